This design comes from an exercise in tuning for small area and a short achievable clock period on the open sky130 flow, not from production work.
At most, simulation tests tie the RTL to the original design; equivalence was not proved.
Order is by start time. A run may have started before the one above it ended, and the first run may already hold edits.
Some runs may be left out. An edit can pass the tests and still lose a function that they never use.
Function not checked in runs 2 to 5, 12, 14 and 15: the RTL went through the layout flow alone.

### run.sh
#!/bin/bash
# synth_recipe.tcl (not shown) runs the flow's synth.tcl, then flattens the netlist and writes it again
# the make line also repeats each setting of config.mk as NAME=value (left out here)
make -C /OpenROAD-flow-scripts/flow DESIGN_CONFIG=/design/flow/config.mk WORK_HOME=/design/flow/orfs CLKGATE_MAP_FILE= SYNTH_SCRIPT=/design/flow/synth_recipe.tcl finish
### config.mk
export PLATFORM = sky130hd
export DESIGN_NAME = Subtractor
export DESIGN_NICKNAME = Subtractor
export VERILOG_FILES = /design/flow/design.v
export SDC_FILE = /design/flow/constraint.sdc
export NUM_CORES = 4
export LEC_CHECK = 0
export CAP_MARGIN = 20
export CORE_MARGIN = 2
export CORE_UTILIZATION = 40
export SLEW_MARGIN = 20
### constraint.sdc
create_clock -name core_clock -period 33.0 [get_ports {clk}]
set_input_delay 6.6000 -clock core_clock [delete_from_list [all_inputs] [get_ports {clk}]]
set_output_delay 6.6000 -clock core_clock [all_outputs]
set_load 0.01 [all_outputs]
### design.v
`timescale 1ns / 1ps
module Subtractor(
    input clk,
    input rst,               
    input in_valid,
    input [1:0] sel,         
    input [15:0] a,
    input [15:0] b,
    output out_valid,
    output [3:0] LED,
    output [26:0] binary_out,
    output [55:0] seg
);
reg [26:0] binary;
wire [3:0] ones, tens, hundreds, thousand1, thousand10, thousand100, million, million10;
wire [6:0] _ones, _tens, _hundreds, _thousand1, _thousand10, _thousand100, _million, _million10;
wire [55:0] disarray;
reg [15:0] A,B;
reg [3:0] led;
reg [1:0] Sel;
reg v1;
reg [55:0] seg_r;
reg [3:0] led_r;
reg [26:0] binary_r;
reg v2;
wire [15:0] addition_sum;
wire [15:0] subtraction_sum;
wire [26:0] addition_total;
wire [26:0] subtraction_total;
wire [15:0] shift_total;
assign addition_total = {11'd0, addition_sum};
assign subtraction_total = {11'd0, subtraction_sum};
always @ (posedge clk) begin
if (rst) v1 <= 1'b0;
else v1 <= in_valid;
if (in_valid) begin Sel <= sel; A <= a; B <= b; end
end
always @ (*) begin
case (Sel)
2'b00: begin
binary = addition_total;
led [3:0] = 4'b0001;
end
2'b01: begin
binary = subtraction_total;
led [3:0] = 4'b0010;
end
2'b10: begin
binary = A*B;
led [3:0] = 4'b0100;
end
2'b11: begin
binary = shift_total;
led [3:0] = 4'b1000;
end
default: begin binary = A+B; led [3:0] = 4'b0001; end
endcase
end
Adder_16 add1(.a(A),.b(B),.cin(1'b0),.sum(addition_sum),.cout());
Adder_16 sub1(.a(A),.b(~B+1),.cin(1'b0),.sum(subtraction_sum),.cout());
Right_Shift RS1(A,shift_total);
BCD x1(binary, ones, tens, hundreds, thousand1, thousand10, thousand100, million, million10);
conversion c1(ones, _ones); conversion c6(tens, _tens); conversion c2(hundreds, _hundreds); conversion c3(thousand1, _thousand1); conversion c4(thousand10, _thousand10); conversion c5(thousand100, _thousand100);
conversion c7(million, _million); conversion c8(million10, _million10);
assign disarray = {_million10,_million,_thousand100,_thousand10,_thousand1,_hundreds,_tens,_ones};
always @ (posedge clk) begin
if (rst) v2 <= 1'b0;
else v2 <= v1;
seg_r <= disarray;
led_r <= led;
binary_r <= binary;
end
assign out_valid = v2;
assign LED = led_r;
assign binary_out = binary_r;
assign seg = seg_r;
endmodule
module BCD(
input [26:0] binary,
output reg [3:0] ones,
output reg [3:0] tens,
output reg [3:0] hundreds,
output reg [3:0] thousand1,
output reg [3:0] thousand10,
output reg [3:0] thousand100,
output reg [3:0] million,
output reg [3:0] million10
);
integer i;
always @ (binary) begin
ones = 4'b0000; tens = 4'b0000; hundreds = 4'b0000; thousand1 = 4'b0000; thousand10 = 4'b0000; thousand100 = 4'b0000; million = 4'b0000; million10 = 4'b0000;
for (i=26;i>=0;i=i-1) begin
if (million10 >= 4'b0101)
    million10 = million10 + 3;
if (million >= 4'b0101)
        million = million + 3;
if (thousand100 >= 4'b0101)
        thousand100 = thousand100 + 3;
if (thousand10 >= 4'b0101)
        thousand10 = thousand10 + 3;
if (thousand1 >= 4'b0101)
        thousand1 = thousand1 + 3;
if (hundreds >= 4'b0101)
        hundreds = hundreds + 3;
if (tens >= 4'b0101)
        tens = tens + 3;
if (ones >= 4'b0101)
        ones = ones + 3;
million10 = million10 << 1;
million10[0] = million[3];
million = million << 1;
million[0] = thousand100[3];
thousand100 = thousand100 << 1;
thousand100[0] = thousand10[3];
thousand10 = thousand10 << 1;
thousand10[0] = thousand1[3];
thousand1 = thousand1 << 1;
thousand1[0] = hundreds[3];
hundreds = hundreds << 1;
hundreds[0] = tens[3];
tens = tens << 1;
tens[0] = ones[3];
ones = ones << 1;
ones[0] = binary[i];
end
if (million10 == 4'b0000) begin million10 = 4'b1111;
    if (million == 4'b0000) begin million = 4'b1111;
        if (thousand100 == 4'b0000) begin thousand100 = 4'b1111;
            if (thousand10 == 4'b0000) begin thousand10 = 4'b1111;
                if (thousand1 == 4'b0000) begin thousand1 = 4'b1111;
                    if (hundreds == 4'b0000) begin hundreds = 4'b1111;
                        if (tens == 4'b0000) begin tens = 4'b1111;
                            if (ones == 4'b0000) begin ones = 4'b1111;
end
    end
        end
            end
                end
                    end
                        end
                            end
end
endmodule
module conversion(
    input [3:0]number,
    output reg [6:0]led
    );   
    always @(number[3:0]) begin
        case (number[3:0])
            4'b0000: led = ~(7'b0111111);
            4'b0001: led = ~(7'b0000110);
            4'b0010: led = ~(7'b1011011);
            4'b0011: led = ~(7'b1001111);
            4'b0100: led = ~(7'b1100110);
            4'b0101: led = ~(7'b1101101);
            4'b0110: led = ~(7'b1111101);
            4'b0111: led = ~(7'b0000111);
            4'b1000: led = ~(7'b1111111);
            4'b1001: led = ~(7'b1101111);
            4'b1111: led = ~(7'b0000000);
            default: led = ~(7'b0000000);
        endcase
    end   
endmodule
module Adder_16 (input  [15:0] a, b, input cin,
                 output [15:0] sum, output cout);
  wire [16:0] c;	     
  assign c[0] = cin;	 
  assign cout = c[16];	 
  Full_Adder adder [15:0] (a[15:0], b[15:0], c[15:0], c[16:1], sum[15:0]);
endmodule
module Full_Adder(input a, b, c, output cout, sum);
  wire w1, w2, w3;
  and (w1, a, b);
  xor (w2, a, b);
  and (w3, w2, c);
  xor (sum, w2, c);
  or  (cout, w1, w3);
endmodule
module Right_Shift(input [15:0] a, output [15:0] c);
reg [15:0] c_1;
always @ (a) begin
c_1 <= a;
c_1 [0] <= a [1];
c_1 [1] <= a [2];
c_1 [2] <= a [3];
c_1 [3] <= a [4];
c_1 [4] <= a [5];
c_1 [5] <= a [6];
c_1 [6] <= a [7];
c_1 [7] <= a [8];
c_1 [8] <= a [9];
c_1 [9] <= a [10];
c_1 [10] <= a [11];
c_1 [11] <= a [12];
c_1 [12] <= a [13];
c_1 [13] <= a [14];
c_1 [14] <= a [15];
c_1 [15] <= 1'b0; 
end
assign c = c_1;
endmodule
==> impl_metrics.prom, run 1 <==
# TYPE chip_impl_metric gauge
chip_impl_metric{name="slowest_delay",unit="ns"} 0.54
chip_impl_metric{name="total_count_of_max_transition_violations_in_the_final_report",unit=""} 0
chip_impl_metric{name="gpl.final_weighted_congestion",unit=""} 0.943
chip_impl_metric{name="worst_pin_slew",unit="ns"} 0.952
chip_impl_metric{name="diodes",unit=""} 0
chip_impl_metric{name="synth-warning-count",unit=""} 5
chip_impl_metric{name="grt_pass1_wl",unit="mm"} 129
chip_impl_metric{name="worst_ep_arrival_time",unit="ns"} 31.71
chip_impl_metric{name="synth.distinct_cells",unit=""} 146
chip_impl_metric{name="clock_insertion_delay_worst_skew",unit="ns"} 0.48
chip_impl_info{name="worstSetupPathType",value="register to register"} 1
chip_impl_metric{name="finalSetupTns",unit="ns"} 0
chip_impl_metric{name="final_nets",unit=""} 4661
chip_impl_metric{name="port-buffer-count",unit=""} 124
chip_impl_metric{name="routed_wire_length_per_instance",unit="um"} 15.5
chip_impl_metric{name="antenna_found_initial",unit=""} 0
chip_impl_info{name="postSynth.topFlopCell",value="sky130_fd_sc_hd__dfxtp_1"} 1
chip_impl_metric{name="clock_skew",unit="ns"} 0.0175
chip_impl_metric{name="r2r_slack",unit="ns"} 1.69
chip_impl_metric{name="sinks_on_the_clock_net",unit=""} 123
chip_impl_info{name="setup.worst_path.end_class",value="register"} 1
chip_impl_metric{name="antenna_violating_nets_post_route",unit=""} 0
chip_impl_info{name="critPathSlowestCell",value="sky130_fd_sc_hd__fa_1"} 1
chip_impl_metric{name="synth-edff-count",unit=""} 34
chip_impl_info{name="cts_tree",value="done"} 1
chip_impl_metric{name="post_synth_instance_area",unit="mm2"} 0.0302
chip_impl_metric{name="clockBufferDepth",unit=""} 2
chip_impl_metric{name="timing.max_slew.rel_slack",unit="%"} 36.5
chip_impl_metric{name="max-cap-violations",unit=""} 0
chip_impl_metric{name="first_iter_violations",unit=""} 1703
chip_impl_metric{name="grt.overflow.total",unit=""} 0
chip_impl_info{name="run_status",value="timing/DRC/antenna clean"} 1
chip_impl_metric{name="floorplan.initialDensity",unit="%"} 40.5
chip_impl_metric{name="flow.area_growth_from_synthesis",unit="%"} 17.2
chip_impl_metric{name="clock_tree.htree_level_count",unit=""} 4
chip_impl_metric{name="finalHoldViolCount",unit=""} 0
chip_impl_metric{name="cts-buffers-inserted",unit=""} 17
chip_impl_metric{name="setup_viol",unit=""} 0
chip_impl_metric{name="core-area",unit="mm2"} 0.0746
chip_impl_metric{name="dr_total_vias",unit=""} 27785
chip_impl_metric{name="fp-row-count",unit=""} 100
chip_impl_metric{name="syn-num-nets",unit=""} 4412
chip_impl_metric{name="die_w",unit="um"} 279
chip_impl_metric{name="pre_cts_slack",unit="ns"} -0.661
chip_impl_info{name="path_delay_family",value="simple AND/OR/NAND/NOR gates"} 1
chip_impl_metric{name="design.portCount",unit=""} 125
chip_impl_metric{name="floorplan_die_height",unit="um"} 279
chip_impl_metric{name="timing.final.crit_share",unit="%"} 94.9
chip_impl_metric{name="timing.final.ws_setup",unit="ns"} 1.69
chip_impl_metric{name="worstPathRequired",unit="ns"} 33.40
chip_impl_metric{name="dieArea",unit="mm2"} 0.0778
chip_impl_metric{name="place.detailed.hpwl",unit="mm"} 61.8
chip_impl_metric{name="async_s_r_ff_share_synth",unit="%"} 0
chip_impl_metric{name="nFillCells",unit=""} 7385
chip_impl_metric{name="post_cts_hold_buffer_count",unit=""} 0
chip_impl_metric{name="totalWireLength",unit="mm"} 78.8
chip_impl_metric{name="share_of_final_layout_standard_cells_stronger_than_drive_strength_1",unit="%"} 15.9
chip_impl_metric{name="post_synthesis_cell_count",unit=""} 3856
chip_impl_metric{name="max_freq",unit="GHz"} 0.0319
chip_impl_metric{name="fin_crit",unit="ns"} 31.31
chip_impl_metric{name="ys_seq_elements",unit=""} 123
chip_impl_metric{name="post-route-drc-count",unit=""} 0
chip_impl_metric{name="path_max_fanout",unit=""} 9
chip_impl_metric{name="post_dp_cell_area",unit="mm2"} 0.0331
chip_impl_metric{name="synth_area_per_cell",unit="um2"} 7.84
chip_impl_info{name="worstSetupStartpointType",value="register"} 1
chip_impl_metric{name="first_pass_detailed_route_iteration_total",unit=""} 5
chip_impl_metric{name="first_global_vias",unit=""} 26288
chip_impl_metric{name="critical_path_buf_inv_count",unit=""} 25
chip_impl_metric{name="design_area",unit="mm2"} 0.0354
chip_impl_info{name="ctsRootBufferMaster",value="sky130_fd_sc_hd__clkbuf_16"} 1
chip_impl_metric{name="yosysSeqAreaShare",unit="%"} 9.27
chip_impl_metric{name="grt_max_degree",unit=""} 35
chip_impl_info{name="hold_path_class",value="register to register"} 1
chip_impl_metric{name="worst_setup_hold_path_clk_slew",unit="ns"} 0.07
chip_impl_metric{name="grt.total_usage",unit="%"} 19.8
chip_impl_metric{name="via_per_inst",unit=""} 5.46
state kept, by name (all words and copies together), names as in the netlist:
register  flops
B            16
Sel           2
v2            1
A            16
led_r         4
binary_r     27
v1            1
seg_r        56
what timing repair did:
action	4_1_cts	5_1_grt
pin swaps	7	70
endpoints found under the hold margin	0	0
buffers inserted	15	80
gates resized for setup	20	201
cloned	0	1
endpoints found under the setup margin	37	56
worst reg2reg max path, delay by kind of cell, from the launching register on:
| kind | cells | cell delay, ns |
|---|---|---|
| simple gates | 65 | 11.30 |
| fa+ha+maj | 35 | 8.77 |
| flops | 1 | 0.44 |
| compound gates | 38 | 6.64 |
| buf+inv | 25 | 2.04 |
| xor+xnor | 8 | 1.63 |
| mux | 2 | 0.35 |
cell type report:
class                      instances  area (um2)  share of cell area [%]
timing repair buffer             331        2860                    8.09
tap                              969        1210                    3.42
inverter                         530        2020                    5.69
clock buffer                      20         478                    1.35
clock inverter                    12         161                   0.456
multi-input combinational       3102       25900                    73.1
sequential                       123        2800                    7.91
placed cells by master, fill, tap and decap left out, drive strengths merged, types with 49 or more instances in the layout:
cell type	netlist	routed
nand2	358	358
a21o	71	71
xnor2	98	98
fa	214	214
dfxtp	89	89
mux2i	101	101
ha	305	305
nor2	338	338
nor3	74	74
and2	86	86
or2	49	49
a21oi	207	207
nand3	81	81
buf	34	207
inv	518	515
clkdlybuf4s50	0	124
mux2	58	58
o21ai	190	190
nand2b	86	86
nor2b	55	55
cell families after synthesis:
family / count (synthesis) / share of synthesized area, %
compound gates: 984 / 23.7
fa+ha+maj: 519 / 26.8
flops: 123 / 9.27
simple gates: 1306 / 21.6
mux: 166 / 6.30
buf+inv: 631 / 8.07
xor+xnor: 127 / 4.24
routing by layer:
metal | share of wire (%) | vias to the layer above | GRT usage, % | routed length, um
li1 | - | 13965 | - | -
met1 | 47 | 13059 | 26.6 | 36700
met2 | 46 | 639 | 32.8 | 36200
met3 | 5.1 | 122 | 3.15 | 4010
met4 | 2.4 | 0 | 5.47 | 1870
met5 | 0 | - | 0 | 0
stage by stage:
stage | std cells | util [%] | hold WS, ns
after floorplan | 3856 | - | 0.414
after global placement | 4959 | 44.3 | 0.419
after detailed placement | 4959 | 44.3 | 0.430
after CTS | 5006 | 45.5 | 0.444
after global routing | 5087 | 47.5 | 0.468
final | 5087 | 47.5 | 0.439
worst paths after layout:
check / end / startpoint / cells past startpoint
max: seg_r[3] / B[6] / 173
min: v2 / v1 / 1
max reg2reg: seg_r[3] / B[6] / 173
min reg2reg: v2 / v1 / 1
synthesized netlist by cell type, types with 15 or more instances:
library cell	count	area share, %
sky130_fd_sc_hd__ha_1	305	13
sky130_fd_sc_hd__nor2b_1	55	1.1
sky130_fd_sc_hd__nor3b_1	16	0.40
sky130_fd_sc_hd__nand2b_1	85	1.8
sky130_fd_sc_hd__o21ai_0	137	2.3
sky130_fd_sc_hd__fa_1	214	14
sky130_fd_sc_hd__o21bai_1	20	0.50
sky130_fd_sc_hd__o21ai_1	44	0.73
sky130_fd_sc_hd__o31ai_1	20	0.50
sky130_fd_sc_hd__o22ai_1	33	0.68
sky130_fd_sc_hd__and3_1	41	0.85
sky130_fd_sc_hd__a21o_1	71	1.8
sky130_fd_sc_hd__a21oi_1	195	3.2
sky130_fd_sc_hd__dfxtp_1	89	5.9
sky130_fd_sc_hd__xor2_1	21	0.61
sky130_fd_sc_hd__or2_2	19	0.39
sky130_fd_sc_hd__inv_1	494	6.1
sky130_fd_sc_hd__o211ai_1	42	1.0
sky130_fd_sc_hd__or2_1	29	0.60
sky130_fd_sc_hd__mux2_2	48	1.8
sky130_fd_sc_hd__inv_2	24	0.30
sky130_fd_sc_hd__a31oi_1	39	0.81
sky130_fd_sc_hd__nor3_1	67	1.1
sky130_fd_sc_hd__nor2_1	333	4.1
sky130_fd_sc_hd__nand2_1	357	4.4
sky130_fd_sc_hd__o21a_1	38	0.94
sky130_fd_sc_hd__a21boi_1	15	0.37
sky130_fd_sc_hd__nor4_1	15	0.31
sky130_fd_sc_hd__mux2i_1	89	2.9
sky130_fd_sc_hd__and2_1	85	1.8
sky130_fd_sc_hd__buf_2	15	0.25
sky130_fd_sc_hd__nand4_1	16	0.33
sky130_fd_sc_hd__edfxtp_1	34	3.4
sky130_fd_sc_hd__a211oi_1	39	0.97
sky130_fd_sc_hd__nand3_1	79	1.3
sky130_fd_sc_hd__clkbuf_1	67	0.83
sky130_fd_sc_hd__or3_1	36	0.75
sky130_fd_sc_hd__xnor2_1	91	2.6
Power of run 1 is left out: the tool's default activity adds up to more than one toggle a clock period on the data nets, which glitch-free logic cannot reach.
==> inputs of run 2 (changes only) <==
==> design.v (replaced) <==
`timescale 1ns / 1ps
module Subtractor(
    input clk,
    input rst,               
    input in_valid,
    input [1:0] sel,         
    input [15:0] a,
    input [15:0] b,
    output out_valid,
    output [3:0] LED,
    output [26:0] binary_out,
    output [55:0] seg
);
function [3:0] add3(input [3:0] d);
    add3 = (d >= 4'd5) ? d + 4'd3 : d;
endfunction
function [6:0] seg7(input [3:0] d);
    case (d)
        4'd0: seg7 = ~7'b0111111;
        4'd1: seg7 = ~7'b0000110;
        4'd2: seg7 = ~7'b1011011;
        4'd3: seg7 = ~7'b1001111;
        4'd4: seg7 = ~7'b1100110;
        4'd5: seg7 = ~7'b1101101;
        4'd6: seg7 = ~7'b1111101;
        4'd7: seg7 = ~7'b0000111;
        4'd8: seg7 = ~7'b1111111;
        4'd9: seg7 = ~7'b1101111;
        default: seg7 = ~7'b0000000;
    endcase
endfunction
reg [15:0] A, B;
reg [1:0] S0;
reg v0;
always @(posedge clk) begin
    v0 <= in_valid & ~rst;
    A <= a; B <= b; S0 <= sel;
end
wire [15:0] addsub = A + (B ^ {16{S0[0]}}) + {15'd0, S0[0]};
wire [26:0] prod = A * B;
reg [26:0] res;
always @(*) begin
    case (S0)
        2'd2: res = prod;
        2'd3: res = {12'd0, A[15:1]};
        default: res = {11'd0, addsub};
    endcase
end
reg [26:0] R1;
reg [1:0] S1;
reg v1;
always @(posedge clk) begin
    v1 <= v0 & ~rst;
    R1 <= res; S1 <= S0;
end
localparam K = 13;                
reg [31:0] dd;
integer i, k;
always @(*) begin
    dd = 32'd0;
    for (i = 26; i >= K; i = i - 1) begin
        for (k = 0; k < 8; k = k + 1) dd[4*k +: 4] = add3(dd[4*k +: 4]);
        dd = {dd[30:0], R1[i]};
    end
end
reg [26:0] R2;
reg [19:0] D2;                    
reg [1:0] S2;
reg v2;
always @(posedge clk) begin
    v2 <= v1 & ~rst;
    R2 <= R1; S2 <= S1; D2 <= dd[19:0];
end
reg [31:0] de;
reg [3:0] dg;
reg blank;
reg [55:0] sg;
always @(*) begin
    de = {12'd0, D2};
    for (i = K - 1; i >= 0; i = i - 1) begin
        for (k = 0; k < 8; k = k + 1) de[4*k +: 4] = add3(de[4*k +: 4]);
        de = {de[30:0], R2[i]};
    end
    blank = 1'b1;
    for (k = 7; k >= 0; k = k - 1) begin
        dg = de[4*k +: 4];
        if (blank && dg == 4'd0) dg = 4'hF;
        else blank = 1'b0;
        sg[7*k +: 7] = seg7(dg);
    end
end
reg [55:0] seg_r;
reg [3:0] led_r;
reg [26:0] bin_r;
reg v3;
always @(posedge clk) begin
    v3 <= v2 & ~rst;
    seg_r <= sg;
    bin_r <= R2;
    led_r <= 4'b0001 << S2;
end
assign out_valid = v3;
assign LED = led_r;
assign binary_out = bin_r;
assign seg = seg_r;
endmodule
==> run 2 against run 1 <==
Clock skew grew 0.015 ns; wire length shrank 18%; sequential share of layout area grew 4.8 points; flip-flop and latch count grew 77; critical path depth shrank 105; global-route usage shrank 2.5 points; hold slack lost 0.11 ns; maximum frequency grew 100%; design area shrank 11%; via count shrank 10%; non-clock buffer count shrank 196; critical path type unchanged; critical endpoint unchanged; largest cell class unchanged.
==> impl_metrics.prom, run 2 <==
# TYPE chip_impl_metric gauge
chip_impl_metric{name="total_count_of_max_transition_violations_in_the_final_report",unit=""} 0
chip_impl_info{name="hold_path_class",value="register to register"} 1
chip_impl_metric{name="max-cap-violations",unit=""} 0
chip_impl_metric{name="first_pass_detailed_route_iteration_total",unit=""} 5
chip_impl_metric{name="synth_area_per_cell",unit="um2"} 7.92
chip_impl_metric{name="antenna_found_initial",unit=""} 1
chip_impl_metric{name="synth-warning-count",unit=""} 1
chip_impl_metric{name="post_synthesis_cell_count",unit=""} 3649
chip_impl_metric{name="cts.repair.resized",unit=""} 0
chip_impl_info{name="yosys-top-cells-count",value="426 x sky130_fd_sc_hd__inv_1, 378 x sky130_fd_sc_hd__nand2_1, 273 x sky130_fd_sc_hd__ha_1, 228 x sky130_fd_sc_hd__nor2_1, 210 x sky130_fd_sc_hd__a21oi_1"} 1
chip_impl_metric{name="synth-edff-count",unit=""} 0
chip_impl_metric{name="largest_register_ffs",unit=""} 56
chip_impl_metric{name="grt_max_degree",unit=""} 44
chip_impl_info{name="main_combinational_cell_family_by_area_after_synthesis",value="adder cells"} 1
chip_impl_metric{name="grt_pass1_wl",unit="mm"} 110
chip_impl_info{name="grt_setup_unrepaired",value="false"} 1
chip_impl_metric{name="port-buffer-count",unit=""} 124
chip_impl_info{name="synth_most_common_cell",value="sky130_fd_sc_hd__inv_1"} 1
chip_impl_metric{name="core-area",unit="mm2"} 0.0715
chip_impl_metric{name="grt.total_usage",unit="%"} 17.3
chip_impl_metric{name="timing.max_slew.rel_slack",unit="%"} 34.4
chip_impl_metric{name="dieArea",unit="mm2"} 0.0744
chip_impl_metric{name="final_nets",unit=""} 4187
chip_impl_metric{name="via_per_inst",unit=""} 5.35
chip_impl_metric{name="antenna_violating_nets_post_route",unit=""} 0
chip_impl_metric{name="yosysSeqAreaShare",unit="%"} 13.9
chip_impl_metric{name="setup_viol",unit=""} 0
chip_impl_metric{name="worstPathRequired",unit="ns"} 33.39
chip_impl_metric{name="timing.final.crit_share",unit="%"} 46.8
chip_impl_metric{name="finalHoldViolCount",unit=""} 0
chip_impl_metric{name="fp-row-count",unit=""} 98
chip_impl_metric{name="fraction_of_the_mapped_netlist_area_in_compound_gates",unit="%"} 23.7
chip_impl_metric{name="yosys.area.top_type_share",unit="%"} 13.9
chip_impl_metric{name="synthMuxAreaShare",unit="%"} 6.13
chip_impl_metric{name="routed_wire_length_per_instance",unit="um"} 13.8
chip_impl_metric{name="worst_ep_arrival_time",unit="ns"} 15.85
chip_impl_metric{name="fin_crit",unit="ns"} 15.46
chip_impl_info{name="rr_endpoint",value="seg_r[3]"} 1
chip_impl_info{name="leading_cell_type_in_the_layout_fill_and_taps_excluded",value="sky130_fd_sc_hd__inv_1"} 1
chip_impl_metric{name="place.detailed.hpwl",unit="mm"} 49.1
chip_impl_info{name="synth_top_area_cells",value="sky130_fd_sc_hd__dfxtp_1 14%, sky130_fd_sc_hd__fa_1 13%, sky130_fd_sc_hd__ha_1 12%"} 1
chip_impl_metric{name="clockBufferDepth",unit=""} 2
chip_impl_metric{name="clock_skew",unit="ns"} 0.0329
chip_impl_metric{name="floorplan_die_height",unit="um"} 273
chip_impl_metric{name="sinks_on_the_clock_net",unit=""} 200
chip_impl_metric{name="synth.distinct_cells",unit=""} 132
chip_impl_metric{name="post-route-drc-count",unit=""} 0
chip_impl_metric{name="max_freq",unit="GHz"} 0.0647
chip_impl_metric{name="post_synth_instance_area",unit="mm2"} 0.0289
chip_impl_metric{name="dr_total_vias",unit=""} 24908
chip_impl_info{name="critPathSlowestCell",value="sky130_fd_sc_hd__nor4_1"} 1
chip_impl_info{name="regMostFlops",value="seg_r"} 1
chip_impl_info{name="worstSetupPathType",value="register to register"} 1
chip_impl_metric{name="r2r.worst_path.cells",unit=""} 68
chip_impl_info{name="postSynth.topFlopCell",value="sky130_fd_sc_hd__dfxtp_1"} 1
chip_impl_metric{name="fraction_of_the_mapped_netlist_area_in_adder_cells",unit="%"} 24.8
chip_impl_metric{name="synth_simple_gate_area_share",unit="%"} 19.8
chip_impl_metric{name="post_dp_cell_area",unit="mm2"} 0.0309
chip_impl_metric{name="clock_insertion_delay_worst_skew",unit="ns"} 0.50
chip_impl_info{name="path_common_cell",value="sky130_fd_sc_hd__ha_1"} 1
chip_impl_info{name="hold_end",value="R2[7]"} 1
chip_impl_info{name="ctsRootBufferMaster",value="sky130_fd_sc_hd__clkbuf_16"} 1
chip_impl_metric{name="die_w",unit="um"} 273
chip_impl_metric{name="path_max_fanout",unit=""} 15
chip_impl_metric{name="flow.area_growth_from_synthesis",unit="%"} 9.26
chip_impl_info{name="netlist.top_cell.by_area",value="sky130_fd_sc_hd__dfxtp_1"} 1
chip_impl_metric{name="slowest_delay",unit="ns"} 0.61
chip_impl_metric{name="gpl.final_weighted_congestion",unit=""} 0.840
chip_impl_metric{name="yosys.area_share.xor_xnor",unit="%"} 4.27
chip_impl_info{name="run_status",value="timing/DRC/antenna clean"} 1
chip_impl_metric{name="clock_tree.htree_level_count",unit=""} 4
chip_impl_metric{name="first_global_vias",unit=""} 23583
chip_impl_metric{name="first_iter_violations",unit=""} 1416
chip_impl_info{name="setup.worst_path.end_class",value="register"} 1
chip_impl_metric{name="min_path_cells",unit=""} 0
chip_impl_info{name="timing.hold.worst.start",value="R1[7]"} 1
chip_impl_metric{name="design.portCount",unit=""} 125
chip_impl_metric{name="worst_setup_hold_path_clk_slew",unit="ns"} 0.09
chip_impl_info{name="worstSetupStartpointType",value="register"} 1
chip_impl_metric{name="cts-buffers-inserted",unit=""} 17
chip_impl_metric{name="finalSetupTns",unit="ns"} 0
chip_impl_metric{name="async_s_r_ff_share_synth",unit="%"} 0
chip_impl_metric{name="share_of_final_layout_standard_cells_stronger_than_drive_strength_1",unit="%"} 6.59
chip_impl_metric{name="nFillCells",unit=""} 7111
chip_impl_info{name="top_regs",value="seg_r (56), R1 (27), bin_r (27)"} 1
chip_impl_metric{name="ys_seq_elements",unit=""} 200
chip_impl_metric{name="grt.overflow.total",unit=""} 0
chip_impl_metric{name="post_cts_hold_buffer_count",unit=""} 0
chip_impl_metric{name="design_area",unit="mm2"} 0.0316
chip_impl_info{name="cts_tree",value="done"} 1
chip_impl_metric{name="cts_setup_buffers",unit=""} 0
chip_impl_metric{name="floorplan.initialDensity",unit="%"} 40.4
chip_impl_metric{name="totalWireLength",unit="mm"} 64.2
chip_impl_info{name="rr_startpoint",value="D2[12]"} 1
chip_impl_info{name="most_used_cells_in_the_layout_excluding_fill_and_tap_cells",value="426 x sky130_fd_sc_hd__inv_1, 378 x sky130_fd_sc_hd__nand2_1, 273 x sky130_fd_sc_hd__ha_1"} 1
chip_impl_metric{name="r2r_slack",unit="ns"} 17.54
chip_impl_metric{name="worst_pin_slew",unit="ns"} 0.983
chip_impl_metric{name="syn-num-nets",unit=""} 4146
==> run 2: metal layers <==
layer  vias up  wire, um  global-route usage (%)
met5         -         0                       0
met4         0       625                    3.79
met3        39      2250                    2.47
met2       406     29700                    29.2
met1     11598     31600                    23.5
li1      12865         -                       -
==> run 2: worst max path at each step <==
stage | startpoint | to | slack (ns) | cells after the start
global placement | D2[12] | seg_r[3] | 18.08 | 66
CTS | D2[12] | seg_r[3] | 17.58 | 66
finish | D2[12] | seg_r[3] | 17.54 | 68
global route | D2[12] | seg_r[3] | 15.91 | 69
detailed placement | D2[12] | seg_r[3] | 17.66 | 66
floorplan | D2[4] | seg_r[3] | 19.58 | 70
==> run 2: critical path, delay by kind of cell, from the launching register on <==
kind,cells,cell delay (ns)
flops,1,0.44
mux,2,0.40
xor+xnor,5,1.41
fa+ha+maj,13,3.04
simple gates,17,3.33
buf+inv,9,0.80
compound gates,22,5.88
==> run 2: area by class of cell <==
type	count	area [um2]	share of cell area, %
multi-input combinational	2889	22700	72.0
sequential	200	4010	12.7
inverter	447	1680	5.33
timing repair buffer	135	1320	4.19
tap	950	1190	3.77
clock buffer	17	425	1.35
clock inverter	15	206	0.654
antenna	1	2.50	0.00793
==> run 2: logic make-up (layout without fill, tap and decap cells) <==
group	after synthesis	after routing
and+or+nand+nor	1162	1162
AOI/OAI and AO/OA	973	973
buffers and inverters	560	614
adders and majority gates	460	460
DFF	200	200
muxes	164	164
xor gates and xnor gates	130	130
other	0	1
==> run 2: through the flow <==
stage | utilization, % | instances | worst slack, ns | hold WS, ns
2_1_floorplan | - | 3649 | 19.58 | 0.310
3_3_place_gp | 43.3 | 4620 | 18.08 | 0.310
3_5_place_dp | 43.3 | 4620 | 17.66 | 0.312
4_1_cts | 44.1 | 4652 | 17.58 | 0.330
5_1_grt | 44.2 | 4654 | 15.91 | 0.337
6_report | 44.2 | 4654 | 17.54 | 0.329
Power of run 2 is left out for the same reason.
==> inputs of run 3 (changes only) <==
==> design.v (replaced) <==
`timescale 1ns / 1ps
module Subtractor(
    input clk,
    input rst,               
    input in_valid,
    input [1:0] sel,         
    input [15:0] a,
    input [15:0] b,
    output out_valid,
    output [3:0] LED,
    output [26:0] binary_out,
    output [55:0] seg
);
function [3:0] add3(input [3:0] x);
    reg ge5;
    begin
        ge5 = x[3] | (x[2] & (x[1] | x[0]));
        add3[3] = ge5;
        add3[2] = (x[3] & x[0]) | (x[2] & ~x[1] & ~x[0]);
        add3[1] = (x[3] & ~x[0]) | (x[1] & (~x[2] | x[0]));
        add3[0] = x[0] ^ ge5;
    end
endfunction
function [6:0] seg7(input [3:0] d, input blank);
    reg [6:0] s;
    begin
        case (d)
            4'd0: s = ~7'b0111111;
            4'd1: s = ~7'b0000110;
            4'd2: s = ~7'b1011011;
            4'd3: s = ~7'b1001111;
            4'd4: s = ~7'b1100110;
            4'd5: s = ~7'b1101101;
            4'd6: s = ~7'b1111101;
            4'd7: s = ~7'b0000111;
            4'd8: s = ~7'b1111111;
            default: s = ~7'b1101111;
        endcase
        seg7 = blank ? 7'b1111111 : s;
    end
endfunction
reg [15:0] A, B;
reg [1:0] S0;
reg v0;
always @(posedge clk) begin
    v0 <= in_valid & ~rst;
    A <= a; B <= b; S0 <= sel;
end
wire mul = (S0 == 2'd2);
wire shr = (S0 == 2'd3);
wire sub = (S0 == 2'd1);
wire as  = ~S0[1];                   
wire [15:0] X = shr ? {1'b0, A[15:1]} : A;
wire [15:0] Y = (B ^ {16{sub}}) & {16{as}};
wire cin = sub;
wire y0 = Y[0];
wire pp0_0 = mul ? (A[0] & B[0]) : X[0];
wire pp0_1 = mul ? (A[1] & B[0]) : X[1];
wire pp0_2 = mul ? (A[2] & B[0]) : X[2];
wire pp0_3 = mul ? (A[3] & B[0]) : X[3];
wire pp0_4 = mul ? (A[4] & B[0]) : X[4];
wire pp0_5 = mul ? (A[5] & B[0]) : X[5];
wire pp0_6 = mul ? (A[6] & B[0]) : X[6];
wire pp0_7 = mul ? (A[7] & B[0]) : X[7];
wire pp0_8 = mul ? (A[8] & B[0]) : X[8];
wire pp0_9 = mul ? (A[9] & B[0]) : X[9];
wire pp0_10 = mul ? (A[10] & B[0]) : X[10];
wire pp0_11 = mul ? (A[11] & B[0]) : X[11];
wire pp0_12 = mul ? (A[12] & B[0]) : X[12];
wire pp0_13 = mul ? (A[13] & B[0]) : X[13];
wire pp0_14 = mul ? (A[14] & B[0]) : X[14];
wire pp0_15 = mul ? (A[15] & B[0]) : X[15];
wire pp1_0 = mul ? (A[0] & B[1]) : Y[1];
wire pp1_1 = mul ? (A[1] & B[1]) : Y[2];
wire pp1_2 = mul ? (A[2] & B[1]) : Y[3];
wire pp1_3 = mul ? (A[3] & B[1]) : Y[4];
wire pp1_4 = mul ? (A[4] & B[1]) : Y[5];
wire pp1_5 = mul ? (A[5] & B[1]) : Y[6];
wire pp1_6 = mul ? (A[6] & B[1]) : Y[7];
wire pp1_7 = mul ? (A[7] & B[1]) : Y[8];
wire pp1_8 = mul ? (A[8] & B[1]) : Y[9];
wire pp1_9 = mul ? (A[9] & B[1]) : Y[10];
wire pp1_10 = mul ? (A[10] & B[1]) : Y[11];
wire pp1_11 = mul ? (A[11] & B[1]) : Y[12];
wire pp1_12 = mul ? (A[12] & B[1]) : Y[13];
wire pp1_13 = mul ? (A[13] & B[1]) : Y[14];
wire pp1_14 = mul ? (A[14] & B[1]) : Y[15];
wire pp1_15 = mul ? (A[15] & B[1]) : 1'b0;
wire pp2_0 = A[0] & B[2] & mul;
wire pp2_1 = A[1] & B[2] & mul;
wire pp2_2 = A[2] & B[2] & mul;
wire pp2_3 = A[3] & B[2] & mul;
wire pp2_4 = A[4] & B[2] & mul;
wire pp2_5 = A[5] & B[2] & mul;
wire pp2_6 = A[6] & B[2] & mul;
wire pp2_7 = A[7] & B[2] & mul;
wire pp2_8 = A[8] & B[2] & mul;
wire pp2_9 = A[9] & B[2] & mul;
wire pp2_10 = A[10] & B[2] & mul;
wire pp2_11 = A[11] & B[2] & mul;
wire pp2_12 = A[12] & B[2] & mul;
wire pp2_13 = A[13] & B[2] & mul;
wire pp2_14 = A[14] & B[2] & mul;
wire pp2_15 = A[15] & B[2] & mul;
wire pp3_0 = A[0] & B[3] & mul;
wire pp3_1 = A[1] & B[3] & mul;
wire pp3_2 = A[2] & B[3] & mul;
wire pp3_3 = A[3] & B[3] & mul;
wire pp3_4 = A[4] & B[3] & mul;
wire pp3_5 = A[5] & B[3] & mul;
wire pp3_6 = A[6] & B[3] & mul;
wire pp3_7 = A[7] & B[3] & mul;
wire pp3_8 = A[8] & B[3] & mul;
wire pp3_9 = A[9] & B[3] & mul;
wire pp3_10 = A[10] & B[3] & mul;
wire pp3_11 = A[11] & B[3] & mul;
wire pp3_12 = A[12] & B[3] & mul;
wire pp3_13 = A[13] & B[3] & mul;
wire pp3_14 = A[14] & B[3] & mul;
wire pp3_15 = A[15] & B[3] & mul;
wire pp4_0 = A[0] & B[4] & mul;
wire pp4_1 = A[1] & B[4] & mul;
wire pp4_2 = A[2] & B[4] & mul;
wire pp4_3 = A[3] & B[4] & mul;
wire pp4_4 = A[4] & B[4] & mul;
wire pp4_5 = A[5] & B[4] & mul;
wire pp4_6 = A[6] & B[4] & mul;
wire pp4_7 = A[7] & B[4] & mul;
wire pp4_8 = A[8] & B[4] & mul;
wire pp4_9 = A[9] & B[4] & mul;
wire pp4_10 = A[10] & B[4] & mul;
wire pp4_11 = A[11] & B[4] & mul;
wire pp4_12 = A[12] & B[4] & mul;
wire pp4_13 = A[13] & B[4] & mul;
wire pp4_14 = A[14] & B[4] & mul;
wire pp4_15 = A[15] & B[4] & mul;
wire pp5_0 = A[0] & B[5] & mul;
wire pp5_1 = A[1] & B[5] & mul;
wire pp5_2 = A[2] & B[5] & mul;
wire pp5_3 = A[3] & B[5] & mul;
wire pp5_4 = A[4] & B[5] & mul;
wire pp5_5 = A[5] & B[5] & mul;
wire pp5_6 = A[6] & B[5] & mul;
wire pp5_7 = A[7] & B[5] & mul;
wire pp5_8 = A[8] & B[5] & mul;
wire pp5_9 = A[9] & B[5] & mul;
wire pp5_10 = A[10] & B[5] & mul;
wire pp5_11 = A[11] & B[5] & mul;
wire pp5_12 = A[12] & B[5] & mul;
wire pp5_13 = A[13] & B[5] & mul;
wire pp5_14 = A[14] & B[5] & mul;
wire pp5_15 = A[15] & B[5] & mul;
wire pp6_0 = A[0] & B[6] & mul;
wire pp6_1 = A[1] & B[6] & mul;
wire pp6_2 = A[2] & B[6] & mul;
wire pp6_3 = A[3] & B[6] & mul;
wire pp6_4 = A[4] & B[6] & mul;
wire pp6_5 = A[5] & B[6] & mul;
wire pp6_6 = A[6] & B[6] & mul;
wire pp6_7 = A[7] & B[6] & mul;
wire pp6_8 = A[8] & B[6] & mul;
wire pp6_9 = A[9] & B[6] & mul;
wire pp6_10 = A[10] & B[6] & mul;
wire pp6_11 = A[11] & B[6] & mul;
wire pp6_12 = A[12] & B[6] & mul;
wire pp6_13 = A[13] & B[6] & mul;
wire pp6_14 = A[14] & B[6] & mul;
wire pp6_15 = A[15] & B[6] & mul;
wire pp7_0 = A[0] & B[7] & mul;
wire pp7_1 = A[1] & B[7] & mul;
wire pp7_2 = A[2] & B[7] & mul;
wire pp7_3 = A[3] & B[7] & mul;
wire pp7_4 = A[4] & B[7] & mul;
wire pp7_5 = A[5] & B[7] & mul;
wire pp7_6 = A[6] & B[7] & mul;
wire pp7_7 = A[7] & B[7] & mul;
wire pp7_8 = A[8] & B[7] & mul;
wire pp7_9 = A[9] & B[7] & mul;
wire pp7_10 = A[10] & B[7] & mul;
wire pp7_11 = A[11] & B[7] & mul;
wire pp7_12 = A[12] & B[7] & mul;
wire pp7_13 = A[13] & B[7] & mul;
wire pp7_14 = A[14] & B[7] & mul;
wire pp7_15 = A[15] & B[7] & mul;
wire pp8_0 = A[0] & B[8] & mul;
wire pp8_1 = A[1] & B[8] & mul;
wire pp8_2 = A[2] & B[8] & mul;
wire pp8_3 = A[3] & B[8] & mul;
wire pp8_4 = A[4] & B[8] & mul;
wire pp8_5 = A[5] & B[8] & mul;
wire pp8_6 = A[6] & B[8] & mul;
wire pp8_7 = A[7] & B[8] & mul;
wire pp8_8 = A[8] & B[8] & mul;
wire pp8_9 = A[9] & B[8] & mul;
wire pp8_10 = A[10] & B[8] & mul;
wire pp8_11 = A[11] & B[8] & mul;
wire pp8_12 = A[12] & B[8] & mul;
wire pp8_13 = A[13] & B[8] & mul;
wire pp8_14 = A[14] & B[8] & mul;
wire pp8_15 = A[15] & B[8] & mul;
wire pp9_0 = A[0] & B[9] & mul;
wire pp9_1 = A[1] & B[9] & mul;
wire pp9_2 = A[2] & B[9] & mul;
wire pp9_3 = A[3] & B[9] & mul;
wire pp9_4 = A[4] & B[9] & mul;
wire pp9_5 = A[5] & B[9] & mul;
wire pp9_6 = A[6] & B[9] & mul;
wire pp9_7 = A[7] & B[9] & mul;
wire pp9_8 = A[8] & B[9] & mul;
wire pp9_9 = A[9] & B[9] & mul;
wire pp9_10 = A[10] & B[9] & mul;
wire pp9_11 = A[11] & B[9] & mul;
wire pp9_12 = A[12] & B[9] & mul;
wire pp9_13 = A[13] & B[9] & mul;
wire pp9_14 = A[14] & B[9] & mul;
wire pp9_15 = A[15] & B[9] & mul;
wire pp10_0 = A[0] & B[10] & mul;
wire pp10_1 = A[1] & B[10] & mul;
wire pp10_2 = A[2] & B[10] & mul;
wire pp10_3 = A[3] & B[10] & mul;
wire pp10_4 = A[4] & B[10] & mul;
wire pp10_5 = A[5] & B[10] & mul;
wire pp10_6 = A[6] & B[10] & mul;
wire pp10_7 = A[7] & B[10] & mul;
wire pp10_8 = A[8] & B[10] & mul;
wire pp10_9 = A[9] & B[10] & mul;
wire pp10_10 = A[10] & B[10] & mul;
wire pp10_11 = A[11] & B[10] & mul;
wire pp10_12 = A[12] & B[10] & mul;
wire pp10_13 = A[13] & B[10] & mul;
wire pp10_14 = A[14] & B[10] & mul;
wire pp10_15 = A[15] & B[10] & mul;
wire pp11_0 = A[0] & B[11] & mul;
wire pp11_1 = A[1] & B[11] & mul;
wire pp11_2 = A[2] & B[11] & mul;
wire pp11_3 = A[3] & B[11] & mul;
wire pp11_4 = A[4] & B[11] & mul;
wire pp11_5 = A[5] & B[11] & mul;
wire pp11_6 = A[6] & B[11] & mul;
wire pp11_7 = A[7] & B[11] & mul;
wire pp11_8 = A[8] & B[11] & mul;
wire pp11_9 = A[9] & B[11] & mul;
wire pp11_10 = A[10] & B[11] & mul;
wire pp11_11 = A[11] & B[11] & mul;
wire pp11_12 = A[12] & B[11] & mul;
wire pp11_13 = A[13] & B[11] & mul;
wire pp11_14 = A[14] & B[11] & mul;
wire pp11_15 = A[15] & B[11] & mul;
wire pp12_0 = A[0] & B[12] & mul;
wire pp12_1 = A[1] & B[12] & mul;
wire pp12_2 = A[2] & B[12] & mul;
wire pp12_3 = A[3] & B[12] & mul;
wire pp12_4 = A[4] & B[12] & mul;
wire pp12_5 = A[5] & B[12] & mul;
wire pp12_6 = A[6] & B[12] & mul;
wire pp12_7 = A[7] & B[12] & mul;
wire pp12_8 = A[8] & B[12] & mul;
wire pp12_9 = A[9] & B[12] & mul;
wire pp12_10 = A[10] & B[12] & mul;
wire pp12_11 = A[11] & B[12] & mul;
wire pp12_12 = A[12] & B[12] & mul;
wire pp12_13 = A[13] & B[12] & mul;
wire pp12_14 = A[14] & B[12] & mul;
wire pp13_0 = A[0] & B[13] & mul;
wire pp13_1 = A[1] & B[13] & mul;
wire pp13_2 = A[2] & B[13] & mul;
wire pp13_3 = A[3] & B[13] & mul;
wire pp13_4 = A[4] & B[13] & mul;
wire pp13_5 = A[5] & B[13] & mul;
wire pp13_6 = A[6] & B[13] & mul;
wire pp13_7 = A[7] & B[13] & mul;
wire pp13_8 = A[8] & B[13] & mul;
wire pp13_9 = A[9] & B[13] & mul;
wire pp13_10 = A[10] & B[13] & mul;
wire pp13_11 = A[11] & B[13] & mul;
wire pp13_12 = A[12] & B[13] & mul;
wire pp13_13 = A[13] & B[13] & mul;
wire pp14_0 = A[0] & B[14] & mul;
wire pp14_1 = A[1] & B[14] & mul;
wire pp14_2 = A[2] & B[14] & mul;
wire pp14_3 = A[3] & B[14] & mul;
wire pp14_4 = A[4] & B[14] & mul;
wire pp14_5 = A[5] & B[14] & mul;
wire pp14_6 = A[6] & B[14] & mul;
wire pp14_7 = A[7] & B[14] & mul;
wire pp14_8 = A[8] & B[14] & mul;
wire pp14_9 = A[9] & B[14] & mul;
wire pp14_10 = A[10] & B[14] & mul;
wire pp14_11 = A[11] & B[14] & mul;
wire pp14_12 = A[12] & B[14] & mul;
wire pp15_0 = A[0] & B[15] & mul;
wire pp15_1 = A[1] & B[15] & mul;
wire pp15_2 = A[2] & B[15] & mul;
wire pp15_3 = A[3] & B[15] & mul;
wire pp15_4 = A[4] & B[15] & mul;
wire pp15_5 = A[5] & B[15] & mul;
wire pp15_6 = A[6] & B[15] & mul;
wire pp15_7 = A[7] & B[15] & mul;
wire pp15_8 = A[8] & B[15] & mul;
wire pp15_9 = A[9] & B[15] & mul;
wire pp15_10 = A[10] & B[15] & mul;
wire pp15_11 = A[11] & B[15] & mul;
wire hs13_0;
wire hc13_0;
wire s14_0;
wire c14_0;
wire hs14_1;
wire hc14_1;
wire s15_1;
wire c15_1;
wire s15_2;
wire c15_2;
wire hs15_2;
wire hc15_2;
wire s16_3;
wire c16_3;
wire s16_4;
wire c16_4;
wire hs16_3;
wire hc16_3;
wire s17_5;
wire c17_5;
wire s17_6;
wire c17_6;
wire s18_7;
wire c18_7;
wire hs9_4;
wire hc9_4;
wire s10_8;
wire c10_8;
wire hs10_5;
wire hc10_5;
wire s11_9;
wire c11_9;
wire s11_10;
wire c11_10;
wire hs11_6;
wire hc11_6;
wire s12_11;
wire c12_11;
wire s12_12;
wire c12_12;
wire s12_13;
wire c12_13;
wire hs12_7;
wire hc12_7;
wire s13_14;
wire c13_14;
wire s13_15;
wire c13_15;
wire s13_16;
wire c13_16;
wire s13_17;
wire c13_17;
wire s14_18;
wire c14_18;
wire s14_19;
wire c14_19;
wire s14_20;
wire c14_20;
wire s14_21;
wire c14_21;
wire s15_22;
wire c15_22;
wire s15_23;
wire c15_23;
wire s15_24;
wire c15_24;
wire s15_25;
wire c15_25;
wire s16_26;
wire c16_26;
wire s16_27;
wire c16_27;
wire s16_28;
wire c16_28;
wire s16_29;
wire c16_29;
wire s17_30;
wire c17_30;
wire s17_31;
wire c17_31;
wire s17_32;
wire c17_32;
wire s17_33;
wire c17_33;
wire s18_34;
wire c18_34;
wire s18_35;
wire c18_35;
wire s18_36;
wire c18_36;
wire s18_37;
wire c18_37;
wire s19_38;
wire c19_38;
wire s19_39;
wire c19_39;
wire s19_40;
wire c19_40;
wire s19_41;
wire c19_41;
wire s20_42;
wire c20_42;
wire s20_43;
wire c20_43;
wire s20_44;
wire c20_44;
wire s21_45;
wire c21_45;
wire s21_46;
wire c21_46;
wire s22_47;
wire c22_47;
wire hs6_8;
wire hc6_8;
wire s7_48;
wire c7_48;
wire hs7_9;
wire hc7_9;
wire s8_49;
wire c8_49;
wire s8_50;
wire c8_50;
wire hs8_10;
wire hc8_10;
wire s9_51;
wire c9_51;
wire s9_52;
wire c9_52;
wire s9_53;
wire c9_53;
wire s10_54;
wire c10_54;
wire s10_55;
wire c10_55;
wire s10_56;
wire c10_56;
wire s11_57;
wire c11_57;
wire s11_58;
wire c11_58;
wire s11_59;
wire c11_59;
wire s12_60;
wire c12_60;
wire s12_61;
wire c12_61;
wire s12_62;
wire c12_62;
wire s13_63;
wire c13_63;
wire s13_64;
wire c13_64;
wire s13_65;
wire c13_65;
wire s14_66;
wire c14_66;
wire s14_67;
wire c14_67;
wire s14_68;
wire c14_68;
wire s15_69;
wire c15_69;
wire s15_70;
wire c15_70;
wire s15_71;
wire c15_71;
wire s16_72;
wire c16_72;
wire s16_73;
wire c16_73;
wire s16_74;
wire c16_74;
wire s17_75;
wire c17_75;
wire s17_76;
wire c17_76;
wire s17_77;
wire c17_77;
wire s18_78;
wire c18_78;
wire s18_79;
wire c18_79;
wire s18_80;
wire c18_80;
wire s19_81;
wire c19_81;
wire s19_82;
wire c19_82;
wire s19_83;
wire c19_83;
wire s20_84;
wire c20_84;
wire s20_85;
wire c20_85;
wire s20_86;
wire c20_86;
wire s21_87;
wire c21_87;
wire s21_88;
wire c21_88;
wire s21_89;
wire c21_89;
wire s22_90;
wire c22_90;
wire s22_91;
wire c22_91;
wire s22_92;
wire c22_92;
wire s23_93;
wire c23_93;
wire s23_94;
wire c23_94;
wire s23_95;
wire c23_95;
wire s24_96;
wire c24_96;
wire s24_97;
wire c24_97;
wire s25_98;
wire c25_98;
wire hs4_11;
wire hc4_11;
wire s5_99;
wire c5_99;
wire hs5_12;
wire hc5_12;
wire s6_100;
wire c6_100;
wire s6_101;
wire c6_101;
wire s7_102;
wire c7_102;
wire s7_103;
wire c7_103;
wire s8_104;
wire c8_104;
wire s8_105;
wire c8_105;
wire s9_106;
wire c9_106;
wire s9_107;
wire c9_107;
wire s10_108;
wire c10_108;
wire s10_109;
wire c10_109;
wire s11_110;
wire c11_110;
wire s11_111;
wire c11_111;
wire s12_112;
wire c12_112;
wire s12_113;
wire c12_113;
wire s13_114;
wire c13_114;
wire s13_115;
wire c13_115;
wire s14_116;
wire c14_116;
wire s14_117;
wire c14_117;
wire s15_118;
wire c15_118;
wire s15_119;
wire c15_119;
wire s16_120;
wire c16_120;
wire s16_121;
wire c16_121;
wire s17_122;
wire c17_122;
wire s17_123;
wire c17_123;
wire s18_124;
wire c18_124;
wire s18_125;
wire c18_125;
wire s19_126;
wire c19_126;
wire s19_127;
wire c19_127;
wire s20_128;
wire c20_128;
wire s20_129;
wire c20_129;
wire s21_130;
wire c21_130;
wire s21_131;
wire c21_131;
wire s22_132;
wire c22_132;
wire s22_133;
wire c22_133;
wire s23_134;
wire c23_134;
wire s23_135;
wire c23_135;
wire s24_136;
wire c24_136;
wire s24_137;
wire c24_137;
wire s25_138;
wire c25_138;
wire s25_139;
wire c25_139;
wire x26_306;
wire x26_307;
wire hs3_13;
wire hc3_13;
wire s4_140;
wire c4_140;
wire s5_141;
wire c5_141;
wire s6_142;
wire c6_142;
wire s7_143;
wire c7_143;
wire s8_144;
wire c8_144;
wire s9_145;
wire c9_145;
wire s10_146;
wire c10_146;
wire s11_147;
wire c11_147;
wire s12_148;
wire c12_148;
wire s13_149;
wire c13_149;
wire s14_150;
wire c14_150;
wire s15_151;
wire c15_151;
wire s16_152;
wire c16_152;
wire s17_153;
wire c17_153;
wire s18_154;
wire c18_154;
wire s19_155;
wire c19_155;
wire s20_156;
wire c20_156;
wire s21_157;
wire c21_157;
wire s22_158;
wire c22_158;
wire s23_159;
wire c23_159;
wire s24_160;
wire c24_160;
wire s25_161;
wire c25_161;
wire x26_354;
wire hs0_14;
wire hc0_14;
wire hs1_15;
wire hc1_15;
wire s2_162;
wire c2_162;
wire s3_163;
wire c3_163;
wire s4_164;
wire c4_164;
wire s5_165;
wire c5_165;
wire s6_166;
wire c6_166;
wire s7_167;
wire c7_167;
wire s8_168;
wire c8_168;
wire s9_169;
wire c9_169;
wire s10_170;
wire c10_170;
wire s11_171;
wire c11_171;
wire s12_172;
wire c12_172;
wire s13_173;
wire c13_173;
wire s14_174;
wire c14_174;
wire s15_175;
wire c15_175;
wire s16_176;
wire c16_176;
wire s17_177;
wire c17_177;
wire s18_178;
wire c18_178;
wire s19_179;
wire c19_179;
wire s20_180;
wire c20_180;
wire s21_181;
wire c21_181;
wire s22_182;
wire c22_182;
wire s23_183;
wire c23_183;
wire s24_184;
wire c24_184;
wire s25_185;
wire c25_185;
wire x26_407;
assign hs13_0 = pp10_3 ^ pp11_2;
assign hc13_0 = pp10_3 & pp11_2;
assign s14_0 = pp10_4 ^ pp11_3 ^ pp12_2;
assign c14_0 = (pp10_4 & pp11_3) | (pp10_4 & pp12_2) | (pp11_3 & pp12_2);
assign hs14_1 = pp13_1 ^ pp14_0;
assign hc14_1 = pp13_1 & pp14_0;
assign s15_1 = pp10_5 ^ pp11_4 ^ pp12_3;
assign c15_1 = (pp10_5 & pp11_4) | (pp10_5 & pp12_3) | (pp11_4 & pp12_3);
assign s15_2 = pp13_2 ^ pp14_1 ^ pp15_0;
assign c15_2 = (pp13_2 & pp14_1) | (pp13_2 & pp15_0) | (pp14_1 & pp15_0);
assign hs15_2 = pp2_13 ^ pp3_12;
assign hc15_2 = pp2_13 & pp3_12;
assign s16_3 = pp10_6 ^ pp11_5 ^ pp12_4;
assign c16_3 = (pp10_6 & pp11_5) | (pp10_6 & pp12_4) | (pp11_5 & pp12_4);
assign s16_4 = pp13_3 ^ pp14_2 ^ pp15_1;
assign c16_4 = (pp13_3 & pp14_2) | (pp13_3 & pp15_1) | (pp14_2 & pp15_1);
assign hs16_3 = pp2_14 ^ pp3_13;
assign hc16_3 = pp2_14 & pp3_13;
assign s17_5 = pp10_7 ^ pp11_6 ^ pp12_5;
assign c17_5 = (pp10_7 & pp11_6) | (pp10_7 & pp12_5) | (pp11_6 & pp12_5);
assign s17_6 = pp13_4 ^ pp14_3 ^ pp15_2;
assign c17_6 = (pp13_4 & pp14_3) | (pp13_4 & pp15_2) | (pp14_3 & pp15_2);
assign s18_7 = pp10_8 ^ pp11_7 ^ pp12_6;
assign c18_7 = (pp10_8 & pp11_7) | (pp10_8 & pp12_6) | (pp11_7 & pp12_6);
assign hs9_4 = pp2_7 ^ pp3_6;
assign hc9_4 = pp2_7 & pp3_6;
assign s10_8 = pp10_0 ^ pp2_8 ^ pp3_7;
assign c10_8 = (pp10_0 & pp2_8) | (pp10_0 & pp3_7) | (pp2_8 & pp3_7);
assign hs10_5 = pp4_6 ^ pp5_5;
assign hc10_5 = pp4_6 & pp5_5;
assign s11_9 = pp10_1 ^ pp11_0 ^ pp2_9;
assign c11_9 = (pp10_1 & pp11_0) | (pp10_1 & pp2_9) | (pp11_0 & pp2_9);
assign s11_10 = pp3_8 ^ pp4_7 ^ pp5_6;
assign c11_10 = (pp3_8 & pp4_7) | (pp3_8 & pp5_6) | (pp4_7 & pp5_6);
assign hs11_6 = pp6_5 ^ pp7_4;
assign hc11_6 = pp6_5 & pp7_4;
assign s12_11 = pp10_2 ^ pp11_1 ^ pp12_0;
assign c12_11 = (pp10_2 & pp11_1) | (pp10_2 & pp12_0) | (pp11_1 & pp12_0);
assign s12_12 = pp2_10 ^ pp3_9 ^ pp4_8;
assign c12_12 = (pp2_10 & pp3_9) | (pp2_10 & pp4_8) | (pp3_9 & pp4_8);
assign s12_13 = pp5_7 ^ pp6_6 ^ pp7_5;
assign c12_13 = (pp5_7 & pp6_6) | (pp5_7 & pp7_5) | (pp6_6 & pp7_5);
assign hs12_7 = pp8_4 ^ pp9_3;
assign hc12_7 = pp8_4 & pp9_3;
assign s13_14 = pp12_1 ^ pp13_0 ^ pp2_11;
assign c13_14 = (pp12_1 & pp13_0) | (pp12_1 & pp2_11) | (pp13_0 & pp2_11);
assign s13_15 = pp3_10 ^ pp4_9 ^ pp5_8;
assign c13_15 = (pp3_10 & pp4_9) | (pp3_10 & pp5_8) | (pp4_9 & pp5_8);
assign s13_16 = pp6_7 ^ pp7_6 ^ pp8_5;
assign c13_16 = (pp6_7 & pp7_6) | (pp6_7 & pp8_5) | (pp7_6 & pp8_5);
assign s13_17 = pp9_4 ^ pp0_13 ^ pp1_12;
assign c13_17 = (pp9_4 & pp0_13) | (pp9_4 & pp1_12) | (pp0_13 & pp1_12);
assign s14_18 = pp2_12 ^ pp3_11 ^ pp4_10;
assign c14_18 = (pp2_12 & pp3_11) | (pp2_12 & pp4_10) | (pp3_11 & pp4_10);
assign s14_19 = pp5_9 ^ pp6_8 ^ pp7_7;
assign c14_19 = (pp5_9 & pp6_8) | (pp5_9 & pp7_7) | (pp6_8 & pp7_7);
assign s14_20 = pp8_6 ^ pp9_5 ^ hc13_0;
assign c14_20 = (pp8_6 & pp9_5) | (pp8_6 & hc13_0) | (pp9_5 & hc13_0);
assign s14_21 = pp0_14 ^ pp1_13 ^ hs14_1;
assign c14_21 = (pp0_14 & pp1_13) | (pp0_14 & hs14_1) | (pp1_13 & hs14_1);
assign s15_22 = pp4_11 ^ pp5_10 ^ pp6_9;
assign c15_22 = (pp4_11 & pp5_10) | (pp4_11 & pp6_9) | (pp5_10 & pp6_9);
assign s15_23 = pp7_8 ^ pp8_7 ^ pp9_6;
assign c15_23 = (pp7_8 & pp8_7) | (pp7_8 & pp9_6) | (pp8_7 & pp9_6);
assign s15_24 = hc14_1 ^ pp0_15 ^ pp1_14;
assign c15_24 = (hc14_1 & pp0_15) | (hc14_1 & pp1_14) | (pp0_15 & pp1_14);
assign s15_25 = hs15_2 ^ c14_0 ^ s15_1;
assign c15_25 = (hs15_2 & c14_0) | (hs15_2 & s15_1) | (c14_0 & s15_1);
assign s16_26 = pp4_12 ^ pp5_11 ^ pp6_10;
assign c16_26 = (pp4_12 & pp5_11) | (pp4_12 & pp6_10) | (pp5_11 & pp6_10);
assign s16_27 = pp7_9 ^ pp8_8 ^ pp9_7;
assign c16_27 = (pp7_9 & pp8_8) | (pp7_9 & pp9_7) | (pp8_8 & pp9_7);
assign s16_28 = hc15_2 ^ pp1_15 ^ hs16_3;
assign c16_28 = (hc15_2 & pp1_15) | (hc15_2 & hs16_3) | (pp1_15 & hs16_3);
assign s16_29 = c15_1 ^ c15_2 ^ s16_3;
assign c16_29 = (c15_1 & c15_2) | (c15_1 & s16_3) | (c15_2 & s16_3);
assign s17_30 = pp2_15 ^ pp3_14 ^ pp4_13;
assign c17_30 = (pp2_15 & pp3_14) | (pp2_15 & pp4_13) | (pp3_14 & pp4_13);
assign s17_31 = pp5_12 ^ pp6_11 ^ pp7_10;
assign c17_31 = (pp5_12 & pp6_11) | (pp5_12 & pp7_10) | (pp6_11 & pp7_10);
assign s17_32 = pp8_9 ^ pp9_8 ^ hc16_3;
assign c17_32 = (pp8_9 & pp9_8) | (pp8_9 & hc16_3) | (pp9_8 & hc16_3);
assign s17_33 = c16_3 ^ c16_4 ^ s17_5;
assign c17_33 = (c16_3 & c16_4) | (c16_3 & s17_5) | (c16_4 & s17_5);
assign s18_34 = pp13_5 ^ pp14_4 ^ pp15_3;
assign c18_34 = (pp13_5 & pp14_4) | (pp13_5 & pp15_3) | (pp14_4 & pp15_3);
assign s18_35 = pp3_15 ^ pp4_14 ^ pp5_13;
assign c18_35 = (pp3_15 & pp4_14) | (pp3_15 & pp5_13) | (pp4_14 & pp5_13);
assign s18_36 = pp6_12 ^ pp7_11 ^ pp8_10;
assign c18_36 = (pp6_12 & pp7_11) | (pp6_12 & pp8_10) | (pp7_11 & pp8_10);
assign s18_37 = pp9_9 ^ c17_5 ^ c17_6;
assign c18_37 = (pp9_9 & c17_5) | (pp9_9 & c17_6) | (c17_5 & c17_6);
assign s19_38 = pp10_9 ^ pp11_8 ^ pp12_7;
assign c19_38 = (pp10_9 & pp11_8) | (pp10_9 & pp12_7) | (pp11_8 & pp12_7);
assign s19_39 = pp13_6 ^ pp14_5 ^ pp15_4;
assign c19_39 = (pp13_6 & pp14_5) | (pp13_6 & pp15_4) | (pp14_5 & pp15_4);
assign s19_40 = pp4_15 ^ pp5_14 ^ pp6_13;
assign c19_40 = (pp4_15 & pp5_14) | (pp4_15 & pp6_13) | (pp5_14 & pp6_13);
assign s19_41 = pp7_12 ^ pp8_11 ^ pp9_10;
assign c19_41 = (pp7_12 & pp8_11) | (pp7_12 & pp9_10) | (pp8_11 & pp9_10);
assign s20_42 = pp10_10 ^ pp11_9 ^ pp12_8;
assign c20_42 = (pp10_10 & pp11_9) | (pp10_10 & pp12_8) | (pp11_9 & pp12_8);
assign s20_43 = pp13_7 ^ pp14_6 ^ pp15_5;
assign c20_43 = (pp13_7 & pp14_6) | (pp13_7 & pp15_5) | (pp14_6 & pp15_5);
assign s20_44 = pp5_15 ^ pp6_14 ^ pp7_13;
assign c20_44 = (pp5_15 & pp6_14) | (pp5_15 & pp7_13) | (pp6_14 & pp7_13);
assign s21_45 = pp10_11 ^ pp11_10 ^ pp12_9;
assign c21_45 = (pp10_11 & pp11_10) | (pp10_11 & pp12_9) | (pp11_10 & pp12_9);
assign s21_46 = pp13_8 ^ pp14_7 ^ pp15_6;
assign c21_46 = (pp13_8 & pp14_7) | (pp13_8 & pp15_6) | (pp14_7 & pp15_6);
assign s22_47 = pp10_12 ^ pp11_11 ^ pp12_10;
assign c22_47 = (pp10_12 & pp11_11) | (pp10_12 & pp12_10) | (pp11_11 & pp12_10);
assign hs6_8 = pp2_4 ^ pp3_3;
assign hc6_8 = pp2_4 & pp3_3;
assign s7_48 = pp2_5 ^ pp3_4 ^ pp4_3;
assign c7_48 = (pp2_5 & pp3_4) | (pp2_5 & pp4_3) | (pp3_4 & pp4_3);
assign hs7_9 = pp5_2 ^ pp6_1;
assign hc7_9 = pp5_2 & pp6_1;
assign s8_49 = pp2_6 ^ pp3_5 ^ pp4_4;
assign c8_49 = (pp2_6 & pp3_5) | (pp2_6 & pp4_4) | (pp3_5 & pp4_4);
assign s8_50 = pp5_3 ^ pp6_2 ^ pp7_1;
assign c8_50 = (pp5_3 & pp6_2) | (pp5_3 & pp7_1) | (pp6_2 & pp7_1);
assign hs8_10 = pp8_0 ^ pp0_8;
assign hc8_10 = pp8_0 & pp0_8;
assign s9_51 = pp4_5 ^ pp5_4 ^ pp6_3;
assign c9_51 = (pp4_5 & pp5_4) | (pp4_5 & pp6_3) | (pp5_4 & pp6_3);
assign s9_52 = pp7_2 ^ pp8_1 ^ pp9_0;
assign c9_52 = (pp7_2 & pp8_1) | (pp7_2 & pp9_0) | (pp8_1 & pp9_0);
assign s9_53 = pp0_9 ^ pp1_8 ^ hs9_4;
assign c9_53 = (pp0_9 & pp1_8) | (pp0_9 & hs9_4) | (pp1_8 & hs9_4);
assign s10_54 = pp6_4 ^ pp7_3 ^ pp8_2;
assign c10_54 = (pp6_4 & pp7_3) | (pp6_4 & pp8_2) | (pp7_3 & pp8_2);
assign s10_55 = pp9_1 ^ hc9_4 ^ pp0_10;
assign c10_55 = (pp9_1 & hc9_4) | (pp9_1 & pp0_10) | (hc9_4 & pp0_10);
assign s10_56 = pp1_9 ^ hs10_5 ^ s10_8;
assign c10_56 = (pp1_9 & hs10_5) | (pp1_9 & s10_8) | (hs10_5 & s10_8);
assign s11_57 = pp8_3 ^ pp9_2 ^ hc10_5;
assign c11_57 = (pp8_3 & pp9_2) | (pp8_3 & hc10_5) | (pp9_2 & hc10_5);
assign s11_58 = pp0_11 ^ pp1_10 ^ hs11_6;
assign c11_58 = (pp0_11 & pp1_10) | (pp0_11 & hs11_6) | (pp1_10 & hs11_6);
assign s11_59 = c10_8 ^ s11_10 ^ s11_9;
assign c11_59 = (c10_8 & s11_10) | (c10_8 & s11_9) | (s11_10 & s11_9);
assign s12_60 = hc11_6 ^ pp0_12 ^ pp1_11;
assign c12_60 = (hc11_6 & pp0_12) | (hc11_6 & pp1_11) | (pp0_12 & pp1_11);
assign s12_61 = hs12_7 ^ c11_10 ^ c11_9;
assign c12_61 = (hs12_7 & c11_10) | (hs12_7 & c11_9) | (c11_10 & c11_9);
assign s12_62 = s12_11 ^ s12_12 ^ s12_13;
assign c12_62 = (s12_11 & s12_12) | (s12_11 & s12_13) | (s12_12 & s12_13);
assign s13_63 = hc12_7 ^ hs13_0 ^ c12_11;
assign c13_63 = (hc12_7 & hs13_0) | (hc12_7 & c12_11) | (hs13_0 & c12_11);
assign s13_64 = c12_12 ^ c12_13 ^ s13_14;
assign c13_64 = (c12_12 & c12_13) | (c12_12 & s13_14) | (c12_13 & s13_14);
assign s13_65 = s13_15 ^ s13_16 ^ s13_17;
assign c13_65 = (s13_15 & s13_16) | (s13_15 & s13_17) | (s13_16 & s13_17);
assign s14_66 = c13_14 ^ c13_15 ^ c13_16;
assign c14_66 = (c13_14 & c13_15) | (c13_14 & c13_16) | (c13_15 & c13_16);
assign s14_67 = s14_0 ^ s14_18 ^ s14_19;
assign c14_67 = (s14_0 & s14_18) | (s14_0 & s14_19) | (s14_18 & s14_19);
assign s14_68 = c13_17 ^ s14_20 ^ s14_21;
assign c14_68 = (c13_17 & s14_20) | (c13_17 & s14_21) | (s14_20 & s14_21);
assign s15_69 = c14_18 ^ c14_19 ^ s15_2;
assign c15_69 = (c14_18 & c14_19) | (c14_18 & s15_2) | (c14_19 & s15_2);
assign s15_70 = s15_22 ^ s15_23 ^ c14_20;
assign c15_70 = (s15_22 & s15_23) | (s15_22 & c14_20) | (s15_23 & c14_20);
assign s15_71 = s15_24 ^ c14_21 ^ s15_25;
assign c15_71 = (s15_24 & c14_21) | (s15_24 & s15_25) | (c14_21 & s15_25);
assign s16_72 = c15_22 ^ c15_23 ^ s16_26;
assign c16_72 = (c15_22 & c15_23) | (c15_22 & s16_26) | (c15_23 & s16_26);
assign s16_73 = s16_27 ^ s16_4 ^ c15_24;
assign c16_73 = (s16_27 & s16_4) | (s16_27 & c15_24) | (s16_4 & c15_24);
assign s16_74 = s16_28 ^ c15_25 ^ s16_29;
assign c16_74 = (s16_28 & c15_25) | (s16_28 & s16_29) | (c15_25 & s16_29);
assign s17_75 = c16_26 ^ c16_27 ^ s17_30;
assign c17_75 = (c16_26 & c16_27) | (c16_26 & s17_30) | (c16_27 & s17_30);
assign s17_76 = s17_31 ^ s17_6 ^ s17_32;
assign c17_76 = (s17_31 & s17_6) | (s17_31 & s17_32) | (s17_6 & s17_32);
assign s17_77 = c16_28 ^ c16_29 ^ s17_33;
assign c17_77 = (c16_28 & c16_29) | (c16_28 & s17_33) | (c16_29 & s17_33);
assign s18_78 = c17_30 ^ c17_31 ^ s18_34;
assign c18_78 = (c17_30 & c17_31) | (c17_30 & s18_34) | (c17_31 & s18_34);
assign s18_79 = s18_35 ^ s18_36 ^ s18_7;
assign c18_79 = (s18_35 & s18_36) | (s18_35 & s18_7) | (s18_36 & s18_7);
assign s18_80 = c17_32 ^ c17_33 ^ s18_37;
assign c18_80 = (c17_32 & c17_33) | (c17_32 & s18_37) | (c17_33 & s18_37);
assign s19_81 = c18_34 ^ c18_35 ^ c18_36;
assign c19_81 = (c18_34 & c18_35) | (c18_34 & c18_36) | (c18_35 & c18_36);
assign s19_82 = c18_7 ^ s19_38 ^ s19_39;
assign c19_82 = (c18_7 & s19_38) | (c18_7 & s19_39) | (s19_38 & s19_39);
assign s19_83 = s19_40 ^ s19_41 ^ c18_37;
assign c19_83 = (s19_40 & s19_41) | (s19_40 & c18_37) | (s19_41 & c18_37);
assign s20_84 = pp8_12 ^ pp9_11 ^ c19_38;
assign c20_84 = (pp8_12 & pp9_11) | (pp8_12 & c19_38) | (pp9_11 & c19_38);
assign s20_85 = c19_39 ^ c19_40 ^ c19_41;
assign c20_85 = (c19_39 & c19_40) | (c19_39 & c19_41) | (c19_40 & c19_41);
assign s20_86 = s20_42 ^ s20_43 ^ s20_44;
assign c20_86 = (s20_42 & s20_43) | (s20_42 & s20_44) | (s20_43 & s20_44);
assign s21_87 = pp6_15 ^ pp7_14 ^ pp8_13;
assign c21_87 = (pp6_15 & pp7_14) | (pp6_15 & pp8_13) | (pp7_14 & pp8_13);
assign s21_88 = pp9_12 ^ c20_42 ^ c20_43;
assign c21_88 = (pp9_12 & c20_42) | (pp9_12 & c20_43) | (c20_42 & c20_43);
assign s21_89 = c20_44 ^ s21_45 ^ s21_46;
assign c21_89 = (c20_44 & s21_45) | (c20_44 & s21_46) | (s21_45 & s21_46);
assign s22_90 = pp13_9 ^ pp14_8 ^ pp15_7;
assign c22_90 = (pp13_9 & pp14_8) | (pp13_9 & pp15_7) | (pp14_8 & pp15_7);
assign s22_91 = pp7_15 ^ pp8_14 ^ pp9_13;
assign c22_91 = (pp7_15 & pp8_14) | (pp7_15 & pp9_13) | (pp8_14 & pp9_13);
assign s22_92 = c21_45 ^ c21_46 ^ s22_47;
assign c22_92 = (c21_45 & c21_46) | (c21_45 & s22_47) | (c21_46 & s22_47);
assign s23_93 = pp10_13 ^ pp11_12 ^ pp12_11;
assign c23_93 = (pp10_13 & pp11_12) | (pp10_13 & pp12_11) | (pp11_12 & pp12_11);
assign s23_94 = pp13_10 ^ pp14_9 ^ pp15_8;
assign c23_94 = (pp13_10 & pp14_9) | (pp13_10 & pp15_8) | (pp14_9 & pp15_8);
assign s23_95 = pp8_15 ^ pp9_14 ^ c22_47;
assign c23_95 = (pp8_15 & pp9_14) | (pp8_15 & c22_47) | (pp9_14 & c22_47);
assign s24_96 = pp10_14 ^ pp11_13 ^ pp12_12;
assign c24_96 = (pp10_14 & pp11_13) | (pp10_14 & pp12_12) | (pp11_13 & pp12_12);
assign s24_97 = pp13_11 ^ pp14_10 ^ pp15_9;
assign c24_97 = (pp13_11 & pp14_10) | (pp13_11 & pp15_9) | (pp14_10 & pp15_9);
assign s25_98 = pp10_15 ^ pp11_14 ^ pp12_13;
assign c25_98 = (pp10_15 & pp11_14) | (pp10_15 & pp12_13) | (pp11_14 & pp12_13);
assign hs4_11 = pp2_2 ^ pp3_1;
assign hc4_11 = pp2_2 & pp3_1;
assign s5_99 = pp2_3 ^ pp3_2 ^ pp4_1;
assign c5_99 = (pp2_3 & pp3_2) | (pp2_3 & pp4_1) | (pp3_2 & pp4_1);
assign hs5_12 = pp5_0 ^ pp0_5;
assign hc5_12 = pp5_0 & pp0_5;
assign s6_100 = pp4_2 ^ pp5_1 ^ pp6_0;
assign c6_100 = (pp4_2 & pp5_1) | (pp4_2 & pp6_0) | (pp5_1 & pp6_0);
assign s6_101 = pp0_6 ^ pp1_5 ^ hs6_8;
assign c6_101 = (pp0_6 & pp1_5) | (pp0_6 & hs6_8) | (pp1_5 & hs6_8);
assign s7_102 = pp7_0 ^ hc6_8 ^ pp0_7;
assign c7_102 = (pp7_0 & hc6_8) | (pp7_0 & pp0_7) | (hc6_8 & pp0_7);
assign s7_103 = pp1_6 ^ hs7_9 ^ s7_48;
assign c7_103 = (pp1_6 & hs7_9) | (pp1_6 & s7_48) | (hs7_9 & s7_48);
assign s8_104 = hc7_9 ^ pp1_7 ^ c7_48;
assign c8_104 = (hc7_9 & pp1_7) | (hc7_9 & c7_48) | (pp1_7 & c7_48);
assign s8_105 = s8_49 ^ s8_50 ^ hs8_10;
assign c8_105 = (s8_49 & s8_50) | (s8_49 & hs8_10) | (s8_50 & hs8_10);
assign s9_106 = c8_49 ^ c8_50 ^ hc8_10;
assign c9_106 = (c8_49 & c8_50) | (c8_49 & hc8_10) | (c8_50 & hc8_10);
assign s9_107 = s9_51 ^ s9_52 ^ s9_53;
assign c9_107 = (s9_51 & s9_52) | (s9_51 & s9_53) | (s9_52 & s9_53);
assign s10_108 = c9_51 ^ c9_52 ^ s10_54;
assign c10_108 = (c9_51 & c9_52) | (c9_51 & s10_54) | (c9_52 & s10_54);
assign s10_109 = s10_55 ^ c9_53 ^ s10_56;
assign c10_109 = (s10_55 & c9_53) | (s10_55 & s10_56) | (c9_53 & s10_56);
assign s11_110 = c10_54 ^ c10_55 ^ s11_57;
assign c11_110 = (c10_54 & c10_55) | (c10_54 & s11_57) | (c10_55 & s11_57);
assign s11_111 = s11_58 ^ c10_56 ^ s11_59;
assign c11_111 = (s11_58 & c10_56) | (s11_58 & s11_59) | (c10_56 & s11_59);
assign s12_112 = c11_57 ^ s12_60 ^ c11_58;
assign c12_112 = (c11_57 & s12_60) | (c11_57 & c11_58) | (s12_60 & c11_58);
assign s12_113 = c11_59 ^ s12_61 ^ s12_62;
assign c12_113 = (c11_59 & s12_61) | (c11_59 & s12_62) | (s12_61 & s12_62);
assign s13_114 = c12_60 ^ c12_61 ^ c12_62;
assign c13_114 = (c12_60 & c12_61) | (c12_60 & c12_62) | (c12_61 & c12_62);
assign s13_115 = s13_63 ^ s13_64 ^ s13_65;
assign c13_115 = (s13_63 & s13_64) | (s13_63 & s13_65) | (s13_64 & s13_65);
assign s14_116 = c13_63 ^ c13_64 ^ s14_66;
assign c14_116 = (c13_63 & c13_64) | (c13_63 & s14_66) | (c13_64 & s14_66);
assign s14_117 = s14_67 ^ c13_65 ^ s14_68;
assign c14_117 = (s14_67 & c13_65) | (s14_67 & s14_68) | (c13_65 & s14_68);
assign s15_118 = c14_66 ^ c14_67 ^ s15_69;
assign c15_118 = (c14_66 & c14_67) | (c14_66 & s15_69) | (c14_67 & s15_69);
assign s15_119 = s15_70 ^ c14_68 ^ s15_71;
assign c15_119 = (s15_70 & c14_68) | (s15_70 & s15_71) | (c14_68 & s15_71);
assign s16_120 = c15_69 ^ s16_72 ^ c15_70;
assign c16_120 = (c15_69 & s16_72) | (c15_69 & c15_70) | (s16_72 & c15_70);
assign s16_121 = s16_73 ^ c15_71 ^ s16_74;
assign c16_121 = (s16_73 & c15_71) | (s16_73 & s16_74) | (c15_71 & s16_74);
assign s17_122 = c16_72 ^ s17_75 ^ c16_73;
assign c17_122 = (c16_72 & s17_75) | (c16_72 & c16_73) | (s17_75 & c16_73);
assign s17_123 = s17_76 ^ c16_74 ^ s17_77;
assign c17_123 = (s17_76 & c16_74) | (s17_76 & s17_77) | (c16_74 & s17_77);
assign s18_124 = c17_75 ^ s18_78 ^ s18_79;
assign c18_124 = (c17_75 & s18_78) | (c17_75 & s18_79) | (s18_78 & s18_79);
assign s18_125 = c17_76 ^ s18_80 ^ c17_77;
assign c18_125 = (c17_76 & s18_80) | (c17_76 & c17_77) | (s18_80 & c17_77);
assign s19_126 = c18_78 ^ c18_79 ^ s19_81;
assign c19_126 = (c18_78 & c18_79) | (c18_78 & s19_81) | (c18_79 & s19_81);
assign s19_127 = s19_82 ^ c18_80 ^ s19_83;
assign c19_127 = (s19_82 & c18_80) | (s19_82 & s19_83) | (c18_80 & s19_83);
assign s20_128 = c19_81 ^ c19_82 ^ s20_84;
assign c20_128 = (c19_81 & c19_82) | (c19_81 & s20_84) | (c19_82 & s20_84);
assign s20_129 = s20_85 ^ s20_86 ^ c19_83;
assign c20_129 = (s20_85 & s20_86) | (s20_85 & c19_83) | (s20_86 & c19_83);
assign s21_130 = s21_87 ^ c20_84 ^ c20_85;
assign c21_130 = (s21_87 & c20_84) | (s21_87 & c20_85) | (c20_84 & c20_85);
assign s21_131 = c20_86 ^ s21_88 ^ s21_89;
assign c21_131 = (c20_86 & s21_88) | (c20_86 & s21_89) | (s21_88 & s21_89);
assign s22_132 = c21_87 ^ s22_90 ^ s22_91;
assign c22_132 = (c21_87 & s22_90) | (c21_87 & s22_91) | (s22_90 & s22_91);
assign s22_133 = c21_88 ^ c21_89 ^ s22_92;
assign c22_133 = (c21_88 & c21_89) | (c21_88 & s22_92) | (c21_89 & s22_92);
assign s23_134 = c22_90 ^ c22_91 ^ s23_93;
assign c23_134 = (c22_90 & c22_91) | (c22_90 & s23_93) | (c22_91 & s23_93);
assign s23_135 = s23_94 ^ c22_92 ^ s23_95;
assign c23_135 = (s23_94 & c22_92) | (s23_94 & s23_95) | (c22_92 & s23_95);
assign s24_136 = pp9_15 ^ c23_93 ^ c23_94;
assign c24_136 = (pp9_15 & c23_93) | (pp9_15 & c23_94) | (c23_93 & c23_94);
assign s24_137 = s24_96 ^ s24_97 ^ c23_95;
assign c24_137 = (s24_96 & s24_97) | (s24_96 & c23_95) | (s24_97 & c23_95);
assign s25_138 = pp13_12 ^ pp14_11 ^ pp15_10;
assign c25_138 = (pp13_12 & pp14_11) | (pp13_12 & pp15_10) | (pp14_11 & pp15_10);
assign s25_139 = c24_96 ^ c24_97 ^ s25_98;
assign c25_139 = (c24_96 & c24_97) | (c24_96 & s25_98) | (c24_97 & s25_98);
assign x26_306 = pp11_15 ^ pp12_14 ^ pp13_13;
assign x26_307 = pp14_12 ^ pp15_11 ^ c25_98;
assign hs3_13 = pp2_1 ^ pp3_0;
assign hc3_13 = pp2_1 & pp3_0;
assign s4_140 = pp4_0 ^ pp0_4 ^ pp1_3;
assign c4_140 = (pp4_0 & pp0_4) | (pp4_0 & pp1_3) | (pp0_4 & pp1_3);
assign s5_141 = hc4_11 ^ pp1_4 ^ s5_99;
assign c5_141 = (hc4_11 & pp1_4) | (hc4_11 & s5_99) | (pp1_4 & s5_99);
assign s6_142 = c5_99 ^ hc5_12 ^ s6_100;
assign c6_142 = (c5_99 & hc5_12) | (c5_99 & s6_100) | (hc5_12 & s6_100);
assign s7_143 = c6_100 ^ s7_102 ^ c6_101;
assign c7_143 = (c6_100 & s7_102) | (c6_100 & c6_101) | (s7_102 & c6_101);
assign s8_144 = c7_102 ^ c7_103 ^ s8_104;
assign c8_144 = (c7_102 & c7_103) | (c7_102 & s8_104) | (c7_103 & s8_104);
assign s9_145 = c8_104 ^ s9_106 ^ c8_105;
assign c9_145 = (c8_104 & s9_106) | (c8_104 & c8_105) | (s9_106 & c8_105);
assign s10_146 = c9_106 ^ s10_108 ^ c9_107;
assign c10_146 = (c9_106 & s10_108) | (c9_106 & c9_107) | (s10_108 & c9_107);
assign s11_147 = c10_108 ^ s11_110 ^ c10_109;
assign c11_147 = (c10_108 & s11_110) | (c10_108 & c10_109) | (s11_110 & c10_109);
assign s12_148 = c11_110 ^ s12_112 ^ c11_111;
assign c12_148 = (c11_110 & s12_112) | (c11_110 & c11_111) | (s12_112 & c11_111);
assign s13_149 = c12_112 ^ s13_114 ^ c12_113;
assign c13_149 = (c12_112 & s13_114) | (c12_112 & c12_113) | (s13_114 & c12_113);
assign s14_150 = c13_114 ^ s14_116 ^ c13_115;
assign c14_150 = (c13_114 & s14_116) | (c13_114 & c13_115) | (s14_116 & c13_115);
assign s15_151 = c14_116 ^ s15_118 ^ c14_117;
assign c15_151 = (c14_116 & s15_118) | (c14_116 & c14_117) | (s15_118 & c14_117);
assign s16_152 = c15_118 ^ s16_120 ^ c15_119;
assign c16_152 = (c15_118 & s16_120) | (c15_118 & c15_119) | (s16_120 & c15_119);
assign s17_153 = c16_120 ^ s17_122 ^ c16_121;
assign c17_153 = (c16_120 & s17_122) | (c16_120 & c16_121) | (s17_122 & c16_121);
assign s18_154 = s18_124 ^ c17_122 ^ c17_123;
assign c18_154 = (s18_124 & c17_122) | (s18_124 & c17_123) | (c17_122 & c17_123);
assign s19_155 = s19_126 ^ c18_124 ^ c18_125;
assign c19_155 = (s19_126 & c18_124) | (s19_126 & c18_125) | (c18_124 & c18_125);
assign s20_156 = c19_126 ^ s20_128 ^ s20_129;
assign c20_156 = (c19_126 & s20_128) | (c19_126 & s20_129) | (s20_128 & s20_129);
assign s21_157 = c20_128 ^ s21_130 ^ s21_131;
assign c21_157 = (c20_128 & s21_130) | (c20_128 & s21_131) | (s21_130 & s21_131);
assign s22_158 = s22_132 ^ c21_130 ^ c21_131;
assign c22_158 = (s22_132 & c21_130) | (s22_132 & c21_131) | (c21_130 & c21_131);
assign s23_159 = c22_132 ^ s23_134 ^ s23_135;
assign c23_159 = (c22_132 & s23_134) | (c22_132 & s23_135) | (s23_134 & s23_135);
assign s24_160 = c23_134 ^ s24_136 ^ c23_135;
assign c24_160 = (c23_134 & s24_136) | (c23_134 & c23_135) | (s24_136 & c23_135);
assign s25_161 = s25_138 ^ c24_136 ^ s25_139;
assign c25_161 = (s25_138 & c24_136) | (s25_138 & s25_139) | (c24_136 & s25_139);
assign x26_354 = c25_138 ^ x26_306 ^ c25_139;
assign hs0_14 = cin ^ y0;
assign hc0_14 = cin & y0;
assign hs1_15 = pp0_1 ^ pp1_0;
assign hc1_15 = pp0_1 & pp1_0;
assign s2_162 = pp2_0 ^ pp0_2 ^ pp1_1;
assign c2_162 = (pp2_0 & pp0_2) | (pp2_0 & pp1_1) | (pp0_2 & pp1_1);
assign s3_163 = pp0_3 ^ pp1_2 ^ hs3_13;
assign c3_163 = (pp0_3 & pp1_2) | (pp0_3 & hs3_13) | (pp1_2 & hs3_13);
assign s4_164 = hc3_13 ^ hs4_11 ^ s4_140;
assign c4_164 = (hc3_13 & hs4_11) | (hc3_13 & s4_140) | (hs4_11 & s4_140);
assign s5_165 = hs5_12 ^ c4_140 ^ s5_141;
assign c5_165 = (hs5_12 & c4_140) | (hs5_12 & s5_141) | (c4_140 & s5_141);
assign s6_166 = s6_101 ^ c5_141 ^ s6_142;
assign c6_166 = (s6_101 & c5_141) | (s6_101 & s6_142) | (c5_141 & s6_142);
assign s7_167 = c6_142 ^ s7_103 ^ s7_143;
assign c7_167 = (c6_142 & s7_103) | (c6_142 & s7_143) | (s7_103 & s7_143);
assign s8_168 = s8_105 ^ c7_143 ^ s8_144;
assign c8_168 = (s8_105 & c7_143) | (s8_105 & s8_144) | (c7_143 & s8_144);
assign s9_169 = s9_107 ^ c8_144 ^ s9_145;
assign c9_169 = (s9_107 & c8_144) | (s9_107 & s9_145) | (c8_144 & s9_145);
assign s10_170 = c9_145 ^ s10_109 ^ s10_146;
assign c10_170 = (c9_145 & s10_109) | (c9_145 & s10_146) | (s10_109 & s10_146);
assign s11_171 = s11_111 ^ c10_146 ^ s11_147;
assign c11_171 = (s11_111 & c10_146) | (s11_111 & s11_147) | (c10_146 & s11_147);
assign s12_172 = s12_113 ^ c11_147 ^ s12_148;
assign c12_172 = (s12_113 & c11_147) | (s12_113 & s12_148) | (c11_147 & s12_148);
assign s13_173 = s13_115 ^ c12_148 ^ s13_149;
assign c13_173 = (s13_115 & c12_148) | (s13_115 & s13_149) | (c12_148 & s13_149);
assign s14_174 = s14_117 ^ c13_149 ^ s14_150;
assign c14_174 = (s14_117 & c13_149) | (s14_117 & s14_150) | (c13_149 & s14_150);
assign s15_175 = s15_119 ^ c14_150 ^ s15_151;
assign c15_175 = (s15_119 & c14_150) | (s15_119 & s15_151) | (c14_150 & s15_151);
assign s16_176 = s16_121 ^ c15_151 ^ s16_152;
assign c16_176 = (s16_121 & c15_151) | (s16_121 & s16_152) | (c15_151 & s16_152);
assign s17_177 = s17_123 ^ c16_152 ^ s17_153;
assign c17_177 = (s17_123 & c16_152) | (s17_123 & s17_153) | (c16_152 & s17_153);
assign s18_178 = s18_125 ^ c17_153 ^ s18_154;
assign c18_178 = (s18_125 & c17_153) | (s18_125 & s18_154) | (c17_153 & s18_154);
assign s19_179 = s19_127 ^ c18_154 ^ s19_155;
assign c19_179 = (s19_127 & c18_154) | (s19_127 & s19_155) | (c18_154 & s19_155);
assign s20_180 = c19_127 ^ c19_155 ^ s20_156;
assign c20_180 = (c19_127 & c19_155) | (c19_127 & s20_156) | (c19_155 & s20_156);
assign s21_181 = c20_129 ^ s21_157 ^ c20_156;
assign c21_181 = (c20_129 & s21_157) | (c20_129 & c20_156) | (s21_157 & c20_156);
assign s22_182 = s22_133 ^ c21_157 ^ s22_158;
assign c22_182 = (s22_133 & c21_157) | (s22_133 & s22_158) | (c21_157 & s22_158);
assign s23_183 = c22_133 ^ c22_158 ^ s23_159;
assign c23_183 = (c22_133 & c22_158) | (c22_133 & s23_159) | (c22_158 & s23_159);
assign s24_184 = s24_137 ^ s24_160 ^ c23_159;
assign c24_184 = (s24_137 & s24_160) | (s24_137 & c23_159) | (s24_160 & c23_159);
assign s25_185 = c24_137 ^ s25_161 ^ c24_160;
assign c25_185 = (c24_137 & s25_161) | (c24_137 & c24_160) | (s25_161 & c24_160);
assign x26_407 = x26_307 ^ x26_354 ^ c25_161;
wire [26:0] ta = {x26_407, s25_185, s24_184, s23_183, s22_182, s21_181, s20_180, s19_179, s18_178, s17_177, s16_176, s15_175, s14_174, s13_173, s12_172, s11_171, s10_170, s9_169, s8_168, s7_167, s6_166, s5_165, s4_164, s3_163, s2_162, hs1_15, pp0_0};
wire [26:0] tb = {c25_185, c24_184, c23_183, c22_182, c21_181, c20_180, c19_179, c18_178, c17_177, c16_176, c15_175, c14_174, c13_173, c12_172, c11_171, c10_170, c9_169, c8_168, c7_167, c6_166, c5_165, c4_164, c3_163, c2_162, hc1_15, hc0_14, hs0_14};
wire [26:0] tsum = ta + tb;
wire [26:0] res = {tsum[26:16] & {11{mul}}, tsum[15:0]};
reg [26:0] R1;
reg [1:0] S1;
reg v1;
always @(posedge clk) begin
    v1 <= v0 & ~rst;
    R1 <= res; S1 <= S0;
end
reg [31:0] dd;
integer i, k;
always @(*) begin
    dd = 32'd0;
    for (i = 26; i >= 13; i = i - 1) begin
        for (k = 0; k < 8; k = k + 1) dd[4*k +: 4] = add3(dd[4*k +: 4]);
        dd = {dd[30:0], R1[i]};
    end
end
reg [26:0] R2;
reg [16:0] D2;                    
reg [1:0] S2;
reg v2;
always @(posedge clk) begin
    v2 <= v1 & ~rst;
    R2 <= R1; S2 <= S1; D2 <= dd[16:0];
end
reg [31:0] de;
reg blank;
reg [55:0] sg;
always @(*) begin
    de = {15'd0, D2};
    for (i = 12; i >= 0; i = i - 1) begin
        for (k = 0; k < 8; k = k + 1) de[4*k +: 4] = add3(de[4*k +: 4]);
        de = {de[30:0], R2[i]};
    end
    blank = 1'b1;
    for (k = 7; k >= 0; k = k - 1) begin
        blank = blank & (de[4*k +: 4] == 4'd0);
        sg[7*k +: 7] = seg7(de[4*k +: 4], blank);
    end
end
reg [55:0] seg_r;
reg [3:0] led_r;
reg [26:0] bin_r;
reg v3;
always @(posedge clk) begin
    v3 <= v2 & ~rst;
    seg_r <= sg;
    bin_r <= R2;
    led_r <= {S2 == 2'd3, S2 == 2'd2, S2 == 2'd1, S2 == 2'd0};
end
assign out_valid = v3;
assign LED = led_r;
assign binary_out = bin_r;
assign seg = seg_r;
endmodule
--- a/config.mk
+++ b/config.mk
@@ -5,7 +5,8 @@
 export SDC_FILE = /design/flow/constraint.sdc
 export NUM_CORES = 4
 export LEC_CHECK = 0
+export ABC_AREA = 1
 export CAP_MARGIN = 20
 export CORE_MARGIN = 2
-export CORE_UTILIZATION = 40
+export CORE_UTILIZATION = 60
 export SLEW_MARGIN = 20
==> run 3 against run 2 <==
Design area down 33%; still clean; synthesized area is 35% lower; register-to-register slack better by 7.4 ns; sequential share of layout area up 6.3 points; highest routed layer is now met5; hold slack worse by 0.0012 ns; non-clock buffer count fell by 8; first-iteration DRC count shrank 28%; largest cell class unchanged.
==> impl_metrics.prom, run 3 <==
# TYPE chip_impl_metric gauge
chip_impl_metric{name="worstPathRequired",unit="ns"} 33.37
chip_impl_metric{name="synth_area_per_cell",unit="um2"} 7.10
chip_impl_metric{name="first_pass_detailed_route_iteration_total",unit=""} 7
chip_impl_metric{name="dieArea",unit="mm2"} 0.0326
chip_impl_info{name="synth_top_area_cells",value="sky130_fd_sc_hd__dfxtp_1 21%, sky130_fd_sc_hd__fa_1 20%, sky130_fd_sc_hd__nand2_1 13%"} 1
chip_impl_metric{name="nFillCells",unit=""} 2564
chip_impl_info{name="regMostFlops",value="seg_r"} 1
chip_impl_metric{name="grt_max_degree",unit=""} 28
chip_impl_metric{name="timing.final.ws_setup",unit="ns"} 24.94
chip_impl_metric{name="total_count_of_max_transition_violations_in_the_final_report",unit=""} 0
chip_impl_metric{name="port-buffer-count",unit=""} 124
chip_impl_info{name="most_used_cells_in_the_layout_excluding_fill_and_tap_cells",value="647 x sky130_fd_sc_hd__nand2_1, 484 x sky130_fd_sc_hd__inv_1, 219 x sky130_fd_sc_hd__nor2_1"} 1
chip_impl_metric{name="max_freq",unit="GHz"} 0.124
chip_impl_info{name="hold_path_class",value="register to register"} 1
chip_impl_metric{name="antenna_found_initial",unit=""} 1
chip_impl_info{name="ctsRootBufferMaster",value="sky130_fd_sc_hd__clkbuf_16"} 1
chip_impl_metric{name="critical_path_buf_inv_count",unit=""} 12
chip_impl_info{name="timing.hold.worst.start",value="R1[1]"} 1
chip_impl_metric{name="antenna_violating_nets_post_route",unit=""} 0
chip_impl_metric{name="path_max_fanout",unit=""} 27
chip_impl_info{name="path_delay_family",value="adder cells"} 1
chip_impl_metric{name="clock_insertion_delay_worst_skew",unit="ns"} 0.48
chip_impl_metric{name="diodes",unit=""} 0
chip_impl_info{name="top_regs",value="seg_r (56), R1 (27), bin_r (27)"} 1
chip_impl_metric{name="fin_crit",unit="ns"} 8.06
chip_impl_info{name="run_status",value="timing/DRC/antenna clean"} 1
chip_impl_info{name="grt_setup_unrepaired",value="false"} 1
chip_impl_metric{name="utilization",unit="%"} 68.5
chip_impl_info{name="worstSetupPathType",value="register to register"} 1
chip_impl_metric{name="cts-buffers-inserted",unit=""} 17
chip_impl_metric{name="worst_ep_arrival_time",unit="ns"} 8.42
chip_impl_metric{name="post_cts_hold_buffer_count",unit=""} 0
chip_impl_metric{name="max-cap-violations",unit=""} 0
chip_impl_metric{name="r2r.worst_path.cells",unit=""} 43
chip_impl_info{name="rr_endpoint",value="R1[25]"} 1
chip_impl_metric{name="sinks_on_the_clock_net",unit=""} 199
chip_impl_metric{name="placed_cells",unit=""} 3135
chip_impl_metric{name="die_w",unit="um"} 180
chip_impl_metric{name="gpl.final_weighted_congestion",unit=""} 1.08
chip_impl_metric{name="yosysSeqAreaShare",unit="%"} 21.3
chip_impl_metric{name="post_synthesis_cell_count",unit=""} 2632
chip_impl_metric{name="core-area",unit="mm2"} 0.0307
chip_impl_info{name="netlist.top_cell.by_area",value="sky130_fd_sc_hd__dfxtp_1"} 1
chip_impl_metric{name="syn-num-nets",unit=""} 2929
chip_impl_metric{name="via_per_inst",unit=""} 5.41
chip_impl_info{name="synth_most_common_cell",value="sky130_fd_sc_hd__nand2_1"} 1
chip_impl_metric{name="first_global_vias",unit=""} 16855
chip_impl_metric{name="instances_no_fill",unit=""} 3167
chip_impl_metric{name="ys_seq_elements",unit=""} 199
chip_impl_metric{name="dr_total_vias",unit=""} 17146
chip_impl_metric{name="synth-edff-count",unit=""} 0
chip_impl_metric{name="worst_pin_slew",unit="ns"} 0.783
chip_impl_metric{name="finalSetupTns",unit="ns"} 0
chip_impl_info{name="setup.worst_path.end_class",value="register"} 1
chip_impl_info{name="worstSetupStartpointType",value="register"} 1
chip_impl_metric{name="design.portCount",unit=""} 125
chip_impl_metric{name="final_nets",unit=""} 3055
chip_impl_info{name="rr_startpoint",value="S0[1]"} 1
chip_impl_metric{name="routed_wire_length_per_instance",unit="um"} 15.0
chip_impl_metric{name="flow.area_growth_from_synthesis",unit="%"} 12.4
chip_impl_metric{name="finalHoldViolCount",unit=""} 0
chip_impl_metric{name="floorplan_die_height",unit="um"} 180
chip_impl_metric{name="first_iter_violations",unit=""} 1016
chip_impl_info{name="path_common_cell",value="sky130_fd_sc_hd__inv_1"} 1
chip_impl_metric{name="grt_pass1_wl",unit="mm"} 77.5
chip_impl_metric{name="post-route-drc-count",unit=""} 0
chip_impl_metric{name="fp-row-count",unit=""} 64
chip_impl_metric{name="cts.repair.resized",unit=""} 0
chip_impl_info{name="yosys-top-cells-count",value="647 x sky130_fd_sc_hd__nand2_1, 484 x sky130_fd_sc_hd__inv_1, 219 x sky130_fd_sc_hd__nor2_1, 199 x sky130_fd_sc_hd__dfxtp_1, 187 x sky130_fd_sc_hd__fa_1"} 1
chip_impl_metric{name="largest_register_ffs",unit=""} 56
chip_impl_metric{name="clock_tree.htree_level_count",unit=""} 4
chip_impl_metric{name="place.detailed.hpwl",unit="mm"} 38.6
chip_impl_info{name="hold_end",value="R2[1]"} 1
chip_impl_metric{name="slowest_delay",unit="ns"} 0.64
chip_impl_metric{name="totalWireLength",unit="mm"} 47.4
chip_impl_metric{name="timing.final.crit_share",unit="%"} 24.4
chip_impl_metric{name="grt.total_usage",unit="%"} 29.4
chip_impl_metric{name="async_s_r_ff_share_synth",unit="%"} 0
chip_impl_metric{name="synth.distinct_cells",unit=""} 54
chip_impl_metric{name="yosys.area.top_type_share",unit="%"} 21.3
chip_impl_metric{name="clock_skew",unit="ns"} 0.0127
chip_impl_metric{name="setup_viol",unit=""} 0
chip_impl_info{name="postSynth.topFlopCell",value="sky130_fd_sc_hd__dfxtp_1"} 1
chip_impl_metric{name="floorplan.initialDensity",unit="%"} 60.9
chip_impl_metric{name="grt.overflow.total",unit=""} 0
chip_impl_metric{name="timing.max_slew.rel_slack",unit="%"} 47.8
chip_impl_metric{name="clockBufferDepth",unit=""} 2
chip_impl_metric{name="share_of_final_layout_standard_cells_stronger_than_drive_strength_1",unit="%"} 8.88
chip_impl_info{name="leading_cell_type_in_the_layout_fill_and_taps_excluded",value="sky130_fd_sc_hd__nand2_1"} 1
chip_impl_metric{name="cts_setup_buffers",unit=""} 0
chip_impl_metric{name="synth-warning-count",unit=""} 1
chip_impl_metric{name="post_synth_instance_area",unit="mm2"} 0.0187
chip_impl_metric{name="r2r_slack",unit="ns"} 24.94
chip_impl_info{name="critPathSlowestCell",value="sky130_fd_sc_hd__dfxtp_1"} 1
chip_impl_metric{name="min_path_cells",unit=""} 0
chip_impl_info{name="cts_tree",value="done"} 1
chip_impl_metric{name="worst_setup_hold_path_clk_slew",unit="ns"} 0.09
chip_impl_metric{name="pre_cts_slack",unit="ns"} 25.02
[run 3: changes by cell type in the layout (fill, tap and decap cells not counted), sizes merged, moves of 83 or more]
cell | before | now
ha | 273 | 73
and2 | 129 | 15
mux2i | 112 | 0
inv | 453 | 547
nor3 | 93 | 10
a21oi | 214 | 57
nand2 | 382 | 747
[run 3: worst max path at each step]
stage | from | end | slack, ns | cells past startpoint
after floorplan | led_r[0] | LED[0] | 26.07 | 0
after CTS | S0[1] | R1[25] | 24.96 | 43
after global placement | S0[1] | R1[25] | 25.23 | 43
after global routing | S0[1] | R1[25] | 24.26 | 43
after detailed placement | S0[1] | R1[25] | 25.02 | 43
final | S0[1] | R1[25] | 24.94 | 43
[run 3: worst reg2reg max path: cells and delay by family (launching register included)]
kind | cells | cell delay [ns]
AND/OR/NAND/NOR | 14 | 1.71
flip-flops | 1 | 0.64
AO/OA/AOI/OAI | 10 | 1.63
buffers and inverters | 12 | 1.39
adder cells (fa/ha/maj) | 6 | 2.40
XOR/XNOR | 1 | 0.18
[run 3: routing by layer]
layer | track usage, % | part of all wire [%]
met1 | 33.3 | 40
met2 | 55.2 | 52
met3 | 4.10 | 4.8
met4 | 12.3 | 3.7
met5 | 0 | 0.023
[run 3: area by class of cell]
class	count	area [um2]	area share (%)
multi-input cells	1868	12600	59.8
flip-flops and latches	199	3980	19.0
inverters	545	2050	9.76
repair buffers	127	1260	6.01
well taps	396	495	2.36
clock buffers	17	425	2.02
clock inverters	15	223	1.06
[run 3: kinds of logic after synthesis]
logic type	synth area share (%)
AND/OR/NAND/NOR	28.4
buffers and inverters	11.4
AO/OA/AOI/OAI	11.3
adder cells (fa/ha/maj)	24.9
flip-flops	21.3
XOR/XNOR	2.62
[run 3: metrics by stage]
step           instance area [um2]  hold slack [ns]
2_1_floorplan                18700            0.310
4_1_cts                      21000            0.332
3_5_place_dp                 20400            0.312
6_report                     21000            0.328
5_1_grt                      21000            0.334
3_3_place_gp                 20400            0.311
Power of run 3 is left out for the same reason.
==> inputs of run 4 (changes only) <==
--- a/design.v
+++ b/design.v
@@ -39,267 +39,265 @@
         seg7 = blank ? 7'b1111111 : s;
     end
 endfunction
-reg [15:0] A, B;
+reg [15:0] Ap, Bm, Yp;
+reg cin;
 reg [1:0] S0;
 reg v0;
 always @(posedge clk) begin
     v0 <= in_valid & ~rst;
-    A <= a; B <= b; S0 <= sel;
+    S0 <= sel;
+    Ap <= (sel == 2'd3) ? {1'b0, a[15:1]} : a;
+    Bm <= (sel == 2'd2) ? b : 16'd1;
+    Yp <= (b ^ {16{sel[0]}}) & {16{~sel[1]}};
+    cin <= (sel == 2'd1);
 end
-wire mul = (S0 == 2'd2);
-wire shr = (S0 == 2'd3);
-wire sub = (S0 == 2'd1);
-wire as  = ~S0[1];                   
-wire [15:0] X = shr ? {1'b0, A[15:1]} : A;
-wire [15:0] Y = (B ^ {16{sub}}) & {16{as}};
-wire cin = sub;
-wire y0 = Y[0];
-wire pp0_0 = mul ? (A[0] & B[0]) : X[0];
-wire pp0_1 = mul ? (A[1] & B[0]) : X[1];
-wire pp0_2 = mul ? (A[2] & B[0]) : X[2];
-wire pp0_3 = mul ? (A[3] & B[0]) : X[3];
-wire pp0_4 = mul ? (A[4] & B[0]) : X[4];
-wire pp0_5 = mul ? (A[5] & B[0]) : X[5];
-wire pp0_6 = mul ? (A[6] & B[0]) : X[6];
-wire pp0_7 = mul ? (A[7] & B[0]) : X[7];
-wire pp0_8 = mul ? (A[8] & B[0]) : X[8];
-wire pp0_9 = mul ? (A[9] & B[0]) : X[9];
-wire pp0_10 = mul ? (A[10] & B[0]) : X[10];
-wire pp0_11 = mul ? (A[11] & B[0]) : X[11];
-wire pp0_12 = mul ? (A[12] & B[0]) : X[12];
-wire pp0_13 = mul ? (A[13] & B[0]) : X[13];
-wire pp0_14 = mul ? (A[14] & B[0]) : X[14];
-wire pp0_15 = mul ? (A[15] & B[0]) : X[15];
-wire pp1_0 = mul ? (A[0] & B[1]) : Y[1];
-wire pp1_1 = mul ? (A[1] & B[1]) : Y[2];
-wire pp1_2 = mul ? (A[2] & B[1]) : Y[3];
-wire pp1_3 = mul ? (A[3] & B[1]) : Y[4];
-wire pp1_4 = mul ? (A[4] & B[1]) : Y[5];
-wire pp1_5 = mul ? (A[5] & B[1]) : Y[6];
-wire pp1_6 = mul ? (A[6] & B[1]) : Y[7];
-wire pp1_7 = mul ? (A[7] & B[1]) : Y[8];
-wire pp1_8 = mul ? (A[8] & B[1]) : Y[9];
-wire pp1_9 = mul ? (A[9] & B[1]) : Y[10];
-wire pp1_10 = mul ? (A[10] & B[1]) : Y[11];
-wire pp1_11 = mul ? (A[11] & B[1]) : Y[12];
-wire pp1_12 = mul ? (A[12] & B[1]) : Y[13];
-wire pp1_13 = mul ? (A[13] & B[1]) : Y[14];
-wire pp1_14 = mul ? (A[14] & B[1]) : Y[15];
-wire pp1_15 = mul ? (A[15] & B[1]) : 1'b0;
-wire pp2_0 = A[0] & B[2] & mul;
-wire pp2_1 = A[1] & B[2] & mul;
-wire pp2_2 = A[2] & B[2] & mul;
-wire pp2_3 = A[3] & B[2] & mul;
-wire pp2_4 = A[4] & B[2] & mul;
-wire pp2_5 = A[5] & B[2] & mul;
-wire pp2_6 = A[6] & B[2] & mul;
-wire pp2_7 = A[7] & B[2] & mul;
-wire pp2_8 = A[8] & B[2] & mul;
-wire pp2_9 = A[9] & B[2] & mul;
-wire pp2_10 = A[10] & B[2] & mul;
-wire pp2_11 = A[11] & B[2] & mul;
-wire pp2_12 = A[12] & B[2] & mul;
-wire pp2_13 = A[13] & B[2] & mul;
-wire pp2_14 = A[14] & B[2] & mul;
-wire pp2_15 = A[15] & B[2] & mul;
-wire pp3_0 = A[0] & B[3] & mul;
-wire pp3_1 = A[1] & B[3] & mul;
-wire pp3_2 = A[2] & B[3] & mul;
-wire pp3_3 = A[3] & B[3] & mul;
-wire pp3_4 = A[4] & B[3] & mul;
-wire pp3_5 = A[5] & B[3] & mul;
-wire pp3_6 = A[6] & B[3] & mul;
-wire pp3_7 = A[7] & B[3] & mul;
-wire pp3_8 = A[8] & B[3] & mul;
-wire pp3_9 = A[9] & B[3] & mul;
-wire pp3_10 = A[10] & B[3] & mul;
-wire pp3_11 = A[11] & B[3] & mul;
-wire pp3_12 = A[12] & B[3] & mul;
-wire pp3_13 = A[13] & B[3] & mul;
-wire pp3_14 = A[14] & B[3] & mul;
-wire pp3_15 = A[15] & B[3] & mul;
-wire pp4_0 = A[0] & B[4] & mul;
-wire pp4_1 = A[1] & B[4] & mul;
-wire pp4_2 = A[2] & B[4] & mul;
-wire pp4_3 = A[3] & B[4] & mul;
-wire pp4_4 = A[4] & B[4] & mul;
-wire pp4_5 = A[5] & B[4] & mul;
-wire pp4_6 = A[6] & B[4] & mul;
-wire pp4_7 = A[7] & B[4] & mul;
-wire pp4_8 = A[8] & B[4] & mul;
-wire pp4_9 = A[9] & B[4] & mul;
-wire pp4_10 = A[10] & B[4] & mul;
-wire pp4_11 = A[11] & B[4] & mul;
-wire pp4_12 = A[12] & B[4] & mul;
-wire pp4_13 = A[13] & B[4] & mul;
-wire pp4_14 = A[14] & B[4] & mul;
-wire pp4_15 = A[15] & B[4] & mul;
-wire pp5_0 = A[0] & B[5] & mul;
-wire pp5_1 = A[1] & B[5] & mul;
-wire pp5_2 = A[2] & B[5] & mul;
-wire pp5_3 = A[3] & B[5] & mul;
-wire pp5_4 = A[4] & B[5] & mul;
-wire pp5_5 = A[5] & B[5] & mul;
-wire pp5_6 = A[6] & B[5] & mul;
-wire pp5_7 = A[7] & B[5] & mul;
-wire pp5_8 = A[8] & B[5] & mul;
-wire pp5_9 = A[9] & B[5] & mul;
-wire pp5_10 = A[10] & B[5] & mul;
-wire pp5_11 = A[11] & B[5] & mul;
-wire pp5_12 = A[12] & B[5] & mul;
-wire pp5_13 = A[13] & B[5] & mul;
-wire pp5_14 = A[14] & B[5] & mul;
-wire pp5_15 = A[15] & B[5] & mul;
-wire pp6_0 = A[0] & B[6] & mul;
-wire pp6_1 = A[1] & B[6] & mul;
-wire pp6_2 = A[2] & B[6] & mul;
-wire pp6_3 = A[3] & B[6] & mul;
-wire pp6_4 = A[4] & B[6] & mul;
-wire pp6_5 = A[5] & B[6] & mul;
-wire pp6_6 = A[6] & B[6] & mul;
-wire pp6_7 = A[7] & B[6] & mul;
-wire pp6_8 = A[8] & B[6] & mul;
-wire pp6_9 = A[9] & B[6] & mul;
-wire pp6_10 = A[10] & B[6] & mul;
-wire pp6_11 = A[11] & B[6] & mul;
-wire pp6_12 = A[12] & B[6] & mul;
-wire pp6_13 = A[13] & B[6] & mul;
-wire pp6_14 = A[14] & B[6] & mul;
-wire pp6_15 = A[15] & B[6] & mul;
-wire pp7_0 = A[0] & B[7] & mul;
-wire pp7_1 = A[1] & B[7] & mul;
-wire pp7_2 = A[2] & B[7] & mul;
-wire pp7_3 = A[3] & B[7] & mul;
-wire pp7_4 = A[4] & B[7] & mul;
-wire pp7_5 = A[5] & B[7] & mul;
-wire pp7_6 = A[6] & B[7] & mul;
-wire pp7_7 = A[7] & B[7] & mul;
-wire pp7_8 = A[8] & B[7] & mul;
-wire pp7_9 = A[9] & B[7] & mul;
-wire pp7_10 = A[10] & B[7] & mul;
-wire pp7_11 = A[11] & B[7] & mul;
-wire pp7_12 = A[12] & B[7] & mul;
-wire pp7_13 = A[13] & B[7] & mul;
-wire pp7_14 = A[14] & B[7] & mul;
-wire pp7_15 = A[15] & B[7] & mul;
-wire pp8_0 = A[0] & B[8] & mul;
-wire pp8_1 = A[1] & B[8] & mul;
-wire pp8_2 = A[2] & B[8] & mul;
-wire pp8_3 = A[3] & B[8] & mul;
-wire pp8_4 = A[4] & B[8] & mul;
-wire pp8_5 = A[5] & B[8] & mul;
-wire pp8_6 = A[6] & B[8] & mul;
-wire pp8_7 = A[7] & B[8] & mul;
-wire pp8_8 = A[8] & B[8] & mul;
-wire pp8_9 = A[9] & B[8] & mul;
-wire pp8_10 = A[10] & B[8] & mul;
-wire pp8_11 = A[11] & B[8] & mul;
-wire pp8_12 = A[12] & B[8] & mul;
-wire pp8_13 = A[13] & B[8] & mul;
-wire pp8_14 = A[14] & B[8] & mul;
-wire pp8_15 = A[15] & B[8] & mul;
-wire pp9_0 = A[0] & B[9] & mul;
-wire pp9_1 = A[1] & B[9] & mul;
-wire pp9_2 = A[2] & B[9] & mul;
-wire pp9_3 = A[3] & B[9] & mul;
-wire pp9_4 = A[4] & B[9] & mul;
-wire pp9_5 = A[5] & B[9] & mul;
-wire pp9_6 = A[6] & B[9] & mul;
-wire pp9_7 = A[7] & B[9] & mul;
-wire pp9_8 = A[8] & B[9] & mul;
-wire pp9_9 = A[9] & B[9] & mul;
-wire pp9_10 = A[10] & B[9] & mul;
-wire pp9_11 = A[11] & B[9] & mul;
-wire pp9_12 = A[12] & B[9] & mul;
-wire pp9_13 = A[13] & B[9] & mul;
-wire pp9_14 = A[14] & B[9] & mul;
-wire pp9_15 = A[15] & B[9] & mul;
-wire pp10_0 = A[0] & B[10] & mul;
-wire pp10_1 = A[1] & B[10] & mul;
-wire pp10_2 = A[2] & B[10] & mul;
-wire pp10_3 = A[3] & B[10] & mul;
-wire pp10_4 = A[4] & B[10] & mul;
-wire pp10_5 = A[5] & B[10] & mul;
-wire pp10_6 = A[6] & B[10] & mul;
-wire pp10_7 = A[7] & B[10] & mul;
-wire pp10_8 = A[8] & B[10] & mul;
-wire pp10_9 = A[9] & B[10] & mul;
-wire pp10_10 = A[10] & B[10] & mul;
-wire pp10_11 = A[11] & B[10] & mul;
-wire pp10_12 = A[12] & B[10] & mul;
-wire pp10_13 = A[13] & B[10] & mul;
-wire pp10_14 = A[14] & B[10] & mul;
-wire pp10_15 = A[15] & B[10] & mul;
-wire pp11_0 = A[0] & B[11] & mul;
-wire pp11_1 = A[1] & B[11] & mul;
-wire pp11_2 = A[2] & B[11] & mul;
-wire pp11_3 = A[3] & B[11] & mul;
-wire pp11_4 = A[4] & B[11] & mul;
-wire pp11_5 = A[5] & B[11] & mul;
-wire pp11_6 = A[6] & B[11] & mul;
-wire pp11_7 = A[7] & B[11] & mul;
-wire pp11_8 = A[8] & B[11] & mul;
-wire pp11_9 = A[9] & B[11] & mul;
-wire pp11_10 = A[10] & B[11] & mul;
-wire pp11_11 = A[11] & B[11] & mul;
-wire pp11_12 = A[12] & B[11] & mul;
-wire pp11_13 = A[13] & B[11] & mul;
-wire pp11_14 = A[14] & B[11] & mul;
-wire pp11_15 = A[15] & B[11] & mul;
-wire pp12_0 = A[0] & B[12] & mul;
-wire pp12_1 = A[1] & B[12] & mul;
-wire pp12_2 = A[2] & B[12] & mul;
-wire pp12_3 = A[3] & B[12] & mul;
-wire pp12_4 = A[4] & B[12] & mul;
-wire pp12_5 = A[5] & B[12] & mul;
-wire pp12_6 = A[6] & B[12] & mul;
-wire pp12_7 = A[7] & B[12] & mul;
-wire pp12_8 = A[8] & B[12] & mul;
-wire pp12_9 = A[9] & B[12] & mul;
-wire pp12_10 = A[10] & B[12] & mul;
-wire pp12_11 = A[11] & B[12] & mul;
-wire pp12_12 = A[12] & B[12] & mul;
-wire pp12_13 = A[13] & B[12] & mul;
-wire pp12_14 = A[14] & B[12] & mul;
-wire pp13_0 = A[0] & B[13] & mul;
-wire pp13_1 = A[1] & B[13] & mul;
-wire pp13_2 = A[2] & B[13] & mul;
-wire pp13_3 = A[3] & B[13] & mul;
-wire pp13_4 = A[4] & B[13] & mul;
-wire pp13_5 = A[5] & B[13] & mul;
-wire pp13_6 = A[6] & B[13] & mul;
-wire pp13_7 = A[7] & B[13] & mul;
-wire pp13_8 = A[8] & B[13] & mul;
-wire pp13_9 = A[9] & B[13] & mul;
-wire pp13_10 = A[10] & B[13] & mul;
-wire pp13_11 = A[11] & B[13] & mul;
-wire pp13_12 = A[12] & B[13] & mul;
-wire pp13_13 = A[13] & B[13] & mul;
-wire pp14_0 = A[0] & B[14] & mul;
-wire pp14_1 = A[1] & B[14] & mul;
-wire pp14_2 = A[2] & B[14] & mul;
-wire pp14_3 = A[3] & B[14] & mul;
-wire pp14_4 = A[4] & B[14] & mul;
-wire pp14_5 = A[5] & B[14] & mul;
-wire pp14_6 = A[6] & B[14] & mul;
-wire pp14_7 = A[7] & B[14] & mul;
-wire pp14_8 = A[8] & B[14] & mul;
-wire pp14_9 = A[9] & B[14] & mul;
-wire pp14_10 = A[10] & B[14] & mul;
-wire pp14_11 = A[11] & B[14] & mul;
-wire pp14_12 = A[12] & B[14] & mul;
-wire pp15_0 = A[0] & B[15] & mul;
-wire pp15_1 = A[1] & B[15] & mul;
-wire pp15_2 = A[2] & B[15] & mul;
-wire pp15_3 = A[3] & B[15] & mul;
-wire pp15_4 = A[4] & B[15] & mul;
-wire pp15_5 = A[5] & B[15] & mul;
-wire pp15_6 = A[6] & B[15] & mul;
-wire pp15_7 = A[7] & B[15] & mul;
-wire pp15_8 = A[8] & B[15] & mul;
-wire pp15_9 = A[9] & B[15] & mul;
-wire pp15_10 = A[10] & B[15] & mul;
-wire pp15_11 = A[11] & B[15] & mul;
+wire y0 = Yp[0];
+wire pp0_0 = Ap[0] & Bm[0];
+wire pp0_1 = Ap[1] & Bm[0];
+wire pp0_2 = Ap[2] & Bm[0];
+wire pp0_3 = Ap[3] & Bm[0];
+wire pp0_4 = Ap[4] & Bm[0];
+wire pp0_5 = Ap[5] & Bm[0];
+wire pp0_6 = Ap[6] & Bm[0];
+wire pp0_7 = Ap[7] & Bm[0];
+wire pp0_8 = Ap[8] & Bm[0];
+wire pp0_9 = Ap[9] & Bm[0];
+wire pp0_10 = Ap[10] & Bm[0];
+wire pp0_11 = Ap[11] & Bm[0];
+wire pp0_12 = Ap[12] & Bm[0];
+wire pp0_13 = Ap[13] & Bm[0];
+wire pp0_14 = Ap[14] & Bm[0];
+wire pp0_15 = Ap[15] & Bm[0];
+wire pp1_0 = (Ap[0] & Bm[1]) | Yp[1];
+wire pp1_1 = (Ap[1] & Bm[1]) | Yp[2];
+wire pp1_2 = (Ap[2] & Bm[1]) | Yp[3];
+wire pp1_3 = (Ap[3] & Bm[1]) | Yp[4];
+wire pp1_4 = (Ap[4] & Bm[1]) | Yp[5];
+wire pp1_5 = (Ap[5] & Bm[1]) | Yp[6];
+wire pp1_6 = (Ap[6] & Bm[1]) | Yp[7];
+wire pp1_7 = (Ap[7] & Bm[1]) | Yp[8];
+wire pp1_8 = (Ap[8] & Bm[1]) | Yp[9];
+wire pp1_9 = (Ap[9] & Bm[1]) | Yp[10];
+wire pp1_10 = (Ap[10] & Bm[1]) | Yp[11];
+wire pp1_11 = (Ap[11] & Bm[1]) | Yp[12];
+wire pp1_12 = (Ap[12] & Bm[1]) | Yp[13];
+wire pp1_13 = (Ap[13] & Bm[1]) | Yp[14];
+wire pp1_14 = (Ap[14] & Bm[1]) | Yp[15];
+wire pp1_15 = Ap[15] & Bm[1];
+wire pp2_0 = Ap[0] & Bm[2];
+wire pp2_1 = Ap[1] & Bm[2];
+wire pp2_2 = Ap[2] & Bm[2];
+wire pp2_3 = Ap[3] & Bm[2];
+wire pp2_4 = Ap[4] & Bm[2];
+wire pp2_5 = Ap[5] & Bm[2];
+wire pp2_6 = Ap[6] & Bm[2];
+wire pp2_7 = Ap[7] & Bm[2];
+wire pp2_8 = Ap[8] & Bm[2];
+wire pp2_9 = Ap[9] & Bm[2];
+wire pp2_10 = Ap[10] & Bm[2];
+wire pp2_11 = Ap[11] & Bm[2];
+wire pp2_12 = Ap[12] & Bm[2];
+wire pp2_13 = Ap[13] & Bm[2];
+wire pp2_14 = Ap[14] & Bm[2];
+wire pp2_15 = Ap[15] & Bm[2];
+wire pp3_0 = Ap[0] & Bm[3];
+wire pp3_1 = Ap[1] & Bm[3];
+wire pp3_2 = Ap[2] & Bm[3];
+wire pp3_3 = Ap[3] & Bm[3];
+wire pp3_4 = Ap[4] & Bm[3];
+wire pp3_5 = Ap[5] & Bm[3];
+wire pp3_6 = Ap[6] & Bm[3];
+wire pp3_7 = Ap[7] & Bm[3];
+wire pp3_8 = Ap[8] & Bm[3];
+wire pp3_9 = Ap[9] & Bm[3];
+wire pp3_10 = Ap[10] & Bm[3];
+wire pp3_11 = Ap[11] & Bm[3];
+wire pp3_12 = Ap[12] & Bm[3];
+wire pp3_13 = Ap[13] & Bm[3];
+wire pp3_14 = Ap[14] & Bm[3];
+wire pp3_15 = Ap[15] & Bm[3];
+wire pp4_0 = Ap[0] & Bm[4];
+wire pp4_1 = Ap[1] & Bm[4];
+wire pp4_2 = Ap[2] & Bm[4];
+wire pp4_3 = Ap[3] & Bm[4];
+wire pp4_4 = Ap[4] & Bm[4];
+wire pp4_5 = Ap[5] & Bm[4];
+wire pp4_6 = Ap[6] & Bm[4];
+wire pp4_7 = Ap[7] & Bm[4];
+wire pp4_8 = Ap[8] & Bm[4];
+wire pp4_9 = Ap[9] & Bm[4];
+wire pp4_10 = Ap[10] & Bm[4];
+wire pp4_11 = Ap[11] & Bm[4];
+wire pp4_12 = Ap[12] & Bm[4];
+wire pp4_13 = Ap[13] & Bm[4];
+wire pp4_14 = Ap[14] & Bm[4];
+wire pp4_15 = Ap[15] & Bm[4];
+wire pp5_0 = Ap[0] & Bm[5];
+wire pp5_1 = Ap[1] & Bm[5];
+wire pp5_2 = Ap[2] & Bm[5];
+wire pp5_3 = Ap[3] & Bm[5];
+wire pp5_4 = Ap[4] & Bm[5];
+wire pp5_5 = Ap[5] & Bm[5];
+wire pp5_6 = Ap[6] & Bm[5];
+wire pp5_7 = Ap[7] & Bm[5];
+wire pp5_8 = Ap[8] & Bm[5];
+wire pp5_9 = Ap[9] & Bm[5];
+wire pp5_10 = Ap[10] & Bm[5];
+wire pp5_11 = Ap[11] & Bm[5];
+wire pp5_12 = Ap[12] & Bm[5];
+wire pp5_13 = Ap[13] & Bm[5];
+wire pp5_14 = Ap[14] & Bm[5];
+wire pp5_15 = Ap[15] & Bm[5];
+wire pp6_0 = Ap[0] & Bm[6];
+wire pp6_1 = Ap[1] & Bm[6];
+wire pp6_2 = Ap[2] & Bm[6];
+wire pp6_3 = Ap[3] & Bm[6];
+wire pp6_4 = Ap[4] & Bm[6];
+wire pp6_5 = Ap[5] & Bm[6];
+wire pp6_6 = Ap[6] & Bm[6];
+wire pp6_7 = Ap[7] & Bm[6];
+wire pp6_8 = Ap[8] & Bm[6];
+wire pp6_9 = Ap[9] & Bm[6];
+wire pp6_10 = Ap[10] & Bm[6];
+wire pp6_11 = Ap[11] & Bm[6];
+wire pp6_12 = Ap[12] & Bm[6];
+wire pp6_13 = Ap[13] & Bm[6];
+wire pp6_14 = Ap[14] & Bm[6];
+wire pp6_15 = Ap[15] & Bm[6];
+wire pp7_0 = Ap[0] & Bm[7];
+wire pp7_1 = Ap[1] & Bm[7];
+wire pp7_2 = Ap[2] & Bm[7];
+wire pp7_3 = Ap[3] & Bm[7];
+wire pp7_4 = Ap[4] & Bm[7];
+wire pp7_5 = Ap[5] & Bm[7];
+wire pp7_6 = Ap[6] & Bm[7];
+wire pp7_7 = Ap[7] & Bm[7];
+wire pp7_8 = Ap[8] & Bm[7];
+wire pp7_9 = Ap[9] & Bm[7];
+wire pp7_10 = Ap[10] & Bm[7];
+wire pp7_11 = Ap[11] & Bm[7];
+wire pp7_12 = Ap[12] & Bm[7];
+wire pp7_13 = Ap[13] & Bm[7];
+wire pp7_14 = Ap[14] & Bm[7];
+wire pp7_15 = Ap[15] & Bm[7];
+wire pp8_0 = Ap[0] & Bm[8];
+wire pp8_1 = Ap[1] & Bm[8];
+wire pp8_2 = Ap[2] & Bm[8];
+wire pp8_3 = Ap[3] & Bm[8];
+wire pp8_4 = Ap[4] & Bm[8];
+wire pp8_5 = Ap[5] & Bm[8];
+wire pp8_6 = Ap[6] & Bm[8];
+wire pp8_7 = Ap[7] & Bm[8];
+wire pp8_8 = Ap[8] & Bm[8];
+wire pp8_9 = Ap[9] & Bm[8];
+wire pp8_10 = Ap[10] & Bm[8];
+wire pp8_11 = Ap[11] & Bm[8];
+wire pp8_12 = Ap[12] & Bm[8];
+wire pp8_13 = Ap[13] & Bm[8];
+wire pp8_14 = Ap[14] & Bm[8];
+wire pp8_15 = Ap[15] & Bm[8];
+wire pp9_0 = Ap[0] & Bm[9];
+wire pp9_1 = Ap[1] & Bm[9];
+wire pp9_2 = Ap[2] & Bm[9];
+wire pp9_3 = Ap[3] & Bm[9];
+wire pp9_4 = Ap[4] & Bm[9];
+wire pp9_5 = Ap[5] & Bm[9];
+wire pp9_6 = Ap[6] & Bm[9];
+wire pp9_7 = Ap[7] & Bm[9];
+wire pp9_8 = Ap[8] & Bm[9];
+wire pp9_9 = Ap[9] & Bm[9];
+wire pp9_10 = Ap[10] & Bm[9];
+wire pp9_11 = Ap[11] & Bm[9];
+wire pp9_12 = Ap[12] & Bm[9];
+wire pp9_13 = Ap[13] & Bm[9];
+wire pp9_14 = Ap[14] & Bm[9];
+wire pp9_15 = Ap[15] & Bm[9];
+wire pp10_0 = Ap[0] & Bm[10];
+wire pp10_1 = Ap[1] & Bm[10];
+wire pp10_2 = Ap[2] & Bm[10];
+wire pp10_3 = Ap[3] & Bm[10];
+wire pp10_4 = Ap[4] & Bm[10];
+wire pp10_5 = Ap[5] & Bm[10];
+wire pp10_6 = Ap[6] & Bm[10];
+wire pp10_7 = Ap[7] & Bm[10];
+wire pp10_8 = Ap[8] & Bm[10];
+wire pp10_9 = Ap[9] & Bm[10];
+wire pp10_10 = Ap[10] & Bm[10];
+wire pp10_11 = Ap[11] & Bm[10];
+wire pp10_12 = Ap[12] & Bm[10];
+wire pp10_13 = Ap[13] & Bm[10];
+wire pp10_14 = Ap[14] & Bm[10];
+wire pp10_15 = Ap[15] & Bm[10];
+wire pp11_0 = Ap[0] & Bm[11];
+wire pp11_1 = Ap[1] & Bm[11];
+wire pp11_2 = Ap[2] & Bm[11];
+wire pp11_3 = Ap[3] & Bm[11];
+wire pp11_4 = Ap[4] & Bm[11];
+wire pp11_5 = Ap[5] & Bm[11];
+wire pp11_6 = Ap[6] & Bm[11];
+wire pp11_7 = Ap[7] & Bm[11];
+wire pp11_8 = Ap[8] & Bm[11];
+wire pp11_9 = Ap[9] & Bm[11];
+wire pp11_10 = Ap[10] & Bm[11];
+wire pp11_11 = Ap[11] & Bm[11];
+wire pp11_12 = Ap[12] & Bm[11];
+wire pp11_13 = Ap[13] & Bm[11];
+wire pp11_14 = Ap[14] & Bm[11];
+wire pp11_15 = Ap[15] & Bm[11];
+wire pp12_0 = Ap[0] & Bm[12];
+wire pp12_1 = Ap[1] & Bm[12];
+wire pp12_2 = Ap[2] & Bm[12];
+wire pp12_3 = Ap[3] & Bm[12];
+wire pp12_4 = Ap[4] & Bm[12];
+wire pp12_5 = Ap[5] & Bm[12];
+wire pp12_6 = Ap[6] & Bm[12];
+wire pp12_7 = Ap[7] & Bm[12];
+wire pp12_8 = Ap[8] & Bm[12];
+wire pp12_9 = Ap[9] & Bm[12];
+wire pp12_10 = Ap[10] & Bm[12];
+wire pp12_11 = Ap[11] & Bm[12];
+wire pp12_12 = Ap[12] & Bm[12];
+wire pp12_13 = Ap[13] & Bm[12];
+wire pp12_14 = Ap[14] & Bm[12];
+wire pp13_0 = Ap[0] & Bm[13];
+wire pp13_1 = Ap[1] & Bm[13];
+wire pp13_2 = Ap[2] & Bm[13];
+wire pp13_3 = Ap[3] & Bm[13];
+wire pp13_4 = Ap[4] & Bm[13];
+wire pp13_5 = Ap[5] & Bm[13];
+wire pp13_6 = Ap[6] & Bm[13];
+wire pp13_7 = Ap[7] & Bm[13];
+wire pp13_8 = Ap[8] & Bm[13];
+wire pp13_9 = Ap[9] & Bm[13];
+wire pp13_10 = Ap[10] & Bm[13];
+wire pp13_11 = Ap[11] & Bm[13];
+wire pp13_12 = Ap[12] & Bm[13];
+wire pp13_13 = Ap[13] & Bm[13];
+wire pp14_0 = Ap[0] & Bm[14];
+wire pp14_1 = Ap[1] & Bm[14];
+wire pp14_2 = Ap[2] & Bm[14];
+wire pp14_3 = Ap[3] & Bm[14];
+wire pp14_4 = Ap[4] & Bm[14];
+wire pp14_5 = Ap[5] & Bm[14];
+wire pp14_6 = Ap[6] & Bm[14];
+wire pp14_7 = Ap[7] & Bm[14];
+wire pp14_8 = Ap[8] & Bm[14];
+wire pp14_9 = Ap[9] & Bm[14];
+wire pp14_10 = Ap[10] & Bm[14];
+wire pp14_11 = Ap[11] & Bm[14];
+wire pp14_12 = Ap[12] & Bm[14];
+wire pp15_0 = Ap[0] & Bm[15];
+wire pp15_1 = Ap[1] & Bm[15];
+wire pp15_2 = Ap[2] & Bm[15];
+wire pp15_3 = Ap[3] & Bm[15];
+wire pp15_4 = Ap[4] & Bm[15];
+wire pp15_5 = Ap[5] & Bm[15];
+wire pp15_6 = Ap[6] & Bm[15];
+wire pp15_7 = Ap[7] & Bm[15];
+wire pp15_8 = Ap[8] & Bm[15];
+wire pp15_9 = Ap[9] & Bm[15];
+wire pp15_10 = Ap[10] & Bm[15];
+wire pp15_11 = Ap[11] & Bm[15];
 wire hs13_0;
 wire hc13_0;
 wire s14_0;
@@ -1119,37 +1117,37 @@
 wire [26:0] ta = {x26_407, s25_185, s24_184, s23_183, s22_182, s21_181, s20_180, s19_179, s18_178, s17_177, s16_176, s15_175, s14_174, s13_173, s12_172, s11_171, s10_170, s9_169, s8_168, s7_167, s6_166, s5_165, s4_164, s3_163, s2_162, hs1_15, pp0_0};
 wire [26:0] tb = {c25_185, c24_184, c23_183, c22_182, c21_181, c20_180, c19_179, c18_178, c17_177, c16_176, c15_175, c14_174, c13_173, c12_172, c11_171, c10_170, c9_169, c8_168, c7_167, c6_166, c5_165, c4_164, c3_163, c2_162, hc1_15, hc0_14, hs0_14};
 wire [26:0] tsum = ta + tb;
-wire [26:0] res = {tsum[26:16] & {11{mul}}, tsum[15:0]};
 reg [26:0] R1;
 reg [1:0] S1;
 reg v1;
 always @(posedge clk) begin
     v1 <= v0 & ~rst;
-    R1 <= res; S1 <= S0;
+    R1 <= tsum; S1 <= S0;
 end
+wire [26:0] Rm = {R1[26:16] & {11{S1 == 2'd2}}, R1[15:0]};
 reg [31:0] dd;
 integer i, k;
 always @(*) begin
     dd = 32'd0;
-    for (i = 26; i >= 13; i = i - 1) begin
+    for (i = 26; i >= 11; i = i - 1) begin
         for (k = 0; k < 8; k = k + 1) dd[4*k +: 4] = add3(dd[4*k +: 4]);
-        dd = {dd[30:0], R1[i]};
+        dd = {dd[30:0], Rm[i]};
     end
 end
 reg [26:0] R2;
-reg [16:0] D2;                    
+reg [18:0] D2;                    
 reg [1:0] S2;
 reg v2;
 always @(posedge clk) begin
     v2 <= v1 & ~rst;
-    R2 <= R1; S2 <= S1; D2 <= dd[16:0];
+    R2 <= Rm; S2 <= S1; D2 <= dd[18:0];
 end
 reg [31:0] de;
 reg blank;
 reg [55:0] sg;
 always @(*) begin
-    de = {15'd0, D2};
-    for (i = 12; i >= 0; i = i - 1) begin
+    de = {13'd0, D2};
+    for (i = 10; i >= 0; i = i - 1) begin
         for (k = 0; k < 8; k = k + 1) de[4*k +: 4] = add3(de[4*k +: 4]);
         de = {de[30:0], R2[i]};
     end
==> flow/run.sh (new file) <==
#!/bin/bash
# Layout flow: the standard ORFS flow (standard.sh) with three changes:
#  - synthesis skips the generic ABC pass inside Yosys's synth (SYNTH_ARGS=-noabc), so
#    extract_fa sees the adder cells' XOR/majority logic as written;
#  - the technology-mapping ABC script (flow/abc_area.script) maps for a delay target
#    and then sizes cells for it, instead of sizing every path for minimum delay;
#  - port buffers use the small buffer given in flow/port_buffer.txt.
set -euo pipefail
W=$(pwd)
mkdir -p "$W/scripts_x"
for f in "$FLOW_HOME"/scripts/*; do ln -sfn "$f" "$W/scripts_x/"; done
rm -f "$W/scripts_x/abc_area.script"
cp "$W/flow/abc_area.script" "$W/scripts_x/abc_area.script"
PB=$(cat "$W/flow/port_buffer.txt")
bash standard.sh SCRIPTS_DIR="$W/scripts_x" SYNTH_ARGS=-noabc "BUFFER_PORTS_ARGS=-buffer_cell $PB" finish > "$W/make_finish.log" 2>&1
==> flow/abc_area.script (new file) <==
strash
dch -f
map -D 6500
topo
stime -c
buffer -c
upsize -c -D 6500
dnsize -c -D 6500
==> flow/port_buffer.txt (new file) <==
sky130_fd_sc_hd__buf_2
==> standard.sh (new file) <==
#!/bin/bash
# synth_recipe.tcl (not shown) runs the flow's synth.tcl, then flattens the netlist and writes it again
# the make line also repeats each setting of config.mk as NAME=value (left out here)
make -C /OpenROAD-flow-scripts/flow DESIGN_CONFIG=/design/flow/config.mk WORK_HOME=/design/flow/orfs CLKGATE_MAP_FILE= SYNTH_SCRIPT=/design/flow/synth_recipe.tcl "${@:-finish}"
removed: run.sh
==> run 4 against run 3 <==
Utilization fell by 1.0 points; synthesized area down 8.2%; synthesized cell count shrank 17%; via count fell by 17%; clock skew increased by 0.016 ns; register-to-register slack improved by 0.36 ns; critical endpoint is now Ap[12]; still clean.
==> impl_metrics.prom, run 4 <==
# TYPE chip_impl_metric gauge
chip_impl_metric{name="dr_total_vias",unit=""} 14208
chip_impl_info{name="grt_setup_unrepaired",value="false"} 1
chip_impl_metric{name="post_synthesis_cell_count",unit=""} 2181
chip_impl_info{name="netlist.top_cell.by_area",value="sky130_fd_sc_hd__dfxtp_1"} 1
chip_impl_info{name="synth_top_area_cells",value="sky130_fd_sc_hd__dfxtp_1 25%, sky130_fd_sc_hd__fa_1 22%, sky130_fd_sc_hd__nor2_1 8.9%"} 1
chip_impl_info{name="regMostFlops",value="seg_r"} 1
chip_impl_metric{name="final_nets",unit=""} 2556
chip_impl_info{name="path_delay_family",value="buffers and inverters"} 1
chip_impl_metric{name="finalSetupTns",unit="ns"} 0
chip_impl_metric{name="slowest_delay",unit="ns"} 0.76
chip_impl_info{name="most_used_cells_in_the_layout_excluding_fill_and_tap_cells",value="406 x sky130_fd_sc_hd__nor2_1, 317 x sky130_fd_sc_hd__nand2_1, 280 x sky130_fd_sc_hd__inv_1"} 1
chip_impl_metric{name="ys_seq_elements",unit=""} 218
chip_impl_metric{name="via_per_inst",unit=""} 5.29
chip_impl_metric{name="worstPathRequired",unit="ns"} 33.43
chip_impl_metric{name="sinks_on_the_clock_net",unit=""} 218
chip_impl_metric{name="first_global_vias",unit=""} 13750
chip_impl_metric{name="flow.area_growth_from_synthesis",unit="%"} 9.97
chip_impl_metric{name="synth_simple_gate_area_share",unit="%"} 19.8
chip_impl_metric{name="die_w",unit="um"} 173
chip_impl_metric{name="synth_area_per_cell",unit="um2"} 7.86
chip_impl_metric{name="finalHoldViolCount",unit=""} 0
chip_impl_info{name="hold_path_class",value="register to register"} 1
chip_impl_metric{name="syn-num-nets",unit=""} 2447
chip_impl_info{name="yosys-top-cells-count",value="407 x sky130_fd_sc_hd__nor2_1, 317 x sky130_fd_sc_hd__nand2_1, 280 x sky130_fd_sc_hd__inv_1, 218 x sky130_fd_sc_hd__dfxtp_1, 187 x sky130_fd_sc_hd__fa_1"} 1
chip_impl_info{name="postSynth.topFlopCell",value="sky130_fd_sc_hd__dfxtp_1"} 1
chip_impl_metric{name="post_synth_instance_area",unit="mm2"} 0.0171
chip_impl_info{name="run_status",value="timing/DRC/antenna clean"} 1
chip_impl_metric{name="grt_max_degree",unit=""} 31
chip_impl_metric{name="path_max_fanout",unit=""} 30
chip_impl_metric{name="synth-warning-count",unit=""} 1
chip_impl_info{name="synth_most_common_cell",value="sky130_fd_sc_hd__nor2_1"} 1
chip_impl_info{name="worstSetupStartpointType",value="input pin"} 1
chip_impl_metric{name="dieArea",unit="mm2"} 0.0299
chip_impl_metric{name="fraction_of_the_mapped_netlist_area_in_compound_gates",unit="%"} 14.9
chip_impl_metric{name="yosys.area_share.xor_xnor",unit="%"} 6.54
chip_impl_metric{name="routed_wire_length_per_instance",unit="um"} 14.1
chip_impl_metric{name="diodes",unit=""} 0
chip_impl_metric{name="synth-edff-count",unit=""} 0
chip_impl_metric{name="floorplan.initialDensity",unit="%"} 61.4
chip_impl_metric{name="antenna_found_initial",unit=""} 0
chip_impl_info{name="cts_tree",value="done"} 1
chip_impl_metric{name="worst_ep_arrival_time",unit="ns"} 8.92
chip_impl_metric{name="post_cts_hold_buffer_count",unit=""} 0
chip_impl_metric{name="timing.max_slew.rel_slack",unit="%"} 45.2
chip_impl_metric{name="largest_register_ffs",unit=""} 56
chip_impl_metric{name="synth.distinct_cells",unit=""} 50
chip_impl_info{name="main_combinational_cell_family_by_area_after_synthesis",value="adder cells"} 1
chip_impl_metric{name="first_pass_detailed_route_iteration_total",unit=""} 5
chip_impl_metric{name="grt.overflow.total",unit=""} 0
chip_impl_metric{name="gpl.final_weighted_congestion",unit=""} 0.833
chip_impl_metric{name="synthMuxAreaShare",unit="%"} 0
chip_impl_info{name="setup.worst_path.end_class",value="register"} 1
chip_impl_metric{name="share_of_final_layout_standard_cells_stronger_than_drive_strength_1",unit="%"} 14.2
chip_impl_metric{name="async_s_r_ff_share_synth",unit="%"} 0
chip_impl_metric{name="cts_setup_buffers",unit=""} 0
chip_impl_info{name="critPathSlowestCell",value="sky130_fd_sc_hd__nor2_2"} 1
chip_impl_metric{name="first_iter_violations",unit=""} 696
chip_impl_info{name="ctsRootBufferMaster",value="sky130_fd_sc_hd__clkbuf_16"} 1
chip_impl_metric{name="clock_tree.htree_level_count",unit=""} 1
chip_impl_metric{name="max_freq",unit="GHz"} 0.118
chip_impl_metric{name="grt_pass1_wl",unit="mm"} 62.8
chip_impl_metric{name="place.detailed.hpwl",unit="mm"} 29.2
chip_impl_metric{name="critical_path_buf_inv_count",unit=""} 3
chip_impl_metric{name="clock_skew",unit="ns"} 0.0288
chip_impl_metric{name="core-area",unit="mm2"} 0.0279
chip_impl_metric{name="clock_insertion_delay_worst_skew",unit="ns"} 0.54
chip_impl_metric{name="antenna_violating_nets_post_route",unit=""} 0
chip_impl_info{name="leading_cell_type_in_the_layout_fill_and_taps_excluded",value="sky130_fd_sc_hd__nor2_1"} 1
chip_impl_metric{name="totalWireLength",unit="mm"} 37.7
chip_impl_metric{name="timing.final.crit_share",unit="%"} 25.7
chip_impl_metric{name="design.portCount",unit=""} 125
chip_impl_metric{name="cts-buffers-inserted",unit=""} 24
chip_impl_metric{name="yosys.area.top_type_share",unit="%"} 25.4
chip_impl_metric{name="max-cap-violations",unit=""} 0
chip_impl_metric{name="worst_setup_hold_path_clk_slew",unit="ns"} 0.06
chip_impl_metric{name="fin_crit",unit="ns"} 8.49
chip_impl_metric{name="nFillCells",unit=""} 2423
chip_impl_metric{name="port-buffer-count",unit=""} 124
chip_impl_info{name="top_regs",value="seg_r (56), R1 (27), bin_r (27)"} 1
chip_impl_metric{name="post-route-drc-count",unit=""} 0
chip_impl_info{name="worstSetupPathType",value="input pin to register"} 1
chip_impl_metric{name="cts.repair.resized",unit=""} 0
chip_impl_metric{name="worst_pin_slew",unit="ns"} 0.813
chip_impl_info{name="crit_path_cell_trace",value="buf_2 -> clkinv_1 -> nor2_2 -> clkinv_1 -> nand2_1 -> nand2_1"} 1
chip_impl_metric{name="grt.total_usage",unit="%"} 25.1
chip_impl_metric{name="floorplan_die_height",unit="um"} 173
chip_impl_metric{name="clockBufferDepth",unit=""} 3
chip_impl_metric{name="setup_viol",unit=""} 0
chip_impl_metric{name="yosysSeqAreaShare",unit="%"} 25.4
chip_impl_metric{name="fp-row-count",unit=""} 61
chip_impl_metric{name="total_count_of_max_transition_violations_in_the_final_report",unit=""} 0
chip_impl_metric{name="fraction_of_the_mapped_netlist_area_in_adder_cells",unit="%"} 24.9
==> run 4: cell types whose count changed in the layout (fill, tap and decap cells not counted), sizes merged, moves of 16 or more <==
cell	change
nand4	-17
xor2	+78
ha	-31
nand3	-145
nand2	-414
a22oi	+28
nor2	+220
a21oi	+63
o21ai	-62
inv	-210
clkbuf	+16
buf	+121
clkdlybuf4s50	-124
dfxtp	+19
==> run 4: per-layer routing <==
layer	global-route usage (%)	vias to the layer above	part of all wire, %
met2	44.7	402	49
met5	0	-	0
li1	-	7073	-
met1	31.5	6662	42
met3	3.78	71	6.0
met4	7.73	0	2.7
==> run 4: layout make-up <==
| type | instances | area, um2 | share of cell area [%] |
|---|---|---|---|
| flip-flops and latches | 218 | 4360 | 23.1 |
| clock inverters | 10 | 92.6 | 0.491 |
| multi-input cells | 1581 | 11400 | 60.2 |
| repair buffers | 124 | 621 | 3.29 |
| inverters | 341 | 1280 | 6.79 |
| well taps | 378 | 473 | 2.51 |
| clock buffers | 33 | 674 | 3.58 |
==> run 4: path summary, 6_finish.rpt <==
kind | from | end | slack (ns) | depth (start not counted)
min reg2reg | R2[17] | bin_r[17] | 0.32 | 0
min | R2[17] | bin_r[17] | 0.32 | 0
max reg2reg | S1[1] | D2[1] | 25.30 | 53
max | sel[0] | Ap[12] | 24.51 | 6
==> run 4: stage by stage <==
step / hold WS (ns) / utilization, % / cells / cell area [um2] / setup WS, ns
5_1_grt: 0.328 / 67.5 / 2685 / 18900 / 24.22
3_5_place_dp: 0.312 / 64.8 / 2642 / 18100 / 23.54
2_1_floorplan: 0.310 / - / 2181 / 17100 / 25.37
4_1_cts: 0.325 / 67.5 / 2685 / 18900 / 24.10
3_3_place_gp: 0.309 / 64.8 / 2642 / 18100 / 23.64
6_report: 0.322 / 67.5 / 2685 / 18900 / 24.51
==> run 4: kinds of logic (layout without fill, tap and decap cells) <==
family,after synthesis,count (layout)
XOR/XNOR,123,123
adder cells (fa/ha/maj),229,229
flip-flops,218,218
AND/OR/NAND/NOR,823,823
AO/OA/AOI/OAI,406,406
buffers and inverters,382,508
Power of run 4 is left out for the same reason.
==> inputs of run 5 (changes only) <==
==> run.sh (new file) <==
#!/bin/bash
# synth_recipe.tcl (not shown) runs the flow's synth.tcl, then flattens the netlist and writes it again
# the make line also repeats each setting of config.mk as NAME=value (left out here)
make -C /OpenROAD-flow-scripts/flow DESIGN_CONFIG=/design/flow/config.mk WORK_HOME=/design/flow/orfs CLKGATE_MAP_FILE= SYNTH_SCRIPT=/design/flow/synth_recipe.tcl finish
removed: flow/run.sh
removed: flow/abc_area.script
removed: flow/port_buffer.txt
removed: standard.sh
==> run 5 against run 4 <==
Via count is 21% higher; maximum frequency increased by 6.2%; clock skew down 0.0053 ns; largest cell class unchanged.
==> impl_metrics.prom, run 5 <==
# TYPE chip_impl_metric gauge
chip_impl_metric{name="floorplan.initialDensity",unit="%"} 60.8
chip_impl_metric{name="die_w",unit="um"} 186
chip_impl_info{name="leading_cell_type_in_the_layout_fill_and_taps_excluded",value="sky130_fd_sc_hd__nand2_1"} 1
chip_impl_metric{name="share_of_final_layout_standard_cells_stronger_than_drive_strength_1",unit="%"} 9.12
chip_impl_info{name="synth_top_area_cells",value="sky130_fd_sc_hd__dfxtp_1 22%, sky130_fd_sc_hd__fa_1 19%, sky130_fd_sc_hd__nand2_1 15%"} 1
chip_impl_metric{name="max-cap-violations",unit=""} 0
chip_impl_metric{name="fp-row-count",unit=""} 66
chip_impl_metric{name="post-route-drc-count",unit=""} 0
chip_impl_info{name="run_status",value="timing/DRC/antenna clean"} 1
chip_impl_info{name="top_regs",value="seg_r (56), R1 (27), bin_r (27)"} 1
chip_impl_metric{name="port-buffer-count",unit=""} 124
chip_impl_metric{name="post_synthesis_cell_count",unit=""} 2856
chip_impl_metric{name="post_cts_hold_buffer_count",unit=""} 0
chip_impl_metric{name="setup_viol",unit=""} 0
chip_impl_metric{name="max_freq",unit="GHz"} 0.125
chip_impl_metric{name="cts_setup_buffers",unit=""} 0
chip_impl_metric{name="flow.area_growth_from_synthesis",unit="%"} 12.2
chip_impl_info{name="postSynth.topFlopCell",value="sky130_fd_sc_hd__dfxtp_1"} 1
chip_impl_metric{name="diodes",unit=""} 0
chip_impl_metric{name="async_s_r_ff_share_synth",unit="%"} 0
chip_impl_info{name="ctsRootBufferMaster",value="sky130_fd_sc_hd__clkbuf_16"} 1
chip_impl_metric{name="yosys.area.top_type_share",unit="%"} 22.1
chip_impl_metric{name="nFillCells",unit=""} 2875
chip_impl_metric{name="grt_max_degree",unit=""} 34
chip_impl_metric{name="totalWireLength",unit="mm"} 41.8
chip_impl_metric{name="syn-num-nets",unit=""} 3154
chip_impl_info{name="netlist.top_cell.by_area",value="sky130_fd_sc_hd__dfxtp_1"} 1
chip_impl_info{name="setup.worst_path.end_class",value="output pin"} 1
chip_impl_metric{name="worst_setup_hold_path_clk_slew",unit="ns"} 0.06
chip_impl_metric{name="finalHoldViolCount",unit=""} 0
chip_impl_metric{name="utilization",unit="%"} 68.3
chip_impl_info{name="yosys-top-cells-count",value="795 x sky130_fd_sc_hd__nand2_1, 599 x sky130_fd_sc_hd__inv_1, 218 x sky130_fd_sc_hd__dfxtp_1, 187 x sky130_fd_sc_hd__fa_1, 163 x sky130_fd_sc_hd__nand3_1"} 1
chip_impl_metric{name="synth_area_per_cell",unit="um2"} 6.93
chip_impl_metric{name="antenna_found_initial",unit=""} 0
chip_impl_metric{name="clockBufferDepth",unit=""} 3
chip_impl_metric{name="r2r_slack",unit="ns"} 26.57
chip_impl_metric{name="ys_seq_elements",unit=""} 218
chip_impl_metric{name="cts.repair.resized",unit=""} 0
chip_impl_metric{name="largest_register_ffs",unit=""} 56
chip_impl_metric{name="core-area",unit="mm2"} 0.0325
chip_impl_metric{name="grt_pass1_wl",unit="mm"} 71.4
chip_impl_metric{name="clock_insertion_delay_worst_skew",unit="ns"} 0.53
chip_impl_metric{name="timing.max_slew.rel_slack",unit="%"} 39.8
chip_impl_info{name="synth_most_common_cell",value="sky130_fd_sc_hd__nand2_1"} 1
chip_impl_metric{name="total_count_of_max_transition_violations_in_the_final_report",unit=""} 0
chip_impl_metric{name="routed_wire_length_per_instance",unit="um"} 12.3
chip_impl_metric{name="grt.total_usage",unit="%"} 25.0
chip_impl_metric{name="grt.overflow.total",unit=""} 0
chip_impl_info{name="regMostFlops",value="seg_r"} 1
chip_impl_info{name="critPathSlowestCell",value="sky130_fd_sc_hd__clkdlybuf4s50_1"} 1
chip_impl_metric{name="path_max_fanout",unit=""} 1
chip_impl_info{name="worstSetupPathType",value="register to output pin"} 1
chip_impl_metric{name="instances_no_fill",unit=""} 3402
chip_impl_metric{name="worst_pin_slew",unit="ns"} 0.902
chip_impl_metric{name="first_iter_violations",unit=""} 714
chip_impl_info{name="hold_path_class",value="register to register"} 1
chip_impl_metric{name="worst_ep_arrival_time",unit="ns"} 1.39
chip_impl_metric{name="final_nets",unit=""} 3243
chip_impl_info{name="worstSetupStartpointType",value="register"} 1
chip_impl_metric{name="gpl.final_weighted_congestion",unit=""} 0.837
chip_impl_metric{name="clock_tree.htree_level_count",unit=""} 1
chip_impl_metric{name="design.portCount",unit=""} 125
chip_impl_metric{name="clock_skew",unit="ns"} 0.0235
chip_impl_info{name="crit_path_cell_trace",value="clkdlybuf4s50_1"} 1
chip_impl_metric{name="synth-edff-count",unit=""} 0
chip_impl_metric{name="synth-warning-count",unit=""} 1
chip_impl_metric{name="antenna_violating_nets_post_route",unit=""} 0
chip_impl_metric{name="dieArea",unit="mm2"} 0.0345
chip_impl_metric{name="finalSetupTns",unit="ns"} 0
chip_impl_metric{name="dr_total_vias",unit=""} 17178
chip_impl_info{name="grt_setup_unrepaired",value="false"} 1
chip_impl_metric{name="sinks_on_the_clock_net",unit=""} 218
chip_impl_info{name="most_used_cells_in_the_layout_excluding_fill_and_tap_cells",value="795 x sky130_fd_sc_hd__nand2_1, 599 x sky130_fd_sc_hd__inv_1, 218 x sky130_fd_sc_hd__dfxtp_1"} 1
chip_impl_metric{name="via_per_inst",unit=""} 5.05
chip_impl_metric{name="place.detailed.hpwl",unit="mm"} 32.8
chip_impl_metric{name="placed_cells",unit=""} 3361
chip_impl_info{name="cts_tree",value="done"} 1
chip_impl_info{name="path_delay_family",value="buffers and inverters"} 1
chip_impl_metric{name="critical_path_buf_inv_count",unit=""} 1
chip_impl_metric{name="worstPathRequired",unit="ns"} 26.40
chip_impl_metric{name="synth.distinct_cells",unit=""} 55
chip_impl_metric{name="post_synth_instance_area",unit="mm2"} 0.0198
chip_impl_metric{name="yosysSeqAreaShare",unit="%"} 22.1
chip_impl_metric{name="slowest_delay",unit="ns"} 0.56
chip_impl_metric{name="cts-buffers-inserted",unit=""} 24
chip_impl_metric{name="first_pass_detailed_route_iteration_total",unit=""} 5
chip_impl_metric{name="timing.final.crit_share",unit="%"} 24.2
chip_impl_metric{name="first_global_vias",unit=""} 16610
chip_impl_metric{name="fin_crit",unit="ns"} 7.99
chip_impl_metric{name="floorplan_die_height",unit="um"} 186
[run 5: cell count changes after synthesis, sizes merged, moves of 27 or more]
cell   delta
xor2     -81
nand3   +148
ha       +32
a22oi    -27
o21ai    +85
nor2    -337
a21oi    -45
inv     +332
nand2   +560
[run 5: through the flow]
step                      worst slack, ns  cell area, um2  hold WS [ns]
after CTS                           24.98           22200         0.303
final                               25.01           22200         0.315
after global placement              24.92           21400         0.310
after detailed placement            24.87           21400         0.312
after floorplan                     25.66           19800         0.310
after global routing                24.96           22200         0.315
[run 5: cell families (layout without fill, tap and decap cells)]
group	count (synthesis)	count (layout)	share of synthesized area [%]
and+or+nand+nor	1209	1209	26.7
buffers and inverters	736	840	14.0
AOI/OAI and AO/OA	384	384	11.4
adders and majority gates	261	261	23.6
DFF	218	218	22.1
xor gates and xnor gates	48	48	2.28
[run 5: per-layer routing]
metal,GRT usage [%],part of all wire (%),vias to the layer above,wire length [um]
li1,-,-,8816,-
met1,28.2,41,7929,17000
met2,48.4,52,347,21600
met3,2.62,4.2,86,1760
met4,8.69,3.5,0,1470
met5,0,0,-,0
[run 5: area by class of cell]
type | instances | area, um2 | share of cell area (%)
Multi-Input combinational cell | 1902 | 12700 | 57.0
Sequential cell | 218 | 4360 | 19.7
Inverter | 672 | 2530 | 11.4
Timing Repair Buffer | 127 | 1260 | 5.69
Clock buffer | 32 | 671 | 3.02
Tap cell | 442 | 553 | 2.49
Clock inverter | 9 | 173 | 0.778
[run 5: path summary, 6_finish.rpt]
kind	end	start	depth (start not counted)
max	binary_out[6]	bin_r[6]	1
min reg2reg	bin_r[16]	R2[16]	0
max reg2reg	R1[26]	Ap[0]	25
min	bin_r[16]	R2[16]	0
Power of run 5 is left out for the same reason.
==> inputs of run 6 (changes only) <==
--- a/design.v
+++ b/design.v
@@ -39,265 +39,266 @@
         seg7 = blank ? 7'b1111111 : s;
     end
 endfunction
-reg [15:0] Ap, Bm, Yp;
-reg cin;
+reg [15:0] A, B;
 reg [1:0] S0;
 reg v0;
 always @(posedge clk) begin
     v0 <= in_valid & ~rst;
-    S0 <= sel;
-    Ap <= (sel == 2'd3) ? {1'b0, a[15:1]} : a;
-    Bm <= (sel == 2'd2) ? b : 16'd1;
-    Yp <= (b ^ {16{sel[0]}}) & {16{~sel[1]}};
-    cin <= (sel == 2'd1);
+    S0 <= sel; A <= a; B <= b;
 end
+wire mul = (S0 == 2'd2);
+wire shr = (S0 == 2'd3);
+wire cin = (S0 == 2'd1);
+wire [15:0] Bm = mul ? B : 16'd1;
+wire [15:0] X = shr ? {1'b0, A[15:1]} : A;
+wire [15:0] Yp = (B ^ {16{S0[0]}}) & {16{~S0[1]}};
 wire y0 = Yp[0];
-wire pp0_0 = Ap[0] & Bm[0];
-wire pp0_1 = Ap[1] & Bm[0];
-wire pp0_2 = Ap[2] & Bm[0];
-wire pp0_3 = Ap[3] & Bm[0];
-wire pp0_4 = Ap[4] & Bm[0];
-wire pp0_5 = Ap[5] & Bm[0];
-wire pp0_6 = Ap[6] & Bm[0];
-wire pp0_7 = Ap[7] & Bm[0];
-wire pp0_8 = Ap[8] & Bm[0];
-wire pp0_9 = Ap[9] & Bm[0];
-wire pp0_10 = Ap[10] & Bm[0];
-wire pp0_11 = Ap[11] & Bm[0];
-wire pp0_12 = Ap[12] & Bm[0];
-wire pp0_13 = Ap[13] & Bm[0];
-wire pp0_14 = Ap[14] & Bm[0];
-wire pp0_15 = Ap[15] & Bm[0];
-wire pp1_0 = (Ap[0] & Bm[1]) | Yp[1];
-wire pp1_1 = (Ap[1] & Bm[1]) | Yp[2];
-wire pp1_2 = (Ap[2] & Bm[1]) | Yp[3];
-wire pp1_3 = (Ap[3] & Bm[1]) | Yp[4];
-wire pp1_4 = (Ap[4] & Bm[1]) | Yp[5];
-wire pp1_5 = (Ap[5] & Bm[1]) | Yp[6];
-wire pp1_6 = (Ap[6] & Bm[1]) | Yp[7];
-wire pp1_7 = (Ap[7] & Bm[1]) | Yp[8];
-wire pp1_8 = (Ap[8] & Bm[1]) | Yp[9];
-wire pp1_9 = (Ap[9] & Bm[1]) | Yp[10];
-wire pp1_10 = (Ap[10] & Bm[1]) | Yp[11];
-wire pp1_11 = (Ap[11] & Bm[1]) | Yp[12];
-wire pp1_12 = (Ap[12] & Bm[1]) | Yp[13];
-wire pp1_13 = (Ap[13] & Bm[1]) | Yp[14];
-wire pp1_14 = (Ap[14] & Bm[1]) | Yp[15];
-wire pp1_15 = Ap[15] & Bm[1];
-wire pp2_0 = Ap[0] & Bm[2];
-wire pp2_1 = Ap[1] & Bm[2];
-wire pp2_2 = Ap[2] & Bm[2];
-wire pp2_3 = Ap[3] & Bm[2];
-wire pp2_4 = Ap[4] & Bm[2];
-wire pp2_5 = Ap[5] & Bm[2];
-wire pp2_6 = Ap[6] & Bm[2];
-wire pp2_7 = Ap[7] & Bm[2];
-wire pp2_8 = Ap[8] & Bm[2];
-wire pp2_9 = Ap[9] & Bm[2];
-wire pp2_10 = Ap[10] & Bm[2];
-wire pp2_11 = Ap[11] & Bm[2];
-wire pp2_12 = Ap[12] & Bm[2];
-wire pp2_13 = Ap[13] & Bm[2];
-wire pp2_14 = Ap[14] & Bm[2];
-wire pp2_15 = Ap[15] & Bm[2];
-wire pp3_0 = Ap[0] & Bm[3];
-wire pp3_1 = Ap[1] & Bm[3];
-wire pp3_2 = Ap[2] & Bm[3];
-wire pp3_3 = Ap[3] & Bm[3];
-wire pp3_4 = Ap[4] & Bm[3];
-wire pp3_5 = Ap[5] & Bm[3];
-wire pp3_6 = Ap[6] & Bm[3];
-wire pp3_7 = Ap[7] & Bm[3];
-wire pp3_8 = Ap[8] & Bm[3];
-wire pp3_9 = Ap[9] & Bm[3];
-wire pp3_10 = Ap[10] & Bm[3];
-wire pp3_11 = Ap[11] & Bm[3];
-wire pp3_12 = Ap[12] & Bm[3];
-wire pp3_13 = Ap[13] & Bm[3];
-wire pp3_14 = Ap[14] & Bm[3];
-wire pp3_15 = Ap[15] & Bm[3];
-wire pp4_0 = Ap[0] & Bm[4];
-wire pp4_1 = Ap[1] & Bm[4];
-wire pp4_2 = Ap[2] & Bm[4];
-wire pp4_3 = Ap[3] & Bm[4];
-wire pp4_4 = Ap[4] & Bm[4];
-wire pp4_5 = Ap[5] & Bm[4];
-wire pp4_6 = Ap[6] & Bm[4];
-wire pp4_7 = Ap[7] & Bm[4];
-wire pp4_8 = Ap[8] & Bm[4];
-wire pp4_9 = Ap[9] & Bm[4];
-wire pp4_10 = Ap[10] & Bm[4];
-wire pp4_11 = Ap[11] & Bm[4];
-wire pp4_12 = Ap[12] & Bm[4];
-wire pp4_13 = Ap[13] & Bm[4];
-wire pp4_14 = Ap[14] & Bm[4];
-wire pp4_15 = Ap[15] & Bm[4];
-wire pp5_0 = Ap[0] & Bm[5];
-wire pp5_1 = Ap[1] & Bm[5];
-wire pp5_2 = Ap[2] & Bm[5];
-wire pp5_3 = Ap[3] & Bm[5];
-wire pp5_4 = Ap[4] & Bm[5];
-wire pp5_5 = Ap[5] & Bm[5];
-wire pp5_6 = Ap[6] & Bm[5];
-wire pp5_7 = Ap[7] & Bm[5];
-wire pp5_8 = Ap[8] & Bm[5];
-wire pp5_9 = Ap[9] & Bm[5];
-wire pp5_10 = Ap[10] & Bm[5];
-wire pp5_11 = Ap[11] & Bm[5];
-wire pp5_12 = Ap[12] & Bm[5];
-wire pp5_13 = Ap[13] & Bm[5];
-wire pp5_14 = Ap[14] & Bm[5];
-wire pp5_15 = Ap[15] & Bm[5];
-wire pp6_0 = Ap[0] & Bm[6];
-wire pp6_1 = Ap[1] & Bm[6];
-wire pp6_2 = Ap[2] & Bm[6];
-wire pp6_3 = Ap[3] & Bm[6];
-wire pp6_4 = Ap[4] & Bm[6];
-wire pp6_5 = Ap[5] & Bm[6];
-wire pp6_6 = Ap[6] & Bm[6];
-wire pp6_7 = Ap[7] & Bm[6];
-wire pp6_8 = Ap[8] & Bm[6];
-wire pp6_9 = Ap[9] & Bm[6];
-wire pp6_10 = Ap[10] & Bm[6];
-wire pp6_11 = Ap[11] & Bm[6];
-wire pp6_12 = Ap[12] & Bm[6];
-wire pp6_13 = Ap[13] & Bm[6];
-wire pp6_14 = Ap[14] & Bm[6];
-wire pp6_15 = Ap[15] & Bm[6];
-wire pp7_0 = Ap[0] & Bm[7];
-wire pp7_1 = Ap[1] & Bm[7];
-wire pp7_2 = Ap[2] & Bm[7];
-wire pp7_3 = Ap[3] & Bm[7];
-wire pp7_4 = Ap[4] & Bm[7];
-wire pp7_5 = Ap[5] & Bm[7];
-wire pp7_6 = Ap[6] & Bm[7];
-wire pp7_7 = Ap[7] & Bm[7];
-wire pp7_8 = Ap[8] & Bm[7];
-wire pp7_9 = Ap[9] & Bm[7];
-wire pp7_10 = Ap[10] & Bm[7];
-wire pp7_11 = Ap[11] & Bm[7];
-wire pp7_12 = Ap[12] & Bm[7];
-wire pp7_13 = Ap[13] & Bm[7];
-wire pp7_14 = Ap[14] & Bm[7];
-wire pp7_15 = Ap[15] & Bm[7];
-wire pp8_0 = Ap[0] & Bm[8];
-wire pp8_1 = Ap[1] & Bm[8];
-wire pp8_2 = Ap[2] & Bm[8];
-wire pp8_3 = Ap[3] & Bm[8];
-wire pp8_4 = Ap[4] & Bm[8];
-wire pp8_5 = Ap[5] & Bm[8];
-wire pp8_6 = Ap[6] & Bm[8];
-wire pp8_7 = Ap[7] & Bm[8];
-wire pp8_8 = Ap[8] & Bm[8];
-wire pp8_9 = Ap[9] & Bm[8];
-wire pp8_10 = Ap[10] & Bm[8];
-wire pp8_11 = Ap[11] & Bm[8];
-wire pp8_12 = Ap[12] & Bm[8];
-wire pp8_13 = Ap[13] & Bm[8];
-wire pp8_14 = Ap[14] & Bm[8];
-wire pp8_15 = Ap[15] & Bm[8];
-wire pp9_0 = Ap[0] & Bm[9];
-wire pp9_1 = Ap[1] & Bm[9];
-wire pp9_2 = Ap[2] & Bm[9];
-wire pp9_3 = Ap[3] & Bm[9];
-wire pp9_4 = Ap[4] & Bm[9];
-wire pp9_5 = Ap[5] & Bm[9];
-wire pp9_6 = Ap[6] & Bm[9];
-wire pp9_7 = Ap[7] & Bm[9];
-wire pp9_8 = Ap[8] & Bm[9];
-wire pp9_9 = Ap[9] & Bm[9];
-wire pp9_10 = Ap[10] & Bm[9];
-wire pp9_11 = Ap[11] & Bm[9];
-wire pp9_12 = Ap[12] & Bm[9];
-wire pp9_13 = Ap[13] & Bm[9];
-wire pp9_14 = Ap[14] & Bm[9];
-wire pp9_15 = Ap[15] & Bm[9];
-wire pp10_0 = Ap[0] & Bm[10];
-wire pp10_1 = Ap[1] & Bm[10];
-wire pp10_2 = Ap[2] & Bm[10];
-wire pp10_3 = Ap[3] & Bm[10];
-wire pp10_4 = Ap[4] & Bm[10];
-wire pp10_5 = Ap[5] & Bm[10];
-wire pp10_6 = Ap[6] & Bm[10];
-wire pp10_7 = Ap[7] & Bm[10];
-wire pp10_8 = Ap[8] & Bm[10];
-wire pp10_9 = Ap[9] & Bm[10];
-wire pp10_10 = Ap[10] & Bm[10];
-wire pp10_11 = Ap[11] & Bm[10];
-wire pp10_12 = Ap[12] & Bm[10];
-wire pp10_13 = Ap[13] & Bm[10];
-wire pp10_14 = Ap[14] & Bm[10];
-wire pp10_15 = Ap[15] & Bm[10];
-wire pp11_0 = Ap[0] & Bm[11];
-wire pp11_1 = Ap[1] & Bm[11];
-wire pp11_2 = Ap[2] & Bm[11];
-wire pp11_3 = Ap[3] & Bm[11];
-wire pp11_4 = Ap[4] & Bm[11];
-wire pp11_5 = Ap[5] & Bm[11];
-wire pp11_6 = Ap[6] & Bm[11];
-wire pp11_7 = Ap[7] & Bm[11];
-wire pp11_8 = Ap[8] & Bm[11];
-wire pp11_9 = Ap[9] & Bm[11];
-wire pp11_10 = Ap[10] & Bm[11];
-wire pp11_11 = Ap[11] & Bm[11];
-wire pp11_12 = Ap[12] & Bm[11];
-wire pp11_13 = Ap[13] & Bm[11];
-wire pp11_14 = Ap[14] & Bm[11];
-wire pp11_15 = Ap[15] & Bm[11];
-wire pp12_0 = Ap[0] & Bm[12];
-wire pp12_1 = Ap[1] & Bm[12];
-wire pp12_2 = Ap[2] & Bm[12];
-wire pp12_3 = Ap[3] & Bm[12];
-wire pp12_4 = Ap[4] & Bm[12];
-wire pp12_5 = Ap[5] & Bm[12];
-wire pp12_6 = Ap[6] & Bm[12];
-wire pp12_7 = Ap[7] & Bm[12];
-wire pp12_8 = Ap[8] & Bm[12];
-wire pp12_9 = Ap[9] & Bm[12];
-wire pp12_10 = Ap[10] & Bm[12];
-wire pp12_11 = Ap[11] & Bm[12];
-wire pp12_12 = Ap[12] & Bm[12];
-wire pp12_13 = Ap[13] & Bm[12];
-wire pp12_14 = Ap[14] & Bm[12];
-wire pp13_0 = Ap[0] & Bm[13];
-wire pp13_1 = Ap[1] & Bm[13];
-wire pp13_2 = Ap[2] & Bm[13];
-wire pp13_3 = Ap[3] & Bm[13];
-wire pp13_4 = Ap[4] & Bm[13];
-wire pp13_5 = Ap[5] & Bm[13];
-wire pp13_6 = Ap[6] & Bm[13];
-wire pp13_7 = Ap[7] & Bm[13];
-wire pp13_8 = Ap[8] & Bm[13];
-wire pp13_9 = Ap[9] & Bm[13];
-wire pp13_10 = Ap[10] & Bm[13];
-wire pp13_11 = Ap[11] & Bm[13];
-wire pp13_12 = Ap[12] & Bm[13];
-wire pp13_13 = Ap[13] & Bm[13];
-wire pp14_0 = Ap[0] & Bm[14];
-wire pp14_1 = Ap[1] & Bm[14];
-wire pp14_2 = Ap[2] & Bm[14];
-wire pp14_3 = Ap[3] & Bm[14];
-wire pp14_4 = Ap[4] & Bm[14];
-wire pp14_5 = Ap[5] & Bm[14];
-wire pp14_6 = Ap[6] & Bm[14];
-wire pp14_7 = Ap[7] & Bm[14];
-wire pp14_8 = Ap[8] & Bm[14];
-wire pp14_9 = Ap[9] & Bm[14];
-wire pp14_10 = Ap[10] & Bm[14];
-wire pp14_11 = Ap[11] & Bm[14];
-wire pp14_12 = Ap[12] & Bm[14];
-wire pp15_0 = Ap[0] & Bm[15];
-wire pp15_1 = Ap[1] & Bm[15];
-wire pp15_2 = Ap[2] & Bm[15];
-wire pp15_3 = Ap[3] & Bm[15];
-wire pp15_4 = Ap[4] & Bm[15];
-wire pp15_5 = Ap[5] & Bm[15];
-wire pp15_6 = Ap[6] & Bm[15];
-wire pp15_7 = Ap[7] & Bm[15];
-wire pp15_8 = Ap[8] & Bm[15];
-wire pp15_9 = Ap[9] & Bm[15];
-wire pp15_10 = Ap[10] & Bm[15];
-wire pp15_11 = Ap[11] & Bm[15];
+wire pp0_0 = X[0] & Bm[0];
+wire pp0_1 = X[1] & Bm[0];
+wire pp0_2 = X[2] & Bm[0];
+wire pp0_3 = X[3] & Bm[0];
+wire pp0_4 = X[4] & Bm[0];
+wire pp0_5 = X[5] & Bm[0];
+wire pp0_6 = X[6] & Bm[0];
+wire pp0_7 = X[7] & Bm[0];
+wire pp0_8 = X[8] & Bm[0];
+wire pp0_9 = X[9] & Bm[0];
+wire pp0_10 = X[10] & Bm[0];
+wire pp0_11 = X[11] & Bm[0];
+wire pp0_12 = X[12] & Bm[0];
+wire pp0_13 = X[13] & Bm[0];
+wire pp0_14 = X[14] & Bm[0];
+wire pp0_15 = X[15] & Bm[0];
+wire pp1_0 = (A[0] & Bm[1]) | Yp[1];
+wire pp1_1 = (A[1] & Bm[1]) | Yp[2];
+wire pp1_2 = (A[2] & Bm[1]) | Yp[3];
+wire pp1_3 = (A[3] & Bm[1]) | Yp[4];
+wire pp1_4 = (A[4] & Bm[1]) | Yp[5];
+wire pp1_5 = (A[5] & Bm[1]) | Yp[6];
+wire pp1_6 = (A[6] & Bm[1]) | Yp[7];
+wire pp1_7 = (A[7] & Bm[1]) | Yp[8];
+wire pp1_8 = (A[8] & Bm[1]) | Yp[9];
+wire pp1_9 = (A[9] & Bm[1]) | Yp[10];
+wire pp1_10 = (A[10] & Bm[1]) | Yp[11];
+wire pp1_11 = (A[11] & Bm[1]) | Yp[12];
+wire pp1_12 = (A[12] & Bm[1]) | Yp[13];
+wire pp1_13 = (A[13] & Bm[1]) | Yp[14];
+wire pp1_14 = (A[14] & Bm[1]) | Yp[15];
+wire pp1_15 = A[15] & Bm[1];
+wire pp2_0 = A[0] & Bm[2];
+wire pp2_1 = A[1] & Bm[2];
+wire pp2_2 = A[2] & Bm[2];
+wire pp2_3 = A[3] & Bm[2];
+wire pp2_4 = A[4] & Bm[2];
+wire pp2_5 = A[5] & Bm[2];
+wire pp2_6 = A[6] & Bm[2];
+wire pp2_7 = A[7] & Bm[2];
+wire pp2_8 = A[8] & Bm[2];
+wire pp2_9 = A[9] & Bm[2];
+wire pp2_10 = A[10] & Bm[2];
+wire pp2_11 = A[11] & Bm[2];
+wire pp2_12 = A[12] & Bm[2];
+wire pp2_13 = A[13] & Bm[2];
+wire pp2_14 = A[14] & Bm[2];
+wire pp2_15 = A[15] & Bm[2];
+wire pp3_0 = A[0] & Bm[3];
+wire pp3_1 = A[1] & Bm[3];
+wire pp3_2 = A[2] & Bm[3];
+wire pp3_3 = A[3] & Bm[3];
+wire pp3_4 = A[4] & Bm[3];
+wire pp3_5 = A[5] & Bm[3];
+wire pp3_6 = A[6] & Bm[3];
+wire pp3_7 = A[7] & Bm[3];
+wire pp3_8 = A[8] & Bm[3];
+wire pp3_9 = A[9] & Bm[3];
+wire pp3_10 = A[10] & Bm[3];
+wire pp3_11 = A[11] & Bm[3];
+wire pp3_12 = A[12] & Bm[3];
+wire pp3_13 = A[13] & Bm[3];
+wire pp3_14 = A[14] & Bm[3];
+wire pp3_15 = A[15] & Bm[3];
+wire pp4_0 = A[0] & Bm[4];
+wire pp4_1 = A[1] & Bm[4];
+wire pp4_2 = A[2] & Bm[4];
+wire pp4_3 = A[3] & Bm[4];
+wire pp4_4 = A[4] & Bm[4];
+wire pp4_5 = A[5] & Bm[4];
+wire pp4_6 = A[6] & Bm[4];
+wire pp4_7 = A[7] & Bm[4];
+wire pp4_8 = A[8] & Bm[4];
+wire pp4_9 = A[9] & Bm[4];
+wire pp4_10 = A[10] & Bm[4];
+wire pp4_11 = A[11] & Bm[4];
+wire pp4_12 = A[12] & Bm[4];
+wire pp4_13 = A[13] & Bm[4];
+wire pp4_14 = A[14] & Bm[4];
+wire pp4_15 = A[15] & Bm[4];
+wire pp5_0 = A[0] & Bm[5];
+wire pp5_1 = A[1] & Bm[5];
+wire pp5_2 = A[2] & Bm[5];
+wire pp5_3 = A[3] & Bm[5];
+wire pp5_4 = A[4] & Bm[5];
+wire pp5_5 = A[5] & Bm[5];
+wire pp5_6 = A[6] & Bm[5];
+wire pp5_7 = A[7] & Bm[5];
+wire pp5_8 = A[8] & Bm[5];
+wire pp5_9 = A[9] & Bm[5];
+wire pp5_10 = A[10] & Bm[5];
+wire pp5_11 = A[11] & Bm[5];
+wire pp5_12 = A[12] & Bm[5];
+wire pp5_13 = A[13] & Bm[5];
+wire pp5_14 = A[14] & Bm[5];
+wire pp5_15 = A[15] & Bm[5];
+wire pp6_0 = A[0] & Bm[6];
+wire pp6_1 = A[1] & Bm[6];
+wire pp6_2 = A[2] & Bm[6];
+wire pp6_3 = A[3] & Bm[6];
+wire pp6_4 = A[4] & Bm[6];
+wire pp6_5 = A[5] & Bm[6];
+wire pp6_6 = A[6] & Bm[6];
+wire pp6_7 = A[7] & Bm[6];
+wire pp6_8 = A[8] & Bm[6];
+wire pp6_9 = A[9] & Bm[6];
+wire pp6_10 = A[10] & Bm[6];
+wire pp6_11 = A[11] & Bm[6];
+wire pp6_12 = A[12] & Bm[6];
+wire pp6_13 = A[13] & Bm[6];
+wire pp6_14 = A[14] & Bm[6];
+wire pp6_15 = A[15] & Bm[6];
+wire pp7_0 = A[0] & Bm[7];
+wire pp7_1 = A[1] & Bm[7];
+wire pp7_2 = A[2] & Bm[7];
+wire pp7_3 = A[3] & Bm[7];
+wire pp7_4 = A[4] & Bm[7];
+wire pp7_5 = A[5] & Bm[7];
+wire pp7_6 = A[6] & Bm[7];
+wire pp7_7 = A[7] & Bm[7];
+wire pp7_8 = A[8] & Bm[7];
+wire pp7_9 = A[9] & Bm[7];
+wire pp7_10 = A[10] & Bm[7];
+wire pp7_11 = A[11] & Bm[7];
+wire pp7_12 = A[12] & Bm[7];
+wire pp7_13 = A[13] & Bm[7];
+wire pp7_14 = A[14] & Bm[7];
+wire pp7_15 = A[15] & Bm[7];
+wire pp8_0 = A[0] & Bm[8];
+wire pp8_1 = A[1] & Bm[8];
+wire pp8_2 = A[2] & Bm[8];
+wire pp8_3 = A[3] & Bm[8];
+wire pp8_4 = A[4] & Bm[8];
+wire pp8_5 = A[5] & Bm[8];
+wire pp8_6 = A[6] & Bm[8];
+wire pp8_7 = A[7] & Bm[8];
+wire pp8_8 = A[8] & Bm[8];
+wire pp8_9 = A[9] & Bm[8];
+wire pp8_10 = A[10] & Bm[8];
+wire pp8_11 = A[11] & Bm[8];
+wire pp8_12 = A[12] & Bm[8];
+wire pp8_13 = A[13] & Bm[8];
+wire pp8_14 = A[14] & Bm[8];
+wire pp8_15 = A[15] & Bm[8];
+wire pp9_0 = A[0] & Bm[9];
+wire pp9_1 = A[1] & Bm[9];
+wire pp9_2 = A[2] & Bm[9];
+wire pp9_3 = A[3] & Bm[9];
+wire pp9_4 = A[4] & Bm[9];
+wire pp9_5 = A[5] & Bm[9];
+wire pp9_6 = A[6] & Bm[9];
+wire pp9_7 = A[7] & Bm[9];
+wire pp9_8 = A[8] & Bm[9];
+wire pp9_9 = A[9] & Bm[9];
+wire pp9_10 = A[10] & Bm[9];
+wire pp9_11 = A[11] & Bm[9];
+wire pp9_12 = A[12] & Bm[9];
+wire pp9_13 = A[13] & Bm[9];
+wire pp9_14 = A[14] & Bm[9];
+wire pp9_15 = A[15] & Bm[9];
+wire pp10_0 = A[0] & Bm[10];
+wire pp10_1 = A[1] & Bm[10];
+wire pp10_2 = A[2] & Bm[10];
+wire pp10_3 = A[3] & Bm[10];
+wire pp10_4 = A[4] & Bm[10];
+wire pp10_5 = A[5] & Bm[10];
+wire pp10_6 = A[6] & Bm[10];
+wire pp10_7 = A[7] & Bm[10];
+wire pp10_8 = A[8] & Bm[10];
+wire pp10_9 = A[9] & Bm[10];
+wire pp10_10 = A[10] & Bm[10];
+wire pp10_11 = A[11] & Bm[10];
+wire pp10_12 = A[12] & Bm[10];
+wire pp10_13 = A[13] & Bm[10];
+wire pp10_14 = A[14] & Bm[10];
+wire pp10_15 = A[15] & Bm[10];
+wire pp11_0 = A[0] & Bm[11];
+wire pp11_1 = A[1] & Bm[11];
+wire pp11_2 = A[2] & Bm[11];
+wire pp11_3 = A[3] & Bm[11];
+wire pp11_4 = A[4] & Bm[11];
+wire pp11_5 = A[5] & Bm[11];
+wire pp11_6 = A[6] & Bm[11];
+wire pp11_7 = A[7] & Bm[11];
+wire pp11_8 = A[8] & Bm[11];
+wire pp11_9 = A[9] & Bm[11];
+wire pp11_10 = A[10] & Bm[11];
+wire pp11_11 = A[11] & Bm[11];
+wire pp11_12 = A[12] & Bm[11];
+wire pp11_13 = A[13] & Bm[11];
+wire pp11_14 = A[14] & Bm[11];
+wire pp11_15 = A[15] & Bm[11];
+wire pp12_0 = A[0] & Bm[12];
+wire pp12_1 = A[1] & Bm[12];
+wire pp12_2 = A[2] & Bm[12];
+wire pp12_3 = A[3] & Bm[12];
+wire pp12_4 = A[4] & Bm[12];
+wire pp12_5 = A[5] & Bm[12];
+wire pp12_6 = A[6] & Bm[12];
+wire pp12_7 = A[7] & Bm[12];
+wire pp12_8 = A[8] & Bm[12];
+wire pp12_9 = A[9] & Bm[12];
+wire pp12_10 = A[10] & Bm[12];
+wire pp12_11 = A[11] & Bm[12];
+wire pp12_12 = A[12] & Bm[12];
+wire pp12_13 = A[13] & Bm[12];
+wire pp12_14 = A[14] & Bm[12];
+wire pp13_0 = A[0] & Bm[13];
+wire pp13_1 = A[1] & Bm[13];
+wire pp13_2 = A[2] & Bm[13];
+wire pp13_3 = A[3] & Bm[13];
+wire pp13_4 = A[4] & Bm[13];
+wire pp13_5 = A[5] & Bm[13];
+wire pp13_6 = A[6] & Bm[13];
+wire pp13_7 = A[7] & Bm[13];
+wire pp13_8 = A[8] & Bm[13];
+wire pp13_9 = A[9] & Bm[13];
+wire pp13_10 = A[10] & Bm[13];
+wire pp13_11 = A[11] & Bm[13];
+wire pp13_12 = A[12] & Bm[13];
+wire pp13_13 = A[13] & Bm[13];
+wire pp14_0 = A[0] & Bm[14];
+wire pp14_1 = A[1] & Bm[14];
+wire pp14_2 = A[2] & Bm[14];
+wire pp14_3 = A[3] & Bm[14];
+wire pp14_4 = A[4] & Bm[14];
+wire pp14_5 = A[5] & Bm[14];
+wire pp14_6 = A[6] & Bm[14];
+wire pp14_7 = A[7] & Bm[14];
+wire pp14_8 = A[8] & Bm[14];
+wire pp14_9 = A[9] & Bm[14];
+wire pp14_10 = A[10] & Bm[14];
+wire pp14_11 = A[11] & Bm[14];
+wire pp14_12 = A[12] & Bm[14];
+wire pp15_0 = A[0] & Bm[15];
+wire pp15_1 = A[1] & Bm[15];
+wire pp15_2 = A[2] & Bm[15];
+wire pp15_3 = A[3] & Bm[15];
+wire pp15_4 = A[4] & Bm[15];
+wire pp15_5 = A[5] & Bm[15];
+wire pp15_6 = A[6] & Bm[15];
+wire pp15_7 = A[7] & Bm[15];
+wire pp15_8 = A[8] & Bm[15];
+wire pp15_9 = A[9] & Bm[15];
+wire pp15_10 = A[10] & Bm[15];
+wire pp15_11 = A[11] & Bm[15];
 wire hs13_0;
 wire hc13_0;
 wire s14_0;
@@ -1122,9 +1123,10 @@
 reg v1;
 always @(posedge clk) begin
     v1 <= v0 & ~rst;
-    R1 <= tsum; S1 <= S0;
+    R1 <= {tsum[26:16] & {11{mul}}, tsum[15:0]};    
+    S1 <= S0;
 end
-wire [26:0] Rm = {R1[26:16] & {11{S1 == 2'd2}}, R1[15:0]};
+wire [26:0] Rm = R1;
 reg [31:0] dd;
 integer i, k;
 always @(*) begin
==> flow/run.sh (new file) <==
#!/bin/bash
# Layout flow: the standard ORFS flow (standard.sh) with three changes:
#  - synthesis skips the generic ABC pass inside Yosys's synth (SYNTH_ARGS=-noabc), so
#    extract_fa sees the adder cells' XOR/majority logic as written;
#  - the technology-mapping ABC script (flow/abc_area.script) maps for a delay target
#    and then sizes cells for it, instead of sizing every path for minimum delay;
#  - port buffers use the small buffer given in flow/port_buffer.txt.
set -euo pipefail
W=$(pwd)
mkdir -p "$W/scripts_x"
for f in "$FLOW_HOME"/scripts/*; do ln -sfn "$f" "$W/scripts_x/"; done
rm -f "$W/scripts_x/abc_area.script"
cp "$W/flow/abc_area.script" "$W/scripts_x/abc_area.script"
PB=$(cat "$W/flow/port_buffer.txt")
bash standard.sh SCRIPTS_DIR="$W/scripts_x" SYNTH_ARGS=-noabc "BUFFER_PORTS_ARGS=-buffer_cell $PB" finish > "$W/make_finish.log" 2>&1
==> flow/abc_area.script (new file) <==
strash
dch -f
map -D 6500
topo
stime -c
buffer -c
upsize -c -D 6500
dnsize -c -D 6500
==> flow/port_buffer.txt (new file) <==
sky130_fd_sc_hd__buf_2
==> standard.sh (new file) <==
#!/bin/bash
# synth_recipe.tcl (not shown) runs the flow's synth.tcl, then flattens the netlist and writes it again
# the make line also repeats each setting of config.mk as NAME=value (left out here)
make -C /OpenROAD-flow-scripts/flow DESIGN_CONFIG=/design/flow/config.mk WORK_HOME=/design/flow/orfs CLKGATE_MAP_FILE= SYNTH_SCRIPT=/design/flow/synth_recipe.tcl "${@:-finish}"
removed: run.sh
==> run 6 against run 5 <==
Via count shrank 19%; maximum frequency is 2.3% higher; final cell count fell by 24%; die area shrank 16%; synthesized cell count decreased by 27%; clock skew down 0.0048 ns; count of clock-buffer cells in the layout down 5; flip-flop and latch count is 17 lower; wire length is 13% lower; critical endpoint is now seg_r[1]; highest routed layer unchanged.
==> impl_metrics.prom, run 6 <==
# TYPE chip_impl_metric gauge
chip_impl_info{name="run_status",value="timing/DRC/antenna clean"} 1
chip_impl_info{name="grt_setup_unrepaired",value="false"} 1
chip_impl_info{name="worstSetupStartpointType",value="register"} 1
chip_impl_info{name="ctsRootBufferMaster",value="sky130_fd_sc_hd__clkbuf_16"} 1
chip_impl_metric{name="post_dp_cell_area",unit="mm2"} 0.0176
chip_impl_metric{name="clock_insertion_delay_worst_skew",unit="ns"} 0.53
chip_impl_metric{name="worst_pin_slew",unit="ns"} 0.856
chip_impl_metric{name="design_area",unit="mm2"} 0.0183
chip_impl_metric{name="timing.max_slew.rel_slack",unit="%"} 42.8
chip_impl_metric{name="nFillCells",unit=""} 2264
chip_impl_metric{name="holdWs",unit="ns"} 0.320
chip_impl_metric{name="share_of_final_layout_standard_cells_stronger_than_drive_strength_1",unit="%"} 12.6
chip_impl_metric{name="post_synth_instance_area",unit="mm2"} 0.0166
chip_impl_metric{name="worstPathRequired",unit="ns"} 33.43
chip_impl_info{name="synth_most_common_cell",value="sky130_fd_sc_hd__nor2_1"} 1
chip_impl_metric{name="place.detailed.hpwl",unit="mm"} 28.0
chip_impl_metric{name="first_iter_violations",unit=""} 915
chip_impl_info{name="postSynth.topFlopCell",value="sky130_fd_sc_hd__dfxtp_1"} 1
chip_impl_metric{name="die_w",unit="um"} 170
chip_impl_info{name="hold_path_class",value="register to register"} 1
chip_impl_info{name="yosys-top-cells-count",value="383 x sky130_fd_sc_hd__nor2_1, 313 x sky130_fd_sc_hd__inv_1, 226 x sky130_fd_sc_hd__nand2_1, 201 x sky130_fd_sc_hd__dfxtp_1, 187 x sky130_fd_sc_hd__fa_1"} 1
chip_impl_metric{name="total_count_of_max_transition_violations_in_the_final_report",unit=""} 0
chip_impl_metric{name="synth_area_per_cell",unit="um2"} 7.96
chip_impl_metric{name="largest_register_ffs",unit=""} 56
chip_impl_metric{name="grt.overflow.total",unit=""} 0
chip_impl_metric{name="worst_setup_hold_path_clk_slew",unit="ns"} 0.06
chip_impl_info{name="critPathSlowestCell",value="sky130_fd_sc_hd__or4_4"} 1
chip_impl_metric{name="worst_ep_arrival_time",unit="ns"} 8.24
chip_impl_metric{name="first_global_vias",unit=""} 13543
chip_impl_metric{name="design.portCount",unit=""} 125
chip_impl_metric{name="flow.area_growth_from_synthesis",unit="%"} 10.3
chip_impl_metric{name="post_synthesis_cell_count",unit=""} 2089
chip_impl_metric{name="dieArea",unit="mm2"} 0.0291
chip_impl_metric{name="yosys.area.top_type_share",unit="%"} 24.2
chip_impl_info{name="synth_top_area_cells",value="sky130_fd_sc_hd__dfxtp_1 24%, sky130_fd_sc_hd__fa_1 23%, sky130_fd_sc_hd__nor2_1 8.6%"} 1
chip_impl_metric{name="routed_wire_length_per_instance",unit="um"} 14.0
chip_impl_metric{name="dr_total_vias",unit=""} 13962
chip_impl_metric{name="core-area",unit="mm2"} 0.0271
chip_impl_metric{name="fp-row-count",unit=""} 60
chip_impl_metric{name="max-cap-violations",unit=""} 0
chip_impl_metric{name="grt_max_degree",unit=""} 23
chip_impl_metric{name="floorplan_die_height",unit="um"} 170
chip_impl_info{name="regMostFlops",value="seg_r"} 1
chip_impl_metric{name="ys_seq_elements",unit=""} 201
chip_impl_metric{name="antenna_found_initial",unit=""} 0
chip_impl_info{name="most_used_cells_in_the_layout_excluding_fill_and_tap_cells",value="383 x sky130_fd_sc_hd__nor2_1, 313 x sky130_fd_sc_hd__inv_1, 226 x sky130_fd_sc_hd__nand2_1"} 1
chip_impl_metric{name="max_freq",unit="GHz"} 0.128
chip_impl_info{name="setup.worst_path.end_class",value="register"} 1
chip_impl_metric{name="port-buffer-count",unit=""} 124
chip_impl_metric{name="clock_tree.htree_level_count",unit=""} 1
chip_impl_metric{name="pre_cts_slack",unit="ns"} 25.24
chip_impl_metric{name="floorplan.initialDensity",unit="%"} 61.4
chip_impl_metric{name="finalSetupTns",unit="ns"} 0
chip_impl_info{name="worstSetupPathType",value="register to register"} 1
chip_impl_metric{name="diodes",unit=""} 0
chip_impl_metric{name="timing.final.crit_share",unit="%"} 23.7
chip_impl_metric{name="sinks_on_the_clock_net",unit=""} 201
chip_impl_metric{name="cts_setup_buffers",unit=""} 0
chip_impl_info{name="top_regs",value="seg_r (56), R1 (27), bin_r (27)"} 1
chip_impl_metric{name="yosysSeqAreaShare",unit="%"} 24.2
chip_impl_metric{name="sequential_cell_area",unit="mm2"} 0.00402
chip_impl_metric{name="antenna_violating_nets_post_route",unit=""} 0
chip_impl_metric{name="setup_viol",unit=""} 0
chip_impl_info{name="cts_tree",value="done"} 1
chip_impl_metric{name="synth-warning-count",unit=""} 1
chip_impl_metric{name="slowest_delay",unit="ns"} 0.63
chip_impl_metric{name="gpl.final_weighted_congestion",unit=""} 0.864
chip_impl_metric{name="post_cts_hold_buffer_count",unit=""} 0
chip_impl_metric{name="clockBufferDepth",unit=""} 3
chip_impl_metric{name="via_per_inst",unit=""} 5.41
chip_impl_metric{name="cts-buffers-inserted",unit=""} 22
chip_impl_metric{name="fin_crit",unit="ns"} 7.81
chip_impl_info{name="netlist.top_cell.by_area",value="sky130_fd_sc_hd__dfxtp_1"} 1
chip_impl_info{name="leading_cell_type_in_the_layout_fill_and_taps_excluded",value="sky130_fd_sc_hd__nor2_1"} 1
chip_impl_metric{name="totalWireLength",unit="mm"} 36.2
chip_impl_metric{name="path_max_fanout",unit=""} 8
chip_impl_info{name="path_common_cell",value="sky130_fd_sc_hd__xor2_1"} 1
chip_impl_metric{name="finalHoldViolCount",unit=""} 0
chip_impl_metric{name="grt.total_usage",unit="%"} 25.1
chip_impl_metric{name="syn-num-nets",unit=""} 2355
chip_impl_metric{name="synth-edff-count",unit=""} 0
chip_impl_metric{name="cts.repair.resized",unit=""} 0
chip_impl_metric{name="first_pass_detailed_route_iteration_total",unit=""} 5
chip_impl_metric{name="multiInputGateArea",unit="mm2"} 0.0111
chip_impl_metric{name="final_nets",unit=""} 2461
chip_impl_metric{name="async_s_r_ff_share_synth",unit="%"} 0
chip_impl_metric{name="synth.distinct_cells",unit=""} 60
chip_impl_metric{name="grt_pass1_wl",unit="mm"} 60.1
chip_impl_metric{name="clock_skew",unit="ns"} 0.0188
chip_impl_metric{name="timing.final.ws_setup",unit="ns"} 25.19
chip_impl_metric{name="post-route-drc-count",unit=""} 0
run 6: area by class of cell:
class	instances	share of cell area (%)
Inverter	343	7.03
Tap cell	372	2.54
Clock inverter	12	0.928
Timing Repair Buffer	126	3.47
Sequential cell	201	21.9
Multi-Input combinational cell	1501	60.8
Clock buffer	27	3.32
run 6: final timing paths:
kind,slack (ns),startpoint,cells after the start,to
max,25.19,D2[8],46,seg_r[1]
min,0.32,R2[18],0,bin_r[18]
max reg2reg,25.19,D2[8],46,seg_r[1]
min reg2reg,0.32,R2[18],0,bin_r[18]
run 6: kinds of logic after synthesis:
| family | count (synthesis) | share of synthesized area (%) |
|---|---|---|
| and+or+nand+nor | 686 | 17.2 |
| buffers and inverters | 387 | 8.79 |
| DFF | 201 | 24.2 |
| AOI/OAI and AO/OA | 466 | 17.7 |
| xor gates and xnor gates | 120 | 6.46 |
| adders and majority gates | 229 | 25.7 |
run 6: worst max-delay path, delay by kind of cell (launching register included):
family	cells	cell delay, ns
simple gates	17	3.04
compound gates	12	1.80
xor+xnor	9	1.67
buf+inv	8	0.84
flops	1	0.36
run 6: per-layer routing:
metal	track usage, %	up-vias	part of all wire, %
met2	46.4	429	51
li1	-	6890	-
met5	0	-	0
met1	30.1	6584	41
met4	6.95	0	2.3
met3	4.14	59	6.6
run 6: through the flow:
step | std cells | utilization [%]
5_1_grt | 2582 | 67.7
6_report | 2582 | 67.7
2_1_floorplan | 2089 | -
3_5_place_dp | 2543 | 64.8
4_1_cts | 2582 | 67.7
3_3_place_gp | 2543 | 64.8
Power of run 6 is left out for the same reason.
==> inputs of run 7 (changes only) <==
--- a/config.mk
+++ b/config.mk
@@ -9,4 +9,5 @@
 export CAP_MARGIN = 20
 export CORE_MARGIN = 2
 export CORE_UTILIZATION = 60
+export CTS_BUF_LIST = sky130_fd_sc_hd__clkbuf_4 sky130_fd_sc_hd__clkbuf_8
 export SLEW_MARGIN = 20
==> run 7 against run 6 <==
Wire length is 1.1% higher; global-route usage up 0.47 points; first-iteration DRC count shrank 7.3%.
==> impl_metrics.prom, run 7 <==
# TYPE chip_impl_metric gauge
chip_impl_info{name="run_status",value="timing/DRC/antenna clean"} 1
chip_impl_metric{name="antenna_violating_nets_post_route",unit=""} 0
chip_impl_metric{name="clockBufferDepth",unit=""} 3
chip_impl_metric{name="clock_skew",unit="ns"} 0.0238
chip_impl_info{name="postSynth.topFlopCell",value="sky130_fd_sc_hd__dfxtp_1"} 1
chip_impl_info{name="critPathSlowestCell",value="sky130_fd_sc_hd__or4_4"} 1
chip_impl_metric{name="finalHoldViolCount",unit=""} 0
chip_impl_metric{name="syn-num-nets",unit=""} 2355
chip_impl_metric{name="synth-warning-count",unit=""} 1
chip_impl_metric{name="ys_seq_elements",unit=""} 201
chip_impl_info{name="netlist.top_cell.by_area",value="sky130_fd_sc_hd__dfxtp_1"} 1
chip_impl_info{name="path_common_cell",value="sky130_fd_sc_hd__xor2_1"} 1
chip_impl_info{name="regMostFlops",value="seg_r"} 1
chip_impl_metric{name="via_per_inst",unit=""} 5.39
chip_impl_metric{name="total_count_of_max_transition_violations_in_the_final_report",unit=""} 0
chip_impl_metric{name="floorplan_die_height",unit="um"} 170
chip_impl_metric{name="post_cts_hold_buffer_count",unit=""} 0
chip_impl_info{name="rr_endpoint",value="seg_r[1]"} 1
chip_impl_metric{name="share_of_final_layout_standard_cells_stronger_than_drive_strength_1",unit="%"} 13.6
chip_impl_info{name="top_regs",value="seg_r (56), R1 (27), bin_r (27)"} 1
chip_impl_metric{name="sinks_on_the_clock_net",unit=""} 201
chip_impl_metric{name="post_synth_instance_area",unit="mm2"} 0.0166
chip_impl_metric{name="timing.final.crit_share",unit="%"} 23.6
chip_impl_info{name="grt_setup_unrepaired",value="false"} 1
chip_impl_info{name="synth_top_area_cells",value="sky130_fd_sc_hd__dfxtp_1 24%, sky130_fd_sc_hd__fa_1 23%, sky130_fd_sc_hd__nor2_1 8.6%"} 1
chip_impl_metric{name="setup_viol",unit=""} 0
chip_impl_metric{name="max-cap-violations",unit=""} 0
chip_impl_metric{name="r2r_slack",unit="ns"} 25.20
chip_impl_metric{name="r2r.worst_path.cells",unit=""} 46
chip_impl_metric{name="grt_max_degree",unit=""} 23
chip_impl_metric{name="grt_pass1_wl",unit="mm"} 60.8
chip_impl_metric{name="final_nets",unit=""} 2474
chip_impl_metric{name="clock_tree.htree_level_count",unit=""} 2
chip_impl_metric{name="path_max_fanout",unit=""} 8
chip_impl_metric{name="yosysSeqAreaShare",unit="%"} 24.2
chip_impl_metric{name="worstPathRequired",unit="ns"} 33.44
chip_impl_info{name="ctsRootBufferMaster",value="sky130_fd_sc_hd__clkbuf_8"} 1
chip_impl_metric{name="flow.area_growth_from_synthesis",unit="%"} 10.0
chip_impl_metric{name="first_global_vias",unit=""} 13773
chip_impl_metric{name="design_area",unit="mm2"} 0.0183
chip_impl_info{name="rr_startpoint",value="D2[8]"} 1
chip_impl_metric{name="totalWireLength",unit="mm"} 36.6
chip_impl_metric{name="post-route-drc-count",unit=""} 0
chip_impl_metric{name="async_s_r_ff_share_synth",unit="%"} 0
chip_impl_metric{name="grt.total_usage",unit="%"} 25.6
chip_impl_metric{name="worst_ep_arrival_time",unit="ns"} 8.23
chip_impl_metric{name="utilization",unit="%"} 67.5
chip_impl_metric{name="grt.overflow.total",unit=""} 0
chip_impl_info{name="cp-startpoint",value="D2[8]"} 1
chip_impl_metric{name="cts-buffers-inserted",unit=""} 35
chip_impl_metric{name="cts_setup_buffers",unit=""} 0
chip_impl_metric{name="floorplan.initialDensity",unit="%"} 61.4
chip_impl_metric{name="yosys.area.top_type_share",unit="%"} 24.2
chip_impl_info{name="yosys-top-cells-count",value="383 x sky130_fd_sc_hd__nor2_1, 313 x sky130_fd_sc_hd__inv_1, 226 x sky130_fd_sc_hd__nand2_1, 201 x sky130_fd_sc_hd__dfxtp_1, 187 x sky130_fd_sc_hd__fa_1"} 1
chip_impl_metric{name="cts.repair.resized",unit=""} 0
chip_impl_info{name="synth_most_common_cell",value="sky130_fd_sc_hd__nor2_1"} 1
chip_impl_info{name="worstSetupStartpointType",value="register"} 1
chip_impl_metric{name="fp-row-count",unit=""} 60
chip_impl_metric{name="synth.distinct_cells",unit=""} 60
chip_impl_metric{name="first_iter_violations",unit=""} 848
chip_impl_metric{name="diodes",unit=""} 0
chip_impl_info{name="most_used_cells_in_the_layout_excluding_fill_and_tap_cells",value="383 x sky130_fd_sc_hd__nor2_1, 313 x sky130_fd_sc_hd__inv_1, 226 x sky130_fd_sc_hd__nand2_1"} 1
chip_impl_metric{name="synth-edff-count",unit=""} 0
chip_impl_metric{name="gpl.final_weighted_congestion",unit=""} 0.864
chip_impl_metric{name="routed_wire_length_per_instance",unit="um"} 14.0
chip_impl_metric{name="synth_area_per_cell",unit="um2"} 7.96
chip_impl_metric{name="first_pass_detailed_route_iteration_total",unit=""} 6
chip_impl_metric{name="max_freq",unit="GHz"} 0.128
chip_impl_metric{name="post_dp_cell_area",unit="mm2"} 0.0176
chip_impl_info{name="worstSetupPathType",value="register to register"} 1
chip_impl_metric{name="dr_total_vias",unit=""} 14034
chip_impl_metric{name="slowest_delay",unit="ns"} 0.63
chip_impl_metric{name="largest_register_ffs",unit=""} 56
chip_impl_info{name="cts_tree",value="done"} 1
chip_impl_metric{name="core-area",unit="mm2"} 0.0271
chip_impl_metric{name="timing.max_slew.rel_slack",unit="%"} 42.2
chip_impl_metric{name="die_w",unit="um"} 170
chip_impl_metric{name="finalSetupTns",unit="ns"} 0
chip_impl_info{name="leading_cell_type_in_the_layout_fill_and_taps_excluded",value="sky130_fd_sc_hd__nor2_1"} 1
chip_impl_info{name="worst_setup_path_endpoint",value="seg_r[1]"} 1
chip_impl_metric{name="fin_crit",unit="ns"} 7.80
chip_impl_metric{name="post_synthesis_cell_count",unit=""} 2089
chip_impl_metric{name="dieArea",unit="mm2"} 0.0291
chip_impl_info{name="hold_path_class",value="register to register"} 1
chip_impl_info{name="setup.worst_path.end_class",value="register"} 1
chip_impl_metric{name="worst_setup_hold_path_clk_slew",unit="ns"} 0.06
chip_impl_metric{name="antenna_found_initial",unit=""} 0
chip_impl_metric{name="place.detailed.hpwl",unit="mm"} 28.0
chip_impl_metric{name="design.portCount",unit=""} 125
chip_impl_metric{name="worst_pin_slew",unit="ns"} 0.864
chip_impl_metric{name="clock_insertion_delay_worst_skew",unit="ns"} 0.55
chip_impl_metric{name="port-buffer-count",unit=""} 124
## run 7: area by class of cell
type                    instances  area [um2]
inverters                     343        1290
multi-input cells            1501       11100
fillers                      2287        8800
clock buffers                  54         662
repair buffers                126         636
well taps                     372         465
flip-flops and latches        201        4020
clock inverters                 9        78.8
## run 7: layer usage
layer | up-vias | track usage [%] | wire length [um]
li1 | 6925 | - | -
met1 | 6615 | 30.1 | 14900
met2 | 420 | 46.9 | 18400
met3 | 74 | 4.72 | 2340
met4 | 0 | 8.62 | 911
met5 | - | 0 | 0
## run 7: worst min-delay path by stage
stage | slack, ns | startpoint | cells after the start | end
CTS | 0.32 | R1[3] | 0 | R2[3]
floorplan | 0.31 | R1[11] | 0 | D2[0]
global route | 0.33 | R1[9] | 0 | R2[9]
detailed placement | 0.31 | R1[9] | 0 | R2[9]
global placement | 0.31 | R2[23] | 0 | bin_r[23]
finish | 0.32 | R1[9] | 0 | R2[9]
## run 7: kinds of logic (layout without fill, tap and decap cells)
kind of cell,Yosys count,in the layout,share of synthesized area (%)
fa+ha+maj,229,229,25.7
compound gates,466,466,17.7
xor+xnor,120,120,6.46
simple gates,686,686,17.2
buf+inv,387,532,8.79
flops,201,201,24.2
## run 7: stage by stage
| step | hold WS [ns] | cells | setup slack (ns) |
|---|---|---|---|
| 2_1_floorplan | 0.310 | 2089 | 26.03 |
| 3_3_place_gp | 0.310 | 2543 | 25.46 |
| 3_5_place_dp | 0.312 | 2543 | 25.24 |
| 4_1_cts | 0.320 | 2606 | 25.20 |
| 5_1_grt | 0.327 | 2606 | 24.33 |
| 6_report | 0.322 | 2606 | 25.20 |
## run 7: worst max-delay path, delay by kind of cell, from the launching register on
kind	cells	cell delay, ns
compound gates	12	1.80
simple gates	17	3.02
buf+inv	8	0.84
flops	1	0.36
xor+xnor	9	1.67
Power of run 7 is left out for the same reason.
==> inputs of run 8 (changes only) <==
==> flow/abc_area.script (replaced) <==
strash
dch -f
map -D 5500
topo
stime -c
buffer -c
upsize -c -D 5500
dnsize -c -D 5500
--- a/config.mk
+++ b/config.mk
@@ -9,5 +9,4 @@
 export CAP_MARGIN = 20
 export CORE_MARGIN = 2
 export CORE_UTILIZATION = 60
-export CTS_BUF_LIST = sky130_fd_sc_hd__clkbuf_4 sky130_fd_sc_hd__clkbuf_8
 export SLEW_MARGIN = 20
==> run 8 against run 7 <==
Still clean on timing, DRC and antenna; non-clock buffer count unchanged; final cell count fell by 2.7%; utilization is 0.10 points higher; flip-flop and latch count unchanged; count of clock-buffer cells in the layout fell by 29; global-route usage up 0.14 points.
==> impl_metrics.prom, run 8 <==
# TYPE chip_impl_metric gauge
chip_impl_info{name="run_status",value="timing/DRC/antenna clean"} 1
chip_impl_info{name="rr_endpoint",value="R1[26]"} 1
chip_impl_metric{name="yosys.area_share.xor_xnor",unit="%"} 6.50
chip_impl_metric{name="crit_path_cell_count",unit=""} 1
chip_impl_metric{name="design.portCount",unit=""} 125
chip_impl_info{name="netlist.top_cell.by_area",value="sky130_fd_sc_hd__dfxtp_1"} 1
chip_impl_metric{name="cts_setup_buffers",unit=""} 0
chip_impl_metric{name="grt.overflow.total",unit=""} 0
chip_impl_metric{name="timing.max_slew.rel_slack",unit="%"} 41.2
chip_impl_metric{name="place.detailed.hpwl",unit="mm"} 28.0
chip_impl_metric{name="fp-row-count",unit=""} 60
chip_impl_metric{name="synth.distinct_cells",unit=""} 55
chip_impl_metric{name="synthMuxAreaShare",unit="%"} 0
chip_impl_metric{name="floorplan.initialDensity",unit="%"} 61.1
chip_impl_info{name="path_delay_family",value="flip-flops"} 1
chip_impl_metric{name="grt.total_usage",unit="%"} 25.7
chip_impl_metric{name="final_nets",unit=""} 2445
chip_impl_metric{name="syn-num-nets",unit=""} 2337
chip_impl_metric{name="flow.area_growth_from_synthesis",unit="%"} 10.7
chip_impl_metric{name="largest_register_ffs",unit=""} 56
chip_impl_metric{name="timing.final.crit_share",unit="%"} 23.0
chip_impl_info{name="synth_top_area_cells",value="sky130_fd_sc_hd__dfxtp_1 24%, sky130_fd_sc_hd__fa_1 23%, sky130_fd_sc_hd__nor2_1 8.2%"} 1
chip_impl_metric{name="first_pass_detailed_route_iteration_total",unit=""} 5
chip_impl_metric{name="worst_pin_slew",unit="ns"} 0.880
chip_impl_metric{name="share_of_final_layout_standard_cells_stronger_than_drive_strength_1",unit="%"} 11.6
chip_impl_metric{name="finalHoldViolCount",unit=""} 0
chip_impl_metric{name="r2r_slack",unit="ns"} 25.48
chip_impl_metric{name="total_count_of_max_transition_violations_in_the_final_report",unit=""} 0
chip_impl_metric{name="cts.repair.resized",unit=""} 0
chip_impl_metric{name="path_max_fanout",unit=""} 1
chip_impl_metric{name="gpl.final_weighted_congestion",unit=""} 0.916
chip_impl_info{name="timing.hold.worst.start",value="R1[10]"} 1
chip_impl_metric{name="post_cts_hold_buffer_count",unit=""} 0
chip_impl_metric{name="dieArea",unit="mm2"} 0.0288
chip_impl_metric{name="fin_crit",unit="ns"} 7.59
chip_impl_metric{name="synth_simple_gate_area_share",unit="%"} 17.5
chip_impl_metric{name="sinks_on_the_clock_net",unit=""} 201
chip_impl_info{name="critPathSlowestCell",value="sky130_fd_sc_hd__dfxtp_1"} 1
chip_impl_metric{name="port-buffer-count",unit=""} 124
chip_impl_metric{name="yosysSeqAreaShare",unit="%"} 24.4
chip_impl_metric{name="post_synth_instance_area",unit="mm2"} 0.0165
chip_impl_metric{name="grt_pass1_wl",unit="mm"} 61.2
chip_impl_info{name="ctsRootBufferMaster",value="sky130_fd_sc_hd__clkbuf_16"} 1
chip_impl_metric{name="synth-warning-count",unit=""} 1
chip_impl_metric{name="worst_setup_hold_path_clk_slew",unit="ns"} 0.06
chip_impl_metric{name="async_s_r_ff_share_synth",unit="%"} 0
chip_impl_metric{name="synth_area_per_cell",unit="um2"} 7.95
chip_impl_info{name="regMostFlops",value="seg_r"} 1
chip_impl_metric{name="dr_total_vias",unit=""} 13965
chip_impl_info{name="yosys-top-cells-count",value="359 x sky130_fd_sc_hd__nor2_1, 315 x sky130_fd_sc_hd__inv_1, 244 x sky130_fd_sc_hd__nand2_1, 201 x sky130_fd_sc_hd__dfxtp_1, 187 x sky130_fd_sc_hd__fa_1"} 1
chip_impl_metric{name="yosys.area.top_type_share",unit="%"} 24.4
chip_impl_metric{name="slowest_delay",unit="ns"} 0.34
chip_impl_metric{name="r2r.worst_path.cells",unit=""} 24
chip_impl_info{name="leading_cell_type_in_the_layout_fill_and_taps_excluded",value="sky130_fd_sc_hd__nor2_1"} 1
chip_impl_info{name="most_used_cells_in_the_layout_excluding_fill_and_tap_cells",value="359 x sky130_fd_sc_hd__nor2_1, 315 x sky130_fd_sc_hd__inv_1, 244 x sky130_fd_sc_hd__nand2_1"} 1
chip_impl_metric{name="cts-buffers-inserted",unit=""} 23
chip_impl_metric{name="die_w",unit="um"} 170
chip_impl_metric{name="totalWireLength",unit="mm"} 36.7
chip_impl_metric{name="grt_max_degree",unit=""} 23
chip_impl_metric{name="routed_wire_length_per_instance",unit="um"} 14.5
chip_impl_info{name="top_regs",value="seg_r (56), R1 (27), bin_r (27)"} 1
chip_impl_metric{name="synth-edff-count",unit=""} 0
chip_impl_info{name="main_combinational_cell_family_by_area_after_synthesis",value="adder cells"} 1
chip_impl_info{name="hold_path_class",value="register to register"} 1
chip_impl_metric{name="max-cap-violations",unit=""} 0
chip_impl_metric{name="diodes",unit=""} 0
chip_impl_info{name="worst_setup_path_endpoint",value="binary_out[5]"} 1
chip_impl_info{name="rr_startpoint",value="S0[1]"} 1
chip_impl_metric{name="nFillCells",unit=""} 2261
chip_impl_info{name="crit_path_cell_trace",value="buf_2"} 1
chip_impl_info{name="setup.worst_path.end_class",value="output pin"} 1
chip_impl_metric{name="clock_insertion_delay_worst_skew",unit="ns"} 0.52
chip_impl_info{name="postSynth.topFlopCell",value="sky130_fd_sc_hd__dfxtp_1"} 1
chip_impl_metric{name="post_synthesis_cell_count",unit=""} 2071
chip_impl_metric{name="first_iter_violations",unit=""} 884
chip_impl_metric{name="worst_ep_arrival_time",unit="ns"} 0.99
chip_impl_metric{name="post-route-drc-count",unit=""} 0
chip_impl_metric{name="ys_seq_elements",unit=""} 201
chip_impl_metric{name="first_global_vias",unit=""} 13325
chip_impl_metric{name="finalSetupTns",unit="ns"} 0
chip_impl_metric{name="floorplan_die_height",unit="um"} 170
chip_impl_metric{name="antenna_violating_nets_post_route",unit=""} 0
chip_impl_metric{name="antenna_found_initial",unit=""} 0
chip_impl_metric{name="clockBufferDepth",unit=""} 3
chip_impl_info{name="cp-startpoint",value="bin_r[5]"} 1
chip_impl_metric{name="worstPathRequired",unit="ns"} 26.40
chip_impl_metric{name="multiInputGateArea",unit="mm2"} 0.0111
chip_impl_info{name="grt_setup_unrepaired",value="false"} 1
chip_impl_metric{name="core-area",unit="mm2"} 0.0270
chip_impl_info{name="worstSetupStartpointType",value="register"} 1
chip_impl_metric{name="via_per_inst",unit=""} 5.51
chip_impl_metric{name="fraction_of_the_mapped_netlist_area_in_adder_cells",unit="%"} 25.9
chip_impl_metric{name="clock_skew",unit="ns"} 0.0116
chip_impl_metric{name="setup_viol",unit=""} 0
chip_impl_metric{name="sequential_cell_area",unit="mm2"} 0.00402
chip_impl_metric{name="clock_tree.htree_level_count",unit=""} 1
chip_impl_metric{name="critical_path_buf_inv_count",unit=""} 1
chip_impl_info{name="cts_tree",value="done"} 1
chip_impl_metric{name="fraction_of_the_mapped_netlist_area_in_compound_gates",unit="%"} 17.3
chip_impl_info{name="synth_most_common_cell",value="sky130_fd_sc_hd__nor2_1"} 1
chip_impl_info{name="worstSetupPathType",value="register to output pin"} 1
chip_impl_metric{name="max_freq",unit="GHz"} 0.132
[run 8: cell count changes after synthesis, moves of 5 or more]
cell	delta
sky130_fd_sc_hd__a21oi_1	-5
sky130_fd_sc_hd__a21oi_2	-5
sky130_fd_sc_hd__a21oi_4	-5
sky130_fd_sc_hd__a31oi_1	+5
sky130_fd_sc_hd__inv_2	-16
sky130_fd_sc_hd__nand2_1	+18
sky130_fd_sc_hd__nand2_2	+6
sky130_fd_sc_hd__nand3_1	+5
sky130_fd_sc_hd__nor2_1	-24
sky130_fd_sc_hd__o21ai_1	+7
sky130_fd_sc_hd__o22ai_1	+8
sky130_fd_sc_hd__or2_2	+5
sky130_fd_sc_hd__xor2_1	-5
[run 8: worst min-delay path by stage]
stage	cells after the start	to	slack, ns
after detailed placement	0	R2[3]	0.31
after floorplan	0	D2[0]	0.31
final	0	R2[10]	0.33
after global routing	0	bin_r[21]	0.33
after global placement	0	bin_r[17]	0.31
after CTS	0	R2[4]	0.33
[run 8: routing by layer]
metal,track usage [%],up-vias,part of all wire (%)
met5,0,-,0
met2,45.2,403,48
li1,-,6893,-
met3,3.19,61,5.5
met1,33.8,6608,44
met4,6.50,0,2.3
[run 8: layout make-up]
class	count	share of cell area (%)
Multi-Input combinational cell	1502	60.7
Sequential cell	201	22.1
Inverter	325	6.69
Timing Repair Buffer	126	3.49
Clock buffer	25	3.31
Tap cell	341	2.34
Clock inverter	16	1.39
[run 8: metrics by stage]
| stage | hold WS (ns) | area, um2 | util (%) | worst slack (ns) | instances |
|---|---|---|---|---|---|
| after global routing | 0.331 | 18200 | 67.6 | 24.46 | 2536 |
| after floorplan | 0.310 | 16500 | - | 26.07 | 2071 |
| final | 0.325 | 18200 | 67.6 | 25.41 | 2536 |
| after CTS | 0.326 | 18200 | 67.6 | 25.39 | 2536 |
| after global placement | 0.309 | 17400 | 64.5 | 25.68 | 2495 |
| after detailed placement | 0.312 | 17400 | 64.5 | 25.59 | 2495 |
[run 8: logic make-up after synthesis]
| family | after synthesis |
|---|---|
| fa+ha+maj | 229 |
| flops | 201 |
| compound gates | 465 |
| xor+xnor | 118 |
| simple gates | 690 |
| buf+inv | 368 |
Power of run 8 is left out for the same reason.
==> inputs of run 9 (changes only) <==
==> flow/abc_area.script (replaced) <==
strash
dch -f
map -D 5000
topo
stime -c
buffer -c
upsize -c -D 5000
dnsize -c -D 5000
==> run 9 against run 8 <==
Synthesized area grew 0.57%; global-route usage decreased by 0.82 points; flip-flop and latch count is the same; critical path depth is the same; utilization about the same; critical path type unchanged.
==> impl_metrics.prom, run 9 <==
# TYPE chip_impl_metric gauge
chip_impl_info{name="critPathSlowestCell",value="sky130_fd_sc_hd__dfxtp_1"} 1
chip_impl_metric{name="worst_ep_arrival_time",unit="ns"} 0.95
chip_impl_metric{name="floorplan_die_height",unit="um"} 170
chip_impl_metric{name="die_w",unit="um"} 170
chip_impl_metric{name="design.portCount",unit=""} 125
chip_impl_metric{name="clock_insertion_delay_worst_skew",unit="ns"} 0.50
chip_impl_metric{name="grt_pass1_wl",unit="mm"} 59.6
chip_impl_metric{name="clockBufferDepth",unit=""} 3
chip_impl_metric{name="clock_skew",unit="ns"} 0.0105
chip_impl_info{name="regMostFlops",value="seg_r"} 1
chip_impl_metric{name="finalHoldViolCount",unit=""} 0
chip_impl_metric{name="synth.distinct_cells",unit=""} 54
chip_impl_metric{name="finalSetupTns",unit="ns"} 0
chip_impl_metric{name="critical_path_buf_inv_count",unit=""} 1
chip_impl_metric{name="flow.area_growth_from_synthesis",unit="%"} 10.4
chip_impl_metric{name="first_iter_violations",unit=""} 763
chip_impl_metric{name="post-route-drc-count",unit=""} 0
chip_impl_metric{name="ys_seq_elements",unit=""} 201
chip_impl_metric{name="path_max_fanout",unit=""} 1
chip_impl_metric{name="antenna_violating_nets_post_route",unit=""} 0
chip_impl_metric{name="sinks_on_the_clock_net",unit=""} 201
chip_impl_metric{name="clock_tree.htree_level_count",unit=""} 1
chip_impl_metric{name="grt_max_degree",unit=""} 31
chip_impl_info{name="worstSetupStartpointType",value="register"} 1
chip_impl_metric{name="multiInputGateArea",unit="mm2"} 0.0113
chip_impl_metric{name="first_pass_detailed_route_iteration_total",unit=""} 7
chip_impl_info{name="worstSetupPathType",value="register to output pin"} 1
chip_impl_metric{name="routed_wire_length_per_instance",unit="um"} 14.1
chip_impl_metric{name="dr_total_vias",unit=""} 13830
chip_impl_metric{name="via_per_inst",unit=""} 5.46
chip_impl_metric{name="worst_pin_slew",unit="ns"} 0.826
chip_impl_metric{name="total_count_of_max_transition_violations_in_the_final_report",unit=""} 0
chip_impl_metric{name="place.detailed.hpwl",unit="mm"} 27.7
chip_impl_metric{name="setup_viol",unit=""} 0
chip_impl_info{name="most_used_cells_in_the_layout_excluding_fill_and_tap_cells",value="352 x sky130_fd_sc_hd__nor2_1, 283 x sky130_fd_sc_hd__inv_1, 265 x sky130_fd_sc_hd__nand2_1"} 1
chip_impl_metric{name="nFillCells",unit=""} 2294
chip_impl_metric{name="synth_area_per_cell",unit="um2"} 8.00
chip_impl_info{name="yosys-top-cells-count",value="352 x sky130_fd_sc_hd__nor2_1, 283 x sky130_fd_sc_hd__inv_1, 265 x sky130_fd_sc_hd__nand2_1, 201 x sky130_fd_sc_hd__dfxtp_1, 187 x sky130_fd_sc_hd__fa_1"} 1
chip_impl_metric{name="cts-buffers-inserted",unit=""} 22
chip_impl_metric{name="first_global_vias",unit=""} 13346
chip_impl_metric{name="timing.max_slew.rel_slack",unit="%"} 44.8
chip_impl_metric{name="gpl.final_weighted_congestion",unit=""} 0.885
chip_impl_metric{name="share_of_final_layout_standard_cells_stronger_than_drive_strength_1",unit="%"} 12.0
chip_impl_info{name="leading_cell_type_in_the_layout_fill_and_taps_excluded",value="sky130_fd_sc_hd__nor2_1"} 1
chip_impl_metric{name="core-area",unit="mm2"} 0.0270
chip_impl_metric{name="worstPathRequired",unit="ns"} 26.40
chip_impl_info{name="postSynth.topFlopCell",value="sky130_fd_sc_hd__dfxtp_1"} 1
chip_impl_info{name="cts_tree",value="done"} 1
chip_impl_info{name="synth_top_area_cells",value="sky130_fd_sc_hd__dfxtp_1 24%, sky130_fd_sc_hd__fa_1 23%, sky130_fd_sc_hd__nor2_1 8.0%"} 1
chip_impl_metric{name="synth-warning-count",unit=""} 1
chip_impl_metric{name="worst_setup_hold_path_clk_slew",unit="ns"} 0.06
chip_impl_info{name="crit_path_cell_trace",value="buf_2"} 1
chip_impl_metric{name="final_nets",unit=""} 2443
chip_impl_metric{name="crit_path_cell_count",unit=""} 1
chip_impl_metric{name="largest_register_ffs",unit=""} 56
chip_impl_metric{name="totalWireLength",unit="mm"} 35.7
chip_impl_metric{name="cts_setup_buffers",unit=""} 0
chip_impl_info{name="hold_path_class",value="register to register"} 1
chip_impl_metric{name="min_path_cells",unit=""} 0
chip_impl_metric{name="diodes",unit=""} 0
chip_impl_metric{name="utilization",unit="%"} 67.7
chip_impl_metric{name="max_freq",unit="GHz"} 0.132
chip_impl_metric{name="grt.total_usage",unit="%"} 24.9
chip_impl_metric{name="post_cts_hold_buffer_count",unit=""} 0
chip_impl_info{name="netlist.top_cell.by_area",value="sky130_fd_sc_hd__dfxtp_1"} 1
chip_impl_metric{name="post_synthesis_cell_count",unit=""} 2070
chip_impl_metric{name="syn-num-nets",unit=""} 2336
chip_impl_metric{name="slowest_delay",unit="ns"} 0.32
chip_impl_info{name="ctsRootBufferMaster",value="sky130_fd_sc_hd__clkbuf_16"} 1
chip_impl_metric{name="sequential_cell_area",unit="mm2"} 0.00402
chip_impl_metric{name="max-cap-violations",unit=""} 0
chip_impl_metric{name="cts.repair.resized",unit=""} 0
chip_impl_metric{name="async_s_r_ff_share_synth",unit="%"} 0
chip_impl_info{name="top_regs",value="seg_r (56), R1 (27), bin_r (27)"} 1
chip_impl_metric{name="yosysSeqAreaShare",unit="%"} 24.3
chip_impl_metric{name="synth-edff-count",unit=""} 0
chip_impl_metric{name="post_synth_instance_area",unit="mm2"} 0.0166
chip_impl_metric{name="r2r.worst_path.cells",unit=""} 25
chip_impl_info{name="setup.worst_path.end_class",value="output pin"} 1
chip_impl_info{name="grt_setup_unrepaired",value="false"} 1
chip_impl_metric{name="grt.overflow.total",unit=""} 0
chip_impl_metric{name="floorplan.initialDensity",unit="%"} 61.3
chip_impl_info{name="path_delay_family",value="flip-flops"} 1
chip_impl_metric{name="antenna_found_initial",unit=""} 0
chip_impl_metric{name="fin_crit",unit="ns"} 7.55
chip_impl_metric{name="yosys.area.top_type_share",unit="%"} 24.3
chip_impl_metric{name="port-buffer-count",unit=""} 124
chip_impl_metric{name="timing.final.crit_share",unit="%"} 22.9
chip_impl_metric{name="fp-row-count",unit=""} 60
chip_impl_metric{name="dieArea",unit="mm2"} 0.0290
chip_impl_info{name="run_status",value="timing/DRC/antenna clean"} 1
chip_impl_info{name="synth_most_common_cell",value="sky130_fd_sc_hd__nor2_1"} 1
-- run 9: cell count changes after synthesis, sizes merged, moves of 3 or more --
cell    delta
a21boi     +4
a21oi      +5
a22oi      +5
and2       +5
inv       -34
nand2     +26
nand3      +3
nor2      -10
o21a       -4
o21ai      +7
o22ai      -9
-- run 9: layout make-up --
| class | count | area share (%) |
|---|---|---|
| clock buffers | 31 | 3.64 |
| well taps | 341 | 2.33 |
| flip-flops and latches | 201 | 22.0 |
| inverters | 293 | 6.02 |
| clock inverters | 8 | 0.842 |
| repair buffers | 126 | 3.48 |
| multi-input cells | 1533 | 61.7 |
-- run 9: cell families (layout without fill, tap and decap cells) --
| family | Yosys count | after routing | synth area share [%] |
|---|---|---|---|
| buffers and inverters | 336 | 458 | 7.61 |
| DFF | 201 | 201 | 24.3 |
| and+or+nand+nor | 712 | 712 | 17.8 |
| AOI/OAI and AO/OA | 475 | 475 | 17.7 |
| adders and majority gates | 229 | 229 | 25.8 |
| xor gates and xnor gates | 117 | 117 | 6.82 |
-- run 9: routing by layer --
| layer | part of all wire (%) | up-vias | GRT usage (%) |
|---|---|---|---|
| li1 | - | 6900 | - |
| met4 | 2.8 | 0 | 8.29 |
| met5 | 0 | - | 0 |
| met2 | 51 | 365 | 45.8 |
| met3 | 5.2 | 76 | 3.21 |
| met1 | 41 | 6489 | 30.1 |
-- run 9: path summary, 6_finish.rpt --
check             startpoint        endpoint  slack (ns)
hold / removal         R1[5]           R2[5]        0.32
setup reg to reg       S0[0]          R1[26]       25.65
setup / recovery   bin_r[20]  binary_out[20]       25.45
hold reg to reg        R1[5]           R2[5]        0.32
-- run 9: metrics by stage --
stage	setup slack (ns)	cells	hold WS (ns)	instance area, um2
floorplan	26.07	2070	0.310	16600
global placement	25.94	2494	0.310	17500
detailed placement	25.80	2494	0.312	17500
CTS	25.42	2533	0.325	18300
global route	25.16	2533	0.333	18300
finish	25.45	2533	0.324	18300
Power of run 9 is left out for the same reason.
==> inputs of run 10 (changes only) <==
--- a/config.mk
+++ b/config.mk
@@ -9,4 +9,6 @@
 export CAP_MARGIN = 20
 export CORE_MARGIN = 2
 export CORE_UTILIZATION = 60
+export CTS_CLUSTER_DIAMETER = 100
+export CTS_CLUSTER_SIZE = 30
 export SLEW_MARGIN = 20
==> run 10 against run 9 <==
Die area stayed put; highest routed layer unchanged; non-clock buffer count is the same; wire length decreased by 1.6%; largest cell class unchanged; first-iteration DRC count is 3.4% lower; critical path type unchanged.
==> impl_metrics.prom, run 10 <==
# TYPE chip_impl_metric gauge
chip_impl_metric{name="timing.final.crit_share",unit="%"} 22.8
chip_impl_metric{name="diodes",unit=""} 0
chip_impl_metric{name="worst_pin_slew",unit="ns"} 0.827
chip_impl_metric{name="fin_crit",unit="ns"} 7.53
chip_impl_info{name="hold_path_class",value="register to register"} 1
chip_impl_metric{name="synth-edff-count",unit=""} 0
chip_impl_info{name="critPathSlowestCell",value="sky130_fd_sc_hd__dfxtp_1"} 1
chip_impl_metric{name="cts_setup_buffers",unit=""} 0
chip_impl_metric{name="clock_skew",unit="ns"} 0.0160
chip_impl_metric{name="yosysSeqAreaShare",unit="%"} 24.3
chip_impl_metric{name="final_nets",unit=""} 2432
chip_impl_info{name="worstSetupStartpointType",value="register"} 1
chip_impl_info{name="most_used_cells_in_the_layout_excluding_fill_and_tap_cells",value="352 x sky130_fd_sc_hd__nor2_1, 283 x sky130_fd_sc_hd__inv_1, 265 x sky130_fd_sc_hd__nand2_1"} 1
chip_impl_metric{name="antenna_found_initial",unit=""} 0
chip_impl_metric{name="port-buffer-count",unit=""} 124
chip_impl_metric{name="timing.max_slew.rel_slack",unit="%"} 44.7
chip_impl_metric{name="synth_area_per_cell",unit="um2"} 8.00
chip_impl_metric{name="clockBufferDepth",unit=""} 3
chip_impl_metric{name="post-route-drc-count",unit=""} 0
chip_impl_metric{name="core-area",unit="mm2"} 0.0270
chip_impl_metric{name="first_global_vias",unit=""} 13166
chip_impl_metric{name="r2r_slack",unit="ns"} 25.66
chip_impl_metric{name="routed_wire_length_per_instance",unit="um"} 14.0
chip_impl_info{name="cts_tree",value="done"} 1
chip_impl_metric{name="r2r.worst_path.cells",unit=""} 25
chip_impl_metric{name="grt.overflow.total",unit=""} 0
chip_impl_metric{name="die_w",unit="um"} 170
chip_impl_metric{name="gpl.final_weighted_congestion",unit=""} 0.885
chip_impl_metric{name="totalWireLength",unit="mm"} 35.1
chip_impl_metric{name="worstPathRequired",unit="ns"} 26.40
chip_impl_metric{name="post_synthesis_cell_count",unit=""} 2070
chip_impl_info{name="worstSetupPathType",value="register to output pin"} 1
chip_impl_info{name="ctsRootBufferMaster",value="sky130_fd_sc_hd__clkbuf_16"} 1
chip_impl_metric{name="via_per_inst",unit=""} 5.46
chip_impl_metric{name="flow.area_growth_from_synthesis",unit="%"} 7.52
chip_impl_metric{name="cts.repair.resized",unit=""} 0
chip_impl_metric{name="slowest_delay",unit="ns"} 0.33
chip_impl_metric{name="syn-num-nets",unit=""} 2336
chip_impl_metric{name="share_of_final_layout_standard_cells_stronger_than_drive_strength_1",unit="%"} 11.1
chip_impl_info{name="grt_setup_unrepaired",value="false"} 1
chip_impl_info{name="synth_top_area_cells",value="sky130_fd_sc_hd__dfxtp_1 24%, sky130_fd_sc_hd__fa_1 23%, sky130_fd_sc_hd__nor2_1 8.0%"} 1
chip_impl_metric{name="async_s_r_ff_share_synth",unit="%"} 0
chip_impl_metric{name="design.portCount",unit=""} 125
chip_impl_metric{name="setup_viol",unit=""} 0
chip_impl_info{name="regMostFlops",value="seg_r"} 1
chip_impl_metric{name="clock_insertion_delay_worst_skew",unit="ns"} 0.47
chip_impl_metric{name="fp-row-count",unit=""} 60
chip_impl_info{name="synth_most_common_cell",value="sky130_fd_sc_hd__nor2_1"} 1
chip_impl_metric{name="antenna_violating_nets_post_route",unit=""} 0
chip_impl_metric{name="largest_register_ffs",unit=""} 56
chip_impl_metric{name="clock_tree.htree_level_count",unit=""} 1
chip_impl_metric{name="max_freq",unit="GHz"} 0.133
chip_impl_info{name="crit_path_cell_trace",value="buf_2"} 1
chip_impl_info{name="setup.worst_path.end_class",value="output pin"} 1
chip_impl_metric{name="min_path_cells",unit=""} 0
chip_impl_metric{name="crit_path_cell_count",unit=""} 1
chip_impl_metric{name="floorplan_die_height",unit="um"} 170
chip_impl_metric{name="floorplan.initialDensity",unit="%"} 61.3
chip_impl_metric{name="cts-buffers-inserted",unit=""} 11
chip_impl_metric{name="synth.distinct_cells",unit=""} 54
chip_impl_info{name="netlist.top_cell.by_area",value="sky130_fd_sc_hd__dfxtp_1"} 1
chip_impl_info{name="path_delay_family",value="flip-flops"} 1
chip_impl_metric{name="yosys.area.top_type_share",unit="%"} 24.3
chip_impl_info{name="run_status",value="timing/DRC/antenna clean"} 1
chip_impl_metric{name="path_max_fanout",unit=""} 1
chip_impl_info{name="top_regs",value="seg_r (56), R1 (27), bin_r (27)"} 1
chip_impl_metric{name="dieArea",unit="mm2"} 0.0290
chip_impl_metric{name="dr_total_vias",unit=""} 13708
chip_impl_metric{name="synth-warning-count",unit=""} 1
chip_impl_info{name="leading_cell_type_in_the_layout_fill_and_taps_excluded",value="sky130_fd_sc_hd__nor2_1"} 1
chip_impl_info{name="postSynth.topFlopCell",value="sky130_fd_sc_hd__dfxtp_1"} 1
chip_impl_metric{name="worst_setup_hold_path_clk_slew",unit="ns"} 0.10
chip_impl_metric{name="grt_max_degree",unit=""} 31
chip_impl_metric{name="grt_pass1_wl",unit="mm"} 58.8
chip_impl_metric{name="critical_path_buf_inv_count",unit=""} 1
chip_impl_metric{name="ys_seq_elements",unit=""} 201
chip_impl_info{name="yosys-top-cells-count",value="352 x sky130_fd_sc_hd__nor2_1, 283 x sky130_fd_sc_hd__inv_1, 265 x sky130_fd_sc_hd__nand2_1, 201 x sky130_fd_sc_hd__dfxtp_1, 187 x sky130_fd_sc_hd__fa_1"} 1
chip_impl_metric{name="grt.total_usage",unit="%"} 24.5
chip_impl_metric{name="post_cts_hold_buffer_count",unit=""} 0
chip_impl_metric{name="finalHoldViolCount",unit=""} 0
chip_impl_metric{name="total_count_of_max_transition_violations_in_the_final_report",unit=""} 0
chip_impl_metric{name="first_iter_violations",unit=""} 737
chip_impl_metric{name="post_synth_instance_area",unit="mm2"} 0.0166
chip_impl_metric{name="place.detailed.hpwl",unit="mm"} 27.7
chip_impl_metric{name="worst_ep_arrival_time",unit="ns"} 0.93
chip_impl_metric{name="first_pass_detailed_route_iteration_total",unit=""} 6
chip_impl_metric{name="max-cap-violations",unit=""} 0
chip_impl_metric{name="sinks_on_the_clock_net",unit=""} 201
chip_impl_metric{name="finalSetupTns",unit="ns"} 0
[run 10: cell counts after synthesis]
No cell type changed its count.
[run 10: path summary, 6_finish.rpt]
| kind | from | endpoint |
|---|---|---|
| worst max-delay path | seg_r[2] | seg[2] |
| worst max register to register | S0[0] | R1[26] |
| worst min-delay path | R2[15] | bin_r[15] |
| worst min register to register | R2[15] | bin_r[15] |
[run 10: cell families after synthesis]
| logic type | synth area share, % |
|---|---|
| AOI/OAI and AO/OA | 17.7 |
| adders and majority gates | 25.8 |
| and+or+nand+nor | 17.8 |
| buffers and inverters | 7.61 |
| DFF | 24.3 |
| xor gates and xnor gates | 6.82 |
[run 10: routing by layer]
metal	vias to the layer above	share of wire, %	global-route usage (%)
met4	0	2.3	7.32
met5	-	0	0
met3	52	4.6	3.09
met2	324	51	45.2
met1	6462	42	29.9
li1	6870	-	-
[run 10: layout make-up]
cell class,count,area [um2]
Clock inverter,4,70.1
Fill cell,2356,9220
Clock buffer,11,275
Inverter,293,1100
Sequential cell,201,4020
Multi-Input combinational cell,1533,11300
Timing Repair Buffer,126,636
Tap cell,341,427
[run 10: through the flow]
stage               instances  cell area (um2)  hold WS [ns]  util (%)  setup WS [ns]
finish                   2509            17800         0.321      65.9          25.47
global route             2509            17800         0.330      65.9          25.18
CTS                      2509            17800         0.325      65.9          25.45
detailed placement       2494            17500         0.312      64.6          25.80
global placement         2494            17500         0.310      64.6          25.94
floorplan                2070            16600         0.310         -          26.07
Power of run 10 is left out for the same reason.
==> inputs of run 11 (changes only) <==
--- a/config.mk
+++ b/config.mk
@@ -9,6 +9,6 @@
 export CAP_MARGIN = 20
 export CORE_MARGIN = 2
 export CORE_UTILIZATION = 60
-export CTS_CLUSTER_DIAMETER = 100
-export CTS_CLUSTER_SIZE = 30
+export CTS_CLUSTER_DIAMETER = 80
+export CTS_CLUSTER_SIZE = 40
 export SLEW_MARGIN = 20
==> run 11 against run 10 <==
Wire length about the same; design area increased by 0.43%; register-to-register slack improved by 0.04 ns; sequential share of layout area decreased by 0.096 points; via count about the same; non-clock buffer count unchanged; clock skew increased by 0.020 ns; synthesized area unchanged; first-iteration DRC count decreased by 0.27%; setup slack got worse by 0.018 ns; highest routed layer unchanged.
==> impl_metrics.prom, run 11 <==
# TYPE chip_impl_metric gauge
chip_impl_info{name="synth_most_common_cell",value="sky130_fd_sc_hd__nor2_1"} 1
chip_impl_metric{name="post_synth_instance_area",unit="mm2"} 0.0166
chip_impl_metric{name="grt_max_degree",unit=""} 34
chip_impl_metric{name="r2r_slack",unit="ns"} 25.70
chip_impl_metric{name="grt_pass1_wl",unit="mm"} 58.9
chip_impl_metric{name="instances_no_fill",unit=""} 2513
chip_impl_metric{name="place.detailed.hpwl",unit="mm"} 27.7
chip_impl_metric{name="synth-warning-count",unit=""} 1
chip_impl_info{name="regMostFlops",value="seg_r"} 1
chip_impl_info{name="hold_path_class",value="register to register"} 1
chip_impl_metric{name="via_per_inst",unit=""} 5.45
chip_impl_metric{name="port-buffer-count",unit=""} 124
chip_impl_info{name="ctsRootBufferMaster",value="sky130_fd_sc_hd__clkbuf_16"} 1
chip_impl_metric{name="dr_total_vias",unit=""} 13704
chip_impl_metric{name="max-cap-violations",unit=""} 0
chip_impl_metric{name="fin_crit",unit="ns"} 7.55
chip_impl_metric{name="post_synthesis_cell_count",unit=""} 2070
chip_impl_metric{name="gpl.final_weighted_congestion",unit=""} 0.885
chip_impl_info{name="synth_top_area_cells",value="sky130_fd_sc_hd__dfxtp_1 24%, sky130_fd_sc_hd__fa_1 23%, sky130_fd_sc_hd__nor2_1 8.0%"} 1
chip_impl_info{name="rr_endpoint",value="R1[26]"} 1
chip_impl_info{name="cts_tree",value="done"} 1
chip_impl_metric{name="diodes",unit=""} 0
chip_impl_info{name="worstSetupPathType",value="register to output pin"} 1
chip_impl_metric{name="grt.total_usage",unit="%"} 24.6
chip_impl_metric{name="clock_tree.htree_level_count",unit=""} 1
chip_impl_metric{name="first_iter_violations",unit=""} 735
chip_impl_info{name="postSynth.topFlopCell",value="sky130_fd_sc_hd__dfxtp_1"} 1
chip_impl_metric{name="slowest_delay",unit="ns"} 0.34
chip_impl_info{name="top_regs",value="seg_r (56), R1 (27), bin_r (27)"} 1
chip_impl_metric{name="worst_ep_arrival_time",unit="ns"} 0.95
chip_impl_metric{name="largest_register_ffs",unit=""} 56
chip_impl_info{name="most_used_cells_in_the_layout_excluding_fill_and_tap_cells",value="352 x sky130_fd_sc_hd__nor2_1, 283 x sky130_fd_sc_hd__inv_1, 265 x sky130_fd_sc_hd__nand2_1"} 1
chip_impl_info{name="cp-startpoint",value="seg_r[2]"} 1
chip_impl_metric{name="post-route-drc-count",unit=""} 0
chip_impl_metric{name="dieArea",unit="mm2"} 0.0290
chip_impl_metric{name="finalSetupTns",unit="ns"} 0
chip_impl_info{name="crit_path_cell_trace",value="buf_2"} 1
chip_impl_metric{name="ys_seq_elements",unit=""} 201
chip_impl_info{name="path_delay_family",value="flip-flops"} 1
chip_impl_metric{name="grt.overflow.total",unit=""} 0
chip_impl_metric{name="clock_skew",unit="ns"} 0.0355
chip_impl_metric{name="path_max_fanout",unit=""} 1
chip_impl_metric{name="totalWireLength",unit="mm"} 35.1
chip_impl_metric{name="post_cts_hold_buffer_count",unit=""} 0
chip_impl_metric{name="antenna_found_initial",unit=""} 0
chip_impl_metric{name="first_global_vias",unit=""} 13204
chip_impl_info{name="rr_startpoint",value="S0[0]"} 1
chip_impl_metric{name="placed_cells",unit=""} 2494
chip_impl_info{name="netlist.top_cell.by_area",value="sky130_fd_sc_hd__dfxtp_1"} 1
chip_impl_metric{name="r2r.worst_path.cells",unit=""} 25
chip_impl_info{name="timing.hold.worst.start",value="R2[17]"} 1
chip_impl_metric{name="max_freq",unit="GHz"} 0.133
chip_impl_metric{name="min_path_cells",unit=""} 0
chip_impl_info{name="grt_setup_unrepaired",value="false"} 1
chip_impl_metric{name="antenna_violating_nets_post_route",unit=""} 0
chip_impl_metric{name="clockBufferDepth",unit=""} 3
chip_impl_metric{name="finalHoldViolCount",unit=""} 0
chip_impl_metric{name="floorplan_die_height",unit="um"} 170
chip_impl_metric{name="syn-num-nets",unit=""} 2336
chip_impl_metric{name="core-area",unit="mm2"} 0.0270
chip_impl_metric{name="synth_area_per_cell",unit="um2"} 8.00
chip_impl_metric{name="sinks_on_the_clock_net",unit=""} 201
chip_impl_metric{name="clock_insertion_delay_worst_skew",unit="ns"} 0.49
chip_impl_metric{name="flow.area_growth_from_synthesis",unit="%"} 7.98
chip_impl_metric{name="synth.distinct_cells",unit=""} 54
chip_impl_info{name="run_status",value="timing/DRC/antenna clean"} 1
chip_impl_metric{name="nFillCells",unit=""} 2345
chip_impl_info{name="setup.worst_path.end_class",value="output pin"} 1
chip_impl_metric{name="routed_wire_length_per_instance",unit="um"} 14.0
chip_impl_metric{name="share_of_final_layout_standard_cells_stronger_than_drive_strength_1",unit="%"} 11.3
chip_impl_metric{name="first_pass_detailed_route_iteration_total",unit=""} 5
chip_impl_metric{name="worst_setup_hold_path_clk_slew",unit="ns"} 0.10
chip_impl_metric{name="fp-row-count",unit=""} 60
chip_impl_metric{name="cts_setup_buffers",unit=""} 0
chip_impl_metric{name="floorplan.initialDensity",unit="%"} 61.3
chip_impl_metric{name="timing.max_slew.rel_slack",unit="%"} 43.9
chip_impl_metric{name="design.portCount",unit=""} 125
chip_impl_metric{name="synth-edff-count",unit=""} 0
chip_impl_metric{name="final_nets",unit=""} 2433
chip_impl_metric{name="total_count_of_max_transition_violations_in_the_final_report",unit=""} 0
chip_impl_metric{name="worst_pin_slew",unit="ns"} 0.839
chip_impl_metric{name="worstPathRequired",unit="ns"} 26.40
chip_impl_metric{name="yosys.area.top_type_share",unit="%"} 24.3
chip_impl_metric{name="cts.repair.resized",unit=""} 0
chip_impl_metric{name="yosysSeqAreaShare",unit="%"} 24.3
chip_impl_metric{name="setup_viol",unit=""} 0
chip_impl_metric{name="holdWs",unit="ns"} 0.333
chip_impl_info{name="hold_end",value="bin_r[17]"} 1
chip_impl_info{name="critPathSlowestCell",value="sky130_fd_sc_hd__dfxtp_1"} 1
chip_impl_metric{name="die_w",unit="um"} 170
chip_impl_metric{name="async_s_r_ff_share_synth",unit="%"} 0
chip_impl_info{name="yosys-top-cells-count",value="352 x sky130_fd_sc_hd__nor2_1, 283 x sky130_fd_sc_hd__inv_1, 265 x sky130_fd_sc_hd__nand2_1, 201 x sky130_fd_sc_hd__dfxtp_1, 187 x sky130_fd_sc_hd__fa_1"} 1
chip_impl_metric{name="cts-buffers-inserted",unit=""} 12
chip_impl_info{name="worstSetupStartpointType",value="register"} 1
chip_impl_metric{name="critical_path_buf_inv_count",unit=""} 1
chip_impl_metric{name="timing.final.crit_share",unit="%"} 22.9
chip_impl_info{name="leading_cell_type_in_the_layout_fill_and_taps_excluded",value="sky130_fd_sc_hd__nor2_1"} 1
[run 11: cell families (layout without fill, tap and decap cells)]
logic type,count (synthesis),after routing,synth area share (%)
and+or+nand+nor,712,712,17.8
AOI/OAI and AO/OA,475,475,17.7
buffers and inverters,336,438,7.61
adders and majority gates,229,229,25.8
DFF,201,201,24.3
xor gates and xnor gates,117,117,6.82
[run 11: final cells by class]
type / instances / area, um2 / area share, %
Clock buffer: 13 / 325 / 1.82
Multi-Input combinational cell: 1533 / 11300 / 63.1
Timing Repair Buffer: 126 / 636 / 3.55
Sequential cell: 201 / 4020 / 22.5
Inverter: 293 / 1100 / 6.15
Clock inverter: 6 / 96.3 / 0.539
Tap cell: 341 / 427 / 2.39
[run 11: how the worst max path moves through the flow]
stage / to / cells past startpoint / slack [ns]
2_1_floorplan: LED[0] / 0 / 26.07
3_3_place_gp: R1[26] / 25 / 25.94
3_5_place_dp: R1[26] / 25 / 25.80
4_1_cts: seg[9] / 1 / 25.44
5_1_grt: R1[26] / 25 / 25.16
6_report: seg[2] / 1 / 25.45
[run 11: stage by stage]
step | worst slack [ns] | instance area (um2) | utilization, %
after CTS | 25.44 | 17900 | 66.2
after floorplan | 26.07 | 16600 | -
after global placement | 25.94 | 17500 | 64.6
after detailed placement | 25.80 | 17500 | 64.6
final | 25.45 | 17900 | 66.2
after global routing | 25.16 | 17900 | 66.2
[run 11: routing by layer]
layer  share of wire, %  routed length, um  up-vias  global-route usage, %
met5                  0                  0        -                      0
met4                2.5                862        0                   7.28
met3                4.9               1710       59                   2.88
met2                 51              17700      335                   45.4
met1                 42              14800     6438                   30.0
li1                   -                  -     6872                      -
Power of run 11 is left out for the same reason.
==> inputs of run 12 (changes only) <==
--- a/design.v
+++ b/design.v
@@ -1131,25 +1131,25 @@
 integer i, k;
 always @(*) begin
     dd = 32'd0;
-    for (i = 26; i >= 11; i = i - 1) begin
+    for (i = 26; i >= 12; i = i - 1) begin
         for (k = 0; k < 8; k = k + 1) dd[4*k +: 4] = add3(dd[4*k +: 4]);
         dd = {dd[30:0], Rm[i]};
     end
 end
 reg [26:0] R2;
-reg [18:0] D2;                    
+reg [17:0] D2;                    
 reg [1:0] S2;
 reg v2;
 always @(posedge clk) begin
     v2 <= v1 & ~rst;
-    R2 <= Rm; S2 <= S1; D2 <= dd[18:0];
+    R2 <= Rm; S2 <= S1; D2 <= dd[17:0];
 end
 reg [31:0] de;
 reg blank;
 reg [55:0] sg;
 always @(*) begin
-    de = {13'd0, D2};
-    for (i = 10; i >= 0; i = i - 1) begin
+    de = {14'd0, D2};
+    for (i = 11; i >= 0; i = i - 1) begin
         for (k = 0; k < 8; k = k + 1) de[4*k +: 4] = add3(de[4*k +: 4]);
         de = {de[30:0], R2[i]};
     end
--- a/config.mk
+++ b/config.mk
@@ -9,6 +9,6 @@
 export CAP_MARGIN = 20
 export CORE_MARGIN = 2
 export CORE_UTILIZATION = 60
-export CTS_CLUSTER_DIAMETER = 80
-export CTS_CLUSTER_SIZE = 40
+export CTS_CLUSTER_DIAMETER = 100
+export CTS_CLUSTER_SIZE = 30
 export SLEW_MARGIN = 20
==> run 12 against run 11 <==
Still clean; synthesized cell count rose by 2.4%; first-iteration DRC count rose by 12%; hold slack got worse by 0.0043 ns; die area rose by 2.4%; final cell count rose by 3.8%; via count rose by 6.0%; critical path type unchanged; highest routed layer unchanged.
==> impl_metrics.prom, run 12 <==
# TYPE chip_impl_metric gauge
chip_impl_info{name="run_status",value="timing/DRC/antenna clean"} 1
chip_impl_metric{name="grt_pass1_wl",unit="mm"} 61.5
chip_impl_metric{name="via_per_inst",unit=""} 5.57
chip_impl_metric{name="ys_seq_elements",unit=""} 200
chip_impl_metric{name="first_iter_violations",unit=""} 826
chip_impl_metric{name="totalWireLength",unit="mm"} 37.0
chip_impl_info{name="ctsRootBufferMaster",value="sky130_fd_sc_hd__clkbuf_16"} 1
chip_impl_metric{name="post-route-drc-count",unit=""} 0
chip_impl_metric{name="dieArea",unit="mm2"} 0.0296
chip_impl_info{name="most_used_cells_in_the_layout_excluding_fill_and_tap_cells",value="335 x sky130_fd_sc_hd__nor2_1, 271 x sky130_fd_sc_hd__nand2_1, 270 x sky130_fd_sc_hd__inv_1"} 1
chip_impl_metric{name="timing.final.crit_share",unit="%"} 22.7
chip_impl_metric{name="first_pass_detailed_route_iteration_total",unit=""} 5
chip_impl_metric{name="syn-num-nets",unit=""} 2385
chip_impl_metric{name="port-buffer-count",unit=""} 124
chip_impl_metric{name="async_s_r_ff_share_synth",unit="%"} 0
chip_impl_metric{name="share_of_final_layout_standard_cells_stronger_than_drive_strength_1",unit="%"} 13.4
chip_impl_metric{name="post_synth_instance_area",unit="mm2"} 0.0170
chip_impl_metric{name="core-area",unit="mm2"} 0.0278
chip_impl_metric{name="sinks_on_the_clock_net",unit=""} 200
chip_impl_info{name="leading_cell_type_in_the_layout_fill_and_taps_excluded",value="sky130_fd_sc_hd__nor2_1"} 1
chip_impl_metric{name="dr_total_vias",unit=""} 14520
chip_impl_metric{name="floorplan_die_height",unit="um"} 172
chip_impl_metric{name="worst_setup_hold_path_clk_slew",unit="ns"} 0.08
chip_impl_metric{name="largest_register_ffs",unit=""} 56
chip_impl_metric{name="cts.repair.resized",unit=""} 0
chip_impl_metric{name="post_cts_hold_buffer_count",unit=""} 0
chip_impl_metric{name="flow.area_growth_from_synthesis",unit="%"} 8.85
chip_impl_metric{name="worstPathRequired",unit="ns"} 26.40
chip_impl_metric{name="finalSetupTns",unit="ns"} 0
chip_impl_info{name="synth_most_common_cell",value="sky130_fd_sc_hd__nor2_1"} 1
chip_impl_metric{name="cts-buffers-inserted",unit=""} 17
chip_impl_metric{name="yosysSeqAreaShare",unit="%"} 23.6
chip_impl_metric{name="worst_ep_arrival_time",unit="ns"} 0.89
chip_impl_metric{name="synth-edff-count",unit=""} 0
chip_impl_info{name="regMostFlops",value="seg_r"} 1
chip_impl_metric{name="routed_wire_length_per_instance",unit="um"} 14.2
chip_impl_metric{name="clock_tree.htree_level_count",unit=""} 4
chip_impl_metric{name="final_nets",unit=""} 2484
chip_impl_metric{name="synth-warning-count",unit=""} 1
chip_impl_metric{name="gpl.final_weighted_congestion",unit=""} 0.884
chip_impl_info{name="critPathSlowestCell",value="sky130_fd_sc_hd__dfxtp_1"} 1
chip_impl_metric{name="die_w",unit="um"} 172
chip_impl_metric{name="utilization",unit="%"} 66.5
chip_impl_metric{name="first_global_vias",unit=""} 13828
chip_impl_info{name="cts_tree",value="done"} 1
chip_impl_metric{name="floorplan.initialDensity",unit="%"} 61.1
chip_impl_metric{name="synth_area_per_cell",unit="um2"} 8.01
chip_impl_metric{name="clock_insertion_delay_worst_skew",unit="ns"} 0.45
chip_impl_metric{name="design.portCount",unit=""} 125
chip_impl_metric{name="fp-row-count",unit=""} 61
chip_impl_metric{name="clockBufferDepth",unit=""} 2
chip_impl_info{name="worstSetupPathType",value="register to output pin"} 1
chip_impl_info{name="hold_path_class",value="register to register"} 1
chip_impl_info{name="worstSetupStartpointType",value="register"} 1
chip_impl_metric{name="yosys.area.top_type_share",unit="%"} 23.6
chip_impl_info{name="synth_top_area_cells",value="sky130_fd_sc_hd__dfxtp_1 24%, sky130_fd_sc_hd__fa_1 22%, sky130_fd_sc_hd__nor2_1 7.4%"} 1
chip_impl_metric{name="critical_path_buf_inv_count",unit=""} 1
chip_impl_metric{name="grt_max_degree",unit=""} 31
chip_impl_metric{name="antenna_violating_nets_post_route",unit=""} 0
chip_impl_metric{name="fin_crit",unit="ns"} 7.49
chip_impl_info{name="postSynth.topFlopCell",value="sky130_fd_sc_hd__dfxtp_1"} 1
chip_impl_metric{name="timing.max_slew.rel_slack",unit="%"} 41.0
chip_impl_metric{name="max-cap-violations",unit=""} 0
chip_impl_info{name="yosys-top-cells-count",value="335 x sky130_fd_sc_hd__nor2_1, 271 x sky130_fd_sc_hd__nand2_1, 270 x sky130_fd_sc_hd__inv_1, 200 x sky130_fd_sc_hd__dfxtp_1, 187 x sky130_fd_sc_hd__fa_1"} 1
chip_impl_info{name="top_regs",value="seg_r (56), R1 (27), bin_r (27)"} 1
chip_impl_metric{name="clock_skew",unit="ns"} 0.0163
chip_impl_metric{name="finalHoldViolCount",unit=""} 0
chip_impl_info{name="setup.worst_path.end_class",value="output pin"} 1
chip_impl_metric{name="total_count_of_max_transition_violations_in_the_final_report",unit=""} 0
chip_impl_info{name="grt_setup_unrepaired",value="false"} 1
chip_impl_metric{name="max_freq",unit="GHz"} 0.134
chip_impl_metric{name="path_max_fanout",unit=""} 1
chip_impl_info{name="crit_path_cell_trace",value="buf_2"} 1
chip_impl_metric{name="post_synthesis_cell_count",unit=""} 2119
chip_impl_info{name="netlist.top_cell.by_area",value="sky130_fd_sc_hd__dfxtp_1"} 1
chip_impl_metric{name="grt.overflow.total",unit=""} 0
chip_impl_metric{name="place.detailed.hpwl",unit="mm"} 28.5
chip_impl_metric{name="diodes",unit=""} 0
chip_impl_metric{name="slowest_delay",unit="ns"} 0.32
chip_impl_metric{name="grt.total_usage",unit="%"} 25.6
chip_impl_metric{name="worst_pin_slew",unit="ns"} 0.884
chip_impl_metric{name="cts_setup_buffers",unit=""} 0
chip_impl_info{name="path_delay_family",value="flip-flops"} 1
chip_impl_metric{name="setup_viol",unit=""} 0
chip_impl_metric{name="synth.distinct_cells",unit=""} 65
chip_impl_metric{name="antenna_found_initial",unit=""} 0
run 12: cell types whose count changed in the layout (fill, tap and decap cells not counted), sizes merged, moves of 7 or more:
cell / change
o31ai: -7
nand3: +20
o21ai: +20
nor2: -19
nand2: +25
xor2: -11
a21oi: +11
run 12: area by class of cell:
cell class,instances,area (um2)
clock buffer,19,433
clock inverter,13,149
fill,2442,9310
inverter,288,1080
multi-input combinational,1585,11700
sequential,200,4000
tap,378,473
timing repair buffer,126,636
run 12: metal layers:
metal / global-route usage, % / up-vias / share of wire, %
li1: - / 7096 / -
met1: 30.8 / 6913 / 41
met2: 46.6 / 441 / 51
met3: 3.43 / 70 / 4.8
met4: 9.76 / 0 / 2.8
met5: 0 / - / 0
run 12: final timing paths:
path	start	endpoint	slack, ns	depth (start not counted)
worst max register to register	S0[0]	R1[25]	25.53	25
worst max-delay path	bin_r[13]	binary_out[13]	25.51	1
worst min register to register	R1[0]	R2[0]	0.33	0
worst min-delay path	R1[0]	R2[0]	0.33	0
run 12: cell families after synthesis:
| family | synth area share, % |
|---|---|
| AOI/OAI and AO/OA | 19.0 |
| xor gates and xnor gates | 5.86 |
| adders and majority gates | 25.2 |
| buffers and inverters | 7.48 |
| DFF | 23.6 |
| and+or+nand+nor | 18.9 |
run 12: per-stage QoR:
step	hold slack (ns)	std cells	setup slack, ns	instance area [um2]
3_5_place_dp	0.312	2577	25.68	17900
4_1_cts	0.329	2609	25.49	18500
2_1_floorplan	0.310	2119	26.07	17000
5_1_grt	0.336	2609	24.92	18500
6_report	0.328	2609	25.51	18500
3_3_place_gp	0.310	2577	25.81	17900
Power of run 12 is left out for the same reason.
==> inputs of run 13 (changes only) <==
--- a/design.v
+++ b/design.v
@@ -1131,25 +1131,25 @@
 integer i, k;
 always @(*) begin
     dd = 32'd0;
-    for (i = 26; i >= 12; i = i - 1) begin
+    for (i = 26; i >= 11; i = i - 1) begin
         for (k = 0; k < 8; k = k + 1) dd[4*k +: 4] = add3(dd[4*k +: 4]);
         dd = {dd[30:0], Rm[i]};
     end
 end
 reg [26:0] R2;
-reg [17:0] D2;                    
+reg [18:0] D2;                    
 reg [1:0] S2;
 reg v2;
 always @(posedge clk) begin
     v2 <= v1 & ~rst;
-    R2 <= Rm; S2 <= S1; D2 <= dd[17:0];
+    R2 <= Rm; S2 <= S1; D2 <= dd[18:0];
 end
 reg [31:0] de;
 reg blank;
 reg [55:0] sg;
 always @(*) begin
-    de = {14'd0, D2};
-    for (i = 11; i >= 0; i = i - 1) begin
+    de = {13'd0, D2};
+    for (i = 10; i >= 0; i = i - 1) begin
         for (k = 0; k < 8; k = k + 1) de[4*k +: 4] = add3(de[4*k +: 4]);
         de = {de[30:0], R2[i]};
     end
--- a/config.mk
+++ b/config.mk
@@ -8,7 +8,7 @@
 export ABC_AREA = 1
 export CAP_MARGIN = 20
 export CORE_MARGIN = 2
-export CORE_UTILIZATION = 60
+export CORE_UTILIZATION = 70
 export CTS_CLUSTER_DIAMETER = 100
 export CTS_CLUSTER_SIZE = 30
 export SLEW_MARGIN = 20
==> run 13 against run 12 <==
Utilization is 9.6 points higher; synthesized cell count is 2.3% lower; maximum frequency is 0.74% lower; critical endpoint is now binary_out[20].
==> impl_metrics.prom, run 13 <==
# TYPE chip_impl_metric gauge
chip_impl_metric{name="fin_crit",unit="ns"} 7.54
chip_impl_metric{name="dieArea",unit="mm2"} 0.0249
chip_impl_info{name="critPathSlowestCell",value="sky130_fd_sc_hd__dfxtp_1"} 1
chip_impl_metric{name="worstPathRequired",unit="ns"} 26.40
chip_impl_metric{name="final_nets",unit=""} 2432
chip_impl_info{name="routed.top_layer",value="met4"} 1
chip_impl_metric{name="design_area",unit="mm2"} 0.0178
chip_impl_info{name="cp-startpoint",value="bin_r[20]"} 1
chip_impl_metric{name="share_of_final_layout_standard_cells_stronger_than_drive_strength_1",unit="%"} 11.0
chip_impl_metric{name="first_global_vias",unit=""} 13499
chip_impl_metric{name="sequential_cell_area",unit="mm2"} 0.00402
chip_impl_metric{name="cts.repair.resized",unit=""} 0
chip_impl_metric{name="clock_skew",unit="ns"} 0.0327
chip_impl_info{name="synth_most_common_cell",value="sky130_fd_sc_hd__nor2_1"} 1
chip_impl_metric{name="detailroute.wirelength.met2",unit="mm"} 18.2
chip_impl_metric{name="grt_max_degree",unit=""} 31
chip_impl_metric{name="clock_tree.htree_level_count",unit=""} 1
chip_impl_metric{name="timing.final.ws_setup",unit="ns"} 25.46
chip_impl_info{name="crit_path_cell_trace",value="buf_2"} 1
chip_impl_metric{name="async_s_r_ff_share_synth",unit="%"} 0
chip_impl_metric{name="placed_cells",unit=""} 2472
chip_impl_metric{name="fp-row-count",unit=""} 56
chip_impl_info{name="run_status",value="timing/DRC/antenna clean"} 1
chip_impl_metric{name="synth_area_per_cell",unit="um2"} 8.00
chip_impl_info{name="top_regs",value="seg_r (56), R1 (27), bin_r (27)"} 1
chip_impl_metric{name="sinks_on_the_clock_net",unit=""} 201
chip_impl_info{name="netlist.top_cell.by_area",value="sky130_fd_sc_hd__dfxtp_1"} 1
chip_impl_metric{name="post-route-drc-count",unit=""} 0
chip_impl_metric{name="post_dp_cell_area",unit="mm2"} 0.0174
chip_impl_metric{name="max-cap-violations",unit=""} 0
chip_impl_metric{name="finalSetupTns",unit="ns"} 0
chip_impl_metric{name="first_pass_detailed_route_iteration_total",unit=""} 6
chip_impl_info{name="hold_path_class",value="register to register"} 1
chip_impl_metric{name="timing.max_slew.rel_slack",unit="%"} 44.8
chip_impl_metric{name="path_max_fanout",unit=""} 1
chip_impl_metric{name="cts-buffers-inserted",unit=""} 11
chip_impl_info{name="regMostFlops",value="seg_r"} 1
chip_impl_info{name="postSynth.topFlopCell",value="sky130_fd_sc_hd__dfxtp_1"} 1
chip_impl_info{name="yosys-top-cells-count",value="352 x sky130_fd_sc_hd__nor2_1, 283 x sky130_fd_sc_hd__inv_1, 265 x sky130_fd_sc_hd__nand2_1, 201 x sky130_fd_sc_hd__dfxtp_1, 187 x sky130_fd_sc_hd__fa_1"} 1
chip_impl_info{name="leading_cell_type_in_the_layout_fill_and_taps_excluded",value="sky130_fd_sc_hd__nor2_1"} 1
chip_impl_metric{name="synth-edff-count",unit=""} 0
chip_impl_metric{name="nFillCells",unit=""} 1781
chip_impl_metric{name="via_per_inst",unit=""} 5.63
chip_impl_info{name="setup.worst_path.end_class",value="output pin"} 1
chip_impl_metric{name="largest_register_ffs",unit=""} 56
chip_impl_info{name="worstSetupPathType",value="register to output pin"} 1
chip_impl_metric{name="port-buffer-count",unit=""} 124
chip_impl_metric{name="design.portCount",unit=""} 125
chip_impl_metric{name="worst_ep_arrival_time",unit="ns"} 0.94
chip_impl_info{name="ctsRootBufferMaster",value="sky130_fd_sc_hd__clkbuf_16"} 1
chip_impl_metric{name="antenna_violating_nets_post_route",unit=""} 0
chip_impl_metric{name="total_count_of_max_transition_violations_in_the_final_report",unit=""} 0
chip_impl_metric{name="finalHoldViolCount",unit=""} 0
chip_impl_metric{name="routed_wire_length_per_instance",unit="um"} 14.2
chip_impl_metric{name="floorplan.initialDensity",unit="%"} 71.0
chip_impl_metric{name="syn-num-nets",unit=""} 2336
chip_impl_metric{name="pre_cts_slack",unit="ns"} 25.88
chip_impl_metric{name="gpl.final_weighted_congestion",unit=""} 0.892
chip_impl_metric{name="grt.overflow.total",unit=""} 0
chip_impl_metric{name="instances_no_fill",unit=""} 2487
chip_impl_metric{name="timing.final.crit_share",unit="%"} 22.9
chip_impl_metric{name="flow.area_growth_from_synthesis",unit="%"} 7.26
chip_impl_info{name="synth_top_area_cells",value="sky130_fd_sc_hd__dfxtp_1 24%, sky130_fd_sc_hd__fa_1 23%, sky130_fd_sc_hd__nor2_1 8.0%"} 1
chip_impl_info{name="path_delay_family",value="flip-flops"} 1
chip_impl_metric{name="worst_setup_hold_path_clk_slew",unit="ns"} 0.11
chip_impl_metric{name="slowest_delay",unit="ns"} 0.34
chip_impl_metric{name="cts_setup_buffers",unit=""} 0
chip_impl_metric{name="post_synthesis_cell_count",unit=""} 2070
chip_impl_info{name="timing.hold.worst.start",value="R2[19]"} 1
chip_impl_metric{name="ys_seq_elements",unit=""} 201
chip_impl_metric{name="clockBufferDepth",unit=""} 3
chip_impl_metric{name="core-area",unit="mm2"} 0.0233
chip_impl_metric{name="floorplan_die_height",unit="um"} 158
chip_impl_metric{name="clock_insertion_delay_worst_skew",unit="ns"} 0.49
chip_impl_metric{name="die_w",unit="um"} 158
chip_impl_metric{name="dr_total_vias",unit=""} 13993
chip_impl_metric{name="post_synth_instance_area",unit="mm2"} 0.0166
chip_impl_metric{name="synth.distinct_cells",unit=""} 54
chip_impl_metric{name="worst_pin_slew",unit="ns"} 0.826
chip_impl_info{name="grt_setup_unrepaired",value="false"} 1
chip_impl_metric{name="synth-warning-count",unit=""} 1
chip_impl_metric{name="totalWireLength",unit="mm"} 35.2
chip_impl_metric{name="multiInputGateArea",unit="mm2"} 0.0113
chip_impl_metric{name="yosysSeqAreaShare",unit="%"} 24.3
chip_impl_metric{name="grt_pass1_wl",unit="mm"} 58.6
chip_impl_info{name="most_used_cells_in_the_layout_excluding_fill_and_tap_cells",value="352 x sky130_fd_sc_hd__nor2_1, 283 x sky130_fd_sc_hd__inv_1, 265 x sky130_fd_sc_hd__nand2_1"} 1
chip_impl_metric{name="grt.total_usage",unit="%"} 28.6
chip_impl_info{name="rr_startpoint",value="S0[0]"} 1
chip_impl_metric{name="wl_met1",unit="mm"} 13.8
chip_impl_metric{name="max_freq",unit="GHz"} 0.133
chip_impl_metric{name="critical_path_buf_inv_count",unit=""} 1
chip_impl_metric{name="first_iter_violations",unit=""} 763
chip_impl_metric{name="antenna_found_initial",unit=""} 0
chip_impl_metric{name="setup_viol",unit=""} 0
chip_impl_info{name="cts_tree",value="done"} 1
chip_impl_metric{name="diodes",unit=""} 0
chip_impl_metric{name="post_cts_hold_buffer_count",unit=""} 0
chip_impl_metric{name="place.detailed.hpwl",unit="mm"} 27.4
chip_impl_metric{name="yosys.area.top_type_share",unit="%"} 24.3
chip_impl_metric{name="route.met3.wl",unit="mm"} 1.95
chip_impl_info{name="worstSetupStartpointType",value="register"} 1
-- run 13: layout make-up --
class | count | area share [%]
multi-input cells | 1533 | 63.5
flip-flops and latches | 201 | 22.6
inverters | 293 | 6.19
repair buffers | 126 | 3.58
well taps | 319 | 2.25
clock buffers | 13 | 1.59
clock inverters | 2 | 0.261
-- run 13: metal layers --
| layer | up-vias | GRT usage, % |
|---|---|---|
| met5 | - | 0 |
| met1 | 6569 | 33.7 |
| li1 | 6875 | - |
| met4 | 0 | 10.6 |
| met3 | 109 | 3.26 |
| met2 | 440 | 53.5 |
-- run 13: final timing paths --
kind	endpoint	slack (ns)	depth (start not counted)
setup / recovery	binary_out[20]	25.46	1
hold reg to reg	bin_r[19]	0.33	0
hold / removal	bin_r[19]	0.33	0
setup reg to reg	R1[26]	25.80	25
-- run 13: per-stage QoR --
stage	util, %	hold slack, ns
2_1_floorplan	-	0.310
3_3_place_gp	74.7	0.310
3_5_place_dp	74.7	0.312
4_1_cts	76.1	0.322
5_1_grt	76.1	0.316
6_report	76.1	0.327
-- run 13: kinds of logic (layout without fill, tap and decap cells) --
group | count (synthesis) | after routing | share of synthesized area [%]
AO/OA/AOI/OAI | 475 | 475 | 17.7
buffers and inverters | 336 | 434 | 7.61
AND/OR/NAND/NOR | 712 | 712 | 17.8
adder cells (fa/ha/maj) | 229 | 229 | 25.8
flip-flops | 201 | 201 | 24.3
XOR/XNOR | 117 | 117 | 6.82
Power of run 13 is left out for the same reason.
==> inputs of run 14 (changes only) <==
==> design.v (replaced) <==
`timescale 1ns / 1ps
module Subtractor(
    input clk,
    input rst,               
    input in_valid,
    input [1:0] sel,         
    input [15:0] a,
    input [15:0] b,
    output out_valid,
    output [3:0] LED,
    output [26:0] binary_out,
    output [55:0] seg
);
function [3:0] add3(input [3:0] x);
    reg ge5;
    begin
        ge5 = x[3] | (x[2] & (x[1] | x[0]));
        add3[3] = ge5;
        add3[2] = (x[3] & x[0]) | (x[2] & ~x[1] & ~x[0]);
        add3[1] = (x[3] & ~x[0]) | (x[1] & (~x[2] | x[0]));
        add3[0] = x[0] ^ ge5;
    end
endfunction
function [6:0] seg7(input [3:0] d, input blank);
    reg [6:0] s;
    begin
        case (d)
            4'd0: s = ~7'b0111111;
            4'd1: s = ~7'b0000110;
            4'd2: s = ~7'b1011011;
            4'd3: s = ~7'b1001111;
            4'd4: s = ~7'b1100110;
            4'd5: s = ~7'b1101101;
            4'd6: s = ~7'b1111101;
            4'd7: s = ~7'b0000111;
            4'd8: s = ~7'b1111111;
            default: s = ~7'b1101111;
        endcase
        seg7 = blank ? 7'b1111111 : s;
    end
endfunction
reg [15:0] A, B;
reg [1:0] S0;
reg v0;
always @(posedge clk) begin
    v0 <= in_valid & ~rst;
    S0 <= sel; A <= a; B <= b;
end
wire mul = (S0 == 2'd2);
wire shr = (S0 == 2'd3);
wire cin = (S0 == 2'd1);
wire [15:0] Bm = mul ? B : 16'd1;
wire [15:0] X = shr ? {1'b0, A[15:1]} : A;
wire [15:0] Yp = (B ^ {16{S0[0]}}) & {16{~S0[1]}};
wire y0 = Yp[0];
wire [16:0] Bx = {B, 1'b0};
wire y1 = Yp[1];
wire as = ~S0[1];
wire one0 = mul ? (Bx[1] ^ Bx[0]) : as;
wire half0 = shr;
wire two0 = mul & ((Bx[2] & ~Bx[1] & ~Bx[0]) | (~Bx[2] & Bx[1] & Bx[0]));
wire neg0 = mul & Bx[2];
wire nneg0 = ~neg0;
wire bp0_0 = ((one0 & A[0]) | (half0 & A[1])) ^ neg0;
wire bp0_1 = ((one0 & A[1]) | (two0 & A[0]) | (half0 & A[2])) ^ neg0;
wire bp0_2 = ((one0 & A[2]) | (two0 & A[1]) | (half0 & A[3])) ^ neg0;
wire bp0_3 = ((one0 & A[3]) | (two0 & A[2]) | (half0 & A[4])) ^ neg0;
wire bp0_4 = ((one0 & A[4]) | (two0 & A[3]) | (half0 & A[5])) ^ neg0;
wire bp0_5 = ((one0 & A[5]) | (two0 & A[4]) | (half0 & A[6])) ^ neg0;
wire bp0_6 = ((one0 & A[6]) | (two0 & A[5]) | (half0 & A[7])) ^ neg0;
wire bp0_7 = ((one0 & A[7]) | (two0 & A[6]) | (half0 & A[8])) ^ neg0;
wire bp0_8 = ((one0 & A[8]) | (two0 & A[7]) | (half0 & A[9])) ^ neg0;
wire bp0_9 = ((one0 & A[9]) | (two0 & A[8]) | (half0 & A[10])) ^ neg0;
wire bp0_10 = ((one0 & A[10]) | (two0 & A[9]) | (half0 & A[11])) ^ neg0;
wire bp0_11 = ((one0 & A[11]) | (two0 & A[10]) | (half0 & A[12])) ^ neg0;
wire bp0_12 = ((one0 & A[12]) | (two0 & A[11]) | (half0 & A[13])) ^ neg0;
wire bp0_13 = ((one0 & A[13]) | (two0 & A[12]) | (half0 & A[14])) ^ neg0;
wire bp0_14 = ((one0 & A[14]) | (two0 & A[13]) | (half0 & A[15])) ^ neg0;
wire bp0_15 = ((one0 & A[15]) | (two0 & A[14])) ^ neg0;
wire bp0_16 = ((two0 & A[15])) ^ neg0;
wire one1 = mul & (Bx[3] ^ Bx[2]);
wire two1 = mul & ((Bx[4] & ~Bx[3] & ~Bx[2]) | (~Bx[4] & Bx[3] & Bx[2]));
wire neg1 = mul & Bx[4];
wire nneg1 = ~neg1;
wire bp1_0 = (((one1 & A[0])) ^ neg1) | Yp[2];
wire bp1_1 = (((one1 & A[1]) | (two1 & A[0])) ^ neg1) | Yp[3];
wire bp1_2 = (((one1 & A[2]) | (two1 & A[1])) ^ neg1) | Yp[4];
wire bp1_3 = (((one1 & A[3]) | (two1 & A[2])) ^ neg1) | Yp[5];
wire bp1_4 = (((one1 & A[4]) | (two1 & A[3])) ^ neg1) | Yp[6];
wire bp1_5 = (((one1 & A[5]) | (two1 & A[4])) ^ neg1) | Yp[7];
wire bp1_6 = (((one1 & A[6]) | (two1 & A[5])) ^ neg1) | Yp[8];
wire bp1_7 = (((one1 & A[7]) | (two1 & A[6])) ^ neg1) | Yp[9];
wire bp1_8 = (((one1 & A[8]) | (two1 & A[7])) ^ neg1) | Yp[10];
wire bp1_9 = (((one1 & A[9]) | (two1 & A[8])) ^ neg1) | Yp[11];
wire bp1_10 = (((one1 & A[10]) | (two1 & A[9])) ^ neg1) | Yp[12];
wire bp1_11 = (((one1 & A[11]) | (two1 & A[10])) ^ neg1) | Yp[13];
wire bp1_12 = (((one1 & A[12]) | (two1 & A[11])) ^ neg1) | Yp[14];
wire bp1_13 = (((one1 & A[13]) | (two1 & A[12])) ^ neg1) | Yp[15];
wire bp1_14 = ((one1 & A[14]) | (two1 & A[13])) ^ neg1;
wire bp1_15 = ((one1 & A[15]) | (two1 & A[14])) ^ neg1;
wire bp1_16 = ((two1 & A[15])) ^ neg1;
wire one2 = mul & (Bx[5] ^ Bx[4]);
wire two2 = mul & ((Bx[6] & ~Bx[5] & ~Bx[4]) | (~Bx[6] & Bx[5] & Bx[4]));
wire neg2 = mul & Bx[6];
wire nneg2 = ~neg2;
wire bp2_0 = ((one2 & A[0])) ^ neg2;
wire bp2_1 = ((one2 & A[1]) | (two2 & A[0])) ^ neg2;
wire bp2_2 = ((one2 & A[2]) | (two2 & A[1])) ^ neg2;
wire bp2_3 = ((one2 & A[3]) | (two2 & A[2])) ^ neg2;
wire bp2_4 = ((one2 & A[4]) | (two2 & A[3])) ^ neg2;
wire bp2_5 = ((one2 & A[5]) | (two2 & A[4])) ^ neg2;
wire bp2_6 = ((one2 & A[6]) | (two2 & A[5])) ^ neg2;
wire bp2_7 = ((one2 & A[7]) | (two2 & A[6])) ^ neg2;
wire bp2_8 = ((one2 & A[8]) | (two2 & A[7])) ^ neg2;
wire bp2_9 = ((one2 & A[9]) | (two2 & A[8])) ^ neg2;
wire bp2_10 = ((one2 & A[10]) | (two2 & A[9])) ^ neg2;
wire bp2_11 = ((one2 & A[11]) | (two2 & A[10])) ^ neg2;
wire bp2_12 = ((one2 & A[12]) | (two2 & A[11])) ^ neg2;
wire bp2_13 = ((one2 & A[13]) | (two2 & A[12])) ^ neg2;
wire bp2_14 = ((one2 & A[14]) | (two2 & A[13])) ^ neg2;
wire bp2_15 = ((one2 & A[15]) | (two2 & A[14])) ^ neg2;
wire bp2_16 = ((two2 & A[15])) ^ neg2;
wire one3 = mul & (Bx[7] ^ Bx[6]);
wire two3 = mul & ((Bx[8] & ~Bx[7] & ~Bx[6]) | (~Bx[8] & Bx[7] & Bx[6]));
wire neg3 = mul & Bx[8];
wire nneg3 = ~neg3;
wire bp3_0 = ((one3 & A[0])) ^ neg3;
wire bp3_1 = ((one3 & A[1]) | (two3 & A[0])) ^ neg3;
wire bp3_2 = ((one3 & A[2]) | (two3 & A[1])) ^ neg3;
wire bp3_3 = ((one3 & A[3]) | (two3 & A[2])) ^ neg3;
wire bp3_4 = ((one3 & A[4]) | (two3 & A[3])) ^ neg3;
wire bp3_5 = ((one3 & A[5]) | (two3 & A[4])) ^ neg3;
wire bp3_6 = ((one3 & A[6]) | (two3 & A[5])) ^ neg3;
wire bp3_7 = ((one3 & A[7]) | (two3 & A[6])) ^ neg3;
wire bp3_8 = ((one3 & A[8]) | (two3 & A[7])) ^ neg3;
wire bp3_9 = ((one3 & A[9]) | (two3 & A[8])) ^ neg3;
wire bp3_10 = ((one3 & A[10]) | (two3 & A[9])) ^ neg3;
wire bp3_11 = ((one3 & A[11]) | (two3 & A[10])) ^ neg3;
wire bp3_12 = ((one3 & A[12]) | (two3 & A[11])) ^ neg3;
wire bp3_13 = ((one3 & A[13]) | (two3 & A[12])) ^ neg3;
wire bp3_14 = ((one3 & A[14]) | (two3 & A[13])) ^ neg3;
wire bp3_15 = ((one3 & A[15]) | (two3 & A[14])) ^ neg3;
wire bp3_16 = ((two3 & A[15])) ^ neg3;
wire one4 = mul & (Bx[9] ^ Bx[8]);
wire two4 = mul & ((Bx[10] & ~Bx[9] & ~Bx[8]) | (~Bx[10] & Bx[9] & Bx[8]));
wire neg4 = mul & Bx[10];
wire nneg4 = ~neg4;
wire bp4_0 = ((one4 & A[0])) ^ neg4;
wire bp4_1 = ((one4 & A[1]) | (two4 & A[0])) ^ neg4;
wire bp4_2 = ((one4 & A[2]) | (two4 & A[1])) ^ neg4;
wire bp4_3 = ((one4 & A[3]) | (two4 & A[2])) ^ neg4;
wire bp4_4 = ((one4 & A[4]) | (two4 & A[3])) ^ neg4;
wire bp4_5 = ((one4 & A[5]) | (two4 & A[4])) ^ neg4;
wire bp4_6 = ((one4 & A[6]) | (two4 & A[5])) ^ neg4;
wire bp4_7 = ((one4 & A[7]) | (two4 & A[6])) ^ neg4;
wire bp4_8 = ((one4 & A[8]) | (two4 & A[7])) ^ neg4;
wire bp4_9 = ((one4 & A[9]) | (two4 & A[8])) ^ neg4;
wire bp4_10 = ((one4 & A[10]) | (two4 & A[9])) ^ neg4;
wire bp4_11 = ((one4 & A[11]) | (two4 & A[10])) ^ neg4;
wire bp4_12 = ((one4 & A[12]) | (two4 & A[11])) ^ neg4;
wire bp4_13 = ((one4 & A[13]) | (two4 & A[12])) ^ neg4;
wire bp4_14 = ((one4 & A[14]) | (two4 & A[13])) ^ neg4;
wire bp4_15 = ((one4 & A[15]) | (two4 & A[14])) ^ neg4;
wire bp4_16 = ((two4 & A[15])) ^ neg4;
wire one5 = mul & (Bx[11] ^ Bx[10]);
wire two5 = mul & ((Bx[12] & ~Bx[11] & ~Bx[10]) | (~Bx[12] & Bx[11] & Bx[10]));
wire neg5 = mul & Bx[12];
wire nneg5 = ~neg5;
wire bp5_0 = ((one5 & A[0])) ^ neg5;
wire bp5_1 = ((one5 & A[1]) | (two5 & A[0])) ^ neg5;
wire bp5_2 = ((one5 & A[2]) | (two5 & A[1])) ^ neg5;
wire bp5_3 = ((one5 & A[3]) | (two5 & A[2])) ^ neg5;
wire bp5_4 = ((one5 & A[4]) | (two5 & A[3])) ^ neg5;
wire bp5_5 = ((one5 & A[5]) | (two5 & A[4])) ^ neg5;
wire bp5_6 = ((one5 & A[6]) | (two5 & A[5])) ^ neg5;
wire bp5_7 = ((one5 & A[7]) | (two5 & A[6])) ^ neg5;
wire bp5_8 = ((one5 & A[8]) | (two5 & A[7])) ^ neg5;
wire bp5_9 = ((one5 & A[9]) | (two5 & A[8])) ^ neg5;
wire bp5_10 = ((one5 & A[10]) | (two5 & A[9])) ^ neg5;
wire bp5_11 = ((one5 & A[11]) | (two5 & A[10])) ^ neg5;
wire bp5_12 = ((one5 & A[12]) | (two5 & A[11])) ^ neg5;
wire bp5_13 = ((one5 & A[13]) | (two5 & A[12])) ^ neg5;
wire bp5_14 = ((one5 & A[14]) | (two5 & A[13])) ^ neg5;
wire bp5_15 = ((one5 & A[15]) | (two5 & A[14])) ^ neg5;
wire bp5_16 = ((two5 & A[15])) ^ neg5;
wire one6 = mul & (Bx[13] ^ Bx[12]);
wire two6 = mul & ((Bx[14] & ~Bx[13] & ~Bx[12]) | (~Bx[14] & Bx[13] & Bx[12]));
wire neg6 = mul & Bx[14];
wire nneg6 = ~neg6;
wire bp6_0 = ((one6 & A[0])) ^ neg6;
wire bp6_1 = ((one6 & A[1]) | (two6 & A[0])) ^ neg6;
wire bp6_2 = ((one6 & A[2]) | (two6 & A[1])) ^ neg6;
wire bp6_3 = ((one6 & A[3]) | (two6 & A[2])) ^ neg6;
wire bp6_4 = ((one6 & A[4]) | (two6 & A[3])) ^ neg6;
wire bp6_5 = ((one6 & A[5]) | (two6 & A[4])) ^ neg6;
wire bp6_6 = ((one6 & A[6]) | (two6 & A[5])) ^ neg6;
wire bp6_7 = ((one6 & A[7]) | (two6 & A[6])) ^ neg6;
wire bp6_8 = ((one6 & A[8]) | (two6 & A[7])) ^ neg6;
wire bp6_9 = ((one6 & A[9]) | (two6 & A[8])) ^ neg6;
wire bp6_10 = ((one6 & A[10]) | (two6 & A[9])) ^ neg6;
wire bp6_11 = ((one6 & A[11]) | (two6 & A[10])) ^ neg6;
wire bp6_12 = ((one6 & A[12]) | (two6 & A[11])) ^ neg6;
wire bp6_13 = ((one6 & A[13]) | (two6 & A[12])) ^ neg6;
wire bp6_14 = ((one6 & A[14]) | (two6 & A[13])) ^ neg6;
wire one7 = mul & (Bx[15] ^ Bx[14]);
wire two7 = mul & ((Bx[16] & ~Bx[15] & ~Bx[14]) | (~Bx[16] & Bx[15] & Bx[14]));
wire neg7 = mul & Bx[16];
wire nneg7 = ~neg7;
wire bp7_0 = ((one7 & A[0])) ^ neg7;
wire bp7_1 = ((one7 & A[1]) | (two7 & A[0])) ^ neg7;
wire bp7_2 = ((one7 & A[2]) | (two7 & A[1])) ^ neg7;
wire bp7_3 = ((one7 & A[3]) | (two7 & A[2])) ^ neg7;
wire bp7_4 = ((one7 & A[4]) | (two7 & A[3])) ^ neg7;
wire bp7_5 = ((one7 & A[5]) | (two7 & A[4])) ^ neg7;
wire bp7_6 = ((one7 & A[6]) | (two7 & A[5])) ^ neg7;
wire bp7_7 = ((one7 & A[7]) | (two7 & A[6])) ^ neg7;
wire bp7_8 = ((one7 & A[8]) | (two7 & A[7])) ^ neg7;
wire bp7_9 = ((one7 & A[9]) | (two7 & A[8])) ^ neg7;
wire bp7_10 = ((one7 & A[10]) | (two7 & A[9])) ^ neg7;
wire bp7_11 = ((one7 & A[11]) | (two7 & A[10])) ^ neg7;
wire bp7_12 = ((one7 & A[12]) | (two7 & A[11])) ^ neg7;
wire b15 = mul & B[15];
wire b8_0 = b15 & A[0];
wire b8_1 = b15 & A[1];
wire b8_2 = b15 & A[2];
wire b8_3 = b15 & A[3];
wire b8_4 = b15 & A[4];
wire b8_5 = b15 & A[5];
wire b8_6 = b15 & A[6];
wire b8_7 = b15 & A[7];
wire b8_8 = b15 & A[8];
wire b8_9 = b15 & A[9];
wire b8_10 = b15 & A[10];
wire hs17_0;
wire hc17_0;
wire hs18_1;
wire hc18_1;
wire hs10_2;
wire hc10_2;
wire hs11_3;
wire hc11_3;
wire s12_0;
wire c12_0;
wire hs12_4;
wire hc12_4;
wire s13_1;
wire c13_1;
wire hs13_5;
wire hc13_5;
wire s14_2;
wire c14_2;
wire s14_3;
wire c14_3;
wire hs14_6;
wire hc14_6;
wire s15_4;
wire c15_4;
wire s15_5;
wire c15_5;
wire hs15_7;
wire hc15_7;
wire s16_6;
wire c16_6;
wire s16_7;
wire c16_7;
wire s16_8;
wire c16_8;
wire s17_9;
wire c17_9;
wire s17_10;
wire c17_10;
wire s17_11;
wire c17_11;
wire s18_12;
wire c18_12;
wire s18_13;
wire c18_13;
wire s18_14;
wire c18_14;
wire s19_15;
wire c19_15;
wire s19_16;
wire c19_16;
wire s19_17;
wire c19_17;
wire s20_18;
wire c20_18;
wire s20_19;
wire c20_19;
wire hs20_8;
wire hc20_8;
wire s21_20;
wire c21_20;
wire s21_21;
wire c21_21;
wire s22_22;
wire c22_22;
wire hs22_9;
wire hc22_9;
wire s23_23;
wire c23_23;
wire hs24_10;
wire hc24_10;
wire hs6_11;
wire hc6_11;
wire hs7_12;
wire hc7_12;
wire s8_24;
wire c8_24;
wire hs8_13;
wire hc8_13;
wire s9_25;
wire c9_25;
wire hs9_14;
wire hc9_14;
wire s10_26;
wire c10_26;
wire s10_27;
wire c10_27;
wire s11_28;
wire c11_28;
wire s11_29;
wire c11_29;
wire s12_30;
wire c12_30;
wire s12_31;
wire c12_31;
wire s13_32;
wire c13_32;
wire s13_33;
wire c13_33;
wire s14_34;
wire c14_34;
wire s14_35;
wire c14_35;
wire s15_36;
wire c15_36;
wire s15_37;
wire c15_37;
wire s16_38;
wire c16_38;
wire s16_39;
wire c16_39;
wire s17_40;
wire c17_40;
wire s17_41;
wire c17_41;
wire s18_42;
wire c18_42;
wire s18_43;
wire c18_43;
wire s19_44;
wire c19_44;
wire s19_45;
wire c19_45;
wire s20_46;
wire c20_46;
wire s20_47;
wire c20_47;
wire s21_48;
wire c21_48;
wire s21_49;
wire c21_49;
wire s22_50;
wire c22_50;
wire s22_51;
wire c22_51;
wire s23_52;
wire c23_52;
wire s23_53;
wire c23_53;
wire s24_54;
wire c24_54;
wire s24_55;
wire c24_55;
wire s25_56;
wire c25_56;
wire s25_57;
wire c25_57;
wire x26_146;
wire x26_147;
wire hs0_15;
wire hc0_15;
wire hs4_16;
wire hc4_16;
wire hs5_17;
wire hc5_17;
wire s6_58;
wire c6_58;
wire s7_59;
wire c7_59;
wire s8_60;
wire c8_60;
wire s9_61;
wire c9_61;
wire s10_62;
wire c10_62;
wire s11_63;
wire c11_63;
wire s12_64;
wire c12_64;
wire s13_65;
wire c13_65;
wire s14_66;
wire c14_66;
wire s15_67;
wire c15_67;
wire s16_68;
wire c16_68;
wire s17_69;
wire c17_69;
wire s18_70;
wire c18_70;
wire s19_71;
wire c19_71;
wire s20_72;
wire c20_72;
wire s21_73;
wire c21_73;
wire s22_74;
wire c22_74;
wire s23_75;
wire c23_75;
wire s24_76;
wire c24_76;
wire s25_77;
wire c25_77;
wire x26_194;
wire hs0_18;
wire hc0_18;
wire s1_78;
wire c1_78;
wire s2_79;
wire c2_79;
wire hs3_19;
wire hc3_19;
wire s4_80;
wire c4_80;
wire s5_81;
wire c5_81;
wire s6_82;
wire c6_82;
wire s7_83;
wire c7_83;
wire s8_84;
wire c8_84;
wire s9_85;
wire c9_85;
wire s10_86;
wire c10_86;
wire s11_87;
wire c11_87;
wire s12_88;
wire c12_88;
wire s13_89;
wire c13_89;
wire s14_90;
wire c14_90;
wire s15_91;
wire c15_91;
wire s16_92;
wire c16_92;
wire s17_93;
wire c17_93;
wire s18_94;
wire c18_94;
wire s19_95;
wire c19_95;
wire s20_96;
wire c20_96;
wire s21_97;
wire c21_97;
wire s22_98;
wire c22_98;
wire s23_99;
wire c23_99;
wire s24_100;
wire c24_100;
wire s25_101;
wire c25_101;
wire x26_247;
assign hs17_0 = 1'b1 ^ b8_1;
assign hc17_0 = 1'b1 & b8_1;
assign hs18_1 = 1'b1 ^ b8_2;
assign hc18_1 = 1'b1 & b8_2;
assign hs10_2 = neg5 ^ bp0_10;
assign hc10_2 = neg5 & bp0_10;
assign hs11_3 = bp0_11 ^ bp2_7;
assign hc11_3 = bp0_11 & bp2_7;
assign s12_0 = neg6 ^ bp0_12 ^ bp2_8;
assign c12_0 = (neg6 & bp0_12) | (neg6 & bp2_8) | (bp0_12 & bp2_8);
assign hs12_4 = bp3_6 ^ bp4_4;
assign hc12_4 = bp3_6 & bp4_4;
assign s13_1 = bp0_13 ^ bp2_9 ^ bp3_7;
assign c13_1 = (bp0_13 & bp2_9) | (bp0_13 & bp3_7) | (bp2_9 & bp3_7);
assign hs13_5 = bp4_5 ^ bp5_3;
assign hc13_5 = bp4_5 & bp5_3;
assign s14_2 = neg7 ^ bp0_14 ^ bp2_10;
assign c14_2 = (neg7 & bp0_14) | (neg7 & bp2_10) | (bp0_14 & bp2_10);
assign s14_3 = bp3_8 ^ bp4_6 ^ bp5_4;
assign c14_3 = (bp3_8 & bp4_6) | (bp3_8 & bp5_4) | (bp4_6 & bp5_4);
assign hs14_6 = bp6_2 ^ bp7_0;
assign hc14_6 = bp6_2 & bp7_0;
assign s15_4 = bp0_15 ^ bp2_11 ^ bp3_9;
assign c15_4 = (bp0_15 & bp2_11) | (bp0_15 & bp3_9) | (bp2_11 & bp3_9);
assign s15_5 = bp4_7 ^ bp5_5 ^ bp6_3;
assign c15_5 = (bp4_7 & bp5_5) | (bp4_7 & bp6_3) | (bp5_5 & bp6_3);
assign hs15_7 = bp7_1 ^ bp1_13;
assign hc15_7 = bp7_1 & bp1_13;
assign s16_6 = b8_0 ^ bp0_16 ^ bp2_12;
assign c16_6 = (b8_0 & bp0_16) | (b8_0 & bp2_12) | (bp0_16 & bp2_12);
assign s16_7 = bp3_10 ^ bp4_8 ^ bp5_6;
assign c16_7 = (bp3_10 & bp4_8) | (bp3_10 & bp5_6) | (bp4_8 & bp5_6);
assign s16_8 = bp6_4 ^ bp7_2 ^ bp1_14;
assign c16_8 = (bp6_4 & bp7_2) | (bp6_4 & bp1_14) | (bp7_2 & bp1_14);
assign s17_9 = nneg0 ^ hs17_0 ^ bp2_13;
assign c17_9 = (nneg0 & hs17_0) | (nneg0 & bp2_13) | (hs17_0 & bp2_13);
assign s17_10 = bp3_11 ^ bp4_9 ^ bp5_7;
assign c17_10 = (bp3_11 & bp4_9) | (bp3_11 & bp5_7) | (bp4_9 & bp5_7);
assign s17_11 = bp6_5 ^ bp7_3 ^ bp1_15;
assign c17_11 = (bp6_5 & bp7_3) | (bp6_5 & bp1_15) | (bp7_3 & bp1_15);
assign s18_12 = hc17_0 ^ hs18_1 ^ bp2_14;
assign c18_12 = (hc17_0 & hs18_1) | (hc17_0 & bp2_14) | (hs18_1 & bp2_14);
assign s18_13 = bp3_12 ^ bp4_10 ^ bp5_8;
assign c18_13 = (bp3_12 & bp4_10) | (bp3_12 & bp5_8) | (bp4_10 & bp5_8);
assign s18_14 = bp6_6 ^ bp7_4 ^ bp1_16;
assign c18_14 = (bp6_6 & bp7_4) | (bp6_6 & bp1_16) | (bp7_4 & bp1_16);
assign s19_15 = b8_3 ^ nneg1 ^ hc18_1;
assign c19_15 = (b8_3 & nneg1) | (b8_3 & hc18_1) | (nneg1 & hc18_1);
assign s19_16 = bp2_15 ^ bp3_13 ^ bp4_11;
assign c19_16 = (bp2_15 & bp3_13) | (bp2_15 & bp4_11) | (bp3_13 & bp4_11);
assign s19_17 = bp5_9 ^ bp6_7 ^ bp7_5;
assign c19_17 = (bp5_9 & bp6_7) | (bp5_9 & bp7_5) | (bp6_7 & bp7_5);
assign s20_18 = 1'b1 ^ b8_4 ^ bp2_16;
assign c20_18 = (1'b1 & b8_4) | (1'b1 & bp2_16) | (b8_4 & bp2_16);
assign s20_19 = bp3_14 ^ bp4_12 ^ bp5_10;
assign c20_19 = (bp3_14 & bp4_12) | (bp3_14 & bp5_10) | (bp4_12 & bp5_10);
assign hs20_8 = bp6_8 ^ bp7_6;
assign hc20_8 = bp6_8 & bp7_6;
assign s21_20 = b8_5 ^ nneg2 ^ bp3_15;
assign c21_20 = (b8_5 & nneg2) | (b8_5 & bp3_15) | (nneg2 & bp3_15);
assign s21_21 = bp4_13 ^ bp5_11 ^ bp6_9;
assign c21_21 = (bp4_13 & bp5_11) | (bp4_13 & bp6_9) | (bp5_11 & bp6_9);
assign s22_22 = 1'b1 ^ b8_6 ^ bp3_16;
assign c22_22 = (1'b1 & b8_6) | (1'b1 & bp3_16) | (b8_6 & bp3_16);
assign hs22_9 = bp4_14 ^ bp5_12;
assign hc22_9 = bp4_14 & bp5_12;
assign s23_23 = b8_7 ^ nneg3 ^ bp4_15;
assign c23_23 = (b8_7 & nneg3) | (b8_7 & bp4_15) | (nneg3 & bp4_15);
assign hs24_10 = 1'b1 ^ b8_8;
assign hc24_10 = 1'b1 & b8_8;
assign hs6_11 = neg3 ^ bp0_6;
assign hc6_11 = neg3 & bp0_6;
assign hs7_12 = bp0_7 ^ bp2_3;
assign hc7_12 = bp0_7 & bp2_3;
assign s8_24 = neg4 ^ bp0_8 ^ bp2_4;
assign c8_24 = (neg4 & bp0_8) | (neg4 & bp2_4) | (bp0_8 & bp2_4);
assign hs8_13 = bp3_2 ^ bp4_0;
assign hc8_13 = bp3_2 & bp4_0;
assign s9_25 = bp0_9 ^ bp2_5 ^ bp3_3;
assign c9_25 = (bp0_9 & bp2_5) | (bp0_9 & bp3_3) | (bp2_5 & bp3_3);
assign hs9_14 = bp4_1 ^ bp1_7;
assign hc9_14 = bp4_1 & bp1_7;
assign s10_26 = bp2_6 ^ bp3_4 ^ bp4_2;
assign c10_26 = (bp2_6 & bp3_4) | (bp2_6 & bp4_2) | (bp3_4 & bp4_2);
assign s10_27 = bp5_0 ^ bp1_8 ^ hs10_2;
assign c10_27 = (bp5_0 & bp1_8) | (bp5_0 & hs10_2) | (bp1_8 & hs10_2);
assign s11_28 = bp3_5 ^ bp4_3 ^ bp5_1;
assign c11_28 = (bp3_5 & bp4_3) | (bp3_5 & bp5_1) | (bp4_3 & bp5_1);
assign s11_29 = bp1_9 ^ hc10_2 ^ hs11_3;
assign c11_29 = (bp1_9 & hc10_2) | (bp1_9 & hs11_3) | (hc10_2 & hs11_3);
assign s12_30 = bp5_2 ^ bp6_0 ^ bp1_10;
assign c12_30 = (bp5_2 & bp6_0) | (bp5_2 & bp1_10) | (bp6_0 & bp1_10);
assign s12_31 = hc11_3 ^ hs12_4 ^ s12_0;
assign c12_31 = (hc11_3 & hs12_4) | (hc11_3 & s12_0) | (hs12_4 & s12_0);
assign s13_32 = bp6_1 ^ bp1_11 ^ hc12_4;
assign c13_32 = (bp6_1 & bp1_11) | (bp6_1 & hc12_4) | (bp1_11 & hc12_4);
assign s13_33 = hs13_5 ^ c12_0 ^ s13_1;
assign c13_33 = (hs13_5 & c12_0) | (hs13_5 & s13_1) | (c12_0 & s13_1);
assign s14_34 = bp1_12 ^ hc13_5 ^ hs14_6;
assign c14_34 = (bp1_12 & hc13_5) | (bp1_12 & hs14_6) | (hc13_5 & hs14_6);
assign s14_35 = c13_1 ^ s14_2 ^ s14_3;
assign c14_35 = (c13_1 & s14_2) | (c13_1 & s14_3) | (s14_2 & s14_3);
assign s15_36 = hc14_6 ^ c14_2 ^ c14_3;
assign c15_36 = (hc14_6 & c14_2) | (hc14_6 & c14_3) | (c14_2 & c14_3);
assign s15_37 = s15_4 ^ s15_5 ^ hs15_7;
assign c15_37 = (s15_4 & s15_5) | (s15_4 & hs15_7) | (s15_5 & hs15_7);
assign s16_38 = c15_4 ^ c15_5 ^ hc15_7;
assign c16_38 = (c15_4 & c15_5) | (c15_4 & hc15_7) | (c15_5 & hc15_7);
assign s16_39 = s16_6 ^ s16_7 ^ s16_8;
assign c16_39 = (s16_6 & s16_7) | (s16_6 & s16_8) | (s16_7 & s16_8);
assign s17_40 = c16_6 ^ c16_7 ^ s17_10;
assign c17_40 = (c16_6 & c16_7) | (c16_6 & s17_10) | (c16_7 & s17_10);
assign s17_41 = s17_9 ^ c16_8 ^ s17_11;
assign c17_41 = (s17_9 & c16_8) | (s17_9 & s17_11) | (c16_8 & s17_11);
assign s18_42 = c17_10 ^ c17_9 ^ s18_12;
assign c18_42 = (c17_10 & c17_9) | (c17_10 & s18_12) | (c17_9 & s18_12);
assign s18_43 = s18_13 ^ c17_11 ^ s18_14;
assign c18_43 = (s18_13 & c17_11) | (s18_13 & s18_14) | (c17_11 & s18_14);
assign s19_44 = s19_15 ^ c18_12 ^ c18_13;
assign c19_44 = (s19_15 & c18_12) | (s19_15 & c18_13) | (c18_12 & c18_13);
assign s19_45 = s19_16 ^ s19_17 ^ c18_14;
assign c19_45 = (s19_16 & s19_17) | (s19_16 & c18_14) | (s19_17 & c18_14);
assign s20_46 = c19_15 ^ hs20_8 ^ c19_16;
assign c20_46 = (c19_15 & hs20_8) | (c19_15 & c19_16) | (hs20_8 & c19_16);
assign s20_47 = c19_17 ^ s20_18 ^ s20_19;
assign c20_47 = (c19_17 & s20_18) | (c19_17 & s20_19) | (s20_18 & s20_19);
assign s21_48 = bp7_7 ^ hc20_8 ^ c20_18;
assign c21_48 = (bp7_7 & hc20_8) | (bp7_7 & c20_18) | (hc20_8 & c20_18);
assign s21_49 = c20_19 ^ s21_20 ^ s21_21;
assign c21_49 = (c20_19 & s21_20) | (c20_19 & s21_21) | (s21_20 & s21_21);
assign s22_50 = bp6_10 ^ bp7_8 ^ hs22_9;
assign c22_50 = (bp6_10 & bp7_8) | (bp6_10 & hs22_9) | (bp7_8 & hs22_9);
assign s22_51 = c21_20 ^ c21_21 ^ s22_22;
assign c22_51 = (c21_20 & c21_21) | (c21_20 & s22_22) | (c21_21 & s22_22);
assign s23_52 = bp5_13 ^ bp6_11 ^ bp7_9;
assign c23_52 = (bp5_13 & bp6_11) | (bp5_13 & bp7_9) | (bp6_11 & bp7_9);
assign s23_53 = hc22_9 ^ c22_22 ^ s23_23;
assign c23_53 = (hc22_9 & c22_22) | (hc22_9 & s23_23) | (c22_22 & s23_23);
assign s24_54 = hs24_10 ^ bp4_16 ^ bp5_14;
assign c24_54 = (hs24_10 & bp4_16) | (hs24_10 & bp5_14) | (bp4_16 & bp5_14);
assign s24_55 = bp6_12 ^ bp7_10 ^ c23_23;
assign c24_55 = (bp6_12 & bp7_10) | (bp6_12 & c23_23) | (bp7_10 & c23_23);
assign s25_56 = b8_9 ^ nneg4 ^ hc24_10;
assign c25_56 = (b8_9 & nneg4) | (b8_9 & hc24_10) | (nneg4 & hc24_10);
assign s25_57 = bp5_15 ^ bp6_13 ^ bp7_11;
assign c25_57 = (bp5_15 & bp6_13) | (bp5_15 & bp7_11) | (bp6_13 & bp7_11);
assign x26_146 = 1'b1 ^ b8_10 ^ bp5_16;
assign x26_147 = bp6_14 ^ bp7_12;
assign hs0_15 = cin ^ y0;
assign hc0_15 = cin & y0;
assign hs4_16 = neg2 ^ bp0_4;
assign hc4_16 = neg2 & bp0_4;
assign hs5_17 = bp0_5 ^ bp2_1;
assign hc5_17 = bp0_5 & bp2_1;
assign s6_58 = bp2_2 ^ bp3_0 ^ bp1_4;
assign c6_58 = (bp2_2 & bp3_0) | (bp2_2 & bp1_4) | (bp3_0 & bp1_4);
assign s7_59 = bp3_1 ^ bp1_5 ^ hc6_11;
assign c7_59 = (bp3_1 & bp1_5) | (bp3_1 & hc6_11) | (bp1_5 & hc6_11);
assign s8_60 = bp1_6 ^ hc7_12 ^ hs8_13;
assign c8_60 = (bp1_6 & hc7_12) | (bp1_6 & hs8_13) | (hc7_12 & hs8_13);
assign s9_61 = hc8_13 ^ c8_24 ^ s9_25;
assign c9_61 = (hc8_13 & c8_24) | (hc8_13 & s9_25) | (c8_24 & s9_25);
assign s10_62 = c9_25 ^ hc9_14 ^ s10_26;
assign c10_62 = (c9_25 & hc9_14) | (c9_25 & s10_26) | (hc9_14 & s10_26);
assign s11_63 = c10_26 ^ s11_28 ^ c10_27;
assign c11_63 = (c10_26 & s11_28) | (c10_26 & c10_27) | (s11_28 & c10_27);
assign s12_64 = c11_28 ^ s12_30 ^ c11_29;
assign c12_64 = (c11_28 & s12_30) | (c11_28 & c11_29) | (s12_30 & c11_29);
assign s13_65 = c12_30 ^ s13_32 ^ c12_31;
assign c13_65 = (c12_30 & s13_32) | (c12_30 & c12_31) | (s13_32 & c12_31);
assign s14_66 = c13_32 ^ s14_34 ^ c13_33;
assign c14_66 = (c13_32 & s14_34) | (c13_32 & c13_33) | (s14_34 & c13_33);
assign s15_67 = c14_34 ^ s15_36 ^ c14_35;
assign c15_67 = (c14_34 & s15_36) | (c14_34 & c14_35) | (s15_36 & c14_35);
assign s16_68 = c15_36 ^ s16_38 ^ c15_37;
assign c16_68 = (c15_36 & s16_38) | (c15_36 & c15_37) | (s16_38 & c15_37);
assign s17_69 = c16_38 ^ s17_40 ^ c16_39;
assign c17_69 = (c16_38 & s17_40) | (c16_38 & c16_39) | (s17_40 & c16_39);
assign s18_70 = c17_40 ^ s18_42 ^ c17_41;
assign c18_70 = (c17_40 & s18_42) | (c17_40 & c17_41) | (s18_42 & c17_41);
assign s19_71 = s19_44 ^ c18_42 ^ c18_43;
assign c19_71 = (s19_44 & c18_42) | (s19_44 & c18_43) | (c18_42 & c18_43);
assign s20_72 = c19_44 ^ s20_46 ^ s20_47;
assign c20_72 = (c19_44 & s20_46) | (c19_44 & s20_47) | (s20_46 & s20_47);
assign s21_73 = c20_46 ^ s21_48 ^ c20_47;
assign c21_73 = (c20_46 & s21_48) | (c20_46 & c20_47) | (s21_48 & c20_47);
assign s22_74 = s22_50 ^ c21_48 ^ c21_49;
assign c22_74 = (s22_50 & c21_48) | (s22_50 & c21_49) | (c21_48 & c21_49);
assign s23_75 = s23_52 ^ c22_50 ^ c22_51;
assign c23_75 = (s23_52 & c22_50) | (s23_52 & c22_51) | (c22_50 & c22_51);
assign s24_76 = c23_52 ^ s24_54 ^ s24_55;
assign c24_76 = (c23_52 & s24_54) | (c23_52 & s24_55) | (s24_54 & s24_55);
assign s25_77 = s25_56 ^ c24_54 ^ s25_57;
assign c25_77 = (s25_56 & c24_54) | (s25_56 & s25_57) | (c24_54 & s25_57);
assign x26_194 = c25_56 ^ x26_147 ^ c25_57;
assign hs0_18 = neg0 ^ hs0_15;
assign hc0_18 = neg0 & hs0_15;
assign s1_78 = y1 ^ hc0_15 ^ bp0_1;
assign c1_78 = (y1 & hc0_15) | (y1 & bp0_1) | (hc0_15 & bp0_1);
assign s2_79 = neg1 ^ bp0_2 ^ bp1_0;
assign c2_79 = (neg1 & bp0_2) | (neg1 & bp1_0) | (bp0_2 & bp1_0);
assign hs3_19 = bp0_3 ^ bp1_1;
assign hc3_19 = bp0_3 & bp1_1;
assign s4_80 = bp2_0 ^ bp1_2 ^ hs4_16;
assign c4_80 = (bp2_0 & bp1_2) | (bp2_0 & hs4_16) | (bp1_2 & hs4_16);
assign s5_81 = bp1_3 ^ hc4_16 ^ hs5_17;
assign c5_81 = (bp1_3 & hc4_16) | (bp1_3 & hs5_17) | (hc4_16 & hs5_17);
assign s6_82 = hc5_17 ^ hs6_11 ^ s6_58;
assign c6_82 = (hc5_17 & hs6_11) | (hc5_17 & s6_58) | (hs6_11 & s6_58);
assign s7_83 = hs7_12 ^ c6_58 ^ s7_59;
assign c7_83 = (hs7_12 & c6_58) | (hs7_12 & s7_59) | (c6_58 & s7_59);
assign s8_84 = s8_24 ^ c7_59 ^ s8_60;
assign c8_84 = (s8_24 & c7_59) | (s8_24 & s8_60) | (c7_59 & s8_60);
assign s9_85 = hs9_14 ^ c8_60 ^ s9_61;
assign c9_85 = (hs9_14 & c8_60) | (hs9_14 & s9_61) | (c8_60 & s9_61);
assign s10_86 = s10_27 ^ c9_61 ^ s10_62;
assign c10_86 = (s10_27 & c9_61) | (s10_27 & s10_62) | (c9_61 & s10_62);
assign s11_87 = s11_29 ^ c10_62 ^ s11_63;
assign c11_87 = (s11_29 & c10_62) | (s11_29 & s11_63) | (c10_62 & s11_63);
assign s12_88 = s12_31 ^ c11_63 ^ s12_64;
assign c12_88 = (s12_31 & c11_63) | (s12_31 & s12_64) | (c11_63 & s12_64);
assign s13_89 = s13_33 ^ c12_64 ^ s13_65;
assign c13_89 = (s13_33 & c12_64) | (s13_33 & s13_65) | (c12_64 & s13_65);
assign s14_90 = s14_35 ^ c13_65 ^ s14_66;
assign c14_90 = (s14_35 & c13_65) | (s14_35 & s14_66) | (c13_65 & s14_66);
assign s15_91 = s15_37 ^ c14_66 ^ s15_67;
assign c15_91 = (s15_37 & c14_66) | (s15_37 & s15_67) | (c14_66 & s15_67);
assign s16_92 = s16_39 ^ c15_67 ^ s16_68;
assign c16_92 = (s16_39 & c15_67) | (s16_39 & s16_68) | (c15_67 & s16_68);
assign s17_93 = s17_41 ^ c16_68 ^ s17_69;
assign c17_93 = (s17_41 & c16_68) | (s17_41 & s17_69) | (c16_68 & s17_69);
assign s18_94 = s18_43 ^ c17_69 ^ s18_70;
assign c18_94 = (s18_43 & c17_69) | (s18_43 & s18_70) | (c17_69 & s18_70);
assign s19_95 = s19_45 ^ c18_70 ^ s19_71;
assign c19_95 = (s19_45 & c18_70) | (s19_45 & s19_71) | (c18_70 & s19_71);
assign s20_96 = c19_45 ^ s20_72 ^ c19_71;
assign c20_96 = (c19_45 & s20_72) | (c19_45 & c19_71) | (s20_72 & c19_71);
assign s21_97 = s21_49 ^ c20_72 ^ s21_73;
assign c21_97 = (s21_49 & c20_72) | (s21_49 & s21_73) | (c20_72 & s21_73);
assign s22_98 = s22_51 ^ c21_73 ^ s22_74;
assign c22_98 = (s22_51 & c21_73) | (s22_51 & s22_74) | (c21_73 & s22_74);
assign s23_99 = s23_53 ^ c22_74 ^ s23_75;
assign c23_99 = (s23_53 & c22_74) | (s23_53 & s23_75) | (c22_74 & s23_75);
assign s24_100 = c23_53 ^ c23_75 ^ s24_76;
assign c24_100 = (c23_53 & c23_75) | (c23_53 & s24_76) | (c23_75 & s24_76);
assign s25_101 = c24_55 ^ s25_77 ^ c24_76;
assign c25_101 = (c24_55 & s25_77) | (c24_55 & c24_76) | (s25_77 & c24_76);
assign x26_247 = x26_146 ^ x26_194 ^ c25_77;
wire [26:0] ta = {x26_247, s25_101, s24_100, s23_99, s22_98, s21_97, s20_96, s19_95, s18_94, s17_93, s16_92, s15_91, s14_90, s13_89, s12_88, s11_87, s10_86, s9_85, s8_84, s7_83, s6_82, s5_81, s4_80, hs3_19, s2_79, s1_78, bp0_0};
wire [26:0] tb = {c25_101, c24_100, c23_99, c22_98, c21_97, c20_96, c19_95, c18_94, c17_93, c16_92, c15_91, c14_90, c13_89, c12_88, c11_87, c10_86, c9_85, c8_84, c7_83, c6_82, c5_81, c4_80, hc3_19, c2_79, c1_78, hc0_18, hs0_18};
wire [26:0] tsum = ta + tb;
reg [26:0] R1;
reg [1:0] S1;
reg v1;
always @(posedge clk) begin
    v1 <= v0 & ~rst;
    R1 <= {tsum[26:16] & {11{mul}}, tsum[15:0]};    
    S1 <= S0;
end
wire [26:0] Rm = R1;
reg [31:0] dd;
integer i, k;
always @(*) begin
    dd = 32'd0;
    for (i = 26; i >= 11; i = i - 1) begin
        for (k = 0; k < 8; k = k + 1) dd[4*k +: 4] = add3(dd[4*k +: 4]);
        dd = {dd[30:0], Rm[i]};
    end
end
reg [26:0] R2;
reg [18:0] D2;                    
reg [1:0] S2;
reg v2;
always @(posedge clk) begin
    v2 <= v1 & ~rst;
    R2 <= Rm; S2 <= S1; D2 <= dd[18:0];
end
reg [31:0] de;
reg blank;
reg [55:0] sg;
always @(*) begin
    de = {13'd0, D2};
    for (i = 10; i >= 0; i = i - 1) begin
        for (k = 0; k < 8; k = k + 1) de[4*k +: 4] = add3(de[4*k +: 4]);
        de = {de[30:0], R2[i]};
    end
    blank = 1'b1;
    for (k = 7; k >= 0; k = k - 1) begin
        blank = blank & (de[4*k +: 4] == 4'd0);
        sg[7*k +: 7] = seg7(de[4*k +: 4], blank);
    end
end
reg [55:0] seg_r;
reg [3:0] led_r;
reg [26:0] bin_r;
reg v3;
always @(posedge clk) begin
    v3 <= v2 & ~rst;
    seg_r <= sg;
    bin_r <= R2;
    led_r <= {S2 == 2'd3, S2 == 2'd2, S2 == 2'd1, S2 == 2'd0};
end
assign out_valid = v3;
assign LED = led_r;
assign binary_out = bin_r;
assign seg = seg_r;
endmodule
--- a/config.mk
+++ b/config.mk
@@ -8,7 +8,7 @@
 export ABC_AREA = 1
 export CAP_MARGIN = 20
 export CORE_MARGIN = 2
-export CORE_UTILIZATION = 70
+export CORE_UTILIZATION = 60
 export CTS_CLUSTER_DIAMETER = 100
 export CTS_CLUSTER_SIZE = 30
 export SLEW_MARGIN = 20
==> run 14 against run 13 <==
Still clean; synthesized cell count is 4.5% higher; design area is 1.6% higher; count of clock-buffer cells in the layout is 2 lower; global-route usage is 4.1 points lower; final cell count is 6.1% higher; die area is 17% higher; critical path depth stayed put; via count is 3.7% higher; synthesized area is 1.0% higher; hold slack hardly changed; utilization is 11 points lower; critical path type unchanged; critical endpoint is now binary_out[21]; largest cell class unchanged.
==> impl_metrics.prom, run 14 <==
# TYPE chip_impl_metric gauge
chip_impl_metric{name="design_area",unit="mm2"} 0.0180
chip_impl_metric{name="multiInputGateArea",unit="mm2"} 0.0112
chip_impl_metric{name="first_global_vias",unit=""} 13473
chip_impl_metric{name="finalHoldViolCount",unit=""} 0
chip_impl_metric{name="async_s_r_ff_share_synth",unit="%"} 0
chip_impl_metric{name="cts_setup_buffers",unit=""} 0
chip_impl_metric{name="post_synth_instance_area",unit="mm2"} 0.0167
chip_impl_metric{name="route.met3.wl",unit="mm"} 2.31
chip_impl_metric{name="floorplan.initialDensity",unit="%"} 60.6
chip_impl_metric{name="dieArea",unit="mm2"} 0.0292
chip_impl_metric{name="clock_skew",unit="ns"} 0.0269
chip_impl_metric{name="core-area",unit="mm2"} 0.0276
chip_impl_metric{name="via_per_inst",unit=""} 5.50
chip_impl_metric{name="worst_ep_arrival_time",unit="ns"} 0.94
chip_impl_metric{name="synth_area_per_cell",unit="um2"} 7.73
chip_impl_metric{name="antenna_found_initial",unit=""} 0
chip_impl_metric{name="first_iter_violations",unit=""} 854
chip_impl_info{name="critPathSlowestCell",value="sky130_fd_sc_hd__dfxtp_1"} 1
chip_impl_metric{name="ys_seq_elements",unit=""} 201
chip_impl_info{name="netlist.top_cell.by_area",value="sky130_fd_sc_hd__dfxtp_1"} 1
chip_impl_info{name="rr_startpoint",value="S0[1]"} 1
chip_impl_metric{name="post_synthesis_cell_count",unit=""} 2164
chip_impl_metric{name="gpl.final_weighted_congestion",unit=""} 0.902
chip_impl_metric{name="design.portCount",unit=""} 125
chip_impl_metric{name="detailroute.wirelength.met2",unit="mm"} 17.7
chip_impl_metric{name="worst_pin_slew",unit="ns"} 1.07
chip_impl_metric{name="grt_pass1_wl",unit="mm"} 60.2
chip_impl_metric{name="holdWs",unit="ns"} 0.327
chip_impl_metric{name="grt.total_usage",unit="%"} 24.6
chip_impl_info{name="regMostFlops",value="seg_r"} 1
chip_impl_metric{name="worst_setup_hold_path_clk_slew",unit="ns"} 0.10
chip_impl_metric{name="antenna_violating_nets_post_route",unit=""} 0
chip_impl_info{name="leading_cell_type_in_the_layout_fill_and_taps_excluded",value="sky130_fd_sc_hd__nand2_1"} 1
chip_impl_metric{name="post_cts_hold_buffer_count",unit=""} 0
chip_impl_metric{name="place.detailed.hpwl",unit="mm"} 27.9
chip_impl_metric{name="critical_path_buf_inv_count",unit=""} 1
chip_impl_metric{name="flow.area_growth_from_synthesis",unit="%"} 7.87
chip_impl_metric{name="max-cap-violations",unit=""} 0
chip_impl_info{name="path_delay_family",value="flip-flops"} 1
chip_impl_info{name="crit_path_cell_trace",value="buf_2"} 1
chip_impl_metric{name="synth-warning-count",unit=""} 1
chip_impl_info{name="cts_tree",value="done"} 1
chip_impl_metric{name="fin_crit",unit="ns"} 7.54
chip_impl_info{name="hold_end",value="R2[6]"} 1
chip_impl_metric{name="largest_register_ffs",unit=""} 56
chip_impl_metric{name="sinks_on_the_clock_net",unit=""} 201
chip_impl_info{name="routed.top_layer",value="met4"} 1
chip_impl_metric{name="wl_met1",unit="mm"} 15.4
chip_impl_metric{name="final_nets",unit=""} 2441
chip_impl_info{name="rr_endpoint",value="R1[26]"} 1
chip_impl_metric{name="finalSetupTns",unit="ns"} 0
chip_impl_metric{name="dr_total_vias",unit=""} 14507
chip_impl_metric{name="slowest_delay",unit="ns"} 0.33
chip_impl_info{name="grt_setup_unrepaired",value="false"} 1
chip_impl_metric{name="share_of_final_layout_standard_cells_stronger_than_drive_strength_1",unit="%"} 14.6
chip_impl_metric{name="port-buffer-count",unit=""} 124
chip_impl_info{name="most_used_cells_in_the_layout_excluding_fill_and_tap_cells",value="327 x sky130_fd_sc_hd__nand2_1, 312 x sky130_fd_sc_hd__inv_1, 201 x sky130_fd_sc_hd__dfxtp_1"} 1
chip_impl_metric{name="cts-buffers-inserted",unit=""} 11
chip_impl_info{name="synth_most_common_cell",value="sky130_fd_sc_hd__nand2_1"} 1
chip_impl_metric{name="post-route-drc-count",unit=""} 0
chip_impl_metric{name="first_pass_detailed_route_iteration_total",unit=""} 5
chip_impl_metric{name="r2r.worst_path.cells",unit=""} 25
chip_impl_metric{name="max_freq",unit="GHz"} 0.133
chip_impl_metric{name="yosysSeqAreaShare",unit="%"} 24.0
chip_impl_info{name="hold_path_class",value="register to register"} 1
chip_impl_metric{name="total_count_of_max_transition_violations_in_the_final_report",unit=""} 0
chip_impl_metric{name="timing.max_slew.rel_slack",unit="%"} 28.1
chip_impl_metric{name="clock_tree.htree_level_count",unit=""} 1
chip_impl_metric{name="clockBufferDepth",unit=""} 3
chip_impl_info{name="yosys-top-cells-count",value="327 x sky130_fd_sc_hd__nand2_1, 312 x sky130_fd_sc_hd__inv_1, 201 x sky130_fd_sc_hd__dfxtp_1, 188 x sky130_fd_sc_hd__o22ai_1, 172 x sky130_fd_sc_hd__xor2_1"} 1
chip_impl_metric{name="worstPathRequired",unit="ns"} 26.40
chip_impl_metric{name="post_dp_cell_area",unit="mm2"} 0.0177
chip_impl_info{name="top_regs",value="seg_r (56), R1 (27), bin_r (27)"} 1
chip_impl_metric{name="nFillCells",unit=""} 2476
chip_impl_metric{name="path_max_fanout",unit=""} 1
chip_impl_metric{name="clock_insertion_delay_worst_skew",unit="ns"} 0.49
chip_impl_metric{name="die_w",unit="um"} 171
chip_impl_metric{name="cts.repair.resized",unit=""} 0
chip_impl_metric{name="setup_viol",unit=""} 0
chip_impl_metric{name="floorplan_die_height",unit="um"} 171
chip_impl_info{name="setup.worst_path.end_class",value="output pin"} 1
chip_impl_info{name="postSynth.topFlopCell",value="sky130_fd_sc_hd__dfxtp_1"} 1
chip_impl_info{name="synth_top_area_cells",value="sky130_fd_sc_hd__dfxtp_1 24%, sky130_fd_sc_hd__fa_1 12%, sky130_fd_sc_hd__xor2_1 9.0%"} 1
chip_impl_metric{name="fp-row-count",unit=""} 61
chip_impl_metric{name="yosys.area.top_type_share",unit="%"} 24.0
chip_impl_metric{name="totalWireLength",unit="mm"} 36.2
chip_impl_metric{name="sequential_cell_area",unit="mm2"} 0.00402
chip_impl_metric{name="r2r_slack",unit="ns"} 25.62
chip_impl_metric{name="synth.distinct_cells",unit=""} 65
chip_impl_metric{name="syn-num-nets",unit=""} 2347
chip_impl_info{name="worstSetupStartpointType",value="register"} 1
chip_impl_metric{name="grt.overflow.total",unit=""} 0
chip_impl_metric{name="grt_max_degree",unit=""} 31
chip_impl_metric{name="synth-edff-count",unit=""} 0
chip_impl_metric{name="min_path_cells",unit=""} 0
chip_impl_info{name="run_status",value="timing/DRC/antenna clean"} 1
chip_impl_info{name="worstSetupPathType",value="register to output pin"} 1
chip_impl_info{name="ctsRootBufferMaster",value="sky130_fd_sc_hd__clkbuf_16"} 1
chip_impl_metric{name="diodes",unit=""} 0
chip_impl_metric{name="timing.final.crit_share",unit="%"} 22.8
chip_impl_metric{name="routed_wire_length_per_instance",unit="um"} 13.7
chip_impl_info{name="timing.hold.worst.start",value="R1[6]"} 1
## run 14: how the worst max path moves through the flow
| stage | from | to | slack (ns) | cells past startpoint |
|---|---|---|---|---|
| after floorplan | led_r[0] | LED[0] | 26.07 | 0 |
| final | bin_r[21] | binary_out[21] | 25.46 | 1 |
| after CTS | bin_r[15] | binary_out[15] | 25.45 | 1 |
| after global placement | S0[1] | R1[26] | 25.92 | 25 |
| after global routing | S0[1] | R1[26] | 25.12 | 25 |
| after detailed placement | S0[1] | R1[26] | 25.74 | 25 |
## run 14: worst register-to-register path: cells and delay by family, from the launching register on
| kind | cells | cell delay [ns] |
|---|---|---|
| xor+xnor | 2 | 0.46 |
| fa+ha+maj | 5 | 2.23 |
| simple gates | 8 | 1.38 |
| flops | 1 | 0.75 |
| compound gates | 5 | 1.26 |
| buf+inv | 5 | 1.18 |
## run 14: final cells by class
| class | instances | area share, % |
|---|---|---|
| Multi-Input combinational cell | 1572 | 62.3 |
| Sequential cell | 201 | 22.3 |
| Inverter | 335 | 6.97 |
| Timing Repair Buffer | 137 | 3.98 |
| Tap cell | 378 | 2.62 |
| Clock buffer | 11 | 1.53 |
| Clock inverter | 5 | 0.284 |
## run 14: cells by family after synthesis
family                   Yosys count  share of synthesized area [%]
AND/OR/NAND/NOR                  635                           17.0
AO/OA/AOI/OAI                    580                           22.4
buffers and inverters            391                           8.88
XOR/XNOR                         211                           12.2
flip-flops                       201                           24.0
adder cells (fa/ha/maj)          146                           15.4
## run 14: routing by layer
| layer | vias up | GRT usage [%] |
|---|---|---|
| li1 | 7351 | - |
| met1 | 6655 | 30.9 |
| met2 | 452 | 44.5 |
| met3 | 49 | 3.08 |
| met4 | 0 | 6.52 |
| met5 | - | 0 |
## run 14: per-stage QoR
stage	worst slack [ns]	utilization (%)	cells
4_1_cts	25.45	65.3	2639
6_report	25.46	65.3	2639
5_1_grt	25.12	65.3	2639
3_3_place_gp	25.92	64.1	2623
2_1_floorplan	26.07	-	2164
3_5_place_dp	25.74	64.1	2623
Power of run 14 is left out for the same reason.
==> inputs of run 15 (changes only) <==
--- a/design.v
+++ b/design.v
@@ -735,10 +735,10 @@
 reg v1;
 always @(posedge clk) begin
     v1 <= v0 & ~rst;
-    R1 <= {tsum[26:16] & {11{mul}}, tsum[15:0]};    
+    R1 <= tsum;
     S1 <= S0;
 end
-wire [26:0] Rm = R1;
+wire [26:0] Rm = {R1[26:16] & {11{S1 == 2'd2}}, R1[15:0]};    
 reg [31:0] dd;
 integer i, k;
 always @(*) begin
==> run 15 against run 14 <==
First-iteration DRC count up 0.47%; wire length up 9.1%; register-to-register slack better by 0.25 ns; design area up 2.3%; clock skew about the same; sequential share of layout area down 0.49 points; synthesized cell count up 2.8%; critical endpoint is now binary_out[14]; highest routed layer unchanged.
==> impl_metrics.prom, run 15 <==
# TYPE chip_impl_metric gauge
chip_impl_metric{name="post_synthesis_cell_count",unit=""} 2225
chip_impl_metric{name="cts-buffers-inserted",unit=""} 11
chip_impl_info{name="timing.hold.worst.start",value="R1[9]"} 1
chip_impl_metric{name="dr_total_vias",unit=""} 15064
chip_impl_metric{name="clock_insertion_delay_worst_skew",unit="ns"} 0.49
chip_impl_info{name="most_used_cells_in_the_layout_excluding_fill_and_tap_cells",value="393 x sky130_fd_sc_hd__nand2_1, 300 x sky130_fd_sc_hd__inv_1, 201 x sky130_fd_sc_hd__dfxtp_1"} 1
chip_impl_metric{name="sinks_on_the_clock_net",unit=""} 201
chip_impl_info{name="setup.worst_path.end_class",value="output pin"} 1
chip_impl_metric{name="synth_area_per_cell",unit="um2"} 7.68
chip_impl_metric{name="worst_ep_arrival_time",unit="ns"} 0.95
chip_impl_metric{name="gpl.final_weighted_congestion",unit=""} 0.960
chip_impl_metric{name="slowest_delay",unit="ns"} 0.34
chip_impl_metric{name="cts.repair.resized",unit=""} 0
chip_impl_metric{name="die_w",unit="um"} 173
chip_impl_metric{name="worst_setup_hold_path_clk_slew",unit="ns"} 0.11
chip_impl_info{name="hold_path_class",value="register to register"} 1
chip_impl_metric{name="finalHoldViolCount",unit=""} 0
chip_impl_info{name="synth_most_common_cell",value="sky130_fd_sc_hd__nand2_1"} 1
chip_impl_metric{name="max_freq",unit="GHz"} 0.132
chip_impl_metric{name="ys_seq_elements",unit=""} 201
chip_impl_info{name="yosys-top-cells-count",value="393 x sky130_fd_sc_hd__nand2_1, 300 x sky130_fd_sc_hd__inv_1, 201 x sky130_fd_sc_hd__dfxtp_1, 183 x sky130_fd_sc_hd__o22ai_1, 177 x sky130_fd_sc_hd__nor2_1"} 1
chip_impl_metric{name="flow.area_growth_from_synthesis",unit="%"} 8.05
chip_impl_metric{name="clock_skew",unit="ns"} 0.0270
chip_impl_metric{name="async_s_r_ff_share_synth",unit="%"} 0
chip_impl_metric{name="min_path_cells",unit=""} 0
chip_impl_metric{name="critical_path_buf_inv_count",unit=""} 1
chip_impl_info{name="synth_top_area_cells",value="sky130_fd_sc_hd__dfxtp_1 24%, sky130_fd_sc_hd__fa_1 12%, sky130_fd_sc_hd__nand2_1 8.6%"} 1
chip_impl_metric{name="r2r_slack",unit="ns"} 25.87
chip_impl_metric{name="yosysSeqAreaShare",unit="%"} 23.6
chip_impl_metric{name="syn-num-nets",unit=""} 2408
chip_impl_metric{name="port-buffer-count",unit=""} 124
chip_impl_metric{name="floorplan_die_height",unit="um"} 173
chip_impl_metric{name="fin_crit",unit="ns"} 7.55
chip_impl_metric{name="clock_tree.htree_level_count",unit=""} 1
chip_impl_metric{name="antenna_found_initial",unit=""} 0
chip_impl_metric{name="yosys.area.top_type_share",unit="%"} 23.6
chip_impl_metric{name="via_per_inst",unit=""} 5.57
chip_impl_metric{name="first_global_vias",unit=""} 14315
chip_impl_metric{name="totalWireLength",unit="mm"} 39.5
chip_impl_metric{name="synth-edff-count",unit=""} 0
chip_impl_metric{name="setup_viol",unit=""} 0
chip_impl_metric{name="r2r.worst_path.cells",unit=""} 25
chip_impl_metric{name="post_synth_instance_area",unit="mm2"} 0.0171
chip_impl_metric{name="grt_max_degree",unit=""} 31
chip_impl_info{name="worstSetupPathType",value="register to output pin"} 1
chip_impl_info{name="leading_cell_type_in_the_layout_fill_and_taps_excluded",value="sky130_fd_sc_hd__nand2_1"} 1
chip_impl_metric{name="path_max_fanout",unit=""} 1
chip_impl_metric{name="floorplan.initialDensity",unit="%"} 61.1
chip_impl_metric{name="share_of_final_layout_standard_cells_stronger_than_drive_strength_1",unit="%"} 15.5
chip_impl_metric{name="clockBufferDepth",unit=""} 3
chip_impl_info{name="top_regs",value="seg_r (56), R1 (27), bin_r (27)"} 1
chip_impl_metric{name="cts_setup_buffers",unit=""} 0
chip_impl_info{name="worstSetupStartpointType",value="register"} 1
chip_impl_metric{name="timing.max_slew.rel_slack",unit="%"} 26.3
chip_impl_info{name="critPathSlowestCell",value="sky130_fd_sc_hd__dfxtp_1"} 1
chip_impl_info{name="rr_startpoint",value="S0[1]"} 1
chip_impl_metric{name="timing.final.crit_share",unit="%"} 22.9
chip_impl_info{name="path_delay_family",value="flip-flops"} 1
chip_impl_metric{name="design.portCount",unit=""} 125
chip_impl_metric{name="dieArea",unit="mm2"} 0.0298
chip_impl_metric{name="max-cap-violations",unit=""} 0
chip_impl_metric{name="post-route-drc-count",unit=""} 0
chip_impl_metric{name="first_pass_detailed_route_iteration_total",unit=""} 5
chip_impl_info{name="hold_end",value="R2[9]"} 1
chip_impl_info{name="run_status",value="timing/DRC/antenna clean"} 1
chip_impl_metric{name="place.detailed.hpwl",unit="mm"} 30.6
chip_impl_metric{name="synth-warning-count",unit=""} 1
chip_impl_metric{name="synth.distinct_cells",unit=""} 66
chip_impl_metric{name="routed_wire_length_per_instance",unit="um"} 14.6
chip_impl_metric{name="nFillCells",unit=""} 2434
chip_impl_metric{name="grt.overflow.total",unit=""} 0
chip_impl_info{name="grt_setup_unrepaired",value="false"} 1
chip_impl_metric{name="grt_pass1_wl",unit="mm"} 65.9
chip_impl_info{name="rr_endpoint",value="R1[26]"} 1
chip_impl_info{name="regMostFlops",value="seg_r"} 1
chip_impl_info{name="cts_tree",value="done"} 1
chip_impl_metric{name="worstPathRequired",unit="ns"} 26.40
chip_impl_metric{name="grt.total_usage",unit="%"} 26.0
chip_impl_info{name="netlist.top_cell.by_area",value="sky130_fd_sc_hd__dfxtp_1"} 1
chip_impl_info{name="postSynth.topFlopCell",value="sky130_fd_sc_hd__dfxtp_1"} 1
chip_impl_metric{name="first_iter_violations",unit=""} 858
chip_impl_metric{name="post_cts_hold_buffer_count",unit=""} 0
chip_impl_metric{name="largest_register_ffs",unit=""} 56
chip_impl_info{name="crit_path_cell_trace",value="buf_2"} 1
chip_impl_metric{name="core-area",unit="mm2"} 0.0279
chip_impl_metric{name="diodes",unit=""} 0
chip_impl_info{name="ctsRootBufferMaster",value="sky130_fd_sc_hd__clkbuf_16"} 1
chip_impl_metric{name="antenna_violating_nets_post_route",unit=""} 0
chip_impl_metric{name="final_nets",unit=""} 2507
chip_impl_metric{name="fp-row-count",unit=""} 61
chip_impl_metric{name="finalSetupTns",unit="ns"} 0
chip_impl_metric{name="worst_pin_slew",unit="ns"} 1.10
chip_impl_metric{name="total_count_of_max_transition_violations_in_the_final_report",unit=""} 0
[run 15: per-stage QoR]
| step | worst slack [ns] | instance area (um2) | cells | util, % | hold slack, ns |
|---|---|---|---|---|---|
| floorplan | 26.07 | 17100 | 2225 | - | 0.310 |
| global route | 25.28 | 18500 | 2704 | 66.1 | 0.342 |
| finish | 25.45 | 18500 | 2704 | 66.1 | 0.330 |
| CTS | 25.43 | 18400 | 2703 | 66.0 | 0.338 |
| detailed placement | 25.63 | 18100 | 2688 | 64.8 | 0.312 |
| global placement | 25.43 | 18100 | 2688 | 64.8 | 0.310 |
[run 15: worst reg2reg max path: stages, from the launching register on]
cell and delay, ns:
sky130_fd_sc_hd__dfxtp_1 0.72, sky130_fd_sc_hd__inv_2 0.22, sky130_fd_sc_hd__nor2_2 0.61, sky130_fd_sc_hd__inv_2 0.17, sky130_fd_sc_hd__nor2_4 0.63, sky130_fd_sc_hd__inv_1 0.13
sky130_fd_sc_hd__nor2_1 0.11, sky130_fd_sc_hd__inv_1 0.22, sky130_fd_sc_hd__o221ai_1 0.30, sky130_fd_sc_hd__xor2_1 0.23, sky130_fd_sc_hd__fa_1 0.45, sky130_fd_sc_hd__fa_1 0.43
sky130_fd_sc_hd__fa_1 0.53, sky130_fd_sc_hd__fa_1 0.41, sky130_fd_sc_hd__ha_1 0.35, sky130_fd_sc_hd__a21oi_1 0.19, sky130_fd_sc_hd__nand2_1 0.11, sky130_fd_sc_hd__a21oi_1 0.27
sky130_fd_sc_hd__o31ai_1 0.16, sky130_fd_sc_hd__nand3_1 0.09, sky130_fd_sc_hd__nand2_1 0.08, sky130_fd_sc_hd__nand3_1 0.08, sky130_fd_sc_hd__nand2_1 0.08, sky130_fd_sc_hd__a21o_1 0.16
sky130_fd_sc_hd__a21oi_1 0.15, sky130_fd_sc_hd__xor2_1 0.19
[run 15: worst max-delay path by stage]
stage / startpoint / end / slack, ns / depth (start not counted)
floorplan: led_r[0] / LED[0] / 26.07 / 0
detailed placement: S0[1] / R1[26] / 25.63 / 25
global route: S0[1] / R1[26] / 25.28 / 25
global placement: S0[1] / R1[26] / 25.43 / 25
CTS: bin_r[14] / binary_out[14] / 25.43 / 1
finish: bin_r[14] / binary_out[14] / 25.45 / 1
[run 15: cells by family (layout without fill, tap and decap cells)]
| kind of cell | Yosys count | in the layout | synth area share, % |
|---|---|---|---|
| xor+xnor | 207 | 207 | 11.8 |
| buf+inv | 385 | 486 | 8.60 |
| simple gates | 721 | 721 | 19.0 |
| flops | 201 | 201 | 23.6 |
| compound gates | 565 | 565 | 22.0 |
| fa+ha+maj | 146 | 146 | 15.1 |
[run 15: area by class of cell]
type | count | area, um2 | share of cell area (%)
multi-input cells | 1639 | 11600 | 63.0
flip-flops and latches | 201 | 4020 | 21.8
inverters | 331 | 1240 | 6.73
repair buffers | 140 | 741 | 4.01
well taps | 378 | 473 | 2.56
clock buffers | 13 | 303 | 1.64
clock inverters | 2 | 46.3 | 0.251
[run 15: per-layer routing]
layer / track usage [%] / wire (um)
met1: 31.5 / 16000
met2: 47.4 / 19400
met3: 3.61 / 2650
met4: 8.86 / 1410
met5: 0 / 0
Power of run 15 is left out for the same reason.
==> inputs of run 16 (changes only) <==
==> design.v: back to that of run 6 <==
--- a/config.mk
+++ b/config.mk
@@ -9,6 +9,6 @@
 export CAP_MARGIN = 20
 export CORE_MARGIN = 2
 export CORE_UTILIZATION = 60
-export CTS_CLUSTER_DIAMETER = 100
-export CTS_CLUSTER_SIZE = 30
+export CTS_CLUSTER_DIAMETER = 110
+export CTS_CLUSTER_SIZE = 36
 export SLEW_MARGIN = 20
==> run 16 against run 15 <==
Still clean; utilization about the same; register-to-register slack got worse by 0.17 ns; synthesized area is 3.0% lower; largest cell class unchanged; highest routed layer unchanged.
==> impl_metrics.prom, run 16 <==
# TYPE chip_impl_metric gauge
chip_impl_info{name="run_status",value="timing/DRC/antenna clean"} 1
chip_impl_metric{name="design.portCount",unit=""} 125
chip_impl_info{name="netlist.top_cell.by_area",value="sky130_fd_sc_hd__dfxtp_1"} 1
chip_impl_metric{name="path_max_fanout",unit=""} 1
chip_impl_metric{name="clockBufferDepth",unit=""} 3
chip_impl_metric{name="fin_crit",unit="ns"} 7.55
chip_impl_metric{name="dieArea",unit="mm2"} 0.0290
chip_impl_metric{name="post_synth_instance_area",unit="mm2"} 0.0166
chip_impl_metric{name="floorplan_die_height",unit="um"} 170
chip_impl_metric{name="finalHoldViolCount",unit=""} 0
chip_impl_metric{name="ys_seq_elements",unit=""} 201
chip_impl_metric{name="synth.distinct_cells",unit=""} 54
chip_impl_metric{name="antenna_violating_nets_post_route",unit=""} 0
chip_impl_metric{name="cts.repair.resized",unit=""} 0
chip_impl_metric{name="yosys.area_share.xor_xnor",unit="%"} 6.82
chip_impl_metric{name="worst_ep_arrival_time",unit="ns"} 0.95
chip_impl_metric{name="final_nets",unit=""} 2431
chip_impl_metric{name="worst_pin_slew",unit="ns"} 0.820
chip_impl_metric{name="antenna_found_initial",unit=""} 0
chip_impl_info{name="regMostFlops",value="seg_r"} 1
chip_impl_metric{name="min_path_cells",unit=""} 0
chip_impl_metric{name="yosysSeqAreaShare",unit="%"} 24.3
chip_impl_metric{name="timing.final.crit_share",unit="%"} 22.9
chip_impl_metric{name="crit_path_cell_count",unit=""} 1
chip_impl_metric{name="cts-buffers-inserted",unit=""} 10
chip_impl_info{name="worstSetupStartpointType",value="register"} 1
chip_impl_metric{name="sinks_on_the_clock_net",unit=""} 201
chip_impl_metric{name="gpl.final_weighted_congestion",unit=""} 0.885
chip_impl_info{name="worstSetupPathType",value="register to output pin"} 1
chip_impl_metric{name="first_global_vias",unit=""} 13188
chip_impl_metric{name="synth-edff-count",unit=""} 0
chip_impl_info{name="postSynth.topFlopCell",value="sky130_fd_sc_hd__dfxtp_1"} 1
chip_impl_metric{name="timing.final.ws_setup",unit="ns"} 25.45
chip_impl_info{name="cts_tree",value="done"} 1
chip_impl_info{name="timing.hold.worst.start",value="R2[17]"} 1
chip_impl_metric{name="fraction_of_the_mapped_netlist_area_in_compound_gates",unit="%"} 17.7
chip_impl_metric{name="syn-num-nets",unit=""} 2336
chip_impl_metric{name="first_iter_violations",unit=""} 766
chip_impl_metric{name="clock_insertion_delay_worst_skew",unit="ns"} 0.48
chip_impl_metric{name="critical_path_buf_inv_count",unit=""} 1
chip_impl_metric{name="grt.total_usage",unit="%"} 24.6
chip_impl_info{name="top_regs",value="seg_r (56), R1 (27), bin_r (27)"} 1
chip_impl_metric{name="floorplan.initialDensity",unit="%"} 61.3
chip_impl_metric{name="synth_area_per_cell",unit="um2"} 8.00
chip_impl_metric{name="pre_cts_slack",unit="ns"} 25.80
chip_impl_info{name="path_delay_family",value="flip-flops"} 1
chip_impl_metric{name="routed_wire_length_per_instance",unit="um"} 14.0
chip_impl_metric{name="worst_setup_hold_path_clk_slew",unit="ns"} 0.12
chip_impl_metric{name="max_freq",unit="GHz"} 0.132
chip_impl_metric{name="post-route-drc-count",unit=""} 0
chip_impl_info{name="crit_path_cell_trace",value="buf_2"} 1
chip_impl_info{name="critPathSlowestCell",value="sky130_fd_sc_hd__dfxtp_1"} 1
chip_impl_metric{name="worstPathRequired",unit="ns"} 26.40
chip_impl_metric{name="post_cts_hold_buffer_count",unit=""} 0
chip_impl_metric{name="cts_setup_buffers",unit=""} 0
chip_impl_metric{name="dr_total_vias",unit=""} 13736
chip_impl_info{name="most_used_cells_in_the_layout_excluding_fill_and_tap_cells",value="352 x sky130_fd_sc_hd__nor2_1, 283 x sky130_fd_sc_hd__inv_1, 265 x sky130_fd_sc_hd__nand2_1"} 1
chip_impl_metric{name="synthMuxAreaShare",unit="%"} 0
chip_impl_metric{name="flow.area_growth_from_synthesis",unit="%"} 7.77
chip_impl_metric{name="diodes",unit=""} 0
chip_impl_info{name="hold_path_class",value="register to register"} 1
chip_impl_metric{name="place.detailed.hpwl",unit="mm"} 27.7
chip_impl_info{name="synth_most_common_cell",value="sky130_fd_sc_hd__nor2_1"} 1
chip_impl_metric{name="synth_simple_gate_area_share",unit="%"} 17.8
chip_impl_metric{name="max-cap-violations",unit=""} 0
chip_impl_info{name="setup.worst_path.end_class",value="output pin"} 1
chip_impl_metric{name="share_of_final_layout_standard_cells_stronger_than_drive_strength_1",unit="%"} 11.1
chip_impl_info{name="leading_cell_type_in_the_layout_fill_and_taps_excluded",value="sky130_fd_sc_hd__nor2_1"} 1
chip_impl_metric{name="grt_max_degree",unit=""} 37
chip_impl_info{name="cp-startpoint",value="seg_r[2]"} 1
chip_impl_metric{name="fraction_of_the_mapped_netlist_area_in_adder_cells",unit="%"} 25.8
chip_impl_metric{name="clock_skew",unit="ns"} 0.0143
chip_impl_info{name="grt_setup_unrepaired",value="false"} 1
chip_impl_metric{name="r2r.worst_path.cells",unit=""} 25
chip_impl_metric{name="async_s_r_ff_share_synth",unit="%"} 0
chip_impl_metric{name="post_synthesis_cell_count",unit=""} 2070
chip_impl_metric{name="first_pass_detailed_route_iteration_total",unit=""} 5
chip_impl_metric{name="grt.overflow.total",unit=""} 0
chip_impl_info{name="synth_top_area_cells",value="sky130_fd_sc_hd__dfxtp_1 24%, sky130_fd_sc_hd__fa_1 23%, sky130_fd_sc_hd__nor2_1 8.0%"} 1
chip_impl_metric{name="die_w",unit="um"} 170
chip_impl_metric{name="via_per_inst",unit=""} 5.47
chip_impl_metric{name="utilization",unit="%"} 66.0
chip_impl_metric{name="yosys.area.top_type_share",unit="%"} 24.3
chip_impl_info{name="rr_startpoint",value="S0[0]"} 1
chip_impl_metric{name="timing.max_slew.rel_slack",unit="%"} 45.2
chip_impl_metric{name="clock_tree.htree_level_count",unit=""} 1
chip_impl_metric{name="finalSetupTns",unit="ns"} 0
chip_impl_metric{name="core-area",unit="mm2"} 0.0270
chip_impl_info{name="main_combinational_cell_family_by_area_after_synthesis",value="adder cells"} 1
chip_impl_metric{name="grt_pass1_wl",unit="mm"} 58.8
chip_impl_metric{name="fp-row-count",unit=""} 60
chip_impl_info{name="yosys-top-cells-count",value="352 x sky130_fd_sc_hd__nor2_1, 283 x sky130_fd_sc_hd__inv_1, 265 x sky130_fd_sc_hd__nand2_1, 201 x sky130_fd_sc_hd__dfxtp_1, 187 x sky130_fd_sc_hd__fa_1"} 1
chip_impl_metric{name="setup_viol",unit=""} 0
chip_impl_metric{name="synth-warning-count",unit=""} 1
chip_impl_info{name="ctsRootBufferMaster",value="sky130_fd_sc_hd__clkbuf_16"} 1
chip_impl_metric{name="totalWireLength",unit="mm"} 35.1
chip_impl_metric{name="total_count_of_max_transition_violations_in_the_final_report",unit=""} 0
chip_impl_metric{name="slowest_delay",unit="ns"} 0.34
chip_impl_metric{name="port-buffer-count",unit=""} 124
chip_impl_metric{name="largest_register_ffs",unit=""} 56
==> run 16: worst paths after layout <==
check | to | slack (ns)
worst min register to register | bin_r[17] | 0.34
worst max register to register | R1[26] | 25.70
worst min-delay path | bin_r[17] | 0.34
worst max-delay path | seg[2] | 25.45
==> run 16: logic make-up after synthesis <==
logic type               after synthesis
adder cells (fa/ha/maj)              229
AND/OR/NAND/NOR                      712
buffers and inverters                336
XOR/XNOR                             117
AO/OA/AOI/OAI                        475
flip-flops                           201
==> run 16: final cells by class <==
class | count | area, um2
Clock buffer | 12 | 279
Fill cell | 2360 | 9180
Sequential cell | 201 | 4020
Clock inverter | 4 | 106
Tap cell | 341 | 427
Inverter | 293 | 1100
Multi-Input combinational cell | 1533 | 11300
Timing Repair Buffer | 126 | 636
==> run 16: metrics by stage <==
step	hold slack [ns]	cell area, um2	std cells
finish	0.337	17800	2510
global route	0.346	17800	2510
CTS	0.340	17800	2510
detailed placement	0.312	17500	2494
global placement	0.310	17500	2494
floorplan	0.310	16600	2070
==> run 16: metal layers <==
metal	up-vias	global-route usage, %	share of wire (%)
li1	6868	-	-
met1	6475	30.0	42
met5	-	0	0
met4	0	7.21	2.3
met2	337	45.4	51
met3	56	2.91	4.9
Power of run 16 is left out for the same reason.
==> inputs of run 17 (changes only) <==
==> run.sh (new file) <==
#!/bin/bash
# synth_recipe.tcl (not shown) runs the flow's synth.tcl, then flattens the netlist and writes it again
# the make line also repeats each setting of config.mk as NAME=value (left out here)
make -C /OpenROAD-flow-scripts/flow DESIGN_CONFIG=/design/flow/config.mk WORK_HOME=/design/flow/orfs CLKGATE_MAP_FILE= SYNTH_SCRIPT=/design/flow/synth_recipe.tcl finish
--- a/config.mk
+++ b/config.mk
@@ -9,6 +9,6 @@
 export CAP_MARGIN = 20
 export CORE_MARGIN = 2
 export CORE_UTILIZATION = 60
-export CTS_CLUSTER_DIAMETER = 110
-export CTS_CLUSTER_SIZE = 36
+export CTS_CLUSTER_DIAMETER = 100
+export CTS_CLUSTER_SIZE = 30
 export SLEW_MARGIN = 20
removed: flow/run.sh
removed: flow/abc_area.script
removed: flow/port_buffer.txt
removed: standard.sh
==> run 17 against run 16 <==
Final cell count is 24% higher; wire length increased by 24%; via count grew 20%; design area is 15% higher; highest routed layer unchanged; critical endpoint is now R1[25]; critical path type is now register to register; count of clock-buffer cells in the layout up 2; still clean on timing, DRC and antenna; first-iteration DRC count is 8.7% lower; register-to-register slack worse by 0.89 ns; clock skew is 0.023 ns higher; setup slack worse by 0.63 ns; synthesized cell count is 26% higher; non-clock buffer count down 1.
==> impl_metrics.prom, run 17 <==
# TYPE chip_impl_metric gauge
chip_impl_metric{name="synth_area_per_cell",unit="um2"} 7.10
chip_impl_info{name="netlist.top_cell.by_area",value="sky130_fd_sc_hd__dfxtp_1"} 1
chip_impl_info{name="run_status",value="timing/DRC/antenna clean"} 1
chip_impl_metric{name="clock_insertion_delay_worst_skew",unit="ns"} 0.50
chip_impl_metric{name="cts_setup_buffers",unit=""} 0
chip_impl_info{name="cts_tree",value="done"} 1
chip_impl_info{name="synth_top_area_cells",value="sky130_fd_sc_hd__dfxtp_1 22%, sky130_fd_sc_hd__fa_1 20%, sky130_fd_sc_hd__nand2_1 14%"} 1
chip_impl_metric{name="post_cts_hold_buffer_count",unit=""} 0
chip_impl_info{name="most_used_cells_in_the_layout_excluding_fill_and_tap_cells",value="668 x sky130_fd_sc_hd__nand2_1, 442 x sky130_fd_sc_hd__inv_1, 223 x sky130_fd_sc_hd__nor2_1"} 1
chip_impl_metric{name="place.detailed.hpwl",unit="mm"} 35.0
chip_impl_metric{name="path_max_fanout",unit=""} 20
chip_impl_metric{name="ys_seq_elements",unit=""} 201
chip_impl_metric{name="antenna_violating_nets_post_route",unit=""} 0
chip_impl_metric{name="yosysSeqAreaShare",unit="%"} 21.7
chip_impl_metric{name="utilization",unit="%"} 67.5
chip_impl_metric{name="cts-buffers-inserted",unit=""} 12
chip_impl_metric{name="total_count_of_max_transition_violations_in_the_final_report",unit=""} 0
chip_impl_info{name="setup.worst_path.end_class",value="register"} 1
chip_impl_metric{name="timing.final.crit_share",unit="%"} 24.8
chip_impl_metric{name="port-buffer-count",unit=""} 124
chip_impl_metric{name="largest_register_ffs",unit=""} 56
chip_impl_metric{name="fp-row-count",unit=""} 64
chip_impl_metric{name="final_nets",unit=""} 3021
chip_impl_metric{name="setup_viol",unit=""} 0
chip_impl_metric{name="clock_tree.htree_level_count",unit=""} 1
chip_impl_metric{name="floorplan_die_height",unit="um"} 180
chip_impl_info{name="postSynth.topFlopCell",value="sky130_fd_sc_hd__dfxtp_1"} 1
chip_impl_metric{name="timing.max_slew.rel_slack",unit="%"} 38.7
chip_impl_info{name="path_common_cell",value="sky130_fd_sc_hd__nand2_1"} 1
chip_impl_metric{name="grt_max_degree",unit=""} 32
chip_impl_metric{name="worst_pin_slew",unit="ns"} 0.917
chip_impl_metric{name="antenna_found_initial",unit=""} 0
chip_impl_metric{name="synth.distinct_cells",unit=""} 50
chip_impl_metric{name="flow.area_growth_from_synthesis",unit="%"} 11.0
chip_impl_metric{name="grt_pass1_wl",unit="mm"} 72.8
chip_impl_metric{name="finalSetupTns",unit="ns"} 0
chip_impl_info{name="yosys-top-cells-count",value="668 x sky130_fd_sc_hd__nand2_1, 442 x sky130_fd_sc_hd__inv_1, 223 x sky130_fd_sc_hd__nor2_1, 201 x sky130_fd_sc_hd__dfxtp_1, 187 x sky130_fd_sc_hd__fa_1"} 1
chip_impl_metric{name="core-area",unit="mm2"} 0.0305
chip_impl_metric{name="post-route-drc-count",unit=""} 0
chip_impl_metric{name="worst_ep_arrival_time",unit="ns"} 8.59
chip_impl_metric{name="timing.final.ws_setup",unit="ns"} 24.81
chip_impl_metric{name="first_iter_violations",unit=""} 699
chip_impl_metric{name="placed_cells",unit=""} 3104
chip_impl_metric{name="routed_wire_length_per_instance",unit="um"} 13.9
chip_impl_metric{name="max-cap-violations",unit=""} 0
chip_impl_metric{name="post_synthesis_cell_count",unit=""} 2617
chip_impl_metric{name="synth-warning-count",unit=""} 1
chip_impl_metric{name="grt.total_usage",unit="%"} 27.0
chip_impl_info{name="worstSetupStartpointType",value="register"} 1
chip_impl_info{name="synth_most_common_cell",value="sky130_fd_sc_hd__nand2_1"} 1
chip_impl_metric{name="sinks_on_the_clock_net",unit=""} 201
chip_impl_metric{name="gpl.final_weighted_congestion",unit=""} 0.967
chip_impl_info{name="hold_path_class",value="register to register"} 1
chip_impl_metric{name="dr_total_vias",unit=""} 16517
chip_impl_metric{name="async_s_r_ff_share_synth",unit="%"} 0
chip_impl_info{name="regMostFlops",value="seg_r"} 1
chip_impl_metric{name="die_w",unit="um"} 180
chip_impl_metric{name="diodes",unit=""} 0
chip_impl_metric{name="share_of_final_layout_standard_cells_stronger_than_drive_strength_1",unit="%"} 7.33
chip_impl_metric{name="pre_cts_slack",unit="ns"} 25.02
chip_impl_metric{name="finalHoldViolCount",unit=""} 0
chip_impl_info{name="leading_cell_type_in_the_layout_fill_and_taps_excluded",value="sky130_fd_sc_hd__nand2_1"} 1
chip_impl_metric{name="instances_no_fill",unit=""} 3123
chip_impl_metric{name="nFillCells",unit=""} 2646
chip_impl_metric{name="slowest_delay",unit="ns"} 0.76
chip_impl_metric{name="design.portCount",unit=""} 125
chip_impl_metric{name="clock_skew",unit="ns"} 0.0368
chip_impl_metric{name="worst_setup_hold_path_clk_slew",unit="ns"} 0.11
chip_impl_metric{name="cts.repair.resized",unit=""} 0
chip_impl_metric{name="fin_crit",unit="ns"} 8.19
chip_impl_info{name="worstSetupPathType",value="register to register"} 1
chip_impl_metric{name="clockBufferDepth",unit=""} 3
chip_impl_metric{name="grt.overflow.total",unit=""} 0
chip_impl_info{name="critPathSlowestCell",value="sky130_fd_sc_hd__dfxtp_1"} 1
chip_impl_metric{name="max_freq",unit="GHz"} 0.122
chip_impl_metric{name="via_per_inst",unit=""} 5.29
chip_impl_metric{name="post_synth_instance_area",unit="mm2"} 0.0186
chip_impl_metric{name="first_pass_detailed_route_iteration_total",unit=""} 5
chip_impl_metric{name="worstPathRequired",unit="ns"} 33.40
chip_impl_metric{name="yosys.area.top_type_share",unit="%"} 21.7
chip_impl_metric{name="synth-edff-count",unit=""} 0
chip_impl_metric{name="totalWireLength",unit="mm"} 43.5
chip_impl_metric{name="floorplan.initialDensity",unit="%"} 60.9
chip_impl_info{name="top_regs",value="seg_r (56), R1 (27), bin_r (27)"} 1
chip_impl_metric{name="dieArea",unit="mm2"} 0.0324
chip_impl_metric{name="first_global_vias",unit=""} 16127
chip_impl_info{name="ctsRootBufferMaster",value="sky130_fd_sc_hd__clkbuf_16"} 1
chip_impl_metric{name="syn-num-nets",unit=""} 2916
chip_impl_info{name="grt_setup_unrepaired",value="false"} 1
[run 17: changes by cell type after synthesis, sizes merged, moves of 12 or more]
cell    change
a21oi      -39
a22oi      -35
and2       +17
clkbuf     -12
ha         +33
inv       +191
nand2     +458
nand3     +147
nand4      +14
nor2      -132
o21ai      +52
o22ai      -48
o31ai      -14
xor2       -79
[run 17: critical path: cells and delay by family (launching register included)]
family | cells | cell delay, ns
AND/OR/NAND/NOR | 11 | 1.66
adder cells (fa/ha/maj) | 4 | 1.74
buffers and inverters | 9 | 1.34
flip-flops | 1 | 0.76
AO/OA/AOI/OAI | 17 | 2.60
[run 17: cell type report]
type	count	area [um2]	share of cell area, %
multi-input cells	1889	12600	61.0
flip-flops and latches	201	4020	19.5
inverters	493	1850	8.99
repair buffers	125	1250	6.06
well taps	396	495	2.40
clock buffers	14	339	1.65
clock inverters	5	81.3	0.395
[run 17: cell families after synthesis]
| logic type | Yosys count | synth area share [%] |
|---|---|---|
| AND/OR/NAND/NOR | 1201 | 28.1 |
| adder cells (fa/ha/maj) | 262 | 25.2 |
| flip-flops | 201 | 21.7 |
| AO/OA/AOI/OAI | 381 | 12.2 |
| XOR/XNOR | 45 | 2.16 |
| buffers and inverters | 527 | 10.7 |
[run 17: stage by stage]
step / instance area (um2) / hold slack, ns
after floorplan: 18600 / 0.310
after global placement: 20200 / 0.310
after detailed placement: 20200 / 0.314
after CTS: 20600 / 0.311
after global routing: 20600 / 0.308
final: 20600 / 0.301
[run 17: path summary, 6_finish.rpt]
path                              from        end  slack [ns]  cells past startpoint
worst min-delay path            R2[26]  bin_r[26]        0.30                      0
worst min register to register  R2[26]  bin_r[26]        0.30                      0
worst max-delay path             S0[1]     R1[25]       24.81                     41
worst max register to register   S0[1]     R1[25]       24.81                     41
[run 17: layer usage]
| layer | global-route usage, % | vias to the layer above | share of wire (%) |
|---|---|---|---|
| met4 | 8.59 | 0 | 3.3 |
| met5 | 0 | - | 0 |
| li1 | - | 8367 | - |
| met3 | 3.28 | 92 | 5.3 |
| met2 | 50.6 | 431 | 51 |
| met1 | 32.1 | 7627 | 41 |
Power of run 17 is left out for the same reason.
==> inputs of run 18 (changes only) <==
==> flow/run.sh (new file) <==
#!/bin/bash
# Layout flow: the standard ORFS flow (standard.sh) with three changes:
#  - synthesis skips the generic ABC pass inside Yosys's synth (SYNTH_ARGS=-noabc), so
#    extract_fa sees the adder cells' XOR/majority logic as written;
#  - the technology-mapping ABC script (flow/abc_area.script) maps for a delay target
#    and then sizes cells for it, instead of sizing every path for minimum delay;
#  - port buffers use the small buffer given in flow/port_buffer.txt.
set -euo pipefail
W=$(pwd)
mkdir -p "$W/scripts_x"
for f in "$FLOW_HOME"/scripts/*; do ln -sfn "$f" "$W/scripts_x/"; done
rm -f "$W/scripts_x/abc_area.script"
cp "$W/flow/abc_area.script" "$W/scripts_x/abc_area.script"
PB=$(cat "$W/flow/port_buffer.txt")
bash standard.sh SCRIPTS_DIR="$W/scripts_x" SYNTH_ARGS=-noabc "BUFFER_PORTS_ARGS=-buffer_cell $PB" finish > "$W/make_finish.log" 2>&1
==> flow/abc_area.script (new file) <==
strash
dch -f
map -D 5000
topo
stime -c
buffer -c
upsize -c -D 5000
dnsize -c -D 5000
==> flow/port_buffer.txt (new file) <==
sky130_fd_sc_hd__buf_1
==> standard.sh (new file) <==
#!/bin/bash
# synth_recipe.tcl (not shown) runs the flow's synth.tcl, then flattens the netlist and writes it again
# the make line also repeats each setting of config.mk as NAME=value (left out here)
make -C /OpenROAD-flow-scripts/flow DESIGN_CONFIG=/design/flow/config.mk WORK_HOME=/design/flow/orfs CLKGATE_MAP_FILE= SYNTH_SCRIPT=/design/flow/synth_recipe.tcl "${@:-finish}"
removed: run.sh
==> run 18 against run 17 <==
Register-to-register slack better by 0.87 ns; synthesized area shrank 11%; final cell count decreased by 20%; first-iteration DRC count is 5.0% higher; utilization decreased by 2.2 points; clock skew decreased by 0.014 ns; setup slack better by 0.61 ns; hold slack improved by 0.014 ns; highest routed layer unchanged.
==> impl_metrics.prom, run 18 <==
# TYPE chip_impl_metric gauge
chip_impl_info{name="run_status",value="timing/DRC/antenna clean"} 1
chip_impl_metric{name="share_of_final_layout_standard_cells_stronger_than_drive_strength_1",unit="%"} 5.40
chip_impl_metric{name="async_s_r_ff_share_synth",unit="%"} 0
chip_impl_metric{name="synth-edff-count",unit=""} 0
chip_impl_metric{name="fp-row-count",unit=""} 60
chip_impl_metric{name="grt.total_usage",unit="%"} 24.2
chip_impl_info{name="rr_startpoint",value="S0[1]"} 1
chip_impl_metric{name="totalWireLength",unit="mm"} 35.0
chip_impl_metric{name="min_path_cells",unit=""} 0
chip_impl_info{name="netlist.top_cell.by_area",value="sky130_fd_sc_hd__dfxtp_1"} 1
chip_impl_info{name="cp-startpoint",value="bin_r[18]"} 1
chip_impl_metric{name="antenna_violating_nets_post_route",unit=""} 0
chip_impl_metric{name="holdWs",unit="ns"} 0.315
chip_impl_metric{name="synth-warning-count",unit=""} 1
chip_impl_metric{name="clockBufferDepth",unit=""} 3
chip_impl_metric{name="post_dp_cell_area",unit="mm2"} 0.0173
chip_impl_metric{name="clock_skew",unit="ns"} 0.0224
chip_impl_metric{name="syn-num-nets",unit=""} 2336
chip_impl_metric{name="largest_register_ffs",unit=""} 56
chip_impl_info{name="top_regs",value="seg_r (56), R1 (27), bin_r (27)"} 1
chip_impl_metric{name="floorplan.initialDensity",unit="%"} 61.3
chip_impl_metric{name="yosys.area.top_type_share",unit="%"} 24.3
chip_impl_metric{name="timing.final.crit_share",unit="%"} 23.0
chip_impl_metric{name="cts_setup_buffers",unit=""} 0
chip_impl_metric{name="max-cap-violations",unit=""} 0
chip_impl_metric{name="crit_path_cell_count",unit=""} 1
chip_impl_info{name="path_delay_family",value="flip-flops"} 1
chip_impl_metric{name="fin_crit",unit="ns"} 7.58
chip_impl_metric{name="floorplan_die_height",unit="um"} 170
chip_impl_metric{name="via_per_inst",unit=""} 5.50
chip_impl_metric{name="port-buffer-count",unit=""} 124
chip_impl_metric{name="sinks_on_the_clock_net",unit=""} 201
chip_impl_metric{name="post_cts_hold_buffer_count",unit=""} 0
chip_impl_metric{name="grt_max_degree",unit=""} 31
chip_impl_metric{name="worstPathRequired",unit="ns"} 26.40
chip_impl_metric{name="setup_viol",unit=""} 0
chip_impl_metric{name="design.portCount",unit=""} 125
chip_impl_metric{name="ys_seq_elements",unit=""} 201
chip_impl_metric{name="slowest_delay",unit="ns"} 0.34
chip_impl_metric{name="first_pass_detailed_route_iteration_total",unit=""} 5
chip_impl_metric{name="routed_wire_length_per_instance",unit="um"} 13.9
chip_impl_metric{name="first_global_vias",unit=""} 13047
chip_impl_metric{name="cts-buffers-inserted",unit=""} 11
chip_impl_metric{name="post-route-drc-count",unit=""} 0
chip_impl_metric{name="worst_ep_arrival_time",unit="ns"} 0.98
chip_impl_metric{name="dr_total_vias",unit=""} 13798
chip_impl_metric{name="post_synth_instance_area",unit="mm2"} 0.0166
chip_impl_metric{name="clock_insertion_delay_worst_skew",unit="ns"} 0.48
chip_impl_info{name="yosys-top-cells-count",value="352 x sky130_fd_sc_hd__nor2_1, 283 x sky130_fd_sc_hd__inv_1, 265 x sky130_fd_sc_hd__nand2_1, 201 x sky130_fd_sc_hd__dfxtp_1, 187 x sky130_fd_sc_hd__fa_1"} 1
chip_impl_metric{name="worst_pin_slew",unit="ns"} 0.807
chip_impl_metric{name="flow.area_growth_from_synthesis",unit="%"} 6.57
chip_impl_metric{name="timing.max_slew.rel_slack",unit="%"} 46.1
chip_impl_metric{name="clock_tree.htree_level_count",unit=""} 1
chip_impl_info{name="regMostFlops",value="seg_r"} 1
chip_impl_metric{name="utilization",unit="%"} 65.3
chip_impl_info{name="worstSetupStartpointType",value="register"} 1
chip_impl_metric{name="finalHoldViolCount",unit=""} 0
chip_impl_info{name="hold_path_class",value="register to register"} 1
chip_impl_metric{name="synth_area_per_cell",unit="um2"} 8.00
chip_impl_metric{name="post_synthesis_cell_count",unit=""} 2070
chip_impl_metric{name="r2r_slack",unit="ns"} 25.68
chip_impl_metric{name="path_max_fanout",unit=""} 1
chip_impl_metric{name="diodes",unit=""} 0
chip_impl_info{name="worstSetupPathType",value="register to output pin"} 1
chip_impl_metric{name="place.detailed.hpwl",unit="mm"} 27.2
chip_impl_metric{name="design_area",unit="mm2"} 0.0177
chip_impl_metric{name="core-area",unit="mm2"} 0.0270
chip_impl_metric{name="gpl.final_weighted_congestion",unit=""} 0.860
chip_impl_info{name="crit_path_cell_trace",value="buf_1"} 1
chip_impl_metric{name="yosysSeqAreaShare",unit="%"} 24.3
chip_impl_info{name="rr_endpoint",value="R1[26]"} 1
chip_impl_metric{name="die_w",unit="um"} 170
chip_impl_info{name="worst_setup_path_endpoint",value="binary_out[18]"} 1
chip_impl_metric{name="worst_setup_hold_path_clk_slew",unit="ns"} 0.10
chip_impl_info{name="postSynth.topFlopCell",value="sky130_fd_sc_hd__dfxtp_1"} 1
chip_impl_info{name="critPathSlowestCell",value="sky130_fd_sc_hd__dfxtp_1"} 1
chip_impl_metric{name="grt_pass1_wl",unit="mm"} 58.0
chip_impl_metric{name="synth.distinct_cells",unit=""} 54
chip_impl_metric{name="grt.overflow.total",unit=""} 0
chip_impl_info{name="grt_setup_unrepaired",value="false"} 1
chip_impl_info{name="synth_most_common_cell",value="sky130_fd_sc_hd__nor2_1"} 1
chip_impl_info{name="cts_tree",value="done"} 1
chip_impl_info{name="ctsRootBufferMaster",value="sky130_fd_sc_hd__clkbuf_16"} 1
chip_impl_info{name="leading_cell_type_in_the_layout_fill_and_taps_excluded",value="sky130_fd_sc_hd__nor2_1"} 1
chip_impl_metric{name="final_nets",unit=""} 2432
chip_impl_metric{name="r2r.worst_path.cells",unit=""} 26
chip_impl_info{name="setup.worst_path.end_class",value="output pin"} 1
chip_impl_metric{name="finalSetupTns",unit="ns"} 0
chip_impl_info{name="synth_top_area_cells",value="sky130_fd_sc_hd__dfxtp_1 24%, sky130_fd_sc_hd__fa_1 23%, sky130_fd_sc_hd__nor2_1 8.0%"} 1
chip_impl_metric{name="max_freq",unit="GHz"} 0.132
chip_impl_metric{name="antenna_found_initial",unit=""} 0
chip_impl_metric{name="dieArea",unit="mm2"} 0.0290
chip_impl_metric{name="critical_path_buf_inv_count",unit=""} 1
chip_impl_metric{name="first_iter_violations",unit=""} 734
chip_impl_info{name="most_used_cells_in_the_layout_excluding_fill_and_tap_cells",value="352 x sky130_fd_sc_hd__nor2_1, 283 x sky130_fd_sc_hd__inv_1, 265 x sky130_fd_sc_hd__nand2_1"} 1
chip_impl_metric{name="cts.repair.resized",unit=""} 0
chip_impl_metric{name="total_count_of_max_transition_violations_in_the_final_report",unit=""} 0
==> run 18: cell types whose count changed in the layout (fill, tap and decap cells not counted), moves of 33 or more <==
cell,previous run,this run
sky130_fd_sc_hd__o21ai_0,144,88
sky130_fd_sc_hd__nand2_2,75,26
sky130_fd_sc_hd__nand3_1,157,24
sky130_fd_sc_hd__a21oi_1,63,104
sky130_fd_sc_hd__o22ai_1,53,103
sky130_fd_sc_hd__inv_1,442,283
sky130_fd_sc_hd__buf_1,0,124
sky130_fd_sc_hd__a22oi_1,9,45
sky130_fd_sc_hd__xor2_1,20,86
sky130_fd_sc_hd__nand2_1,668,265
sky130_fd_sc_hd__ha_1,75,42
sky130_fd_sc_hd__clkdlybuf4s50_1,124,0
sky130_fd_sc_hd__nor2_1,223,352
==> run 18: final cells by class <==
type                    count  area, um2
clock buffers              12        289
clock inverters             3       53.8
repair buffers            126        480
inverters                 293       1100
well taps                 341        427
fillers                  2408       9370
flip-flops and latches    201       4020
multi-input cells        1533      11300
==> run 18: how the worst min path moves through the flow <==
stage | startpoint | endpoint | slack (ns)
after floorplan | R1[11] | D2[0] | 0.31
after global placement | R1[9] | R2[9] | 0.31
after detailed placement | R1[3] | R2[3] | 0.31
after CTS | R2[25] | bin_r[25] | 0.32
after global routing | R2[25] | bin_r[25] | 0.32
final | R2[25] | bin_r[25] | 0.31
==> run 18: layer usage <==
metal | track usage, % | part of all wire [%] | routed length [um]
met5 | 0 | 0 | 0
met4 | 6.28 | 2.5 | 868
met3 | 2.40 | 4.5 | 1570
met2 | 45.4 | 51 | 17800
met1 | 29.7 | 42 | 14700
==> run 18: logic make-up after synthesis <==
| logic type | after synthesis | synth area share (%) |
|---|---|---|
| simple gates | 712 | 17.8 |
| xor+xnor | 117 | 6.82 |
| flops | 201 | 24.3 |
| fa+ha+maj | 229 | 25.8 |
| buf+inv | 336 | 7.61 |
| compound gates | 475 | 17.7 |
==> run 18: metrics by stage <==
step | setup WS, ns | std cells
finish | 25.42 | 2509
global route | 25.13 | 2509
CTS | 25.39 | 2509
detailed placement | 25.81 | 2494
global placement | 25.90 | 2494
floorplan | 26.07 | 2070
Power of run 18 is left out for the same reason.

port drivers added, routing unchanged:
The results above use ideal ports. As a check the final layouts listed here were re-extracted and re-timed, cells and wires unchanged. Step 1, drivers: a clkbuf_16 drives clk and a buf_2 each remaining input, both assumed. Step 2, shift: input delay + t, output delay - t, t = (earliest + latest rising clock arrival at the registers) / 2. This alone moves slack from input paths to output paths. Three values: ideal, step 1, step 2; two values: the first two.
run	t (ns)	slack for setup (ns)	worst hold slack (ns)	worst setup path at the end	worst register clock-pin slew, ns
run 1	0.534	1.692 / 1.692 / 1.692	0.439 / 0.439 / 0.439	register to register	0.07 / 0.07
run 2	0.550	17.544 / 17.544 / 17.544	0.329 / 0.329 / 0.329	register to register	0.09 / 0.09
run 3	0.526	24.945 / 24.945 / 24.945	0.328 / 0.328 / 0.328	register to register	0.09 / 0.09
run 4	0.575	24.513 / 24.541 / 23.967	0.322 / 0.322 / 0.322	input to register	0.06 / 0.06
run 5	0.577	25.010 / 24.955 / 24.834	0.315 / 0.315 / 0.315	input to register	0.06 / 0.06
run 6	0.573	25.190 / 25.190 / 25.190	0.320 / 0.320 / 0.320	register to register	0.06 / 0.06
run 7	0.584	25.202 / 25.202 / 25.202	0.322 / 0.322 / 0.322	register to register	0.07 / 0.07
run 8	0.564	25.412 / 25.359 / 25.475	0.325 / 0.325 / 0.325	register to register	0.06 / 0.06
run 9	0.548	25.450 / 25.399 / 25.653	0.324 / 0.324 / 0.324	register to register	0.06 / 0.06
run 10	0.516	25.471 / 25.419 / 25.660	0.321 / 0.321 / 0.321	register to register	0.10 / 0.10
run 11	0.522	25.453 / 25.402 / 25.696	0.333 / 0.333 / 0.333	register to register	0.11 / 0.11
run 12	0.495	25.511 / 25.460 / 25.533	0.328 / 0.328 / 0.328	register to register	0.09 / 0.09
run 13	0.519	25.455 / 25.406 / 25.801	0.327 / 0.327 / 0.327	register to register	0.11 / 0.11
run 14	0.528	25.464 / 25.412 / 25.617	0.327 / 0.327 / 0.327	register to register	0.11 / 0.11
run 15	0.526	25.452 / 25.401 / 25.866	0.330 / 0.330 / 0.330	register to register	0.11 / 0.11
run 16	0.528	25.447 / 25.395 / 25.700	0.337 / 0.337 / 0.337	register to register	0.12 / 0.12
run 17	0.538	24.812 / 24.812 / 24.812	0.301 / 0.301 / 0.301	register to register	0.11 / 0.11
run 18	0.522	25.425 / 25.374 / 25.678	0.315 / 0.315 / 0.315	register to register	0.11 / 0.11
After both steps setup and hold are still met in every run listed. For run 4, which loses most, drivers alone change the setup slack by +0.028 ns; drivers and shift together by -0.546 ns.
